From an optimization exercise on the open Yosys and OpenROAD flow, aimed at small area, a short achievable clock period and few clock cycles per item; shortcuts taken in it are not production practice.
At most, simulation tests tie the RTL to the original design; equivalence was not proved.
Runs are listed by start time; runs that overlapped did not see each other's results, and the first one shown may already differ from the original design.
Not every run is shown, and edits may drop behaviour that the tests do not exercise.
For runs 5 to 8, 13, 14 and 19, only the layout was checked, not whether the RTL still works.
Power figures rest on the tool's default switching activity, not on a simulated workload.

`design/flow/design.v`:
```
`timescale 1ns/1ps
`default_nettype none
module mult_unit #(
    parameter integer LATENCY    = 3    
) (
    input  logic        clk_i,
    input  logic        rst_ni,
    input  logic        start_i,       
    input  logic [2:0]  op_type_i,     
    input  logic [31:0]       operand_a_i,   
    input  logic [31:0]       operand_b_i,   
    output logic [31:0]       result_o,      
    output logic        done_o,        
    output logic        exception_valid_o,  
    output logic [31:0] exception_cause_o   
);
    localparam integer DATA_WIDTH = 32;
    localparam logic [2:0] OP_TYPE_MUL    = 3'b000;  
    localparam logic [2:0] OP_TYPE_MULH   = 3'b001;  
    localparam logic [2:0] OP_TYPE_MULHSU = 3'b010;  
    localparam logic [2:0] OP_TYPE_MULHU  = 3'b011;  
    logic [31:0] operand_a_q, operand_b_q;
    logic [2:0] op_type_q;
    logic [63:0] product_ss;  
    logic [63:0] product_su;  
    logic [63:0] product_uu;  
    logic [LATENCY-1:0] busy_q;
    always_ff @(posedge clk_i or negedge rst_ni) begin
        if (!rst_ni) begin
            operand_a_q <= '0;
            operand_b_q <= '0;
            op_type_q   <= '0;
        end else if (start_i) begin
            operand_a_q <= operand_a_i;
            operand_b_q <= operand_b_i;
            op_type_q   <= op_type_i;
        end
    end
    assign product_ss = $signed(operand_a_q) * $signed(operand_b_q);  
    assign product_su = $signed({operand_a_q[DATA_WIDTH-1], operand_a_q}) * $signed({1'b0, operand_b_q});  
    assign product_uu = operand_a_q * operand_b_q;                    
    always_comb begin
        case (op_type_q)
            OP_TYPE_MUL:    result_o = product_ss[DATA_WIDTH-1:0];      
            OP_TYPE_MULH:   result_o = product_ss[2*DATA_WIDTH-1:DATA_WIDTH];  
            OP_TYPE_MULHSU: result_o = product_su[2*DATA_WIDTH-1:DATA_WIDTH];  
            OP_TYPE_MULHU:  result_o = product_uu[2*DATA_WIDTH-1:DATA_WIDTH];  
            default:        result_o = '0;
        endcase
    end
    always_ff @(posedge clk_i or negedge rst_ni) begin
        if (!rst_ni) begin
            busy_q <= '0;
        end else begin
            if (start_i) begin
                busy_q <= {1'b1, {LATENCY-1{1'b0}}};  
            end else begin
                busy_q <= {1'b0, busy_q[LATENCY-1:1]};  
            end
        end
    end
    assign done_o = busy_q[0];  
    assign exception_valid_o = 1'b0;
    assign exception_cause_o = '0;
endmodule
```
`design/flow/constraint.sdc`:
```
create_clock -name core_clock -period 15.0 [get_ports {clk_i}]
set_input_delay 3.0000 -clock core_clock [delete_from_list [all_inputs] [get_ports {clk_i}]]
set_output_delay 3.0000 -clock core_clock [all_outputs]
set_load 0.01 [all_outputs]
```
`design/flow/config.mk`:
```
export PLATFORM = sky130hd
export DESIGN_NAME = mult_unit
export DESIGN_NICKNAME = mult_unit
export VERILOG_FILES = /design/flow/design.v
export SDC_FILE = /design/flow/constraint.sdc
export NUM_CORES = 4
export LEC_CHECK = 0
export CAP_MARGIN = 20
export CORE_MARGIN = 2
export CORE_UTILIZATION = 40
export SLEW_MARGIN = 20
```
`design/flow/run.sh`:
```
#!/bin/bash
# synth_recipe.tcl (not shown) runs the flow's synth.tcl, then flattens the netlist and writes it again
# the make line also repeats each setting of config.mk as NAME=value (left out here)
make -C /OpenROAD-flow-scripts/flow DESIGN_CONFIG=/design/flow/config.mk WORK_HOME=/design/flow/orfs CLKGATE_MAP_FILE= SYNTH_SCRIPT=/design/flow/synth_recipe.tcl finish
```
==> run_results.csv, run 1 <==
group,metric,value,unit
clocking,ctsResizeCount,0,
timing,timing.final.crit_share,95.5,%
setup_path,reg2reg_slack,12.28,ns
timing,setup_tns,0,ns
cells_and_area,drive_above_1_share,2.57,%
setup_path,crit_path_max_fanout,19,
die,placementRows,163,
logic_synthesis,synth_cells,8259,
setup_path,cp.arrival,11.32,ns
min_path,holdCritStartpoint,"busy_q[2]",
cells_and_area,final_common_cell,"inv_1",
cells_and_area,nets,11214,
die,boundaryPins,136,
die,die_w,451,µm
detailed_routing,ant_nets,0,
logic_synthesis,ys_seq_area_share,2.19,%
timing,finalCriticalPeriod,14.32,ns
detailed_routing,drc,0,
detailed_routing,drtIter0Drc,3690,
global_route,grt_max_degree,46,
timing,fmax,69.8,MHz
timing,slew_viol_final,0,
clocking,htree_num_levels,3,
timing,maxSlewHeadroom,21.9,%
logic_synthesis,synth_cell_type_count,83,
logic_synthesis,synth_ff_type,"dfrtp_1",
place,gp_congestion,1.00,
place,dp.cells,10840,
setup_path,end_kind,"primary output",
detailed_routing,via_count,54828,
logic_synthesis,synth-edff-count,0,
setup_path,path_class,"flop to primary output",
logic_synthesis,synth_area_per_cell,9.67,µm²
die,initial_utilization,40.4,%
setup_path,ff2ff_path_depth,4,
setup_path,critPathRequiredTime,12.00,ns
timing,fin_skew,0.000103,ns
setup_path,crit_path_start_kind,"flop",
global_route,antenna_found_initial,10,
timing,rsz0062_at_grt,"no",
clocking,ctsHoldBuffers,0,
detailed_routing,drtPass1Iterations,6,
clocking,cts_tree,"built",
die,die_height,451,µm
clocking,cts-root-buf,"clkbuf_16",
min_path,hold_path_class,"flop to flop",
clocking,clk_latency,0.48,ns
setup_path,timing.rr.end,"operand_b_q[31]",
timing,holdWs,0.467,ns
detailed_routing,wl_per_cell,23.3,µm
global_route,grt_pass1_vias,62588,
min_path,hold_end,"busy_q[1]",
detailed_routing,wl,254,mm
place,io_buffers,102,
place,hpwl,228,mm
logic_synthesis,netlist_area,79800,µm²
run,drv_cap,0,
timing,worst_slack,0.677,ns
clocking,clock_sinks,70,
clocking,cts_buffers,9,
timing,finalSetupViolCount,0,
cells_and_area,final_cells,10866,
logic_synthesis,yosys_warnings,1,
min_path,hold_depth,1,
clocking,cts.clk_slew.worst_paths,0.12,ns
cells_and_area,area_growth,5.47,%
global_route,grt_pass1_wl,388,mm
place,place_ws,1.42,ns
detailed_routing,via_per_inst,5.05,
global_route,grt.overflow.total,0,
die,fp.dieArea,203000,µm²
clocking,clock_path_buffers,2,
die,core,198000,µm²
logic_synthesis,synth_seq_cells,70,
timing,hold_violations,0,
logic_synthesis,synthArstFlopShare,100,%
status,status,"complete, no violations",
setup_path,rr_startpoint,"operand_b_q[31]",
global_route,gr-usage-all-layers,25.9,%
clocking,post_cts_buffers,0,
cells_and_area,layout_common_cells,"2696 x inv_1, 2275 x fa_1, 705 x nand2_1",
timing,tightest_slew,1.17,ns
==> logic make-up (layout without fill, tap and decap cells) <==
group | count (synthesis) | in the layout | synth area share [%]
compound gates | 586 | 586 | 4.79
xor+xnor | 147 | 147 | 1.61
fa+ha+maj | 2932 | 2932 | 67.4
buf+inv | 2987 | 2913 | 14.2
flops | 70 | 70 | 2.19
mux | 73 | 73 | 1.02
other cells | 1 | 42 | 0.00470
simple gates | 1463 | 1463 | 8.82
==> worst max path at each step <==
| stage | start | endpoint | slack (ns) |
|---|---|---|---|
| 4_1_cts | operand_b_q[19] | result_o[28] | 0.80 |
| 6_report | operand_b_q[19] | result_o[28] | 0.68 |
| 2_1_floorplan | operand_a_q[31] | result_o[31] | 3.92 |
| 3_5_place_dp | operand_b_q[19] | result_o[28] | 1.42 |
| 3_3_place_gp | operand_b_q[19] | result_o[28] | 1.38 |
| 5_1_grt | operand_a_q[31] | result_o[21] | 0.46 |
==> worst max-delay path, stage by stage, from the launching register on <==
cell and delay (ns):
dfrtp_1 1.13, buf_4 0.44, and2_1 0.19, fa_1 0.46, fa_1 0.52, inv_1 0.05, fa_1 0.46, fa_1 0.51
inv_1 0.05, fa_1 0.57, fa_1 0.44, fa_1 0.49, inv_1 0.05, fa_1 0.47, inv_1 0.04, ha_1 0.69
nand4_1 0.64, a211oi_1 0.79, a211oi_1 0.11, buf_4 0.24, o41ai_2 0.47, a21oi_1 0.29, o41ai_1 0.42, xor2_1 0.25
a22oi_1 0.11, o221ai_1 0.25, clkdlybuf4s50_1 0.64
==> Yosys cell counts (8+ instances only) <==
cell	instances	area [µm²]
nand3_1	41	205
and3_1	13	81.3
a221oi_1	9	78.8
a21oi_1	178	891
nand4_1	34	213
o22ai_1	20	125
nor3_1	14	70.1
o211ai_1	11	82.6
xor2_1	61	534
and2_1	445	2780
mux2_2	65	732
and4_1	8	70.1
clkbuf_1	250	938
nand2_1	705	2650
o21ai_0	108	541
ha_1	657	8220
nor2b_1	15	93.8
o21bai_1	20	150
inv_1	2696	10100
a21o_1	86	646
dfrtp_1	70	1750
xnor2_1	86	753
a211oi_1	19	143
nor2_1	137	514
a31oi_1	26	163
nand2b_1	19	119
fa_1	2275	45500
buf_4	33	248
o21a_1	12	90.1
a22oi_1	9	67.6
==> routing by layer <==
| layer | up-vias | wire [µm] | GRT usage (%) | part of all wire, % |
|---|---|---|---|---|
| li1 | 23610 | - | - | - |
| met1 | 28938 | 92300 | 30.3 | 36 |
| met2 | 1736 | 129000 | 45.4 | 51 |
| met3 | 542 | 12000 | 2.59 | 4.7 |
| met4 | 2 | 20000 | 16.5 | 7.9 |
| met5 | - | 13 | 0 | 0.0051 |
==> per-stage QoR <==
step	cell area, µm²	utilization, %
global placement	83800	42.4
floorplan	79900	-
global route	84200	42.6
CTS	84100	42.5
detailed placement	83800	42.4
finish	84200	42.6
==> registers in the layout, indices dropped and copies added, names as in the netlist <==
name	flops
operand_a_q	32
op_type_q	3
busy_q	3
operand_b_q	32
==> final cells by class <==
type	instances	area, µm²
fill	19439	114000
multi-input combinational	5234	66900
inverter	2696	10100
tap	2640	3300
timing repair buffer	201	1800
sequential	70	1750
clock buffer	9	225
clock inverter	7	104
antenna	9	22.5
Testbench counts, summed over its fixed seeds: cycles 4,808, ops 1,600.
Power of run 1 is left out: the tool's default activity adds up to more than one toggle a clock period on the data nets, which glitch-free logic cannot reach.
==> inputs of run 2 (changes only) <==
==> design/flow/design.v (replaced) <==
`timescale 1ns/1ps
`default_nettype none
module mult_unit (
    input  logic        clk_i,
    input  logic        rst_ni,
    input  logic        start_i,
    input  logic [2:0]  op_type_i,
    input  logic [31:0] operand_a_i,
    input  logic [31:0] operand_b_i,
    output logic [31:0] result_o,
    output logic        done_o,
    output logic        exception_valid_o,
    output logic [31:0] exception_cause_o
);
    logic a_sgn, b_sgn;
    assign a_sgn = ~(op_type_i[1] & op_type_i[0]);
    assign b_sgn = ~op_type_i[1];
    logic [33:0] am;    
    assign am = {operand_a_i[31] & a_sgn, operand_a_i, 1'b0};
    logic [34:0] bm;    
    assign bm = {{2{operand_b_i[31] & b_sgn}}, operand_b_i, 1'b0};
    logic [16:0] one, two, neg;
    logic [577:0] pp;
    genvar gj, gi;
    generate
        for (gj = 0; gj < 17; gj = gj + 1) begin : g_booth
            assign one[gj] = bm[2*gj+1] ^ bm[2*gj];
            assign two[gj] = (bm[2*gj+2] & ~bm[2*gj+1] & ~bm[2*gj]) | (~bm[2*gj+2] & bm[2*gj+1] & bm[2*gj]);
            assign neg[gj] = bm[2*gj+2];
            for (gi = 0; gi < 33; gi = gi + 1) begin : g_bit
                assign pp[gj*34+gi] = ((one[gj] & am[gi+1]) | (two[gj] & am[gi])) ^ neg[gj];
            end
            assign pp[gj*34+33] = ~(((one[gj] | two[gj]) & am[33]) ^ neg[gj]);
        end
    endgenerate
    logic [480:0] fs, fc;
    logic [45:0] hs, hc;
    mu_ha u_ha0 (.a(neg[12]), .b(pp[24]), .s(hs[0]), .co(hc[0]));
    mu_ha u_ha1 (.a(pp[25]), .b(pp[57]), .s(hs[1]), .co(hc[1]));
    mu_fa u_fa0 (.a(neg[13]), .b(pp[26]), .c(pp[58]), .s(fs[0]), .co(fc[0]));
    mu_ha u_ha2 (.a(pp[90]), .b(pp[122]), .s(hs[2]), .co(hc[2]));
    mu_fa u_fa1 (.a(pp[27]), .b(pp[59]), .c(pp[91]), .s(fs[1]), .co(fc[1]));
    mu_ha u_ha3 (.a(pp[123]), .b(pp[155]), .s(hs[3]), .co(hc[3]));
    mu_fa u_fa2 (.a(neg[14]), .b(pp[28]), .c(pp[60]), .s(fs[2]), .co(fc[2]));
    mu_fa u_fa3 (.a(pp[92]), .b(pp[124]), .c(pp[156]), .s(fs[3]), .co(fc[3]));
    mu_ha u_ha4 (.a(pp[188]), .b(pp[220]), .s(hs[4]), .co(hc[4]));
    mu_fa u_fa4 (.a(pp[29]), .b(pp[61]), .c(pp[93]), .s(fs[4]), .co(fc[4]));
    mu_fa u_fa5 (.a(pp[125]), .b(pp[157]), .c(pp[189]), .s(fs[5]), .co(fc[5]));
    mu_ha u_ha5 (.a(pp[221]), .b(pp[253]), .s(hs[5]), .co(hc[5]));
    mu_fa u_fa6 (.a(neg[15]), .b(pp[30]), .c(pp[62]), .s(fs[6]), .co(fc[6]));
    mu_fa u_fa7 (.a(pp[94]), .b(pp[126]), .c(pp[158]), .s(fs[7]), .co(fc[7]));
    mu_fa u_fa8 (.a(pp[190]), .b(pp[222]), .c(pp[254]), .s(fs[8]), .co(fc[8]));
    mu_ha u_ha6 (.a(pp[286]), .b(pp[318]), .s(hs[6]), .co(hc[6]));
    mu_fa u_fa9 (.a(pp[31]), .b(pp[63]), .c(pp[95]), .s(fs[9]), .co(fc[9]));
    mu_fa u_fa10 (.a(pp[127]), .b(pp[159]), .c(pp[191]), .s(fs[10]), .co(fc[10]));
    mu_fa u_fa11 (.a(pp[223]), .b(pp[255]), .c(pp[287]), .s(fs[11]), .co(fc[11]));
    mu_ha u_ha7 (.a(pp[319]), .b(pp[351]), .s(hs[7]), .co(hc[7]));
    mu_fa u_fa12 (.a(neg[16]), .b(pp[32]), .c(pp[64]), .s(fs[12]), .co(fc[12]));
    mu_fa u_fa13 (.a(pp[96]), .b(pp[128]), .c(pp[160]), .s(fs[13]), .co(fc[13]));
    mu_fa u_fa14 (.a(pp[192]), .b(pp[224]), .c(pp[256]), .s(fs[14]), .co(fc[14]));
    mu_fa u_fa15 (.a(pp[288]), .b(pp[320]), .c(pp[352]), .s(fs[15]), .co(fc[15]));
    mu_ha u_ha8 (.a(pp[384]), .b(pp[416]), .s(hs[8]), .co(hc[8]));
    mu_fa u_fa16 (.a(1'b1), .b(pp[33]), .c(pp[65]), .s(fs[16]), .co(fc[16]));
    mu_fa u_fa17 (.a(pp[97]), .b(pp[129]), .c(pp[161]), .s(fs[17]), .co(fc[17]));
    mu_fa u_fa18 (.a(pp[193]), .b(pp[225]), .c(pp[257]), .s(fs[18]), .co(fc[18]));
    mu_fa u_fa19 (.a(pp[289]), .b(pp[321]), .c(pp[353]), .s(fs[19]), .co(fc[19]));
    mu_fa u_fa20 (.a(pp[385]), .b(pp[417]), .c(pp[449]), .s(fs[20]), .co(fc[20]));
    mu_fa u_fa21 (.a(1'b1), .b(pp[66]), .c(pp[98]), .s(fs[21]), .co(fc[21]));
    mu_fa u_fa22 (.a(pp[130]), .b(pp[162]), .c(pp[194]), .s(fs[22]), .co(fc[22]));
    mu_fa u_fa23 (.a(pp[226]), .b(pp[258]), .c(pp[290]), .s(fs[23]), .co(fc[23]));
    mu_fa u_fa24 (.a(pp[322]), .b(pp[354]), .c(pp[386]), .s(fs[24]), .co(fc[24]));
    mu_ha u_ha9 (.a(pp[418]), .b(pp[450]), .s(hs[9]), .co(hc[9]));
    mu_fa u_fa25 (.a(pp[67]), .b(pp[99]), .c(pp[131]), .s(fs[25]), .co(fc[25]));
    mu_fa u_fa26 (.a(pp[163]), .b(pp[195]), .c(pp[227]), .s(fs[26]), .co(fc[26]));
    mu_fa u_fa27 (.a(pp[259]), .b(pp[291]), .c(pp[323]), .s(fs[27]), .co(fc[27]));
    mu_fa u_fa28 (.a(pp[355]), .b(pp[387]), .c(pp[419]), .s(fs[28]), .co(fc[28]));
    mu_fa u_fa29 (.a(1'b1), .b(pp[100]), .c(pp[132]), .s(fs[29]), .co(fc[29]));
    mu_fa u_fa30 (.a(pp[164]), .b(pp[196]), .c(pp[228]), .s(fs[30]), .co(fc[30]));
    mu_fa u_fa31 (.a(pp[260]), .b(pp[292]), .c(pp[324]), .s(fs[31]), .co(fc[31]));
    mu_ha u_ha10 (.a(pp[356]), .b(pp[388]), .s(hs[10]), .co(hc[10]));
    mu_fa u_fa32 (.a(pp[101]), .b(pp[133]), .c(pp[165]), .s(fs[32]), .co(fc[32]));
    mu_fa u_fa33 (.a(pp[197]), .b(pp[229]), .c(pp[261]), .s(fs[33]), .co(fc[33]));
    mu_fa u_fa34 (.a(pp[293]), .b(pp[325]), .c(pp[357]), .s(fs[34]), .co(fc[34]));
    mu_fa u_fa35 (.a(1'b1), .b(pp[134]), .c(pp[166]), .s(fs[35]), .co(fc[35]));
    mu_fa u_fa36 (.a(pp[198]), .b(pp[230]), .c(pp[262]), .s(fs[36]), .co(fc[36]));
    mu_ha u_ha11 (.a(pp[294]), .b(pp[326]), .s(hs[11]), .co(hc[11]));
    mu_fa u_fa37 (.a(pp[135]), .b(pp[167]), .c(pp[199]), .s(fs[37]), .co(fc[37]));
    mu_fa u_fa38 (.a(pp[231]), .b(pp[263]), .c(pp[295]), .s(fs[38]), .co(fc[38]));
    mu_fa u_fa39 (.a(1'b1), .b(pp[168]), .c(pp[200]), .s(fs[39]), .co(fc[39]));
    mu_ha u_ha12 (.a(pp[232]), .b(pp[264]), .s(hs[12]), .co(hc[12]));
    mu_fa u_fa40 (.a(pp[169]), .b(pp[201]), .c(pp[233]), .s(fs[40]), .co(fc[40]));
    mu_ha u_ha13 (.a(1'b1), .b(pp[202]), .s(hs[13]), .co(hc[13]));
    mu_ha u_ha14 (.a(neg[8]), .b(pp[16]), .s(hs[14]), .co(hc[14]));
    mu_ha u_ha15 (.a(pp[17]), .b(pp[49]), .s(hs[15]), .co(hc[15]));
    mu_fa u_fa41 (.a(neg[9]), .b(pp[18]), .c(pp[50]), .s(fs[41]), .co(fc[41]));
    mu_ha u_ha16 (.a(pp[82]), .b(pp[114]), .s(hs[16]), .co(hc[16]));
    mu_fa u_fa42 (.a(pp[19]), .b(pp[51]), .c(pp[83]), .s(fs[42]), .co(fc[42]));
    mu_ha u_ha17 (.a(pp[115]), .b(pp[147]), .s(hs[17]), .co(hc[17]));
    mu_fa u_fa43 (.a(neg[10]), .b(pp[20]), .c(pp[52]), .s(fs[43]), .co(fc[43]));
    mu_fa u_fa44 (.a(pp[84]), .b(pp[116]), .c(pp[148]), .s(fs[44]), .co(fc[44]));
    mu_ha u_ha18 (.a(pp[180]), .b(pp[212]), .s(hs[18]), .co(hc[18]));
    mu_fa u_fa45 (.a(pp[21]), .b(pp[53]), .c(pp[85]), .s(fs[45]), .co(fc[45]));
    mu_fa u_fa46 (.a(pp[117]), .b(pp[149]), .c(pp[181]), .s(fs[46]), .co(fc[46]));
    mu_ha u_ha19 (.a(pp[213]), .b(pp[245]), .s(hs[19]), .co(hc[19]));
    mu_fa u_fa47 (.a(neg[11]), .b(pp[22]), .c(pp[54]), .s(fs[47]), .co(fc[47]));
    mu_fa u_fa48 (.a(pp[86]), .b(pp[118]), .c(pp[150]), .s(fs[48]), .co(fc[48]));
    mu_fa u_fa49 (.a(pp[182]), .b(pp[214]), .c(pp[246]), .s(fs[49]), .co(fc[49]));
    mu_ha u_ha20 (.a(pp[278]), .b(pp[310]), .s(hs[20]), .co(hc[20]));
    mu_fa u_fa50 (.a(pp[23]), .b(pp[55]), .c(pp[87]), .s(fs[50]), .co(fc[50]));
    mu_fa u_fa51 (.a(pp[119]), .b(pp[151]), .c(pp[183]), .s(fs[51]), .co(fc[51]));
    mu_fa u_fa52 (.a(pp[215]), .b(pp[247]), .c(pp[279]), .s(fs[52]), .co(fc[52]));
    mu_ha u_ha21 (.a(pp[311]), .b(pp[343]), .s(hs[21]), .co(hc[21]));
    mu_fa u_fa53 (.a(pp[56]), .b(pp[88]), .c(pp[120]), .s(fs[53]), .co(fc[53]));
    mu_fa u_fa54 (.a(pp[152]), .b(pp[184]), .c(pp[216]), .s(fs[54]), .co(fc[54]));
    mu_fa u_fa55 (.a(pp[248]), .b(pp[280]), .c(pp[312]), .s(fs[55]), .co(fc[55]));
    mu_fa u_fa56 (.a(pp[344]), .b(pp[376]), .c(pp[408]), .s(fs[56]), .co(fc[56]));
    mu_fa u_fa57 (.a(pp[89]), .b(pp[121]), .c(pp[153]), .s(fs[57]), .co(fc[57]));
    mu_fa u_fa58 (.a(pp[185]), .b(pp[217]), .c(pp[249]), .s(fs[58]), .co(fc[58]));
    mu_fa u_fa59 (.a(pp[281]), .b(pp[313]), .c(pp[345]), .s(fs[59]), .co(fc[59]));
    mu_fa u_fa60 (.a(pp[377]), .b(pp[409]), .c(hc[0]), .s(fs[60]), .co(fc[60]));
    mu_fa u_fa61 (.a(pp[154]), .b(pp[186]), .c(pp[218]), .s(fs[61]), .co(fc[61]));
    mu_fa u_fa62 (.a(pp[250]), .b(pp[282]), .c(pp[314]), .s(fs[62]), .co(fc[62]));
    mu_fa u_fa63 (.a(pp[346]), .b(pp[378]), .c(pp[410]), .s(fs[63]), .co(fc[63]));
    mu_fa u_fa64 (.a(pp[442]), .b(hc[1]), .c(hs[2]), .s(fs[64]), .co(fc[64]));
    mu_fa u_fa65 (.a(pp[187]), .b(pp[219]), .c(pp[251]), .s(fs[65]), .co(fc[65]));
    mu_fa u_fa66 (.a(pp[283]), .b(pp[315]), .c(pp[347]), .s(fs[66]), .co(fc[66]));
    mu_fa u_fa67 (.a(pp[379]), .b(pp[411]), .c(pp[443]), .s(fs[67]), .co(fc[67]));
    mu_fa u_fa68 (.a(hc[2]), .b(hs[3]), .c(fc[0]), .s(fs[68]), .co(fc[68]));
    mu_fa u_fa69 (.a(pp[252]), .b(pp[284]), .c(pp[316]), .s(fs[69]), .co(fc[69]));
    mu_fa u_fa70 (.a(pp[348]), .b(pp[380]), .c(pp[412]), .s(fs[70]), .co(fc[70]));
    mu_fa u_fa71 (.a(pp[444]), .b(pp[476]), .c(hc[3]), .s(fs[71]), .co(fc[71]));
    mu_fa u_fa72 (.a(hs[4]), .b(fc[1]), .c(fs[2]), .s(fs[72]), .co(fc[72]));
    mu_fa u_fa73 (.a(pp[285]), .b(pp[317]), .c(pp[349]), .s(fs[73]), .co(fc[73]));
    mu_fa u_fa74 (.a(pp[381]), .b(pp[413]), .c(pp[445]), .s(fs[74]), .co(fc[74]));
    mu_fa u_fa75 (.a(pp[477]), .b(hc[4]), .c(hs[5]), .s(fs[75]), .co(fc[75]));
    mu_fa u_fa76 (.a(fc[2]), .b(fc[3]), .c(fs[4]), .s(fs[76]), .co(fc[76]));
    mu_fa u_fa77 (.a(pp[350]), .b(pp[382]), .c(pp[414]), .s(fs[77]), .co(fc[77]));
    mu_fa u_fa78 (.a(pp[446]), .b(pp[478]), .c(pp[510]), .s(fs[78]), .co(fc[78]));
    mu_fa u_fa79 (.a(hc[5]), .b(hs[6]), .c(fc[4]), .s(fs[79]), .co(fc[79]));
    mu_fa u_fa80 (.a(fc[5]), .b(fs[6]), .c(fs[7]), .s(fs[80]), .co(fc[80]));
    mu_fa u_fa81 (.a(pp[383]), .b(pp[415]), .c(pp[447]), .s(fs[81]), .co(fc[81]));
    mu_fa u_fa82 (.a(pp[479]), .b(pp[511]), .c(hc[6]), .s(fs[82]), .co(fc[82]));
    mu_fa u_fa83 (.a(hs[7]), .b(fc[6]), .c(fc[7]), .s(fs[83]), .co(fc[83]));
    mu_fa u_fa84 (.a(fc[8]), .b(fs[9]), .c(fs[10]), .s(fs[84]), .co(fc[84]));
    mu_fa u_fa85 (.a(pp[448]), .b(pp[480]), .c(pp[512]), .s(fs[85]), .co(fc[85]));
    mu_fa u_fa86 (.a(pp[544]), .b(hc[7]), .c(hs[8]), .s(fs[86]), .co(fc[86]));
    mu_fa u_fa87 (.a(fc[9]), .b(fc[10]), .c(fc[11]), .s(fs[87]), .co(fc[87]));
    mu_fa u_fa88 (.a(fs[12]), .b(fs[13]), .c(fs[14]), .s(fs[88]), .co(fc[88]));
    mu_fa u_fa89 (.a(pp[481]), .b(pp[513]), .c(pp[545]), .s(fs[89]), .co(fc[89]));
    mu_fa u_fa90 (.a(hc[8]), .b(fc[12]), .c(fc[13]), .s(fs[90]), .co(fc[90]));
    mu_fa u_fa91 (.a(fc[14]), .b(fc[15]), .c(fs[16]), .s(fs[91]), .co(fc[91]));
    mu_fa u_fa92 (.a(fs[17]), .b(fs[18]), .c(fs[19]), .s(fs[92]), .co(fc[92]));
    mu_fa u_fa93 (.a(pp[482]), .b(pp[514]), .c(pp[546]), .s(fs[93]), .co(fc[93]));
    mu_fa u_fa94 (.a(hs[9]), .b(fc[16]), .c(fc[17]), .s(fs[94]), .co(fc[94]));
    mu_fa u_fa95 (.a(fc[18]), .b(fc[19]), .c(fc[20]), .s(fs[95]), .co(fc[95]));
    mu_fa u_fa96 (.a(fs[21]), .b(fs[22]), .c(fs[23]), .s(fs[96]), .co(fc[96]));
    mu_fa u_fa97 (.a(pp[451]), .b(pp[483]), .c(pp[515]), .s(fs[97]), .co(fc[97]));
    mu_fa u_fa98 (.a(pp[547]), .b(hc[9]), .c(fc[21]), .s(fs[98]), .co(fc[98]));
    mu_fa u_fa99 (.a(fc[22]), .b(fc[23]), .c(fc[24]), .s(fs[99]), .co(fc[99]));
    mu_fa u_fa100 (.a(fs[25]), .b(fs[26]), .c(fs[27]), .s(fs[100]), .co(fc[100]));
    mu_fa u_fa101 (.a(pp[420]), .b(pp[452]), .c(pp[484]), .s(fs[101]), .co(fc[101]));
    mu_fa u_fa102 (.a(pp[516]), .b(pp[548]), .c(hs[10]), .s(fs[102]), .co(fc[102]));
    mu_fa u_fa103 (.a(fc[25]), .b(fc[26]), .c(fc[27]), .s(fs[103]), .co(fc[103]));
    mu_fa u_fa104 (.a(fc[28]), .b(fs[29]), .c(fs[30]), .s(fs[104]), .co(fc[104]));
    mu_fa u_fa105 (.a(pp[389]), .b(pp[421]), .c(pp[453]), .s(fs[105]), .co(fc[105]));
    mu_fa u_fa106 (.a(pp[485]), .b(pp[517]), .c(pp[549]), .s(fs[106]), .co(fc[106]));
    mu_fa u_fa107 (.a(hc[10]), .b(fc[29]), .c(fc[30]), .s(fs[107]), .co(fc[107]));
    mu_fa u_fa108 (.a(fc[31]), .b(fs[32]), .c(fs[33]), .s(fs[108]), .co(fc[108]));
    mu_fa u_fa109 (.a(pp[358]), .b(pp[390]), .c(pp[422]), .s(fs[109]), .co(fc[109]));
    mu_fa u_fa110 (.a(pp[454]), .b(pp[486]), .c(pp[518]), .s(fs[110]), .co(fc[110]));
    mu_fa u_fa111 (.a(pp[550]), .b(hs[11]), .c(fc[32]), .s(fs[111]), .co(fc[111]));
    mu_fa u_fa112 (.a(fc[33]), .b(fc[34]), .c(fs[35]), .s(fs[112]), .co(fc[112]));
    mu_fa u_fa113 (.a(pp[327]), .b(pp[359]), .c(pp[391]), .s(fs[113]), .co(fc[113]));
    mu_fa u_fa114 (.a(pp[423]), .b(pp[455]), .c(pp[487]), .s(fs[114]), .co(fc[114]));
    mu_fa u_fa115 (.a(pp[519]), .b(pp[551]), .c(hc[11]), .s(fs[115]), .co(fc[115]));
    mu_fa u_fa116 (.a(fc[35]), .b(fc[36]), .c(fs[37]), .s(fs[116]), .co(fc[116]));
    mu_fa u_fa117 (.a(pp[296]), .b(pp[328]), .c(pp[360]), .s(fs[117]), .co(fc[117]));
    mu_fa u_fa118 (.a(pp[392]), .b(pp[424]), .c(pp[456]), .s(fs[118]), .co(fc[118]));
    mu_fa u_fa119 (.a(pp[488]), .b(pp[520]), .c(pp[552]), .s(fs[119]), .co(fc[119]));
    mu_fa u_fa120 (.a(hs[12]), .b(fc[37]), .c(fc[38]), .s(fs[120]), .co(fc[120]));
    mu_fa u_fa121 (.a(pp[265]), .b(pp[297]), .c(pp[329]), .s(fs[121]), .co(fc[121]));
    mu_fa u_fa122 (.a(pp[361]), .b(pp[393]), .c(pp[425]), .s(fs[122]), .co(fc[122]));
    mu_fa u_fa123 (.a(pp[457]), .b(pp[489]), .c(pp[521]), .s(fs[123]), .co(fc[123]));
    mu_fa u_fa124 (.a(pp[553]), .b(hc[12]), .c(fc[39]), .s(fs[124]), .co(fc[124]));
    mu_fa u_fa125 (.a(pp[234]), .b(pp[266]), .c(pp[298]), .s(fs[125]), .co(fc[125]));
    mu_fa u_fa126 (.a(pp[330]), .b(pp[362]), .c(pp[394]), .s(fs[126]), .co(fc[126]));
    mu_fa u_fa127 (.a(pp[426]), .b(pp[458]), .c(pp[490]), .s(fs[127]), .co(fc[127]));
    mu_fa u_fa128 (.a(pp[522]), .b(pp[554]), .c(hs[13]), .s(fs[128]), .co(fc[128]));
    mu_fa u_fa129 (.a(pp[203]), .b(pp[235]), .c(pp[267]), .s(fs[129]), .co(fc[129]));
    mu_fa u_fa130 (.a(pp[299]), .b(pp[331]), .c(pp[363]), .s(fs[130]), .co(fc[130]));
    mu_fa u_fa131 (.a(pp[395]), .b(pp[427]), .c(pp[459]), .s(fs[131]), .co(fc[131]));
    mu_fa u_fa132 (.a(pp[491]), .b(pp[523]), .c(pp[555]), .s(fs[132]), .co(fc[132]));
    mu_fa u_fa133 (.a(1'b1), .b(pp[236]), .c(pp[268]), .s(fs[133]), .co(fc[133]));
    mu_fa u_fa134 (.a(pp[300]), .b(pp[332]), .c(pp[364]), .s(fs[134]), .co(fc[134]));
    mu_fa u_fa135 (.a(pp[396]), .b(pp[428]), .c(pp[460]), .s(fs[135]), .co(fc[135]));
    mu_ha u_ha22 (.a(pp[492]), .b(pp[524]), .s(hs[22]), .co(hc[22]));
    mu_fa u_fa136 (.a(pp[237]), .b(pp[269]), .c(pp[301]), .s(fs[136]), .co(fc[136]));
    mu_fa u_fa137 (.a(pp[333]), .b(pp[365]), .c(pp[397]), .s(fs[137]), .co(fc[137]));
    mu_fa u_fa138 (.a(pp[429]), .b(pp[461]), .c(pp[493]), .s(fs[138]), .co(fc[138]));
    mu_fa u_fa139 (.a(1'b1), .b(pp[270]), .c(pp[302]), .s(fs[139]), .co(fc[139]));
    mu_fa u_fa140 (.a(pp[334]), .b(pp[366]), .c(pp[398]), .s(fs[140]), .co(fc[140]));
    mu_ha u_ha23 (.a(pp[430]), .b(pp[462]), .s(hs[23]), .co(hc[23]));
    mu_fa u_fa141 (.a(pp[271]), .b(pp[303]), .c(pp[335]), .s(fs[141]), .co(fc[141]));
    mu_fa u_fa142 (.a(pp[367]), .b(pp[399]), .c(pp[431]), .s(fs[142]), .co(fc[142]));
    mu_fa u_fa143 (.a(1'b1), .b(pp[304]), .c(pp[336]), .s(fs[143]), .co(fc[143]));
    mu_ha u_ha24 (.a(pp[368]), .b(pp[400]), .s(hs[24]), .co(hc[24]));
    mu_fa u_fa144 (.a(pp[305]), .b(pp[337]), .c(pp[369]), .s(fs[144]), .co(fc[144]));
    mu_ha u_ha25 (.a(1'b1), .b(pp[338]), .s(hs[25]), .co(hc[25]));
    mu_ha u_ha26 (.a(neg[5]), .b(pp[10]), .s(hs[26]), .co(hc[26]));
    mu_ha u_ha27 (.a(pp[11]), .b(pp[43]), .s(hs[27]), .co(hc[27]));
    mu_fa u_fa145 (.a(neg[6]), .b(pp[12]), .c(pp[44]), .s(fs[145]), .co(fc[145]));
    mu_ha u_ha28 (.a(pp[76]), .b(pp[108]), .s(hs[28]), .co(hc[28]));
    mu_fa u_fa146 (.a(pp[13]), .b(pp[45]), .c(pp[77]), .s(fs[146]), .co(fc[146]));
    mu_ha u_ha29 (.a(pp[109]), .b(pp[141]), .s(hs[29]), .co(hc[29]));
    mu_fa u_fa147 (.a(neg[7]), .b(pp[14]), .c(pp[46]), .s(fs[147]), .co(fc[147]));
    mu_fa u_fa148 (.a(pp[78]), .b(pp[110]), .c(pp[142]), .s(fs[148]), .co(fc[148]));
    mu_ha u_ha30 (.a(pp[174]), .b(pp[206]), .s(hs[30]), .co(hc[30]));
    mu_fa u_fa149 (.a(pp[15]), .b(pp[47]), .c(pp[79]), .s(fs[149]), .co(fc[149]));
    mu_fa u_fa150 (.a(pp[111]), .b(pp[143]), .c(pp[175]), .s(fs[150]), .co(fc[150]));
    mu_ha u_ha31 (.a(pp[207]), .b(pp[239]), .s(hs[31]), .co(hc[31]));
    mu_fa u_fa151 (.a(pp[48]), .b(pp[80]), .c(pp[112]), .s(fs[151]), .co(fc[151]));
    mu_fa u_fa152 (.a(pp[144]), .b(pp[176]), .c(pp[208]), .s(fs[152]), .co(fc[152]));
    mu_fa u_fa153 (.a(pp[240]), .b(pp[272]), .c(hs[14]), .s(fs[153]), .co(fc[153]));
    mu_fa u_fa154 (.a(pp[81]), .b(pp[113]), .c(pp[145]), .s(fs[154]), .co(fc[154]));
    mu_fa u_fa155 (.a(pp[177]), .b(pp[209]), .c(pp[241]), .s(fs[155]), .co(fc[155]));
    mu_fa u_fa156 (.a(pp[273]), .b(hc[14]), .c(hs[15]), .s(fs[156]), .co(fc[156]));
    mu_fa u_fa157 (.a(pp[146]), .b(pp[178]), .c(pp[210]), .s(fs[157]), .co(fc[157]));
    mu_fa u_fa158 (.a(pp[242]), .b(pp[274]), .c(pp[306]), .s(fs[158]), .co(fc[158]));
    mu_fa u_fa159 (.a(hc[15]), .b(hs[16]), .c(fs[41]), .s(fs[159]), .co(fc[159]));
    mu_fa u_fa160 (.a(pp[179]), .b(pp[211]), .c(pp[243]), .s(fs[160]), .co(fc[160]));
    mu_fa u_fa161 (.a(pp[275]), .b(pp[307]), .c(hc[16]), .s(fs[161]), .co(fc[161]));
    mu_fa u_fa162 (.a(hs[17]), .b(fc[41]), .c(fs[42]), .s(fs[162]), .co(fc[162]));
    mu_fa u_fa163 (.a(pp[244]), .b(pp[276]), .c(pp[308]), .s(fs[163]), .co(fc[163]));
    mu_fa u_fa164 (.a(pp[340]), .b(hc[17]), .c(hs[18]), .s(fs[164]), .co(fc[164]));
    mu_fa u_fa165 (.a(fc[42]), .b(fs[43]), .c(fs[44]), .s(fs[165]), .co(fc[165]));
    mu_fa u_fa166 (.a(pp[277]), .b(pp[309]), .c(pp[341]), .s(fs[166]), .co(fc[166]));
    mu_fa u_fa167 (.a(hc[18]), .b(hs[19]), .c(fc[43]), .s(fs[167]), .co(fc[167]));
    mu_fa u_fa168 (.a(fc[44]), .b(fs[45]), .c(fs[46]), .s(fs[168]), .co(fc[168]));
    mu_fa u_fa169 (.a(pp[342]), .b(pp[374]), .c(hc[19]), .s(fs[169]), .co(fc[169]));
    mu_fa u_fa170 (.a(hs[20]), .b(fc[45]), .c(fc[46]), .s(fs[170]), .co(fc[170]));
    mu_fa u_fa171 (.a(fs[47]), .b(fs[48]), .c(fs[49]), .s(fs[171]), .co(fc[171]));
    mu_fa u_fa172 (.a(pp[375]), .b(hc[20]), .c(hs[21]), .s(fs[172]), .co(fc[172]));
    mu_fa u_fa173 (.a(fc[47]), .b(fc[48]), .c(fc[49]), .s(fs[173]), .co(fc[173]));
    mu_fa u_fa174 (.a(fs[50]), .b(fs[51]), .c(fs[52]), .s(fs[174]), .co(fc[174]));
    mu_fa u_fa175 (.a(hc[21]), .b(hs[0]), .c(fc[50]), .s(fs[175]), .co(fc[175]));
    mu_fa u_fa176 (.a(fc[51]), .b(fc[52]), .c(fs[53]), .s(fs[176]), .co(fc[176]));
    mu_fa u_fa177 (.a(fs[54]), .b(fs[55]), .c(fs[56]), .s(fs[177]), .co(fc[177]));
    mu_fa u_fa178 (.a(hs[1]), .b(fc[53]), .c(fc[54]), .s(fs[178]), .co(fc[178]));
    mu_fa u_fa179 (.a(fc[55]), .b(fc[56]), .c(fs[57]), .s(fs[179]), .co(fc[179]));
    mu_fa u_fa180 (.a(fs[58]), .b(fs[59]), .c(fs[60]), .s(fs[180]), .co(fc[180]));
    mu_fa u_fa181 (.a(fc[57]), .b(fc[58]), .c(fc[59]), .s(fs[181]), .co(fc[181]));
    mu_fa u_fa182 (.a(fs[61]), .b(fs[62]), .c(fs[63]), .s(fs[182]), .co(fc[182]));
    mu_fa u_fa183 (.a(fs[0]), .b(fc[60]), .c(fs[64]), .s(fs[183]), .co(fc[183]));
    mu_fa u_fa184 (.a(fc[61]), .b(fc[62]), .c(fc[63]), .s(fs[184]), .co(fc[184]));
    mu_fa u_fa185 (.a(fs[65]), .b(fs[66]), .c(fs[67]), .s(fs[185]), .co(fc[185]));
    mu_fa u_fa186 (.a(fs[1]), .b(fc[64]), .c(fs[68]), .s(fs[186]), .co(fc[186]));
    mu_fa u_fa187 (.a(fc[65]), .b(fc[66]), .c(fc[67]), .s(fs[187]), .co(fc[187]));
    mu_fa u_fa188 (.a(fs[69]), .b(fs[70]), .c(fs[3]), .s(fs[188]), .co(fc[188]));
    mu_fa u_fa189 (.a(fs[71]), .b(fc[68]), .c(fs[72]), .s(fs[189]), .co(fc[189]));
    mu_fa u_fa190 (.a(fc[69]), .b(fc[70]), .c(fs[73]), .s(fs[190]), .co(fc[190]));
    mu_fa u_fa191 (.a(fs[74]), .b(fs[5]), .c(fc[71]), .s(fs[191]), .co(fc[191]));
    mu_fa u_fa192 (.a(fs[75]), .b(fc[72]), .c(fs[76]), .s(fs[192]), .co(fc[192]));
    mu_fa u_fa193 (.a(fc[73]), .b(fc[74]), .c(fs[77]), .s(fs[193]), .co(fc[193]));
    mu_fa u_fa194 (.a(fs[78]), .b(fs[8]), .c(fc[75]), .s(fs[194]), .co(fc[194]));
    mu_fa u_fa195 (.a(fc[76]), .b(fs[79]), .c(fs[80]), .s(fs[195]), .co(fc[195]));
    mu_fa u_fa196 (.a(fc[77]), .b(fc[78]), .c(fs[81]), .s(fs[196]), .co(fc[196]));
    mu_fa u_fa197 (.a(fs[11]), .b(fs[82]), .c(fc[79]), .s(fs[197]), .co(fc[197]));
    mu_fa u_fa198 (.a(fc[80]), .b(fs[83]), .c(fs[84]), .s(fs[198]), .co(fc[198]));
    mu_fa u_fa199 (.a(fc[81]), .b(fs[85]), .c(fs[15]), .s(fs[199]), .co(fc[199]));
    mu_fa u_fa200 (.a(fc[82]), .b(fs[86]), .c(fc[83]), .s(fs[200]), .co(fc[200]));
    mu_fa u_fa201 (.a(fc[84]), .b(fs[87]), .c(fs[88]), .s(fs[201]), .co(fc[201]));
    mu_fa u_fa202 (.a(fc[85]), .b(fs[89]), .c(fs[20]), .s(fs[202]), .co(fc[202]));
    mu_fa u_fa203 (.a(fc[86]), .b(fc[87]), .c(fc[88]), .s(fs[203]), .co(fc[203]));
    mu_fa u_fa204 (.a(fs[90]), .b(fs[91]), .c(fs[92]), .s(fs[204]), .co(fc[204]));
    mu_fa u_fa205 (.a(fc[89]), .b(fs[93]), .c(fs[24]), .s(fs[205]), .co(fc[205]));
    mu_fa u_fa206 (.a(fc[90]), .b(fc[91]), .c(fc[92]), .s(fs[206]), .co(fc[206]));
    mu_fa u_fa207 (.a(fs[94]), .b(fs[95]), .c(fs[96]), .s(fs[207]), .co(fc[207]));
    mu_fa u_fa208 (.a(fc[93]), .b(fs[97]), .c(fs[28]), .s(fs[208]), .co(fc[208]));
    mu_fa u_fa209 (.a(fc[94]), .b(fc[95]), .c(fc[96]), .s(fs[209]), .co(fc[209]));
    mu_fa u_fa210 (.a(fs[98]), .b(fs[99]), .c(fs[100]), .s(fs[210]), .co(fc[210]));
    mu_fa u_fa211 (.a(fc[97]), .b(fs[101]), .c(fs[31]), .s(fs[211]), .co(fc[211]));
    mu_fa u_fa212 (.a(fs[102]), .b(fc[98]), .c(fc[99]), .s(fs[212]), .co(fc[212]));
    mu_fa u_fa213 (.a(fc[100]), .b(fs[103]), .c(fs[104]), .s(fs[213]), .co(fc[213]));
    mu_fa u_fa214 (.a(fc[101]), .b(fs[105]), .c(fs[106]), .s(fs[214]), .co(fc[214]));
    mu_fa u_fa215 (.a(fs[34]), .b(fc[102]), .c(fc[103]), .s(fs[215]), .co(fc[215]));
    mu_fa u_fa216 (.a(fc[104]), .b(fs[107]), .c(fs[108]), .s(fs[216]), .co(fc[216]));
    mu_fa u_fa217 (.a(fc[105]), .b(fc[106]), .c(fs[109]), .s(fs[217]), .co(fc[217]));
    mu_fa u_fa218 (.a(fs[110]), .b(fs[36]), .c(fc[107]), .s(fs[218]), .co(fc[218]));
    mu_fa u_fa219 (.a(fc[108]), .b(fs[111]), .c(fs[112]), .s(fs[219]), .co(fc[219]));
    mu_fa u_fa220 (.a(fc[109]), .b(fc[110]), .c(fs[113]), .s(fs[220]), .co(fc[220]));
    mu_fa u_fa221 (.a(fs[114]), .b(fs[38]), .c(fs[115]), .s(fs[221]), .co(fc[221]));
    mu_fa u_fa222 (.a(fc[111]), .b(fc[112]), .c(fs[116]), .s(fs[222]), .co(fc[222]));
    mu_fa u_fa223 (.a(fc[113]), .b(fc[114]), .c(fs[117]), .s(fs[223]), .co(fc[223]));
    mu_fa u_fa224 (.a(fs[118]), .b(fs[119]), .c(fs[39]), .s(fs[224]), .co(fc[224]));
    mu_fa u_fa225 (.a(fc[115]), .b(fc[116]), .c(fs[120]), .s(fs[225]), .co(fc[225]));
    mu_fa u_fa226 (.a(fc[117]), .b(fc[118]), .c(fc[119]), .s(fs[226]), .co(fc[226]));
    mu_fa u_fa227 (.a(fs[121]), .b(fs[122]), .c(fs[123]), .s(fs[227]), .co(fc[227]));
    mu_fa u_fa228 (.a(fs[40]), .b(fc[120]), .c(fs[124]), .s(fs[228]), .co(fc[228]));
    mu_fa u_fa229 (.a(fc[121]), .b(fc[122]), .c(fc[123]), .s(fs[229]), .co(fc[229]));
    mu_fa u_fa230 (.a(fc[40]), .b(fs[125]), .c(fs[126]), .s(fs[230]), .co(fc[230]));
    mu_fa u_fa231 (.a(fs[127]), .b(fs[128]), .c(fc[124]), .s(fs[231]), .co(fc[231]));
    mu_fa u_fa232 (.a(hc[13]), .b(fc[125]), .c(fc[126]), .s(fs[232]), .co(fc[232]));
    mu_fa u_fa233 (.a(fc[127]), .b(fs[129]), .c(fs[130]), .s(fs[233]), .co(fc[233]));
    mu_fa u_fa234 (.a(fs[131]), .b(fs[132]), .c(fc[128]), .s(fs[234]), .co(fc[234]));
    mu_fa u_fa235 (.a(pp[556]), .b(hs[22]), .c(fc[129]), .s(fs[235]), .co(fc[235]));
    mu_fa u_fa236 (.a(fc[130]), .b(fc[131]), .c(fc[132]), .s(fs[236]), .co(fc[236]));
    mu_fa u_fa237 (.a(fs[133]), .b(fs[134]), .c(fs[135]), .s(fs[237]), .co(fc[237]));
    mu_fa u_fa238 (.a(pp[525]), .b(pp[557]), .c(hc[22]), .s(fs[238]), .co(fc[238]));
    mu_fa u_fa239 (.a(fc[133]), .b(fc[134]), .c(fc[135]), .s(fs[239]), .co(fc[239]));
    mu_fa u_fa240 (.a(fs[136]), .b(fs[137]), .c(fs[138]), .s(fs[240]), .co(fc[240]));
    mu_fa u_fa241 (.a(pp[494]), .b(pp[526]), .c(pp[558]), .s(fs[241]), .co(fc[241]));
    mu_fa u_fa242 (.a(hs[23]), .b(fc[136]), .c(fc[137]), .s(fs[242]), .co(fc[242]));
    mu_fa u_fa243 (.a(fc[138]), .b(fs[139]), .c(fs[140]), .s(fs[243]), .co(fc[243]));
    mu_fa u_fa244 (.a(pp[463]), .b(pp[495]), .c(pp[527]), .s(fs[244]), .co(fc[244]));
    mu_fa u_fa245 (.a(pp[559]), .b(hc[23]), .c(fc[139]), .s(fs[245]), .co(fc[245]));
    mu_fa u_fa246 (.a(fc[140]), .b(fs[141]), .c(fs[142]), .s(fs[246]), .co(fc[246]));
    mu_fa u_fa247 (.a(pp[432]), .b(pp[464]), .c(pp[496]), .s(fs[247]), .co(fc[247]));
    mu_fa u_fa248 (.a(pp[528]), .b(pp[560]), .c(hs[24]), .s(fs[248]), .co(fc[248]));
    mu_fa u_fa249 (.a(fc[141]), .b(fc[142]), .c(fs[143]), .s(fs[249]), .co(fc[249]));
    mu_fa u_fa250 (.a(pp[401]), .b(pp[433]), .c(pp[465]), .s(fs[250]), .co(fc[250]));
    mu_fa u_fa251 (.a(pp[497]), .b(pp[529]), .c(pp[561]), .s(fs[251]), .co(fc[251]));
    mu_fa u_fa252 (.a(hc[24]), .b(fc[143]), .c(fs[144]), .s(fs[252]), .co(fc[252]));
    mu_fa u_fa253 (.a(pp[370]), .b(pp[402]), .c(pp[434]), .s(fs[253]), .co(fc[253]));
    mu_fa u_fa254 (.a(pp[466]), .b(pp[498]), .c(pp[530]), .s(fs[254]), .co(fc[254]));
    mu_fa u_fa255 (.a(pp[562]), .b(hs[25]), .c(fc[144]), .s(fs[255]), .co(fc[255]));
    mu_fa u_fa256 (.a(pp[339]), .b(pp[371]), .c(pp[403]), .s(fs[256]), .co(fc[256]));
    mu_fa u_fa257 (.a(pp[435]), .b(pp[467]), .c(pp[499]), .s(fs[257]), .co(fc[257]));
    mu_fa u_fa258 (.a(pp[531]), .b(pp[563]), .c(hc[25]), .s(fs[258]), .co(fc[258]));
    mu_fa u_fa259 (.a(1'b1), .b(pp[372]), .c(pp[404]), .s(fs[259]), .co(fc[259]));
    mu_fa u_fa260 (.a(pp[436]), .b(pp[468]), .c(pp[500]), .s(fs[260]), .co(fc[260]));
    mu_ha u_ha32 (.a(pp[532]), .b(pp[564]), .s(hs[32]), .co(hc[32]));
    mu_fa u_fa261 (.a(pp[373]), .b(pp[405]), .c(pp[437]), .s(fs[261]), .co(fc[261]));
    mu_fa u_fa262 (.a(pp[469]), .b(pp[501]), .c(pp[533]), .s(fs[262]), .co(fc[262]));
    mu_fa u_fa263 (.a(1'b1), .b(pp[406]), .c(pp[438]), .s(fs[263]), .co(fc[263]));
    mu_ha u_ha33 (.a(pp[470]), .b(pp[502]), .s(hs[33]), .co(hc[33]));
    mu_fa u_fa264 (.a(pp[407]), .b(pp[439]), .c(pp[471]), .s(fs[264]), .co(fc[264]));
    mu_ha u_ha34 (.a(1'b1), .b(pp[440]), .s(hs[34]), .co(hc[34]));
    mu_ha u_ha35 (.a(neg[3]), .b(pp[6]), .s(hs[35]), .co(hc[35]));
    mu_ha u_ha36 (.a(pp[7]), .b(pp[39]), .s(hs[36]), .co(hc[36]));
    mu_fa u_fa265 (.a(neg[4]), .b(pp[8]), .c(pp[40]), .s(fs[265]), .co(fc[265]));
    mu_ha u_ha37 (.a(pp[72]), .b(pp[104]), .s(hs[37]), .co(hc[37]));
    mu_fa u_fa266 (.a(pp[9]), .b(pp[41]), .c(pp[73]), .s(fs[266]), .co(fc[266]));
    mu_ha u_ha38 (.a(pp[105]), .b(pp[137]), .s(hs[38]), .co(hc[38]));
    mu_fa u_fa267 (.a(pp[42]), .b(pp[74]), .c(pp[106]), .s(fs[267]), .co(fc[267]));
    mu_fa u_fa268 (.a(pp[138]), .b(pp[170]), .c(hs[26]), .s(fs[268]), .co(fc[268]));
    mu_fa u_fa269 (.a(pp[75]), .b(pp[107]), .c(pp[139]), .s(fs[269]), .co(fc[269]));
    mu_fa u_fa270 (.a(pp[171]), .b(hc[26]), .c(hs[27]), .s(fs[270]), .co(fc[270]));
    mu_fa u_fa271 (.a(pp[140]), .b(pp[172]), .c(pp[204]), .s(fs[271]), .co(fc[271]));
    mu_fa u_fa272 (.a(hc[27]), .b(hs[28]), .c(fs[145]), .s(fs[272]), .co(fc[272]));
    mu_fa u_fa273 (.a(pp[173]), .b(pp[205]), .c(hc[28]), .s(fs[273]), .co(fc[273]));
    mu_fa u_fa274 (.a(hs[29]), .b(fc[145]), .c(fs[146]), .s(fs[274]), .co(fc[274]));
    mu_fa u_fa275 (.a(pp[238]), .b(hc[29]), .c(hs[30]), .s(fs[275]), .co(fc[275]));
    mu_fa u_fa276 (.a(fc[146]), .b(fs[147]), .c(fs[148]), .s(fs[276]), .co(fc[276]));
    mu_fa u_fa277 (.a(hc[30]), .b(hs[31]), .c(fc[147]), .s(fs[277]), .co(fc[277]));
    mu_fa u_fa278 (.a(fc[148]), .b(fs[149]), .c(fs[150]), .s(fs[278]), .co(fc[278]));
    mu_fa u_fa279 (.a(hc[31]), .b(fc[149]), .c(fc[150]), .s(fs[279]), .co(fc[279]));
    mu_fa u_fa280 (.a(fs[151]), .b(fs[152]), .c(fs[153]), .s(fs[280]), .co(fc[280]));
    mu_fa u_fa281 (.a(fc[151]), .b(fc[152]), .c(fs[154]), .s(fs[281]), .co(fc[281]));
    mu_fa u_fa282 (.a(fs[155]), .b(fc[153]), .c(fs[156]), .s(fs[282]), .co(fc[282]));
    mu_fa u_fa283 (.a(fc[154]), .b(fc[155]), .c(fs[157]), .s(fs[283]), .co(fc[283]));
    mu_fa u_fa284 (.a(fs[158]), .b(fc[156]), .c(fs[159]), .s(fs[284]), .co(fc[284]));
    mu_fa u_fa285 (.a(fc[157]), .b(fc[158]), .c(fs[160]), .s(fs[285]), .co(fc[285]));
    mu_fa u_fa286 (.a(fs[161]), .b(fc[159]), .c(fs[162]), .s(fs[286]), .co(fc[286]));
    mu_fa u_fa287 (.a(fc[160]), .b(fs[163]), .c(fc[161]), .s(fs[287]), .co(fc[287]));
    mu_fa u_fa288 (.a(fs[164]), .b(fc[162]), .c(fs[165]), .s(fs[288]), .co(fc[288]));
    mu_fa u_fa289 (.a(fc[163]), .b(fs[166]), .c(fc[164]), .s(fs[289]), .co(fc[289]));
    mu_fa u_fa290 (.a(fc[165]), .b(fs[167]), .c(fs[168]), .s(fs[290]), .co(fc[290]));
    mu_fa u_fa291 (.a(fc[166]), .b(fs[169]), .c(fc[167]), .s(fs[291]), .co(fc[291]));
    mu_fa u_fa292 (.a(fc[168]), .b(fs[170]), .c(fs[171]), .s(fs[292]), .co(fc[292]));
    mu_fa u_fa293 (.a(fc[169]), .b(fs[172]), .c(fc[170]), .s(fs[293]), .co(fc[293]));
    mu_fa u_fa294 (.a(fc[171]), .b(fs[173]), .c(fs[174]), .s(fs[294]), .co(fc[294]));
    mu_fa u_fa295 (.a(fc[172]), .b(fc[173]), .c(fc[174]), .s(fs[295]), .co(fc[295]));
    mu_fa u_fa296 (.a(fs[175]), .b(fs[176]), .c(fs[177]), .s(fs[296]), .co(fc[296]));
    mu_fa u_fa297 (.a(fc[175]), .b(fc[176]), .c(fc[177]), .s(fs[297]), .co(fc[297]));
    mu_fa u_fa298 (.a(fs[178]), .b(fs[179]), .c(fs[180]), .s(fs[298]), .co(fc[298]));
    mu_fa u_fa299 (.a(fc[178]), .b(fc[179]), .c(fs[181]), .s(fs[299]), .co(fc[299]));
    mu_fa u_fa300 (.a(fs[182]), .b(fc[180]), .c(fs[183]), .s(fs[300]), .co(fc[300]));
    mu_fa u_fa301 (.a(fc[181]), .b(fc[182]), .c(fs[184]), .s(fs[301]), .co(fc[301]));
    mu_fa u_fa302 (.a(fs[185]), .b(fc[183]), .c(fs[186]), .s(fs[302]), .co(fc[302]));
    mu_fa u_fa303 (.a(fc[184]), .b(fc[185]), .c(fs[187]), .s(fs[303]), .co(fc[303]));
    mu_fa u_fa304 (.a(fs[188]), .b(fc[186]), .c(fs[189]), .s(fs[304]), .co(fc[304]));
    mu_fa u_fa305 (.a(fc[187]), .b(fc[188]), .c(fs[190]), .s(fs[305]), .co(fc[305]));
    mu_fa u_fa306 (.a(fs[191]), .b(fc[189]), .c(fs[192]), .s(fs[306]), .co(fc[306]));
    mu_fa u_fa307 (.a(fc[190]), .b(fs[193]), .c(fc[191]), .s(fs[307]), .co(fc[307]));
    mu_fa u_fa308 (.a(fs[194]), .b(fc[192]), .c(fs[195]), .s(fs[308]), .co(fc[308]));
    mu_fa u_fa309 (.a(fc[193]), .b(fs[196]), .c(fc[194]), .s(fs[309]), .co(fc[309]));
    mu_fa u_fa310 (.a(fs[197]), .b(fc[195]), .c(fs[198]), .s(fs[310]), .co(fc[310]));
    mu_fa u_fa311 (.a(fc[196]), .b(fs[199]), .c(fc[197]), .s(fs[311]), .co(fc[311]));
    mu_fa u_fa312 (.a(fs[200]), .b(fc[198]), .c(fs[201]), .s(fs[312]), .co(fc[312]));
    mu_fa u_fa313 (.a(fc[199]), .b(fs[202]), .c(fc[200]), .s(fs[313]), .co(fc[313]));
    mu_fa u_fa314 (.a(fc[201]), .b(fs[203]), .c(fs[204]), .s(fs[314]), .co(fc[314]));
    mu_fa u_fa315 (.a(fc[202]), .b(fs[205]), .c(fc[203]), .s(fs[315]), .co(fc[315]));
    mu_fa u_fa316 (.a(fc[204]), .b(fs[206]), .c(fs[207]), .s(fs[316]), .co(fc[316]));
    mu_fa u_fa317 (.a(fc[205]), .b(fs[208]), .c(fc[206]), .s(fs[317]), .co(fc[317]));
    mu_fa u_fa318 (.a(fc[207]), .b(fs[209]), .c(fs[210]), .s(fs[318]), .co(fc[318]));
    mu_fa u_fa319 (.a(fc[208]), .b(fs[211]), .c(fc[209]), .s(fs[319]), .co(fc[319]));
    mu_fa u_fa320 (.a(fs[212]), .b(fc[210]), .c(fs[213]), .s(fs[320]), .co(fc[320]));
    mu_fa u_fa321 (.a(fc[211]), .b(fs[214]), .c(fc[212]), .s(fs[321]), .co(fc[321]));
    mu_fa u_fa322 (.a(fs[215]), .b(fc[213]), .c(fs[216]), .s(fs[322]), .co(fc[322]));
    mu_fa u_fa323 (.a(fc[214]), .b(fs[217]), .c(fc[215]), .s(fs[323]), .co(fc[323]));
    mu_fa u_fa324 (.a(fs[218]), .b(fc[216]), .c(fs[219]), .s(fs[324]), .co(fc[324]));
    mu_fa u_fa325 (.a(fc[217]), .b(fs[220]), .c(fc[218]), .s(fs[325]), .co(fc[325]));
    mu_fa u_fa326 (.a(fs[221]), .b(fc[219]), .c(fs[222]), .s(fs[326]), .co(fc[326]));
    mu_fa u_fa327 (.a(fc[220]), .b(fs[223]), .c(fs[224]), .s(fs[327]), .co(fc[327]));
    mu_fa u_fa328 (.a(fc[221]), .b(fc[222]), .c(fs[225]), .s(fs[328]), .co(fc[328]));
    mu_fa u_fa329 (.a(fc[223]), .b(fc[224]), .c(fs[226]), .s(fs[329]), .co(fc[329]));
    mu_fa u_fa330 (.a(fs[227]), .b(fc[225]), .c(fs[228]), .s(fs[330]), .co(fc[330]));
    mu_fa u_fa331 (.a(fc[226]), .b(fc[227]), .c(fs[229]), .s(fs[331]), .co(fc[331]));
    mu_fa u_fa332 (.a(fs[230]), .b(fc[228]), .c(fs[231]), .s(fs[332]), .co(fc[332]));
    mu_fa u_fa333 (.a(fc[229]), .b(fc[230]), .c(fs[232]), .s(fs[333]), .co(fc[333]));
    mu_fa u_fa334 (.a(fs[233]), .b(fs[234]), .c(fc[231]), .s(fs[334]), .co(fc[334]));
    mu_fa u_fa335 (.a(fc[232]), .b(fc[233]), .c(fs[235]), .s(fs[335]), .co(fc[335]));
    mu_fa u_fa336 (.a(fs[236]), .b(fs[237]), .c(fc[234]), .s(fs[336]), .co(fc[336]));
    mu_fa u_fa337 (.a(fs[238]), .b(fc[235]), .c(fc[236]), .s(fs[337]), .co(fc[337]));
    mu_fa u_fa338 (.a(fc[237]), .b(fs[239]), .c(fs[240]), .s(fs[338]), .co(fc[338]));
    mu_fa u_fa339 (.a(fs[241]), .b(fc[238]), .c(fc[239]), .s(fs[339]), .co(fc[339]));
    mu_fa u_fa340 (.a(fc[240]), .b(fs[242]), .c(fs[243]), .s(fs[340]), .co(fc[340]));
    mu_fa u_fa341 (.a(fc[241]), .b(fs[244]), .c(fc[242]), .s(fs[341]), .co(fc[341]));
    mu_fa u_fa342 (.a(fc[243]), .b(fs[245]), .c(fs[246]), .s(fs[342]), .co(fc[342]));
    mu_fa u_fa343 (.a(fc[244]), .b(fs[247]), .c(fs[248]), .s(fs[343]), .co(fc[343]));
    mu_fa u_fa344 (.a(fc[245]), .b(fc[246]), .c(fs[249]), .s(fs[344]), .co(fc[344]));
    mu_fa u_fa345 (.a(fc[247]), .b(fs[250]), .c(fs[251]), .s(fs[345]), .co(fc[345]));
    mu_fa u_fa346 (.a(fc[248]), .b(fc[249]), .c(fs[252]), .s(fs[346]), .co(fc[346]));
    mu_fa u_fa347 (.a(fc[250]), .b(fc[251]), .c(fs[253]), .s(fs[347]), .co(fc[347]));
    mu_fa u_fa348 (.a(fs[254]), .b(fc[252]), .c(fs[255]), .s(fs[348]), .co(fc[348]));
    mu_fa u_fa349 (.a(fc[253]), .b(fc[254]), .c(fs[256]), .s(fs[349]), .co(fc[349]));
    mu_fa u_fa350 (.a(fs[257]), .b(fs[258]), .c(fc[255]), .s(fs[350]), .co(fc[350]));
    mu_fa u_fa351 (.a(hs[32]), .b(fc[256]), .c(fc[257]), .s(fs[351]), .co(fc[351]));
    mu_fa u_fa352 (.a(fs[259]), .b(fs[260]), .c(fc[258]), .s(fs[352]), .co(fc[352]));
    mu_fa u_fa353 (.a(pp[565]), .b(hc[32]), .c(fc[259]), .s(fs[353]), .co(fc[353]));
    mu_fa u_fa354 (.a(fc[260]), .b(fs[261]), .c(fs[262]), .s(fs[354]), .co(fc[354]));
    mu_fa u_fa355 (.a(pp[534]), .b(pp[566]), .c(hs[33]), .s(fs[355]), .co(fc[355]));
    mu_fa u_fa356 (.a(fc[261]), .b(fc[262]), .c(fs[263]), .s(fs[356]), .co(fc[356]));
    mu_fa u_fa357 (.a(pp[503]), .b(pp[535]), .c(pp[567]), .s(fs[357]), .co(fc[357]));
    mu_fa u_fa358 (.a(hc[33]), .b(fc[263]), .c(fs[264]), .s(fs[358]), .co(fc[358]));
    mu_fa u_fa359 (.a(pp[472]), .b(pp[504]), .c(pp[536]), .s(fs[359]), .co(fc[359]));
    mu_fa u_fa360 (.a(pp[568]), .b(hs[34]), .c(fc[264]), .s(fs[360]), .co(fc[360]));
    mu_fa u_fa361 (.a(pp[441]), .b(pp[473]), .c(pp[505]), .s(fs[361]), .co(fc[361]));
    mu_fa u_fa362 (.a(pp[537]), .b(pp[569]), .c(hc[34]), .s(fs[362]), .co(fc[362]));
    mu_fa u_fa363 (.a(1'b1), .b(pp[474]), .c(pp[506]), .s(fs[363]), .co(fc[363]));
    mu_ha u_ha39 (.a(pp[538]), .b(pp[570]), .s(hs[39]), .co(hc[39]));
    mu_fa u_fa364 (.a(pp[475]), .b(pp[507]), .c(pp[539]), .s(fs[364]), .co(fc[364]));
    mu_ha u_ha40 (.a(1'b1), .b(pp[508]), .s(hs[40]), .co(hc[40]));
    mu_ha u_ha41 (.a(neg[2]), .b(pp[4]), .s(hs[41]), .co(hc[41]));
    mu_ha u_ha42 (.a(pp[5]), .b(pp[37]), .s(hs[42]), .co(hc[42]));
    mu_fa u_fa365 (.a(pp[38]), .b(pp[70]), .c(pp[102]), .s(fs[365]), .co(fc[365]));
    mu_fa u_fa366 (.a(pp[71]), .b(pp[103]), .c(hc[35]), .s(fs[366]), .co(fc[366]));
    mu_fa u_fa367 (.a(pp[136]), .b(hc[36]), .c(hs[37]), .s(fs[367]), .co(fc[367]));
    mu_fa u_fa368 (.a(hc[37]), .b(hs[38]), .c(fc[265]), .s(fs[368]), .co(fc[368]));
    mu_fa u_fa369 (.a(hc[38]), .b(fc[266]), .c(fs[267]), .s(fs[369]), .co(fc[369]));
    mu_fa u_fa370 (.a(fc[267]), .b(fs[269]), .c(fc[268]), .s(fs[370]), .co(fc[370]));
    mu_fa u_fa371 (.a(fc[269]), .b(fs[271]), .c(fc[270]), .s(fs[371]), .co(fc[371]));
    mu_fa u_fa372 (.a(fc[271]), .b(fs[273]), .c(fc[272]), .s(fs[372]), .co(fc[372]));
    mu_fa u_fa373 (.a(fc[273]), .b(fs[275]), .c(fc[274]), .s(fs[373]), .co(fc[373]));
    mu_fa u_fa374 (.a(fc[275]), .b(fc[276]), .c(fs[277]), .s(fs[374]), .co(fc[374]));
    mu_fa u_fa375 (.a(fc[277]), .b(fc[278]), .c(fs[279]), .s(fs[375]), .co(fc[375]));
    mu_fa u_fa376 (.a(fc[279]), .b(fs[281]), .c(fc[280]), .s(fs[376]), .co(fc[376]));
    mu_fa u_fa377 (.a(fc[281]), .b(fs[283]), .c(fc[282]), .s(fs[377]), .co(fc[377]));
    mu_fa u_fa378 (.a(fc[283]), .b(fs[285]), .c(fc[284]), .s(fs[378]), .co(fc[378]));
    mu_fa u_fa379 (.a(fc[285]), .b(fs[287]), .c(fc[286]), .s(fs[379]), .co(fc[379]));
    mu_fa u_fa380 (.a(fc[287]), .b(fs[289]), .c(fc[288]), .s(fs[380]), .co(fc[380]));
    mu_fa u_fa381 (.a(fc[289]), .b(fs[291]), .c(fc[290]), .s(fs[381]), .co(fc[381]));
    mu_fa u_fa382 (.a(fc[291]), .b(fs[293]), .c(fc[292]), .s(fs[382]), .co(fc[382]));
    mu_fa u_fa383 (.a(fc[293]), .b(fc[294]), .c(fs[295]), .s(fs[383]), .co(fc[383]));
    mu_fa u_fa384 (.a(fc[295]), .b(fc[296]), .c(fs[297]), .s(fs[384]), .co(fc[384]));
    mu_fa u_fa385 (.a(fc[297]), .b(fs[299]), .c(fc[298]), .s(fs[385]), .co(fc[385]));
    mu_fa u_fa386 (.a(fc[299]), .b(fs[301]), .c(fc[300]), .s(fs[386]), .co(fc[386]));
    mu_fa u_fa387 (.a(fc[301]), .b(fs[303]), .c(fc[302]), .s(fs[387]), .co(fc[387]));
    mu_fa u_fa388 (.a(fc[303]), .b(fs[305]), .c(fc[304]), .s(fs[388]), .co(fc[388]));
    mu_fa u_fa389 (.a(fc[305]), .b(fs[307]), .c(fc[306]), .s(fs[389]), .co(fc[389]));
    mu_fa u_fa390 (.a(fc[307]), .b(fs[309]), .c(fc[308]), .s(fs[390]), .co(fc[390]));
    mu_fa u_fa391 (.a(fc[309]), .b(fs[311]), .c(fc[310]), .s(fs[391]), .co(fc[391]));
    mu_fa u_fa392 (.a(fc[311]), .b(fs[313]), .c(fc[312]), .s(fs[392]), .co(fc[392]));
    mu_fa u_fa393 (.a(fc[313]), .b(fs[315]), .c(fc[314]), .s(fs[393]), .co(fc[393]));
    mu_fa u_fa394 (.a(fc[315]), .b(fs[317]), .c(fc[316]), .s(fs[394]), .co(fc[394]));
    mu_fa u_fa395 (.a(fc[317]), .b(fs[319]), .c(fc[318]), .s(fs[395]), .co(fc[395]));
    mu_fa u_fa396 (.a(fc[319]), .b(fs[321]), .c(fc[320]), .s(fs[396]), .co(fc[396]));
    mu_fa u_fa397 (.a(fc[321]), .b(fs[323]), .c(fc[322]), .s(fs[397]), .co(fc[397]));
    mu_fa u_fa398 (.a(fc[323]), .b(fs[325]), .c(fc[324]), .s(fs[398]), .co(fc[398]));
    mu_fa u_fa399 (.a(fs[327]), .b(fc[325]), .c(fc[326]), .s(fs[399]), .co(fc[399]));
    mu_fa u_fa400 (.a(fc[327]), .b(fs[329]), .c(fc[328]), .s(fs[400]), .co(fc[400]));
    mu_fa u_fa401 (.a(fc[329]), .b(fs[331]), .c(fc[330]), .s(fs[401]), .co(fc[401]));
    mu_fa u_fa402 (.a(fc[331]), .b(fs[333]), .c(fc[332]), .s(fs[402]), .co(fc[402]));
    mu_fa u_fa403 (.a(fc[333]), .b(fs[335]), .c(fs[336]), .s(fs[403]), .co(fc[403]));
    mu_fa u_fa404 (.a(fc[335]), .b(fs[337]), .c(fc[336]), .s(fs[404]), .co(fc[404]));
    mu_fa u_fa405 (.a(fc[337]), .b(fs[339]), .c(fc[338]), .s(fs[405]), .co(fc[405]));
    mu_fa u_fa406 (.a(fc[339]), .b(fs[341]), .c(fc[340]), .s(fs[406]), .co(fc[406]));
    mu_fa u_fa407 (.a(fc[341]), .b(fs[343]), .c(fc[342]), .s(fs[407]), .co(fc[407]));
    mu_fa u_fa408 (.a(fs[345]), .b(fc[343]), .c(fc[344]), .s(fs[408]), .co(fc[408]));
    mu_fa u_fa409 (.a(fc[345]), .b(fs[347]), .c(fc[346]), .s(fs[409]), .co(fc[409]));
    mu_fa u_fa410 (.a(fc[347]), .b(fs[349]), .c(fc[348]), .s(fs[410]), .co(fc[410]));
    mu_fa u_fa411 (.a(fc[349]), .b(fs[351]), .c(fs[352]), .s(fs[411]), .co(fc[411]));
    mu_fa u_fa412 (.a(fc[351]), .b(fs[353]), .c(fs[354]), .s(fs[412]), .co(fc[412]));
    mu_fa u_fa413 (.a(fs[355]), .b(fc[353]), .c(fc[354]), .s(fs[413]), .co(fc[413]));
    mu_fa u_fa414 (.a(fs[357]), .b(fc[355]), .c(fc[356]), .s(fs[414]), .co(fc[414]));
    mu_fa u_fa415 (.a(fc[357]), .b(fs[359]), .c(fc[358]), .s(fs[415]), .co(fc[415]));
    mu_fa u_fa416 (.a(fc[359]), .b(fs[361]), .c(fs[362]), .s(fs[416]), .co(fc[416]));
    mu_fa u_fa417 (.a(hs[39]), .b(fc[361]), .c(fs[363]), .s(fs[417]), .co(fc[417]));
    mu_fa u_fa418 (.a(pp[571]), .b(hc[39]), .c(fc[363]), .s(fs[418]), .co(fc[418]));
    mu_fa u_fa419 (.a(pp[540]), .b(pp[572]), .c(hs[40]), .s(fs[419]), .co(fc[419]));
    mu_fa u_fa420 (.a(pp[509]), .b(pp[541]), .c(pp[573]), .s(fs[420]), .co(fc[420]));
    mu_ha u_ha43 (.a(1'b1), .b(pp[542]), .s(hs[43]), .co(hc[43]));
    mu_ha u_ha44 (.a(neg[1]), .b(pp[2]), .s(hs[44]), .co(hc[44]));
    mu_ha u_ha45 (.a(pp[3]), .b(pp[35]), .s(hs[45]), .co(hc[45]));
    mu_fa u_fa421 (.a(pp[36]), .b(pp[68]), .c(hs[41]), .s(fs[421]), .co(fc[421]));
    mu_fa u_fa422 (.a(pp[69]), .b(hc[41]), .c(hs[42]), .s(fs[422]), .co(fc[422]));
    mu_fa u_fa423 (.a(hc[42]), .b(hs[35]), .c(fs[365]), .s(fs[423]), .co(fc[423]));
    mu_fa u_fa424 (.a(hs[36]), .b(fc[365]), .c(fs[366]), .s(fs[424]), .co(fc[424]));
    mu_fa u_fa425 (.a(fs[265]), .b(fc[366]), .c(fs[367]), .s(fs[425]), .co(fc[425]));
    mu_fa u_fa426 (.a(fs[266]), .b(fc[367]), .c(fs[368]), .s(fs[426]), .co(fc[426]));
    mu_fa u_fa427 (.a(fs[268]), .b(fc[368]), .c(fs[369]), .s(fs[427]), .co(fc[427]));
    mu_fa u_fa428 (.a(fs[270]), .b(fc[369]), .c(fs[370]), .s(fs[428]), .co(fc[428]));
    mu_fa u_fa429 (.a(fs[272]), .b(fc[370]), .c(fs[371]), .s(fs[429]), .co(fc[429]));
    mu_fa u_fa430 (.a(fs[274]), .b(fc[371]), .c(fs[372]), .s(fs[430]), .co(fc[430]));
    mu_fa u_fa431 (.a(fs[276]), .b(fc[372]), .c(fs[373]), .s(fs[431]), .co(fc[431]));
    mu_fa u_fa432 (.a(fs[278]), .b(fc[373]), .c(fs[374]), .s(fs[432]), .co(fc[432]));
    mu_fa u_fa433 (.a(fs[280]), .b(fc[374]), .c(fs[375]), .s(fs[433]), .co(fc[433]));
    mu_fa u_fa434 (.a(fs[282]), .b(fc[375]), .c(fs[376]), .s(fs[434]), .co(fc[434]));
    mu_fa u_fa435 (.a(fs[284]), .b(fc[376]), .c(fs[377]), .s(fs[435]), .co(fc[435]));
    mu_fa u_fa436 (.a(fs[286]), .b(fc[377]), .c(fs[378]), .s(fs[436]), .co(fc[436]));
    mu_fa u_fa437 (.a(fs[288]), .b(fc[378]), .c(fs[379]), .s(fs[437]), .co(fc[437]));
    mu_fa u_fa438 (.a(fs[290]), .b(fc[379]), .c(fs[380]), .s(fs[438]), .co(fc[438]));
    mu_fa u_fa439 (.a(fs[292]), .b(fc[380]), .c(fs[381]), .s(fs[439]), .co(fc[439]));
    mu_fa u_fa440 (.a(fs[294]), .b(fc[381]), .c(fs[382]), .s(fs[440]), .co(fc[440]));
    mu_fa u_fa441 (.a(fs[296]), .b(fc[382]), .c(fs[383]), .s(fs[441]), .co(fc[441]));
    mu_fa u_fa442 (.a(fs[298]), .b(fc[383]), .c(fs[384]), .s(fs[442]), .co(fc[442]));
    mu_fa u_fa443 (.a(fs[300]), .b(fc[384]), .c(fs[385]), .s(fs[443]), .co(fc[443]));
    mu_fa u_fa444 (.a(fs[302]), .b(fc[385]), .c(fs[386]), .s(fs[444]), .co(fc[444]));
    mu_fa u_fa445 (.a(fs[304]), .b(fc[386]), .c(fs[387]), .s(fs[445]), .co(fc[445]));
    mu_fa u_fa446 (.a(fs[306]), .b(fc[387]), .c(fs[388]), .s(fs[446]), .co(fc[446]));
    mu_fa u_fa447 (.a(fs[308]), .b(fc[388]), .c(fs[389]), .s(fs[447]), .co(fc[447]));
    mu_fa u_fa448 (.a(fs[310]), .b(fc[389]), .c(fs[390]), .s(fs[448]), .co(fc[448]));
    mu_fa u_fa449 (.a(fs[312]), .b(fc[390]), .c(fs[391]), .s(fs[449]), .co(fc[449]));
    mu_fa u_fa450 (.a(fs[314]), .b(fc[391]), .c(fs[392]), .s(fs[450]), .co(fc[450]));
    mu_fa u_fa451 (.a(fs[316]), .b(fc[392]), .c(fs[393]), .s(fs[451]), .co(fc[451]));
    mu_fa u_fa452 (.a(fs[318]), .b(fc[393]), .c(fs[394]), .s(fs[452]), .co(fc[452]));
    mu_fa u_fa453 (.a(fs[320]), .b(fc[394]), .c(fs[395]), .s(fs[453]), .co(fc[453]));
    mu_fa u_fa454 (.a(fs[322]), .b(fc[395]), .c(fs[396]), .s(fs[454]), .co(fc[454]));
    mu_fa u_fa455 (.a(fs[324]), .b(fc[396]), .c(fs[397]), .s(fs[455]), .co(fc[455]));
    mu_fa u_fa456 (.a(fs[326]), .b(fc[397]), .c(fs[398]), .s(fs[456]), .co(fc[456]));
    mu_fa u_fa457 (.a(fs[328]), .b(fc[398]), .c(fs[399]), .s(fs[457]), .co(fc[457]));
    mu_fa u_fa458 (.a(fs[330]), .b(fs[400]), .c(fc[399]), .s(fs[458]), .co(fc[458]));
    mu_fa u_fa459 (.a(fs[332]), .b(fc[400]), .c(fs[401]), .s(fs[459]), .co(fc[459]));
    mu_fa u_fa460 (.a(fs[334]), .b(fc[401]), .c(fs[402]), .s(fs[460]), .co(fc[460]));
    mu_fa u_fa461 (.a(fc[334]), .b(fs[403]), .c(fc[402]), .s(fs[461]), .co(fc[461]));
    mu_fa u_fa462 (.a(fs[338]), .b(fc[403]), .c(fs[404]), .s(fs[462]), .co(fc[462]));
    mu_fa u_fa463 (.a(fs[340]), .b(fc[404]), .c(fs[405]), .s(fs[463]), .co(fc[463]));
    mu_fa u_fa464 (.a(fs[342]), .b(fc[405]), .c(fs[406]), .s(fs[464]), .co(fc[464]));
    mu_fa u_fa465 (.a(fs[344]), .b(fc[406]), .c(fs[407]), .s(fs[465]), .co(fc[465]));
    mu_fa u_fa466 (.a(fs[346]), .b(fc[407]), .c(fs[408]), .s(fs[466]), .co(fc[466]));
    mu_fa u_fa467 (.a(fs[348]), .b(fc[408]), .c(fs[409]), .s(fs[467]), .co(fc[467]));
    mu_fa u_fa468 (.a(fs[350]), .b(fc[409]), .c(fs[410]), .s(fs[468]), .co(fc[468]));
    mu_fa u_fa469 (.a(fc[350]), .b(fs[411]), .c(fc[410]), .s(fs[469]), .co(fc[469]));
    mu_fa u_fa470 (.a(fc[352]), .b(fs[412]), .c(fc[411]), .s(fs[470]), .co(fc[470]));
    mu_fa u_fa471 (.a(fs[356]), .b(fc[412]), .c(fs[413]), .s(fs[471]), .co(fc[471]));
    mu_fa u_fa472 (.a(fs[358]), .b(fc[413]), .c(fs[414]), .s(fs[472]), .co(fc[472]));
    mu_fa u_fa473 (.a(fs[360]), .b(fc[414]), .c(fs[415]), .s(fs[473]), .co(fc[473]));
    mu_fa u_fa474 (.a(fc[360]), .b(fs[416]), .c(fc[415]), .s(fs[474]), .co(fc[474]));
    mu_fa u_fa475 (.a(fc[362]), .b(fs[417]), .c(fc[416]), .s(fs[475]), .co(fc[475]));
    mu_fa u_fa476 (.a(fs[364]), .b(fc[417]), .c(fs[418]), .s(fs[476]), .co(fc[476]));
    mu_fa u_fa477 (.a(fc[364]), .b(fs[419]), .c(fc[418]), .s(fs[477]), .co(fc[477]));
    mu_fa u_fa478 (.a(hc[40]), .b(fs[420]), .c(fc[419]), .s(fs[478]), .co(fc[478]));
    mu_fa u_fa479 (.a(pp[574]), .b(hs[43]), .c(fc[420]), .s(fs[479]), .co(fc[479]));
    mu_fa u_fa480 (.a(pp[543]), .b(pp[575]), .c(hc[43]), .s(fs[480]), .co(fc[480]));
    logic [63:0] ra, rb;
    assign ra = {fs[480], fs[479], fs[478], fc[476], fs[476], fs[475], fc[473], fc[472], fc[471], fs[471], fs[470], fc[468], fs[468], fc[466], fc[465], fc[464], fc[463], fc[462], fs[462], fc[460], fc[459], fc[458], fc[457], fc[456], fc[455], fc[454], fc[453], fc[452], fc[451], fc[450], fc[449], fc[448], fc[447], fc[446], fc[445], fc[444], fc[443], fc[442], fc[441], fc[440], fc[439], fc[438], fc[437], fc[436], fc[435], fc[434], fc[433], fc[432], fc[431], fc[430], fc[429], fc[428], fc[427], fc[426], fc[425], fc[424], fc[423], fc[422], fc[421], hc[45], hc[44], pp[34], pp[1], neg[0]};
    assign rb = {fc[479], fc[478], fc[477], fs[477], fc[475], fc[474], fs[474], fs[473], fs[472], fc[470], fc[469], fs[469], fc[467], fs[467], fs[466], fs[465], fs[464], fs[463], fc[461], fs[461], fs[460], fs[459], fs[458], fs[457], fs[456], fs[455], fs[454], fs[453], fs[452], fs[451], fs[450], fs[449], fs[448], fs[447], fs[446], fs[445], fs[444], fs[443], fs[442], fs[441], fs[440], fs[439], fs[438], fs[437], fs[436], fs[435], fs[434], fs[433], fs[432], fs[431], fs[430], fs[429], fs[428], fs[427], fs[426], fs[425], fs[424], fs[423], fs[422], fs[421], hs[45], hs[44], 1'b0, pp[0]};
    logic [63:0] ra_q, rb_q;
    logic [1:0]  sel_q;    
    always_ff @(posedge clk_i) begin
        ra_q  <= ra;
        rb_q  <= rb;
        sel_q <= {op_type_i[2], op_type_i[1] | op_type_i[0]};
    end
    logic done_q;
    always_ff @(posedge clk_i or negedge rst_ni) begin
        if (!rst_ni) done_q <= 1'b0;
        else         done_q <= start_i;
    end
    logic [63:0] prod;
    logic [63:0] ag, ap;    
    assign ag = ra_q & rb_q;
    assign ap = ra_q ^ rb_q;
    logic bg0, bp0;
    assign bg0 = ag[1] | (ap[1] & ag[0]);
    assign bp0 = 1'b0;
    logic bg1, bp1;
    assign bg1 = ag[3] | (ap[3] & ag[2]);
    assign bp1 = ap[3] & ap[2];
    logic bg2, bp2;
    assign bg2 = ag[5] | (ap[5] & ag[4]);
    assign bp2 = ap[5] & ap[4];
    logic bg3, bp3;
    assign bg3 = ag[7] | (ap[7] & ag[6]);
    assign bp3 = ap[7] & ap[6];
    logic bg4, bp4;
    assign bg4 = ag[9] | (ap[9] & ag[8]);
    assign bp4 = ap[9] & ap[8];
    logic bg5, bp5;
    assign bg5 = ag[11] | (ap[11] & ag[10]);
    assign bp5 = ap[11] & ap[10];
    logic bg6, bp6;
    assign bg6 = ag[13] | (ap[13] & ag[12]);
    assign bp6 = ap[13] & ap[12];
    logic bg7, bp7;
    assign bg7 = ag[15] | (ap[15] & ag[14]);
    assign bp7 = ap[15] & ap[14];
    logic bg8, bp8;
    assign bg8 = ag[17] | (ap[17] & ag[16]);
    assign bp8 = ap[17] & ap[16];
    logic bg9, bp9;
    assign bg9 = ag[19] | (ap[19] & ag[18]);
    assign bp9 = ap[19] & ap[18];
    logic bg10, bp10;
    assign bg10 = ag[21] | (ap[21] & ag[20]);
    assign bp10 = ap[21] & ap[20];
    logic bg11, bp11;
    assign bg11 = ag[23] | (ap[23] & ag[22]);
    assign bp11 = ap[23] & ap[22];
    logic bg12, bp12;
    assign bg12 = ag[25] | (ap[25] & ag[24]);
    assign bp12 = ap[25] & ap[24];
    logic bg13, bp13;
    assign bg13 = ag[27] | (ap[27] & ag[26]);
    assign bp13 = ap[27] & ap[26];
    logic bg14, bp14;
    assign bg14 = ag[29] | (ap[29] & ag[28]);
    assign bp14 = ap[29] & ap[28];
    logic bg15, bp15;
    assign bg15 = ag[31] | (ap[31] & ag[30]);
    assign bp15 = ap[31] & ap[30];
    logic bg16, bp16;
    assign bg16 = ag[33] | (ap[33] & ag[32]);
    assign bp16 = ap[33] & ap[32];
    logic bg17, bp17;
    assign bg17 = ag[35] | (ap[35] & ag[34]);
    assign bp17 = ap[35] & ap[34];
    logic bg18, bp18;
    assign bg18 = ag[37] | (ap[37] & ag[36]);
    assign bp18 = ap[37] & ap[36];
    logic bg19, bp19;
    assign bg19 = ag[39] | (ap[39] & ag[38]);
    assign bp19 = ap[39] & ap[38];
    logic bg20, bp20;
    assign bg20 = ag[41] | (ap[41] & ag[40]);
    assign bp20 = ap[41] & ap[40];
    logic bg21, bp21;
    assign bg21 = ag[43] | (ap[43] & ag[42]);
    assign bp21 = ap[43] & ap[42];
    logic bg22, bp22;
    assign bg22 = ag[45] | (ap[45] & ag[44]);
    assign bp22 = ap[45] & ap[44];
    logic bg23, bp23;
    assign bg23 = ag[47] | (ap[47] & ag[46]);
    assign bp23 = ap[47] & ap[46];
    logic bg24, bp24;
    assign bg24 = ag[49] | (ap[49] & ag[48]);
    assign bp24 = ap[49] & ap[48];
    logic bg25, bp25;
    assign bg25 = ag[51] | (ap[51] & ag[50]);
    assign bp25 = ap[51] & ap[50];
    logic bg26, bp26;
    assign bg26 = ag[53] | (ap[53] & ag[52]);
    assign bp26 = ap[53] & ap[52];
    logic bg27, bp27;
    assign bg27 = ag[55] | (ap[55] & ag[54]);
    assign bp27 = ap[55] & ap[54];
    logic bg28, bp28;
    assign bg28 = ag[57] | (ap[57] & ag[56]);
    assign bp28 = ap[57] & ap[56];
    logic bg29, bp29;
    assign bg29 = ag[59] | (ap[59] & ag[58]);
    assign bp29 = ap[59] & ap[58];
    logic bg30, bp30;
    assign bg30 = ag[61] | (ap[61] & ag[60]);
    assign bp30 = ap[61] & ap[60];
    logic bg31, bp31;
    assign bg31 = ag[63] | (ap[63] & ag[62]);
    assign bp31 = ap[63] & ap[62];
    logic bg32, bp32;
    assign bg32 = bg1 | (bp1 & bg0);
    assign bp32 = 1'b0;
    logic bg33, bp33;
    assign bg33 = bg3 | (bp3 & bg2);
    assign bp33 = bp3 & bp2;
    logic bg34, bp34;
    assign bg34 = bg5 | (bp5 & bg4);
    assign bp34 = bp5 & bp4;
    logic bg35, bp35;
    assign bg35 = bg7 | (bp7 & bg6);
    assign bp35 = bp7 & bp6;
    logic bg36, bp36;
    assign bg36 = bg9 | (bp9 & bg8);
    assign bp36 = bp9 & bp8;
    logic bg37, bp37;
    assign bg37 = bg11 | (bp11 & bg10);
    assign bp37 = bp11 & bp10;
    logic bg38, bp38;
    assign bg38 = bg13 | (bp13 & bg12);
    assign bp38 = bp13 & bp12;
    logic bg39, bp39;
    assign bg39 = bg15 | (bp15 & bg14);
    assign bp39 = bp15 & bp14;
    logic bg40, bp40;
    assign bg40 = bg17 | (bp17 & bg16);
    assign bp40 = bp17 & bp16;
    logic bg41, bp41;
    assign bg41 = bg19 | (bp19 & bg18);
    assign bp41 = bp19 & bp18;
    logic bg42, bp42;
    assign bg42 = bg21 | (bp21 & bg20);
    assign bp42 = bp21 & bp20;
    logic bg43, bp43;
    assign bg43 = bg23 | (bp23 & bg22);
    assign bp43 = bp23 & bp22;
    logic bg44, bp44;
    assign bg44 = bg25 | (bp25 & bg24);
    assign bp44 = bp25 & bp24;
    logic bg45, bp45;
    assign bg45 = bg27 | (bp27 & bg26);
    assign bp45 = bp27 & bp26;
    logic bg46, bp46;
    assign bg46 = bg29 | (bp29 & bg28);
    assign bp46 = bp29 & bp28;
    logic bg47, bp47;
    assign bg47 = bg31 | (bp31 & bg30);
    assign bp47 = bp31 & bp30;
    logic bg48, bp48;
    assign bg48 = bg33 | (bp33 & bg32);
    assign bp48 = 1'b0;
    logic bg49, bp49;
    assign bg49 = bg35 | (bp35 & bg34);
    assign bp49 = bp35 & bp34;
    logic bg50, bp50;
    assign bg50 = bg37 | (bp37 & bg36);
    assign bp50 = bp37 & bp36;
    logic bg51, bp51;
    assign bg51 = bg39 | (bp39 & bg38);
    assign bp51 = bp39 & bp38;
    logic bg52, bp52;
    assign bg52 = bg41 | (bp41 & bg40);
    assign bp52 = bp41 & bp40;
    logic bg53, bp53;
    assign bg53 = bg43 | (bp43 & bg42);
    assign bp53 = bp43 & bp42;
    logic bg54, bp54;
    assign bg54 = bg45 | (bp45 & bg44);
    assign bp54 = bp45 & bp44;
    logic bg55, bp55;
    assign bg55 = bg47 | (bp47 & bg46);
    assign bp55 = bp47 & bp46;
    logic bg56, bp56;
    assign bg56 = bg49 | (bp49 & bg48);
    assign bp56 = 1'b0;
    logic bg57, bp57;
    assign bg57 = bg51 | (bp51 & bg50);
    assign bp57 = bp51 & bp50;
    logic bg58, bp58;
    assign bg58 = bg53 | (bp53 & bg52);
    assign bp58 = bp53 & bp52;
    logic bg59, bp59;
    assign bg59 = bg55 | (bp55 & bg54);
    assign bp59 = bp55 & bp54;
    logic bg60, bp60;
    assign bg60 = bg57 | (bp57 & bg56);
    assign bp60 = 1'b0;
    logic bg61, bp61;
    assign bg61 = bg59 | (bp59 & bg58);
    assign bp61 = bp59 & bp58;
    logic bg62, bp62;
    assign bg62 = bg61 | (bp61 & bg60);
    assign bp62 = 1'b0;
    logic bg63, bp63;
    assign bg63 = bg58 | (bp58 & bg60);
    assign bp63 = 1'b0;
    logic bg64, bp64;
    assign bg64 = bg50 | (bp50 & bg56);
    assign bp64 = 1'b0;
    logic bg65, bp65;
    assign bg65 = bg52 | (bp52 & bg60);
    assign bp65 = 1'b0;
    logic bg66, bp66;
    assign bg66 = bg54 | (bp54 & bg63);
    assign bp66 = 1'b0;
    logic bg67, bp67;
    assign bg67 = bg34 | (bp34 & bg48);
    assign bp67 = 1'b0;
    logic bg68, bp68;
    assign bg68 = bg36 | (bp36 & bg56);
    assign bp68 = 1'b0;
    logic bg69, bp69;
    assign bg69 = bg38 | (bp38 & bg64);
    assign bp69 = 1'b0;
    logic bg70, bp70;
    assign bg70 = bg40 | (bp40 & bg60);
    assign bp70 = 1'b0;
    logic bg71, bp71;
    assign bg71 = bg42 | (bp42 & bg65);
    assign bp71 = 1'b0;
    logic bg72, bp72;
    assign bg72 = bg44 | (bp44 & bg63);
    assign bp72 = 1'b0;
    logic bg73, bp73;
    assign bg73 = bg46 | (bp46 & bg66);
    assign bp73 = 1'b0;
    logic bg74, bp74;
    assign bg74 = bg2 | (bp2 & bg32);
    assign bp74 = 1'b0;
    logic bg75, bp75;
    assign bg75 = bg4 | (bp4 & bg48);
    assign bp75 = 1'b0;
    logic bg76, bp76;
    assign bg76 = bg6 | (bp6 & bg67);
    assign bp76 = 1'b0;
    logic bg77, bp77;
    assign bg77 = bg8 | (bp8 & bg56);
    assign bp77 = 1'b0;
    logic bg78, bp78;
    assign bg78 = bg10 | (bp10 & bg68);
    assign bp78 = 1'b0;
    logic bg79, bp79;
    assign bg79 = bg12 | (bp12 & bg64);
    assign bp79 = 1'b0;
    logic bg80, bp80;
    assign bg80 = bg14 | (bp14 & bg69);
    assign bp80 = 1'b0;
    logic bg81, bp81;
    assign bg81 = bg16 | (bp16 & bg60);
    assign bp81 = 1'b0;
    logic bg82, bp82;
    assign bg82 = bg18 | (bp18 & bg70);
    assign bp82 = 1'b0;
    logic bg83, bp83;
    assign bg83 = bg20 | (bp20 & bg65);
    assign bp83 = 1'b0;
    logic bg84, bp84;
    assign bg84 = bg22 | (bp22 & bg71);
    assign bp84 = 1'b0;
    logic bg85, bp85;
    assign bg85 = bg24 | (bp24 & bg63);
    assign bp85 = 1'b0;
    logic bg86, bp86;
    assign bg86 = bg26 | (bp26 & bg72);
    assign bp86 = 1'b0;
    logic bg87, bp87;
    assign bg87 = bg28 | (bp28 & bg66);
    assign bp87 = 1'b0;
    logic bg88, bp88;
    assign bg88 = bg30 | (bp30 & bg73);
    assign bp88 = 1'b0;
    logic bg89, bp89;
    assign bg89 = ag[2] | (ap[2] & bg0);
    assign bp89 = 1'b0;
    logic bg90, bp90;
    assign bg90 = ag[4] | (ap[4] & bg32);
    assign bp90 = 1'b0;
    logic bg91, bp91;
    assign bg91 = ag[6] | (ap[6] & bg74);
    assign bp91 = 1'b0;
    logic bg92, bp92;
    assign bg92 = ag[8] | (ap[8] & bg48);
    assign bp92 = 1'b0;
    logic bg93, bp93;
    assign bg93 = ag[10] | (ap[10] & bg75);
    assign bp93 = 1'b0;
    logic bg94, bp94;
    assign bg94 = ag[12] | (ap[12] & bg67);
    assign bp94 = 1'b0;
    logic bg95, bp95;
    assign bg95 = ag[14] | (ap[14] & bg76);
    assign bp95 = 1'b0;
    logic bg96, bp96;
    assign bg96 = ag[16] | (ap[16] & bg56);
    assign bp96 = 1'b0;
    logic bg97, bp97;
    assign bg97 = ag[18] | (ap[18] & bg77);
    assign bp97 = 1'b0;
    logic bg98, bp98;
    assign bg98 = ag[20] | (ap[20] & bg68);
    assign bp98 = 1'b0;
    logic bg99, bp99;
    assign bg99 = ag[22] | (ap[22] & bg78);
    assign bp99 = 1'b0;
    logic bg100, bp100;
    assign bg100 = ag[24] | (ap[24] & bg64);
    assign bp100 = 1'b0;
    logic bg101, bp101;
    assign bg101 = ag[26] | (ap[26] & bg79);
    assign bp101 = 1'b0;
    logic bg102, bp102;
    assign bg102 = ag[28] | (ap[28] & bg69);
    assign bp102 = 1'b0;
    logic bg103, bp103;
    assign bg103 = ag[30] | (ap[30] & bg80);
    assign bp103 = 1'b0;
    logic bg104, bp104;
    assign bg104 = ag[32] | (ap[32] & bg60);
    assign bp104 = 1'b0;
    logic bg105, bp105;
    assign bg105 = ag[34] | (ap[34] & bg81);
    assign bp105 = 1'b0;
    logic bg106, bp106;
    assign bg106 = ag[36] | (ap[36] & bg70);
    assign bp106 = 1'b0;
    logic bg107, bp107;
    assign bg107 = ag[38] | (ap[38] & bg82);
    assign bp107 = 1'b0;
    logic bg108, bp108;
    assign bg108 = ag[40] | (ap[40] & bg65);
    assign bp108 = 1'b0;
    logic bg109, bp109;
    assign bg109 = ag[42] | (ap[42] & bg83);
    assign bp109 = 1'b0;
    logic bg110, bp110;
    assign bg110 = ag[44] | (ap[44] & bg71);
    assign bp110 = 1'b0;
    logic bg111, bp111;
    assign bg111 = ag[46] | (ap[46] & bg84);
    assign bp111 = 1'b0;
    logic bg112, bp112;
    assign bg112 = ag[48] | (ap[48] & bg63);
    assign bp112 = 1'b0;
    logic bg113, bp113;
    assign bg113 = ag[50] | (ap[50] & bg85);
    assign bp113 = 1'b0;
    logic bg114, bp114;
    assign bg114 = ag[52] | (ap[52] & bg72);
    assign bp114 = 1'b0;
    logic bg115, bp115;
    assign bg115 = ag[54] | (ap[54] & bg86);
    assign bp115 = 1'b0;
    logic bg116, bp116;
    assign bg116 = ag[56] | (ap[56] & bg66);
    assign bp116 = 1'b0;
    logic bg117, bp117;
    assign bg117 = ag[58] | (ap[58] & bg87);
    assign bp117 = 1'b0;
    logic bg118, bp118;
    assign bg118 = ag[60] | (ap[60] & bg73);
    assign bp118 = 1'b0;
    logic bg119, bp119;
    assign bg119 = ag[62] | (ap[62] & bg88);
    assign bp119 = 1'b0;
    assign prod = ap ^ {bg119, bg88, bg118, bg73, bg117, bg87, bg116, bg66, bg115, bg86, bg114, bg72, bg113, bg85, bg112, bg63, bg111, bg84, bg110, bg71, bg109, bg83, bg108, bg65, bg107, bg82, bg106, bg70, bg105, bg81, bg104, bg60, bg103, bg80, bg102, bg69, bg101, bg79, bg100, bg64, bg99, bg78, bg98, bg68, bg97, bg77, bg96, bg56, bg95, bg76, bg94, bg67, bg93, bg75, bg92, bg48, bg91, bg74, bg90, bg32, bg89, bg0, ag[0], 1'b0};
    always_comb begin
        case (sel_q)
            2'b00:   result_o = prod[31:0];
            2'b01:   result_o = prod[63:32];
            default: result_o = '0;
        endcase
    end
    assign done_o = done_q;
    assign exception_valid_o = 1'b0;
    assign exception_cause_o = '0;
endmodule
module mu_fa (input logic a, input logic b, input logic c, output logic s, output logic co);
    assign s  = a ^ b ^ c;
    assign co = (a & b) | (a & c) | (b & c);
endmodule
module mu_ha (input logic a, input logic b, output logic s, output logic co);
    assign s  = a ^ b;
    assign co = a & b;
endmodule
--- a/design/flow/config.mk
+++ b/design/flow/config.mk
@@ -5,7 +5,10 @@
 export SDC_FILE = /design/flow/constraint.sdc
 export NUM_CORES = 4
 export LEC_CHECK = 0
+export ABC_AREA = 1
 export CAP_MARGIN = 20
 export CORE_MARGIN = 2
-export CORE_UTILIZATION = 40
+export CORE_UTILIZATION = 60
 export SLEW_MARGIN = 20
+export SYNTH_HIERARCHICAL = 1
+export SYNTH_MINIMUM_KEEP_SIZE = 0
==> run 2 against run 1 <==
Clock-buffer cell count grew 10. Critical path depth shrank 14. Via count shrank 60%. Utilization grew 22 points. Synthesized cell count shrank 68%. First-iteration DRC count shrank 28%. Largest cell class unchanged.
==> run_results.csv, run 2 <==
group,metric,value,unit
status,status,"complete, no violations",
logic_synthesis,synthArstFlopShare,0.769,%
setup_path,critPathRequiredTime,15.37,ns
timing,finalSetupViolCount,0,
logic_synthesis,netlist_area,26100,µm²
cells_and_area,largest-register,"ra_q",
setup_path,worstPathCellList,"buf_2, buf_4, inv_1, o21ai_2, o22ai_1, xor2_1, fa_1, fa_1, fa_1, fa_1, fa_1, fa_1",
clocking,cts_tree,"built",
logic_synthesis,synth_cells,2671,
logic_synthesis,yosys.area.top_type,"fa_1",
setup_path,path_class,"input pin to flop",
logic_synthesis,synth_seq_cells,130,
die,core,43000,µm²
die,die_w,212,µm
clocking,clock_sinks,130,
setup_path,crit_start,"operand_b_i[7]",
logic_synthesis,synth_cell_type_count,37,
setup_path,end_kind,"flop",
cells_and_area,largest_reg_flops,64,
setup_path,critPathBufInv,3,
global_route,grt_pass1_wl,138,mm
cells_and_area,final_common_cell,"xor2_1",
setup_path,endpoint,"rb_q[34]",
detailed_routing,wl_per_cell,28.1,µm
cells_and_area,final_cells,3215,
timing,worst_slack,7.29,ns
timing,hold_violations,0,
clocking,htree_num_levels,4,
logic_synthesis,synth_common_cells,"522 x xor2_1, 512 x fa_1, 510 x o22ai_1",
setup_path,slowest_delay,0.84,ns
setup_path,path_depth,12,
setup_path,crit_path_max_fanout,38,
die,boundaryPins,136,
cells_and_area,layout_common_cells,"522 x xor2_1, 512 x fa_1, 510 x o22ai_1",
place,post_dp_cell_area,27200,µm²
clocking,cts.clk_slew.worst_paths,0.06,ns
place,dp.cells,3184,
detailed_routing,wl,90.4,mm
setup_path,critPathTopFamily,"adder cells",
cells_and_area,final_cell_area,27800,µm²
cells_and_area,area_growth,6.76,%
timing,maxSlewHeadroom,29.2,%
power_and_ir_drop,p_leak,0.0118,µW
place,place_ws,6.92,ns
clocking,ctsResizeCount,0,
logic_synthesis,yosysMostFrequentCell,"xor2_1",
detailed_routing,drtPass1Iterations,6,
cells_and_area,largestRegisters,"ra_q (64), rb_q (63), sel_q (2)",
timing,fmax,130,MHz
min_path,hold_path_class,"input pin to asynchronous set/reset pin",
logic_synthesis,synth_ff_type,"dfxtp_1",
logic_synthesis,ys_seq_area_share,10.0,%
logic_synthesis,yosys_warnings,7,
detailed_routing,via_per_inst,6.74,
power_and_ir_drop,peakVddDrop,0.223,mV
global_route,grt_pass1_vias,22720,
timing,setup_tns,0,ns
detailed_routing,via_count,21681,
place,hpwl,62.2,mm
logic_synthesis,synth_top_area_share,39.3,%
die,fp.dieArea,45100,µm²
clocking,ctsHoldBuffers,0,
detailed_routing,ant_nets,0,
timing,rsz0062_at_grt,"no",
setup_path,cp.arrival,8.07,ns
clocking,cts_buffers,17,
setup_path,crit_path_start_kind,"input pin",
logic_synthesis,synth-edff-count,0,
die,placementRows,76,
clocking,clock_path_buffers,2,
run,drv_cap,0,
global_route,gr-usage-all-layers,41.8,%
setup_path,crit_top_cell,"fa_1",
die,die_height,212,µm
global_route,grt.met3_usage,12.2,%
global_route,gr-usage-met2,63.3,%
setup_path,worst_path_max_delay_cell,"o21ai_2",
cells_and_area,drive_above_1_share,6.24,%
timing,finalCriticalPeriod,7.71,ns
detailed_routing,drtIter0Drc,2651,
detailed_routing,drc,0,
timing,slew_viol_final,0,
global_route,grt_max_degree,39,
cells_and_area,antenna_cells,0,
clocking,cts-root-buf,"clkbuf_16",
cells_and_area,fillCellCount,3592,
power_and_ir_drop,power_density,238,nW/µm²
global_route,gr-usage-met1,53.9,%
die,initial_utilization,60.6,%
timing,timing.final.crit_share,51.4,%
place,gp_congestion,0.944,
global_route,grt_busiest_layer,"met2",
logic_synthesis,netlist_top_cells_area,"fa_1 39%, xor2_1 18%, o22ai_1 12%",
cells_and_area,nets,3308,
timing,tightest_slew,1.06,ns
clocking,post_cts_buffers,0,
global_route,grt.overflow.total,0,
logic_synthesis,synth_area_per_cell,9.76,µm²
global_route,antenna_found_initial,2,
place,io_buffers,102,
[run 2: cell types whose count changed after synthesis, moves of 97 or more]
cell / before / now
inv_1: 2696 / 166
xor2_1: 61 / 522
dfxtp_1: 0 / 129
buf_2: 1 / 107
nand2_1: 705 / 153
fa_1: 2275 / 512
a21oi_1: 178 / 57
clkbuf_1: 250 / 153
o22ai_1: 20 / 510
and2_1: 445 / 0
ha_1: 657 / 108
[run 2: how the worst min path moves through the flow]
stage / end / cells past startpoint
after global placement: done_q / 1
after floorplan: done_q / 0
final: done_q / 1
after CTS: done_q / 1
after global routing: done_q / 1
after detailed placement: done_q / 1
[run 2: stage by stage]
stage	utilization (%)	total power, µW	hold slack (ns)
after detailed placement	63.3	6150	3.16
after global placement	63.3	6030	3.15
after global routing	64.7	7320	2.64
after CTS	64.7	6650	2.62
after floorplan	-	4240	2.70
final	64.7	6620	2.65
[run 2: cell families after synthesis]
group,count (synthesis),share of synthesized area (%)
flip-flops,130,10.0
other,2,0.0288
AO/OA/AOI/OAI,674,16.1
XOR/XNOR,526,17.7
adder cells (fa/ha/maj),620,44.5
AND/OR/NAND/NOR,244,3.84
buffers and inverters,475,7.83
[run 2: metal layers]
layer,vias up,part of all wire [%]
met4,4,6.2
met3,389,11
li1,8836,-
met2,1546,45
met1,10906,37
met5,-,0.030
[run 2: area by class of cell]
type	count	area, µm²	share of cell area [%]
clock buffers	19	443	1.59
clock inverters	12	183	0.657
inverters	171	642	2.31
multi-input cells	2113	21600	77.8
flip-flops and latches	130	2610	9.37
well taps	585	732	2.63
repair buffers	185	1570	5.64
[run 2: where the power goes]
part           internal [µW]  switching [µW]  leakage (µW)
Combinational           2360            3050        0.0104
Sequential               650            91.7       0.00110
Clock                    282             185      0.000307
[run 2: per-module statistics from Yosys (local to each module, per instance)]
| module | copies in the design | cell area, µm² | cells |
|---|---|---|---|
| mu_fa | 481 | 20.0 | 1 |
| mu_ha | 46 | 12.5 | 1 |
| mult_unit | 1 | 15900 | 2144 |
Testbench counts for the RTL of run 2, summed over its fixed seeds: cycles 1,608, ops 1,600.
==> inputs of run 3 (changes only) <==
--- a/design/flow/config.mk
+++ b/design/flow/config.mk
@@ -9,6 +9,6 @@
 export CAP_MARGIN = 20
 export CORE_MARGIN = 2
 export CORE_UTILIZATION = 60
-export SLEW_MARGIN = 20
+export SLEW_MARGIN = 70
 export SYNTH_HIERARCHICAL = 1
 export SYNTH_MINIMUM_KEEP_SIZE = 0
==> run 3 against run 2 <==
Via count up 0.89%. Clock power up 2%. Still clean on timing, DRC and antenna. Sequential power about the same. First-iteration DRC count up 2.5%.
==> run_results.csv, run 3 <==
group,metric,value,unit
setup_path,path_class,"input pin to flop",
cells_and_area,nets,3323,
logic_synthesis,synth_seq_cells,130,
detailed_routing,via_count,21873,
global_route,antenna_found_initial,0,
cells_and_area,final_cell_area,28500,µm²
logic_synthesis,netlist_area,26100,µm²
cells_and_area,antenna_cells,0,
die,placementRows,76,
place,gp_congestion,0.944,
detailed_routing,wl_per_cell,28.2,µm
die,die_w,212,µm
detailed_routing,drtPass1Iterations,6,
clocking,cts-root-buf,"clkbuf_16",
timing,slew_viol_final,0,
timing,fmax,134,MHz
die,die_height,212,µm
logic_synthesis,synth_cell_type_count,37,
cells_and_area,largest-register,"ra_q",
die,core,43000,µm²
logic_synthesis,netlist_top_cells_area,"fa_1 39%, xor2_1 18%, o22ai_1 12%",
place,hpwl,63.0,mm
clocking,htree_num_levels,4,
setup_path,endpoint,"rb_q[37]",
cells_and_area,fillCellCount,3545,
run,drv_cap,0,
global_route,grt_max_degree,39,
cells_and_area,largestRegisters,"ra_q (64), rb_q (63), sel_q (2)",
cells_and_area,largest_reg_flops,64,
cells_and_area,final_common_cell,"xor2_1",
global_route,grt_pass1_wl,138,mm
setup_path,path_depth,14,
clocking,cts.clk_slew.worst_paths,0.06,ns
setup_path,crit_top_cell,"fa_1",
timing,worst_slack,7.52,ns
setup_path,critPathBufInv,4,
clocking,cts_tree,"built",
cells_and_area,layout_common_cells,"519 x xor2_1, 512 x fa_1, 510 x o22ai_1",
place,post_dp_cell_area,27600,µm²
logic_synthesis,synth-edff-count,0,
setup_path,slowest_delay,0.53,ns
setup_path,crit_path_max_fanout,38,
status,status,"complete, no violations",
setup_path,worstPathCellList,"buf_2, buf_8, nor2_1, nor2_1, clkinv_1, buf_4, o22ai_1, xor2_1, fa_1, fa_1, fa_1, fa_1, fa_1, fa_1",
global_route,grt.overflow.total,0,
place,dp.cells,3192,
clocking,cts_buffers,17,
die,initial_utilization,60.6,%
detailed_routing,drtIter0Drc,2717,
setup_path,crit_path_start_kind,"input pin",
clocking,ctsHoldBuffers,0,
timing,hold_violations,0,
logic_synthesis,yosys_warnings,7,
cells_and_area,area_growth,9.28,%
timing,rsz0062_at_grt,"no",
place,place_ws,7.10,ns
detailed_routing,drc,0,
setup_path,end_kind,"flop",
place,io_buffers,102,
detailed_routing,wl,91.2,mm
timing,tightest_slew,0.513,ns
die,fp.dieArea,45100,µm²
power_and_ir_drop,peakVddDrop,0.235,mV
logic_synthesis,ys_seq_area_share,10.0,%
setup_path,worst_path_max_delay_cell,"fa_1",
logic_synthesis,synth_common_cells,"522 x xor2_1, 512 x fa_1, 510 x o22ai_1",
logic_synthesis,synth_ff_type,"dfxtp_1",
global_route,grt_pass1_vias,22525,
cells_and_area,final_cells,3231,
die,boundaryPins,136,
setup_path,critPathTopFamily,"adder cells",
logic_synthesis,synth_cells,2671,
clocking,clock_path_buffers,2,
logic_synthesis,synth_area_per_cell,9.76,µm²
setup_path,critPathRequiredTime,15.35,ns
setup_path,cp.arrival,7.84,ns
detailed_routing,via_per_inst,6.77,
logic_synthesis,yosys.area.top_type,"fa_1",
clocking,clock_sinks,130,
logic_synthesis,yosysMostFrequentCell,"xor2_1",
power_and_ir_drop,p_leak,0.0120,µW
cells_and_area,drive_above_1_share,7.90,%
timing,finalCriticalPeriod,7.48,ns
power_and_ir_drop,p_total,6700,µW
global_route,gr-usage-all-layers,41.8,%
power_and_ir_drop,power_density,235,nW/µm²
logic_synthesis,synthArstFlopShare,0.769,%
timing,setup_tns,0,ns
min_path,hold_path_class,"input pin to asynchronous set/reset pin",
timing,finalSetupViolCount,0,
clocking,ctsResizeCount,0,
timing,maxSlewHeadroom,65.7,%
clocking,post_cts_buffers,0,
timing,timing.final.crit_share,49.9,%
logic_synthesis,synth_top_area_share,39.3,%
setup_path,crit_start,"operand_b_i[9]",
detailed_routing,ant_nets,0,
[run 3: worst min-delay path by stage]
stage / startpoint / endpoint / slack (ns)
after floorplan: rst_ni / done_q / 2.70
after global placement: rst_ni / done_q / 3.15
after detailed placement: rst_ni / done_q / 3.15
after CTS: rst_ni / done_q / 2.62
after global routing: rst_ni / done_q / 2.63
final: rst_ni / done_q / 2.65
[run 3: per-layer routing]
metal | GRT usage (%) | wire length, µm | vias up
met5 | 0 | 0 | -
met1 | 54.5 | 34000 | 10996
met2 | 62.9 | 41200 | 1616
met3 | 11.2 | 10500 | 381
met4 | 24.3 | 5420 | 0
li1 | - | - | 8880
[run 3: final cells by class]
cell class | count | area [µm²] | area share, %
sequential | 130 | 2610 | 9.16
timing repair buffer | 200 | 2060 | 7.25
multi-input combinational | 2113 | 21800 | 76.5
tap | 585 | 732 | 2.57
clock buffer | 20 | 437 | 1.53
clock inverter | 12 | 208 | 0.729
inverter | 171 | 657 | 2.31
[run 3: per-module statistics from Yosys, one instance, submodules excluded]
module	cells inside	flops+latches	area, µm²
mu_fa	1	0	20.0
mu_ha	1	0	12.5
mult_unit	2144	130	15900
[run 3: where the power goes]
group	internal, µW	total [µW]	switching, µW	leakage (µW)
logic	2400	5480	3080	0.0106
clock network	295	477	181	0.000313
registers	650	743	92.5	0.00110
total	3350	6700	3350	0.0120
[run 3: logic make-up after synthesis]
family,share of synthesized area [%]
fa+ha+maj,44.5
compound gates,16.1
simple gates,3.84
other cells,0.0288
xor+xnor,17.7
buf+inv,7.83
flops,10.0
[run 3: stage by stage]
step | utilization (%) | hold slack [ns]
floorplan | - | 2.70
global placement | 63.3 | 3.15
detailed placement | 64.3 | 3.15
CTS | 65.8 | 2.62
global route | 66.3 | 2.63
finish | 66.3 | 2.65
==> inputs of run 4 (changes only) <==
--- a/design/flow/config.mk
+++ b/design/flow/config.mk
@@ -6,9 +6,9 @@
 export NUM_CORES = 4
 export LEC_CHECK = 0
 export ABC_AREA = 1
-export CAP_MARGIN = 20
+export CAP_MARGIN = 50
 export CORE_MARGIN = 2
 export CORE_UTILIZATION = 60
-export SLEW_MARGIN = 70
+export SLEW_MARGIN = 85
 export SYNTH_HIERARCHICAL = 1
 export SYNTH_MINIMUM_KEEP_SIZE = 0
==> run 4 against run 3 <==
Still clean on timing, DRC and antenna. Sequential share of layout area fell by 1.8 points. Utilization rose by 16 points. Largest cell class unchanged. Die area did not move. Non-clock buffer count rose by 172.
==> run_results.csv, run 4 <==
group,metric,value,unit
cells_and_area,final_common_cell,"fa_1",
cells_and_area,largest_reg_flops,64,
global_route,grt_max_degree,29,
global_route,grt.overflow.total,0,
cells_and_area,nets,3495,
cells_and_area,area_growth,36.1,%
global_route,grt_pass1_wl,148,mm
detailed_routing,drtIter0Drc,3190,
logic_synthesis,synth_cell_type_count,37,
timing,setup_tns,0,ns
timing,timing.final.crit_share,51.6,%
detailed_routing,wl_per_cell,30.3,µm
setup_path,crit_path_max_fanout,15,
setup_path,path_class,"input pin to flop",
setup_path,critPathRequiredTime,15.36,ns
clocking,clock_path_buffers,2,
setup_path,cp.arrival,8.10,ns
clocking,cts_tree,"built",
clocking,ctsHoldBuffers,0,
logic_synthesis,synth_common_cells,"522 x xor2_1, 512 x fa_1, 510 x o22ai_1",
min_path,hold_path_class,"input pin to asynchronous set/reset pin",
power_and_ir_drop,power_density,213,nW/µm²
power_and_ir_drop,p_leak,0.0143,µW
logic_synthesis,netlist_area,26100,µm²
cells_and_area,largest-register,"ra_q",
cells_and_area,final_cells,3403,
global_route,antenna_found_initial,3,
detailed_routing,via_per_inst,6.94,
die,fp.dieArea,45100,µm²
die,core,43000,µm²
detailed_routing,dr_wl_met3,13.1,mm
clocking,cts_buffers,17,
detailed_routing,top_layer,"met5",
status,status,"complete, no violations",
logic_synthesis,synth_seq_cells,130,
place,hpwl,76.3,mm
logic_synthesis,yosys.area.top_type,"fa_1",
setup_path,crit_path_start_kind,"input pin",
timing,finalSetupViolCount,0,
detailed_routing,drtPass1Iterations,10,
detailed_routing,drc,0,
cells_and_area,layout_common_cells,"502 x fa_1, 292 x xor2_1, 271 x o22ai_1",
detailed_routing,ant_nets,0,
run,drv_cap,0,
clocking,cts-root-buf,"clkbuf_16",
die,die_height,212,µm
setup_path,worstPathCellList,"clkdlybuf4s50_1, buf_8, buf_8, a21oi_2, buf_8, buf_16, buf_8, o211ai_1, clkdlybuf4s50_1, o21ai_4, clkbuf_2, fa_1, fa_1, fa_1, fa_1, fa_1, fa_1",
die,die_w,212,µm
logic_synthesis,synth_cells,2671,
cells_and_area,antenna_cells,0,
cells_and_area,utilization,82.5,%
detailed_routing,via_count,23608,
cells_and_area,largestRegisters,"ra_q (64), rb_q (63), sel_q (2)",
setup_path,slowest_delay,0.56,ns
die,initial_utilization,60.6,%
logic_synthesis,synth_ff_type,"dfxtp_1",
timing,rsz0062_at_grt,"no",
clocking,clock_sinks,130,
clocking,post_cts_buffers,0,
cells_and_area,drive_above_1_share,34.3,%
setup_path,worst_path_max_delay_cell,"clkdlybuf4s50_1",
power_and_ir_drop,peakVddDrop,0.239,mV
clocking,htree_num_levels,4,
detailed_routing,dr_wl_met2,46.3,mm
detailed_routing,wl,103,mm
clocking,cts.clk_slew.worst_paths,0.06,ns
global_route,grt_pass1_vias,24567,
timing,fmax,129,MHz
timing,slew_viol_final,0,
setup_path,crit_top_cell,"fa_1",
place,gp_congestion,0.944,
detailed_routing,met1_length,34.7,mm
place,io_buffers,102,
global_route,gr-usage-all-layers,44.7,%
logic_synthesis,ys_seq_area_share,10.0,%
logic_synthesis,synth-edff-count,0,
logic_synthesis,synthArstFlopShare,0.769,%
setup_path,end_kind,"flop",
timing,finalCriticalPeriod,7.74,ns
logic_synthesis,synth_top_area_share,39.3,%
cells_and_area,fillCellCount,2394,
logic_synthesis,yosys_warnings,7,
die,placementRows,76,
die,boundaryPins,136,
timing,hold_violations,0,
clocking,ctsResizeCount,0,
logic_synthesis,yosysMostFrequentCell,"xor2_1",
logic_synthesis,netlist_top_cells_area,"fa_1 39%, xor2_1 18%, o22ai_1 12%",
logic_synthesis,synth_area_per_cell,9.76,µm²
place,dp.cells,3354,
[run 4: cell counts after synthesis]
Identical to the previous run, type by type.
[run 4: layout make-up]
type	count	area (µm²)	area share (%)
multi-input combinational	2113	25900	73.1
timing repair buffer	372	4860	13.7
sequential	130	2610	7.36
tap	585	732	2.06
inverter	171	729	2.06
clock buffer	20	437	1.23
clock inverter	12	158	0.445
[run 4: per-layer routing]
layer / global-route usage [%] / vias to the layer above
li1: - / 9049
met1: 55.9 / 11777
met2: 68.4 / 2062
met3: 12.6 / 716
met4: 28.6 / 4
met5: 0 / -
[run 4: worst max-delay path: cells and delay by family]
family	cells	cell delay (ns)
AOI/OAI and AO/OA	3	0.26
adders and majority gates	6	2.77
buffers and inverters	8	2.02
[run 4: kinds of logic (layout without fill, tap and decap cells)]
kind of cell               after synthesis  after routing  synth area share, %
and+or+nand+nor                        244            244                 3.84
buffers and inverters                  475            575                 7.83
adders and majority gates              620            620                 44.5
DFF                                    130            130                 10.0
other                                    2             49               0.0288
xor gates and xnor gates               526            526                 17.7
AOI/OAI and AO/OA                      674            674                 16.1
[run 4: metrics by stage]
stage               hold slack, ns  power [µW]  setup slack (ns)  area [µm²]
floorplan                     2.70        4240              8.08       26200
global placement              3.15        6030              6.96       27200
detailed placement            3.15        6860              6.92       32100
CTS                           2.62        7360              7.44       32700
global route                  2.64        8180              7.15       35500
finish                        2.65        7540              7.26       35500
[run 4: worst max path at each step]
stage,end,from,depth (start not counted)
floorplan,rb_q[35],op_type_i[1],12
global placement,rb_q[38],operand_b_i[13],13
detailed placement,rb_q[39],op_type_i[1],16
CTS,rb_q[39],op_type_i[1],16
global route,rb_q[41],op_type_i[1],17
finish,rb_q[41],op_type_i[1],17
[run 4: modules after synthesis (local to each module, per instance)]
module	area (µm²)	copies in the design	flip-flops and latches
mult_unit	15900	1	130
mu_fa	20.0	481	0
mu_ha	12.5	46	0
[run 4: power by group]
part	switching (µW)	total, µW	internal (µW)
clock network	179	439	261
logic	3510	6350	2850
registers	98.3	750	651
total	3780	7540	3760
==> inputs of run 5 (changes only) <==
==> design/flow/design.v (replaced) <==
`timescale 1ns/1ps
`default_nettype none
module mult_unit (
    input  logic        clk_i,
    input  logic        rst_ni,
    input  logic        start_i,
    input  logic [2:0]  op_type_i,
    input  logic [31:0] operand_a_i,
    input  logic [31:0] operand_b_i,
    output logic [31:0] result_o,
    output logic        done_o,
    output logic        exception_valid_o,
    output logic [31:0] exception_cause_o
);
    logic a_sgn, b_sgn;
    assign a_sgn = ~(op_type_i[1] & op_type_i[0]);
    assign b_sgn = ~op_type_i[1];
    logic [33:0] am;    
    assign am = {operand_a_i[31] & a_sgn, operand_a_i, 1'b0};
    logic [32:0] bm;    
    assign bm = {operand_b_i, 1'b0};
    logic [15:0] one, two, neg;
    logic [577:0] pp;
    genvar gj, gi;
    generate
        for (gj = 0; gj < 16; gj = gj + 1) begin : g_booth
            assign one[gj] = bm[2*gj+1] ^ bm[2*gj];
            assign two[gj] = (bm[2*gj+2] & ~bm[2*gj+1] & ~bm[2*gj]) | (~bm[2*gj+2] & bm[2*gj+1] & bm[2*gj]);
            assign neg[gj] = bm[2*gj+2];
            for (gi = 0; gi < 33; gi = gi + 1) begin : g_bit
                assign pp[gj*34+gi] = ((one[gj] & am[gi+1]) | (two[gj] & am[gi])) ^ neg[gj];
            end
            assign pp[gj*34+33] = ~(((one[gj] | two[gj]) & am[33]) ^ neg[gj]);
        end
    endgenerate
    logic d16;
    assign d16 = operand_b_i[31] & ~b_sgn;
    generate
        for (gi = 0; gi < 33; gi = gi + 1) begin : g_row16
            assign pp[16*34+gi] = d16 & am[gi+1];
        end
    endgenerate
    assign pp[16*34+33] = ~(d16 & am[33]);
    logic [479:0] fs, fc;
    logic [45:0] hs, hc;
    mu_ha u_ha0 (.a(neg[12]), .b(pp[24]), .s(hs[0]), .co(hc[0]));
    mu_ha u_ha1 (.a(pp[25]), .b(pp[57]), .s(hs[1]), .co(hc[1]));
    mu_fa u_fa0 (.a(neg[13]), .b(pp[26]), .c(pp[58]), .s(fs[0]), .co(fc[0]));
    mu_ha u_ha2 (.a(pp[90]), .b(pp[122]), .s(hs[2]), .co(hc[2]));
    mu_fa u_fa1 (.a(pp[27]), .b(pp[59]), .c(pp[91]), .s(fs[1]), .co(fc[1]));
    mu_ha u_ha3 (.a(pp[123]), .b(pp[155]), .s(hs[3]), .co(hc[3]));
    mu_fa u_fa2 (.a(neg[14]), .b(pp[28]), .c(pp[60]), .s(fs[2]), .co(fc[2]));
    mu_fa u_fa3 (.a(pp[92]), .b(pp[124]), .c(pp[156]), .s(fs[3]), .co(fc[3]));
    mu_ha u_ha4 (.a(pp[188]), .b(pp[220]), .s(hs[4]), .co(hc[4]));
    mu_fa u_fa4 (.a(pp[29]), .b(pp[61]), .c(pp[93]), .s(fs[4]), .co(fc[4]));
    mu_fa u_fa5 (.a(pp[125]), .b(pp[157]), .c(pp[189]), .s(fs[5]), .co(fc[5]));
    mu_ha u_ha5 (.a(pp[221]), .b(pp[253]), .s(hs[5]), .co(hc[5]));
    mu_fa u_fa6 (.a(neg[15]), .b(pp[30]), .c(pp[62]), .s(fs[6]), .co(fc[6]));
    mu_fa u_fa7 (.a(pp[94]), .b(pp[126]), .c(pp[158]), .s(fs[7]), .co(fc[7]));
    mu_fa u_fa8 (.a(pp[190]), .b(pp[222]), .c(pp[254]), .s(fs[8]), .co(fc[8]));
    mu_ha u_ha6 (.a(pp[286]), .b(pp[318]), .s(hs[6]), .co(hc[6]));
    mu_fa u_fa9 (.a(pp[31]), .b(pp[63]), .c(pp[95]), .s(fs[9]), .co(fc[9]));
    mu_fa u_fa10 (.a(pp[127]), .b(pp[159]), .c(pp[191]), .s(fs[10]), .co(fc[10]));
    mu_fa u_fa11 (.a(pp[223]), .b(pp[255]), .c(pp[287]), .s(fs[11]), .co(fc[11]));
    mu_ha u_ha7 (.a(pp[319]), .b(pp[351]), .s(hs[7]), .co(hc[7]));
    mu_fa u_fa12 (.a(pp[32]), .b(pp[64]), .c(pp[96]), .s(fs[12]), .co(fc[12]));
    mu_fa u_fa13 (.a(pp[128]), .b(pp[160]), .c(pp[192]), .s(fs[13]), .co(fc[13]));
    mu_fa u_fa14 (.a(pp[224]), .b(pp[256]), .c(pp[288]), .s(fs[14]), .co(fc[14]));
    mu_fa u_fa15 (.a(pp[320]), .b(pp[352]), .c(pp[384]), .s(fs[15]), .co(fc[15]));
    mu_fa u_fa16 (.a(1'b1), .b(pp[33]), .c(pp[65]), .s(fs[16]), .co(fc[16]));
    mu_fa u_fa17 (.a(pp[97]), .b(pp[129]), .c(pp[161]), .s(fs[17]), .co(fc[17]));
    mu_fa u_fa18 (.a(pp[193]), .b(pp[225]), .c(pp[257]), .s(fs[18]), .co(fc[18]));
    mu_fa u_fa19 (.a(pp[289]), .b(pp[321]), .c(pp[353]), .s(fs[19]), .co(fc[19]));
    mu_ha u_ha8 (.a(pp[385]), .b(pp[417]), .s(hs[8]), .co(hc[8]));
    mu_fa u_fa20 (.a(1'b1), .b(pp[66]), .c(pp[98]), .s(fs[20]), .co(fc[20]));
    mu_fa u_fa21 (.a(pp[130]), .b(pp[162]), .c(pp[194]), .s(fs[21]), .co(fc[21]));
    mu_fa u_fa22 (.a(pp[226]), .b(pp[258]), .c(pp[290]), .s(fs[22]), .co(fc[22]));
    mu_fa u_fa23 (.a(pp[322]), .b(pp[354]), .c(pp[386]), .s(fs[23]), .co(fc[23]));
    mu_ha u_ha9 (.a(pp[418]), .b(pp[450]), .s(hs[9]), .co(hc[9]));
    mu_fa u_fa24 (.a(pp[67]), .b(pp[99]), .c(pp[131]), .s(fs[24]), .co(fc[24]));
    mu_fa u_fa25 (.a(pp[163]), .b(pp[195]), .c(pp[227]), .s(fs[25]), .co(fc[25]));
    mu_fa u_fa26 (.a(pp[259]), .b(pp[291]), .c(pp[323]), .s(fs[26]), .co(fc[26]));
    mu_fa u_fa27 (.a(pp[355]), .b(pp[387]), .c(pp[419]), .s(fs[27]), .co(fc[27]));
    mu_fa u_fa28 (.a(1'b1), .b(pp[100]), .c(pp[132]), .s(fs[28]), .co(fc[28]));
    mu_fa u_fa29 (.a(pp[164]), .b(pp[196]), .c(pp[228]), .s(fs[29]), .co(fc[29]));
    mu_fa u_fa30 (.a(pp[260]), .b(pp[292]), .c(pp[324]), .s(fs[30]), .co(fc[30]));
    mu_ha u_ha10 (.a(pp[356]), .b(pp[388]), .s(hs[10]), .co(hc[10]));
    mu_fa u_fa31 (.a(pp[101]), .b(pp[133]), .c(pp[165]), .s(fs[31]), .co(fc[31]));
    mu_fa u_fa32 (.a(pp[197]), .b(pp[229]), .c(pp[261]), .s(fs[32]), .co(fc[32]));
    mu_fa u_fa33 (.a(pp[293]), .b(pp[325]), .c(pp[357]), .s(fs[33]), .co(fc[33]));
    mu_fa u_fa34 (.a(1'b1), .b(pp[134]), .c(pp[166]), .s(fs[34]), .co(fc[34]));
    mu_fa u_fa35 (.a(pp[198]), .b(pp[230]), .c(pp[262]), .s(fs[35]), .co(fc[35]));
    mu_ha u_ha11 (.a(pp[294]), .b(pp[326]), .s(hs[11]), .co(hc[11]));
    mu_fa u_fa36 (.a(pp[135]), .b(pp[167]), .c(pp[199]), .s(fs[36]), .co(fc[36]));
    mu_fa u_fa37 (.a(pp[231]), .b(pp[263]), .c(pp[295]), .s(fs[37]), .co(fc[37]));
    mu_fa u_fa38 (.a(1'b1), .b(pp[168]), .c(pp[200]), .s(fs[38]), .co(fc[38]));
    mu_ha u_ha12 (.a(pp[232]), .b(pp[264]), .s(hs[12]), .co(hc[12]));
    mu_fa u_fa39 (.a(pp[169]), .b(pp[201]), .c(pp[233]), .s(fs[39]), .co(fc[39]));
    mu_ha u_ha13 (.a(1'b1), .b(pp[202]), .s(hs[13]), .co(hc[13]));
    mu_ha u_ha14 (.a(neg[8]), .b(pp[16]), .s(hs[14]), .co(hc[14]));
    mu_ha u_ha15 (.a(pp[17]), .b(pp[49]), .s(hs[15]), .co(hc[15]));
    mu_fa u_fa40 (.a(neg[9]), .b(pp[18]), .c(pp[50]), .s(fs[40]), .co(fc[40]));
    mu_ha u_ha16 (.a(pp[82]), .b(pp[114]), .s(hs[16]), .co(hc[16]));
    mu_fa u_fa41 (.a(pp[19]), .b(pp[51]), .c(pp[83]), .s(fs[41]), .co(fc[41]));
    mu_ha u_ha17 (.a(pp[115]), .b(pp[147]), .s(hs[17]), .co(hc[17]));
    mu_fa u_fa42 (.a(neg[10]), .b(pp[20]), .c(pp[52]), .s(fs[42]), .co(fc[42]));
    mu_fa u_fa43 (.a(pp[84]), .b(pp[116]), .c(pp[148]), .s(fs[43]), .co(fc[43]));
    mu_ha u_ha18 (.a(pp[180]), .b(pp[212]), .s(hs[18]), .co(hc[18]));
    mu_fa u_fa44 (.a(pp[21]), .b(pp[53]), .c(pp[85]), .s(fs[44]), .co(fc[44]));
    mu_fa u_fa45 (.a(pp[117]), .b(pp[149]), .c(pp[181]), .s(fs[45]), .co(fc[45]));
    mu_ha u_ha19 (.a(pp[213]), .b(pp[245]), .s(hs[19]), .co(hc[19]));
    mu_fa u_fa46 (.a(neg[11]), .b(pp[22]), .c(pp[54]), .s(fs[46]), .co(fc[46]));
    mu_fa u_fa47 (.a(pp[86]), .b(pp[118]), .c(pp[150]), .s(fs[47]), .co(fc[47]));
    mu_fa u_fa48 (.a(pp[182]), .b(pp[214]), .c(pp[246]), .s(fs[48]), .co(fc[48]));
    mu_ha u_ha20 (.a(pp[278]), .b(pp[310]), .s(hs[20]), .co(hc[20]));
    mu_fa u_fa49 (.a(pp[23]), .b(pp[55]), .c(pp[87]), .s(fs[49]), .co(fc[49]));
    mu_fa u_fa50 (.a(pp[119]), .b(pp[151]), .c(pp[183]), .s(fs[50]), .co(fc[50]));
    mu_fa u_fa51 (.a(pp[215]), .b(pp[247]), .c(pp[279]), .s(fs[51]), .co(fc[51]));
    mu_ha u_ha21 (.a(pp[311]), .b(pp[343]), .s(hs[21]), .co(hc[21]));
    mu_fa u_fa52 (.a(pp[56]), .b(pp[88]), .c(pp[120]), .s(fs[52]), .co(fc[52]));
    mu_fa u_fa53 (.a(pp[152]), .b(pp[184]), .c(pp[216]), .s(fs[53]), .co(fc[53]));
    mu_fa u_fa54 (.a(pp[248]), .b(pp[280]), .c(pp[312]), .s(fs[54]), .co(fc[54]));
    mu_fa u_fa55 (.a(pp[344]), .b(pp[376]), .c(pp[408]), .s(fs[55]), .co(fc[55]));
    mu_fa u_fa56 (.a(pp[89]), .b(pp[121]), .c(pp[153]), .s(fs[56]), .co(fc[56]));
    mu_fa u_fa57 (.a(pp[185]), .b(pp[217]), .c(pp[249]), .s(fs[57]), .co(fc[57]));
    mu_fa u_fa58 (.a(pp[281]), .b(pp[313]), .c(pp[345]), .s(fs[58]), .co(fc[58]));
    mu_fa u_fa59 (.a(pp[377]), .b(pp[409]), .c(hc[0]), .s(fs[59]), .co(fc[59]));
    mu_fa u_fa60 (.a(pp[154]), .b(pp[186]), .c(pp[218]), .s(fs[60]), .co(fc[60]));
    mu_fa u_fa61 (.a(pp[250]), .b(pp[282]), .c(pp[314]), .s(fs[61]), .co(fc[61]));
    mu_fa u_fa62 (.a(pp[346]), .b(pp[378]), .c(pp[410]), .s(fs[62]), .co(fc[62]));
    mu_fa u_fa63 (.a(pp[442]), .b(hc[1]), .c(hs[2]), .s(fs[63]), .co(fc[63]));
    mu_fa u_fa64 (.a(pp[187]), .b(pp[219]), .c(pp[251]), .s(fs[64]), .co(fc[64]));
    mu_fa u_fa65 (.a(pp[283]), .b(pp[315]), .c(pp[347]), .s(fs[65]), .co(fc[65]));
    mu_fa u_fa66 (.a(pp[379]), .b(pp[411]), .c(pp[443]), .s(fs[66]), .co(fc[66]));
    mu_fa u_fa67 (.a(hc[2]), .b(hs[3]), .c(fc[0]), .s(fs[67]), .co(fc[67]));
    mu_fa u_fa68 (.a(pp[252]), .b(pp[284]), .c(pp[316]), .s(fs[68]), .co(fc[68]));
    mu_fa u_fa69 (.a(pp[348]), .b(pp[380]), .c(pp[412]), .s(fs[69]), .co(fc[69]));
    mu_fa u_fa70 (.a(pp[444]), .b(pp[476]), .c(hc[3]), .s(fs[70]), .co(fc[70]));
    mu_fa u_fa71 (.a(hs[4]), .b(fc[1]), .c(fs[2]), .s(fs[71]), .co(fc[71]));
    mu_fa u_fa72 (.a(pp[285]), .b(pp[317]), .c(pp[349]), .s(fs[72]), .co(fc[72]));
    mu_fa u_fa73 (.a(pp[381]), .b(pp[413]), .c(pp[445]), .s(fs[73]), .co(fc[73]));
    mu_fa u_fa74 (.a(pp[477]), .b(hc[4]), .c(hs[5]), .s(fs[74]), .co(fc[74]));
    mu_fa u_fa75 (.a(fc[2]), .b(fc[3]), .c(fs[4]), .s(fs[75]), .co(fc[75]));
    mu_fa u_fa76 (.a(pp[350]), .b(pp[382]), .c(pp[414]), .s(fs[76]), .co(fc[76]));
    mu_fa u_fa77 (.a(pp[446]), .b(pp[478]), .c(pp[510]), .s(fs[77]), .co(fc[77]));
    mu_fa u_fa78 (.a(hc[5]), .b(hs[6]), .c(fc[4]), .s(fs[78]), .co(fc[78]));
    mu_fa u_fa79 (.a(fc[5]), .b(fs[6]), .c(fs[7]), .s(fs[79]), .co(fc[79]));
    mu_fa u_fa80 (.a(pp[383]), .b(pp[415]), .c(pp[447]), .s(fs[80]), .co(fc[80]));
    mu_fa u_fa81 (.a(pp[479]), .b(pp[511]), .c(hc[6]), .s(fs[81]), .co(fc[81]));
    mu_fa u_fa82 (.a(hs[7]), .b(fc[6]), .c(fc[7]), .s(fs[82]), .co(fc[82]));
    mu_fa u_fa83 (.a(fc[8]), .b(fs[9]), .c(fs[10]), .s(fs[83]), .co(fc[83]));
    mu_fa u_fa84 (.a(pp[416]), .b(pp[448]), .c(pp[480]), .s(fs[84]), .co(fc[84]));
    mu_fa u_fa85 (.a(pp[512]), .b(pp[544]), .c(hc[7]), .s(fs[85]), .co(fc[85]));
    mu_fa u_fa86 (.a(fc[9]), .b(fc[10]), .c(fc[11]), .s(fs[86]), .co(fc[86]));
    mu_fa u_fa87 (.a(fs[12]), .b(fs[13]), .c(fs[14]), .s(fs[87]), .co(fc[87]));
    mu_fa u_fa88 (.a(pp[449]), .b(pp[481]), .c(pp[513]), .s(fs[88]), .co(fc[88]));
    mu_fa u_fa89 (.a(pp[545]), .b(hs[8]), .c(fc[12]), .s(fs[89]), .co(fc[89]));
    mu_fa u_fa90 (.a(fc[13]), .b(fc[14]), .c(fc[15]), .s(fs[90]), .co(fc[90]));
    mu_fa u_fa91 (.a(fs[16]), .b(fs[17]), .c(fs[18]), .s(fs[91]), .co(fc[91]));
    mu_fa u_fa92 (.a(pp[482]), .b(pp[514]), .c(pp[546]), .s(fs[92]), .co(fc[92]));
    mu_fa u_fa93 (.a(hc[8]), .b(hs[9]), .c(fc[16]), .s(fs[93]), .co(fc[93]));
    mu_fa u_fa94 (.a(fc[17]), .b(fc[18]), .c(fc[19]), .s(fs[94]), .co(fc[94]));
    mu_fa u_fa95 (.a(fs[20]), .b(fs[21]), .c(fs[22]), .s(fs[95]), .co(fc[95]));
    mu_fa u_fa96 (.a(pp[451]), .b(pp[483]), .c(pp[515]), .s(fs[96]), .co(fc[96]));
    mu_fa u_fa97 (.a(pp[547]), .b(hc[9]), .c(fc[20]), .s(fs[97]), .co(fc[97]));
    mu_fa u_fa98 (.a(fc[21]), .b(fc[22]), .c(fc[23]), .s(fs[98]), .co(fc[98]));
    mu_fa u_fa99 (.a(fs[24]), .b(fs[25]), .c(fs[26]), .s(fs[99]), .co(fc[99]));
    mu_fa u_fa100 (.a(pp[420]), .b(pp[452]), .c(pp[484]), .s(fs[100]), .co(fc[100]));
    mu_fa u_fa101 (.a(pp[516]), .b(pp[548]), .c(hs[10]), .s(fs[101]), .co(fc[101]));
    mu_fa u_fa102 (.a(fc[24]), .b(fc[25]), .c(fc[26]), .s(fs[102]), .co(fc[102]));
    mu_fa u_fa103 (.a(fc[27]), .b(fs[28]), .c(fs[29]), .s(fs[103]), .co(fc[103]));
    mu_fa u_fa104 (.a(pp[389]), .b(pp[421]), .c(pp[453]), .s(fs[104]), .co(fc[104]));
    mu_fa u_fa105 (.a(pp[485]), .b(pp[517]), .c(pp[549]), .s(fs[105]), .co(fc[105]));
    mu_fa u_fa106 (.a(hc[10]), .b(fc[28]), .c(fc[29]), .s(fs[106]), .co(fc[106]));
    mu_fa u_fa107 (.a(fc[30]), .b(fs[31]), .c(fs[32]), .s(fs[107]), .co(fc[107]));
    mu_fa u_fa108 (.a(pp[358]), .b(pp[390]), .c(pp[422]), .s(fs[108]), .co(fc[108]));
    mu_fa u_fa109 (.a(pp[454]), .b(pp[486]), .c(pp[518]), .s(fs[109]), .co(fc[109]));
    mu_fa u_fa110 (.a(pp[550]), .b(hs[11]), .c(fc[31]), .s(fs[110]), .co(fc[110]));
    mu_fa u_fa111 (.a(fc[32]), .b(fc[33]), .c(fs[34]), .s(fs[111]), .co(fc[111]));
    mu_fa u_fa112 (.a(pp[327]), .b(pp[359]), .c(pp[391]), .s(fs[112]), .co(fc[112]));
    mu_fa u_fa113 (.a(pp[423]), .b(pp[455]), .c(pp[487]), .s(fs[113]), .co(fc[113]));
    mu_fa u_fa114 (.a(pp[519]), .b(pp[551]), .c(hc[11]), .s(fs[114]), .co(fc[114]));
    mu_fa u_fa115 (.a(fc[34]), .b(fc[35]), .c(fs[36]), .s(fs[115]), .co(fc[115]));
    mu_fa u_fa116 (.a(pp[296]), .b(pp[328]), .c(pp[360]), .s(fs[116]), .co(fc[116]));
    mu_fa u_fa117 (.a(pp[392]), .b(pp[424]), .c(pp[456]), .s(fs[117]), .co(fc[117]));
    mu_fa u_fa118 (.a(pp[488]), .b(pp[520]), .c(pp[552]), .s(fs[118]), .co(fc[118]));
    mu_fa u_fa119 (.a(hs[12]), .b(fc[36]), .c(fc[37]), .s(fs[119]), .co(fc[119]));
    mu_fa u_fa120 (.a(pp[265]), .b(pp[297]), .c(pp[329]), .s(fs[120]), .co(fc[120]));
    mu_fa u_fa121 (.a(pp[361]), .b(pp[393]), .c(pp[425]), .s(fs[121]), .co(fc[121]));
    mu_fa u_fa122 (.a(pp[457]), .b(pp[489]), .c(pp[521]), .s(fs[122]), .co(fc[122]));
    mu_fa u_fa123 (.a(pp[553]), .b(hc[12]), .c(fc[38]), .s(fs[123]), .co(fc[123]));
    mu_fa u_fa124 (.a(pp[234]), .b(pp[266]), .c(pp[298]), .s(fs[124]), .co(fc[124]));
    mu_fa u_fa125 (.a(pp[330]), .b(pp[362]), .c(pp[394]), .s(fs[125]), .co(fc[125]));
    mu_fa u_fa126 (.a(pp[426]), .b(pp[458]), .c(pp[490]), .s(fs[126]), .co(fc[126]));
    mu_fa u_fa127 (.a(pp[522]), .b(pp[554]), .c(hs[13]), .s(fs[127]), .co(fc[127]));
    mu_fa u_fa128 (.a(pp[203]), .b(pp[235]), .c(pp[267]), .s(fs[128]), .co(fc[128]));
    mu_fa u_fa129 (.a(pp[299]), .b(pp[331]), .c(pp[363]), .s(fs[129]), .co(fc[129]));
    mu_fa u_fa130 (.a(pp[395]), .b(pp[427]), .c(pp[459]), .s(fs[130]), .co(fc[130]));
    mu_fa u_fa131 (.a(pp[491]), .b(pp[523]), .c(pp[555]), .s(fs[131]), .co(fc[131]));
    mu_fa u_fa132 (.a(1'b1), .b(pp[236]), .c(pp[268]), .s(fs[132]), .co(fc[132]));
    mu_fa u_fa133 (.a(pp[300]), .b(pp[332]), .c(pp[364]), .s(fs[133]), .co(fc[133]));
    mu_fa u_fa134 (.a(pp[396]), .b(pp[428]), .c(pp[460]), .s(fs[134]), .co(fc[134]));
    mu_ha u_ha22 (.a(pp[492]), .b(pp[524]), .s(hs[22]), .co(hc[22]));
    mu_fa u_fa135 (.a(pp[237]), .b(pp[269]), .c(pp[301]), .s(fs[135]), .co(fc[135]));
    mu_fa u_fa136 (.a(pp[333]), .b(pp[365]), .c(pp[397]), .s(fs[136]), .co(fc[136]));
    mu_fa u_fa137 (.a(pp[429]), .b(pp[461]), .c(pp[493]), .s(fs[137]), .co(fc[137]));
    mu_fa u_fa138 (.a(1'b1), .b(pp[270]), .c(pp[302]), .s(fs[138]), .co(fc[138]));
    mu_fa u_fa139 (.a(pp[334]), .b(pp[366]), .c(pp[398]), .s(fs[139]), .co(fc[139]));
    mu_ha u_ha23 (.a(pp[430]), .b(pp[462]), .s(hs[23]), .co(hc[23]));
    mu_fa u_fa140 (.a(pp[271]), .b(pp[303]), .c(pp[335]), .s(fs[140]), .co(fc[140]));
    mu_fa u_fa141 (.a(pp[367]), .b(pp[399]), .c(pp[431]), .s(fs[141]), .co(fc[141]));
    mu_fa u_fa142 (.a(1'b1), .b(pp[304]), .c(pp[336]), .s(fs[142]), .co(fc[142]));
    mu_ha u_ha24 (.a(pp[368]), .b(pp[400]), .s(hs[24]), .co(hc[24]));
    mu_fa u_fa143 (.a(pp[305]), .b(pp[337]), .c(pp[369]), .s(fs[143]), .co(fc[143]));
    mu_ha u_ha25 (.a(1'b1), .b(pp[338]), .s(hs[25]), .co(hc[25]));
    mu_ha u_ha26 (.a(neg[5]), .b(pp[10]), .s(hs[26]), .co(hc[26]));
    mu_ha u_ha27 (.a(pp[11]), .b(pp[43]), .s(hs[27]), .co(hc[27]));
    mu_fa u_fa144 (.a(neg[6]), .b(pp[12]), .c(pp[44]), .s(fs[144]), .co(fc[144]));
    mu_ha u_ha28 (.a(pp[76]), .b(pp[108]), .s(hs[28]), .co(hc[28]));
    mu_fa u_fa145 (.a(pp[13]), .b(pp[45]), .c(pp[77]), .s(fs[145]), .co(fc[145]));
    mu_ha u_ha29 (.a(pp[109]), .b(pp[141]), .s(hs[29]), .co(hc[29]));
    mu_fa u_fa146 (.a(neg[7]), .b(pp[14]), .c(pp[46]), .s(fs[146]), .co(fc[146]));
    mu_fa u_fa147 (.a(pp[78]), .b(pp[110]), .c(pp[142]), .s(fs[147]), .co(fc[147]));
    mu_ha u_ha30 (.a(pp[174]), .b(pp[206]), .s(hs[30]), .co(hc[30]));
    mu_fa u_fa148 (.a(pp[15]), .b(pp[47]), .c(pp[79]), .s(fs[148]), .co(fc[148]));
    mu_fa u_fa149 (.a(pp[111]), .b(pp[143]), .c(pp[175]), .s(fs[149]), .co(fc[149]));
    mu_ha u_ha31 (.a(pp[207]), .b(pp[239]), .s(hs[31]), .co(hc[31]));
    mu_fa u_fa150 (.a(pp[48]), .b(pp[80]), .c(pp[112]), .s(fs[150]), .co(fc[150]));
    mu_fa u_fa151 (.a(pp[144]), .b(pp[176]), .c(pp[208]), .s(fs[151]), .co(fc[151]));
    mu_fa u_fa152 (.a(pp[240]), .b(pp[272]), .c(hs[14]), .s(fs[152]), .co(fc[152]));
    mu_fa u_fa153 (.a(pp[81]), .b(pp[113]), .c(pp[145]), .s(fs[153]), .co(fc[153]));
    mu_fa u_fa154 (.a(pp[177]), .b(pp[209]), .c(pp[241]), .s(fs[154]), .co(fc[154]));
    mu_fa u_fa155 (.a(pp[273]), .b(hc[14]), .c(hs[15]), .s(fs[155]), .co(fc[155]));
    mu_fa u_fa156 (.a(pp[146]), .b(pp[178]), .c(pp[210]), .s(fs[156]), .co(fc[156]));
    mu_fa u_fa157 (.a(pp[242]), .b(pp[274]), .c(pp[306]), .s(fs[157]), .co(fc[157]));
    mu_fa u_fa158 (.a(hc[15]), .b(hs[16]), .c(fs[40]), .s(fs[158]), .co(fc[158]));
    mu_fa u_fa159 (.a(pp[179]), .b(pp[211]), .c(pp[243]), .s(fs[159]), .co(fc[159]));
    mu_fa u_fa160 (.a(pp[275]), .b(pp[307]), .c(hc[16]), .s(fs[160]), .co(fc[160]));
    mu_fa u_fa161 (.a(hs[17]), .b(fc[40]), .c(fs[41]), .s(fs[161]), .co(fc[161]));
    mu_fa u_fa162 (.a(pp[244]), .b(pp[276]), .c(pp[308]), .s(fs[162]), .co(fc[162]));
    mu_fa u_fa163 (.a(pp[340]), .b(hc[17]), .c(hs[18]), .s(fs[163]), .co(fc[163]));
    mu_fa u_fa164 (.a(fc[41]), .b(fs[42]), .c(fs[43]), .s(fs[164]), .co(fc[164]));
    mu_fa u_fa165 (.a(pp[277]), .b(pp[309]), .c(pp[341]), .s(fs[165]), .co(fc[165]));
    mu_fa u_fa166 (.a(hc[18]), .b(hs[19]), .c(fc[42]), .s(fs[166]), .co(fc[166]));
    mu_fa u_fa167 (.a(fc[43]), .b(fs[44]), .c(fs[45]), .s(fs[167]), .co(fc[167]));
    mu_fa u_fa168 (.a(pp[342]), .b(pp[374]), .c(hc[19]), .s(fs[168]), .co(fc[168]));
    mu_fa u_fa169 (.a(hs[20]), .b(fc[44]), .c(fc[45]), .s(fs[169]), .co(fc[169]));
    mu_fa u_fa170 (.a(fs[46]), .b(fs[47]), .c(fs[48]), .s(fs[170]), .co(fc[170]));
    mu_fa u_fa171 (.a(pp[375]), .b(hc[20]), .c(hs[21]), .s(fs[171]), .co(fc[171]));
    mu_fa u_fa172 (.a(fc[46]), .b(fc[47]), .c(fc[48]), .s(fs[172]), .co(fc[172]));
    mu_fa u_fa173 (.a(fs[49]), .b(fs[50]), .c(fs[51]), .s(fs[173]), .co(fc[173]));
    mu_fa u_fa174 (.a(hc[21]), .b(hs[0]), .c(fc[49]), .s(fs[174]), .co(fc[174]));
    mu_fa u_fa175 (.a(fc[50]), .b(fc[51]), .c(fs[52]), .s(fs[175]), .co(fc[175]));
    mu_fa u_fa176 (.a(fs[53]), .b(fs[54]), .c(fs[55]), .s(fs[176]), .co(fc[176]));
    mu_fa u_fa177 (.a(hs[1]), .b(fc[52]), .c(fc[53]), .s(fs[177]), .co(fc[177]));
    mu_fa u_fa178 (.a(fc[54]), .b(fc[55]), .c(fs[56]), .s(fs[178]), .co(fc[178]));
    mu_fa u_fa179 (.a(fs[57]), .b(fs[58]), .c(fs[59]), .s(fs[179]), .co(fc[179]));
    mu_fa u_fa180 (.a(fc[56]), .b(fc[57]), .c(fc[58]), .s(fs[180]), .co(fc[180]));
    mu_fa u_fa181 (.a(fs[60]), .b(fs[61]), .c(fs[62]), .s(fs[181]), .co(fc[181]));
    mu_fa u_fa182 (.a(fs[0]), .b(fc[59]), .c(fs[63]), .s(fs[182]), .co(fc[182]));
    mu_fa u_fa183 (.a(fc[60]), .b(fc[61]), .c(fc[62]), .s(fs[183]), .co(fc[183]));
    mu_fa u_fa184 (.a(fs[64]), .b(fs[65]), .c(fs[66]), .s(fs[184]), .co(fc[184]));
    mu_fa u_fa185 (.a(fs[1]), .b(fc[63]), .c(fs[67]), .s(fs[185]), .co(fc[185]));
    mu_fa u_fa186 (.a(fc[64]), .b(fc[65]), .c(fc[66]), .s(fs[186]), .co(fc[186]));
    mu_fa u_fa187 (.a(fs[68]), .b(fs[69]), .c(fs[3]), .s(fs[187]), .co(fc[187]));
    mu_fa u_fa188 (.a(fs[70]), .b(fc[67]), .c(fs[71]), .s(fs[188]), .co(fc[188]));
    mu_fa u_fa189 (.a(fc[68]), .b(fc[69]), .c(fs[72]), .s(fs[189]), .co(fc[189]));
    mu_fa u_fa190 (.a(fs[73]), .b(fs[5]), .c(fc[70]), .s(fs[190]), .co(fc[190]));
    mu_fa u_fa191 (.a(fs[74]), .b(fc[71]), .c(fs[75]), .s(fs[191]), .co(fc[191]));
    mu_fa u_fa192 (.a(fc[72]), .b(fc[73]), .c(fs[76]), .s(fs[192]), .co(fc[192]));
    mu_fa u_fa193 (.a(fs[77]), .b(fs[8]), .c(fc[74]), .s(fs[193]), .co(fc[193]));
    mu_fa u_fa194 (.a(fc[75]), .b(fs[78]), .c(fs[79]), .s(fs[194]), .co(fc[194]));
    mu_fa u_fa195 (.a(fc[76]), .b(fc[77]), .c(fs[80]), .s(fs[195]), .co(fc[195]));
    mu_fa u_fa196 (.a(fs[11]), .b(fs[81]), .c(fc[78]), .s(fs[196]), .co(fc[196]));
    mu_fa u_fa197 (.a(fc[79]), .b(fs[82]), .c(fs[83]), .s(fs[197]), .co(fc[197]));
    mu_fa u_fa198 (.a(fc[80]), .b(fs[84]), .c(fs[15]), .s(fs[198]), .co(fc[198]));
    mu_fa u_fa199 (.a(fc[81]), .b(fs[85]), .c(fc[82]), .s(fs[199]), .co(fc[199]));
    mu_fa u_fa200 (.a(fc[83]), .b(fs[86]), .c(fs[87]), .s(fs[200]), .co(fc[200]));
    mu_fa u_fa201 (.a(fc[84]), .b(fs[88]), .c(fs[19]), .s(fs[201]), .co(fc[201]));
    mu_fa u_fa202 (.a(fc[85]), .b(fc[86]), .c(fc[87]), .s(fs[202]), .co(fc[202]));
    mu_fa u_fa203 (.a(fs[89]), .b(fs[90]), .c(fs[91]), .s(fs[203]), .co(fc[203]));
    mu_fa u_fa204 (.a(fc[88]), .b(fs[92]), .c(fs[23]), .s(fs[204]), .co(fc[204]));
    mu_fa u_fa205 (.a(fc[89]), .b(fc[90]), .c(fc[91]), .s(fs[205]), .co(fc[205]));
    mu_fa u_fa206 (.a(fs[93]), .b(fs[94]), .c(fs[95]), .s(fs[206]), .co(fc[206]));
    mu_fa u_fa207 (.a(fc[92]), .b(fs[96]), .c(fs[27]), .s(fs[207]), .co(fc[207]));
    mu_fa u_fa208 (.a(fc[93]), .b(fc[94]), .c(fc[95]), .s(fs[208]), .co(fc[208]));
    mu_fa u_fa209 (.a(fs[97]), .b(fs[98]), .c(fs[99]), .s(fs[209]), .co(fc[209]));
    mu_fa u_fa210 (.a(fc[96]), .b(fs[100]), .c(fs[30]), .s(fs[210]), .co(fc[210]));
    mu_fa u_fa211 (.a(fs[101]), .b(fc[97]), .c(fc[98]), .s(fs[211]), .co(fc[211]));
    mu_fa u_fa212 (.a(fc[99]), .b(fs[102]), .c(fs[103]), .s(fs[212]), .co(fc[212]));
    mu_fa u_fa213 (.a(fc[100]), .b(fs[104]), .c(fs[105]), .s(fs[213]), .co(fc[213]));
    mu_fa u_fa214 (.a(fs[33]), .b(fc[101]), .c(fc[102]), .s(fs[214]), .co(fc[214]));
    mu_fa u_fa215 (.a(fc[103]), .b(fs[106]), .c(fs[107]), .s(fs[215]), .co(fc[215]));
    mu_fa u_fa216 (.a(fc[104]), .b(fc[105]), .c(fs[108]), .s(fs[216]), .co(fc[216]));
    mu_fa u_fa217 (.a(fs[109]), .b(fs[35]), .c(fc[106]), .s(fs[217]), .co(fc[217]));
    mu_fa u_fa218 (.a(fc[107]), .b(fs[110]), .c(fs[111]), .s(fs[218]), .co(fc[218]));
    mu_fa u_fa219 (.a(fc[108]), .b(fc[109]), .c(fs[112]), .s(fs[219]), .co(fc[219]));
    mu_fa u_fa220 (.a(fs[113]), .b(fs[37]), .c(fs[114]), .s(fs[220]), .co(fc[220]));
    mu_fa u_fa221 (.a(fc[110]), .b(fc[111]), .c(fs[115]), .s(fs[221]), .co(fc[221]));
    mu_fa u_fa222 (.a(fc[112]), .b(fc[113]), .c(fs[116]), .s(fs[222]), .co(fc[222]));
    mu_fa u_fa223 (.a(fs[117]), .b(fs[118]), .c(fs[38]), .s(fs[223]), .co(fc[223]));
    mu_fa u_fa224 (.a(fc[114]), .b(fc[115]), .c(fs[119]), .s(fs[224]), .co(fc[224]));
    mu_fa u_fa225 (.a(fc[116]), .b(fc[117]), .c(fc[118]), .s(fs[225]), .co(fc[225]));
    mu_fa u_fa226 (.a(fs[120]), .b(fs[121]), .c(fs[122]), .s(fs[226]), .co(fc[226]));
    mu_fa u_fa227 (.a(fs[39]), .b(fc[119]), .c(fs[123]), .s(fs[227]), .co(fc[227]));
    mu_fa u_fa228 (.a(fc[120]), .b(fc[121]), .c(fc[122]), .s(fs[228]), .co(fc[228]));
    mu_fa u_fa229 (.a(fc[39]), .b(fs[124]), .c(fs[125]), .s(fs[229]), .co(fc[229]));
    mu_fa u_fa230 (.a(fs[126]), .b(fs[127]), .c(fc[123]), .s(fs[230]), .co(fc[230]));
    mu_fa u_fa231 (.a(hc[13]), .b(fc[124]), .c(fc[125]), .s(fs[231]), .co(fc[231]));
    mu_fa u_fa232 (.a(fc[126]), .b(fs[128]), .c(fs[129]), .s(fs[232]), .co(fc[232]));
    mu_fa u_fa233 (.a(fs[130]), .b(fs[131]), .c(fc[127]), .s(fs[233]), .co(fc[233]));
    mu_fa u_fa234 (.a(pp[556]), .b(hs[22]), .c(fc[128]), .s(fs[234]), .co(fc[234]));
    mu_fa u_fa235 (.a(fc[129]), .b(fc[130]), .c(fc[131]), .s(fs[235]), .co(fc[235]));
    mu_fa u_fa236 (.a(fs[132]), .b(fs[133]), .c(fs[134]), .s(fs[236]), .co(fc[236]));
    mu_fa u_fa237 (.a(pp[525]), .b(pp[557]), .c(hc[22]), .s(fs[237]), .co(fc[237]));
    mu_fa u_fa238 (.a(fc[132]), .b(fc[133]), .c(fc[134]), .s(fs[238]), .co(fc[238]));
    mu_fa u_fa239 (.a(fs[135]), .b(fs[136]), .c(fs[137]), .s(fs[239]), .co(fc[239]));
    mu_fa u_fa240 (.a(pp[494]), .b(pp[526]), .c(pp[558]), .s(fs[240]), .co(fc[240]));
    mu_fa u_fa241 (.a(hs[23]), .b(fc[135]), .c(fc[136]), .s(fs[241]), .co(fc[241]));
    mu_fa u_fa242 (.a(fc[137]), .b(fs[138]), .c(fs[139]), .s(fs[242]), .co(fc[242]));
    mu_fa u_fa243 (.a(pp[463]), .b(pp[495]), .c(pp[527]), .s(fs[243]), .co(fc[243]));
    mu_fa u_fa244 (.a(pp[559]), .b(hc[23]), .c(fc[138]), .s(fs[244]), .co(fc[244]));
    mu_fa u_fa245 (.a(fc[139]), .b(fs[140]), .c(fs[141]), .s(fs[245]), .co(fc[245]));
    mu_fa u_fa246 (.a(pp[432]), .b(pp[464]), .c(pp[496]), .s(fs[246]), .co(fc[246]));
    mu_fa u_fa247 (.a(pp[528]), .b(pp[560]), .c(hs[24]), .s(fs[247]), .co(fc[247]));
    mu_fa u_fa248 (.a(fc[140]), .b(fc[141]), .c(fs[142]), .s(fs[248]), .co(fc[248]));
    mu_fa u_fa249 (.a(pp[401]), .b(pp[433]), .c(pp[465]), .s(fs[249]), .co(fc[249]));
    mu_fa u_fa250 (.a(pp[497]), .b(pp[529]), .c(pp[561]), .s(fs[250]), .co(fc[250]));
    mu_fa u_fa251 (.a(hc[24]), .b(fc[142]), .c(fs[143]), .s(fs[251]), .co(fc[251]));
    mu_fa u_fa252 (.a(pp[370]), .b(pp[402]), .c(pp[434]), .s(fs[252]), .co(fc[252]));
    mu_fa u_fa253 (.a(pp[466]), .b(pp[498]), .c(pp[530]), .s(fs[253]), .co(fc[253]));
    mu_fa u_fa254 (.a(pp[562]), .b(hs[25]), .c(fc[143]), .s(fs[254]), .co(fc[254]));
    mu_fa u_fa255 (.a(pp[339]), .b(pp[371]), .c(pp[403]), .s(fs[255]), .co(fc[255]));
    mu_fa u_fa256 (.a(pp[435]), .b(pp[467]), .c(pp[499]), .s(fs[256]), .co(fc[256]));
    mu_fa u_fa257 (.a(pp[531]), .b(pp[563]), .c(hc[25]), .s(fs[257]), .co(fc[257]));
    mu_fa u_fa258 (.a(1'b1), .b(pp[372]), .c(pp[404]), .s(fs[258]), .co(fc[258]));
    mu_fa u_fa259 (.a(pp[436]), .b(pp[468]), .c(pp[500]), .s(fs[259]), .co(fc[259]));
    mu_ha u_ha32 (.a(pp[532]), .b(pp[564]), .s(hs[32]), .co(hc[32]));
    mu_fa u_fa260 (.a(pp[373]), .b(pp[405]), .c(pp[437]), .s(fs[260]), .co(fc[260]));
    mu_fa u_fa261 (.a(pp[469]), .b(pp[501]), .c(pp[533]), .s(fs[261]), .co(fc[261]));
    mu_fa u_fa262 (.a(1'b1), .b(pp[406]), .c(pp[438]), .s(fs[262]), .co(fc[262]));
    mu_ha u_ha33 (.a(pp[470]), .b(pp[502]), .s(hs[33]), .co(hc[33]));
    mu_fa u_fa263 (.a(pp[407]), .b(pp[439]), .c(pp[471]), .s(fs[263]), .co(fc[263]));
    mu_ha u_ha34 (.a(1'b1), .b(pp[440]), .s(hs[34]), .co(hc[34]));
    mu_ha u_ha35 (.a(neg[3]), .b(pp[6]), .s(hs[35]), .co(hc[35]));
    mu_ha u_ha36 (.a(pp[7]), .b(pp[39]), .s(hs[36]), .co(hc[36]));
    mu_fa u_fa264 (.a(neg[4]), .b(pp[8]), .c(pp[40]), .s(fs[264]), .co(fc[264]));
    mu_ha u_ha37 (.a(pp[72]), .b(pp[104]), .s(hs[37]), .co(hc[37]));
    mu_fa u_fa265 (.a(pp[9]), .b(pp[41]), .c(pp[73]), .s(fs[265]), .co(fc[265]));
    mu_ha u_ha38 (.a(pp[105]), .b(pp[137]), .s(hs[38]), .co(hc[38]));
    mu_fa u_fa266 (.a(pp[42]), .b(pp[74]), .c(pp[106]), .s(fs[266]), .co(fc[266]));
    mu_fa u_fa267 (.a(pp[138]), .b(pp[170]), .c(hs[26]), .s(fs[267]), .co(fc[267]));
    mu_fa u_fa268 (.a(pp[75]), .b(pp[107]), .c(pp[139]), .s(fs[268]), .co(fc[268]));
    mu_fa u_fa269 (.a(pp[171]), .b(hc[26]), .c(hs[27]), .s(fs[269]), .co(fc[269]));
    mu_fa u_fa270 (.a(pp[140]), .b(pp[172]), .c(pp[204]), .s(fs[270]), .co(fc[270]));
    mu_fa u_fa271 (.a(hc[27]), .b(hs[28]), .c(fs[144]), .s(fs[271]), .co(fc[271]));
    mu_fa u_fa272 (.a(pp[173]), .b(pp[205]), .c(hc[28]), .s(fs[272]), .co(fc[272]));
    mu_fa u_fa273 (.a(hs[29]), .b(fc[144]), .c(fs[145]), .s(fs[273]), .co(fc[273]));
    mu_fa u_fa274 (.a(pp[238]), .b(hc[29]), .c(hs[30]), .s(fs[274]), .co(fc[274]));
    mu_fa u_fa275 (.a(fc[145]), .b(fs[146]), .c(fs[147]), .s(fs[275]), .co(fc[275]));
    mu_fa u_fa276 (.a(hc[30]), .b(hs[31]), .c(fc[146]), .s(fs[276]), .co(fc[276]));
    mu_fa u_fa277 (.a(fc[147]), .b(fs[148]), .c(fs[149]), .s(fs[277]), .co(fc[277]));
    mu_fa u_fa278 (.a(hc[31]), .b(fc[148]), .c(fc[149]), .s(fs[278]), .co(fc[278]));
    mu_fa u_fa279 (.a(fs[150]), .b(fs[151]), .c(fs[152]), .s(fs[279]), .co(fc[279]));
    mu_fa u_fa280 (.a(fc[150]), .b(fc[151]), .c(fs[153]), .s(fs[280]), .co(fc[280]));
    mu_fa u_fa281 (.a(fs[154]), .b(fc[152]), .c(fs[155]), .s(fs[281]), .co(fc[281]));
    mu_fa u_fa282 (.a(fc[153]), .b(fc[154]), .c(fs[156]), .s(fs[282]), .co(fc[282]));
    mu_fa u_fa283 (.a(fs[157]), .b(fc[155]), .c(fs[158]), .s(fs[283]), .co(fc[283]));
    mu_fa u_fa284 (.a(fc[156]), .b(fc[157]), .c(fs[159]), .s(fs[284]), .co(fc[284]));
    mu_fa u_fa285 (.a(fs[160]), .b(fc[158]), .c(fs[161]), .s(fs[285]), .co(fc[285]));
    mu_fa u_fa286 (.a(fc[159]), .b(fs[162]), .c(fc[160]), .s(fs[286]), .co(fc[286]));
    mu_fa u_fa287 (.a(fs[163]), .b(fc[161]), .c(fs[164]), .s(fs[287]), .co(fc[287]));
    mu_fa u_fa288 (.a(fc[162]), .b(fs[165]), .c(fc[163]), .s(fs[288]), .co(fc[288]));
    mu_fa u_fa289 (.a(fc[164]), .b(fs[166]), .c(fs[167]), .s(fs[289]), .co(fc[289]));
    mu_fa u_fa290 (.a(fc[165]), .b(fs[168]), .c(fc[166]), .s(fs[290]), .co(fc[290]));
    mu_fa u_fa291 (.a(fc[167]), .b(fs[169]), .c(fs[170]), .s(fs[291]), .co(fc[291]));
    mu_fa u_fa292 (.a(fc[168]), .b(fs[171]), .c(fc[169]), .s(fs[292]), .co(fc[292]));
    mu_fa u_fa293 (.a(fc[170]), .b(fs[172]), .c(fs[173]), .s(fs[293]), .co(fc[293]));
    mu_fa u_fa294 (.a(fc[171]), .b(fc[172]), .c(fc[173]), .s(fs[294]), .co(fc[294]));
    mu_fa u_fa295 (.a(fs[174]), .b(fs[175]), .c(fs[176]), .s(fs[295]), .co(fc[295]));
    mu_fa u_fa296 (.a(fc[174]), .b(fc[175]), .c(fc[176]), .s(fs[296]), .co(fc[296]));
    mu_fa u_fa297 (.a(fs[177]), .b(fs[178]), .c(fs[179]), .s(fs[297]), .co(fc[297]));
    mu_fa u_fa298 (.a(fc[177]), .b(fc[178]), .c(fs[180]), .s(fs[298]), .co(fc[298]));
    mu_fa u_fa299 (.a(fs[181]), .b(fc[179]), .c(fs[182]), .s(fs[299]), .co(fc[299]));
    mu_fa u_fa300 (.a(fc[180]), .b(fc[181]), .c(fs[183]), .s(fs[300]), .co(fc[300]));
    mu_fa u_fa301 (.a(fs[184]), .b(fc[182]), .c(fs[185]), .s(fs[301]), .co(fc[301]));
    mu_fa u_fa302 (.a(fc[183]), .b(fc[184]), .c(fs[186]), .s(fs[302]), .co(fc[302]));
    mu_fa u_fa303 (.a(fs[187]), .b(fc[185]), .c(fs[188]), .s(fs[303]), .co(fc[303]));
    mu_fa u_fa304 (.a(fc[186]), .b(fc[187]), .c(fs[189]), .s(fs[304]), .co(fc[304]));
    mu_fa u_fa305 (.a(fs[190]), .b(fc[188]), .c(fs[191]), .s(fs[305]), .co(fc[305]));
    mu_fa u_fa306 (.a(fc[189]), .b(fs[192]), .c(fc[190]), .s(fs[306]), .co(fc[306]));
    mu_fa u_fa307 (.a(fs[193]), .b(fc[191]), .c(fs[194]), .s(fs[307]), .co(fc[307]));
    mu_fa u_fa308 (.a(fc[192]), .b(fs[195]), .c(fc[193]), .s(fs[308]), .co(fc[308]));
    mu_fa u_fa309 (.a(fs[196]), .b(fc[194]), .c(fs[197]), .s(fs[309]), .co(fc[309]));
    mu_fa u_fa310 (.a(fc[195]), .b(fs[198]), .c(fc[196]), .s(fs[310]), .co(fc[310]));
    mu_fa u_fa311 (.a(fs[199]), .b(fc[197]), .c(fs[200]), .s(fs[311]), .co(fc[311]));
    mu_fa u_fa312 (.a(fc[198]), .b(fs[201]), .c(fc[199]), .s(fs[312]), .co(fc[312]));
    mu_fa u_fa313 (.a(fc[200]), .b(fs[202]), .c(fs[203]), .s(fs[313]), .co(fc[313]));
    mu_fa u_fa314 (.a(fc[201]), .b(fs[204]), .c(fc[202]), .s(fs[314]), .co(fc[314]));
    mu_fa u_fa315 (.a(fc[203]), .b(fs[205]), .c(fs[206]), .s(fs[315]), .co(fc[315]));
    mu_fa u_fa316 (.a(fc[204]), .b(fs[207]), .c(fc[205]), .s(fs[316]), .co(fc[316]));
    mu_fa u_fa317 (.a(fc[206]), .b(fs[208]), .c(fs[209]), .s(fs[317]), .co(fc[317]));
    mu_fa u_fa318 (.a(fc[207]), .b(fs[210]), .c(fc[208]), .s(fs[318]), .co(fc[318]));
    mu_fa u_fa319 (.a(fs[211]), .b(fc[209]), .c(fs[212]), .s(fs[319]), .co(fc[319]));
    mu_fa u_fa320 (.a(fc[210]), .b(fs[213]), .c(fc[211]), .s(fs[320]), .co(fc[320]));
    mu_fa u_fa321 (.a(fs[214]), .b(fc[212]), .c(fs[215]), .s(fs[321]), .co(fc[321]));
    mu_fa u_fa322 (.a(fc[213]), .b(fs[216]), .c(fc[214]), .s(fs[322]), .co(fc[322]));
    mu_fa u_fa323 (.a(fs[217]), .b(fc[215]), .c(fs[218]), .s(fs[323]), .co(fc[323]));
    mu_fa u_fa324 (.a(fc[216]), .b(fs[219]), .c(fs[220]), .s(fs[324]), .co(fc[324]));
    mu_fa u_fa325 (.a(fc[217]), .b(fc[218]), .c(fs[221]), .s(fs[325]), .co(fc[325]));
    mu_fa u_fa326 (.a(fc[219]), .b(fs[222]), .c(fs[223]), .s(fs[326]), .co(fc[326]));
    mu_fa u_fa327 (.a(fc[220]), .b(fc[221]), .c(fs[224]), .s(fs[327]), .co(fc[327]));
    mu_fa u_fa328 (.a(fc[222]), .b(fc[223]), .c(fs[225]), .s(fs[328]), .co(fc[328]));
    mu_fa u_fa329 (.a(fs[226]), .b(fc[224]), .c(fs[227]), .s(fs[329]), .co(fc[329]));
    mu_fa u_fa330 (.a(fc[225]), .b(fc[226]), .c(fs[228]), .s(fs[330]), .co(fc[330]));
    mu_fa u_fa331 (.a(fs[229]), .b(fc[227]), .c(fs[230]), .s(fs[331]), .co(fc[331]));
    mu_fa u_fa332 (.a(fc[228]), .b(fc[229]), .c(fs[231]), .s(fs[332]), .co(fc[332]));
    mu_fa u_fa333 (.a(fs[232]), .b(fs[233]), .c(fc[230]), .s(fs[333]), .co(fc[333]));
    mu_fa u_fa334 (.a(fc[231]), .b(fc[232]), .c(fs[234]), .s(fs[334]), .co(fc[334]));
    mu_fa u_fa335 (.a(fs[235]), .b(fs[236]), .c(fc[233]), .s(fs[335]), .co(fc[335]));
    mu_fa u_fa336 (.a(fs[237]), .b(fc[234]), .c(fc[235]), .s(fs[336]), .co(fc[336]));
    mu_fa u_fa337 (.a(fc[236]), .b(fs[238]), .c(fs[239]), .s(fs[337]), .co(fc[337]));
    mu_fa u_fa338 (.a(fs[240]), .b(fc[237]), .c(fc[238]), .s(fs[338]), .co(fc[338]));
    mu_fa u_fa339 (.a(fc[239]), .b(fs[241]), .c(fs[242]), .s(fs[339]), .co(fc[339]));
    mu_fa u_fa340 (.a(fc[240]), .b(fs[243]), .c(fc[241]), .s(fs[340]), .co(fc[340]));
    mu_fa u_fa341 (.a(fc[242]), .b(fs[244]), .c(fs[245]), .s(fs[341]), .co(fc[341]));
    mu_fa u_fa342 (.a(fc[243]), .b(fs[246]), .c(fs[247]), .s(fs[342]), .co(fc[342]));
    mu_fa u_fa343 (.a(fc[244]), .b(fc[245]), .c(fs[248]), .s(fs[343]), .co(fc[343]));
    mu_fa u_fa344 (.a(fc[246]), .b(fs[249]), .c(fs[250]), .s(fs[344]), .co(fc[344]));
    mu_fa u_fa345 (.a(fc[247]), .b(fc[248]), .c(fs[251]), .s(fs[345]), .co(fc[345]));
    mu_fa u_fa346 (.a(fc[249]), .b(fc[250]), .c(fs[252]), .s(fs[346]), .co(fc[346]));
    mu_fa u_fa347 (.a(fs[253]), .b(fc[251]), .c(fs[254]), .s(fs[347]), .co(fc[347]));
    mu_fa u_fa348 (.a(fc[252]), .b(fc[253]), .c(fs[255]), .s(fs[348]), .co(fc[348]));
    mu_fa u_fa349 (.a(fs[256]), .b(fs[257]), .c(fc[254]), .s(fs[349]), .co(fc[349]));
    mu_fa u_fa350 (.a(hs[32]), .b(fc[255]), .c(fc[256]), .s(fs[350]), .co(fc[350]));
    mu_fa u_fa351 (.a(fs[258]), .b(fs[259]), .c(fc[257]), .s(fs[351]), .co(fc[351]));
    mu_fa u_fa352 (.a(pp[565]), .b(hc[32]), .c(fc[258]), .s(fs[352]), .co(fc[352]));
    mu_fa u_fa353 (.a(fc[259]), .b(fs[260]), .c(fs[261]), .s(fs[353]), .co(fc[353]));
    mu_fa u_fa354 (.a(pp[534]), .b(pp[566]), .c(hs[33]), .s(fs[354]), .co(fc[354]));
    mu_fa u_fa355 (.a(fc[260]), .b(fc[261]), .c(fs[262]), .s(fs[355]), .co(fc[355]));
    mu_fa u_fa356 (.a(pp[503]), .b(pp[535]), .c(pp[567]), .s(fs[356]), .co(fc[356]));
    mu_fa u_fa357 (.a(hc[33]), .b(fc[262]), .c(fs[263]), .s(fs[357]), .co(fc[357]));
    mu_fa u_fa358 (.a(pp[472]), .b(pp[504]), .c(pp[536]), .s(fs[358]), .co(fc[358]));
    mu_fa u_fa359 (.a(pp[568]), .b(hs[34]), .c(fc[263]), .s(fs[359]), .co(fc[359]));
    mu_fa u_fa360 (.a(pp[441]), .b(pp[473]), .c(pp[505]), .s(fs[360]), .co(fc[360]));
    mu_fa u_fa361 (.a(pp[537]), .b(pp[569]), .c(hc[34]), .s(fs[361]), .co(fc[361]));
    mu_fa u_fa362 (.a(1'b1), .b(pp[474]), .c(pp[506]), .s(fs[362]), .co(fc[362]));
    mu_ha u_ha39 (.a(pp[538]), .b(pp[570]), .s(hs[39]), .co(hc[39]));
    mu_fa u_fa363 (.a(pp[475]), .b(pp[507]), .c(pp[539]), .s(fs[363]), .co(fc[363]));
    mu_ha u_ha40 (.a(1'b1), .b(pp[508]), .s(hs[40]), .co(hc[40]));
    mu_ha u_ha41 (.a(neg[2]), .b(pp[4]), .s(hs[41]), .co(hc[41]));
    mu_ha u_ha42 (.a(pp[5]), .b(pp[37]), .s(hs[42]), .co(hc[42]));
    mu_fa u_fa364 (.a(pp[38]), .b(pp[70]), .c(pp[102]), .s(fs[364]), .co(fc[364]));
    mu_fa u_fa365 (.a(pp[71]), .b(pp[103]), .c(hc[35]), .s(fs[365]), .co(fc[365]));
    mu_fa u_fa366 (.a(pp[136]), .b(hc[36]), .c(hs[37]), .s(fs[366]), .co(fc[366]));
    mu_fa u_fa367 (.a(hc[37]), .b(hs[38]), .c(fc[264]), .s(fs[367]), .co(fc[367]));
    mu_fa u_fa368 (.a(hc[38]), .b(fc[265]), .c(fs[266]), .s(fs[368]), .co(fc[368]));
    mu_fa u_fa369 (.a(fc[266]), .b(fs[268]), .c(fc[267]), .s(fs[369]), .co(fc[369]));
    mu_fa u_fa370 (.a(fc[268]), .b(fs[270]), .c(fc[269]), .s(fs[370]), .co(fc[370]));
    mu_fa u_fa371 (.a(fc[270]), .b(fs[272]), .c(fc[271]), .s(fs[371]), .co(fc[371]));
    mu_fa u_fa372 (.a(fc[272]), .b(fs[274]), .c(fc[273]), .s(fs[372]), .co(fc[372]));
    mu_fa u_fa373 (.a(fc[274]), .b(fc[275]), .c(fs[276]), .s(fs[373]), .co(fc[373]));
    mu_fa u_fa374 (.a(fc[276]), .b(fc[277]), .c(fs[278]), .s(fs[374]), .co(fc[374]));
    mu_fa u_fa375 (.a(fc[278]), .b(fs[280]), .c(fc[279]), .s(fs[375]), .co(fc[375]));
    mu_fa u_fa376 (.a(fc[280]), .b(fs[282]), .c(fc[281]), .s(fs[376]), .co(fc[376]));
    mu_fa u_fa377 (.a(fc[282]), .b(fs[284]), .c(fc[283]), .s(fs[377]), .co(fc[377]));
    mu_fa u_fa378 (.a(fc[284]), .b(fs[286]), .c(fc[285]), .s(fs[378]), .co(fc[378]));
    mu_fa u_fa379 (.a(fc[286]), .b(fs[288]), .c(fc[287]), .s(fs[379]), .co(fc[379]));
    mu_fa u_fa380 (.a(fc[288]), .b(fs[290]), .c(fc[289]), .s(fs[380]), .co(fc[380]));
    mu_fa u_fa381 (.a(fc[290]), .b(fs[292]), .c(fc[291]), .s(fs[381]), .co(fc[381]));
    mu_fa u_fa382 (.a(fc[292]), .b(fc[293]), .c(fs[294]), .s(fs[382]), .co(fc[382]));
    mu_fa u_fa383 (.a(fc[294]), .b(fc[295]), .c(fs[296]), .s(fs[383]), .co(fc[383]));
    mu_fa u_fa384 (.a(fc[296]), .b(fs[298]), .c(fc[297]), .s(fs[384]), .co(fc[384]));
    mu_fa u_fa385 (.a(fc[298]), .b(fs[300]), .c(fc[299]), .s(fs[385]), .co(fc[385]));
    mu_fa u_fa386 (.a(fc[300]), .b(fs[302]), .c(fc[301]), .s(fs[386]), .co(fc[386]));
    mu_fa u_fa387 (.a(fc[302]), .b(fs[304]), .c(fc[303]), .s(fs[387]), .co(fc[387]));
    mu_fa u_fa388 (.a(fc[304]), .b(fs[306]), .c(fc[305]), .s(fs[388]), .co(fc[388]));
    mu_fa u_fa389 (.a(fc[306]), .b(fs[308]), .c(fc[307]), .s(fs[389]), .co(fc[389]));
    mu_fa u_fa390 (.a(fc[308]), .b(fs[310]), .c(fc[309]), .s(fs[390]), .co(fc[390]));
    mu_fa u_fa391 (.a(fc[310]), .b(fs[312]), .c(fc[311]), .s(fs[391]), .co(fc[391]));
    mu_fa u_fa392 (.a(fc[312]), .b(fs[314]), .c(fc[313]), .s(fs[392]), .co(fc[392]));
    mu_fa u_fa393 (.a(fc[314]), .b(fs[316]), .c(fc[315]), .s(fs[393]), .co(fc[393]));
    mu_fa u_fa394 (.a(fc[316]), .b(fs[318]), .c(fc[317]), .s(fs[394]), .co(fc[394]));
    mu_fa u_fa395 (.a(fc[318]), .b(fs[320]), .c(fc[319]), .s(fs[395]), .co(fc[395]));
    mu_fa u_fa396 (.a(fc[320]), .b(fs[322]), .c(fc[321]), .s(fs[396]), .co(fc[396]));
    mu_fa u_fa397 (.a(fc[322]), .b(fs[324]), .c(fc[323]), .s(fs[397]), .co(fc[397]));
    mu_fa u_fa398 (.a(fs[326]), .b(fc[324]), .c(fc[325]), .s(fs[398]), .co(fc[398]));
    mu_fa u_fa399 (.a(fc[326]), .b(fs[328]), .c(fc[327]), .s(fs[399]), .co(fc[399]));
    mu_fa u_fa400 (.a(fc[328]), .b(fs[330]), .c(fc[329]), .s(fs[400]), .co(fc[400]));
    mu_fa u_fa401 (.a(fc[330]), .b(fs[332]), .c(fc[331]), .s(fs[401]), .co(fc[401]));
    mu_fa u_fa402 (.a(fc[332]), .b(fs[334]), .c(fs[335]), .s(fs[402]), .co(fc[402]));
    mu_fa u_fa403 (.a(fc[334]), .b(fs[336]), .c(fs[337]), .s(fs[403]), .co(fc[403]));
    mu_fa u_fa404 (.a(fc[336]), .b(fs[338]), .c(fc[337]), .s(fs[404]), .co(fc[404]));
    mu_fa u_fa405 (.a(fc[338]), .b(fs[340]), .c(fc[339]), .s(fs[405]), .co(fc[405]));
    mu_fa u_fa406 (.a(fc[340]), .b(fs[342]), .c(fc[341]), .s(fs[406]), .co(fc[406]));
    mu_fa u_fa407 (.a(fs[344]), .b(fc[342]), .c(fc[343]), .s(fs[407]), .co(fc[407]));
    mu_fa u_fa408 (.a(fc[344]), .b(fs[346]), .c(fc[345]), .s(fs[408]), .co(fc[408]));
    mu_fa u_fa409 (.a(fc[346]), .b(fs[348]), .c(fc[347]), .s(fs[409]), .co(fc[409]));
    mu_fa u_fa410 (.a(fc[348]), .b(fs[350]), .c(fs[351]), .s(fs[410]), .co(fc[410]));
    mu_fa u_fa411 (.a(fc[350]), .b(fs[352]), .c(fs[353]), .s(fs[411]), .co(fc[411]));
    mu_fa u_fa412 (.a(fs[354]), .b(fc[352]), .c(fc[353]), .s(fs[412]), .co(fc[412]));
    mu_fa u_fa413 (.a(fs[356]), .b(fc[354]), .c(fc[355]), .s(fs[413]), .co(fc[413]));
    mu_fa u_fa414 (.a(fc[356]), .b(fs[358]), .c(fc[357]), .s(fs[414]), .co(fc[414]));
    mu_fa u_fa415 (.a(fc[358]), .b(fs[360]), .c(fs[361]), .s(fs[415]), .co(fc[415]));
    mu_fa u_fa416 (.a(hs[39]), .b(fc[360]), .c(fs[362]), .s(fs[416]), .co(fc[416]));
    mu_fa u_fa417 (.a(pp[571]), .b(hc[39]), .c(fc[362]), .s(fs[417]), .co(fc[417]));
    mu_fa u_fa418 (.a(pp[540]), .b(pp[572]), .c(hs[40]), .s(fs[418]), .co(fc[418]));
    mu_fa u_fa419 (.a(pp[509]), .b(pp[541]), .c(pp[573]), .s(fs[419]), .co(fc[419]));
    mu_ha u_ha43 (.a(1'b1), .b(pp[542]), .s(hs[43]), .co(hc[43]));
    mu_ha u_ha44 (.a(neg[1]), .b(pp[2]), .s(hs[44]), .co(hc[44]));
    mu_ha u_ha45 (.a(pp[3]), .b(pp[35]), .s(hs[45]), .co(hc[45]));
    mu_fa u_fa420 (.a(pp[36]), .b(pp[68]), .c(hs[41]), .s(fs[420]), .co(fc[420]));
    mu_fa u_fa421 (.a(pp[69]), .b(hc[41]), .c(hs[42]), .s(fs[421]), .co(fc[421]));
    mu_fa u_fa422 (.a(hc[42]), .b(hs[35]), .c(fs[364]), .s(fs[422]), .co(fc[422]));
    mu_fa u_fa423 (.a(hs[36]), .b(fc[364]), .c(fs[365]), .s(fs[423]), .co(fc[423]));
    mu_fa u_fa424 (.a(fs[264]), .b(fc[365]), .c(fs[366]), .s(fs[424]), .co(fc[424]));
    mu_fa u_fa425 (.a(fs[265]), .b(fc[366]), .c(fs[367]), .s(fs[425]), .co(fc[425]));
    mu_fa u_fa426 (.a(fs[267]), .b(fc[367]), .c(fs[368]), .s(fs[426]), .co(fc[426]));
    mu_fa u_fa427 (.a(fs[269]), .b(fc[368]), .c(fs[369]), .s(fs[427]), .co(fc[427]));
    mu_fa u_fa428 (.a(fs[271]), .b(fc[369]), .c(fs[370]), .s(fs[428]), .co(fc[428]));
    mu_fa u_fa429 (.a(fs[273]), .b(fc[370]), .c(fs[371]), .s(fs[429]), .co(fc[429]));
    mu_fa u_fa430 (.a(fs[275]), .b(fc[371]), .c(fs[372]), .s(fs[430]), .co(fc[430]));
    mu_fa u_fa431 (.a(fs[277]), .b(fc[372]), .c(fs[373]), .s(fs[431]), .co(fc[431]));
    mu_fa u_fa432 (.a(fs[279]), .b(fc[373]), .c(fs[374]), .s(fs[432]), .co(fc[432]));
    mu_fa u_fa433 (.a(fs[281]), .b(fc[374]), .c(fs[375]), .s(fs[433]), .co(fc[433]));
    mu_fa u_fa434 (.a(fs[283]), .b(fc[375]), .c(fs[376]), .s(fs[434]), .co(fc[434]));
    mu_fa u_fa435 (.a(fs[285]), .b(fc[376]), .c(fs[377]), .s(fs[435]), .co(fc[435]));
    mu_fa u_fa436 (.a(fs[287]), .b(fc[377]), .c(fs[378]), .s(fs[436]), .co(fc[436]));
    mu_fa u_fa437 (.a(fs[289]), .b(fc[378]), .c(fs[379]), .s(fs[437]), .co(fc[437]));
    mu_fa u_fa438 (.a(fs[291]), .b(fc[379]), .c(fs[380]), .s(fs[438]), .co(fc[438]));
    mu_fa u_fa439 (.a(fs[293]), .b(fc[380]), .c(fs[381]), .s(fs[439]), .co(fc[439]));
    mu_fa u_fa440 (.a(fs[295]), .b(fc[381]), .c(fs[382]), .s(fs[440]), .co(fc[440]));
    mu_fa u_fa441 (.a(fs[297]), .b(fc[382]), .c(fs[383]), .s(fs[441]), .co(fc[441]));
    mu_fa u_fa442 (.a(fs[299]), .b(fc[383]), .c(fs[384]), .s(fs[442]), .co(fc[442]));
    mu_fa u_fa443 (.a(fs[301]), .b(fc[384]), .c(fs[385]), .s(fs[443]), .co(fc[443]));
    mu_fa u_fa444 (.a(fs[303]), .b(fc[385]), .c(fs[386]), .s(fs[444]), .co(fc[444]));
    mu_fa u_fa445 (.a(fs[305]), .b(fc[386]), .c(fs[387]), .s(fs[445]), .co(fc[445]));
    mu_fa u_fa446 (.a(fs[307]), .b(fc[387]), .c(fs[388]), .s(fs[446]), .co(fc[446]));
    mu_fa u_fa447 (.a(fs[309]), .b(fc[388]), .c(fs[389]), .s(fs[447]), .co(fc[447]));
    mu_fa u_fa448 (.a(fs[311]), .b(fc[389]), .c(fs[390]), .s(fs[448]), .co(fc[448]));
    mu_fa u_fa449 (.a(fs[313]), .b(fc[390]), .c(fs[391]), .s(fs[449]), .co(fc[449]));
    mu_fa u_fa450 (.a(fs[315]), .b(fc[391]), .c(fs[392]), .s(fs[450]), .co(fc[450]));
    mu_fa u_fa451 (.a(fs[317]), .b(fc[392]), .c(fs[393]), .s(fs[451]), .co(fc[451]));
    mu_fa u_fa452 (.a(fs[319]), .b(fc[393]), .c(fs[394]), .s(fs[452]), .co(fc[452]));
    mu_fa u_fa453 (.a(fs[321]), .b(fc[394]), .c(fs[395]), .s(fs[453]), .co(fc[453]));
    mu_fa u_fa454 (.a(fs[323]), .b(fc[395]), .c(fs[396]), .s(fs[454]), .co(fc[454]));
    mu_fa u_fa455 (.a(fs[325]), .b(fc[396]), .c(fs[397]), .s(fs[455]), .co(fc[455]));
    mu_fa u_fa456 (.a(fs[327]), .b(fc[397]), .c(fs[398]), .s(fs[456]), .co(fc[456]));
    mu_fa u_fa457 (.a(fs[329]), .b(fc[398]), .c(fs[399]), .s(fs[457]), .co(fc[457]));
    mu_fa u_fa458 (.a(fs[331]), .b(fc[399]), .c(fs[400]), .s(fs[458]), .co(fc[458]));
    mu_fa u_fa459 (.a(fs[333]), .b(fc[400]), .c(fs[401]), .s(fs[459]), .co(fc[459]));
    mu_fa u_fa460 (.a(fc[333]), .b(fs[402]), .c(fc[401]), .s(fs[460]), .co(fc[460]));
    mu_fa u_fa461 (.a(fc[335]), .b(fs[403]), .c(fc[402]), .s(fs[461]), .co(fc[461]));
    mu_fa u_fa462 (.a(fs[339]), .b(fc[403]), .c(fs[404]), .s(fs[462]), .co(fc[462]));
    mu_fa u_fa463 (.a(fs[341]), .b(fc[404]), .c(fs[405]), .s(fs[463]), .co(fc[463]));
    mu_fa u_fa464 (.a(fs[343]), .b(fc[405]), .c(fs[406]), .s(fs[464]), .co(fc[464]));
    mu_fa u_fa465 (.a(fs[345]), .b(fc[406]), .c(fs[407]), .s(fs[465]), .co(fc[465]));
    mu_fa u_fa466 (.a(fs[347]), .b(fc[407]), .c(fs[408]), .s(fs[466]), .co(fc[466]));
    mu_fa u_fa467 (.a(fs[349]), .b(fc[408]), .c(fs[409]), .s(fs[467]), .co(fc[467]));
    mu_fa u_fa468 (.a(fc[349]), .b(fs[410]), .c(fc[409]), .s(fs[468]), .co(fc[468]));
    mu_fa u_fa469 (.a(fc[351]), .b(fs[411]), .c(fc[410]), .s(fs[469]), .co(fc[469]));
    mu_fa u_fa470 (.a(fs[355]), .b(fc[411]), .c(fs[412]), .s(fs[470]), .co(fc[470]));
    mu_fa u_fa471 (.a(fs[357]), .b(fc[412]), .c(fs[413]), .s(fs[471]), .co(fc[471]));
    mu_fa u_fa472 (.a(fs[359]), .b(fc[413]), .c(fs[414]), .s(fs[472]), .co(fc[472]));
    mu_fa u_fa473 (.a(fc[359]), .b(fs[415]), .c(fc[414]), .s(fs[473]), .co(fc[473]));
    mu_fa u_fa474 (.a(fc[361]), .b(fs[416]), .c(fc[415]), .s(fs[474]), .co(fc[474]));
    mu_fa u_fa475 (.a(fs[363]), .b(fc[416]), .c(fs[417]), .s(fs[475]), .co(fc[475]));
    mu_fa u_fa476 (.a(fc[363]), .b(fs[418]), .c(fc[417]), .s(fs[476]), .co(fc[476]));
    mu_fa u_fa477 (.a(hc[40]), .b(fs[419]), .c(fc[418]), .s(fs[477]), .co(fc[477]));
    mu_fa u_fa478 (.a(pp[574]), .b(hs[43]), .c(fc[419]), .s(fs[478]), .co(fc[478]));
    mu_fa u_fa479 (.a(pp[543]), .b(pp[575]), .c(hc[43]), .s(fs[479]), .co(fc[479]));
    logic [126:0] st_d, st_q;
    assign st_d = {fs[479], fc[478], fs[478], fc[477], fs[477], fc[476], fs[476], fc[475], fs[475], fc[474], fs[474], fc[473], fs[473], fc[472], fs[472], fc[471], fs[471], fc[470], fs[470], fc[469], fs[469], fc[468], fs[468], fc[467], fs[467], fc[466], fs[466], fc[465], fs[465], fc[464], fs[464], fc[463], fs[463], fc[462], fs[462], fc[461], fs[461], fc[460], fs[460], fc[459], fs[459], fc[458], fs[458], fc[457], fs[457], fc[456], fs[456], fc[455], fs[455], fc[454], fs[454], fc[453], fs[453], fc[452], fs[452], fc[451], fs[451], fc[450], fs[450], fc[449], fs[449], fc[448], fs[448], fc[447], fs[447], fc[446], fs[446], fc[445], fs[445], fc[444], fs[444], fc[443], fs[443], fc[442], fs[442], fc[441], fs[441], fc[440], fs[440], fc[439], fs[439], fc[438], fs[438], fc[437], fs[437], fc[436], fs[436], fc[435], fs[435], fc[434], fs[434], fc[433], fs[433], fc[432], fs[432], fc[431], fs[431], fc[430], fs[430], fc[429], fs[429], fc[428], fs[428], fc[427], fs[427], fc[426], fs[426], fc[425], fs[425], fc[424], fs[424], fc[423], fs[423], fc[422], fs[422], fc[421], fs[421], fc[420], fs[420], hc[45], hs[45], hc[44], pp[34], hs[44], pp[1], pp[0], neg[0]};
    logic [1:0] sel_q;    
    always_ff @(posedge clk_i) begin
        st_q  <= st_d;
        sel_q <= {op_type_i[2], op_type_i[1] | op_type_i[0]};
    end
    logic done_q;
    always_ff @(posedge clk_i or negedge rst_ni) begin
        if (!rst_ni) done_q <= 1'b0;
        else         done_q <= start_i;
    end
    logic [63:0] ra, rb, prod;
    assign ra = {st_q[125], st_q[123], st_q[121], st_q[119], st_q[117], st_q[115], st_q[113], st_q[111], st_q[109], st_q[107], st_q[105], st_q[103], st_q[101], st_q[99], st_q[97], st_q[95], st_q[93], st_q[91], st_q[89], st_q[87], st_q[85], st_q[83], st_q[81], st_q[79], st_q[77], st_q[75], st_q[73], st_q[71], st_q[69], st_q[67], st_q[65], st_q[63], st_q[61], st_q[59], st_q[57], st_q[55], st_q[53], st_q[51], st_q[49], st_q[47], st_q[45], st_q[43], st_q[41], st_q[39], st_q[37], st_q[35], st_q[33], st_q[31], st_q[29], st_q[27], st_q[25], st_q[23], st_q[21], st_q[19], st_q[17], st_q[15], st_q[13], st_q[11], st_q[9], st_q[7], st_q[5], st_q[3], st_q[2], st_q[0]};
    assign rb = {st_q[126], st_q[124], st_q[122], st_q[120], st_q[118], st_q[116], st_q[114], st_q[112], st_q[110], st_q[108], st_q[106], st_q[104], st_q[102], st_q[100], st_q[98], st_q[96], st_q[94], st_q[92], st_q[90], st_q[88], st_q[86], st_q[84], st_q[82], st_q[80], st_q[78], st_q[76], st_q[74], st_q[72], st_q[70], st_q[68], st_q[66], st_q[64], st_q[62], st_q[60], st_q[58], st_q[56], st_q[54], st_q[52], st_q[50], st_q[48], st_q[46], st_q[44], st_q[42], st_q[40], st_q[38], st_q[36], st_q[34], st_q[32], st_q[30], st_q[28], st_q[26], st_q[24], st_q[22], st_q[20], st_q[18], st_q[16], st_q[14], st_q[12], st_q[10], st_q[8], st_q[6], st_q[4], 1'b0, st_q[1]};
    logic [63:0] ag, ap;    
    assign ag = ra & rb;
    assign ap = ra ^ rb;
    logic bg0, bp0;
    assign bg0 = ag[1] | (ap[1] & ag[0]);
    assign bp0 = 1'b0;
    logic bg1, bp1;
    assign bg1 = ag[3] | (ap[3] & ag[2]);
    assign bp1 = ap[3] & ap[2];
    logic bg2, bp2;
    assign bg2 = ag[5] | (ap[5] & ag[4]);
    assign bp2 = ap[5] & ap[4];
    logic bg3, bp3;
    assign bg3 = ag[7] | (ap[7] & ag[6]);
    assign bp3 = ap[7] & ap[6];
    logic bg4, bp4;
    assign bg4 = ag[9] | (ap[9] & ag[8]);
    assign bp4 = ap[9] & ap[8];
    logic bg5, bp5;
    assign bg5 = ag[11] | (ap[11] & ag[10]);
    assign bp5 = ap[11] & ap[10];
    logic bg6, bp6;
    assign bg6 = ag[13] | (ap[13] & ag[12]);
    assign bp6 = ap[13] & ap[12];
    logic bg7, bp7;
    assign bg7 = ag[15] | (ap[15] & ag[14]);
    assign bp7 = ap[15] & ap[14];
    logic bg8, bp8;
    assign bg8 = ag[17] | (ap[17] & ag[16]);
    assign bp8 = ap[17] & ap[16];
    logic bg9, bp9;
    assign bg9 = ag[19] | (ap[19] & ag[18]);
    assign bp9 = ap[19] & ap[18];
    logic bg10, bp10;
    assign bg10 = ag[21] | (ap[21] & ag[20]);
    assign bp10 = ap[21] & ap[20];
    logic bg11, bp11;
    assign bg11 = ag[23] | (ap[23] & ag[22]);
    assign bp11 = ap[23] & ap[22];
    logic bg12, bp12;
    assign bg12 = ag[25] | (ap[25] & ag[24]);
    assign bp12 = ap[25] & ap[24];
    logic bg13, bp13;
    assign bg13 = ag[27] | (ap[27] & ag[26]);
    assign bp13 = ap[27] & ap[26];
    logic bg14, bp14;
    assign bg14 = ag[29] | (ap[29] & ag[28]);
    assign bp14 = ap[29] & ap[28];
    logic bg15, bp15;
    assign bg15 = ag[31] | (ap[31] & ag[30]);
    assign bp15 = ap[31] & ap[30];
    logic bg16, bp16;
    assign bg16 = ag[33] | (ap[33] & ag[32]);
    assign bp16 = ap[33] & ap[32];
    logic bg17, bp17;
    assign bg17 = ag[35] | (ap[35] & ag[34]);
    assign bp17 = ap[35] & ap[34];
    logic bg18, bp18;
    assign bg18 = ag[37] | (ap[37] & ag[36]);
    assign bp18 = ap[37] & ap[36];
    logic bg19, bp19;
    assign bg19 = ag[39] | (ap[39] & ag[38]);
    assign bp19 = ap[39] & ap[38];
    logic bg20, bp20;
    assign bg20 = ag[41] | (ap[41] & ag[40]);
    assign bp20 = ap[41] & ap[40];
    logic bg21, bp21;
    assign bg21 = ag[43] | (ap[43] & ag[42]);
    assign bp21 = ap[43] & ap[42];
    logic bg22, bp22;
    assign bg22 = ag[45] | (ap[45] & ag[44]);
    assign bp22 = ap[45] & ap[44];
    logic bg23, bp23;
    assign bg23 = ag[47] | (ap[47] & ag[46]);
    assign bp23 = ap[47] & ap[46];
    logic bg24, bp24;
    assign bg24 = ag[49] | (ap[49] & ag[48]);
    assign bp24 = ap[49] & ap[48];
    logic bg25, bp25;
    assign bg25 = ag[51] | (ap[51] & ag[50]);
    assign bp25 = ap[51] & ap[50];
    logic bg26, bp26;
    assign bg26 = ag[53] | (ap[53] & ag[52]);
    assign bp26 = ap[53] & ap[52];
    logic bg27, bp27;
    assign bg27 = ag[55] | (ap[55] & ag[54]);
    assign bp27 = ap[55] & ap[54];
    logic bg28, bp28;
    assign bg28 = ag[57] | (ap[57] & ag[56]);
    assign bp28 = ap[57] & ap[56];
    logic bg29, bp29;
    assign bg29 = ag[59] | (ap[59] & ag[58]);
    assign bp29 = ap[59] & ap[58];
    logic bg30, bp30;
    assign bg30 = ag[61] | (ap[61] & ag[60]);
    assign bp30 = ap[61] & ap[60];
    logic bg31, bp31;
    assign bg31 = ag[63] | (ap[63] & ag[62]);
    assign bp31 = ap[63] & ap[62];
    logic bg32, bp32;
    assign bg32 = bg1 | (bp1 & bg0);
    assign bp32 = 1'b0;
    logic bg33, bp33;
    assign bg33 = bg3 | (bp3 & bg2);
    assign bp33 = bp3 & bp2;
    logic bg34, bp34;
    assign bg34 = bg5 | (bp5 & bg4);
    assign bp34 = bp5 & bp4;
    logic bg35, bp35;
    assign bg35 = bg7 | (bp7 & bg6);
    assign bp35 = bp7 & bp6;
    logic bg36, bp36;
    assign bg36 = bg9 | (bp9 & bg8);
    assign bp36 = bp9 & bp8;
    logic bg37, bp37;
    assign bg37 = bg11 | (bp11 & bg10);
    assign bp37 = bp11 & bp10;
    logic bg38, bp38;
    assign bg38 = bg13 | (bp13 & bg12);
    assign bp38 = bp13 & bp12;
    logic bg39, bp39;
    assign bg39 = bg15 | (bp15 & bg14);
    assign bp39 = bp15 & bp14;
    logic bg40, bp40;
    assign bg40 = bg17 | (bp17 & bg16);
    assign bp40 = bp17 & bp16;
    logic bg41, bp41;
    assign bg41 = bg19 | (bp19 & bg18);
    assign bp41 = bp19 & bp18;
    logic bg42, bp42;
    assign bg42 = bg21 | (bp21 & bg20);
    assign bp42 = bp21 & bp20;
    logic bg43, bp43;
    assign bg43 = bg23 | (bp23 & bg22);
    assign bp43 = bp23 & bp22;
    logic bg44, bp44;
    assign bg44 = bg25 | (bp25 & bg24);
    assign bp44 = bp25 & bp24;
    logic bg45, bp45;
    assign bg45 = bg27 | (bp27 & bg26);
    assign bp45 = bp27 & bp26;
    logic bg46, bp46;
    assign bg46 = bg29 | (bp29 & bg28);
    assign bp46 = bp29 & bp28;
    logic bg47, bp47;
    assign bg47 = bg31 | (bp31 & bg30);
    assign bp47 = bp31 & bp30;
    logic bg48, bp48;
    assign bg48 = bg33 | (bp33 & bg32);
    assign bp48 = 1'b0;
    logic bg49, bp49;
    assign bg49 = bg35 | (bp35 & bg34);
    assign bp49 = bp35 & bp34;
    logic bg50, bp50;
    assign bg50 = bg37 | (bp37 & bg36);
    assign bp50 = bp37 & bp36;
    logic bg51, bp51;
    assign bg51 = bg39 | (bp39 & bg38);
    assign bp51 = bp39 & bp38;
    logic bg52, bp52;
    assign bg52 = bg41 | (bp41 & bg40);
    assign bp52 = bp41 & bp40;
    logic bg53, bp53;
    assign bg53 = bg43 | (bp43 & bg42);
    assign bp53 = bp43 & bp42;
    logic bg54, bp54;
    assign bg54 = bg45 | (bp45 & bg44);
    assign bp54 = bp45 & bp44;
    logic bg55, bp55;
    assign bg55 = bg47 | (bp47 & bg46);
    assign bp55 = bp47 & bp46;
    logic bg56, bp56;
    assign bg56 = bg49 | (bp49 & bg48);
    assign bp56 = 1'b0;
    logic bg57, bp57;
    assign bg57 = bg51 | (bp51 & bg50);
    assign bp57 = bp51 & bp50;
    logic bg58, bp58;
    assign bg58 = bg53 | (bp53 & bg52);
    assign bp58 = bp53 & bp52;
    logic bg59, bp59;
    assign bg59 = bg55 | (bp55 & bg54);
    assign bp59 = bp55 & bp54;
    logic bg60, bp60;
    assign bg60 = bg57 | (bp57 & bg56);
    assign bp60 = 1'b0;
    logic bg61, bp61;
    assign bg61 = bg59 | (bp59 & bg58);
    assign bp61 = bp59 & bp58;
    logic bg62, bp62;
    assign bg62 = bg61 | (bp61 & bg60);
    assign bp62 = 1'b0;
    logic bg63, bp63;
    assign bg63 = bg58 | (bp58 & bg60);
    assign bp63 = 1'b0;
    logic bg64, bp64;
    assign bg64 = bg50 | (bp50 & bg56);
    assign bp64 = 1'b0;
    logic bg65, bp65;
    assign bg65 = bg52 | (bp52 & bg60);
    assign bp65 = 1'b0;
    logic bg66, bp66;
    assign bg66 = bg54 | (bp54 & bg63);
    assign bp66 = 1'b0;
    logic bg67, bp67;
    assign bg67 = bg34 | (bp34 & bg48);
    assign bp67 = 1'b0;
    logic bg68, bp68;
    assign bg68 = bg36 | (bp36 & bg56);
    assign bp68 = 1'b0;
    logic bg69, bp69;
    assign bg69 = bg38 | (bp38 & bg64);
    assign bp69 = 1'b0;
    logic bg70, bp70;
    assign bg70 = bg40 | (bp40 & bg60);
    assign bp70 = 1'b0;
    logic bg71, bp71;
    assign bg71 = bg42 | (bp42 & bg65);
    assign bp71 = 1'b0;
    logic bg72, bp72;
    assign bg72 = bg44 | (bp44 & bg63);
    assign bp72 = 1'b0;
    logic bg73, bp73;
    assign bg73 = bg46 | (bp46 & bg66);
    assign bp73 = 1'b0;
    logic bg74, bp74;
    assign bg74 = bg2 | (bp2 & bg32);
    assign bp74 = 1'b0;
    logic bg75, bp75;
    assign bg75 = bg4 | (bp4 & bg48);
    assign bp75 = 1'b0;
    logic bg76, bp76;
    assign bg76 = bg6 | (bp6 & bg67);
    assign bp76 = 1'b0;
    logic bg77, bp77;
    assign bg77 = bg8 | (bp8 & bg56);
    assign bp77 = 1'b0;
    logic bg78, bp78;
    assign bg78 = bg10 | (bp10 & bg68);
    assign bp78 = 1'b0;
    logic bg79, bp79;
    assign bg79 = bg12 | (bp12 & bg64);
    assign bp79 = 1'b0;
    logic bg80, bp80;
    assign bg80 = bg14 | (bp14 & bg69);
    assign bp80 = 1'b0;
    logic bg81, bp81;
    assign bg81 = bg16 | (bp16 & bg60);
    assign bp81 = 1'b0;
    logic bg82, bp82;
    assign bg82 = bg18 | (bp18 & bg70);
    assign bp82 = 1'b0;
    logic bg83, bp83;
    assign bg83 = bg20 | (bp20 & bg65);
    assign bp83 = 1'b0;
    logic bg84, bp84;
    assign bg84 = bg22 | (bp22 & bg71);
    assign bp84 = 1'b0;
    logic bg85, bp85;
    assign bg85 = bg24 | (bp24 & bg63);
    assign bp85 = 1'b0;
    logic bg86, bp86;
    assign bg86 = bg26 | (bp26 & bg72);
    assign bp86 = 1'b0;
    logic bg87, bp87;
    assign bg87 = bg28 | (bp28 & bg66);
    assign bp87 = 1'b0;
    logic bg88, bp88;
    assign bg88 = bg30 | (bp30 & bg73);
    assign bp88 = 1'b0;
    logic bg89, bp89;
    assign bg89 = ag[2] | (ap[2] & bg0);
    assign bp89 = 1'b0;
    logic bg90, bp90;
    assign bg90 = ag[4] | (ap[4] & bg32);
    assign bp90 = 1'b0;
    logic bg91, bp91;
    assign bg91 = ag[6] | (ap[6] & bg74);
    assign bp91 = 1'b0;
    logic bg92, bp92;
    assign bg92 = ag[8] | (ap[8] & bg48);
    assign bp92 = 1'b0;
    logic bg93, bp93;
    assign bg93 = ag[10] | (ap[10] & bg75);
    assign bp93 = 1'b0;
    logic bg94, bp94;
    assign bg94 = ag[12] | (ap[12] & bg67);
    assign bp94 = 1'b0;
    logic bg95, bp95;
    assign bg95 = ag[14] | (ap[14] & bg76);
    assign bp95 = 1'b0;
    logic bg96, bp96;
    assign bg96 = ag[16] | (ap[16] & bg56);
    assign bp96 = 1'b0;
    logic bg97, bp97;
    assign bg97 = ag[18] | (ap[18] & bg77);
    assign bp97 = 1'b0;
    logic bg98, bp98;
    assign bg98 = ag[20] | (ap[20] & bg68);
    assign bp98 = 1'b0;
    logic bg99, bp99;
    assign bg99 = ag[22] | (ap[22] & bg78);
    assign bp99 = 1'b0;
    logic bg100, bp100;
    assign bg100 = ag[24] | (ap[24] & bg64);
    assign bp100 = 1'b0;
    logic bg101, bp101;
    assign bg101 = ag[26] | (ap[26] & bg79);
    assign bp101 = 1'b0;
    logic bg102, bp102;
    assign bg102 = ag[28] | (ap[28] & bg69);
    assign bp102 = 1'b0;
    logic bg103, bp103;
    assign bg103 = ag[30] | (ap[30] & bg80);
    assign bp103 = 1'b0;
    logic bg104, bp104;
    assign bg104 = ag[32] | (ap[32] & bg60);
    assign bp104 = 1'b0;
    logic bg105, bp105;
    assign bg105 = ag[34] | (ap[34] & bg81);
    assign bp105 = 1'b0;
    logic bg106, bp106;
    assign bg106 = ag[36] | (ap[36] & bg70);
    assign bp106 = 1'b0;
    logic bg107, bp107;
    assign bg107 = ag[38] | (ap[38] & bg82);
    assign bp107 = 1'b0;
    logic bg108, bp108;
    assign bg108 = ag[40] | (ap[40] & bg65);
    assign bp108 = 1'b0;
    logic bg109, bp109;
    assign bg109 = ag[42] | (ap[42] & bg83);
    assign bp109 = 1'b0;
    logic bg110, bp110;
    assign bg110 = ag[44] | (ap[44] & bg71);
    assign bp110 = 1'b0;
    logic bg111, bp111;
    assign bg111 = ag[46] | (ap[46] & bg84);
    assign bp111 = 1'b0;
    logic bg112, bp112;
    assign bg112 = ag[48] | (ap[48] & bg63);
    assign bp112 = 1'b0;
    logic bg113, bp113;
    assign bg113 = ag[50] | (ap[50] & bg85);
    assign bp113 = 1'b0;
    logic bg114, bp114;
    assign bg114 = ag[52] | (ap[52] & bg72);
    assign bp114 = 1'b0;
    logic bg115, bp115;
    assign bg115 = ag[54] | (ap[54] & bg86);
    assign bp115 = 1'b0;
    logic bg116, bp116;
    assign bg116 = ag[56] | (ap[56] & bg66);
    assign bp116 = 1'b0;
    logic bg117, bp117;
    assign bg117 = ag[58] | (ap[58] & bg87);
    assign bp117 = 1'b0;
    logic bg118, bp118;
    assign bg118 = ag[60] | (ap[60] & bg73);
    assign bp118 = 1'b0;
    logic bg119, bp119;
    assign bg119 = ag[62] | (ap[62] & bg88);
    assign bp119 = 1'b0;
    assign prod = ap ^ {bg119, bg88, bg118, bg73, bg117, bg87, bg116, bg66, bg115, bg86, bg114, bg72, bg113, bg85, bg112, bg63, bg111, bg84, bg110, bg71, bg109, bg83, bg108, bg65, bg107, bg82, bg106, bg70, bg105, bg81, bg104, bg60, bg103, bg80, bg102, bg69, bg101, bg79, bg100, bg64, bg99, bg78, bg98, bg68, bg97, bg77, bg96, bg56, bg95, bg76, bg94, bg67, bg93, bg75, bg92, bg48, bg91, bg74, bg90, bg32, bg89, bg0, ag[0], 1'b0};
    always_comb begin
        case (sel_q)
            2'b00:   result_o = prod[31:0];
            2'b01:   result_o = prod[63:32];
            default: result_o = '0;
        endcase
    end
    assign done_o = done_q;
    assign exception_valid_o = 1'b0;
    assign exception_cause_o = '0;
endmodule
module mu_fa (input logic a, input logic b, input logic c, output logic s, output logic co);
    assign s  = a ^ b ^ c;
    assign co = (a & b) | (a & c) | (b & c);
endmodule
module mu_ha (input logic a, input logic b, output logic s, output logic co);
    assign s  = a ^ b;
    assign co = a & b;
endmodule
==> design/flow/flow/run.sh (new file) <==
#!/bin/bash
# The standard layout, with repair_timing asked for extra setup slack and plain port buffers
bash standard.sh SETUP_SLACK_MARGIN=8.5 "BUFFER_PORTS_ARGS=-buffer_cell sky130_fd_sc_hd__buf_2" finish > standard.log 2>&1
==> design/flow/standard.sh (new file) <==
#!/bin/bash
# synth_recipe.tcl (not shown) runs the flow's synth.tcl, then flattens the netlist and writes it again
# the make line also repeats each setting of config.mk as NAME=value (left out here)
make -C /OpenROAD-flow-scripts/flow DESIGN_CONFIG=/design/flow/config.mk WORK_HOME=/design/flow/orfs CLKGATE_MAP_FILE= SYNTH_SCRIPT=/design/flow/synth_recipe.tcl "${@:-finish}"
--- a/design/flow/config.mk
+++ b/design/flow/config.mk
@@ -6,9 +6,9 @@
 export NUM_CORES = 4
 export LEC_CHECK = 0
 export ABC_AREA = 1
-export CAP_MARGIN = 50
+export CAP_MARGIN = 20
 export CORE_MARGIN = 2
 export CORE_UTILIZATION = 60
-export SLEW_MARGIN = 85
+export SLEW_MARGIN = 20
 export SYNTH_HIERARCHICAL = 1
 export SYNTH_MINIMUM_KEEP_SIZE = 0
removed: design/flow/run.sh
==> run 5 against run 4 <==
Still clean on timing, DRC and antenna. Hold slack lost 0.36 ns. Utilization shrank 7.3 points. Via count grew 3.3%. Clock power shrank 6.6%. Critical path type unchanged. Largest cell class unchanged. Highest routed layer unchanged.
==> run_results.csv, run 5 <==
group,metric,value,unit
status,status,"complete, no violations",
cells_and_area,largestRegisters,"st_q (127), sel_q (2), done_q (1)",
timing,finalSetupViolCount,0,
clocking,cts.clk_slew.worst_paths,0.06,ns
place,gp_congestion,0.921,
setup_path,crit_start,"operand_b_i[13]",
cells_and_area,nets,3450,
logic_synthesis,netlist_top_cells_area,"fa_1 39%, xor2_1 19%, o22ai_1 13%",
min_path,hold_path_class,"input pin to asynchronous set/reset pin",
logic_synthesis,synth_cells,2662,
cells_and_area,final_cell_area,32300,µm²
logic_synthesis,synth_ff_type,"dfxtp_1",
timing,setup_tns,0,ns
detailed_routing,drtIter0Drc,3946,
power_and_ir_drop,power.internal,3630,µW
clocking,htree_num_levels,4,
logic_synthesis,synthArstFlopShare,0.769,%
logic_synthesis,yosysMostFrequentCell,"xor2_1",
cells_and_area,layout_common_cells,"513 x xor2_1, 443 x o22ai_1, 421 x fa_1",
detailed_routing,via_per_inst,7.26,
run,drv_cap,0,
detailed_routing,wl,118,mm
power_and_ir_drop,swShare,51.9,%
cells_and_area,final_common_cell,"xor2_1",
timing,timing.final.crit_share,44.6,%
setup_path,end_kind,"flop",
detailed_routing,drtPass1Iterations,14,
global_route,grt_pass1_wl,164,mm
timing,rsz0062_at_grt,"yes",
cells_and_area,drive_above_1_share,27.1,%
timing,tightest_slew,1.10,ns
logic_synthesis,netlist_area,26100,µm²
die,boundaryPins,136,
setup_path,crit_path_max_fanout,8,
logic_synthesis,synth_common_cells,"553 x xor2_1, 536 x o22ai_1, 511 x fa_1",
timing,slew_viol_final,0,
global_route,antenna_found_initial,4,
global_route,grt_max_degree,38,
power_and_ir_drop,p_leak,0.0137,µW
logic_synthesis,yosys.area.top_type,"fa_1",
die,initial_utilization,60.6,%
detailed_routing,ant_nets,0,
power_and_ir_drop,switchingPower,3910,µW
timing,fmax,150,MHz
clocking,clock_path_buffers,2,
power_and_ir_drop,peakVddDrop,0.167,mV
clocking,cts-root-buf,"clkbuf_16",
timing,finalCriticalPeriod,6.69,ns
setup_path,crit_path_start_kind,"input pin",
place,hpwl,64.0,mm
die,core,43000,µm²
logic_synthesis,synth_cell_type_count,34,
logic_synthesis,synth_seq_cells,130,
timing,hold_violations,0,
setup_path,cp.arrival,7.04,ns
global_route,grt.overflow.total,0,
detailed_routing,drc,0,
detailed_routing,wl_per_cell,35.1,µm
logic_synthesis,synth_area_per_cell,9.79,µm²
place,io_buffers,102,
power_and_ir_drop,power_density,234,nW/µm²
power_and_ir_drop,seqPwrFrac,10.1,%
cells_and_area,largest_reg_flops,127,
cells_and_area,largest-register,"st_q",
power_and_ir_drop,pwr-share-clk,5.4,%
logic_synthesis,yosys_warnings,7,
cells_and_area,area_growth,24.1,%
timing,maxSlewHeadroom,26.4,%
die,placementRows,76,
clocking,cts_tree,"built",
global_route,gr-usage-all-layers,51.6,%
global_route,grt_pass1_vias,24586,
clocking,cts_buffers,17,
power_and_ir_drop,power_frac_comb,84.4,%
setup_path,critPathRequiredTime,15.36,ns
clocking,clock_sinks,130,
place,post_dp_cell_area,27100,µm²
die,die_height,212,µm
logic_synthesis,synth_top_area_share,39.3,%
logic_synthesis,ys_seq_area_share,10.0,%
logic_synthesis,synth-edff-count,0,
die,fp.dieArea,45100,µm²
detailed_routing,via_count,24397,
die,die_w,212,µm
clocking,ctsHoldBuffers,0,
setup_path,path_class,"input pin to flop",
==> run 5: cell count changes after synthesis, moves of 26 or more <==
| cell | previous run | this run |
|---|---|---|
| xor2_1 | 522 | 553 |
| buf_1 | 11 | 81 |
| o221ai_1 | 26 | 0 |
| o22ai_1 | 510 | 536 |
| nand2_1 | 153 | 125 |
| a21oi_1 | 57 | 20 |
| nor2_1 | 61 | 91 |
| clkbuf_1 | 153 | 80 |
==> run 5: routing by layer <==
metal	GRT usage, %	wire length (µm)	up-vias
li1	-	-	9066
met1	61.9	38700	11994
met2	70.5	46800	2513
met3	26.4	21100	816
met4	37.8	11200	8
met5	2.11	175	-
==> run 5: cells by family after synthesis <==
family | share of synthesized area (%)
and+or+nand+nor | 3.87
adders and majority gates | 44.5
buffers and inverters | 7.79
other | 0.0288
DFF | 10.0
xor gates and xnor gates | 18.8
AOI/OAI and AO/OA | 15.1
==> run 5: per-stage QoR <==
step,hold WS (ns),worst slack (ns),instances,util [%],power [µW]
floorplan,2.70,8.27,2709,-,4340
global placement,2.77,7.06,3168,63.0,6060
detailed placement,2.78,6.97,3168,63.0,6280
CTS,2.27,8.42,3325,71.6,6970
global route,2.28,8.25,3360,75.2,8140
finish,2.29,8.31,3361,75.2,7550
==> run 5: repair_timing <==
item | CTS | global route
cloned | 41 | 6
setup endpoints to repair | 101 | 89
pin swaps | 59 | 102
gates resized for setup | 292 | 255
buffers inserted | 84 | 28
==> run 5: cell type report <==
type                            count  area [µm²]
Antenna cell                        2        5.00
Clock buffer                       19         443
Clock inverter                     13         110
Fill cell                        2995       10700
Inverter                          171         818
Multi-Input combinational cell   2107       23700
Sequential cell                   130        2610
Tap cell                          585         732
Timing Repair Buffer              327        3850
Timing Repair inverter              7        61.3
==> run 5: modules after synthesis, one instance, submodules excluded <==
module / cell area, µm² / times used / cells inside
mu_fa: 20.0 / 480 / 1
mu_ha: 12.5 / 46 / 1
mult_unit: 15900 / 1 / 2136
==> run 5: worst paths after layout <==
path	to	cells after the start
setup / recovery	st_q[72]	14
hold / removal	done_q	1
max in group asynchronous	done_q	1
min in group core_clock	sel_q[1]	1
==> run 5: critical path: stages <==
cell       delay, ns
buf_4           0.14
buf_12          0.14
nand2_4         0.07
inv_1           0.07
nor2_4          0.14
bufinv_16       0.22
o22ai_1         0.21
xor2_1          0.25
fa_1            0.45
fa_2            0.58
fa_1            0.44
fa_2            0.36
fa_1            0.51
fa_2            0.43
==> run 5: power by group through the flow <==
| stage | registers (µW) | logic [µW] | clock network (µW) |
|---|---|---|---|
| 6_report | 764 | 6370 | 410 |
| 5_1_grt | 776 | 6940 | 425 |
| 4_1_cts | 745 | 5810 | 411 |
| 3_5_place_dp | 751 | 5530 | 0 |
| 3_3_place_gp | 746 | 5310 | 0 |
| 2_1_floorplan | 714 | 3620 | 0 |
==> inputs of run 6 (changes only) <==
==> design/flow/flow/run.sh (replaced) <==
#!/bin/bash
# The standard layout, with repair_timing asked for extra setup slack and plain port buffers
bash standard.sh SETUP_SLACK_MARGIN=7.8 "BUFFER_PORTS_ARGS=-buffer_cell sky130_fd_sc_hd__buf_2" finish > standard.log 2>&1
==> run 6 against run 5 <==
Synthesized cell count unchanged. Highest routed layer unchanged. Total power decreased by 9.7%. Critical path depth decreased by 3. Still clean on timing, DRC and antenna. Sequential power about the same. Critical endpoint is now st_q[56].
==> run_results.csv, run 6 <==
group,metric,value,unit
cells_and_area,area_growth,6.81,%
timing,setup_tns,0,ns
timing,tightest_slew,1.21,ns
cells_and_area,largestRegisters,"st_q (127), sel_q (2), done_q (1)",
setup_path,crit_path_start_kind,"input pin",
cells_and_area,drive_above_1_share,10.4,%
die,initial_utilization,60.6,%
detailed_routing,via_count,22250,
setup_path,worst_path_max_delay_cell,"clkinv_1",
cells_and_area,final_common_cell,"xor2_1",
setup_path,crit_top_cell,"fa_1",
power_and_ir_drop,p_leak,0.0120,µW
min_path,hold_path_class,"input pin to asynchronous set/reset pin",
clocking,clock_path_buffers,2,
clocking,htree_num_levels,4,
timing,slew_viol_final,0,
setup_path,end_kind,"flop",
die,die_w,212,µm
global_route,gr-usage-all-layers,44.9,%
timing,finalSetupViolCount,0,
logic_synthesis,synth_area_per_cell,9.79,µm²
logic_synthesis,synth_top_area_share,39.3,%
detailed_routing,via_per_inst,6.90,
cells_and_area,regArea,2610,µm²
logic_synthesis,yosys.area.top_type,"fa_1",
setup_path,slowest_delay,0.62,ns
detailed_routing,wl,99.7,mm
place,hpwl,65.1,mm
setup_path,worstPathCellList,"buf_2, buf_4, clkinv_1, buf_4, o22ai_1, xor2_1, fa_1, fa_1, fa_1, fa_1, fa_1",
detailed_routing,drtIter0Drc,3037,
clocking,cts_tree,"built",
cells_and_area,layout_common_cells,"553 x xor2_1, 536 x o22ai_1, 511 x fa_1",
logic_synthesis,synth_cell_type_count,34,
clocking,cts-root-buf,"clkbuf_16",
place,io_buffers,102,
logic_synthesis,netlist_top_cells_area,"fa_1 39%, xor2_1 19%, o22ai_1 13%",
timing,maxSlewHeadroom,18.5,%
detailed_routing,drc,0,
clocking,cts.clk_slew.worst_paths,0.06,ns
global_route,grt_pass1_vias,22535,
logic_synthesis,synthArstFlopShare,0.769,%
detailed_routing,drtPass1Iterations,6,
timing,holdWs,2.30,ns
clocking,ctsHoldBuffers,0,
cells_and_area,largest-register,"st_q",
clocking,clock_sinks,130,
logic_synthesis,netlist_area,26100,µm²
setup_path,critPathTopFamily,"adder cells",
setup_path,cp.arrival,7.50,ns
place,post_dp_cell_area,26800,µm²
clocking,cts_buffers,17,
logic_synthesis,yosysMostFrequentCell,"xor2_1",
power_and_ir_drop,power_density,245,nW/µm²
setup_path,critPathRequiredTime,15.33,ns
logic_synthesis,ys_seq_area_share,10.0,%
global_route,grt_pass1_wl,146,mm
cells_and_area,multiInputGateArea,21700,µm²
cells_and_area,fillCellCount,3596,
run,drv_cap,0,
cells_and_area,final_cell_area,27800,µm²
timing,fmax,139,MHz
status,status,"complete, no violations",
die,placementRows,76,
logic_synthesis,synth_seq_cells,130,
timing,timing.final.crit_share,47.8,%
detailed_routing,ant_nets,0,
setup_path,path_class,"input pin to flop",
place,gp_congestion,0.940,
die,boundaryPins,136,
cells_and_area,largest_reg_flops,127,
detailed_routing,wl_per_cell,30.9,µm
logic_synthesis,synth_cells,2662,
power_and_ir_drop,peakVddDrop,0.180,mV
die,fp.dieArea,45100,µm²
global_route,grt.overflow.total,0,
global_route,grt_max_degree,41,
cells_and_area,final_cells,3224,
timing,finalCriticalPeriod,7.18,ns
setup_path,critPathBufInv,4,
die,core,43000,µm²
cells_and_area,nets,3312,
timing,rsz0062_at_grt,"no",
place,dp.cells,3176,
global_route,antenna_found_initial,2,
setup_path,crit_path_max_fanout,17,
logic_synthesis,yosys_warnings,7,
die,die_height,212,µm
logic_synthesis,synth_common_cells,"553 x xor2_1, 536 x o22ai_1, 511 x fa_1",
timing,hold_violations,0,
logic_synthesis,synth-edff-count,0,
logic_synthesis,synth_ff_type,"dfxtp_1",
## run 6: kinds of logic after synthesis
| logic type | synth area share [%] |
|---|---|
| adders and majority gates | 44.5 |
| and+or+nand+nor | 3.87 |
| DFF | 10.0 |
| xor gates and xnor gates | 18.8 |
| AOI/OAI and AO/OA | 15.1 |
| other | 0.0288 |
| buffers and inverters | 7.79 |
## run 6: per-module statistics from Yosys, one instance, submodules excluded
module | flops+latches | cell area [µm²]
mu_ha | 0 | 12.5
mu_fa | 0 | 20.0
mult_unit | 130 | 15900
## run 6: layout make-up
class | instances | share of cell area [%]
clock inverters | 12 | 0.486
diodes | 3 | 0.0270
inverters | 171 | 2.37
multi-input cells | 2107 | 78.1
well taps | 585 | 2.63
repair buffers | 196 | 5.48
flip-flops and latches | 130 | 9.37
clock buffers | 20 | 1.57
## run 6: final timing paths
kind                       depth (start not counted)  slack, ns            from       end
min in group core_clock                            1       2.64    op_type_i[2]  sel_q[1]
worst max-delay path                              11       7.82  operand_a_i[0]  st_q[56]
worst min-delay path                               1       2.30          rst_ni    done_q
max in group asynchronous                          1      12.62          rst_ni    done_q
## run 6: what timing repair did
item                                    in CTS  in global routing
resized for setup                           32                 61
gates cloned                                 0                  2
pin swaps                                    1                  2
endpoints found under the setup margin      62                 50
setup buffers                                4                  7
## run 6: per-stage QoR
stage	setup slack [ns]	utilization, %	power (µW)
after floorplan	8.15	-	4260
after global placement	6.81	62.3	6000
after detailed placement	6.74	62.3	6250
after CTS	7.77	64.0	6700
after global routing	7.79	64.7	7460
final	7.82	64.7	6810
## run 6: where the power goes
group | total, µW | internal [µW] | switching [µW]
registers | 764 | 652 | 112
logic | 5630 | 2370 | 3270
clock network | 417 | 244 | 172
total | 6810 | 3260 | 3550
## run 6: routing by layer
metal  vias up  track usage, %  share of wire [%]
met5         -               0              0.088
met4         2            23.0                6.0
met3       424            17.1                 16
met2      2053            63.2                 41
met1     10981            60.2                 37
li1       8790               -                  -
==> inputs of run 7 (changes only) <==
==> design/flow/flow/run.sh (replaced) <==
#!/bin/bash
# The standard layout, with repair_timing asked for extra setup slack and plain port buffers
bash standard.sh SETUP_SLACK_MARGIN=8.0 "BUFFER_PORTS_ARGS=-buffer_cell sky130_fd_sc_hd__buf_2" finish > standard.log 2>&1
==> run 7 against run 6 <==
Utilization grew 1.3 points. Die area stayed put. Largest cell class unchanged. Hold slack worse by 0.00050 ns. Total power up 0.74%. Flip-flop and latch count unchanged. Largest power group unchanged. Fmax grew 2.3%. Worst setup slack gained 0.16 ns. Via count is 1.6% higher. Non-clock buffer count increased by 27.
==> run_results.csv, run 7 <==
group,metric,value,unit
clocking,cts_buffers,17,
logic_synthesis,muxShareOfSynthArea,0,%
logic_synthesis,synth-xor-area-share,18.8,%
setup_path,cp.arrival,7.34,ns
detailed_routing,via_count,22602,
die,initial_utilization,60.6,%
logic_synthesis,synthSimpleGateAreaFrac,3.87,%
place,gp_congestion,0.940,
logic_synthesis,netlist_area,26100,µm²
die,die_height,212,µm
timing,timing.final.crit_share,46.7,%
global_route,antenna_found_initial,5,
die,die_w,212,µm
setup_path,crit_top_cell,"fa_1",
die,fp.dieArea,45100,µm²
setup_path,end_kind,"flop",
cells_and_area,largest-register,"st_q",
timing,maxSlewHeadroom,25.4,%
clocking,cts-root-buf,"clkbuf_16",
timing,worst_slack,7.99,ns
power_and_ir_drop,power_density,242,nW/µm²
detailed_routing,wl_per_cell,31.7,µm
clocking,cts.clk_slew.worst_paths,0.06,ns
logic_synthesis,synthArstFlopShare,0.769,%
status,status,"complete, no violations",
detailed_routing,drtIter0Drc,3435,
logic_synthesis,synth_cells,2662,
die,boundaryPins,136,
cells_and_area,final_common_cell,"xor2_1",
detailed_routing,drtPass1Iterations,6,
setup_path,crit_path_max_fanout,17,
logic_synthesis,synth_top_family_by_area,"adder cells",
cells_and_area,multiInputGateArea,21800,µm²
detailed_routing,drc,0,
global_route,grt.overflow.total,0,
logic_synthesis,synth_ff_type,"dfxtp_1",
detailed_routing,wl,103,mm
cells_and_area,nets,3339,
setup_path,critPathRequiredTime,15.33,ns
timing,fmax,143,MHz
timing,setup_tns,0,ns
logic_synthesis,yosys_warnings,7,
logic_synthesis,yosysMostFrequentCell,"xor2_1",
place,place_ws,6.74,ns
cells_and_area,regArea,2610,µm²
timing,tightest_slew,1.11,ns
timing,hold_violations,0,
min_path,hold_path_class,"input pin to asynchronous set/reset pin",
setup_path,path_class,"input pin to flop",
die,placementRows,76,
timing,rsz0062_at_grt,"yes",
clocking,htree_num_levels,4,
global_route,grt_pass1_vias,22617,
power_and_ir_drop,peakVddDrop,0.183,mV
logic_synthesis,synthAdderAreaFrac,44.5,%
logic_synthesis,yosys.area.top_type,"fa_1",
logic_synthesis,synth-edff-count,0,
logic_synthesis,synth_top_area_share,39.3,%
cells_and_area,area_growth,8.97,%
place,io_buffers,102,
logic_synthesis,synth_cell_type_count,34,
logic_synthesis,synth_common_cells,"553 x xor2_1, 536 x o22ai_1, 511 x fa_1",
setup_path,critPathTopFamily,"adder cells",
timing,finalSetupViolCount,0,
global_route,grt_max_degree,41,
setup_path,worst_path_max_delay_cell,"fa_1",
setup_path,crit_path_start_kind,"input pin",
die,core,43000,µm²
global_route,gr-usage-all-layers,45.1,%
setup_path,worstPathCellList,"buf_2, buf_4, clkinvlp_4, buf_4, o22ai_1, xor2_1, fa_1, fa_1, fa_1, fa_1, fa_1",
place,hpwl,65.1,mm
logic_synthesis,netlist_top_cells_area,"fa_1 39%, xor2_1 19%, o22ai_1 13%",
cells_and_area,largestRegisters,"st_q (127), sel_q (2), done_q (1)",
power_and_ir_drop,p_leak,0.0123,µW
clocking,ctsHoldBuffers,0,
detailed_routing,via_per_inst,6.95,
setup_path,slowest_delay,0.57,ns
cells_and_area,largest_reg_flops,127,
cells_and_area,fillCellCount,3520,
detailed_routing,ant_nets,0,
timing,slew_viol_final,0,
logic_synthesis,synth_compound_area_share,15.1,%
cells_and_area,drive_above_1_share,11.6,%
logic_synthesis,synth_seq_cells,130,
logic_synthesis,synth_area_per_cell,9.79,µm²
setup_path,critPathBufInv,4,
clocking,cts_tree,"built",
clocking,clock_path_buffers,2,
global_route,grt_pass1_wl,146,mm
run,drv_cap,0,
timing,finalCriticalPeriod,7.01,ns
clocking,clock_sinks,130,
cells_and_area,layout_common_cells,"553 x xor2_1, 533 x o22ai_1, 511 x fa_1",
logic_synthesis,ys_seq_area_share,10.0,%
[run 7: cell counts after synthesis]
No cell type changed its count.
[run 7: area by class of cell]
| class | count | area share [%] |
|---|---|---|
| Sequential cell | 130 | 9.19 |
| Inverter | 171 | 2.34 |
| Clock inverter | 12 | 0.476 |
| Timing Repair Buffer | 223 | 7.21 |
| Tap cell | 585 | 2.58 |
| Antenna cell | 4 | 0.0353 |
| Clock buffer | 20 | 1.54 |
| Multi-Input combinational cell | 2107 | 76.6 |
[run 7: through the flow]
stage	util, %	cell area (µm²)	hold slack, ns	power, µW	cells
6_report	66.0	28400	2.30	6860	3252
2_1_floorplan	-	26200	2.70	4260	2709
3_3_place_gp	62.3	26800	2.77	6000	3176
4_1_cts	64.5	27700	2.28	6710	3216
3_5_place_dp	62.3	26800	2.78	6250	3176
5_1_grt	66.0	28400	2.29	7480	3248
[run 7: metal layers]
layer	wire length [µm]	GRT usage, %	vias to the layer above
met1	37900	59.8	11149
met2	42300	63.6	2169
met4	6130	23.0	4
met5	27	0	-
met3	16900	18.4	431
li1	-	-	8849
[run 7: worst max path at each step]
stage / from / to / cells after the start
after detailed placement: operand_b_i[19] / st_q[70] / 13
after floorplan: operand_b_i[7] / st_q[66] / 12
after CTS: operand_b_i[17] / st_q[72] / 14
final: operand_a_i[0] / st_q[56] / 11
after global routing: operand_b_i[11] / st_q[66] / 15
after global placement: operand_b_i[19] / st_q[68] / 13
[run 7: cells by family (layout without fill, tap and decap cells)]
group / count (synthesis) / after routing
other cells: 2 / 53
fa+ha+maj: 619 / 619
xor+xnor: 558 / 558
simple gates: 246 / 246
compound gates: 635 / 635
flops: 130 / 130
buf+inv: 472 / 426
[run 7: power by group]
group          internal [µW]  leakage, µW  switching [µW]
sequential               652      0.00110             111
clock                    244     0.000267             174
combinational           2390       0.0109            3290
total                   3290       0.0123            3580
[run 7: repair_timing]
action,in CTS,in global routing
buffers inserted,7,21
pin swaps,1,14
gates cloned,1,11
endpoints found under the setup margin,68,56
resized for setup,73,49
[run 7: Yosys stat by module (local to each module, per instance)]
module | cell area, µm² | cells inside | flops+latches | copies in the design
mu_ha | 12.5 | 1 | 0 | 46
mu_fa | 20.0 | 1 | 0 | 480
mult_unit | 15900 | 2136 | 130 | 1
==> inputs of run 8 (changes only) <==
==> design/flow/flow/run.sh (replaced) <==
#!/bin/bash
# The standard layout, with repair_timing asked for extra setup slack and plain port buffers
bash standard.sh SETUP_SLACK_MARGIN=8.2 "BUFFER_PORTS_ARGS=-buffer_cell sky130_fd_sc_hd__buf_2" finish > standard.log 2>&1
==> run 8 against run 7 <==
Still clean on timing, DRC and antenna. Total power up 1.2%. Clock-buffer cell count down 1. Global-route usage up 1.2 points. Combinational power about the same. Non-clock buffer count up 41. Synthesized cell count unchanged. Routed wire length up 5.0%. Critical path type unchanged. Largest cell class unchanged. Highest routed layer unchanged.
==> run_results.csv, run 8 <==
group,metric,value,unit
detailed_routing,wl,108,mm
timing,fmax,146,MHz
cells_and_area,layout_common_cells,"547 x xor2_1, 523 x o22ai_1, 499 x fa_1",
timing,setup_tns,0,ns
die,die_w,212,µm
setup_path,end_kind,"flop",
timing,maxSlewHeadroom,10.9,%
timing,slew_viol_final,0,
logic_synthesis,synth_top_area_share,39.3,%
logic_synthesis,synth_area_per_cell,9.79,µm²
die,placementRows,76,
cells_and_area,area_growth,13.3,%
timing,holdWs,2.30,ns
timing,worst_slack,8.16,ns
setup_path,worst_path_max_delay_cell,"o21ai_0",
clocking,cts_tree,"built",
setup_path,worstPathCellList,"buf_2, inv_2, buf_12, a21oi_4, buf_4, bufbuf_16, o21ai_0, fa_1, fa_1, fa_1, fa_1, fa_1",
die,core,43000,µm²
detailed_routing,drtIter0Drc,3569,
timing,rsz0062_at_grt,"yes",
cells_and_area,final_cell_area,29500,µm²
global_route,gr-usage-all-layers,46.3,%
clocking,cts.clk_slew.worst_paths,0.06,ns
detailed_routing,wl_per_cell,32.9,µm
clocking,clock_sinks,130,
logic_synthesis,netlist_area,26100,µm²
logic_synthesis,yosysMostFrequentCell,"xor2_1",
detailed_routing,drtPass1Iterations,6,
setup_path,crit_start,"operand_a_i[31]",
setup_path,cp.arrival,7.18,ns
cells_and_area,regArea,2610,µm²
timing,finalCriticalPeriod,6.84,ns
place,place_ws,6.91,ns
timing,tightest_slew,1.32,ns
cells_and_area,utilization,68.7,%
logic_synthesis,synth_cell_type_count,34,
global_route,antenna_found_initial,2,
global_route,grt.met3_usage,19.9,%
timing,timing.final.crit_share,45.6,%
setup_path,critPathRequiredTime,15.34,ns
detailed_routing,drc,0,
logic_synthesis,yosys_warnings,7,
cells_and_area,largest_reg_flops,127,
detailed_routing,ant_nets,0,
global_route,grt_pass1_wl,149,mm
setup_path,endpoint,"st_q[88]",
logic_synthesis,synth-edff-count,0,
cells_and_area,final_common_cell,"xor2_1",
logic_synthesis,yosys.area.top_type,"fa_1",
global_route,gr-usage-met2,63.9,%
setup_path,crit_path_max_fanout,34,
cells_and_area,largestRegisters,"st_q (127), sel_q (2), done_q (1)",
place,io_buffers,102,
status,status,"complete, no violations",
logic_synthesis,synth_ff_type,"dfxtp_1",
clocking,cts-root-buf,"clkbuf_16",
setup_path,crit_top_cell,"fa_1",
logic_synthesis,synth_seq_cells,130,
die,die_height,212,µm
setup_path,path_class,"input pin to flop",
cells_and_area,fillCellCount,3367,
place,post_dp_cell_area,26800,µm²
power_and_ir_drop,peakVddDrop,0.144,mV
logic_synthesis,synth_cells,2662,
clocking,ctsHoldBuffers,0,
logic_synthesis,synthArstFlopShare,0.769,%
run,drv_cap,0,
clocking,htree_num_levels,4,
timing,finalSetupViolCount,0,
clocking,clock_path_buffers,2,
global_route,grt_pass1_vias,22978,
clocking,cts_buffers,17,
die,initial_utilization,60.6,%
logic_synthesis,netlist_top_cells_area,"fa_1 39%, xor2_1 19%, o22ai_1 13%",
die,boundaryPins,136,
place,gp_congestion,0.938,
detailed_routing,via_per_inst,7.01,
detailed_routing,via_count,23073,
timing,hold_violations,0,
min_path,hold_path_class,"input pin to asynchronous set/reset pin",
die,fp.dieArea,45100,µm²
place,hpwl,63.7,mm
global_route,gr-usage-met1,60.2,%
logic_synthesis,synth_common_cells,"553 x xor2_1, 536 x o22ai_1, 511 x fa_1",
setup_path,crit_path_start_kind,"input pin",
setup_path,slowest_delay,0.69,ns
global_route,grt_max_degree,39,
logic_synthesis,ys_seq_area_share,10.0,%
cells_and_area,multiInputGateArea,22000,µm²
global_route,grt_busiest_layer,"met2",
power_and_ir_drop,power_density,235,nW/µm²
cells_and_area,largest-register,"st_q",
global_route,grt.overflow.total,0,
cells_and_area,drive_above_1_share,15.1,%
cells_and_area,nets,3380,
power_and_ir_drop,p_leak,0.0128,µW
## run 8: cell counts after synthesis
Identical to the previous run, type by type.
## run 8: timing repair
action | CTS | global route
endpoints found under the setup margin | 81 | 64
pin swaps | 4 | 29
resized for setup | 107 | 107
buffers inserted | 13 | 40
gates cloned | 9 | 19
## run 8: through the flow
| stage | cells | total power (µW) |
|---|---|---|
| after floorplan | 2709 | 4260 |
| after global placement | 3176 | 5890 |
| after detailed placement | 3176 | 6110 |
| after CTS | 3230 | 6680 |
| after global routing | 3290 | 7560 |
| final | 3292 | 6950 |
## run 8: logic make-up (layout without fill, tap and decap cells)
family,after synthesis,after routing,share of synthesized area [%]
flops,130,130,10.0
compound gates,635,635,15.1
xor+xnor,558,558,18.8
simple gates,246,246,3.87
other cells,2,52,0.0288
buf+inv,472,467,7.79
fa+ha+maj,619,619,44.5
## run 8: where the power goes
| part | switching, µW | total [µW] | leakage [µW] | internal, µW |
|---|---|---|---|---|
| Sequential | 102 | 753 | 0.00110 | 651 |
| Combinational | 3290 | 5710 | 0.0114 | 2420 |
| Clock | 175 | 486 | 0.000318 | 311 |
## run 8: worst min-delay path by stage
stage | end | cells past startpoint
after floorplan | done_q | 0
after detailed placement | done_q | 1
final | done_q | 1
after CTS | done_q | 1
after global placement | done_q | 1
after global routing | done_q | 1
## run 8: critical path: cells and delay by family
kind / cells / cell delay, ns
adders and majority gates: 5 / 2.53
buffers and inverters: 5 / 0.89
AOI/OAI and AO/OA: 2 / 0.75
## run 8: final cells by class
type	count	share of cell area [%]
Antenna cell	3	0.0254
Inverter	171	2.25
Clock inverter	13	0.784
Sequential cell	130	8.83
Multi-Input combinational cell	2107	74.6
Clock buffer	19	1.47
Tap cell	585	2.48
Timing Repair Buffer	264	9.59
## run 8: routing by layer
layer,part of all wire (%),up-vias
met3,17,551
met5,0.037,-
met4,7.7,2
met1,35,11260
li1,-,8924
met2,40,2336
## run 8: per-module statistics from Yosys (local to each module, per instance)
module,times used,cells inside
mult_unit,1,2136
mu_fa,480,1
mu_ha,46,1
==> inputs of run 9 (changes only) <==
--- a/design/flow/design.v
+++ b/design/flow/design.v
@@ -67,12 +67,14 @@
     mu_fa u_fa13 (.a(pp[128]), .b(pp[160]), .c(pp[192]), .s(fs[13]), .co(fc[13]));
     mu_fa u_fa14 (.a(pp[224]), .b(pp[256]), .c(pp[288]), .s(fs[14]), .co(fc[14]));
     mu_fa u_fa15 (.a(pp[320]), .b(pp[352]), .c(pp[384]), .s(fs[15]), .co(fc[15]));
-    mu_fa u_fa16 (.a(1'b1), .b(pp[33]), .c(pp[65]), .s(fs[16]), .co(fc[16]));
+    assign fs[16] = ~(pp[33] ^ pp[65]);
+    assign fc[16] = pp[33] | pp[65];
     mu_fa u_fa17 (.a(pp[97]), .b(pp[129]), .c(pp[161]), .s(fs[17]), .co(fc[17]));
     mu_fa u_fa18 (.a(pp[193]), .b(pp[225]), .c(pp[257]), .s(fs[18]), .co(fc[18]));
     mu_fa u_fa19 (.a(pp[289]), .b(pp[321]), .c(pp[353]), .s(fs[19]), .co(fc[19]));
     mu_ha u_ha8 (.a(pp[385]), .b(pp[417]), .s(hs[8]), .co(hc[8]));
-    mu_fa u_fa20 (.a(1'b1), .b(pp[66]), .c(pp[98]), .s(fs[20]), .co(fc[20]));
+    assign fs[20] = ~(pp[66] ^ pp[98]);
+    assign fc[20] = pp[66] | pp[98];
     mu_fa u_fa21 (.a(pp[130]), .b(pp[162]), .c(pp[194]), .s(fs[21]), .co(fc[21]));
     mu_fa u_fa22 (.a(pp[226]), .b(pp[258]), .c(pp[290]), .s(fs[22]), .co(fc[22]));
     mu_fa u_fa23 (.a(pp[322]), .b(pp[354]), .c(pp[386]), .s(fs[23]), .co(fc[23]));
@@ -81,22 +83,26 @@
     mu_fa u_fa25 (.a(pp[163]), .b(pp[195]), .c(pp[227]), .s(fs[25]), .co(fc[25]));
     mu_fa u_fa26 (.a(pp[259]), .b(pp[291]), .c(pp[323]), .s(fs[26]), .co(fc[26]));
     mu_fa u_fa27 (.a(pp[355]), .b(pp[387]), .c(pp[419]), .s(fs[27]), .co(fc[27]));
-    mu_fa u_fa28 (.a(1'b1), .b(pp[100]), .c(pp[132]), .s(fs[28]), .co(fc[28]));
+    assign fs[28] = ~(pp[100] ^ pp[132]);
+    assign fc[28] = pp[100] | pp[132];
     mu_fa u_fa29 (.a(pp[164]), .b(pp[196]), .c(pp[228]), .s(fs[29]), .co(fc[29]));
     mu_fa u_fa30 (.a(pp[260]), .b(pp[292]), .c(pp[324]), .s(fs[30]), .co(fc[30]));
     mu_ha u_ha10 (.a(pp[356]), .b(pp[388]), .s(hs[10]), .co(hc[10]));
     mu_fa u_fa31 (.a(pp[101]), .b(pp[133]), .c(pp[165]), .s(fs[31]), .co(fc[31]));
     mu_fa u_fa32 (.a(pp[197]), .b(pp[229]), .c(pp[261]), .s(fs[32]), .co(fc[32]));
     mu_fa u_fa33 (.a(pp[293]), .b(pp[325]), .c(pp[357]), .s(fs[33]), .co(fc[33]));
-    mu_fa u_fa34 (.a(1'b1), .b(pp[134]), .c(pp[166]), .s(fs[34]), .co(fc[34]));
+    assign fs[34] = ~(pp[134] ^ pp[166]);
+    assign fc[34] = pp[134] | pp[166];
     mu_fa u_fa35 (.a(pp[198]), .b(pp[230]), .c(pp[262]), .s(fs[35]), .co(fc[35]));
     mu_ha u_ha11 (.a(pp[294]), .b(pp[326]), .s(hs[11]), .co(hc[11]));
     mu_fa u_fa36 (.a(pp[135]), .b(pp[167]), .c(pp[199]), .s(fs[36]), .co(fc[36]));
     mu_fa u_fa37 (.a(pp[231]), .b(pp[263]), .c(pp[295]), .s(fs[37]), .co(fc[37]));
-    mu_fa u_fa38 (.a(1'b1), .b(pp[168]), .c(pp[200]), .s(fs[38]), .co(fc[38]));
+    assign fs[38] = ~(pp[168] ^ pp[200]);
+    assign fc[38] = pp[168] | pp[200];
     mu_ha u_ha12 (.a(pp[232]), .b(pp[264]), .s(hs[12]), .co(hc[12]));
     mu_fa u_fa39 (.a(pp[169]), .b(pp[201]), .c(pp[233]), .s(fs[39]), .co(fc[39]));
-    mu_ha u_ha13 (.a(1'b1), .b(pp[202]), .s(hs[13]), .co(hc[13]));
+    assign hs[13] = ~pp[202];
+    assign hc[13] = pp[202];
     mu_ha u_ha14 (.a(neg[8]), .b(pp[16]), .s(hs[14]), .co(hc[14]));
     mu_ha u_ha15 (.a(pp[17]), .b(pp[49]), .s(hs[15]), .co(hc[15]));
     mu_fa u_fa40 (.a(neg[9]), .b(pp[18]), .c(pp[50]), .s(fs[40]), .co(fc[40]));
@@ -197,22 +203,26 @@
     mu_fa u_fa129 (.a(pp[299]), .b(pp[331]), .c(pp[363]), .s(fs[129]), .co(fc[129]));
     mu_fa u_fa130 (.a(pp[395]), .b(pp[427]), .c(pp[459]), .s(fs[130]), .co(fc[130]));
     mu_fa u_fa131 (.a(pp[491]), .b(pp[523]), .c(pp[555]), .s(fs[131]), .co(fc[131]));
-    mu_fa u_fa132 (.a(1'b1), .b(pp[236]), .c(pp[268]), .s(fs[132]), .co(fc[132]));
+    assign fs[132] = ~(pp[236] ^ pp[268]);
+    assign fc[132] = pp[236] | pp[268];
     mu_fa u_fa133 (.a(pp[300]), .b(pp[332]), .c(pp[364]), .s(fs[133]), .co(fc[133]));
     mu_fa u_fa134 (.a(pp[396]), .b(pp[428]), .c(pp[460]), .s(fs[134]), .co(fc[134]));
     mu_ha u_ha22 (.a(pp[492]), .b(pp[524]), .s(hs[22]), .co(hc[22]));
     mu_fa u_fa135 (.a(pp[237]), .b(pp[269]), .c(pp[301]), .s(fs[135]), .co(fc[135]));
     mu_fa u_fa136 (.a(pp[333]), .b(pp[365]), .c(pp[397]), .s(fs[136]), .co(fc[136]));
     mu_fa u_fa137 (.a(pp[429]), .b(pp[461]), .c(pp[493]), .s(fs[137]), .co(fc[137]));
-    mu_fa u_fa138 (.a(1'b1), .b(pp[270]), .c(pp[302]), .s(fs[138]), .co(fc[138]));
+    assign fs[138] = ~(pp[270] ^ pp[302]);
+    assign fc[138] = pp[270] | pp[302];
     mu_fa u_fa139 (.a(pp[334]), .b(pp[366]), .c(pp[398]), .s(fs[139]), .co(fc[139]));
     mu_ha u_ha23 (.a(pp[430]), .b(pp[462]), .s(hs[23]), .co(hc[23]));
     mu_fa u_fa140 (.a(pp[271]), .b(pp[303]), .c(pp[335]), .s(fs[140]), .co(fc[140]));
     mu_fa u_fa141 (.a(pp[367]), .b(pp[399]), .c(pp[431]), .s(fs[141]), .co(fc[141]));
-    mu_fa u_fa142 (.a(1'b1), .b(pp[304]), .c(pp[336]), .s(fs[142]), .co(fc[142]));
+    assign fs[142] = ~(pp[304] ^ pp[336]);
+    assign fc[142] = pp[304] | pp[336];
     mu_ha u_ha24 (.a(pp[368]), .b(pp[400]), .s(hs[24]), .co(hc[24]));
     mu_fa u_fa143 (.a(pp[305]), .b(pp[337]), .c(pp[369]), .s(fs[143]), .co(fc[143]));
-    mu_ha u_ha25 (.a(1'b1), .b(pp[338]), .s(hs[25]), .co(hc[25]));
+    assign hs[25] = ~pp[338];
+    assign hc[25] = pp[338];
     mu_ha u_ha26 (.a(neg[5]), .b(pp[10]), .s(hs[26]), .co(hc[26]));
     mu_ha u_ha27 (.a(pp[11]), .b(pp[43]), .s(hs[27]), .co(hc[27]));
     mu_fa u_fa144 (.a(neg[6]), .b(pp[12]), .c(pp[44]), .s(fs[144]), .co(fc[144]));
@@ -333,15 +343,18 @@
     mu_fa u_fa255 (.a(pp[339]), .b(pp[371]), .c(pp[403]), .s(fs[255]), .co(fc[255]));
     mu_fa u_fa256 (.a(pp[435]), .b(pp[467]), .c(pp[499]), .s(fs[256]), .co(fc[256]));
     mu_fa u_fa257 (.a(pp[531]), .b(pp[563]), .c(hc[25]), .s(fs[257]), .co(fc[257]));
-    mu_fa u_fa258 (.a(1'b1), .b(pp[372]), .c(pp[404]), .s(fs[258]), .co(fc[258]));
+    assign fs[258] = ~(pp[372] ^ pp[404]);
+    assign fc[258] = pp[372] | pp[404];
     mu_fa u_fa259 (.a(pp[436]), .b(pp[468]), .c(pp[500]), .s(fs[259]), .co(fc[259]));
     mu_ha u_ha32 (.a(pp[532]), .b(pp[564]), .s(hs[32]), .co(hc[32]));
     mu_fa u_fa260 (.a(pp[373]), .b(pp[405]), .c(pp[437]), .s(fs[260]), .co(fc[260]));
     mu_fa u_fa261 (.a(pp[469]), .b(pp[501]), .c(pp[533]), .s(fs[261]), .co(fc[261]));
-    mu_fa u_fa262 (.a(1'b1), .b(pp[406]), .c(pp[438]), .s(fs[262]), .co(fc[262]));
+    assign fs[262] = ~(pp[406] ^ pp[438]);
+    assign fc[262] = pp[406] | pp[438];
     mu_ha u_ha33 (.a(pp[470]), .b(pp[502]), .s(hs[33]), .co(hc[33]));
     mu_fa u_fa263 (.a(pp[407]), .b(pp[439]), .c(pp[471]), .s(fs[263]), .co(fc[263]));
-    mu_ha u_ha34 (.a(1'b1), .b(pp[440]), .s(hs[34]), .co(hc[34]));
+    assign hs[34] = ~pp[440];
+    assign hc[34] = pp[440];
     mu_ha u_ha35 (.a(neg[3]), .b(pp[6]), .s(hs[35]), .co(hc[35]));
     mu_ha u_ha36 (.a(pp[7]), .b(pp[39]), .s(hs[36]), .co(hc[36]));
     mu_fa u_fa264 (.a(neg[4]), .b(pp[8]), .c(pp[40]), .s(fs[264]), .co(fc[264]));
@@ -444,10 +457,12 @@
     mu_fa u_fa359 (.a(pp[568]), .b(hs[34]), .c(fc[263]), .s(fs[359]), .co(fc[359]));
     mu_fa u_fa360 (.a(pp[441]), .b(pp[473]), .c(pp[505]), .s(fs[360]), .co(fc[360]));
     mu_fa u_fa361 (.a(pp[537]), .b(pp[569]), .c(hc[34]), .s(fs[361]), .co(fc[361]));
-    mu_fa u_fa362 (.a(1'b1), .b(pp[474]), .c(pp[506]), .s(fs[362]), .co(fc[362]));
+    assign fs[362] = ~(pp[474] ^ pp[506]);
+    assign fc[362] = pp[474] | pp[506];
     mu_ha u_ha39 (.a(pp[538]), .b(pp[570]), .s(hs[39]), .co(hc[39]));
     mu_fa u_fa363 (.a(pp[475]), .b(pp[507]), .c(pp[539]), .s(fs[363]), .co(fc[363]));
-    mu_ha u_ha40 (.a(1'b1), .b(pp[508]), .s(hs[40]), .co(hc[40]));
+    assign hs[40] = ~pp[508];
+    assign hc[40] = pp[508];
     mu_ha u_ha41 (.a(neg[2]), .b(pp[4]), .s(hs[41]), .co(hc[41]));
     mu_ha u_ha42 (.a(pp[5]), .b(pp[37]), .s(hs[42]), .co(hc[42]));
     mu_fa u_fa364 (.a(pp[38]), .b(pp[70]), .c(pp[102]), .s(fs[364]), .co(fc[364]));
@@ -506,7 +521,8 @@
     mu_fa u_fa417 (.a(pp[571]), .b(hc[39]), .c(fc[362]), .s(fs[417]), .co(fc[417]));
     mu_fa u_fa418 (.a(pp[540]), .b(pp[572]), .c(hs[40]), .s(fs[418]), .co(fc[418]));
     mu_fa u_fa419 (.a(pp[509]), .b(pp[541]), .c(pp[573]), .s(fs[419]), .co(fc[419]));
-    mu_ha u_ha43 (.a(1'b1), .b(pp[542]), .s(hs[43]), .co(hc[43]));
+    assign hs[43] = ~pp[542];
+    assign hc[43] = pp[542];
     mu_ha u_ha44 (.a(neg[1]), .b(pp[2]), .s(hs[44]), .co(hc[44]));
     mu_ha u_ha45 (.a(pp[3]), .b(pp[35]), .s(hs[45]), .co(hc[45]));
     mu_fa u_fa420 (.a(pp[36]), .b(pp[68]), .c(hs[41]), .s(fs[420]), .co(fc[420]));
@@ -963,6 +979,31 @@
     assign s  = a ^ b ^ c;
     assign co = (a & b) | (a & c) | (b & c);
 endmodule
+module mu_pp_lo (input logic [2:0] b, input logic [17:0] am, output logic [16:0] pp, output logic neg);
+    logic one, two;
+    assign one = b[1] ^ b[0];
+    assign two = (b[2] & ~b[1] & ~b[0]) | (~b[2] & b[1] & b[0]);
+    assign neg = b[2] & ~(b[1] & b[0]);
+    genvar i;
+    generate
+        for (i = 0; i < 17; i = i + 1) begin : g_bit
+            assign pp[i] = ((one & am[i+1]) | (two & am[i])) ^ neg;
+        end
+    endgenerate
+endmodule
+module mu_pp_hi (input logic [2:0] b, input logic [16:0] am, output logic [16:0] pp);
+    logic one, two, neg;
+    assign one = b[1] ^ b[0];
+    assign two = (b[2] & ~b[1] & ~b[0]) | (~b[2] & b[1] & b[0]);
+    assign neg = b[2] & ~(b[1] & b[0]);
+    genvar i;
+    generate
+        for (i = 0; i < 16; i = i + 1) begin : g_bit
+            assign pp[i] = ((one & am[i+1]) | (two & am[i])) ^ neg;
+        end
+    endgenerate
+    assign pp[16] = ~(((one | two) & am[16]) ^ neg);
+endmodule
 module mu_ha (input logic a, input logic b, output logic s, output logic co);
     assign s  = a ^ b;
     assign co = a & b;
==> design/flow/flow/run.sh (replaced) <==
#!/bin/bash
# The standard layout, with repair_timing asked for extra setup slack and plain port buffers
bash standard.sh SETUP_SLACK_MARGIN=8.0 "BUFFER_PORTS_ARGS=-buffer_cell sky130_fd_sc_hd__buf_2" finish > standard.log 2>&1
--- a/design/flow/config.mk
+++ b/design/flow/config.mk
@@ -8,7 +8,7 @@
 export ABC_AREA = 1
 export CAP_MARGIN = 20
 export CORE_MARGIN = 2
-export CORE_UTILIZATION = 60
+export CORE_UTILIZATION = 70
 export SLEW_MARGIN = 20
 export SYNTH_HIERARCHICAL = 1
 export SYNTH_MINIMUM_KEEP_SIZE = 0
==> run 9 against run 8 <==
Largest cell class unchanged. Cell area decreased by 5.5%. Via count shrank 3.6%. Synthesized area shrank 0.42%. Still clean on timing, DRC and antenna. Non-clock buffer count shrank 44. Critical path depth grew 2.
==> run_results.csv, run 9 <==
group,metric,value,unit
clocking,htree_num_levels,4,
logic_synthesis,synth-edff-count,0,
power_and_ir_drop,switchingPower,3370,µW
power_and_ir_drop,seqPwrFrac,11.2,%
global_route,grt_pass1_vias,23415,
logic_synthesis,synth_seq_cells,130,
setup_path,crit_path_max_fanout,36,
power_and_ir_drop,pwr-share-clk,6.5,%
setup_path,critPathBufInv,4,
logic_synthesis,ys_seq_area_share,10.1,%
place,gp_congestion,0.998,
cells_and_area,fillCellCount,2596,
setup_path,end_kind,"flop",
timing,slew_viol_final,0,
clocking,clock_sinks,130,
logic_synthesis,synth_cells,2677,
global_route,grt_pass1_wl,133,mm
clocking,cts_buffers,17,
cells_and_area,multiInputGateArea,21500,µm²
die,die_height,197,µm
die,boundaryPins,136,
setup_path,critPathTopFamily,"adder cells",
setup_path,path_class,"input pin to flop",
logic_synthesis,netlist_top_cells_area,"fa_1 39%, xor2_1 19%, o22ai_1 13%",
timing,maxSlewHeadroom,33.9,%
power_and_ir_drop,swShare,51.1,%
clocking,clock_path_buffers,2,
setup_path,crit_top_cell,"fa_1",
cells_and_area,largestRegisters,"st_q (127), sel_q (2), done_q (1)",
logic_synthesis,synth_area_per_cell,9.69,µm²
cells_and_area,regArea,2610,µm²
clocking,cts.clk_slew.worst_paths,0.07,ns
run,drv_cap,0,
detailed_routing,drtPass1Iterations,7,
timing,timing.final.crit_share,46.5,%
die,core,36500,µm²
die,fp.dieArea,38600,µm²
logic_synthesis,synthArstFlopShare,0.769,%
timing,tightest_slew,0.981,ns
power_and_ir_drop,p_leak,0.0122,µW
setup_path,cp.arrival,7.33,ns
detailed_routing,wl,88.1,mm
timing,rsz0062_at_grt,"yes",
setup_path,worst_path_max_delay_cell,"fa_1",
status,status,"complete, no violations",
detailed_routing,wl_per_cell,28.1,µm
power_and_ir_drop,peakVddDrop,0.285,mV
setup_path,slowest_delay,0.54,ns
detailed_routing,via_count,22253,
place,io_buffers,102,
detailed_routing,drc,0,
cells_and_area,nets,3335,
min_path,hold_path_class,"input pin to asynchronous set/reset pin",
logic_synthesis,synth_cell_type_count,35,
logic_synthesis,yosys.area.top_type,"fa_1",
timing,finalSetupViolCount,0,
cells_and_area,final_common_cell,"xor2_1",
setup_path,critPathRequiredTime,15.35,ns
cells_and_area,largest_reg_flops,127,
logic_synthesis,synth_ff_type,"dfxtp_1",
detailed_routing,via_per_inst,7.10,
timing,fmax,143,MHz
detailed_routing,drtIter0Drc,2873,
logic_synthesis,synth_common_cells,"553 x xor2_1, 536 x o22ai_1, 500 x fa_1",
global_route,grt.overflow.total,0,
setup_path,worstPathCellList,"buf_2, buf_12, nor2_1, nor2_4, clkinvlp_4, buf_4, o22ai_1, xor2_1, fa_1, fa_1, fa_1, fa_1, fa_1, fa_1",
global_route,grt_max_degree,41,
place,hpwl,58.2,mm
global_route,gr-usage-all-layers,46.3,%
logic_synthesis,yosys_warnings,7,
die,placementRows,70,
logic_synthesis,netlist_area,25900,µm²
power_and_ir_drop,power_density,236,nW/µm²
detailed_routing,ant_nets,0,
setup_path,crit_path_start_kind,"input pin",
timing,holdWs,2.29,ns
clocking,cts_tree,"built",
cells_and_area,drive_above_1_share,12.0,%
clocking,cts-root-buf,"clkbuf_16",
logic_synthesis,yosysMostFrequentCell,"xor2_1",
power_and_ir_drop,power_frac_comb,82.3,%
cells_and_area,largest-register,"st_q",
global_route,antenna_found_initial,0,
die,die_w,197,µm
die,initial_utilization,71.0,%
cells_and_area,area_growth,7.58,%
timing,finalCriticalPeriod,6.98,ns
power_and_ir_drop,power.internal,3220,µW
timing,setup_tns,0,ns
timing,hold_violations,0,
cells_and_area,layout_common_cells,"553 x xor2_1, 536 x o22ai_1, 500 x fa_1",
logic_synthesis,synth_top_area_share,38.6,%
## run 9: kinds of logic after synthesis
logic type | share of synthesized area [%]
AO/OA/AOI/OAI | 15.2
adder cells (fa/ha/maj) | 44.1
XOR/XNOR | 18.8
buffers and inverters | 8.04
AND/OR/NAND/NOR | 3.78
flip-flops | 10.1
other | 0.0145
## run 9: path summary, 6_finish.rpt
check / end / startpoint / slack [ns] / cells after the start
max in group asynchronous: done_q / rst_ni / 12.63 / 1
min in group core_clock: sel_q[1] / op_type_i[2] / 2.63 / 1
min: done_q / rst_ni / 2.29 / 1
max: st_q[78] / operand_b_i[19] / 8.02 / 14
## run 9: what timing repair did
action                                 4_1_cts  5_1_grt
setup buffers                               25       12
hold buffers                                 0        0
cloned                                       2        5
pin swaps                                    3        4
endpoints found under the hold margin        0        0
resized for setup                           65       61
setup endpoints to repair                   67       45
## run 9: metrics by stage
stage                     utilization, %  setup slack [ns]  cells  instance area (µm²)  total power (µW)
after floorplan                        -              8.08   2709                26100              4240
after global placement              72.4              6.72   3056                26500              5820
after detailed placement            72.4              6.85   3056                26500              6060
after CTS                           75.3              8.00   3115                27500              6540
after global routing                76.4              7.97   3132                27900              7250
final                               76.4              8.02   3134                27900              6590
## run 9: final cells by class
type                    instances  share of cell area [%]
multi-input cells            2082                    77.2
flip-flops and latches        130                    9.34
repair buffers                220                    6.46
inverters                     197                    2.81
well taps                     468                    2.10
clock buffers                  18                    1.57
clock inverters                14                   0.457
repair inverters                3                  0.0717
diodes                          2                  0.0179
## run 9: per-module statistics from Yosys, one instance, submodules excluded
module	cell area [µm²]	cells inside	copies in the design
mult_unit	16000	2167	1
mu_fa	20.0	1	469
mu_ha	12.5	1	41
## run 9: layer usage
metal  wire length, µm  up-vias  GRT usage (%)
met2             39300     1914           69.8
met1             31000    10961           58.7
li1                  -     8870              -
met3             11700      508           14.2
met4              6200        0           29.2
met5                 0        -              0
## run 9: power groups by stage
stage	logic, µW	clock network, µW	registers [µW]
global placement	5080	0	739
global route	6060	443	750
detailed placement	5310	0	742
floorplan	3530	0	714
CTS	5370	429	735
finish	5420	430	736
Testbench counts for the RTL of run 9, summed over its fixed seeds: cycles 1,608, ops 1,600.
==> inputs of run 10 (changes only) <==
--- a/design/flow/config.mk
+++ b/design/flow/config.mk
@@ -8,7 +8,9 @@
 export ABC_AREA = 1
 export CAP_MARGIN = 20
 export CORE_MARGIN = 2
-export CORE_UTILIZATION = 70
+export CORE_UTILIZATION = 60
+export CTS_BUF_LIST = sky130_fd_sc_hd__clkbuf_8
+export CTS_CLUSTER_SIZE = 40
 export SLEW_MARGIN = 20
 export SYNTH_HIERARCHICAL = 1
 export SYNTH_MINIMUM_KEEP_SIZE = 0
==> run 10 against run 9 <==
Still clean on timing, DRC and antenna. Utilization shrank 12 points. Clock-buffer cell count up 1. Synthesized area stayed put. Hold slack worse by 0.097 ns. Critical path depth is 1 lower. Routed wire length increased by 2.4%. Flip-flop and latch count is the same. Critical path type unchanged. Highest routed layer is now met5.
==> run_results.csv, run 10 <==
group,metric,value,unit
status,status,"complete, no violations",
cells_and_area,largest_reg_flops,127,
clocking,cts_tree,"built",
clocking,cts.clk_slew.worst_paths,0.08,ns
clocking,ctsHoldBuffers,0,
power_and_ir_drop,power_density,229,nW/µm²
clocking,clock_sinks,130,
setup_path,cp.arrival,7.39,ns
place,io_buffers,102,
logic_synthesis,synth_ff_type,"dfxtp_1",
cells_and_area,antenna_cells,0,
logic_synthesis,synth_area_per_cell,9.69,µm²
logic_synthesis,netlist_area,25900,µm²
logic_synthesis,synth_top_area_share,38.6,%
timing,maxSlewHeadroom,26.8,%
global_route,grt.overflow.total,0,
global_route,grt_pass1_wl,137,mm
setup_path,path_class,"input pin to flop",
run,drv_cap,0,
timing,fmax,144,MHz
setup_path,critPathRequiredTime,15.45,ns
die,die_w,212,µm
logic_synthesis,netlist_top_cells_area,"fa_1 39%, xor2_1 19%, o22ai_1 13%",
logic_synthesis,synthArstFlopShare,0.769,%
cells_and_area,layout_common_cells,"552 x xor2_1, 536 x o22ai_1, 500 x fa_1",
logic_synthesis,yosys_warnings,7,
cells_and_area,drive_above_1_share,11.2,%
global_route,antenna_found_initial,1,
place,gp_congestion,0.954,
detailed_routing,wl_per_cell,27.9,µm
detailed_routing,drc,0,
timing,finalSetupViolCount,0,
detailed_routing,drtIter0Drc,2423,
die,boundaryPins,136,
clocking,htree_num_levels,4,
place,dp.cells,3177,
global_route,grt_max_degree,41,
timing,tightest_slew,1.09,ns
global_route,grt_pass1_vias,22602,
cells_and_area,multiInputGateArea,21500,µm²
cells_and_area,area_growth,6.59,%
die,initial_utilization,60.5,%
timing,slew_viol_final,0,
detailed_routing,via_per_inst,6.69,
detailed_routing,wl,90.3,mm
cells_and_area,largestRegisters,"st_q (127), sel_q (2), done_q (1)",
logic_synthesis,ys_seq_area_share,10.1,%
die,die_height,212,µm
setup_path,crit_path_max_fanout,36,
logic_synthesis,yosysMostFrequentCell,"xor2_1",
cells_and_area,nets,3320,
logic_synthesis,synth-edff-count,0,
logic_synthesis,synth_common_cells,"553 x xor2_1, 536 x o22ai_1, 500 x fa_1",
timing,hold_violations,0,
logic_synthesis,synth_cells,2677,
logic_synthesis,synth_seq_cells,130,
cells_and_area,fillCellCount,3610,
die,fp.dieArea,44900,µm²
timing,rsz0062_at_grt,"yes",
power_and_ir_drop,peakVddDrop,0.229,mV
clocking,cts_buffers,17,
timing,setup_tns,0,ns
die,core,42900,µm²
cells_and_area,final_cells,3231,
detailed_routing,ant_nets,0,
die,placementRows,76,
cells_and_area,largest-register,"st_q",
min_path,hold_path_class,"input pin to asynchronous set/reset pin",
logic_synthesis,synth_cell_type_count,35,
setup_path,crit_path_start_kind,"input pin",
detailed_routing,drtPass1Iterations,6,
setup_path,end_kind,"flop",
cells_and_area,regArea,2610,µm²
timing,timing.final.crit_share,46.3,%
cells_and_area,final_common_cell,"xor2_1",
global_route,gr-usage-all-layers,41.9,%
clocking,clock_path_buffers,2,
logic_synthesis,yosys.area.top_type,"fa_1",
clocking,cts-root-buf,"clkbuf_8",
place,hpwl,61.3,mm
detailed_routing,via_count,21608,
power_and_ir_drop,p_leak,0.0120,µW
timing,finalCriticalPeriod,6.94,ns
-- run 10: worst max path at each step --
stage                               to  cells after the start  slack, ns       startpoint
after global placement        st_q[64]                     14       6.80  operand_b_i[11]
after global routing      result_o[31]                     22       7.91         st_q[17]
after detailed placement      st_q[70]                     13       6.88  operand_b_i[19]
after floorplan               st_q[70]                     13       8.08   operand_b_i[5]
final                         st_q[70]                     13       8.06  operand_b_i[15]
after CTS                     st_q[70]                     15       7.99   operand_b_i[3]
-- run 10: worst max-delay path, cell delays in order --
cell	delay [ns]
buf_2	0.10
buf_12	0.26
inv_1	0.21
o21ai_2	0.17
buf_4	0.43
o22ai_1	0.14
xor2_1	0.24
fa_1	0.49
fa_1	0.51
fa_1	0.44
fa_1	0.40
fa_1	0.52
fa_1	0.41
-- run 10: final cells by class --
class | count | share of cell area, %
Multi-Input combinational cell | 2081 | 77.8
Sequential cell | 130 | 9.43
Timing Repair Buffer | 209 | 5.87
Inverter | 197 | 2.77
Tap cell | 585 | 2.65
Clock buffer | 19 | 0.946
Clock inverter | 10 | 0.493
-- run 10: per-layer routing --
| layer | GRT usage (%) | wire (µm) | vias up |
|---|---|---|---|
| met4 | 25.0 | 5460 | 2 |
| met1 | 54.0 | 33200 | 10912 |
| met5 | 0 | 18 | - |
| met2 | 62.7 | 40900 | 1511 |
| met3 | 12.1 | 10700 | 352 |
| li1 | - | - | 8831 |
-- run 10: modules after synthesis (local to each module, per instance) --
module	cells inside	area [µm²]	times used	flops+latches
mu_fa	1	20.0	469	0
mult_unit	2167	16000	1	130
mu_ha	1	12.5	41	0
-- run 10: timing repair --
item,4_1_cts,5_1_grt
setup endpoints to repair,65,58
pin swaps,5,3
endpoints found under the hold margin,0,0
gates cloned,0,0
buffers inserted,17,8
gates resized for setup,45,52
-- run 10: cells by family after synthesis --
family          after synthesis  synth area share, %
other cells                   1               0.0145
compound gates              637                 15.2
buf+inv                     498                 8.04
fa+ha+maj                   614                 44.1
simple gates                240                 3.78
flops                       130                 10.1
xor+xnor                    557                 18.8
-- run 10: through the flow --
step | total power [µW] | cell area (µm²) | util (%) | setup WS (ns) | hold WS (ns)
2_1_floorplan | 4240 | 26100 | - | 8.08 | 2.70
3_3_place_gp | 5810 | 26600 | 62.1 | 6.80 | 2.77
6_report | 6330 | 27700 | 64.5 | 8.06 | 2.19
5_1_grt | 7060 | 27700 | 64.5 | 7.91 | 2.17
3_5_place_dp | 5990 | 26600 | 62.1 | 6.88 | 2.78
4_1_cts | 6350 | 27400 | 63.8 | 7.99 | 2.15
-- run 10: power by group --
group | internal, µW | total (µW) | leakage [µW] | switching (µW)
Sequential | 650 | 741 | 0.00110 | 90.9
Clock | 170 | 340 | 0.000201 | 171
Combinational | 2260 | 5250 | 0.0107 | 2990
Total | 3080 | 6330 | 0.0120 | 3250
==> inputs of run 11 (changes only) <==
--- a/design/flow/design.v
+++ b/design/flow/design.v
@@ -19,18 +19,22 @@
     assign am = {operand_a_i[31] & a_sgn, operand_a_i, 1'b0};
     logic [32:0] bm;    
     assign bm = {operand_b_i, 1'b0};
-    logic [15:0] one, two, neg;
+    logic [15:0] one, two, neg, negz;
     logic [577:0] pp;
     genvar gj, gi;
     generate
         for (gj = 0; gj < 16; gj = gj + 1) begin : g_booth
-            assign one[gj] = bm[2*gj+1] ^ bm[2*gj];
-            assign two[gj] = (bm[2*gj+2] & ~bm[2*gj+1] & ~bm[2*gj]) | (~bm[2*gj+2] & bm[2*gj+1] & bm[2*gj]);
-            assign neg[gj] = bm[2*gj+2];
-            for (gi = 0; gi < 33; gi = gi + 1) begin : g_bit
-                assign pp[gj*34+gi] = ((one[gj] & am[gi+1]) | (two[gj] & am[gi])) ^ neg[gj];
+            logic [33:0] x;    
+            assign one[gj]  = bm[2*gj+1] ^ bm[2*gj];
+            assign two[gj]  = (bm[2*gj+2] & ~bm[2*gj+1] & ~bm[2*gj]) | (~bm[2*gj+2] & bm[2*gj+1] & bm[2*gj]);
+            assign neg[gj]  = bm[2*gj+2];
+            assign negz[gj] = bm[2*gj+2] & ~(bm[2*gj+1] & bm[2*gj]);
+            assign x = {am[33], am[33:1]} ^ {34{neg[gj]}};
+            assign pp[gj*34] = (one[gj] & x[0]) | (two[gj] & neg[gj]);
+            for (gi = 1; gi < 33; gi = gi + 1) begin : g_bit
+                assign pp[gj*34+gi] = (one[gj] & x[gi]) | (two[gj] & x[gi-1]);
             end
-            assign pp[gj*34+33] = ~(((one[gj] | two[gj]) & am[33]) ^ neg[gj]);
+            assign pp[gj*34+33] = ~((one[gj] | two[gj]) & x[33]);
         end
     endgenerate
     logic d16;
@@ -43,19 +47,19 @@
     assign pp[16*34+33] = ~(d16 & am[33]);
     logic [479:0] fs, fc;
     logic [45:0] hs, hc;
-    mu_ha u_ha0 (.a(neg[12]), .b(pp[24]), .s(hs[0]), .co(hc[0]));
+    mu_ha u_ha0 (.a(negz[12]), .b(pp[24]), .s(hs[0]), .co(hc[0]));
     mu_ha u_ha1 (.a(pp[25]), .b(pp[57]), .s(hs[1]), .co(hc[1]));
-    mu_fa u_fa0 (.a(neg[13]), .b(pp[26]), .c(pp[58]), .s(fs[0]), .co(fc[0]));
+    mu_fa u_fa0 (.a(negz[13]), .b(pp[26]), .c(pp[58]), .s(fs[0]), .co(fc[0]));
     mu_ha u_ha2 (.a(pp[90]), .b(pp[122]), .s(hs[2]), .co(hc[2]));
     mu_fa u_fa1 (.a(pp[27]), .b(pp[59]), .c(pp[91]), .s(fs[1]), .co(fc[1]));
     mu_ha u_ha3 (.a(pp[123]), .b(pp[155]), .s(hs[3]), .co(hc[3]));
-    mu_fa u_fa2 (.a(neg[14]), .b(pp[28]), .c(pp[60]), .s(fs[2]), .co(fc[2]));
+    mu_fa u_fa2 (.a(negz[14]), .b(pp[28]), .c(pp[60]), .s(fs[2]), .co(fc[2]));
     mu_fa u_fa3 (.a(pp[92]), .b(pp[124]), .c(pp[156]), .s(fs[3]), .co(fc[3]));
     mu_ha u_ha4 (.a(pp[188]), .b(pp[220]), .s(hs[4]), .co(hc[4]));
     mu_fa u_fa4 (.a(pp[29]), .b(pp[61]), .c(pp[93]), .s(fs[4]), .co(fc[4]));
     mu_fa u_fa5 (.a(pp[125]), .b(pp[157]), .c(pp[189]), .s(fs[5]), .co(fc[5]));
     mu_ha u_ha5 (.a(pp[221]), .b(pp[253]), .s(hs[5]), .co(hc[5]));
-    mu_fa u_fa6 (.a(neg[15]), .b(pp[30]), .c(pp[62]), .s(fs[6]), .co(fc[6]));
+    mu_fa u_fa6 (.a(negz[15]), .b(pp[30]), .c(pp[62]), .s(fs[6]), .co(fc[6]));
     mu_fa u_fa7 (.a(pp[94]), .b(pp[126]), .c(pp[158]), .s(fs[7]), .co(fc[7]));
     mu_fa u_fa8 (.a(pp[190]), .b(pp[222]), .c(pp[254]), .s(fs[8]), .co(fc[8]));
     mu_ha u_ha6 (.a(pp[286]), .b(pp[318]), .s(hs[6]), .co(hc[6]));
@@ -103,19 +107,19 @@
     mu_fa u_fa39 (.a(pp[169]), .b(pp[201]), .c(pp[233]), .s(fs[39]), .co(fc[39]));
     assign hs[13] = ~pp[202];
     assign hc[13] = pp[202];
-    mu_ha u_ha14 (.a(neg[8]), .b(pp[16]), .s(hs[14]), .co(hc[14]));
+    mu_ha u_ha14 (.a(negz[8]), .b(pp[16]), .s(hs[14]), .co(hc[14]));
     mu_ha u_ha15 (.a(pp[17]), .b(pp[49]), .s(hs[15]), .co(hc[15]));
-    mu_fa u_fa40 (.a(neg[9]), .b(pp[18]), .c(pp[50]), .s(fs[40]), .co(fc[40]));
+    mu_fa u_fa40 (.a(negz[9]), .b(pp[18]), .c(pp[50]), .s(fs[40]), .co(fc[40]));
     mu_ha u_ha16 (.a(pp[82]), .b(pp[114]), .s(hs[16]), .co(hc[16]));
     mu_fa u_fa41 (.a(pp[19]), .b(pp[51]), .c(pp[83]), .s(fs[41]), .co(fc[41]));
     mu_ha u_ha17 (.a(pp[115]), .b(pp[147]), .s(hs[17]), .co(hc[17]));
-    mu_fa u_fa42 (.a(neg[10]), .b(pp[20]), .c(pp[52]), .s(fs[42]), .co(fc[42]));
+    mu_fa u_fa42 (.a(negz[10]), .b(pp[20]), .c(pp[52]), .s(fs[42]), .co(fc[42]));
     mu_fa u_fa43 (.a(pp[84]), .b(pp[116]), .c(pp[148]), .s(fs[43]), .co(fc[43]));
     mu_ha u_ha18 (.a(pp[180]), .b(pp[212]), .s(hs[18]), .co(hc[18]));
     mu_fa u_fa44 (.a(pp[21]), .b(pp[53]), .c(pp[85]), .s(fs[44]), .co(fc[44]));
     mu_fa u_fa45 (.a(pp[117]), .b(pp[149]), .c(pp[181]), .s(fs[45]), .co(fc[45]));
     mu_ha u_ha19 (.a(pp[213]), .b(pp[245]), .s(hs[19]), .co(hc[19]));
-    mu_fa u_fa46 (.a(neg[11]), .b(pp[22]), .c(pp[54]), .s(fs[46]), .co(fc[46]));
+    mu_fa u_fa46 (.a(negz[11]), .b(pp[22]), .c(pp[54]), .s(fs[46]), .co(fc[46]));
     mu_fa u_fa47 (.a(pp[86]), .b(pp[118]), .c(pp[150]), .s(fs[47]), .co(fc[47]));
     mu_fa u_fa48 (.a(pp[182]), .b(pp[214]), .c(pp[246]), .s(fs[48]), .co(fc[48]));
     mu_ha u_ha20 (.a(pp[278]), .b(pp[310]), .s(hs[20]), .co(hc[20]));
@@ -223,13 +227,13 @@
     mu_fa u_fa143 (.a(pp[305]), .b(pp[337]), .c(pp[369]), .s(fs[143]), .co(fc[143]));
     assign hs[25] = ~pp[338];
     assign hc[25] = pp[338];
-    mu_ha u_ha26 (.a(neg[5]), .b(pp[10]), .s(hs[26]), .co(hc[26]));
+    mu_ha u_ha26 (.a(negz[5]), .b(pp[10]), .s(hs[26]), .co(hc[26]));
     mu_ha u_ha27 (.a(pp[11]), .b(pp[43]), .s(hs[27]), .co(hc[27]));
-    mu_fa u_fa144 (.a(neg[6]), .b(pp[12]), .c(pp[44]), .s(fs[144]), .co(fc[144]));
+    mu_fa u_fa144 (.a(negz[6]), .b(pp[12]), .c(pp[44]), .s(fs[144]), .co(fc[144]));
     mu_ha u_ha28 (.a(pp[76]), .b(pp[108]), .s(hs[28]), .co(hc[28]));
     mu_fa u_fa145 (.a(pp[13]), .b(pp[45]), .c(pp[77]), .s(fs[145]), .co(fc[145]));
     mu_ha u_ha29 (.a(pp[109]), .b(pp[141]), .s(hs[29]), .co(hc[29]));
-    mu_fa u_fa146 (.a(neg[7]), .b(pp[14]), .c(pp[46]), .s(fs[146]), .co(fc[146]));
+    mu_fa u_fa146 (.a(negz[7]), .b(pp[14]), .c(pp[46]), .s(fs[146]), .co(fc[146]));
     mu_fa u_fa147 (.a(pp[78]), .b(pp[110]), .c(pp[142]), .s(fs[147]), .co(fc[147]));
     mu_ha u_ha30 (.a(pp[174]), .b(pp[206]), .s(hs[30]), .co(hc[30]));
     mu_fa u_fa148 (.a(pp[15]), .b(pp[47]), .c(pp[79]), .s(fs[148]), .co(fc[148]));
@@ -355,9 +359,9 @@
     mu_fa u_fa263 (.a(pp[407]), .b(pp[439]), .c(pp[471]), .s(fs[263]), .co(fc[263]));
     assign hs[34] = ~pp[440];
     assign hc[34] = pp[440];
-    mu_ha u_ha35 (.a(neg[3]), .b(pp[6]), .s(hs[35]), .co(hc[35]));
+    mu_ha u_ha35 (.a(negz[3]), .b(pp[6]), .s(hs[35]), .co(hc[35]));
     mu_ha u_ha36 (.a(pp[7]), .b(pp[39]), .s(hs[36]), .co(hc[36]));
-    mu_fa u_fa264 (.a(neg[4]), .b(pp[8]), .c(pp[40]), .s(fs[264]), .co(fc[264]));
+    mu_fa u_fa264 (.a(negz[4]), .b(pp[8]), .c(pp[40]), .s(fs[264]), .co(fc[264]));
     mu_ha u_ha37 (.a(pp[72]), .b(pp[104]), .s(hs[37]), .co(hc[37]));
     mu_fa u_fa265 (.a(pp[9]), .b(pp[41]), .c(pp[73]), .s(fs[265]), .co(fc[265]));
     mu_ha u_ha38 (.a(pp[105]), .b(pp[137]), .s(hs[38]), .co(hc[38]));
@@ -463,7 +467,7 @@
     mu_fa u_fa363 (.a(pp[475]), .b(pp[507]), .c(pp[539]), .s(fs[363]), .co(fc[363]));
     assign hs[40] = ~pp[508];
     assign hc[40] = pp[508];
-    mu_ha u_ha41 (.a(neg[2]), .b(pp[4]), .s(hs[41]), .co(hc[41]));
+    mu_ha u_ha41 (.a(negz[2]), .b(pp[4]), .s(hs[41]), .co(hc[41]));
     mu_ha u_ha42 (.a(pp[5]), .b(pp[37]), .s(hs[42]), .co(hc[42]));
     mu_fa u_fa364 (.a(pp[38]), .b(pp[70]), .c(pp[102]), .s(fs[364]), .co(fc[364]));
     mu_fa u_fa365 (.a(pp[71]), .b(pp[103]), .c(hc[35]), .s(fs[365]), .co(fc[365]));
@@ -523,7 +527,7 @@
     mu_fa u_fa419 (.a(pp[509]), .b(pp[541]), .c(pp[573]), .s(fs[419]), .co(fc[419]));
     assign hs[43] = ~pp[542];
     assign hc[43] = pp[542];
-    mu_ha u_ha44 (.a(neg[1]), .b(pp[2]), .s(hs[44]), .co(hc[44]));
+    mu_ha u_ha44 (.a(negz[1]), .b(pp[2]), .s(hs[44]), .co(hc[44]));
     mu_ha u_ha45 (.a(pp[3]), .b(pp[35]), .s(hs[45]), .co(hc[45]));
     mu_fa u_fa420 (.a(pp[36]), .b(pp[68]), .c(hs[41]), .s(fs[420]), .co(fc[420]));
     mu_fa u_fa421 (.a(pp[69]), .b(hc[41]), .c(hs[42]), .s(fs[421]), .co(fc[421]));
@@ -586,7 +590,7 @@
     mu_fa u_fa478 (.a(pp[574]), .b(hs[43]), .c(fc[419]), .s(fs[478]), .co(fc[478]));
     mu_fa u_fa479 (.a(pp[543]), .b(pp[575]), .c(hc[43]), .s(fs[479]), .co(fc[479]));
     logic [126:0] st_d, st_q;
-    assign st_d = {fs[479], fc[478], fs[478], fc[477], fs[477], fc[476], fs[476], fc[475], fs[475], fc[474], fs[474], fc[473], fs[473], fc[472], fs[472], fc[471], fs[471], fc[470], fs[470], fc[469], fs[469], fc[468], fs[468], fc[467], fs[467], fc[466], fs[466], fc[465], fs[465], fc[464], fs[464], fc[463], fs[463], fc[462], fs[462], fc[461], fs[461], fc[460], fs[460], fc[459], fs[459], fc[458], fs[458], fc[457], fs[457], fc[456], fs[456], fc[455], fs[455], fc[454], fs[454], fc[453], fs[453], fc[452], fs[452], fc[451], fs[451], fc[450], fs[450], fc[449], fs[449], fc[448], fs[448], fc[447], fs[447], fc[446], fs[446], fc[445], fs[445], fc[444], fs[444], fc[443], fs[443], fc[442], fs[442], fc[441], fs[441], fc[440], fs[440], fc[439], fs[439], fc[438], fs[438], fc[437], fs[437], fc[436], fs[436], fc[435], fs[435], fc[434], fs[434], fc[433], fs[433], fc[432], fs[432], fc[431], fs[431], fc[430], fs[430], fc[429], fs[429], fc[428], fs[428], fc[427], fs[427], fc[426], fs[426], fc[425], fs[425], fc[424], fs[424], fc[423], fs[423], fc[422], fs[422], fc[421], fs[421], fc[420], fs[420], hc[45], hs[45], hc[44], pp[34], hs[44], pp[1], pp[0], neg[0]};
+    assign st_d = {fs[479], fc[478], fs[478], fc[477], fs[477], fc[476], fs[476], fc[475], fs[475], fc[474], fs[474], fc[473], fs[473], fc[472], fs[472], fc[471], fs[471], fc[470], fs[470], fc[469], fs[469], fc[468], fs[468], fc[467], fs[467], fc[466], fs[466], fc[465], fs[465], fc[464], fs[464], fc[463], fs[463], fc[462], fs[462], fc[461], fs[461], fc[460], fs[460], fc[459], fs[459], fc[458], fs[458], fc[457], fs[457], fc[456], fs[456], fc[455], fs[455], fc[454], fs[454], fc[453], fs[453], fc[452], fs[452], fc[451], fs[451], fc[450], fs[450], fc[449], fs[449], fc[448], fs[448], fc[447], fs[447], fc[446], fs[446], fc[445], fs[445], fc[444], fs[444], fc[443], fs[443], fc[442], fs[442], fc[441], fs[441], fc[440], fs[440], fc[439], fs[439], fc[438], fs[438], fc[437], fs[437], fc[436], fs[436], fc[435], fs[435], fc[434], fs[434], fc[433], fs[433], fc[432], fs[432], fc[431], fs[431], fc[430], fs[430], fc[429], fs[429], fc[428], fs[428], fc[427], fs[427], fc[426], fs[426], fc[425], fs[425], fc[424], fs[424], fc[423], fs[423], fc[422], fs[422], fc[421], fs[421], fc[420], fs[420], hc[45], hs[45], hc[44], pp[34], hs[44], pp[1], pp[0], negz[0]};
     logic [1:0] sel_q;    
     always_ff @(posedge clk_i) begin
         st_q  <= st_d;
--- a/design/flow/config.mk
+++ b/design/flow/config.mk
@@ -8,7 +8,7 @@
 export ABC_AREA = 1
 export CAP_MARGIN = 20
 export CORE_MARGIN = 2
-export CORE_UTILIZATION = 60
+export CORE_UTILIZATION = 70
 export CTS_BUF_LIST = sky130_fd_sc_hd__clkbuf_8
 export CTS_CLUSTER_SIZE = 40
 export SLEW_MARGIN = 20
==> run 11 against run 10 <==
Still clean on timing, DRC and antenna. Highest routed layer unchanged. Cell area is 0.67% lower. Combinational power fell by 8.0%. Critical endpoint is now st_q[90]. Flip-flop and latch count unchanged.
==> run_results.csv, run 11 <==
group,metric,value,unit
cells_and_area,largest_reg_flops,127,
detailed_routing,ant_nets,0,
logic_synthesis,synth_top_area_share,38.3,%
run,drv_cap,0,
cells_and_area,largest-register,"st_q",
timing,fmax,143,MHz
setup_path,cp.arrival,7.42,ns
setup_path,path_class,"input pin to flop",
cells_and_area,utilization,74.8,%
global_route,grt.overflow.total,0,
die,initial_utilization,71.3,%
logic_synthesis,synth_common_cells,"518 x o22ai_1, 515 x xnor2_1, 500 x fa_1",
logic_synthesis,yosys_warnings,7,
clocking,cts_buffers,17,
die,placementRows,70,
logic_synthesis,netlist_top_cells_area,"fa_1 38%, xnor2_1 17%, o22ai_1 12%",
timing,hold_violations,0,
clocking,cts-root-buf,"clkbuf_8",
global_route,grt_max_degree,39,
place,gp_congestion,1.02,
global_route,grt_pass1_wl,130,mm
timing,finalCriticalPeriod,7.01,ns
setup_path,critPathTopFamily,"adder cells",
detailed_routing,via_count,21464,
detailed_routing,via_per_inst,6.85,
logic_synthesis,synth_area_per_cell,9.80,µm²
cells_and_area,area_growth,4.96,%
clocking,cts.clk_slew.worst_paths,0.09,ns
logic_synthesis,synthArstFlopShare,0.769,%
place,dp.cells,3046,
clocking,htree_num_levels,4,
setup_path,worstPathCellList,"buf_4, o21ai_2, buf_4, xor2_1, o21bai_1, fa_1, fa_1, fa_1, fa_1, fa_1",
cells_and_area,final_common_cell,"xnor2_1",
die,die_height,197,µm
cells_and_area,nets,3345,
timing,timing.final.crit_share,46.8,%
timing,tightest_slew,1.18,ns
setup_path,crit_path_start_kind,"input pin",
setup_path,slowest_delay,0.59,ns
clocking,clock_sinks,130,
die,die_w,197,µm
timing,slew_viol_final,0,
global_route,gr-usage-all-layers,45.6,%
timing,setup_tns,0,ns
setup_path,end_kind,"flop",
die,core,36700,µm²
logic_synthesis,synth_seq_cells,130,
detailed_routing,wl_per_cell,27.5,µm
place,io_buffers,102,
cells_and_area,final_cells,3132,
place,hpwl,64.4,mm
logic_synthesis,synth_ff_type,"dfxtp_1",
cells_and_area,largestRegisters,"st_q (127), sel_q (2), done_q (1)",
logic_synthesis,netlist_area,26200,µm²
timing,finalSetupViolCount,0,
clocking,ctsHoldBuffers,0,
logic_synthesis,yosysMostFrequentCell,"o22ai_1",
detailed_routing,drc,0,
detailed_routing,drtPass1Iterations,8,
global_route,grt_pass1_vias,22546,
logic_synthesis,yosys.area.top_type,"fa_1",
timing,maxSlewHeadroom,20.3,%
timing,rsz0062_at_grt,"yes",
die,fp.dieArea,38900,µm²
status,status,"complete, no violations",
clocking,clock_path_buffers,2,
setup_path,crit_top_cell,"fa_1",
power_and_ir_drop,p_leak,0.0111,µW
logic_synthesis,ys_seq_area_share,9.96,%
die,boundaryPins,136,
logic_synthesis,synth-edff-count,0,
clocking,cts_tree,"built",
setup_path,critPathRequiredTime,15.40,ns
global_route,antenna_found_initial,6,
detailed_routing,drtIter0Drc,2428,
power_and_ir_drop,power_density,214,nW/µm²
logic_synthesis,synth_cells,2671,
detailed_routing,wl,86.3,mm
logic_synthesis,synth_cell_type_count,34,
cells_and_area,drive_above_1_share,10.2,%
power_and_ir_drop,peakVddDrop,0.262,mV
setup_path,worst_path_max_delay_cell,"fa_1",
min_path,hold_path_class,"input pin to asynchronous set/reset pin",
cells_and_area,layout_common_cells,"515 x xnor2_1, 511 x o22ai_1, 500 x fa_1",
setup_path,crit_path_max_fanout,19,
setup_path,critPathBufInv,2,
run 11: cell types whose count changed after synthesis, moves of 15 or more:
cell | before | now
o211ai_1 | 15 | 0
buf_1 | 87 | 3
xor2_1 | 553 | 44
ha_1 | 114 | 129
clkbuf_1 | 107 | 72
o22ai_1 | 536 | 518
xnor2_1 | 4 | 515
inv_1 | 192 | 213
o21ai_1 | 15 | 0
buf_2 | 74 | 157
nand3_1 | 7 | 24
run 11: path summary, 6_finish.rpt:
| check | startpoint | end | slack (ns) | depth (start not counted) |
|---|---|---|---|---|
| max in group asynchronous | rst_ni | done_q | 12.69 | 1 |
| min in group core_clock | op_type_i[2] | sel_q[1] | 2.56 | 1 |
| max | operand_a_i[31] | st_q[90] | 7.99 | 10 |
| min | rst_ni | done_q | 2.22 | 1 |
run 11: layout make-up:
type / instances / area [µm²]
fillers: 2689 / 9230
multi-input cells: 2092 / 21600
clock inverters: 13 / 163
clock buffers: 18 / 248
repair buffers: 180 / 1290
repair inverters: 10 / 62.6
well taps: 468 / 586
diodes: 6 / 15.0
flip-flops and latches: 130 / 2610
inverters: 215 / 878
run 11: modules after synthesis, one instance, submodules excluded:
module     cell area [µm²]  cells inside  flops+latches  times used
mu_fa                 20.0             1              0         469
mu_ha                 12.5             1              0          41
mult_unit            16300          2161            130           1
run 11: metal layers:
metal / global-route usage (%) / part of all wire, % / vias up
li1: - / - / 8889
met2: 70.1 / 44 / 1669
met1: 56.3 / 35 / 10445
met4: 27.7 / 7.5 / 2
met3: 14.8 / 13 / 459
met5: 0.383 / 0.014 / -
run 11: what timing repair did:
item | CTS | global route
resized for setup | 38 | 37
endpoints found under the setup margin | 51 | 66
gates cloned | 7 | 5
setup buffers | 7 | 30
pin swaps | 0 | 0
run 11: cell families (layout without fill, tap and decap cells):
group | Yosys count | after routing | synth area share, %
and+or+nand+nor | 257 | 257 | 4.08
DFF | 130 | 130 | 9.96
adders and majority gates | 629 | 629 | 44.4
other | 1 | 39 | 0.0143
buffers and inverters | 481 | 436 | 8.14
AOI/OAI and AO/OA | 614 | 614 | 14.7
xor gates and xnor gates | 559 | 559 | 18.7
run 11: power by group:
| group | switching [µW] | internal, µW | leakage (µW) |
|---|---|---|---|
| Combinational | 2760 | 2070 | 0.00983 |
| Sequential | 86.7 | 621 | 0.00110 |
| Clock | 165 | 167 | 0.000195 |
| Total | 3010 | 2860 | 0.0111 |
run 11: stage by stage:
stage	power (µW)	instance area [µm²]	setup slack [ns]	hold WS, ns
2_1_floorplan	3850	26300	8.18	2.70
5_1_grt	6460	27500	7.98	2.20
3_5_place_dp	5460	26400	6.88	2.78
3_3_place_gp	5270	26400	7.01	2.77
6_report	5870	27500	7.99	2.22
4_1_cts	5830	27000	8.01	2.21
Testbench counts for the RTL of run 11, summed over its fixed seeds: cycles 1,608, ops 1,600.
==> inputs of run 12 (changes only) <==
--- a/design/flow/config.mk
+++ b/design/flow/config.mk
@@ -8,7 +8,7 @@
 export ABC_AREA = 1
 export CAP_MARGIN = 20
 export CORE_MARGIN = 2
-export CORE_UTILIZATION = 70
+export CORE_UTILIZATION = 60
 export CTS_BUF_LIST = sky130_fd_sc_hd__clkbuf_8
 export CTS_CLUSTER_SIZE = 40
 export SLEW_MARGIN = 20
==> run 12 against run 11 <==
Synthesized area unchanged. Via count decreased by 3.0%. Utilization decreased by 11 points. Cell area about the same. Global-route usage decreased by 6.1 points. Routed wire length decreased by 0.27%. Non-clock buffer count decreased by 14. Worst setup slack improved by 0.083 ns. Cell count increased by 3.2%. Critical endpoint is now st_q[82].
==> run_results.csv, run 12 <==
group,metric,value,unit
status,status,"complete, no violations",
setup_path,end_kind,"flop",
place,dp.cells,3164,
cells_and_area,final_common_cell,"xnor2_1",
global_route,grt.overflow.total,0,
cells_and_area,regArea,2610,µm²
timing,fmax,144,MHz
place,gp_congestion,0.974,
timing,timing.final.crit_share,46.2,%
logic_synthesis,netlist_top_cells_area,"fa_1 38%, xnor2_1 17%, o22ai_1 12%",
clocking,clock_path_buffers,2,
detailed_routing,via_per_inst,6.45,
timing,setup_tns,0,ns
detailed_routing,wl_per_cell,26.6,µm
global_route,antenna_found_initial,3,
min_path,hold_path_class,"input pin to asynchronous set/reset pin",
die,core,43100,µm²
cells_and_area,multiInputGateArea,21600,µm²
global_route,grt_pass1_wl,130,mm
die,initial_utilization,60.7,%
detailed_routing,drc,0,
logic_synthesis,synth_common_cells,"518 x o22ai_1, 515 x xnor2_1, 500 x fa_1",
logic_synthesis,synth_area_per_cell,9.80,µm²
cells_and_area,drive_above_1_share,9.57,%
die,fp.dieArea,45300,µm²
clocking,ctsHoldBuffers,0,
logic_synthesis,yosysMostFrequentCell,"o22ai_1",
cells_and_area,largest-register,"st_q",
setup_path,crit_path_max_fanout,19,
cells_and_area,layout_common_cells,"515 x xnor2_1, 514 x o22ai_1, 500 x fa_1",
cells_and_area,nets,3330,
run,drv_cap,0,
detailed_routing,via_count,20830,
timing,slew_viol_final,0,
clocking,cts_tree,"built",
setup_path,critPathRequiredTime,15.42,ns
logic_synthesis,ys_seq_area_share,9.96,%
clocking,cts-root-buf,"clkbuf_8",
clocking,cts.clk_slew.worst_paths,0.09,ns
logic_synthesis,netlist_area,26200,µm²
place,io_buffers,102,
die,die_height,213,µm
setup_path,slowest_delay,0.59,ns
setup_path,cp.arrival,7.35,ns
die,boundaryPins,136,
cells_and_area,largestRegisters,"st_q (127), sel_q (2), done_q (1)",
timing,maxSlewHeadroom,31.4,%
power_and_ir_drop,p_leak,0.0111,µW
setup_path,endpoint,"st_q[82]",
power_and_ir_drop,power_density,212,nW/µm²
logic_synthesis,synth_ff_type,"dfxtp_1",
global_route,grt_max_degree,39,
setup_path,crit_path_start_kind,"input pin",
setup_path,crit_start,"operand_a_i[31]",
setup_path,worstPathCellList,"buf_2, o21ai_2, buf_4, xor2_1, o21bai_1, fa_1, fa_1, fa_1, fa_1, fa_1, fa_1",
setup_path,crit_top_cell,"fa_1",
global_route,gr-usage-all-layers,39.5,%
timing,tightest_slew,1.02,ns
timing,finalCriticalPeriod,6.93,ns
logic_synthesis,yosys.area.top_type,"fa_1",
die,placementRows,76,
timing,hold_violations,0,
cells_and_area,area_growth,4.90,%
detailed_routing,ant_nets,0,
logic_synthesis,synth_cells,2671,
place,hpwl,65.7,mm
detailed_routing,drtPass1Iterations,9,
logic_synthesis,synthArstFlopShare,0.769,%
cells_and_area,final_cells,3231,
logic_synthesis,synth_seq_cells,130,
logic_synthesis,synth-edff-count,0,
logic_synthesis,synth_cell_type_count,34,
timing,rsz0062_at_grt,"yes",
logic_synthesis,yosys_warnings,7,
cells_and_area,fillCellCount,3631,
clocking,htree_num_levels,4,
cells_and_area,utilization,63.7,%
logic_synthesis,synth_top_area_share,38.3,%
clocking,clock_sinks,130,
clocking,cts_buffers,17,
detailed_routing,wl,86.0,mm
global_route,grt_pass1_vias,21886,
setup_path,worst_path_max_delay_cell,"buf_2",
detailed_routing,drtIter0Drc,2070,
timing,finalSetupViolCount,0,
power_and_ir_drop,peakVddDrop,0.207,mV
cells_and_area,largest_reg_flops,127,
setup_path,path_class,"input pin to flop",
power_and_ir_drop,p_total,5810,µW
die,die_w,213,µm
==> run 12: cell counts after synthesis <==
No cell type changed its count.
==> run 12: power breakdown <==
part | leakage, µW | internal, µW | switching, µW
Combinational | 0.00977 | 2040 | 2730
Sequential | 0.00110 | 621 | 85.4
Clock | 0.000201 | 162 | 164
Total | 0.0111 | 2830 | 2980
==> run 12: cell families (layout without fill, tap and decap cells) <==
| logic type | after synthesis | after routing | share of synthesized area (%) |
|---|---|---|---|
| XOR/XNOR | 559 | 559 | 18.7 |
| AO/OA/AOI/OAI | 614 | 614 | 14.7 |
| other | 1 | 35 | 0.0143 |
| adder cells (fa/ha/maj) | 629 | 629 | 44.4 |
| buffers and inverters | 481 | 422 | 8.14 |
| AND/OR/NAND/NOR | 257 | 257 | 4.08 |
| flip-flops | 130 | 130 | 9.96 |
==> run 12: modules after synthesis (local to each module, per instance) <==
module	flip-flops and latches	area, µm²	times used
mu_fa	0	20.0	469
mult_unit	130	16300	1
mu_ha	0	12.5	41
==> run 12: metal layers <==
| metal | vias to the layer above | wire length [µm] | global-route usage (%) |
|---|---|---|---|
| met5 | - | 19 | 0 |
| met4 | 2 | 5280 | 21.8 |
| met3 | 321 | 8640 | 11.6 |
| met2 | 1166 | 39200 | 62.2 |
| met1 | 10489 | 32900 | 49.0 |
| li1 | 8852 | - | - |
==> run 12: per-stage QoR <==
step                      hold slack [ns]  cell area, µm²  worst slack, ns
after floorplan                      2.70           26300             8.18
after global placement               2.78           26500             7.05
after detailed placement             2.78           26500             6.96
after CTS                            2.15           27100             8.00
after global routing                 2.17           27500             7.99
final                                2.20           27500             8.07
==> run 12: how the worst min path moves through the flow <==
stage                      start      to  slack, ns  cells after the start
after floorplan           rst_ni  done_q       2.70                      0
after global placement    rst_ni  done_q       2.78                      1
after global routing      rst_ni  done_q       2.17                      1
after CTS                 rst_ni  done_q       2.15                      1
after detailed placement  rst_ni  done_q       2.78                      1
final                     rst_ni  done_q       2.20                      1
==> run 12: layout make-up <==
cell class              instances  area share (%)
multi-input cells            2092            78.7
flip-flops and latches        130            9.50
repair buffers                166            4.25
inverters                     215            3.17
well taps                     585            2.67
clock buffers                  17           0.852
clock inverters                15           0.615
repair inverters                9           0.182
diodes                          2          0.0182
==> run 12: critical path, delay by kind of cell <==
| kind | cells | cell delay [ns] |
|---|---|---|
| AO/OA/AOI/OAI | 2 | 0.43 |
| adder cells (fa/ha/maj) | 6 | 2.83 |
| buffers and inverters | 2 | 0.88 |
| XOR/XNOR | 1 | 0.19 |
==> run 12: repair_timing <==
item / in CTS / in global routing
gates resized for setup: 28 / 41
buffers inserted: 4 / 20
gates cloned: 8 / 1
setup endpoints to repair: 42 / 56
==> inputs of run 13 (changes only) <==
--- a/design/flow/design.v
+++ b/design/flow/design.v
@@ -25,7 +25,7 @@
     generate
         for (gj = 0; gj < 16; gj = gj + 1) begin : g_booth
             logic [33:0] x;    
-            assign one[gj]  = bm[2*gj+1] ^ bm[2*gj];
+            mu_xor u_one (.a(bm[2*gj+1]), .b(bm[2*gj]), .y(one[gj]));
             assign two[gj]  = (bm[2*gj+2] & ~bm[2*gj+1] & ~bm[2*gj]) | (~bm[2*gj+2] & bm[2*gj+1] & bm[2*gj]);
             assign neg[gj]  = bm[2*gj+2];
             assign negz[gj] = bm[2*gj+2] & ~(bm[2*gj+1] & bm[2*gj]);
@@ -983,30 +983,8 @@
     assign s  = a ^ b ^ c;
     assign co = (a & b) | (a & c) | (b & c);
 endmodule
-module mu_pp_lo (input logic [2:0] b, input logic [17:0] am, output logic [16:0] pp, output logic neg);
-    logic one, two;
-    assign one = b[1] ^ b[0];
-    assign two = (b[2] & ~b[1] & ~b[0]) | (~b[2] & b[1] & b[0]);
-    assign neg = b[2] & ~(b[1] & b[0]);
-    genvar i;
-    generate
-        for (i = 0; i < 17; i = i + 1) begin : g_bit
-            assign pp[i] = ((one & am[i+1]) | (two & am[i])) ^ neg;
-        end
-    endgenerate
-endmodule
-module mu_pp_hi (input logic [2:0] b, input logic [16:0] am, output logic [16:0] pp);
-    logic one, two, neg;
-    assign one = b[1] ^ b[0];
-    assign two = (b[2] & ~b[1] & ~b[0]) | (~b[2] & b[1] & b[0]);
-    assign neg = b[2] & ~(b[1] & b[0]);
-    genvar i;
-    generate
-        for (i = 0; i < 16; i = i + 1) begin : g_bit
-            assign pp[i] = ((one & am[i+1]) | (two & am[i])) ^ neg;
-        end
-    endgenerate
-    assign pp[16] = ~(((one | two) & am[16]) ^ neg);
+module mu_xor (input logic a, input logic b, output logic y);
+    assign y = a ^ b;
 endmodule
 module mu_ha (input logic a, input logic b, output logic s, output logic co);
     assign s  = a ^ b;
==> run 13 against run 12 <==
Combinational power down 2%. Total power down 0.62%. Global-route usage increased by 4.2 points. Cell area is essentially flat. Sequential share of layout area is essentially flat. Highest routed layer unchanged.
==> run_results.csv, run 13 <==
group,metric,value,unit
logic_synthesis,synth_seq_cells,130,
timing,slew_viol_final,0,
power_and_ir_drop,power.internal,2710,µW
clocking,clock_sinks,130,
clocking,ctsHoldBuffers,0,
place,post_dp_cell_area,26700,µm²
detailed_routing,drc,0,
logic_synthesis,ys_seq_area_share,9.94,%
timing,holdWs,2.25,ns
die,placementRows,76,
clocking,cts.clk_slew.worst_paths,0.10,ns
power_and_ir_drop,p_total,5770,µW
timing,setup_tns,0,ns
die,core,43100,µm²
setup_path,crit_start,"operand_b_i[27]",
setup_path,endpoint,"st_q[60]",
cells_and_area,layout_common_cells,"518 x o22ai_1, 514 x xnor2_1, 500 x fa_1",
logic_synthesis,yosys_warnings,7,
die,boundaryPins,136,
cells_and_area,nets,3360,
setup_path,worst_path_max_delay_cell,"o21ai_1",
power_and_ir_drop,power_frac_comb,81.3,%
status,status,"complete, no violations",
power_and_ir_drop,pwr-share-clk,5.9,%
cells_and_area,drive_above_1_share,9.04,%
die,die_w,213,µm
detailed_routing,dr_wl_met2,38.4,mm
clocking,clock_path_buffers,2,
cells_and_area,area_growth,4.68,%
logic_synthesis,synth_cell_type_count,38,
setup_path,critPathTopFamily,"adder cells",
logic_synthesis,yosys.area.top_type,"fa_1",
global_route,grt_pass1_wl,141,mm
logic_synthesis,synth_cells,2720,
global_route,antenna_found_initial,6,
setup_path,crit_path_max_fanout,41,
detailed_routing,drtPass1Iterations,6,
clocking,cts-root-buf,"clkbuf_8",
logic_synthesis,netlist_area,26200,µm²
setup_path,path_depth,12,
power_and_ir_drop,power_density,210,nW/µm²
timing,rsz0062_at_grt,"no",
cells_and_area,regArea,2610,µm²
cells_and_area,largest_reg_flops,127,
cells_and_area,largestRegisters,"st_q (127), sel_q (2), done_q (1)",
setup_path,path_class,"input pin to flop",
global_route,grt_max_degree,42,
power_and_ir_drop,p_leak,0.0112,µW
logic_synthesis,netlist_top_cells_area,"fa_1 38%, xnor2_1 17%, o22ai_1 12%",
detailed_routing,top_layer,"met5",
min_path,hold_path_class,"input pin to asynchronous set/reset pin",
detailed_routing,drtIter0Drc,2384,
detailed_routing,via_per_inst,6.55,
detailed_routing,met1_length,37.8,mm
cells_and_area,fillCellCount,3655,
global_route,grt.overflow.total,0,
logic_synthesis,synth_ff_type,"dfxtp_1",
cells_and_area,multiInputGateArea,21600,µm²
timing,tightest_slew,1.11,ns
logic_synthesis,yosysMostFrequentCell,"o22ai_1",
setup_path,end_kind,"flop",
setup_path,crit_top_cell,"fa_1",
cells_and_area,largest-register,"st_q",
global_route,grt_pass1_vias,21559,
logic_synthesis,synthArstFlopShare,0.769,%
timing,maxSlewHeadroom,25.5,%
timing,finalCriticalPeriod,7.00,ns
setup_path,slowest_delay,0.56,ns
place,gp_congestion,1.03,
setup_path,critPathRequiredTime,15.41,ns
cells_and_area,final_common_cell,"o22ai_1",
power_and_ir_drop,swShare,53.1,%
clocking,htree_num_levels,4,
detailed_routing,wl_per_cell,29.5,µm
cells_and_area,final_cell_area,27500,µm²
run,drv_cap,0,
global_route,gr-usage-all-layers,43.7,%
timing,fmax,143,MHz
logic_synthesis,synth_area_per_cell,9.65,µm²
detailed_routing,via_count,21453,
setup_path,cp.arrival,7.41,ns
clocking,cts_tree,"built",
detailed_routing,dr_wl_met3,14.8,mm
setup_path,crit_path_start_kind,"input pin",
setup_path,worstPathCellList,"buf_2, buf_6, nand2_1, o21ai_1, inv_1, buf_4, o22ai_1, fa_1, fa_1, fa_1, fa_1, fa_1",
clocking,cts_buffers,17,
logic_synthesis,synth_top_area_share,38.2,%
timing,timing.final.crit_share,46.7,%
die,fp.dieArea,45400,µm²
power_and_ir_drop,switchingPower,3070,µW
power_and_ir_drop,peakVddDrop,0.141,mV
place,io_buffers,102,
logic_synthesis,synth-edff-count,0,
detailed_routing,wl,96.6,mm
detailed_routing,ant_nets,0,
timing,hold_violations,0,
power_and_ir_drop,seqPwrFrac,12.8,%
logic_synthesis,synth_common_cells,"518 x o22ai_1, 514 x xnor2_1, 500 x fa_1",
die,die_height,213,µm
die,initial_utilization,60.9,%
setup_path,critPathBufInv,4,
timing,finalSetupViolCount,0,
place,hpwl,73.1,mm
-- run 13: cell families after synthesis --
family	after synthesis	synth area share, %
AND/OR/NAND/NOR	279	4.38
other	1	0.0143
AO/OA/AOI/OAI	641	15.3
flip-flops	130	9.94
buffers and inverters	498	8.22
XOR/XNOR	557	18.6
adder cells (fa/ha/maj)	614	43.6
-- run 13: timing repair --
item / 4_1_cts / 5_1_grt
cloned: 4 / 0
setup endpoints to repair: 43 / 51
resized for setup: 37 / 43
buffers inserted: 9 / 5
-- run 13: worst min-delay path by stage --
stage          cells past startpoint   start  slack [ns]  endpoint
2_1_floorplan                      0  rst_ni        2.70    done_q
3_3_place_gp                       1  rst_ni        2.77    done_q
3_5_place_dp                       1  rst_ni        2.78    done_q
4_1_cts                            1  rst_ni        2.20    done_q
5_1_grt                            1  rst_ni        2.22    done_q
6_report                           1  rst_ni        2.25    done_q
-- run 13: cell type report --
type | instances | share of cell area [%]
Tap cell | 585 | 2.67
Multi-Input combinational cell | 2126 | 78.7
Antenna cell | 1 | 0.00911
Inverter | 232 | 3.28
Timing Repair Buffer | 165 | 4.18
Clock inverter | 14 | 0.638
Sequential cell | 130 | 9.49
Clock buffer | 18 | 0.902
Timing Repair inverter | 4 | 0.0911
-- run 13: per-module statistics from Yosys, one instance, submodules excluded --
module	cells	copies in the design	flops+latches
mu_xor	5	16	0
mult_unit	2130	1	130
mu_fa	1	469	0
mu_ha	1	41	0
-- run 13: power by group through the flow --
stage          clock network, µW  registers [µW]  logic [µW]
3_3_place_gp                   0             732        4420
3_5_place_dp                   0             734        4590
2_1_floorplan                  0             665        2880
5_1_grt                      358             746        5170
6_report                     341             739        4690
4_1_cts                      348             726        4610
-- run 13: metrics by stage --
stage,worst slack (ns),util [%],instances
2_1_floorplan,8.21,-,2754
3_3_place_gp,6.88,62.0,3224
3_5_place_dp,6.87,62.0,3224
4_1_cts,7.96,63.4,3269
5_1_grt,8.00,63.8,3274
6_report,8.00,63.8,3275
-- run 13: layer usage --
| layer | track usage (%) | vias to the layer above |
|---|---|---|
| met2 | 59.9 | 1643 |
| met1 | 60.0 | 10568 |
| met4 | 21.3 | 6 |
| li1 | - | 8988 |
| met3 | 17.5 | 248 |
| met5 | 0 | - |
==> inputs of run 14 (changes only) <==
--- a/design/flow/design.v
+++ b/design/flow/design.v
@@ -19,22 +19,22 @@
     assign am = {operand_a_i[31] & a_sgn, operand_a_i, 1'b0};
     logic [32:0] bm;    
     assign bm = {operand_b_i, 1'b0};
-    logic [15:0] one, two, neg, negz;
+    logic [15:0] neg, negz;
     logic [577:0] pp;
     genvar gj, gi;
     generate
         for (gj = 0; gj < 16; gj = gj + 1) begin : g_booth
             logic [33:0] x;    
-            mu_xor u_one (.a(bm[2*gj+1]), .b(bm[2*gj]), .y(one[gj]));
-            assign two[gj]  = (bm[2*gj+2] & ~bm[2*gj+1] & ~bm[2*gj]) | (~bm[2*gj+2] & bm[2*gj+1] & bm[2*gj]);
+            logic [1:0] one2, two2;
+            mu_benc u_enc0 (.b(bm[2*gj+2:2*gj]), .one(one2[0]), .two(two2[0]), .negz(negz[gj]));
+            mu_benc u_enc1 (.b(bm[2*gj+2:2*gj]), .one(one2[1]), .two(two2[1]), .negz());
             assign neg[gj]  = bm[2*gj+2];
-            assign negz[gj] = bm[2*gj+2] & ~(bm[2*gj+1] & bm[2*gj]);
             assign x = {am[33], am[33:1]} ^ {34{neg[gj]}};
-            assign pp[gj*34] = (one[gj] & x[0]) | (two[gj] & neg[gj]);
+            assign pp[gj*34] = (one2[0] & x[0]) | (two2[0] & neg[gj]);
             for (gi = 1; gi < 33; gi = gi + 1) begin : g_bit
-                assign pp[gj*34+gi] = (one[gj] & x[gi]) | (two[gj] & x[gi-1]);
+                assign pp[gj*34+gi] = (one2[gi/17] & x[gi]) | (two2[gi/17] & x[gi-1]);
             end
-            assign pp[gj*34+33] = ~((one[gj] | two[gj]) & x[33]);
+            assign pp[gj*34+33] = ~((one2[1] | two2[1]) & x[33]);
         end
     endgenerate
     logic d16;
@@ -983,8 +983,10 @@
     assign s  = a ^ b ^ c;
     assign co = (a & b) | (a & c) | (b & c);
 endmodule
-module mu_xor (input logic a, input logic b, output logic y);
-    assign y = a ^ b;
+module mu_benc (input logic [2:0] b, output logic one, output logic two, output logic negz);
+    assign one  = b[1] ^ b[0];
+    assign two  = ~one & (b[2] ^ b[1]);
+    assign negz = b[2] & (one | ~b[1]);
 endmodule
 module mu_ha (input logic a, input logic b, output logic s, output logic co);
     assign s  = a ^ b;
==> run 14 against run 13 <==
Global-route usage shrank 6.5 points. Hold slack lost 0.051 ns. Die area increased by 1.9%. Still clean. Flip-flop and latch count did not move. Largest power group unchanged. Routed wire length is 13% lower. Cell area up 1.6%. First-iteration DRC count down 12%. Clock power is 2% lower. Cell count up 3.0%. Combinational power is 7.9% higher. Fmax is 0.83% higher. Clock-buffer cell count stayed put.
==> run_results.csv, run 14 <==
group,metric,value,unit
status,status,"complete, no violations",
place,place_ws,6.96,ns
clocking,cts_buffers,17,
cells_and_area,final_cells,3373,
die,core,44100,µm²
detailed_routing,via_per_inst,6.32,
timing,timing.final.crit_share,46.3,%
global_route,antenna_found_initial,3,
setup_path,crit_path_max_fanout,21,
cells_and_area,drive_above_1_share,7.13,%
setup_path,critPathTopFamily,"adder cells",
global_route,grt_pass1_vias,22501,
timing,slew_viol_final,0,
setup_path,crit_top_cell,"fa_1",
global_route,gr-usage-met1,46.7,%
setup_path,crit_start,"operand_b_i[9]",
place,hpwl,65.9,mm
clocking,clock_path_buffers,2,
timing,worst_slack,8.05,ns
cells_and_area,largest-register,"st_q",
setup_path,cp.arrival,7.39,ns
die,fp.dieArea,46300,µm²
cells_and_area,area_growth,4.37,%
cells_and_area,nets,3481,
timing,finalCriticalPeriod,6.95,ns
global_route,grt.overflow.total,0,
detailed_routing,wl,84.1,mm
detailed_routing,drtPass1Iterations,6,
global_route,gr-usage-all-layers,37.2,%
cells_and_area,largestRegisters,"st_q (127), sel_q (2), done_q (1)",
setup_path,endpoint,"st_q[86]",
place,gp_congestion,0.963,
global_route,grt_busiest_layer,"met2",
cells_and_area,final_common_cell,"o22ai_1",
clocking,htree_num_levels,4,
power_and_ir_drop,peakVddDrop,0.209,mV
setup_path,crit_path_start_kind,"input pin",
setup_path,worstPathCellList,"buf_2, buf_12, ha_1, inv_1, nand2_1, nor2_1, clkinvlp_4, buf_12, o21ai_0, inv_1, fa_1, fa_1, fa_1, fa_1, fa_1",
die,initial_utilization,60.6,%
setup_path,path_depth,15,
detailed_routing,ant_nets,0,
die,boundaryPins,136,
die,die_w,215,µm
timing,setup_tns,0,ns
timing,maxSlewHeadroom,31.6,%
place,post_dp_cell_area,27100,µm²
cells_and_area,largest_reg_flops,127,
logic_synthesis,synth_cells,2811,
timing,hold_violations,0,
global_route,gr-usage-met2,60.4,%
min_path,hold_path_class,"input pin to asynchronous set/reset pin",
detailed_routing,drc,0,
power_and_ir_drop,p_leak,0.0116,µW
die,placementRows,77,
cells_and_area,final_cell_area,27900,µm²
setup_path,critPathRequiredTime,15.44,ns
clocking,clock_sinks,130,
detailed_routing,via_count,21330,
place,io_buffers,102,
logic_synthesis,yosys_warnings,7,
clocking,cts-root-buf,"clkbuf_8",
cells_and_area,layout_common_cells,"528 x o22ai_1, 516 x xnor2_1, 500 x fa_1",
global_route,grt_max_degree,42,
setup_path,worst_path_max_delay_cell,"fa_1",
setup_path,path_class,"input pin to flop",
power_and_ir_drop,power_density,219,nW/µm²
timing,rsz0062_at_grt,"yes",
place,dp.cells,3326,
power_and_ir_drop,p_total,6120,µW
setup_path,slowest_delay,0.56,ns
clocking,cts_tree,"built",
run,drv_cap,0,
global_route,grt.met3_usage,7.81,%
die,die_height,215,µm
timing,tightest_slew,1.02,ns
timing,finalSetupViolCount,0,
logic_synthesis,synth_area_per_cell,9.51,µm²
setup_path,end_kind,"flop",
timing,fmax,144,MHz
logic_synthesis,netlist_area,26700,µm²
setup_path,critPathBufInv,6,
detailed_routing,drtIter0Drc,2090,
global_route,grt_pass1_wl,129,mm
clocking,cts.clk_slew.worst_paths,0.08,ns
detailed_routing,wl_per_cell,24.9,µm
==> run 14: area by class of cell <==
cell class,count,area (µm²)
repair buffers,135,957
well taps,592,741
clock inverters,14,164
clock buffers,18,248
flip-flops and latches,130,2610
diodes,3,7.51
multi-input cells,2189,22100
inverters,292,1120
fillers,3826,16200
==> run 14: how the worst min path moves through the flow <==
stage | cells past startpoint | slack (ns) | endpoint
global placement | 1 | 2.78 | done_q
floorplan | 0 | 2.70 | done_q
global route | 1 | 2.16 | done_q
finish | 1 | 2.19 | done_q
detailed placement | 1 | 2.78 | done_q
CTS | 1 | 2.14 | done_q
==> run 14: what timing repair did <==
| item | in CTS | in global routing |
|---|---|---|
| gates cloned | 0 | 2 |
| gates resized for setup | 14 | 43 |
| setup endpoints to repair | 33 | 36 |
| hold buffers | 0 | 0 |
| setup buffers | 2 | 8 |
==> run 14: layer usage <==
layer,vias to the layer above,share of wire (%)
li1,9231,-
met1,10661,39
met2,1137,47
met3,299,8.4
met4,2,5.8
met5,-,0.015
==> run 14: through the flow <==
step                      utilization [%]  hold slack [ns]
after floorplan                         -             2.70
after CTS                            62.6             2.14
after global routing                 63.2             2.16
final                                63.2             2.19
after detailed placement             61.5             2.78
after global placement               61.5             2.78
==> run 14: where the power goes <==
| group | total (µW) | switching [µW] | leakage [µW] | internal [µW] |
|---|---|---|---|---|
| registers | 728 | 89.1 | 0.00110 | 639 |
| logic | 5060 | 2870 | 0.0102 | 2180 |
| clock network | 333 | 166 | 0.000210 | 167 |
| total | 6120 | 3130 | 0.0116 | 2990 |
==> inputs of run 15 (changes only) <==
==> design/flow/design.v: back to that of run 11 <==
==> design/flow/flow/run.sh (replaced) <==
#!/bin/bash
# The standard layout, with repair_timing asked for extra setup slack, plain port buffers
# and one tie cell for the constant outputs
bash standard.sh SETUP_SLACK_MARGIN=8.0 "BUFFER_PORTS_ARGS=-buffer_cell sky130_fd_sc_hd__buf_2" SKIP_REPAIR_TIE_FANOUT=1 finish > standard.log 2>&1
==> run 15 against run 14 <==
Still clean. Total power decreased by 4.5%. Global-route usage increased by 2.4 points. Synthesized cell count decreased by 5.0%. Routed wire length increased by 3.3%. Critical path depth decreased by 5. Cell count decreased by 5.4%. Non-clock buffer count increased by 32. Via count decreased by 3.3%. First-iteration DRC count decreased by 3.9%.
==> run_results.csv, run 15 <==
group,metric,value,unit
detailed_routing,drc,0,
clocking,clock_sinks,130,
detailed_routing,ant_nets,0,
logic_synthesis,synth_cells,2671,
cells_and_area,largest_reg_flops,127,
power_and_ir_drop,p_total,5840,µW
setup_path,crit_path_max_fanout,19,
min_path,hold_path_class,"input pin to asynchronous set/reset pin",
cells_and_area,layout_common_cells,"515 x xnor2_1, 511 x o22ai_1, 500 x fa_1",
timing,setup_tns,0,ns
place,post_dp_cell_area,26400,µm²
clocking,ctsHoldBuffers,0,
die,core,43100,µm²
power_and_ir_drop,p_leak,0.0110,µW
clocking,clock_path_buffers,2,
power_and_ir_drop,power_density,214,nW/µm²
cells_and_area,multiInputGateArea,21500,µm²
global_route,grt.overflow.total,0,
run,drv_cap,0,
cells_and_area,final_common_cell,"xnor2_1",
cells_and_area,largestRegisters,"st_q (127), sel_q (2), done_q (1)",
timing,slew_viol_final,0,
logic_synthesis,synth_top_area_share,38.3,%
clocking,htree_num_levels,4,
logic_synthesis,synthArstFlopShare,0.769,%
detailed_routing,via_per_inst,6.46,
global_route,grt_pass1_wl,130,mm
logic_synthesis,ys_seq_area_share,9.96,%
timing,tightest_slew,1.10,ns
timing,holdWs,2.20,ns
logic_synthesis,yosys_warnings,7,
logic_synthesis,yosysMostFrequentCell,"o22ai_1",
logic_synthesis,synth_ff_type,"dfxtp_1",
cells_and_area,area_growth,4.35,%
detailed_routing,drtPass1Iterations,5,
place,io_buffers,102,
cells_and_area,fillCellCount,3690,
logic_synthesis,synth_seq_cells,130,
logic_synthesis,synth_common_cells,"518 x o22ai_1, 515 x xnor2_1, 500 x fa_1",
global_route,grt_max_degree,39,
cells_and_area,regArea,2610,µm²
clocking,cts_buffers,17,
die,initial_utilization,60.7,%
global_route,gr-usage-all-layers,39.7,%
timing,rsz0062_at_grt,"no",
detailed_routing,via_count,20632,
place,gp_congestion,0.961,
power_and_ir_drop,peakVddDrop,0.231,mV
timing,hold_violations,0,
setup_path,cp.arrival,7.50,ns
logic_synthesis,synth_area_per_cell,9.80,µm²
cells_and_area,drive_above_1_share,9.63,%
timing,finalCriticalPeriod,7.07,ns
detailed_routing,wl,86.8,mm
logic_synthesis,synth-edff-count,0,
die,fp.dieArea,45300,µm²
die,boundaryPins,136,
clocking,cts_tree,"built",
place,dp.cells,3135,
status,status,"complete, no violations",
global_route,antenna_found_initial,2,
global_route,grt_pass1_vias,21527,
cells_and_area,nets,3294,
detailed_routing,wl_per_cell,27.2,µm
setup_path,end_kind,"flop",
detailed_routing,drtIter0Drc,2009,
logic_synthesis,netlist_top_cells_area,"fa_1 38%, xnor2_1 17%, o22ai_1 12%",
cells_and_area,final_cell_area,27300,µm²
timing,maxSlewHeadroom,25.8,%
setup_path,path_class,"input pin to flop",
cells_and_area,final_cells,3192,
clocking,cts-root-buf,"clkbuf_8",
die,die_height,213,µm
timing,finalSetupViolCount,0,
timing,timing.final.crit_share,47.1,%
cells_and_area,largest-register,"st_q",
setup_path,crit_path_start_kind,"input pin",
die,die_w,213,µm
clocking,cts.clk_slew.worst_paths,0.07,ns
logic_synthesis,synth_cell_type_count,34,
die,placementRows,76,
setup_path,critPathRequiredTime,15.43,ns
logic_synthesis,netlist_area,26200,µm²
timing,fmax,142,MHz
logic_synthesis,yosys.area.top_type,"fa_1",
place,hpwl,66.8,mm
-- run 15: kinds of logic (layout without fill, tap and decap cells) --
family / after synthesis / count (layout) / synth area share [%]
other cells: 1 / 2 / 0.0143
flops: 130 / 130 / 9.96
buf+inv: 481 / 416 / 8.14
fa+ha+maj: 629 / 629 / 44.4
xor+xnor: 559 / 559 / 18.7
compound gates: 614 / 614 / 14.7
simple gates: 257 / 257 / 4.08
-- run 15: final timing paths --
path	startpoint	endpoint	slack (ns)	cells after the start
min in group core_clock	op_type_i[2]	sel_q[1]	2.54	1
max in group asynchronous	rst_ni	done_q	12.71	1
worst min-delay path	rst_ni	done_q	2.20	1
worst max-delay path	operand_a_i[31]	st_q[90]	7.93	10
-- run 15: routing by layer --
| layer | vias to the layer above | routed length (µm) | track usage (%) | share of wire, % |
|---|---|---|---|---|
| met5 | - | 30 | 0 | 0.035 |
| met4 | 4 | 4710 | 20.7 | 5.4 |
| met3 | 288 | 8150 | 10.0 | 9.4 |
| met2 | 1100 | 40100 | 62.5 | 46 |
| li1 | 8807 | - | - | - |
| met1 | 10433 | 33800 | 50.7 | 39 |
-- run 15: cell type report --
type / instances / area share, %
clock inverters: 12 / 0.664
clock buffers: 18 / 0.907
repair inverters: 4 / 0.0916
multi-input cells: 2060 / 78.7
well taps: 585 / 2.68
inverters: 215 / 3.20
diodes: 1 / 0.00916
flip-flops and latches: 130 / 9.55
repair buffers: 167 / 4.16
-- run 15: per-module statistics from Yosys, one instance, submodules excluded --
module	area [µm²]	flops+latches	cells	times used
mult_unit	16300	130	2161	1
mu_fa	20.0	0	1	469
mu_ha	12.5	0	1	41
-- run 15: through the flow --
| stage | util (%) | setup slack [ns] |
|---|---|---|
| 3_3_place_gp | 61.3 | 6.94 |
| 6_report | 63.4 | 7.93 |
| 5_1_grt | 63.4 | 7.99 |
| 4_1_cts | 62.6 | 7.99 |
| 3_5_place_dp | 61.3 | 6.88 |
| 2_1_floorplan | - | 8.18 |
-- run 15: report_power, final --
group / internal, µW / switching [µW] / total (µW) / leakage [µW]
registers: 621 / 87.4 / 708 / 0.00110
clock network: 184 / 162 / 346 / 0.000215
logic: 2050 / 2740 / 4790 / 0.00966
-- run 15: what timing repair did --
action,CTS,global route
gates cloned,3,1
setup buffers,1,21
gates resized for setup,26,36
endpoints found under the setup margin,53,54
-- run 15: critical path, cell delays in order --
cell and delay [ns]:
buf_2 0.54, o21ai_2 0.13, buf_4 0.29, xor2_1 0.48, o21bai_1 0.41, fa_1 0.56
fa_1 0.61, fa_1 0.46, fa_1 0.58, fa_1 0.42
Testbench counts for the RTL of run 15, summed over its fixed seeds: cycles 1,608, ops 1,600.
==> inputs of run 16 (changes only) <==
==> design/flow/flow/run.sh (replaced) <==
#!/bin/bash
# The standard layout, with repair_timing asked for extra setup slack, plain port buffers
# and one tie cell for the constant outputs
bash standard.sh SETUP_SLACK_MARGIN=8.4 "BUFFER_PORTS_ARGS=-buffer_cell sky130_fd_sc_hd__buf_2" SKIP_REPAIR_TIE_FANOUT=1 finish > standard.log 2>&1
==> run 16 against run 15 <==
Via count is 4.0% higher. Global-route usage is 1.4 points higher. Largest power group unchanged. Still clean. Worst setup slack better by 0.43 ns. Critical path depth is 4 higher.
==> run_results.csv, run 16 <==
group,metric,value,unit
status,status,"complete, no violations",
global_route,gr-usage-all-layers,41.1,%
global_route,antenna_found_initial,3,
timing,timing.final.crit_share,44.2,%
place,gp_congestion,0.935,
setup_path,slowest_delay,0.54,ns
cells_and_area,final_cells,3284,
logic_synthesis,synth_area_per_cell,9.80,µm²
detailed_routing,drc,0,
place,hpwl,66.4,mm
setup_path,path_class,"input pin to flop",
cells_and_area,fillCellCount,3453,
logic_synthesis,synth-edff-count,0,
cells_and_area,utilization,68.0,%
logic_synthesis,synth_ff_type,"dfxtp_1",
clocking,cts_tree,"built",
die,die_height,213,µm
logic_synthesis,synth_common_cells,"518 x o22ai_1, 515 x xnor2_1, 500 x fa_1",
setup_path,critPathTopFamily,"adder cells",
logic_synthesis,synth_seq_cells,130,
timing,fmax,151,MHz
timing,finalSetupViolCount,0,
setup_path,crit_start,"operand_b_i[11]",
logic_synthesis,yosysMostFrequentCell,"o22ai_1",
setup_path,worstPathCellList,"buf_2, buf_12, inv_1, nand3_1, nand2_4, clkinvlp_4, buf_4, o22ai_2, fa_1, fa_1, fa_1, fa_1, fa_1, fa_1",
cells_and_area,nets,3384,
cells_and_area,layout_common_cells,"512 x xnor2_1, 486 x fa_1, 473 x o22ai_1",
power_and_ir_drop,power_density,210,nW/µm²
clocking,htree_num_levels,4,
cells_and_area,largest_reg_flops,127,
die,placementRows,76,
die,core,43100,µm²
detailed_routing,drtIter0Drc,2305,
die,fp.dieArea,45300,µm²
detailed_routing,drtPass1Iterations,6,
logic_synthesis,ys_seq_area_share,9.96,%
global_route,grt.overflow.total,0,
detailed_routing,ant_nets,0,
detailed_routing,wl_per_cell,27.9,µm
die,initial_utilization,60.7,%
timing,setup_tns,0,ns
cells_and_area,final_common_cell,"xnor2_1",
timing,hold_violations,0,
clocking,clock_sinks,130,
timing,rsz0062_at_grt,"yes",
setup_path,crit_top_cell,"fa_1",
clocking,cts-root-buf,"clkbuf_8",
setup_path,cp.arrival,7.09,ns
power_and_ir_drop,peakVddDrop,0.278,mV
min_path,hold_path_class,"input pin to asynchronous set/reset pin",
setup_path,crit_path_start_kind,"input pin",
logic_synthesis,synth_top_area_share,38.3,%
logic_synthesis,yosys.area.top_type,"fa_1",
clocking,clock_path_buffers,2,
logic_synthesis,synthArstFlopShare,0.769,%
timing,finalCriticalPeriod,6.63,ns
setup_path,critPathBufInv,5,
timing,slew_viol_final,0,
clocking,cts_buffers,17,
logic_synthesis,synth_cell_type_count,34,
place,dp.cells,3134,
run,drv_cap,0,
cells_and_area,largestRegisters,"st_q (127), sel_q (2), done_q (1)",
detailed_routing,via_per_inst,6.54,
logic_synthesis,yosys_warnings,7,
global_route,grt_pass1_wl,135,mm
setup_path,end_kind,"flop",
setup_path,path_depth,14,
cells_and_area,largest-register,"st_q",
clocking,ctsHoldBuffers,0,
global_route,grt_max_degree,39,
timing,tightest_slew,0.975,ns
die,die_w,213,µm
power_and_ir_drop,p_leak,0.0117,µW
cells_and_area,drive_above_1_share,16.7,%
cells_and_area,area_growth,12.0,%
timing,maxSlewHeadroom,35.0,%
logic_synthesis,netlist_top_cells_area,"fa_1 38%, xnor2_1 17%, o22ai_1 12%",
clocking,cts.clk_slew.worst_paths,0.09,ns
logic_synthesis,netlist_area,26200,µm²
setup_path,crit_path_max_fanout,6,
place,io_buffers,102,
detailed_routing,wl,91.7,mm
logic_synthesis,synth_cells,2671,
detailed_routing,via_count,21467,
die,boundaryPins,136,
global_route,grt_pass1_vias,22376,
setup_path,worst_path_max_delay_cell,"fa_1",
setup_path,critPathRequiredTime,15.45,ns
==> run 16: logic make-up (layout without fill, tap and decap cells) <==
group	after synthesis	after routing	synth area share (%)
compound gates	614	614	14.7
buf+inv	481	508	8.14
fa+ha+maj	629	629	44.4
xor+xnor	559	559	18.7
other cells	1	2	0.0143
simple gates	257	257	4.08
flops	130	130	9.96
==> run 16: where the power goes <==
| part | internal (µW) | total (µW) | switching (µW) |
|---|---|---|---|
| combinational | 2190 | 5030 | 2840 |
| sequential | 622 | 725 | 103 |
| clock | 224 | 388 | 164 |
| total | 3040 | 6140 | 3100 |
==> run 16: final cells by class <==
type / instances / area, µm² / share of cell area [%]
diodes: 1 / 2.50 / 0.00854
clock buffers: 19 / 262 / 0.893
clock inverters: 13 / 231 / 0.790
inverters: 215 / 890 / 3.04
multi-input cells: 2060 / 22200 / 75.9
flip-flops and latches: 130 / 2610 / 8.91
well taps: 585 / 732 / 2.50
repair buffers: 245 / 2220 / 7.59
repair inverters: 16 / 118 / 0.401
==> run 16: what timing repair did <==
action                     in CTS  in global routing
pin swaps                      11                 22
setup buffers                  47                 43
cloned                         15                 12
resized for setup             118                130
setup endpoints to repair      97                 72
==> run 16: Yosys stat by module, one instance, submodules excluded <==
module | cells | times used | flops+latches | cell area (µm²)
mu_fa | 1 | 469 | 0 | 20.0
mult_unit | 2161 | 1 | 130 | 16300
mu_ha | 1 | 41 | 0 | 12.5
==> run 16: metal layers <==
layer	GRT usage (%)	part of all wire, %	up-vias
li1	-	-	8999
met1	52.9	37	10736
met4	22.3	6.3	4
met3	11.2	11	374
met2	63.3	45	1354
met5	0	0.028	-
==> run 16: worst paths after layout <==
path	end	slack [ns]
worst max-delay path	st_q[64]	8.37
worst min-delay path	done_q	2.18
max in group asynchronous	done_q	12.74
min in group core_clock	done_q	2.53
==> run 16: per-stage QoR <==
step	setup slack (ns)	cell area [µm²]	power (µW)	hold WS (ns)
CTS	8.33	28100	6010	2.14
global route	8.31	29300	6750	2.16
floorplan	8.38	26400	3870	2.70
global placement	6.82	26500	5340	2.77
finish	8.37	29300	6140	2.18
detailed placement	6.84	26500	5480	2.78
==> inputs of run 17 (changes only) <==
==> design/flow/flow/run.sh (replaced) <==
#!/bin/bash
# The standard layout, with repair_timing asked for extra setup slack, plain port buffers
# and one tie cell for the constant outputs
bash standard.sh SETUP_SLACK_MARGIN=8.1 "BUFFER_PORTS_ARGS=-buffer_cell sky130_fd_sc_hd__buf_2" SKIP_REPAIR_TIE_FANOUT=1 finish > standard.log 2>&1
==> run 17 against run 16 <==
Clock power shrank 11%. Total power shrank 4.0%. Hold slack better by 0.023 ns. Sequential power decreased by 2%. Non-clock buffer count shrank 52. Critical path type unchanged. Largest cell class unchanged. Largest power group unchanged.
==> run_results.csv, run 17 <==
group,metric,value,unit
clocking,cts-root-buf,"clkbuf_8",
clocking,cts_tree,"built",
logic_synthesis,synth_cell_type_count,34,
global_route,gr-usage-all-layers,39.8,%
timing,finalSetupViolCount,0,
run,drv_cap,0,
die,die_height,213,µm
status,status,"complete, no violations",
logic_synthesis,synth_common_cells,"518 x o22ai_1, 515 x xnor2_1, 500 x fa_1",
cells_and_area,drive_above_1_share,10.9,%
place,gp_congestion,0.961,
global_route,antenna_found_initial,2,
detailed_routing,drtIter0Drc,2142,
timing,tightest_slew,1.08,ns
timing,hold_violations,0,
cells_and_area,area_growth,5.87,%
logic_synthesis,synth_area_per_cell,9.80,µm²
timing,slew_viol_final,0,
setup_path,worstPathCellList,"clkbuf_4, o21ai_2, buf_4, xor2_1, o21bai_1, fa_1, fa_1, fa_1, fa_1, fa_1",
power_and_ir_drop,p_leak,0.0112,µW
logic_synthesis,synth_seq_cells,130,
clocking,cts.clk_slew.worst_paths,0.07,ns
logic_synthesis,synth_top_area_share,38.3,%
global_route,grt.overflow.total,0,
power_and_ir_drop,peakVddDrop,0.224,mV
setup_path,endpoint,"st_q[90]",
cells_and_area,final_common_cell,"xnor2_1",
detailed_routing,wl,87.6,mm
clocking,clock_path_buffers,2,
detailed_routing,wl_per_cell,27.2,µm
global_route,grt_pass1_wl,130,mm
clocking,htree_num_levels,4,
global_route,grt_max_degree,39,
cells_and_area,final_cells,3219,
logic_synthesis,synthArstFlopShare,0.769,%
timing,fmax,144,MHz
clocking,clock_sinks,130,
setup_path,slowest_delay,0.60,ns
logic_synthesis,yosysMostFrequentCell,"o22ai_1",
setup_path,end_kind,"flop",
setup_path,path_depth,10,
setup_path,crit_top_cell,"fa_1",
timing,maxSlewHeadroom,26.9,%
setup_path,critPathRequiredTime,15.43,ns
timing,finalCriticalPeriod,6.96,ns
logic_synthesis,synth-edff-count,0,
logic_synthesis,ys_seq_area_share,9.96,%
die,core,43100,µm²
detailed_routing,drtPass1Iterations,6,
cells_and_area,largest-register,"st_q",
setup_path,worst_path_max_delay_cell,"fa_1",
clocking,cts_buffers,17,
logic_synthesis,yosys.area.top_type,"fa_1",
logic_synthesis,synth_cells,2671,
die,die_w,213,µm
detailed_routing,ant_nets,0,
die,initial_utilization,60.7,%
logic_synthesis,netlist_top_cells_area,"fa_1 38%, xnor2_1 17%, o22ai_1 12%",
detailed_routing,via_count,20840,
logic_synthesis,netlist_area,26200,µm²
power_and_ir_drop,p_total,5900,µW
timing,rsz0062_at_grt,"no",
detailed_routing,via_per_inst,6.47,
cells_and_area,largest_reg_flops,127,
cells_and_area,nets,3321,
setup_path,critPathBufInv,2,
timing,setup_tns,0,ns
logic_synthesis,yosys_warnings,7,
place,io_buffers,102,
setup_path,critPathTopFamily,"adder cells",
clocking,ctsHoldBuffers,0,
timing,timing.final.crit_share,46.4,%
min_path,hold_path_class,"input pin to asynchronous set/reset pin",
setup_path,crit_start,"operand_a_i[31]",
setup_path,cp.arrival,7.39,ns
place,hpwl,66.8,mm
cells_and_area,layout_common_cells,"515 x xnor2_1, 509 x o22ai_1, 500 x fa_1",
setup_path,path_class,"input pin to flop",
detailed_routing,drc,0,
setup_path,crit_path_start_kind,"input pin",
logic_synthesis,synth_ff_type,"dfxtp_1",
global_route,grt_pass1_vias,21578,
power_and_ir_drop,power_density,213,nW/µm²
place,dp.cells,3135,
setup_path,crit_path_max_fanout,19,
cells_and_area,largestRegisters,"st_q (127), sel_q (2), done_q (1)",
die,boundaryPins,136,
die,fp.dieArea,45300,µm²
die,placementRows,76,
run 17: repair_timing:
| item | in CTS | in global routing |
|---|---|---|
| setup endpoints to repair | 64 | 46 |
| buffers inserted | 6 | 40 |
| gates resized for setup | 38 | 58 |
| cloned | 4 | 3 |
run 17: Yosys stat by module (local to each module, per instance):
module / cell area (µm²) / cells inside / flip-flops and latches
mu_fa: 20.0 / 1 / 0
mu_ha: 12.5 / 1 / 0
mult_unit: 16300 / 2161 / 130
run 17: power by group:
group / switching [µW] / total [µW] / internal (µW) / leakage (µW)
registers: 88.1 / 709 / 621 / 0.00110
clock network: 163 / 347 / 184 / 0.000215
logic: 2770 / 4840 / 2070 / 0.00984
run 17: layout make-up:
| class | instances | area (µm²) |
|---|---|---|
| Clock buffer | 18 | 248 |
| Multi-Input combinational cell | 2060 | 21600 |
| Timing Repair inverter | 5 | 30.0 |
| Antenna cell | 1 | 2.50 |
| Sequential cell | 130 | 2610 |
| Inverter | 215 | 886 |
| Fill cell | 3671 | 15400 |
| Clock inverter | 12 | 181 |
| Tap cell | 585 | 732 |
| Timing Repair Buffer | 193 | 1440 |
run 17: through the flow:
stage	setup slack [ns]	cell area, µm²	hold slack (ns)	utilization, %
after floorplan	8.18	26200	2.70	-
after global placement	6.94	26400	2.77	61.3
after detailed placement	6.88	26400	2.78	61.3
after CTS	8.10	27100	2.14	62.8
after global routing	8.09	27700	2.17	64.3
final	8.04	27700	2.20	64.3
run 17: per-layer routing:
layer / share of wire (%) / up-vias / wire length, µm / track usage [%]
li1: - / 8873 / - / -
met1: 39 / 10526 / 34000 / 51.1
met2: 46 / 1159 / 40400 / 62.7
met3: 9.6 / 278 / 8460 / 9.57
met4: 5.4 / 4 / 4770 / 20.6
met5: 0.034 / - / 30 / 0
run 17: worst min-delay path by stage:
| stage | startpoint | end | slack (ns) | cells after the start |
|---|---|---|---|---|
| 2_1_floorplan | rst_ni | done_q | 2.70 | 0 |
| 3_3_place_gp | rst_ni | done_q | 2.77 | 1 |
| 3_5_place_dp | rst_ni | done_q | 2.78 | 1 |
| 4_1_cts | rst_ni | done_q | 2.14 | 1 |
| 5_1_grt | rst_ni | done_q | 2.17 | 1 |
| 6_report | rst_ni | done_q | 2.20 | 1 |
run 17: logic make-up after synthesis:
kind of cell,synth area share (%)
other,0.0143
buffers and inverters,8.14
xor gates and xnor gates,18.7
and+or+nand+nor,4.08
AOI/OAI and AO/OA,14.7
adders and majority gates,44.4
DFF,9.96
==> inputs of run 18 (changes only) <==
==> design/flow/flow/run.sh (replaced) <==
#!/bin/bash
# The standard layout, with: fanout-limited repair_design at placement, repair_timing asked
# for extra setup slack, plain port buffers and one tie cell for the constant outputs
bash standard.sh SETUP_SLACK_MARGIN=8.0 "BUFFER_PORTS_ARGS=-buffer_cell sky130_fd_sc_hd__buf_2" SKIP_REPAIR_TIE_FANOUT=1 PRE_RESIZE_TCL=$PWD/flow/fanout.tcl finish > standard.log 2>&1
==> design/flow/flow/fanout.tcl (new file) <==
# limit fanout for the placement-stage repair_design (buffer trees on the Booth select nets)
set_max_fanout 12 [current_design]
==> run 18 against run 17 <==
Worst setup slack worse by 0.13 ns. First-iteration DRC count increased by 24%. Combinational power is 2% higher. Cell count grew 5.5%. Synthesized cell count unchanged. Hold slack got worse by 0.028 ns. Sequential share of layout area is 0.49 points lower. Flip-flop and latch count did not move. Cell area is 5.4% higher. Synthesized area is the same. Critical endpoint is now st_q[76]. Highest routed layer unchanged.
==> run_results.csv, run 18 <==
group,metric,value,unit
clocking,clock_sinks,130,
run,drv_cap,0,
logic_synthesis,netlist_top_cells_area,"fa_1 38%, xnor2_1 17%, o22ai_1 12%",
cells_and_area,largest_reg_flops,127,
die,die_w,213,µm
setup_path,path_class,"input pin to flop",
timing,rsz0062_at_grt,"yes",
timing,tightest_slew,1.15,ns
clocking,cts_tree,"built",
global_route,grt_pass1_vias,23450,
timing,finalSetupViolCount,0,
detailed_routing,ant_nets,0,
detailed_routing,via_per_inst,6.60,
cells_and_area,final_common_cell,"xnor2_1",
timing,timing.final.crit_share,47.2,%
detailed_routing,drc,0,
logic_synthesis,ys_seq_area_share,9.96,%
global_route,antenna_found_initial,12,
timing,maxSlewHeadroom,23.2,%
cells_and_area,multiInputGateArea,21700,µm²
setup_path,cp.arrival,7.54,ns
cells_and_area,fillCellCount,3526,
die,die_height,213,µm
logic_synthesis,synth_ff_type,"dfxtp_1",
logic_synthesis,synth_cell_type_count,34,
timing,hold_violations,0,
detailed_routing,via_count,22410,
global_route,gr-usage-all-layers,45.0,%
place,hpwl,83.1,mm
logic_synthesis,yosys.area.top_type,"fa_1",
timing,slew_viol_final,0,
logic_synthesis,synth_seq_cells,130,
status,status,"complete, no violations",
timing,fmax,141,MHz
logic_synthesis,netlist_area,26200,µm²
place,dp.cells,3357,
detailed_routing,wl,98.3,mm
power_and_ir_drop,p_leak,0.0121,µW
cells_and_area,largest-register,"st_q",
logic_synthesis,synthArstFlopShare,0.769,%
cells_and_area,final_cells,3396,
cells_and_area,utilization,67.8,%
clocking,htree_num_levels,4,
clocking,clock_path_buffers,2,
cells_and_area,regArea,2610,µm²
clocking,cts_buffers,17,
global_route,grt_max_degree,34,
logic_synthesis,synth_common_cells,"518 x o22ai_1, 515 x xnor2_1, 500 x fa_1",
cells_and_area,area_growth,11.6,%
detailed_routing,drtIter0Drc,2656,
detailed_routing,drtPass1Iterations,8,
logic_synthesis,synth_top_area_share,38.3,%
clocking,cts-root-buf,"clkbuf_8",
die,boundaryPins,136,
cells_and_area,largestRegisters,"st_q (127), sel_q (2), done_q (1)",
die,initial_utilization,60.7,%
cells_and_area,nets,3492,
die,fp.dieArea,45300,µm²
logic_synthesis,yosys_warnings,7,
place,gp_congestion,0.961,
logic_synthesis,synth_area_per_cell,9.80,µm²
place,io_buffers,102,
setup_path,crit_path_start_kind,"input pin",
min_path,hold_path_class,"input pin to asynchronous set/reset pin",
power_and_ir_drop,power_density,205,nW/µm²
global_route,grt.overflow.total,0,
cells_and_area,layout_common_cells,"513 x xnor2_1, 493 x fa_1, 484 x o22ai_1",
logic_synthesis,synth-edff-count,0,
timing,setup_tns,0,ns
power_and_ir_drop,peakVddDrop,0.262,mV
cells_and_area,drive_above_1_share,13.5,%
logic_synthesis,yosysMostFrequentCell,"o22ai_1",
detailed_routing,wl_per_cell,28.9,µm
clocking,cts.clk_slew.worst_paths,0.08,ns
setup_path,critPathRequiredTime,15.45,ns
logic_synthesis,synth_cells,2671,
global_route,grt_pass1_wl,145,mm
die,placementRows,76,
setup_path,end_kind,"flop",
die,core,43100,µm²
setup_path,crit_path_max_fanout,12,
timing,finalCriticalPeriod,7.09,ns
## run 18: changes by cell type in the layout (fill, tap and decap cells not counted), sizes merged
cell / change
clkinvlp: -25
clkdlybuf4s50: +52
dlymetal6s2s: +9
clkdlybuf4s15: +18
diode: +4
clkdlybuf4s18: +3
clkbuf: +20
buf: +38
inv: +23
dlygate4sd2: +35
## run 18: cells by family (layout without fill, tap and decap cells)
logic type	after synthesis	after routing	synth area share (%)
adders and majority gates	629	629	44.4
AOI/OAI and AO/OA	614	614	14.7
xor gates and xnor gates	559	559	18.7
buffers and inverters	481	616	8.14
and+or+nand+nor	257	257	4.08
DFF	130	130	9.96
other	1	6	0.0143
## run 18: modules after synthesis (local to each module, per instance)
module / times used / flip-flops and latches
mu_fa: 469 / 0
mu_ha: 41 / 0
mult_unit: 1 / 130
## run 18: final timing paths
path / startpoint / slack [ns] / to / cells after the start
max in group asynchronous: rst_ni / 12.74 / done_q / 1
min in group core_clock: start_i / 2.52 / done_q / 1
worst min-delay path: rst_ni / 2.18 / done_q / 1
worst max-delay path: operand_b_i[15] / 7.91 / st_q[76] / 17
## run 18: critical path, cell delays in order
cell and delay [ns]:
buf_2 0.07, buf_4 0.17, clkbuf_4 0.24, inv_1 0.12, nor2_2 0.19, nand2_1 0.20
nand2_1 0.16, inv_1 0.05, buf_4 0.17, buf_4 0.19, o22ai_2 0.16, fa_1 0.47
fa_2 0.55, fa_1 0.43, fa_1 0.41, fa_1 0.51, fa_1 0.41
## run 18: area by class of cell
type	instances	share of cell area (%)
multi-input combinational	2060	74.4
timing repair buffer	369	9.93
antenna	5	0.0428
clock buffer	17	0.801
inverter	215	2.78
sequential	130	8.93
clock inverter	15	0.660
tap	585	2.51
## run 18: per-layer routing
metal / vias up / global-route usage (%) / wire [µm]
li1: 9224 / - / -
met1: 11078 / 56.1 / 36000
met2: 1640 / 66.5 / 42300
met3: 454 / 15.4 / 12300
met4: 14 / 29.6 / 7570
met5: - / 0 / 102
## run 18: metrics by stage
step                      cell area [µm²]  setup slack [ns]  hold WS, ns  power [µW]
final                               29200              7.91         2.18        5980
after global routing                29200              7.99         2.13        6580
after CTS                           29000              7.97         2.13        5960
after detailed placement            28600              3.56         2.78        5600
after global placement              26400              6.94         2.77        5350
after floorplan                     26200              8.18         2.70        3850
## run 18: timing repair
item	CTS	global route
resized for setup	661	133
buffers inserted	2	0
hold buffers	0	0
pin swaps	1	3
endpoints found under the setup margin	123	69
## run 18: report_power, final
group	switching [µW]	internal, µW	total, µW
Combinational	2820	2110	4930
Clock	164	180	344
Sequential	86.8	621	708
Total	3070	2920	5980
==> inputs of run 19 (changes only) <==
--- a/design/flow/design.v
+++ b/design/flow/design.v
@@ -25,10 +25,8 @@
     generate
         for (gj = 0; gj < 16; gj = gj + 1) begin : g_booth
             logic [33:0] x;    
-            assign one[gj]  = bm[2*gj+1] ^ bm[2*gj];
-            assign two[gj]  = (bm[2*gj+2] & ~bm[2*gj+1] & ~bm[2*gj]) | (~bm[2*gj+2] & bm[2*gj+1] & bm[2*gj]);
+            mu_benc u_enc (.b(bm[2*gj+2:2*gj]), .one(one[gj]), .two(two[gj]), .negz(negz[gj]));
             assign neg[gj]  = bm[2*gj+2];
-            assign negz[gj] = bm[2*gj+2] & ~(bm[2*gj+1] & bm[2*gj]);
             assign x = {am[33], am[33:1]} ^ {34{neg[gj]}};
             assign pp[gj*34] = (one[gj] & x[0]) | (two[gj] & neg[gj]);
             for (gi = 1; gi < 33; gi = gi + 1) begin : g_bit
@@ -983,30 +981,10 @@
     assign s  = a ^ b ^ c;
     assign co = (a & b) | (a & c) | (b & c);
 endmodule
-module mu_pp_lo (input logic [2:0] b, input logic [17:0] am, output logic [16:0] pp, output logic neg);
-    logic one, two;
-    assign one = b[1] ^ b[0];
-    assign two = (b[2] & ~b[1] & ~b[0]) | (~b[2] & b[1] & b[0]);
-    assign neg = b[2] & ~(b[1] & b[0]);
-    genvar i;
-    generate
-        for (i = 0; i < 17; i = i + 1) begin : g_bit
-            assign pp[i] = ((one & am[i+1]) | (two & am[i])) ^ neg;
-        end
-    endgenerate
-endmodule
-module mu_pp_hi (input logic [2:0] b, input logic [16:0] am, output logic [16:0] pp);
-    logic one, two, neg;
-    assign one = b[1] ^ b[0];
-    assign two = (b[2] & ~b[1] & ~b[0]) | (~b[2] & b[1] & b[0]);
-    assign neg = b[2] & ~(b[1] & b[0]);
-    genvar i;
-    generate
-        for (i = 0; i < 16; i = i + 1) begin : g_bit
-            assign pp[i] = ((one & am[i+1]) | (two & am[i])) ^ neg;
-        end
-    endgenerate
-    assign pp[16] = ~(((one | two) & am[16]) ^ neg);
+module mu_benc (input logic [2:0] b, output logic one, output logic two, output logic negz);
+    assign one  = b[1] ^ b[0];
+    assign two  = ~one & (b[2] ^ b[1]);
+    assign negz = b[2] & (one | ~b[1]);
 endmodule
 module mu_ha (input logic a, input logic b, output logic s, output logic co);
     assign s  = a ^ b;
==> design/flow/flow/run.sh (replaced) <==
#!/bin/bash
# The standard layout, with repair_timing asked for extra setup slack, plain port buffers
# and one tie cell for the constant outputs
bash standard.sh SETUP_SLACK_MARGIN=8.0 "BUFFER_PORTS_ARGS=-buffer_cell sky130_fd_sc_hd__buf_2" SKIP_REPAIR_TIE_FANOUT=1 finish > standard.log 2>&1
removed: design/flow/flow/fanout.tcl
==> run 19 against run 18 <==
Still clean on timing, DRC and antenna. First-iteration DRC count shrank 31%. Routed wire length shrank 14%. Via count shrank 7.0%. Combinational power is 4% higher. Non-clock buffer count is 200 lower. Utilization decreased by 3.6 points. Sequential power rose by 2.8%. Flip-flop and latch count unchanged. Hold slack improved by 0.034 ns. Fmax grew 0.97%. Critical path depth shrank 7. Critical path type unchanged. Critical endpoint is now st_q[90]. Largest power group unchanged.
==> run_results.csv, run 19 <==
group,metric,value,unit
setup_path,path_class,"input pin to flop",
cells_and_area,largest_reg_flops,127,
logic_synthesis,synth_top_area_share,38.2,%
die,die_w,213,µm
clocking,ctsHoldBuffers,0,
logic_synthesis,synth_area_per_cell,9.66,µm²
clocking,htree_num_levels,4,
cells_and_area,drive_above_1_share,9.81,%
global_route,gr-usage-all-layers,38.2,%
setup_path,crit_path_max_fanout,18,
setup_path,critPathBufInv,2,
die,die_height,213,µm
logic_synthesis,netlist_area,26200,µm²
timing,rsz0062_at_grt,"yes",
die,initial_utilization,60.9,%
logic_synthesis,ys_seq_area_share,9.94,%
detailed_routing,ant_nets,0,
die,core,43100,µm²
timing,hold_violations,0,
timing,maxSlewHeadroom,33.8,%
detailed_routing,via_per_inst,6.44,
power_and_ir_drop,power_density,223,nW/µm²
setup_path,critPathTopFamily,"adder cells",
clocking,clock_sinks,130,
timing,worst_slack,7.98,ns
die,placementRows,76,
timing,timing.final.crit_share,46.8,%
setup_path,worstPathCellList,"buf_2, o21ai_2, buf_4, xor2_1, o21bai_1, fa_1, fa_1, fa_1, fa_1, fa_1",
logic_synthesis,synth_seq_cells,130,
global_route,antenna_found_initial,5,
detailed_routing,drc,0,
clocking,cts_tree,"built",
setup_path,end_kind,"flop",
place,io_buffers,102,
detailed_routing,drtPass1Iterations,6,
cells_and_area,largest-register,"st_q",
timing,tightest_slew,0.992,ns
setup_path,slowest_delay,0.59,ns
setup_path,cp.arrival,7.44,ns
logic_synthesis,synth_cells,2715,
setup_path,critPathRequiredTime,15.42,ns
cells_and_area,final_common_cell,"o22ai_1",
power_and_ir_drop,p_leak,0.0112,µW
detailed_routing,wl,84.3,mm
cells_and_area,layout_common_cells,"517 x o22ai_1, 516 x xnor2_1, 500 x fa_1",
logic_synthesis,synth_common_cells,"531 x o22ai_1, 516 x xnor2_1, 500 x fa_1",
logic_synthesis,yosys_warnings,7,
timing,finalSetupViolCount,0,
setup_path,crit_path_start_kind,"input pin",
power_and_ir_drop,peakVddDrop,0.263,mV
logic_synthesis,yosys.area.top_type,"fa_1",
cells_and_area,nets,3339,
cells_and_area,largestRegisters,"st_q (127), sel_q (2), done_q (1)",
setup_path,crit_top_cell,"fa_1",
logic_synthesis,netlist_top_cells_area,"fa_1 38%, xnor2_1 17%, o22ai_1 13%",
place,hpwl,65.2,mm
clocking,cts-root-buf,"clkbuf_8",
cells_and_area,utilization,64.3,%
clocking,cts_buffers,17,
logic_synthesis,yosysMostFrequentCell,"o22ai_1",
timing,slew_viol_final,0,
global_route,grt_pass1_wl,126,mm
min_path,hold_path_class,"input pin to asynchronous set/reset pin",
logic_synthesis,synthArstFlopShare,0.769,%
timing,fmax,142,MHz
run,drv_cap,0,
clocking,clock_path_buffers,2,
logic_synthesis,synth_cell_type_count,32,
detailed_routing,via_count,20850,
cells_and_area,area_growth,5.52,%
global_route,grt.overflow.total,0,
logic_synthesis,synth-edff-count,0,
detailed_routing,wl_per_cell,26.0,µm
status,status,"complete, no violations",
place,place_ws,6.97,ns
clocking,cts.clk_slew.worst_paths,0.08,ns
die,fp.dieArea,45400,µm²
global_route,grt_max_degree,39,
setup_path,worst_path_max_delay_cell,"fa_1",
place,gp_congestion,0.980,
global_route,grt_pass1_vias,21629,
die,boundaryPins,136,
timing,finalCriticalPeriod,7.02,ns
logic_synthesis,synth_ff_type,"dfxtp_1",
detailed_routing,drtIter0Drc,1843,
timing,setup_tns,0,ns
==> run 19: logic make-up (layout without fill, tap and decap cells) <==
group | count (synthesis) | count (layout) | share of synthesized area [%]
fa+ha+maj | 630 | 630 | 44.4
compound gates | 619 | 619 | 14.6
buf+inv | 510 | 446 | 8.30
flops | 130 | 130 | 9.94
xor+xnor | 559 | 559 | 18.7
simple gates | 266 | 266 | 4.09
other cells | 1 | 5 | 0.0143
==> run 19: how the worst max path moves through the flow <==
stage               endpoint  cells past startpoint  slack, ns             from
global placement    st_q[64]                     11       7.10   operand_b_i[9]
detailed placement  st_q[68]                     15       6.97  operand_b_i[13]
global route        st_q[68]                     15       7.99  operand_b_i[11]
CTS                 st_q[68]                     15       7.99  operand_b_i[11]
finish              st_q[90]                     10       7.98  operand_a_i[31]
floorplan           st_q[66]                     13       8.11   operand_b_i[1]
==> run 19: layer usage <==
metal  global-route usage [%]  share of wire, %
met5                        0                 0
met4                     19.3               5.6
met3                     7.75               8.4
met2                     61.1                47
met1                     49.4                39
==> run 19: area by class of cell <==
type / instances / area (µm²)
Antenna cell: 4 / 10.0
Clock buffer: 19 / 262
Clock inverter: 12 / 141
Fill cell: 3652 / 15400
Inverter: 244 / 952
Multi-Input combinational cell: 2075 / 21600
Sequential cell: 130 / 2610
Tap cell: 585 / 732
Timing Repair Buffer: 169 / 1340
Timing Repair inverter: 2 / 15.0
==> run 19: power by group <==
part,internal (µW),switching (µW)
clock,169,158
sequential,639,88.8
combinational,2210,2920
total,3020,3170
==> run 19: per-module statistics from Yosys, one instance, submodules excluded <==
module     times used  area [µm²]  cells  flops+latches
mult_unit           1       15700   2077            130
mu_benc            16        38.8      8              0
mu_fa             469        20.0      1              0
mu_ha              41        12.5      1              0
==> run 19: timing repair <==
item,in CTS,in global routing
setup buffers,5,8
gates resized for setup,36,68
pin swaps,0,0
setup endpoints to repair,41,46
gates cloned,0,7
==> run 19: metrics by stage <==
step / cells / cell area (µm²) / hold WS, ns / total power (µW)
after CTS: 3221 / 27200 / 2.15 / 6230
after floorplan: 2715 / 26200 / 2.70 / 4140
after global routing: 3239 / 27700 / 2.17 / 6880
after global placement: 3185 / 26600 / 2.77 / 5680
final: 3240 / 27700 / 2.21 / 6190
after detailed placement: 3185 / 26600 / 2.78 / 5860
==> inputs of run 20 (changes only) <==
--- a/design/flow/design.v
+++ b/design/flow/design.v
@@ -25,8 +25,10 @@
     generate
         for (gj = 0; gj < 16; gj = gj + 1) begin : g_booth
             logic [33:0] x;    
-            mu_benc u_enc (.b(bm[2*gj+2:2*gj]), .one(one[gj]), .two(two[gj]), .negz(negz[gj]));
+            assign one[gj]  = bm[2*gj+1] ^ bm[2*gj];
+            assign two[gj]  = (bm[2*gj+2] & ~bm[2*gj+1] & ~bm[2*gj]) | (~bm[2*gj+2] & bm[2*gj+1] & bm[2*gj]);
             assign neg[gj]  = bm[2*gj+2];
+            assign negz[gj] = bm[2*gj+2] & ~(bm[2*gj+1] & bm[2*gj]);
             assign x = {am[33], am[33:1]} ^ {34{neg[gj]}};
             assign pp[gj*34] = (one[gj] & x[0]) | (two[gj] & neg[gj]);
             for (gi = 1; gi < 33; gi = gi + 1) begin : g_bit
@@ -981,10 +983,30 @@
     assign s  = a ^ b ^ c;
     assign co = (a & b) | (a & c) | (b & c);
 endmodule
-module mu_benc (input logic [2:0] b, output logic one, output logic two, output logic negz);
-    assign one  = b[1] ^ b[0];
-    assign two  = ~one & (b[2] ^ b[1]);
-    assign negz = b[2] & (one | ~b[1]);
+module mu_pp_lo (input logic [2:0] b, input logic [17:0] am, output logic [16:0] pp, output logic neg);
+    logic one, two;
+    assign one = b[1] ^ b[0];
+    assign two = (b[2] & ~b[1] & ~b[0]) | (~b[2] & b[1] & b[0]);
+    assign neg = b[2] & ~(b[1] & b[0]);
+    genvar i;
+    generate
+        for (i = 0; i < 17; i = i + 1) begin : g_bit
+            assign pp[i] = ((one & am[i+1]) | (two & am[i])) ^ neg;
+        end
+    endgenerate
+endmodule
+module mu_pp_hi (input logic [2:0] b, input logic [16:0] am, output logic [16:0] pp);
+    logic one, two, neg;
+    assign one = b[1] ^ b[0];
+    assign two = (b[2] & ~b[1] & ~b[0]) | (~b[2] & b[1] & b[0]);
+    assign neg = b[2] & ~(b[1] & b[0]);
+    genvar i;
+    generate
+        for (i = 0; i < 16; i = i + 1) begin : g_bit
+            assign pp[i] = ((one & am[i+1]) | (two & am[i])) ^ neg;
+        end
+    endgenerate
+    assign pp[16] = ~(((one | two) & am[16]) ^ neg);
 endmodule
 module mu_ha (input logic a, input logic b, output logic s, output logic co);
     assign s  = a ^ b;
==> design/flow/flow/run.sh (replaced) <==
#!/bin/bash
# The standard layout, with repair_timing asked for extra setup slack, plain port buffers
# one tie cell for the constant outputs, and synthesis buffers removed before placement
bash standard.sh SETUP_SLACK_MARGIN=8.0 "BUFFER_PORTS_ARGS=-buffer_cell sky130_fd_sc_hd__buf_2" SKIP_REPAIR_TIE_FANOUT=1 REMOVE_ABC_BUFFERS=1 finish > standard.log 2>&1
--- a/design/flow/config.mk
+++ b/design/flow/config.mk
@@ -8,7 +8,7 @@
 export ABC_AREA = 1
 export CAP_MARGIN = 20
 export CORE_MARGIN = 2
-export CORE_UTILIZATION = 60
+export CORE_UTILIZATION = 50
 export CTS_BUF_LIST = sky130_fd_sc_hd__clkbuf_8
 export CTS_CLUSTER_SIZE = 40
 export SLEW_MARGIN = 20
==> run 20 against run 19 <==
Still clean on timing, DRC and antenna. Fmax grew 1.6%. Via count down 0.50%. Cell count increased by 1.8%. Total power fell by 8.1%. Combinational power shrank 9.4%. Synthesized area decreased by 0.25%. Worst setup slack better by 0.11 ns. Synthesized cell count is 1.6% lower. Routed wire length grew 5.0%.
==> run_results.csv, run 20 <==
group,metric,value,unit
status,status,"complete, no violations",
global_route,grt_pass1_vias,21492,
cells_and_area,nets,3303,
setup_path,endpoint,"st_q[66]",
logic_synthesis,yosysMostFrequentCell,"o22ai_1",
timing,tightest_slew,1.03,ns
place,gp_congestion,0.933,
detailed_routing,via_count,20746,
detailed_routing,wl_per_cell,26.8,µm
global_route,gr-usage-all-layers,33.7,%
run,drv_cap,0,
detailed_routing,wl,88.5,mm
logic_synthesis,yosys.area.top_type,"fa_1",
timing,worst_slack,8.09,ns
power_and_ir_drop,peakVddDrop,0.134,mV
timing,setup_tns,0,ns
cells_and_area,largest_reg_flops,127,
logic_synthesis,ys_seq_area_share,9.96,%
clocking,cts-root-buf,"clkbuf_8",
die,placementRows,83,
cells_and_area,antenna_cells,0,
min_path,hold_path_class,"input pin to asynchronous set/reset pin",
detailed_routing,ant_nets,0,
setup_path,worstPathCellList,"buf_2, buf_8, inv_1, nor2_1, nand2_1, nand2_1, clkinvlp_4, buf_4, o22ai_1, fa_1, fa_1, fa_1, fa_1, fa_1, fa_1",
detailed_routing,drtPass1Iterations,7,
setup_path,crit_start,"operand_b_i[17]",
die,boundaryPins,136,
detailed_routing,via_per_inst,6.29,
timing,slew_viol_final,0,
cells_and_area,final_cells,3297,
global_route,grt_max_degree,39,
setup_path,cp.arrival,7.37,ns
cells_and_area,largestRegisters,"st_q (127), sel_q (2), done_q (1)",
setup_path,critPathBufInv,5,
timing,finalCriticalPeriod,6.91,ns
power_and_ir_drop,p_leak,0.0110,µW
cells_and_area,regArea,2610,µm²
global_route,grt_pass1_wl,133,mm
power_and_ir_drop,power_density,207,nW/µm²
setup_path,path_class,"input pin to flop",
clocking,ctsHoldBuffers,0,
clocking,cts.clk_slew.worst_paths,0.10,ns
logic_synthesis,synth_cells,2671,
setup_path,critPathRequiredTime,15.46,ns
setup_path,path_depth,15,
setup_path,end_kind,"flop",
cells_and_area,multiInputGateArea,21500,µm²
die,die_w,233,µm
clocking,clock_path_buffers,2,
logic_synthesis,synth_seq_cells,130,
timing,finalSetupViolCount,0,
detailed_routing,drc,0,
logic_synthesis,netlist_top_cells_area,"fa_1 38%, xnor2_1 17%, o22ai_1 12%",
die,fp.dieArea,54200,µm²
place,io_buffers,102,
timing,maxSlewHeadroom,30.7,%
die,initial_utilization,50.8,%
timing,timing.final.crit_share,46.0,%
cells_and_area,fillCellCount,4736,
logic_synthesis,synth_common_cells,"518 x o22ai_1, 515 x xnor2_1, 500 x fa_1",
clocking,clock_sinks,130,
logic_synthesis,synth_top_area_share,38.3,%
timing,hold_violations,0,
cells_and_area,drive_above_1_share,9.94,%
logic_synthesis,yosys_warnings,7,
cells_and_area,layout_common_cells,"517 x o22ai_1, 513 x xnor2_1, 500 x fa_1",
place,dp.cells,3235,
clocking,cts_tree,"built",
cells_and_area,utilization,53.2,%
global_route,grt.overflow.total,0,
timing,rsz0062_at_grt,"yes",
place,hpwl,67.4,mm
cells_and_area,largest-register,"st_q",
logic_synthesis,synth_cell_type_count,34,
clocking,cts_buffers,17,
logic_synthesis,synthArstFlopShare,0.769,%
global_route,antenna_found_initial,1,
setup_path,critPathTopFamily,"adder cells",
die,die_height,233,µm
logic_synthesis,netlist_area,26200,µm²
timing,fmax,145,MHz
setup_path,slowest_delay,0.52,ns
place,place_ws,6.73,ns
logic_synthesis,synth_area_per_cell,9.80,µm²
clocking,htree_num_levels,4,
logic_synthesis,synth_ff_type,"dfxtp_1",
setup_path,crit_top_cell,"fa_1",
setup_path,worst_path_max_delay_cell,"fa_1",
logic_synthesis,synth-edff-count,0,
cells_and_area,area_growth,4.82,%
cells_and_area,final_common_cell,"o22ai_1",
setup_path,crit_path_start_kind,"input pin",
die,core,51500,µm²
power_and_ir_drop,p_total,5680,µW
setup_path,crit_path_max_fanout,36,
detailed_routing,drtIter0Drc,2412,
-- run 20: area by class of cell --
| class | count | share of cell area [%] |
|---|---|---|
| multi-input cells | 2060 | 78.4 |
| flip-flops and latches | 130 | 9.51 |
| repair buffers | 172 | 4.22 |
| inverters | 215 | 3.18 |
| well taps | 680 | 3.10 |
| clock buffers | 17 | 0.853 |
| clock inverters | 15 | 0.584 |
| repair inverters | 8 | 0.155 |
-- run 20: routing by layer --
layer	routed length, µm	global-route usage, %
met1	35100	44.3
met2	41300	54.0
met3	8070	7.06
met4	4030	14.3
met5	0	0
-- run 20: per-stage QoR --
step           hold WS [ns]  instance area, µm²
3_3_place_gp           2.78               26600
5_1_grt                2.16               27400
3_5_place_dp           2.78               26600
4_1_cts                2.12               27100
2_1_floorplan          2.70               24800
6_report               2.19               27400
-- run 20: worst min-delay path by stage --
stage                start  slack [ns]      to  cells after the start
detailed placement  rst_ni        2.78  done_q                      1
global placement    rst_ni        2.78  done_q                      1
finish              rst_ni        2.19  done_q                      1
CTS                 rst_ni        2.12  done_q                      1
global route        rst_ni        2.16  done_q                      1
floorplan           rst_ni        2.70  done_q                      0
-- run 20: where the power goes --
group / total [µW] / internal (µW) / switching [µW]
Combinational: 4650 / 2000 / 2650
Sequential: 711 / 621 / 90.3
Clock: 320 / 148 / 172
Total: 5680 / 2770 / 2920
-- run 20: modules after synthesis, one instance, submodules excluded --
module | times used | cells | flops+latches
mult_unit | 1 | 2161 | 130
mu_fa | 469 | 1 | 0
mu_ha | 41 | 1 | 0
-- run 20: timing repair --
| item | CTS | global route |
|---|---|---|
| resized for setup | 30 | 29 |
| cloned | 5 | 3 |
| setup buffers | 1 | 21 |
| endpoints found under the setup margin | 66 | 64 |
-- run 20: cells by family after synthesis --
kind of cell	after synthesis	share of synthesized area (%)
AOI/OAI and AO/OA	614	14.7
xor gates and xnor gates	559	18.7
adders and majority gates	629	44.4
buffers and inverters	481	8.14
DFF	130	9.96
other	1	0.0143
and+or+nand+nor	257	4.08
Testbench counts for the RTL of run 20, summed over its fixed seeds: cycles 1,608, ops 1,600.
==> inputs of run 21 (changes only) <==
--- a/design/flow/config.mk
+++ b/design/flow/config.mk
@@ -8,7 +8,7 @@
 export ABC_AREA = 1
 export CAP_MARGIN = 20
 export CORE_MARGIN = 2
-export CORE_UTILIZATION = 50
+export CORE_UTILIZATION = 60
 export CTS_BUF_LIST = sky130_fd_sc_hd__clkbuf_8
 export CTS_CLUSTER_SIZE = 40
 export SLEW_MARGIN = 20
==> run 21 against run 20 <==
Still clean. Via count rose by 0.26%. Routed wire length fell by 1.6%. Clock-buffer cell count rose by 1. Combinational power rose by 3%. Sequential share of layout area barely moved. Total power rose by 2.4%. Cell count fell by 2.8%. Synthesized cell count did not move. Worst setup slack got worse by 0.048 ns. Fmax fell by 0.69%. Largest cell class unchanged. Highest routed layer unchanged.
==> run_results.csv, run 21 <==
group,metric,value,unit
logic_synthesis,synth_seq_cells,130,
detailed_routing,via_per_inst,6.49,
die,die_height,213,µm
place,io_buffers,102,
timing,setup_tns,0,ns
cells_and_area,nets,3305,
timing,finalSetupViolCount,0,
power_and_ir_drop,p_total,5820,µW
logic_synthesis,synth_common_cells,"518 x o22ai_1, 515 x xnor2_1, 500 x fa_1",
cells_and_area,multiInputGateArea,21500,µm²
run,drv_cap,0,
place,gp_congestion,0.984,
setup_path,end_kind,"flop",
clocking,cts_buffers,17,
power_and_ir_drop,power_density,212,nW/µm²
logic_synthesis,synth-edff-count,0,
clocking,clock_sinks,130,
detailed_routing,drtIter0Drc,2241,
cells_and_area,utilization,63.6,%
global_route,grt_pass1_vias,21727,
detailed_routing,wl,87.1,mm
die,core,43100,µm²
status,status,"complete, no violations",
die,initial_utilization,60.7,%
timing,rsz0062_at_grt,"yes",
cells_and_area,largest-register,"st_q",
logic_synthesis,synth_area_per_cell,9.80,µm²
logic_synthesis,ys_seq_area_share,9.96,%
clocking,cts.clk_slew.worst_paths,0.11,ns
detailed_routing,ant_nets,0,
global_route,grt_pass1_wl,132,mm
cells_and_area,fillCellCount,3672,
logic_synthesis,synth_cell_type_count,34,
timing,finalCriticalPeriod,6.96,ns
logic_synthesis,netlist_area,26200,µm²
min_path,hold_path_class,"input pin to asynchronous set/reset pin",
clocking,htree_num_levels,4,
logic_synthesis,synth_cells,2671,
timing,timing.final.crit_share,46.4,%
cells_and_area,layout_common_cells,"513 x xnor2_1, 512 x o22ai_1, 500 x fa_1",
place,hpwl,64.7,mm
global_route,grt_max_degree,39,
global_route,grt.overflow.total,0,
logic_synthesis,netlist_top_cells_area,"fa_1 38%, xnor2_1 17%, o22ai_1 12%",
clocking,cts-root-buf,"clkbuf_8",
cells_and_area,area_growth,4.77,%
cells_and_area,drive_above_1_share,10.1,%
setup_path,crit_path_start_kind,"input pin",
logic_synthesis,synthArstFlopShare,0.769,%
detailed_routing,via_count,20799,
setup_path,cp.arrival,7.40,ns
cells_and_area,largest_reg_flops,127,
logic_synthesis,yosys.area.top_type,"fa_1",
logic_synthesis,synth_ff_type,"dfxtp_1",
logic_synthesis,yosysMostFrequentCell,"o22ai_1",
die,fp.dieArea,45300,µm²
clocking,cts_tree,"built",
timing,fmax,144,MHz
cells_and_area,final_common_cell,"xnor2_1",
clocking,ctsHoldBuffers,0,
die,die_w,213,µm
global_route,antenna_found_initial,0,
detailed_routing,drc,0,
setup_path,path_class,"input pin to flop",
cells_and_area,regArea,2610,µm²
power_and_ir_drop,peakVddDrop,0.205,mV
die,boundaryPins,136,
detailed_routing,wl_per_cell,27.2,µm
logic_synthesis,synth_top_area_share,38.3,%
die,placementRows,76,
power_and_ir_drop,p_leak,0.0110,µW
detailed_routing,drtPass1Iterations,5,
timing,maxSlewHeadroom,34.7,%
clocking,clock_path_buffers,2,
global_route,gr-usage-all-layers,40.1,%
logic_synthesis,yosys_warnings,7,
timing,slew_viol_final,0,
timing,tightest_slew,0.974,ns
setup_path,critPathRequiredTime,15.44,ns
setup_path,crit_path_max_fanout,19,
cells_and_area,largestRegisters,"st_q (127), sel_q (2), done_q (1)",
timing,hold_violations,0,
## run 21: changes by cell type in the layout (fill, tap and decap cells not counted), sizes merged
cell,before,now
buf,170,167
clkbuf,19,22
inv,198,201
clkinv,8,6
bufinv,2,3
diode,0,1
## run 21: modules after synthesis (local to each module, per instance)
module | area, µm² | flops+latches
mult_unit | 16300 | 130
mu_ha | 12.5 | 0
mu_fa | 20.0 | 0
## run 21: critical path: stages
cell	delay (ns)
clkbuf_4	0.33
o21ai_2	0.15
buf_4	0.35
xor2_1	0.50
o21bai_1	0.39
fa_1	0.56
fa_1	0.58
fa_1	0.45
fa_1	0.61
fa_1	0.46
## run 21: logic make-up (layout without fill, tap and decap cells)
| kind of cell | count (synthesis) | in the layout | synth area share, % |
|---|---|---|---|
| AOI/OAI and AO/OA | 614 | 614 | 14.7 |
| and+or+nand+nor | 257 | 257 | 4.08 |
| other | 1 | 2 | 0.0143 |
| buffers and inverters | 481 | 429 | 8.14 |
| DFF | 130 | 130 | 9.96 |
| adders and majority gates | 629 | 629 | 44.4 |
| xor gates and xnor gates | 559 | 559 | 18.7 |
## run 21: cell type report
cell class                      count  share of cell area [%]
Antenna cell                        1                 0.00913
Sequential cell                   130                    9.51
Clock buffer                       18                   0.904
Inverter                          215                    3.16
Multi-Input combinational cell   2060                    78.5
Clock inverter                     14                   0.598
Timing Repair Buffer              171                    4.37
Tap cell                          585                    2.67
Timing Repair inverter             11                   0.256
## run 21: worst paths after layout
| kind | start | end | slack, ns | cells after the start |
|---|---|---|---|---|
| worst max-delay path | operand_a_i[31] | st_q[90] | 8.04 | 10 |
| worst min-delay path | rst_ni | done_q | 2.22 | 1 |
| max in group asynchronous | rst_ni | done_q | 12.69 | 1 |
| min in group core_clock | op_type_i[2] | sel_q[1] | 2.56 | 1 |
## run 21: stage by stage
| step | hold WS [ns] | std cells | area (µm²) | setup slack [ns] |
|---|---|---|---|---|
| after CTS | 2.17 | 3177 | 27000 | 7.99 |
| final | 2.22 | 3205 | 27400 | 8.04 |
| after global placement | 2.77 | 3132 | 26400 | 6.92 |
| after detailed placement | 2.78 | 3132 | 26400 | 6.88 |
| after floorplan | 2.70 | 2405 | 24800 | 7.62 |
| after global routing | 2.19 | 3204 | 27400 | 7.99 |
## run 21: timing repair
action                                  in CTS  in global routing
gates cloned                                 9                  2
endpoints found under the setup margin      47                 63
gates resized for setup                     29                 56
setup buffers                                4                 25
## run 21: power by group
part	switching [µW]	internal, µW	leakage (µW)
clock	173	168	0.000209
combinational	2740	2030	0.00970
sequential	87.6	621	0.00110
total	3000	2820	0.0110
## run 21: routing by layer
metal,GRT usage (%),share of wire (%),wire (µm)
met5,0,0,0
met4,19.5,5.3,4580
met3,10.8,11,9200
met2,62.3,46,39600
met1,52.2,39,33700
==> inputs of run 22 (changes only) <==
==> design/flow/flow/run.sh (replaced) <==
#!/bin/bash
# The standard layout, with repair_timing asked for extra setup slack, plain port buffers
# and one tie cell for the constant outputs
bash standard.sh SETUP_SLACK_MARGIN=8.0 "BUFFER_PORTS_ARGS=-buffer_cell sky130_fd_sc_hd__buf_2" SKIP_REPAIR_TIE_FANOUT=1 finish > standard.log 2>&1
--- a/design/flow/config.mk
+++ b/design/flow/config.mk
@@ -8,7 +8,7 @@
 export ABC_AREA = 1
 export CAP_MARGIN = 20
 export CORE_MARGIN = 2
-export CORE_UTILIZATION = 60
+export CORE_UTILIZATION = 50
 export CTS_BUF_LIST = sky130_fd_sc_hd__clkbuf_8
 export CTS_CLUSTER_SIZE = 40
 export SLEW_MARGIN = 20
==> run 22 against run 21 <==
Flip-flop and latch count unchanged. Cell count up 2.7%. Global-route usage down 6.8 points. Die area up 20%. Cell area about the same. Synthesized area unchanged. Sequential power about the same. Utilization down 10 points. Fmax up 0.44%. Clock power down 5.9%. Critical path depth unchanged. Sequential share of layout area about the same.
==> run_results.csv, run 22 <==
group,metric,value,unit
status,status,"complete, no violations",
timing,rsz0062_at_grt,"no",
clocking,cts_buffers,17,
timing,maxSlewHeadroom,31.8,%
logic_synthesis,synth-edff-count,0,
setup_path,crit_top_cell,"fa_1",
logic_synthesis,synth_compound_area_share,14.7,%
power_and_ir_drop,p_leak,0.0109,µW
clocking,clock_sinks,130,
logic_synthesis,synth_top_family_by_area,"adder cells",
die,die_w,233,µm
timing,finalSetupViolCount,0,
global_route,gr-usage-all-layers,33.3,%
die,fp.dieArea,54200,µm²
logic_synthesis,ys_seq_area_share,9.96,%
power_and_ir_drop,seqPwrFrac,12.3,%
setup_path,end_kind,"flop",
cells_and_area,nets,3295,
power_and_ir_drop,pwr-share-clk,5.6,%
setup_path,path_class,"input pin to flop",
power_and_ir_drop,power_frac_comb,82.2,%
die,core,51500,µm²
logic_synthesis,synth_cells,2671,
setup_path,cp.arrival,7.37,ns
clocking,clock_path_buffers,2,
setup_path,slowest_delay,0.61,ns
logic_synthesis,netlist_area,26200,µm²
detailed_routing,drtIter0Drc,1994,
timing,hold_violations,0,
power_and_ir_drop,p_total,5770,µW
logic_synthesis,synth_area_per_cell,9.80,µm²
die,boundaryPins,136,
die,placementRows,83,
place,place_ws,6.73,ns
clocking,cts_tree,"built",
run,drv_cap,0,
cells_and_area,largest-register,"st_q",
detailed_routing,via_count,20690,
clocking,htree_num_levels,4,
setup_path,crit_path_max_fanout,19,
detailed_routing,wl_per_cell,26.7,µm
logic_synthesis,netlist_top_cells_area,"fa_1 38%, xnor2_1 17%, o22ai_1 12%",
place,gp_congestion,0.950,
clocking,cts.clk_slew.worst_paths,0.11,ns
min_path,hold_path_class,"input pin to asynchronous set/reset pin",
setup_path,worstPathCellList,"buf_4, o21ai_2, buf_4, xor2_1, o21bai_1, fa_1, fa_1, fa_1, fa_1, fa_1",
logic_synthesis,synth_common_cells,"518 x o22ai_1, 515 x xnor2_1, 500 x fa_1",
cells_and_area,final_common_cell,"xnor2_1",
detailed_routing,via_per_inst,6.29,
global_route,grt_pass1_wl,132,mm
logic_synthesis,synthSimpleGateAreaFrac,4.08,%
setup_path,worst_path_max_delay_cell,"fa_1",
clocking,cts-root-buf,"clkbuf_8",
cells_and_area,utilization,53.2,%
detailed_routing,ant_nets,0,
logic_synthesis,synth_top_area_share,38.3,%
power_and_ir_drop,swShare,51.5,%
timing,slew_viol_final,0,
logic_synthesis,yosys_warnings,7,
global_route,grt_pass1_vias,21893,
setup_path,crit_path_start_kind,"input pin",
logic_synthesis,synth_ff_type,"dfxtp_1",
logic_synthesis,synthAdderAreaFrac,44.4,%
setup_path,critPathRequiredTime,15.45,ns
setup_path,critPathBufInv,2,
detailed_routing,drtPass1Iterations,7,
global_route,antenna_found_initial,2,
logic_synthesis,synthArstFlopShare,0.769,%
timing,holdWs,2.21,ns
timing,setup_tns,0,ns
cells_and_area,layout_common_cells,"515 x xnor2_1, 513 x o22ai_1, 500 x fa_1",
die,die_height,233,µm
cells_and_area,largest_reg_flops,127,
power_and_ir_drop,power.internal,2800,µW
cells_and_area,largestRegisters,"st_q (127), sel_q (2), done_q (1)",
logic_synthesis,synth-xor-area-share,18.7,%
cells_and_area,fillCellCount,4758,
global_route,grt.overflow.total,0,
global_route,grt_max_degree,39,
setup_path,critPathTopFamily,"adder cells",
die,initial_utilization,50.8,%
detailed_routing,drc,0,
timing,worst_slack,8.07,ns
timing,finalCriticalPeriod,6.93,ns
logic_synthesis,synth_seq_cells,130,
logic_synthesis,muxShareOfSynthArea,0,%
logic_synthesis,synth_cell_type_count,34,
place,hpwl,67.3,mm
power_and_ir_drop,peakVddDrop,0.169,mV
logic_synthesis,yosys.area.top_type,"fa_1",
cells_and_area,area_growth,4.68,%
place,io_buffers,102,
power_and_ir_drop,switchingPower,2970,µW
cells_and_area,drive_above_1_share,9.58,%
power_and_ir_drop,power_density,211,nW/µm²
timing,timing.final.crit_share,46.2,%
timing,fmax,144,MHz
timing,tightest_slew,1.02,ns
detailed_routing,wl,87.9,mm
logic_synthesis,yosysMostFrequentCell,"o22ai_1",
[run 22: cell counts after synthesis]
Identical to the previous run, type by type.
[run 22: power by group through the flow]
stage | clock, µW | sequential [µW] | combinational, µW
4_1_cts | 331 | 709 | 4780
3_5_place_dp | 0 | 716 | 4750
2_1_floorplan | 0 | 683 | 3170
5_1_grt | 343 | 724 | 5360
3_3_place_gp | 0 | 714 | 4650
6_report | 321 | 708 | 4740
[run 22: timing repair]
action | 4_1_cts | 5_1_grt
gates resized for setup | 30 | 42
buffers inserted | 7 | 11
gates cloned | 7 | 4
hold buffers | 0 | 0
endpoints found under the setup margin | 53 | 62
[run 22: worst max-delay path by stage]
stage / startpoint / to / slack (ns) / cells past startpoint
3_5_place_dp: operand_b_i[5] / st_q[72] / 6.73 / 10
5_1_grt: operand_b_i[23] / st_q[74] / 7.99 / 12
6_report: operand_a_i[31] / st_q[90] / 8.07 / 10
4_1_cts: operand_b_i[3] / st_q[72] / 8.00 / 11
3_3_place_gp: operand_b_i[5] / st_q[72] / 6.80 / 10
2_1_floorplan: operand_a_i[31] / st_q[72] / 8.18 / 11
[run 22: metal layers]
| metal | track usage, % | part of all wire (%) | vias to the layer above |
|---|---|---|---|
| met5 | 0 | 0 | - |
| met4 | 18.2 | 5.6 | 0 |
| met3 | 7.59 | 8.6 | 270 |
| met2 | 52.9 | 47 | 1059 |
| met1 | 42.1 | 39 | 10548 |
| li1 | - | - | 8813 |
[run 22: area by class of cell]
| class | instances | area [µm²] | share of cell area, % |
|---|---|---|---|
| antenna | 2 | 5.00 | 0.0183 |
| clock buffer | 17 | 234 | 0.854 |
| clock inverter | 15 | 159 | 0.580 |
| inverter | 215 | 863 | 3.15 |
| multi-input combinational | 2060 | 21500 | 78.5 |
| sequential | 130 | 2610 | 9.52 |
| tap | 680 | 851 | 3.11 |
| timing repair buffer | 162 | 1110 | 4.06 |
| timing repair inverter | 10 | 60.1 | 0.219 |
[run 22: cells by family (layout without fill, tap and decap cells)]
family | count (synthesis) | count (layout)
other cells | 1 | 3
flops | 130 | 130
buf+inv | 481 | 419
fa+ha+maj | 629 | 629
compound gates | 614 | 614
xor+xnor | 559 | 559
simple gates | 257 | 257
[run 22: modules after synthesis, one instance, submodules excluded]
module | flops+latches | times used | cells | area [µm²]
mu_fa | 0 | 469 | 1 | 20.0
mult_unit | 130 | 1 | 2161 | 16300
mu_ha | 0 | 41 | 1 | 12.5
[run 22: per-stage QoR]
step / instances / instance area, µm²
after floorplan: 2671 / 26200
after detailed placement: 3228 / 26500
after CTS: 3274 / 27100
after global routing: 3291 / 27400
after global placement: 3228 / 26500
final: 3291 / 27400

-- afterwards: timing with drivers on the ports --
The results above use ideal ports. As a check the final layouts listed here were re-extracted and re-timed, cells and wires unchanged. Step 1, drivers: a clkbuf_16 drives clk_i and a buf_2 each remaining input, both assumed. Step 2 also shifts input and output timing later by t, the mid clock arrival at the registers, as if the neighbouring blocks saw the same clock. Slacks: no drivers / after step 1 / after step 2; pairs: no drivers / after step 1.
| run | t (ns) | slack for setup (ns) | worst setup path after step 2 | pins driven straight from the clock port |
|---|---|---|---|---|
| run 1 | 0.556 | 0.677 / 0.616 / 1.172 | register to output | 1 |
| run 2 | 0.547 | 7.295 / 7.330 / 6.783 | input to register | 1 |
| run 3 | 0.538 | 7.516 / 7.550 / 7.012 | input to register | 1 |
| run 4 | 0.545 | 7.263 / 7.300 / 6.755 | input to register | 1 |
| run 5 | 0.526 | 8.315 / 8.323 / 7.797 | input to register | 1 |
| run 6 | 0.520 | 7.824 / 7.860 / 7.339 | input to register | 1 |
| run 7 | 0.524 | 7.989 / 8.022 / 7.499 | input to register | 1 |
| run 8 | 0.522 | 8.158 / 8.194 / 7.672 | input to register | 1 |
| run 9 | 0.528 | 8.019 / 8.055 / 7.527 | input to register | 1 |
| run 10 | 0.617 | 8.061 / 8.090 / 7.473 | input to register | 1 |
| run 11 | 0.577 | 7.985 / 8.014 / 7.437 | input to register | 1 |
| run 12 | 0.601 | 8.069 / 8.101 / 7.500 | input to register | 1 |
| run 13 | 0.564 | 7.995 / 8.023 / 7.459 | input to register | 1 |
| run 14 | 0.623 | 8.053 / 8.079 / 7.455 | input to register | 1 |
| run 15 | 0.611 | 7.934 / 7.967 / 7.356 | input to register | 1 |
| run 16 | 0.621 | 8.366 / 8.362 / 7.784 | input to register | 1 |
| run 17 | 0.612 | 8.041 / 8.078 / 7.466 | input to register | 1 |
| run 18 | 0.631 | 7.913 / 7.950 / 7.318 | input to register | 1 |
| run 19 | 0.595 | 7.981 / 8.013 / 7.418 | input to register | 1 |
| run 20 | 0.617 | 8.093 / 8.125 / 7.507 | input to register | 1 |
| run 21 | 0.602 | 8.045 / 8.080 / 7.478 | input to register | 1 |
| run 22 | 0.607 | 8.075 / 8.108 / 7.500 | input to register | 1 |
After both steps every run listed still meets setup and hold. For run 14, which loses most, drivers alone change the setup slack by +0.026 ns; drivers and shift together by -0.598 ns.
